This is an optimization exercise on Yosys and OpenROAD, whose aim is small area, not a production implementation.
RTL that was checked went through simulation tests only; none was proved equivalent to the original.
Order is by start time. A run may have started before the one above it ended, and the first run may already hold edits.
Some runs may be left out. An edit can pass the tests and still lose a function that they never use.
For runs 2 to 6, 8, 15, 16, 18 and 24, only the layout was checked, not whether the RTL still works.
Power figures rest on the tool's default switching activity, not on a simulated workload.

==> flow/design.v <==
module AddRawFN(
  input         clock,
  input         reset,
  input         io_a_isNaN,
  input         io_a_isInf,
  input         io_a_isZero,
  input  [8:0]  io_a_exp,
  input  [22:0] io_a_sig,
  input         io_b_isNaN,
  input         io_b_isInf,
  input         io_b_isZero,
  input  [8:0]  io_b_exp,
  input  [22:0] io_b_sig,
  output        io_invalidExc,
  output        io_rawOut_isNaN,
  output        io_rawOut_isInf,
  output        io_rawOut_isZero,
  output [8:0]  io_rawOut_exp,
  output [22:0] io_rawOut_sig
);
  wire  notSigNaN_invalidExc = io_a_isInf & io_b_isZero | io_a_isZero & io_b_isInf;  
  wire [9:0] _sDiffExps_T = {1'h0,io_a_exp};  
  wire [9:0] _sDiffExps_T_1 = {1'h0,io_b_exp};  
  wire  _io_invalidExc_T_12 = io_a_isNaN & ~io_a_isInf & ~io_a_isZero & io_a_exp[7:0] == 8'hff & ~io_a_sig[22] &
    io_a_sig[21:0] != 22'h0;  
  wire  _io_invalidExc_T_25 = io_b_isNaN & ~io_b_isInf & ~io_b_isZero & io_b_exp[7:0] == 8'hff & ~io_b_sig[22] &
    io_b_sig[21:0] != 22'h0;  
  reg [9:0] sDiffExps_reg;  
  reg [8:0] a_exp_s1, b_exp_s1;
  reg [22:0] a_sig_s1, b_sig_s1;
  reg [3:0] flags_s1;
  wire [8:0] _modNatAlignDist_T_2 = 9'h0 - sDiffExps_reg[8:0];  
  wire [8:0] _GEN_0 = sDiffExps_reg[9] ? _modNatAlignDist_T_2 : sDiffExps_reg[8:0];  
  wire [8:0] common_exp = sDiffExps_reg[9] ? b_exp_s1 : a_exp_s1;  
  wire [22:0] small_sig = sDiffExps_reg[9] ? a_sig_s1 : b_sig_s1;  
  wire [22:0] large_sig = sDiffExps_reg[9] ? b_sig_s1 : a_sig_s1;  
  wire [47:0] _pre_shifted_sig_T = {2'h1,small_sig,23'h0};  
  wire [9:0] modNatAlignDist = {{1'd0}, _GEN_0};  
  reg [47:0] pre_shifted_sig_reg;  
  reg [9:0] modNatAlignDist_s2;
  reg [8:0] common_exp_s2;
  reg [22:0] large_sig_s2;
  reg [3:0] flags_s2;
  reg [47:0] shifted_sig_reg;  
  reg [8:0] common_exp_s3;
  reg [22:0] large_sig_s3;
  reg [3:0] flags_s3;
  wire [47:0] _sig_sum_T = {2'h1,large_sig_s3,23'h0};  
  wire [47:0] sig_sum = _sig_sum_T + shifted_sig_reg;  
  reg [47:0] sig_sum_reg;  
  reg [8:0] common_exp_s4;
  reg [3:0] flags_s4;
  wire [48:0] _fullrawout_sig_T = {sig_sum_reg, 1'h0};  
  wire [8:0] _fullrawout_exp_T_1 = common_exp_s4 + 9'h1;  
  wire [49:0] _fullrawout_sig_T_1 = {sig_sum_reg, 2'h0};  
  wire [49:0] _GEN_4 = sig_sum_reg[47] ? {{1'd0}, _fullrawout_sig_T} : _fullrawout_sig_T_1;  
  reg [47:0] fullrawout_sig_reg;  
  reg [8:0] fullrawout_exp_reg;
  reg [3:0] flags_s5;
  wire  guardBit = fullrawout_sig_reg[24];  
  wire  roundBit = fullrawout_sig_reg[23];  
  wire  stickyBit = |fullrawout_sig_reg[22:0];  
  wire  leastSigBitOfResult = fullrawout_sig_reg[25];  
  wire  roundUp = guardBit & (roundBit | stickyBit | ~roundBit & ~stickyBit & leastSigBitOfResult);  
  wire [22:0] preRoundSig = fullrawout_sig_reg[47:25];  
  wire [22:0] _rawOut_sig_reg_T_1 = preRoundSig + 23'h1;  
  wire  roundCarry = roundUp & (&preRoundSig);
  reg [22:0] rawOut_sig_reg;  
  reg [8:0] rawOut_exp_reg;
  reg [3:0] flags_s6;
  assign io_invalidExc = flags_s6[3];  
  assign io_rawOut_isNaN = flags_s6[2];  
  assign io_rawOut_isInf = flags_s6[1];  
  assign io_rawOut_isZero = flags_s6[0];  
  assign io_rawOut_exp = rawOut_exp_reg;  
  assign io_rawOut_sig = rawOut_sig_reg;  
  always @(posedge clock) begin
    sDiffExps_reg <= _sDiffExps_T - _sDiffExps_T_1;  
    a_exp_s1 <= io_a_exp;
    b_exp_s1 <= io_b_exp;
    a_sig_s1 <= io_a_sig;
    b_sig_s1 <= io_b_sig;
    flags_s1 <= {_io_invalidExc_T_12 | _io_invalidExc_T_25 | notSigNaN_invalidExc, io_a_isNaN | io_b_isNaN,
                 io_a_isInf | io_b_isInf, io_a_isZero | io_b_isZero};
    pre_shifted_sig_reg <= _pre_shifted_sig_T >> modNatAlignDist;  
    modNatAlignDist_s2 <= modNatAlignDist;
    common_exp_s2 <= common_exp;
    large_sig_s2 <= large_sig;
    flags_s2 <= flags_s1;
    if (modNatAlignDist_s2 > 10'h18) begin  
      shifted_sig_reg <= 48'h0;
    end else begin
      shifted_sig_reg <= pre_shifted_sig_reg;
    end
    common_exp_s3 <= common_exp_s2;
    large_sig_s3 <= large_sig_s2;
    flags_s3 <= flags_s2;
    sig_sum_reg <= sig_sum;  
    common_exp_s4 <= common_exp_s3;
    flags_s4 <= flags_s3;
    fullrawout_sig_reg <= _GEN_4[47:0];  
    fullrawout_exp_reg <= sig_sum_reg[47] ? _fullrawout_exp_T_1 : common_exp_s4;
    flags_s5 <= flags_s4;
    if (roundUp) begin  
      rawOut_sig_reg <= _rawOut_sig_reg_T_1;
    end else begin
      rawOut_sig_reg <= preRoundSig;
    end
    rawOut_exp_reg <= fullrawout_exp_reg + {8'h0, roundCarry};
    flags_s6 <= flags_s5;
  end
endmodule
==> flow/run.sh <==
#!/bin/bash
# synth_recipe.tcl (not shown) runs the flow's synth.tcl, then flattens the netlist and writes it again
# the make line also repeats each setting of config.mk as NAME=value (left out here)
make -C /OpenROAD-flow-scripts/flow DESIGN_CONFIG=/design/flow/config.mk WORK_HOME=/design/flow/orfs CLKGATE_MAP_FILE= SYNTH_SCRIPT=/design/flow/synth_recipe.tcl finish
==> flow/config.mk <==
export PLATFORM = sky130hd
export DESIGN_NAME = AddRawFN
export DESIGN_NICKNAME = AddRawFN
export VERILOG_FILES = /design/flow/design.v
export SDC_FILE = /design/flow/constraint.sdc
export NUM_CORES = 4
export LEC_CHECK = 0
export CAP_MARGIN = 20
export CORE_MARGIN = 2
export CORE_UTILIZATION = 40
export SLEW_MARGIN = 20
==> flow/constraint.sdc <==
create_clock -name core_clock -period 4.0 [get_ports {clock}]
set_input_delay 0.8000 -clock core_clock [delete_from_list [all_inputs] [get_ports {clock}]]
set_output_delay 0.8000 -clock core_clock [all_outputs]
set_load 0.01 [all_outputs]
==> key figures, run 1 <==
Synth
  – Asr flop ratio synth: 0
  – Number of synthesized flops with an enable pin: 0
  – Top-count cell post-synth: dfxtp_1
  – Sequential share of the synthesized area: 0.585
  – Post-Syn Instances: 1216
  – Post-synth top cells: 410 x dfxtp_1, 93 x nand2_1, 89 x mux2_2, 53 x nor2_1, 51 x and2_1
  – FF+latch count, synth: slightly above 400
  – Warnings from Yosys: 1
  – Area leader, netlist: dfxtp_1
  – Avg Cell Area, Syn: 11.5 µm²
  – Commonest register cell after synthesis: dfxtp_1
  – Cell area after synthesis: between 10000 and 15000 µm²
  – Top cell type's share of synthesized area: 0.585
  – Synth top area cells: dfxtp_1 59%, mux2_2 7.1%, ha_1 3.3%
  – Syn nets: roughly 1300
  – Yosys cell types: between 60 and 70

GRT
  – Overall Global Routing Usage: 0.163
  – First-pass GRT wire length: about 46000 µm
  – Largest net degree at the start of global routing: 48
  – GR Overflow Total: 0
  – Initial antenna violation count: 2
  – Vias in the first global route: 8702

Setup path
  – Worst setup SP type: flop
  – Worst r2r dst: sig_sum_reg[47]$_DFF_P_
  – R2R Path Start: shifted_sig_reg[23]$_SDFF_PN0_
  – Worst reg2reg path depth: 10
  – Critical path class: flop to flop
  – Reg2reg setup slack: 0.83 ns
  – Worst Path Required: ~4.4 ns
  – Crit Path Max Fanout: 4
  – CP Data Arrival Time: between 3 and 4 ns
  – Worst setup EP type: flop

Placement
  – Final GP Congestion: roughly 0.87
  – Placed standard-cell area: between 15000 and 20000 µm²
  – Post-DP HPWL: around 22000 µm
  – Input/output buffers: between 100 and 150

Final layout
  – Final Cell Area: about 17000 µm²
  – Antenna fix cells: 0
  – Final nets: roughly 1400
  – Area grow syn2layout: 21.6%
  – Layout cells sized above 1: 0.154
  – Finished Core Util: 0.494
  – Largest register FFs: 48

Status
  – Outcome: timing/DRC/antenna clean

Min path
  – Hold path depth: 0
  – Hold Path Class: flop to flop
  – Worst Min Path Start: flags_s4[3]$_DFF_P_
  – Hold endpoint: flags_s5[3]$_DFF_P_

Power and ir drop
  – P_leak: 6.87 nW
  – PwrDens: between 500 and 600 nW/µm²
  – Pwr Total: between 10 and 15 mW
  – Maximum VDD drop: between 300 and 400 µV

Timing
  – Final min period: about 3.2 ns
  – Worst-Margin Slew: between 0.9 and 1 ns
  – Slew headroom: 0.385
  – RSZ-0062 raised after global routing: false
  – Setup violators final: 0
  – Final hold violation count: 0
  – Slew Viols, Final: 0
  – Max Fclk: between 300 and 400 MHz
  – Setup TNS: 0 ns
  – Clock skew: between 0.015 and 0.02 ns
  – Post-route clock period utilization: 0.792

Floorplanning
  – DIE WIDTH: ~190 µm
  – Row count: 68
  – Die Y-Extent: 191 µm
  – Initial Utilization: 0.406
  – Core region area: approximately 35000 µm²
  – Die area: 36600 µm²
  – Ports: 108

CTS
  – Clock Tree Root: clkbuf_16
  – Worst-path clk slew: 0.06 ns
  – H-tree Lvls: 2
  – CTS tree: yes
  – Clk latency of the worst-skew pair: ~0.53 ns
  – Deepest clock path buffer count: 3
  – CTS sink cnt: slightly above 400
  – Post-CTS Setup Inserts: 0
  – Total CTS buffers: about 40
  – Number of hold buffers added after CTS: 0
  – PostCTS Resize Cnt: 0

Route
  – Met2 wire len: 12400 µm
  – Wire per inst: approximately 16 µm
  – Vias: just under 9000
  – WL final: a little under 30000 µm
  – Vias per std cell: about 4.9
  – Met3 wire length: 1540 µm
  – DR iter-0 viols: between 500 and 600
  – Post-route antenna net violation count: 0
  – 1st-pass router iterations: 5
  – Met1 Wirelength: between 10000 and 15000 µm
  – Drt drc: 0
  – Top Metal Used: met4

Flow run
  – Number of max-cap violations: 0
## final cells by class
class                           count  area [µm²]
Multi-Input combinational cell    732        5560
Clock inverter                     14         229
Fill cell                        3134       17500
Timing Repair Buffer              126        1210
Tap cell                          455         569
Sequential cell                   410        8210
Clock buffer                       58        1170
Inverter                           27         101
## worst max-delay path: stages (launching register included)
cell	delay (ns)
dfxtp_1	0.30
ha_1	0.23
fa_1	0.42
a21o_1	0.19
a221oi_1	0.56
a211oi_1	0.22
o21ai_0	0.27
a31oi_1	0.20
a211o_1	0.30
a21oi_1	0.24
o21ai_0	0.11
## metrics by stage
step	hold slack [ns]	instances	worst slack (ns)
floorplan	0.310	1216	0.799
CTS	0.323	1822	0.817
global placement	0.310	1750	0.841
global route	0.329	1822	0.560
detailed placement	0.312	1750	0.806
finish	0.322	1822	0.832
## how the worst max path moves through the flow
stage,start,depth (start not counted),to
floorplan,sDiffExps_reg[0]$_DFF_P_,11,pre_shifted_sig_reg[20]$_SDFF_PP0_
global placement,io_a_exp[0],12,sDiffExps_reg[8]$_DFF_P_
detailed placement,shifted_sig_reg[23]$_SDFF_PN0_,10,sig_sum_reg[47]$_DFF_P_
CTS,shifted_sig_reg[23]$_SDFF_PN0_,10,sig_sum_reg[47]$_DFF_P_
global route,large_sig_s3[0]$_DFF_P_,10,sig_sum_reg[47]$_DFF_P_
finish,shifted_sig_reg[23]$_SDFF_PN0_,10,sig_sum_reg[47]$_DFF_P_
## cells in the final DEF, fill, tap and decap left out, types with 23 or more instances in the layout
master	count
nor2_1	53
dfxtp_1	408
mux2_2	89
o22ai_1	23
xnor2_1	48
inv_1	25
nand2_1	93
o21ai_0	37
clkbuf_16	42
a21oi_1	41
and2_1	51
ha_1	37
nand3_1	26
clkdlybuf4s50_1	106
## routing by layer
metal / vias up / track usage
met5: - / 0
met4: 0 / 0.0518
met3: 54 / 0.0286
met2: 245 / 0.249
met1: 4093 / 0.234
li1: 4518 / -
## report_power, final
| part | switching, mW | total [mW] | internal [mW] |
|---|---|---|---|
| sequential | 0.172 | 4.62 | 4.45 |
| combinational | 0.890 | 1.53 | 0.644 |
| clock | 1.52 | 3.89 | 2.38 |
## cells by family (layout without fill, tap and decap cells)
group	Yosys count	in the layout	synth area share
buffers and inverters	74	225	0.0211
muxes	129	129	0.117
adders and majority gates	39	39	0.0359
DFF	410	410	0.585
AOI/OAI and AO/OA	174	174	0.0815
xor gates and xnor gates	68	68	0.0425
and+or+nand+nor	322	322	0.117
==> run 2: changes to the inputs <==
==> flow/design.v (replaced) <==
module AddRawFN(
  input         clock,
  input         reset,
  input         io_a_isNaN,
  input         io_a_isInf,
  input         io_a_isZero,
  input  [8:0]  io_a_exp,
  input  [22:0] io_a_sig,
  input         io_b_isNaN,
  input         io_b_isInf,
  input         io_b_isZero,
  input  [8:0]  io_b_exp,
  input  [22:0] io_b_sig,
  output        io_invalidExc,
  output        io_rawOut_isNaN,
  output        io_rawOut_isInf,
  output        io_rawOut_isZero,
  output [8:0]  io_rawOut_exp,
  output [22:0] io_rawOut_sig
);
  wire sNaN_a = io_a_isNaN & ~io_a_isInf & ~io_a_isZero & (&io_a_exp[7:0]) & ~io_a_sig[22] & (|io_a_sig[21:0]);
  wire sNaN_b = io_b_isNaN & ~io_b_isInf & ~io_b_isZero & (&io_b_exp[7:0]) & ~io_b_sig[22] & (|io_b_sig[21:0]);
  wire [3:0] flags = {sNaN_a | sNaN_b | (io_a_isInf & io_b_isZero) | (io_a_isZero & io_b_isInf),
                      io_a_isNaN | io_b_isNaN, io_a_isInf | io_b_isInf, io_a_isZero | io_b_isZero};
  wire [9:0] dab = {1'b0, io_a_exp} - {1'b0, io_b_exp};
  wire [8:0] dba = io_b_exp - io_a_exp;
  wire swap = dab[9];
  wire [8:0] M = swap ? dba : dab[8:0];
  wire [8:0] E = swap ? io_b_exp : io_a_exp;
  wire [22:0] L = swap ? io_b_sig : io_a_sig;
  wire [22:0] S = swap ? io_a_sig : io_b_sig;
  wire far = M > 9'd24;
  wire [47:0] T = far ? 48'h0 : ({2'b01, S, 23'h0} >> M[4:0]);
  wire [25:0] Uhi = {2'b01, L} + T[47:23];
  wire ovf = Uhi[24];
  wire [22:0] F = ovf ? Uhi[23:1] : Uhi[22:0];
  wire G = ovf ? Uhi[0] : T[22];
  wire RS = ovf ? (|T[22:0]) : (|T[21:0]);
  wire up = G & (RS | F[0]);
  wire [23:0] Fr = {1'b0, F} + {23'h0, up};
  wire [8:0] Eo = E + {8'h0, ovf} + {8'h0, Fr[23]};
  reg [35:0] p1, p2, p3, p4, p5, p6;
  always @(posedge clock) begin
    p1 <= {flags, Eo, Fr[22:0]};
    p2 <= p1;
    p3 <= p2;
    p4 <= p3;
    p5 <= p4;
    p6 <= p5;
  end
  assign {io_invalidExc, io_rawOut_isNaN, io_rawOut_isInf, io_rawOut_isZero, io_rawOut_exp, io_rawOut_sig} = p6;
endmodule
==> run 2 against run 1 <==
- the layout now fails its checks (setup timing)
- synthesized area is 28% lower
- die area is 28% lower
- wire length is 22% higher
- global-route usage is 9.9 points higher
- register-to-register slack better by 2.7 ns
- core utilization is 19 points higher
- final area is 0.20% higher
- non-clock buffer count is 455 higher
- synthesized cell count is 9.3% lower
- clock power is 54% lower
- combinational power is 100% higher
- critical path type is now input port to flop
==> key figures, run 2 <==
Setup path
  – Worst r2r dst: p2[20]$_DFF_P_
  – Critical path class: input port to flop
  – Crit Path Max Fanout: 4
  – Slowest cell on the critical path: mux4_2
  – Worst Path Required: 4.32 ns
  – Worst reg2reg path depth: 0
  – CP Buf/Inv Count: 5
  – Critical path's largest stage delay: around 0.54 ns
  – Reg2reg setup slack: ~3.6 ns
  – Worst setup EP type: flop
  – Worst setup SP type: input port
  – CP Data Arrival Time: 7.15 ns
  – CP top delay family: simple AND/OR/NAND/NOR gates
  – R2R Path Start: p1[20]$_DFF_P_

CTS
  – Number of hold buffers added after CTS: 0
  – Total CTS buffers: 19
  – Clock Tree Root: clkbuf_16
  – Deepest clock path buffer count: 3
  – CTS tree: yes
  – H-tree Lvls: 1
  – Clk latency of the worst-skew pair: 0.46 ns
  – Worst-path clk slew: 0.07 ns
  – CTS sink cnt: between 200 and 250

Synth
  – Cell area after synthesis: ~10000 µm²
  – Synth top area cells: dfxtp_1 43%, nand2_1 5.8%, ha_1 5.2%
  – Avg Cell Area, Syn: 9.14 µm²
  – Sequential share of the synthesized area: 0.429
  – Post-synth top cells: 216 x dfxtp_1, 157 x nand2_1, 87 x nor2_1, 64 x a21oi_1
  – Commonest register cell after synthesis: dfxtp_1
  – FF+latch count, synth: between 200 and 250
  – Warnings from Yosys: 1
  – Area leader, netlist: dfxtp_1
  – Syn nets: roughly 1200
  – Post-Syn Instances: between 1000 and 1500
  – Top-count cell post-synth: dfxtp_1
  – Asr flop ratio synth: 0
  – Top cell type's share of synthesized area: 0.429
  – Yosys cell types: 77
  – Number of synthesized flops with an enable pin: 0

Route
  – Post-route antenna net violation count: 0
  – Wire per inst: approximately 18 µm
  – Vias per std cell: between 5 and 6
  – WL final: about 35000 µm
  – Vias: between 10000 and 15000
  – 1st-pass router iterations: 5
  – DR iter-0 viols: approximately 590
  – Drt drc: 0

Final layout
  – Area grow syn2layout: 69.4%
  – Finished Core Util: 0.684
  – Fin cells: ~2000
  – Final nets: roughly 1800
  – Most common cell after layout, fill and taps aside: buf_4
  – Commonest cells after routing, fill and taps aside: 426 x buf_4, 216 x dfxtp_1, 139 x nand2_1
  – Layout cells sized above 1: 0.455

Placement
  – Final GP Congestion: around 0.95
  – Placement Setup Slack: -4.27 ns
  – Placed Instances: 1860
  – Input/output buffers: 106
  – Post-DP HPWL: between 20000 and 30000 µm

Timing
  – Final WS setup: -2.82 ns
  – Setup TNS: -76.58 ns
  – Slew Viols, Final: 0
  – Post-route clock period utilization: 1.71
  – Max Fclk: approximately 150 MHz
  – RSZ-0062 raised after global routing: true
  – Final min period: slightly below 7 ns
  – Setup violators final: 32
  – Slew headroom: 0.496
  – Final hold violation count: 0
  – Clock skew: 0.0104 ns
  – Worst-Margin Slew: roughly 0.75 ns

GRT
  – GR Overflow Total: 0
  – Vias in the first global route: about 11000
  – Largest net degree at the start of global routing: 26
  – Overall Global Routing Usage: 0.262
  – First-pass GRT wire length: 54500 µm
  – Initial antenna violation count: 1

Status
  – Outcome: complete, but fails checks
  – Layout check faults: setup timing

Min path
  – Hold endpoint: p2[31]$_DFF_P_
  – Hold path depth: 0
  – Worst Min Path Start: p1[31]$_DFF_P_
  – Hold Path Class: flop to flop

Power and ir drop
  – Pwr Total: about 7.6 mW
  – PwrDens: between 400 and 500 nW/µm²
  – Maximum VDD drop: between 400 and 500 µV
  – P_leak: 7.50 nW

Floorplanning
  – Row count: 58
  – Die area: 26500 µm²
  – Initial Utilization: 0.404
  – DIE WIDTH: ~160 µm
  – Die Y-Extent: about 160 µm
  – Ports: roughly 110
  – Core region area: approximately 25000 µm²

Flow run
  – Number of max-cap violations: 0
## run 2: cell count changes after synthesis, sizes merged, moves of 10 or more
cell,previous run,this run
nor2,53,89
nand2,93,157
mux2i,21,38
dfxtp,410,216
xnor2,48,37
nor3,14,32
o22ai,23,4
and2,51,9
o21ai,37,47
a21oi,41,66
inv,25,44
mux2,89,3
## run 2: final cells by class
type,count,area [µm²]
antenna,1,2.50
inverter,44,185
clock inverter,8,125
clock buffer,25,518
fill,1913,7880
tap,330,413
timing repair buffer,581,4860
sequential,216,4320
multi-input combinational,798,6660
## run 2: worst max-delay path by stage
stage,cells past startpoint,slack [ns],endpoint,startpoint
3_5_place_dp,33,-4.27,p1[31]$_DFF_P_,io_a_exp[4]
3_3_place_gp,33,-4.08,p1[31]$_DFF_P_,io_a_exp[4]
4_1_cts,36,-2.87,p1[31]$_DFF_P_,io_a_exp[4]
6_report,36,-2.82,p1[31]$_DFF_P_,io_b_exp[4]
2_1_floorplan,40,-3.75,p1[20]$_DFF_P_,io_a_exp[4]
5_1_grt,34,-3.09,p1[20]$_DFF_P_,io_b_exp[6]
## run 2: through the flow
stage	hold WS [ns]	instance area, µm²
after floorplan	0.310	10300
after global placement	0.310	14300
after detailed placement	0.312	14300
after CTS	0.314	16500
after global routing	0.318	17100
final	0.313	17100
## run 2: what timing repair did
action                     CTS  global route
buffers inserted           114            38
cloned                       0             0
setup endpoints to repair   32            33
gates resized for setup    224           149
pin swaps                   80            84
## run 2: metal layers
metal | up-vias | track usage | share of wire
li1 | 5069 | - | -
met1 | 4923 | 0.313 | 0.41
met2 | 380 | 0.461 | 0.48
met3 | 120 | 0.0344 | 0.052
met4 | 0 | 0.134 | 0.060
met5 | - | 0 | 0
## run 2: kinds of logic after synthesis
logic type / count (synthesis) / synth area share
buffers and inverters: 89 / 0.0350
adder cells (fa/ha/maj): 46 / 0.0600
multiplexers: 60 / 0.0835
XOR/XNOR: 48 / 0.0417
AND/OR/NAND/NOR: 403 / 0.190
AO/OA/AOI/OAI: 241 / 0.161
flip-flops: 216 / 0.429
## run 2: report_power, final
group	switching, mW	total, mW	internal (mW)
combinational	1.50	3.12	1.62
clock	0.731	1.79	1.06
sequential	0.0912	2.68	2.59
==> run 3: changes to the inputs <==
--- a/flow/design.v
+++ b/flow/design.v
@@ -33,14 +33,34 @@
   wire [47:0] T = far ? 48'h0 : ({2'b01, S, 23'h0} >> M[4:0]);
-  wire [25:0] Uhi = {2'b01, L} + T[47:23];
-  wire ovf = Uhi[24];
-  wire [22:0] F = ovf ? Uhi[23:1] : Uhi[22:0];
-  wire G = ovf ? Uhi[0] : T[22];
-  wire RS = ovf ? (|T[22:0]) : (|T[21:0]);
+  wire [24:0] A = {2'b01, L};
+  wire [24:0] B = T[47:23];
+  wire [8:0] s0 = {1'b0, A[7:0]} + {1'b0, B[7:0]};
+  wire [8:0] s1 = {1'b0, A[15:8]} + {1'b0, B[15:8]};
+  wire [8:0] s2 = {1'b0, A[24:16]} + {1'b0, B[24:16]};
+  reg [24:0] q_s;
+  reg [1:0]  q_c;
+  reg        q_g, q_st;
+  reg [8:0]  q_e;
+  reg [3:0]  q_f;
+  always @(posedge clock) begin
+    q_s <= {s2[8:0], s1[7:0], s0[7:0]};
+    q_c <= {s1[8], s0[8]};
+    q_g <= T[22];
+    q_st <= |T[21:0];
+    q_e <= E;
+    q_f <= flags;
+  end
+  wire [7:0] u1 = q_s[15:8] + {7'h0, q_c[0]};
+  wire c16 = q_c[1] | (q_c[0] & (&q_s[15:8]));
+  wire [8:0] u2 = q_s[24:16] + {8'h0, c16};
+  wire [24:0] U = {u2, u1, q_s[7:0]};
+  wire ovf = U[24];
+  wire [22:0] F = ovf ? U[23:1] : U[22:0];
+  wire G = ovf ? U[0] : q_g;
+  wire RS = ovf ? (q_g | q_st) : q_st;
   wire up = G & (RS | F[0]);
   wire [23:0] Fr = {1'b0, F} + {23'h0, up};
-  wire [8:0] Eo = E + {8'h0, ovf} + {8'h0, Fr[23]};
-  reg [35:0] p1, p2, p3, p4, p5, p6;
+  wire [8:0] Eo = q_e + {8'h0, ovf} + {8'h0, Fr[23]};
+  reg [35:0] p2, p3, p4, p5, p6;
   always @(posedge clock) begin
-    p1 <= {flags, Eo, Fr[22:0]};
-    p2 <= p1;
+    p2 <= {q_f, Eo, Fr[22:0]};
     p3 <= p2;
--- a/flow/config.mk
+++ b/flow/config.mk
@@ -7,2 +7,3 @@
 export LEC_CHECK = 0
+export ABC_AREA = 1
 export CAP_MARGIN = 20
==> run 3 against run 2 <==
- still fails the layout checks on setup timing
- critical path depth down 7
- clock skew increased by 0.0058 ns
- register-to-register slack worse by 3.7 ns
- final area fell by 9.9%
- maximum frequency is 65% higher
- sequential power grew 4%
- global-route usage decreased by 5.2 points
- critical endpoint is now p2[29]$_DFF_P_
- largest power group is now sequential cells
==> key figures, run 3 <==
Status
  – Outcome: complete, but fails checks
  – Layout check faults: setup timing

Route
  – 1st-pass router iterations: 7
  – Drt drc: 0
  – WL final: between 20000 and 30000 µm
  – Wire per inst: around 15 µm
  – Vias: approximately 9600
  – Vias per std cell: roughly 4.9
  – DR iter-0 viols: about 550
  – Post-route antenna net violation count: 0

CTS
  – CTS tree: yes
  – Number of hold buffers added after CTS: 0
  – Worst-path clk slew: about 0.070 ns
  – H-tree Lvls: 1
  – Deepest clock path buffer count: 3
  – CTS sink cnt: ~220
  – Clock Tree Root: clkbuf_16
  – Total CTS buffers: 21
  – Clk latency of the worst-skew pair: about 0.50 ns

Setup path
  – Critical path's largest stage delay: 0.34 ns
  – Slowest cell on the critical path: xor2_4
  – Reg2reg setup slack: -0.13 ns
  – Crit path from: q_s[12]$_DFF_P_
  – Critical path class: flop to flop
  – R2R Path Start: q_s[12]$_DFF_P_
  – Worst r2r dst: p2[29]$_DFF_P_
  – CP Data Arrival Time: approximately 4.5 ns
  – Crit Path Max Fanout: 7
  – Worst reg2reg path depth: 29
  – Worst setup EP type: flop
  – Worst Path Required: approximately 4.4 ns
  – Worst setup endpoint: p2[29]$_DFF_P_
  – Worst setup SP type: flop

Timing
  – Slew headroom: 0.529
  – Worst-Margin Slew: 0.699 ns
  – Final hold violation count: 0
  – Final WS setup: -0.131 ns
  – Clock skew: 0.0163 ns
  – RSZ-0062 raised after global routing: true
  – WHS: 0.318 ns
  – Max Fclk: 242 MHz
  – Post-route clock period utilization: 1.03
  – Slew Viols, Final: 0
  – Setup violators final: 5
  – Final min period: around 4.1 ns

Synth
  – Yosys cell types: 51
  – Area leader, netlist: dfxtp_1
  – Syn nets: around 1300
  – Post-Syn Instances: 1215
  – Number of synthesized flops with an enable pin: 0
  – Cell area after synthesis: 9850 µm²
  – Commonest register cell after synthesis: dfxtp_1
  – Avg Cell Area, Syn: slightly above 8 µm²
  – FF+latch count, synth: 222
  – Warnings from Yosys: 1
  – Asr flop ratio synth: 0
  – Post-synth top cells: 253 x nand2_1, 222 x dfxtp_1, 183 x nand3_1, 113 x inv_1, 64 x nor2_1
  – Top cell type's share of synthesized area: 0.451
  – Top-count cell post-synth: nand2_1
  – Synth top area cells: dfxtp_1 45%, nand2_1 9.6%, nand3_1 9.3%
  – Sequential share of the synthesized area: 0.451

Power and ir drop
  – Maximum VDD drop: around 340 µV
  – Sequential share of power: 0.369
  – Pint: 5.20 mW
  – PwrDens: about 490 nW/µm²
  – Switch share: 0.314
  – Psw: 2.38 mW
  – Clk pwr share: 0.268
  – P_leak: 7.18 nW
  – Comb pwr share: 0.364

Floorplanning
  – Ports: between 100 and 150
  – DIE WIDTH: ~160 µm
  – Core region area: approximately 24000 µm²
  – Die Y-Extent: about 160 µm
  – Die area: between 20000 and 30000 µm²
  – Row count: 57
  – Initial Utilization: 0.406

Final layout
  – Area grow syn2layout: 56.3%
  – Most common cell after layout, fill and taps aside: buf_4
  – Antenna fix cells: 0
  – Commonest cells after routing, fill and taps aside: 270 x buf_4, 220 x dfxtp_1, 212 x nand2_1
  – Fin cells: around 2000
  – Final nets: between 1500 and 2000
  – Layout cells sized above 1: 0.368
  – Multi-input logic area: 5740 µm²
  – Fillers: between 2000 and 2500
  – Sequential cell area: 4450 µm²

GRT
  – Overall Global Routing Usage: 0.210
  – Vias in the first global route: ~9000
  – First-pass GRT wire length: between 40000 and 50000 µm
  – Initial antenna violation count: 0
  – Largest net degree at the start of global routing: 24
  – GR Overflow Total: 0

Placement
  – Input/output buffers: between 100 and 150
  – Placed Instances: approximately 1800
  – Post-DP HPWL: approximately 21000 µm
  – Final GP Congestion: around 0.95

Min path
  – Hold Path Class: flop to flop

Flow run
  – Number of max-cap violations: 0
[run 3: power groups by stage]
stage	logic [mW]	clock network (mW)	registers [mW]
CTS	2.46	2.08	2.80
floorplan	1.12	0	2.85
global route	2.97	2.17	2.84
detailed placement	2.24	0	2.84
finish	2.76	2.03	2.79
global placement	2.22	0	2.82
[run 3: how the worst min path moves through the flow]
stage                     cells past startpoint        endpoint            from  slack [ns]
after floorplan                               0  p2[32]$_DFF_P_  q_f[0]$_DFF_P_        0.31
after global placement                        0  p5[13]$_DFF_P_  p4[13]$_DFF_P_        0.31
after detailed placement                      0  p3[20]$_DFF_P_  p2[20]$_DFF_P_        0.31
after CTS                                     0  p5[33]$_DFF_P_  p4[33]$_DFF_P_        0.32
after global routing                          0  p4[28]$_DFF_P_  p3[28]$_DFF_P_        0.33
final                                         0  p5[33]$_DFF_P_  p4[33]$_DFF_P_        0.32
[run 3: stage by stage]
| stage | util | setup slack, ns | setup TNS, ns | area [µm²] | power [mW] |
|---|---|---|---|---|---|
| floorplan | - | -0.165 | -0.330 | 10100 | 3.97 |
| global placement | 0.541 | -0.759 | -15.32 | 13100 | 5.04 |
| detailed placement | 0.541 | -0.849 | -17.76 | 13100 | 5.07 |
| CTS | 0.601 | -0.497 | -3.32 | 14600 | 7.33 |
| global route | 0.635 | -0.487 | -3.33 | 15400 | 7.98 |
| finish | 0.635 | -0.131 | -0.440 | 15400 | 7.58 |
[run 3: layer usage]
metal  global-route usage  wire [µm]  vias up
met5                    0          0        -
met4               0.0731        884        0
met3               0.0204       1330       68
met2                0.375      14300      287
met1                0.264      12200     4397
li1                     -          -     4799
[run 3: timing repair]
action | in CTS | in global routing
pin swaps | 61 | 94
endpoints found under the setup margin | 24 | 31
buffers inserted | 46 | 33
gates cloned | 4 | 2
gates resized for setup | 101 | 192
[run 3: layout make-up]
class | count | area share
well taps | 324 | 0.0263
repair buffers | 414 | 0.234
inverters | 120 | 0.0315
multi-input cells | 833 | 0.373
clock buffers | 26 | 0.0379
flip-flops and latches | 222 | 0.289
clock inverters | 12 | 0.00886
[run 3: critical path, delay by kind of cell (launching register included)]
family          cells  cell delay (ns)
simple gates       15             1.71
fa+ha+maj           4             0.72
buf+inv             5             0.47
xor+xnor            2             0.46
flops               1             0.33
compound gates      3             0.31
[run 3: cells by family after synthesis]
logic type	Yosys count	share of synthesized area
and+or+nand+nor	589	0.279
buffers and inverters	162	0.0677
DFF	222	0.451
AOI/OAI and AO/OA	128	0.0740
adders and majority gates	52	0.0699
xor gates and xnor gates	62	0.0585
==> run 4: changes to the inputs <==
--- a/flow/config.mk
+++ b/flow/config.mk
@@ -7,3 +7,2 @@
 export LEC_CHECK = 0
-export ABC_AREA = 1
 export CAP_MARGIN = 20
==> run 4 against run 3 <==
- still fails the layout checks on setup timing
- final area grew 1.6%
- combinational power shrank 16%
- synthesized cell count shrank 8.3%
- count of clock-buffer cells in the layout grew 5
- wire length shrank 1.4%
- first-iteration DRC count grew 1.6%
==> key figures, run 4 <==
Status
  – Outcome: complete, but fails checks
  – Layout check faults: setup timing

Timing
  – Slew Viols, Final: 0
  – RSZ-0062 raised after global routing: true
  – Worst-Margin Slew: 0.782 ns
  – Setup violators final: 18
  – Final hold violation count: 0
  – Final WS setup: -0.487 ns
  – Setup TNS: -6.28 ns
  – Clock skew: between 0.02 and 0.025 ns
  – Slew headroom: 0.472
  – WHS: just over 0.3 ns
  – Post-route clock period utilization: 1.12
  – Max Fclk: 223 MHz
  – Final min period: around 4.5 ns

Min path
  – Hold Path Class: flop to flop
  – Worst Min Path Start: p3[13]$_DFF_P_
  – Hold path depth: 0
  – Hold endpoint: p4[13]$_DFF_P_

Synth
  – Sequential share of the synthesized area: 0.438
  – Syn nets: around 1200
  – Number of synthesized flops with an enable pin: 0
  – Post-synth top cells: 222 x dfxtp_1, 142 x nand2_1, 79 x o21ai_0, 63 x nor2_1, 58 x a21oi_1
  – Top cell type's share of synthesized area: 0.438
  – Post-Syn Instances: between 1000 and 1500
  – Yosys cell types: between 60 and 70
  – Area leader, netlist: dfxtp_1
  – Asr flop ratio synth: 0
  – Commonest register cell after synthesis: dfxtp_1
  – Warnings from Yosys: 1
  – Synth top area cells: dfxtp_1 44%, ha_1 5.8%, nand2_1 5.3%
  – Top-count cell post-synth: dfxtp_1
  – Avg Cell Area, Syn: approximately 9.1 µm²
  – Cell area after synthesis: 10100 µm²
  – FF+latch count, synth: ~220

Final layout
  – Commonest cells after routing, fill and taps aside: 298 x buf_4, 220 x dfxtp_1, 138 x nand2_1
  – Antenna fix cells: 0
  – Layout cells sized above 1: 0.344
  – Final nets: about 1600
  – Area grow syn2layout: 54.2%
  – Final Cell Area: 15600 µm²
  – Fin cells: 1863
  – Most common cell after layout, fill and taps aside: buf_4
  – Finished Core Util: 0.625

Floorplanning
  – Core region area: between 20000 and 30000 µm²
  – Ports: ~110
  – Die area: about 27000 µm²
  – Die Y-Extent: approximately 160 µm
  – Initial Utilization: 0.405
  – Row count: between 50 and 60
  – DIE WIDTH: between 150 and 200 µm

CTS
  – H-tree Lvls: 1
  – CTS sink cnt: 222
  – Number of hold buffers added after CTS: 0
  – Total CTS buffers: 22
  – Worst-path clk slew: 0.06 ns
  – Clock Tree Root: clkbuf_16
  – CTS tree: yes
  – Deepest clock path buffer count: 3
  – Clk latency of the worst-skew pair: 0.51 ns

Route
  – Vias: roughly 9400
  – 1st-pass router iterations: 5
  – WL final: roughly 28000 µm
  – Vias per std cell: ~5
  – Drt drc: 0
  – Post-route antenna net violation count: 0
  – Wire per inst: ~15 µm
  – DR iter-0 viols: about 560

GRT
  – Vias in the first global route: about 9100
  – Initial antenna violation count: 0
  – Overall Global Routing Usage: 0.209
  – GR Overflow Total: 0
  – First-pass GRT wire length: about 45000 µm
  – Largest net degree at the start of global routing: 29

Setup path
  – Worst r2r dst: p2[27]$_DFF_P_
  – Worst Path Required: between 4 and 5 ns
  – Slowest cell on the critical path: mux4_2
  – Most used cell, CP: buf_4
  – Worst reg2reg path depth: 21
  – Worst setup SP type: input port
  – CP Buf/Inv Count: 11
  – Reg2reg setup slack: between 0.1 and 0.15 ns
  – CP top delay family: buffers and inverters
  – CP Data Arrival Time: 4.92 ns
  – Critical path class: input port to flop
  – Worst setup EP type: flop
  – R2R Path Start: q_s[11]$_DFF_P_
  – Crit Path Max Fanout: 4
  – Critical path's largest stage delay: between 0.5 and 0.6 ns

Power and ir drop
  – P_leak: 6.82 nW
  – Pwr Total: between 7 and 8 mW
  – PwrDens: 463 nW/µm²
  – Maximum VDD drop: 342 µV

Placement
  – Placement Setup Slack: -1.56 ns
  – Placed standard-cell area: around 14000 µm²
  – Input/output buffers: about 110
  – Final GP Congestion: 0.934
  – Post-DP HPWL: 21400 µm
  – Placed Instances: 1770

Flow run
  – Number of max-cap violations: 0
## run 4: final cells by class
cell class                 count  area, µm²
clock inverter                 8        158
multi-input combinational    791       6060
timing repair buffer         430       3720
tap                          330        413
fill                        2128       9400
inverter                      51        208
clock buffer                  31        624
sequential                   222       4450
## run 4: what timing repair did
action / in CTS / in global routing
pin swaps: 60 / 73
cloned: 3 / 1
setup buffers: 41 / 19
hold endpoints to repair: 0 / 0
resized for setup: 121 / 95
setup endpoints to repair: 32 / 38
## run 4: cell families (layout without fill, tap and decap cells)
group	count (synthesis)	in the layout	share of synthesized area
AOI/OAI and AO/OA	259	259	0.163
xor gates and xnor gates	62	62	0.0535
adders and majority gates	52	52	0.0679
buffers and inverters	101	520	0.0400
DFF	222	222	0.438
muxes	56	56	0.0633
and+or+nand+nor	362	362	0.174
## run 4: layer usage
layer | vias up | part of all wire | routed length [µm] | GRT usage
met2 | 244 | 0.49 | 13800 | 0.373
met4 | 0 | 0.031 | 888 | 0.0656
met1 | 4355 | 0.44 | 12400 | 0.267
met3 | 53 | 0.042 | 1190 | 0.0190
li1 | 4740 | - | - | -
met5 | - | 0 | 0 | 0
## run 4: how the worst max path moves through the flow
stage / endpoint / startpoint / slack [ns] / cells after the start
after floorplan: q_c[1]$_DFF_P_ / io_a_exp[1] / -0.71 / 23
after global placement: q_s[22]$_DFF_P_ / io_a_exp[1] / -1.42 / 25
after detailed placement: q_s[23]$_DFF_P_ / io_a_exp[1] / -1.56 / 26
after CTS: q_s[22]$_DFF_P_ / io_a_exp[1] / -0.51 / 25
after global routing: q_c[1]$_DFF_P_ / io_b_exp[0] / -0.67 / 25
final: q_s[23]$_DFF_P_ / io_a_exp[3] / -0.49 / 27
## run 4: where the power goes
group          internal, mW  switching (mW)  leakage [nW]
combinational          1.21            1.13          4.57
clock                  1.35           0.791         0.378
sequential             2.62           0.138          1.87
total                  5.18            2.05          6.82
==> run 5: changes to the inputs <==
--- a/flow/design.v
+++ b/flow/design.v
@@ -33,9 +33,21 @@
   wire [47:0] T = far ? 48'h0 : ({2'b01, S, 23'h0} >> M[4:0]);
-  wire [24:0] A = {2'b01, L};
-  wire [24:0] B = T[47:23];
-  wire [8:0] s0 = {1'b0, A[7:0]} + {1'b0, B[7:0]};
-  wire [8:0] s1 = {1'b0, A[15:8]} + {1'b0, B[15:8]};
-  wire [8:0] s2 = {1'b0, A[24:16]} + {1'b0, B[24:16]};
-  reg [24:0] q_s;
-  reg [1:0]  q_c;
+  wire [23:0] A = {1'b1, L};
+  wire [23:0] B = T[46:23];
+  wire [23:0] s1;
+  wire [24:0] cc;
+  wire [5:0] c1;
+  genvar i;
+  generate for (i = 0; i < 24; i = i + 1) begin : rip
+    wire ci = (i == 0 || i == 4 || i == 8 || i == 12 || i == 16 || i == 20) ? 1'b0 : cc[i];
+    assign s1[i] = A[i] ^ B[i] ^ ci;
+    assign cc[i+1] = (A[i] & B[i]) | (ci & (A[i] ^ B[i]));
+  end endgenerate
+  assign c1[0] = cc[4];
+  assign c1[1] = cc[8];
+  assign c1[2] = cc[12];
+  assign c1[3] = cc[16];
+  assign c1[4] = cc[20];
+  assign c1[5] = cc[24];
+  reg [23:0] q_s;
+  reg [5:0] q_c;
   reg        q_g, q_st;
@@ -44,4 +56,4 @@
   always @(posedge clock) begin
-    q_s <= {s2[8:0], s1[7:0], s0[7:0]};
-    q_c <= {s1[8], s0[8]};
+    q_s <= s1;
+    q_c <= c1;
     q_g <= T[22];
@@ -51,16 +63,43 @@
   end
-  wire [7:0] u1 = q_s[15:8] + {7'h0, q_c[0]};
-  wire c16 = q_c[1] | (q_c[0] & (&q_s[15:8]));
-  wire [8:0] u2 = q_s[24:16] + {8'h0, c16};
-  wire [24:0] U = {u2, u1, q_s[7:0]};
-  wire ovf = U[24];
-  wire [22:0] F = ovf ? U[23:1] : U[22:0];
-  wire G = ovf ? U[0] : q_g;
-  wire RS = ovf ? (q_g | q_st) : q_st;
-  wire up = G & (RS | F[0]);
-  wire [23:0] Fr = {1'b0, F} + {23'h0, up};
-  wire [8:0] Eo = q_e + {8'h0, ovf} + {8'h0, Fr[23]};
+  wire bp0 = &q_s[3:0];
+  wire bp1 = &q_s[7:4];
+  wire bp2 = &q_s[11:8];
+  wire bp3 = &q_s[15:12];
+  wire bp4 = &q_s[19:16];
+  wire bp5 = &q_s[23:20];
+  wire gp1 = 1'b0, pp1 = 1'b1;
+  wire gp2 = q_c[1] | (bp1 & gp1);
+  wire pp2 = bp1 & pp1;
+  wire gp3 = q_c[2] | (bp2 & gp2);
+  wire pp3 = bp2 & pp2;
+  wire gp4 = q_c[3] | (bp3 & gp3);
+  wire pp4 = bp3 & pp3;
+  wire gp5 = q_c[4] | (bp4 & gp4);
+  wire pp5 = bp4 & pp4;
+  wire gp6 = q_c[5] | (bp5 & gp5);
+  wire pp6 = bp5 & pp5;
+  wire up0 = q_g & (q_st | q_s[0]);
+  wire up1 = q_s[0] & (q_g | q_st | q_s[1]);
+  wire ovf = gp6 | (pp6 & q_c[0]);
+  wire rnz = ovf ? up1 : up0;
+  wire [3:0] r0 = ovf ? {up1, 1'b0} : {1'b0, up0};
+  wire co0 = q_c[0] | (bp0 & rnz);
+  wire [23:0] V;
+  assign V[3:0] = q_s[3:0] + r0;
+  wire ci1 = gp1 | (pp1 & co0);
+  assign V[7:4] = q_s[7:4] + {3'd0, ci1};
+  wire ci2 = gp2 | (pp2 & co0);
+  assign V[11:8] = q_s[11:8] + {3'd0, ci2};
+  wire ci3 = gp3 | (pp3 & co0);
+  assign V[15:12] = q_s[15:12] + {3'd0, ci3};
+  wire ci4 = gp4 | (pp4 & co0);
+  assign V[19:16] = q_s[19:16] + {3'd0, ci4};
+  wire ci5 = gp5 | (pp5 & co0);
+  assign V[23:20] = q_s[23:20] + {3'd0, ci5};
+  wire V24 = gp6 | (pp6 & co0);
+  wire [22:0] F = V24 ? V[23:1] : V[22:0];
+  wire [8:0] Eo = q_e + {8'h0, V24};
   reg [35:0] p2, p3, p4, p5, p6;
   always @(posedge clock) begin
-    p2 <= {q_f, Eo, Fr[22:0]};
+    p2 <= {q_f, Eo, F};
     p3 <= p2;
==> run 5 against run 4 <==
- core utilization shrank 2.8 points
- the layout still fails its checks (setup timing)
- die area decreased by 5.9%
- combinational power decreased by 6%
- critical path type unchanged
- final cell count fell by 13%
- critical path depth shrank 7
- count of clock-buffer cells in the layout is 9 lower
- synthesized area fell by 6.0%
- wire length decreased by 9.5%
- largest cell class unchanged
==> key figures, run 5 <==
Status
  – Outcome: complete, but fails checks
  – Layout check faults: setup timing

Route
  – Vias: between 8000 and 9000
  – Vias per std cell: 5.00
  – 1st-pass router iterations: 5
  – Drt drc: 0
  – Wire per inst: around 16 µm
  – DR iter-0 viols: ~400
  – WL final: 25700 µm
  – Post-route antenna net violation count: 0

Setup path
  – Crit path from: io_a_exp[0]
  – Worst setup endpoint: q_s[11]$_DFF_P_
  – Critical path's largest stage delay: around 0.41 ns
  – Worst setup SP type: input port
  – Critical path class: input port to flop
  – CP Cell Sequence: buf_8 -> buf_4 -> ha_4 -> inv_2 -> fa_2 -> a21o_1 -> a21o_1 -> buf_4 -> mux2_4 -> buf_6 -> xnor2_4 -> o311ai_1 -> or3_4 -> or2_4 -> buf_6 -> a211o_1 -> fa_2 -> inv_2 -> fa_2 -> fa_2
  – R2R Path Start: q_s[11]$_DFF_P_
  – Levels on crit path: 20
  – Worst reg2reg path depth: 15
  – Worst Path Required: around 4.4 ns
  – CP Buf/Inv Count: 7
  – Most used cell, CP: fa_2
  – Worst r2r dst: p2[31]$_DFF_P_
  – Worst setup EP type: flop
  – Reg2reg setup slack: just under 0.9 ns
  – Slowest cell on the critical path: fa_2
  – Crit Path Max Fanout: 4
  – CP top delay family: adder cells
  – CP Data Arrival Time: between 4 and 5 ns

Timing
  – Final WS setup: -0.435 ns
  – Final hold violation count: 0
  – Clock skew: 0.00871 ns
  – Final min period: around 4.4 ns
  – Max Fclk: 225 MHz
  – RSZ-0062 raised after global routing: true
  – Post-route clock period utilization: 1.11
  – Slew Viols, Final: 0
  – Setup TNS: -4.33 ns
  – Slew headroom: 0.304
  – Setup violators final: 19
  – Worst-Margin Slew: roughly 1.0 ns

Synth
  – Top-count cell post-synth: dfxtp_1
  – Area leader, netlist: dfxtp_1
  – Warnings from Yosys: 1
  – Synth top area cells: dfxtp_1 47%, ha_1 5.0%, mux2i_1 4.8%
  – Post-synth top cells: 225 x dfxtp_1, 121 x nand2_1, 67 x o21ai_0, 54 x inv_1, 50 x nor2_1
  – Top cell type's share of synthesized area: 0.473
  – Commonest register cell after synthesis: dfxtp_1
  – Syn nets: between 1000 and 1500
  – Asr flop ratio synth: 0
  – Cell area after synthesis: between 9000 and 10000 µm²
  – Post-Syn Instances: around 1000
  – Sequential share of the synthesized area: 0.473
  – Avg Cell Area, Syn: 9.78 µm²
  – FF+latch count, synth: roughly 230
  – Yosys cell types: 75
  – Number of synthesized flops with an enable pin: 0

Placement
  – Placed standard-cell area: roughly 13000 µm²
  – Input/output buffers: roughly 110
  – Placement Setup Slack: -1.44 ns
  – Placed Instances: roughly 1600
  – Post-DP HPWL: around 20000 µm
  – Final GP Congestion: approximately 0.94

Flow run
  – Number of max-cap violations: 0

Floorplanning
  – Die area: around 25000 µm²
  – DIE WIDTH: roughly 160 µm
  – Initial Utilization: 0.407
  – Ports: roughly 110
  – Core region area: 23400 µm²
  – Row count: between 50 and 60
  – Die Y-Extent: ~160 µm

CTS
  – Worst-path clk slew: around 0.070 ns
  – Clock Tree Root: clkbuf_16
  – Clk latency of the worst-skew pair: between 0.4 and 0.5 ns
  – CTS sink cnt: about 230
  – CTS tree: yes
  – Deepest clock path buffer count: 3
  – Total CTS buffers: 18
  – H-tree Lvls: 1

Min path
  – Hold Path Class: flop to flop

GRT
  – Overall Global Routing Usage: 0.208
  – GR Overflow Total: 0
  – Largest net degree at the start of global routing: 45
  – Vias in the first global route: ~8000
  – Initial antenna violation count: 1
  – First-pass GRT wire length: between 40000 and 50000 µm

Power and ir drop
  – P_leak: about 6 nW
  – PwrDens: around 490 nW/µm²
  – Maximum VDD drop: 334 µV
  – Pwr Total: between 6 and 7 mW

Final layout
  – Fin cells: 1626
  – Final nets: around 1400
  – Final Cell Area: 14000 µm²
  – Most common cell after layout, fill and taps aside: dfxtp_1
  – Layout cells sized above 1: 0.335
  – Commonest cells after routing, fill and taps aside: 225 x dfxtp_1, 224 x buf_4, 120 x nand2_1
  – Area grow syn2layout: 46.5%
[run 5: final cells by class]
class / count / area (µm²)
clock buffer: 22 / 517
fill: 2095 / 9450
tap: 319 / 399
sequential: 225 / 4500
antenna: 1 / 2.50
inverter: 54 / 218
clock inverter: 9 / 106
timing repair buffer: 350 / 2980
multi-input combinational: 646 / 5230
[run 5: how the worst min path moves through the flow]
stage | start | to | slack [ns] | depth (start not counted)
detailed placement | q_f[3]$_DFF_P_ | p2[35]$_DFF_P_ | 0.31 | 0
finish | p2[2]$_DFF_P_ | p3[2]$_DFF_P_ | 0.32 | 0
floorplan | q_f[0]$_DFF_P_ | p2[32]$_DFF_P_ | 0.31 | 0
CTS | p2[22]$_DFF_P_ | p3[22]$_DFF_P_ | 0.32 | 0
global route | p3[8]$_DFF_P_ | p4[8]$_DFF_P_ | 0.33 | 0
global placement | p2[30]$_DFF_P_ | p3[30]$_DFF_P_ | 0.31 | 0
[run 5: per-stage QoR]
stage | hold slack [ns] | utilization
after floorplan | 0.310 | -
after global placement | 0.310 | 0.536
after detailed placement | 0.312 | 0.536
after CTS | 0.322 | 0.584
after global routing | 0.330 | 0.596
final | 0.318 | 0.596
[run 5: metal layers]
metal | part of all wire | track usage
met4 | 0.024 | 0.0579
met1 | 0.45 | 0.268
met3 | 0.052 | 0.0240
met5 | 0 | 0
met2 | 0.48 | 0.368
[run 5: kinds of logic (layout without fill, tap and decap cells)]
group / after synthesis / in the layout / share of synthesized area
adders and majority gates: 58 / 58 / 0.0919
and+or+nand+nor: 296 / 296 / 0.153
buffers and inverters: 103 / 435 / 0.0444
muxes: 59 / 59 / 0.0667
DFF: 225 / 225 / 0.473
AOI/OAI and AO/OA: 211 / 211 / 0.151
other: 0 / 1 / 0
xor gates and xnor gates: 22 / 22 / 0.0210
[run 5: power breakdown]
part | total, mW | switching [mW] | internal [mW]
clock | 1.77 | 0.716 | 1.05
sequential | 2.82 | 0.138 | 2.68
combinational | 2.20 | 1.07 | 1.14
[run 5: worst reg2reg max path, cell delays in order, from the launching register on]
cell,delay (ns)
dfxtp_1,0.44
and4_1,0.24
a21oi_1,0.07
o21bai_1,0.24
a21oi_1,0.16
o21ai_0,0.17
a21oi_1,0.15
o21ai_0,0.42
a21oi_4,0.13
inv_1,0.08
ha_1,0.19
ha_1,0.23
nand2_1,0.07
nor2_1,0.18
nand3_1,0.12
xnor2_1,0.14
[run 5: repair_timing]
| item | in CTS | in global routing |
|---|---|---|
| hold buffers | 0 | 0 |
| cloned | 1 | 0 |
| endpoints found under the setup margin | 26 | 25 |
| setup buffers | 14 | 13 |
| pin swaps | 33 | 38 |
| gates resized for setup | 140 | 75 |
==> run 6: changes to the inputs <==
--- a/flow/design.v
+++ b/flow/design.v
@@ -37,6 +37,6 @@
   wire [24:0] cc;
-  wire [5:0] c1;
+  wire [3:0] c1;
   genvar i;
   generate for (i = 0; i < 24; i = i + 1) begin : rip
-    wire ci = (i == 0 || i == 4 || i == 8 || i == 12 || i == 16 || i == 20) ? 1'b0 : cc[i];
+    wire ci = (i == 0 || i == 6 || i == 12 || i == 18) ? 1'b0 : cc[i];
     assign s1[i] = A[i] ^ B[i] ^ ci;
@@ -44,10 +44,8 @@
   end endgenerate
-  assign c1[0] = cc[4];
-  assign c1[1] = cc[8];
-  assign c1[2] = cc[12];
-  assign c1[3] = cc[16];
-  assign c1[4] = cc[20];
-  assign c1[5] = cc[24];
+  assign c1[0] = cc[6];
+  assign c1[1] = cc[12];
+  assign c1[2] = cc[18];
+  assign c1[3] = cc[24];
   reg [23:0] q_s;
-  reg [5:0] q_c;
+  reg [3:0] q_c;
   reg        q_g, q_st;
@@ -63,8 +61,6 @@
   end
-  wire bp0 = &q_s[3:0];
-  wire bp1 = &q_s[7:4];
-  wire bp2 = &q_s[11:8];
-  wire bp3 = &q_s[15:12];
-  wire bp4 = &q_s[19:16];
-  wire bp5 = &q_s[23:20];
+  wire bp0 = &q_s[5:0];
+  wire bp1 = &q_s[11:6];
+  wire bp2 = &q_s[17:12];
+  wire bp3 = &q_s[23:18];
   wire gp1 = 1'b0, pp1 = 1'b1;
@@ -76,25 +72,17 @@
   wire pp4 = bp3 & pp3;
-  wire gp5 = q_c[4] | (bp4 & gp4);
-  wire pp5 = bp4 & pp4;
-  wire gp6 = q_c[5] | (bp5 & gp5);
-  wire pp6 = bp5 & pp5;
   wire up0 = q_g & (q_st | q_s[0]);
   wire up1 = q_s[0] & (q_g | q_st | q_s[1]);
-  wire ovf = gp6 | (pp6 & q_c[0]);
+  wire ovf = gp4 | (pp4 & q_c[0]);
   wire rnz = ovf ? up1 : up0;
-  wire [3:0] r0 = ovf ? {up1, 1'b0} : {1'b0, up0};
+  wire [5:0] r0 = ovf ? {up1, 1'b0} : {1'b0, up0};
   wire co0 = q_c[0] | (bp0 & rnz);
   wire [23:0] V;
-  assign V[3:0] = q_s[3:0] + r0;
+  assign V[5:0] = q_s[5:0] + r0;
   wire ci1 = gp1 | (pp1 & co0);
-  assign V[7:4] = q_s[7:4] + {3'd0, ci1};
+  assign V[11:6] = q_s[11:6] + {5'd0, ci1};
   wire ci2 = gp2 | (pp2 & co0);
-  assign V[11:8] = q_s[11:8] + {3'd0, ci2};
+  assign V[17:12] = q_s[17:12] + {5'd0, ci2};
   wire ci3 = gp3 | (pp3 & co0);
-  assign V[15:12] = q_s[15:12] + {3'd0, ci3};
-  wire ci4 = gp4 | (pp4 & co0);
-  assign V[19:16] = q_s[19:16] + {3'd0, ci4};
-  wire ci5 = gp5 | (pp5 & co0);
-  assign V[23:20] = q_s[23:20] + {3'd0, ci5};
-  wire V24 = gp6 | (pp6 & co0);
+  assign V[23:18] = q_s[23:18] + {5'd0, ci3};
+  wire V24 = gp4 | (pp4 & co0);
   wire [22:0] F = V24 ? V[23:1] : V[22:0];
==> run 6 against run 5 <==
- largest cell class unchanged
- core utilization increased by 2.5 points
- via count increased by 3.9%
- wire length increased by 11%
- clock skew increased by 0.0048 ns
- final cell count increased by 2.6%
- still fails the layout checks on setup timing
- count of clock-buffer cells in the layout increased by 7
- worst setup slack got worse by 0.57 ns
- register-to-register slack got worse by 0.31 ns
==> key figures, run 6 <==
Floorplanning
  – Core region area: roughly 23000 µm²
  – DIE WIDTH: about 160 µm
  – Die area: ~25000 µm²
  – Ports: ~110
  – Row count: 56
  – Initial Utilization: 0.405
  – Die Y-Extent: ~160 µm

Timing
  – Setup TNS: -10.87 ns
  – Worst-Margin Slew: 0.762 ns
  – WHS: around 0.32 ns
  – Final min period: roughly 5 ns
  – Setup violators final: 18
  – Max Fclk: between 150 and 200 MHz
  – Slew headroom: 0.486
  – Slew Viols, Final: 0
  – Clock skew: around 0.014 ns
  – Post-route clock period utilization: 1.25
  – Final hold violation count: 0
  – RSZ-0062 raised after global routing: true
  – Final WS setup: -1.01 ns

Synth
  – Syn nets: around 1100
  – Commonest register cell after synthesis: dfxtp_1
  – Warnings from Yosys: 1
  – Synth top area cells: dfxtp_1 47%, nand2_1 4.9%, fa_1 4.6%
  – Area leader, netlist: dfxtp_1
  – Avg Cell Area, Syn: a little under 10 µm²
  – Post-synth top cells: 223 x dfxtp_1, 124 x nand2_1, 85 x nor2_1, 52 x a21oi_1, 46 x o21ai_0
  – Asr flop ratio synth: 0
  – FF+latch count, synth: approximately 220
  – Cell area after synthesis: between 9000 and 10000 µm²
  – Top cell type's share of synthesized area: 0.471
  – Top-count cell post-synth: dfxtp_1
  – Post-Syn Instances: about 980
  – Sequential share of the synthesized area: 0.471
  – Number of synthesized flops with an enable pin: 0
  – Yosys cell types: 75

Final layout
  – Commonest cells after routing, fill and taps aside: 233 x buf_4, 223 x dfxtp_1, 123 x nand2_1
  – Final nets: around 1500
  – Sequential cell area: about 4500 µm²
  – Finished Core Util: 0.621
  – Most common cell after layout, fill and taps aside: buf_4
  – Antenna fix cells: 0
  – Final Cell Area: 14500 µm²
  – Fillers: slightly below 2000
  – Layout cells sized above 1: 0.362
  – Multi-input logic area: between 5000 and 6000 µm²
  – Fin cells: 1668
  – Area grow syn2layout: 53.2%

Setup path
  – Slowest cell on the critical path: fa_2
  – Crit path from: io_a_exp[0]
  – Worst setup endpoint: q_s[11]$_DFF_P_
  – Worst Path Required: 4.42 ns
  – Worst setup SP type: input port
  – Most used cell, CP: fa_2
  – Crit Path Max Fanout: 11
  – Worst r2r dst: p2[22]$_DFF_P_
  – R2R Path Start: q_s[9]$_DFF_P_
  – Worst reg2reg path depth: 15
  – Levels on crit path: 25
  – Worst setup EP type: flop
  – CP top delay family: adder cells
  – CP Data Arrival Time: between 5 and 6 ns
  – Critical path's largest stage delay: 0.57 ns
  – Reg2reg setup slack: between 0.5 and 0.6 ns
  – Critical path class: input port to flop
  – CP Buf/Inv Count: 9

Route
  – Vias: between 8000 and 9000
  – 1st-pass router iterations: 5
  – Wire per inst: about 17 µm
  – WL final: around 28000 µm
  – DR iter-0 viols: around 670
  – Drt drc: 0
  – Post-route antenna net violation count: 0
  – Vias per std cell: between 5 and 6

Min path
  – Hold Path Class: flop to flop

Power and ir drop
  – Sequential share of power: 0.404
  – Switch share: 0.294
  – Pwr Total: 7.04 mW
  – Clk pwr share: 0.249
  – Pint: 4.97 mW
  – Maximum VDD drop: around 300 µV
  – P_leak: approximately 6.2 nW
  – Psw: 2.07 mW
  – PwrDens: 484 nW/µm²
  – Comb pwr share: 0.347

GRT
  – First-pass GRT wire length: roughly 44000 µm
  – Vias in the first global route: about 8300
  – Largest net degree at the start of global routing: 43
  – Overall Global Routing Usage: 0.227
  – GR Overflow Total: 0
  – Initial antenna violation count: 0

Placement
  – Input/output buffers: roughly 110
  – Placed standard-cell area: 12800 µm²
  – Final GP Congestion: around 0.94
  – Placement Setup Slack: -1.98 ns
  – Placed Instances: 1578
  – Post-DP HPWL: 22100 µm

CTS
  – H-tree Lvls: 1
  – Clock Tree Root: clkbuf_16
  – Clk latency of the worst-skew pair: 0.48 ns
  – Deepest clock path buffer count: 3
  – CTS sink cnt: around 220
  – Total CTS buffers: 20
  – Worst-path clk slew: about 0.06 ns
  – CTS tree: yes

Flow run
  – Number of max-cap violations: 0

Status
  – Outcome: complete, but fails checks
  – Layout check faults: setup timing
[run 6: cell types whose count changed after synthesis, moves of 9 or more]
cell      change
nor2_1       +35
o21ai_0      -21
mux2i_1      -19
a21oi_1      +16
nor3_1       +15
nor2b_1      -14
clkbuf_1      -9
inv_1         -9
[run 6: power groups by stage]
stage / combinational [mW] / sequential (mW) / clock, mW
global route: 2.61 / 2.90 / 1.90
CTS: 2.25 / 2.85 / 1.80
global placement: 1.98 / 2.88 / 0
floorplan: 0.958 / 2.88 / 0
finish: 2.44 / 2.85 / 1.75
detailed placement: 1.98 / 2.90 / 0
[run 6: final cells by class]
class / instances / area share
timing repair buffer: 378 / 0.233
multi-input combinational: 667 / 0.375
tap: 319 / 0.0275
clock inverter: 5 / 0.00293
inverter: 47 / 0.0147
clock buffer: 29 / 0.0396
sequential: 223 / 0.307
[run 6: cell families after synthesis]
| group | Yosys count | synth area share |
|---|---|---|
| AO/OA/AOI/OAI | 206 | 0.145 |
| XOR/XNOR | 19 | 0.0175 |
| adder cells (fa/ha/maj) | 54 | 0.0886 |
| buffers and inverters | 93 | 0.0404 |
| flip-flops | 223 | 0.471 |
| multiplexers | 56 | 0.0762 |
| AND/OR/NAND/NOR | 332 | 0.162 |
[run 6: what timing repair did]
action                     in CTS  in global routing
cloned                          0                  1
pin swaps                      32                 38
hold buffers                    0                  0
gates resized for setup       119                 78
setup buffers                  45                 14
setup endpoints to repair      25                 25
[run 6: worst min path at each step]
stage	startpoint	to	slack, ns	depth (start not counted)
final	p5[17]$_DFF_P_	p6[17]$_DFF_P_	0.32	0
after global routing	q_f[2]$_DFF_P_	p2[34]$_DFF_P_	0.33	0
after CTS	p5[17]$_DFF_P_	p6[17]$_DFF_P_	0.32	0
after detailed placement	p2[20]$_DFF_P_	p3[20]$_DFF_P_	0.31	0
after global placement	p3[8]$_DFF_P_	p4[8]$_DFF_P_	0.31	0
after floorplan	q_f[0]$_DFF_P_	p2[32]$_DFF_P_	0.31	0
[run 6: per-layer routing]
layer / GRT usage / up-vias / part of all wire
met5: 0 / - / 0
met4: 0.0828 / 0 / 0.031
met3: 0.0282 / 54 / 0.056
met2: 0.389 / 280 / 0.48
met1: 0.294 / 3956 / 0.44
li1: - / 4163 / -
==> run 7: changes to the inputs <==
--- a/flow/design.v
+++ b/flow/design.v
@@ -24,19 +24,25 @@
                       io_a_isNaN | io_b_isNaN, io_a_isInf | io_b_isInf, io_a_isZero | io_b_isZero};
-  wire [9:0] dab = {1'b0, io_a_exp} - {1'b0, io_b_exp};
-  wire [8:0] dba = io_b_exp - io_a_exp;
-  wire swap = dab[9];
-  wire [8:0] M = swap ? dba : dab[8:0];
+  wire [9:0] d = {1'b0, io_a_exp} - {1'b0, io_b_exp};
+  wire swap = d[9];
+  wire [8:0] nd = ~d[8:0];
+  wire far = swap ? (nd >= 9'd24) : (d[8:0] >= 9'd25);
+  wire [4:0] m = d[4:0] ^ {5{swap}};
+  wire sel_a = swap & ~far;
+  wire sel_b = ~swap & ~far;
+  wire [24:0] xa = {2'b01, io_a_sig};
+  wire [24:0] xb = {1'b1, io_b_sig, 1'b0};
+  wire [24:0] X = ({25{sel_a}} & xa) | ({25{sel_b}} & xb);
   wire [8:0] E = swap ? io_b_exp : io_a_exp;
   wire [22:0] L = swap ? io_b_sig : io_a_sig;
-  wire [22:0] S = swap ? io_a_sig : io_b_sig;
-  wire far = M > 9'd24;
-  wire [47:0] T = far ? 48'h0 : ({2'b01, S, 23'h0} >> M[4:0]);
+  wire [47:0] W = {X, 23'h0} >> m;
   wire [23:0] A = {1'b1, L};
-  wire [23:0] B = T[46:23];
+  wire [23:0] B = W[47:24];
+  wire Tg = W[23];
+  wire Tst = |W[22:1];
   wire [23:0] s1;
   wire [24:0] cc;
-  wire [3:0] c1;
+  wire [11:0] c1;
   genvar i;
   generate for (i = 0; i < 24; i = i + 1) begin : rip
-    wire ci = (i == 0 || i == 6 || i == 12 || i == 18) ? 1'b0 : cc[i];
+    wire ci = (i == 0 || i == 2 || i == 4 || i == 6 || i == 8 || i == 10 || i == 12 || i == 14 || i == 16 || i == 18 || i == 20 || i == 22) ? 1'b0 : cc[i];
     assign s1[i] = A[i] ^ B[i] ^ ci;
@@ -44,8 +50,16 @@
   end endgenerate
-  assign c1[0] = cc[6];
-  assign c1[1] = cc[12];
-  assign c1[2] = cc[18];
-  assign c1[3] = cc[24];
+  assign c1[0] = cc[2];
+  assign c1[1] = cc[4];
+  assign c1[2] = cc[6];
+  assign c1[3] = cc[8];
+  assign c1[4] = cc[10];
+  assign c1[5] = cc[12];
+  assign c1[6] = cc[14];
+  assign c1[7] = cc[16];
+  assign c1[8] = cc[18];
+  assign c1[9] = cc[20];
+  assign c1[10] = cc[22];
+  assign c1[11] = cc[24];
   reg [23:0] q_s;
-  reg [3:0] q_c;
+  reg [11:0] q_c;
   reg        q_g, q_st;
@@ -56,4 +70,4 @@
     q_c <= c1;
-    q_g <= T[22];
-    q_st <= |T[21:0];
+    q_g <= Tg;
+    q_st <= Tst;
     q_e <= E;
@@ -61,6 +75,14 @@
   end
-  wire bp0 = &q_s[5:0];
-  wire bp1 = &q_s[11:6];
-  wire bp2 = &q_s[17:12];
-  wire bp3 = &q_s[23:18];
+  wire bp0 = &q_s[1:0];
+  wire bp1 = &q_s[3:2];
+  wire bp2 = &q_s[5:4];
+  wire bp3 = &q_s[7:6];
+  wire bp4 = &q_s[9:8];
+  wire bp5 = &q_s[11:10];
+  wire bp6 = &q_s[13:12];
+  wire bp7 = &q_s[15:14];
+  wire bp8 = &q_s[17:16];
+  wire bp9 = &q_s[19:18];
+  wire bp10 = &q_s[21:20];
+  wire bp11 = &q_s[23:22];
   wire gp1 = 1'b0, pp1 = 1'b1;
@@ -72,17 +94,49 @@
   wire pp4 = bp3 & pp3;
+  wire gp5 = q_c[4] | (bp4 & gp4);
+  wire pp5 = bp4 & pp4;
+  wire gp6 = q_c[5] | (bp5 & gp5);
+  wire pp6 = bp5 & pp5;
+  wire gp7 = q_c[6] | (bp6 & gp6);
+  wire pp7 = bp6 & pp6;
+  wire gp8 = q_c[7] | (bp7 & gp7);
+  wire pp8 = bp7 & pp7;
+  wire gp9 = q_c[8] | (bp8 & gp8);
+  wire pp9 = bp8 & pp8;
+  wire gp10 = q_c[9] | (bp9 & gp9);
+  wire pp10 = bp9 & pp9;
+  wire gp11 = q_c[10] | (bp10 & gp10);
+  wire pp11 = bp10 & pp10;
+  wire gp12 = q_c[11] | (bp11 & gp11);
+  wire pp12 = bp11 & pp11;
   wire up0 = q_g & (q_st | q_s[0]);
   wire up1 = q_s[0] & (q_g | q_st | q_s[1]);
-  wire ovf = gp4 | (pp4 & q_c[0]);
+  wire ovf = gp12 | (pp12 & q_c[0]);
   wire rnz = ovf ? up1 : up0;
-  wire [5:0] r0 = ovf ? {up1, 1'b0} : {1'b0, up0};
+  wire [1:0] r0 = ovf ? {up1, 1'b0} : {1'b0, up0};
   wire co0 = q_c[0] | (bp0 & rnz);
   wire [23:0] V;
-  assign V[5:0] = q_s[5:0] + r0;
+  assign V[1:0] = q_s[1:0] + r0;
   wire ci1 = gp1 | (pp1 & co0);
-  assign V[11:6] = q_s[11:6] + {5'd0, ci1};
+  assign V[3:2] = q_s[3:2] + {1'd0, ci1};
   wire ci2 = gp2 | (pp2 & co0);
-  assign V[17:12] = q_s[17:12] + {5'd0, ci2};
+  assign V[5:4] = q_s[5:4] + {1'd0, ci2};
   wire ci3 = gp3 | (pp3 & co0);
-  assign V[23:18] = q_s[23:18] + {5'd0, ci3};
-  wire V24 = gp4 | (pp4 & co0);
+  assign V[7:6] = q_s[7:6] + {1'd0, ci3};
+  wire ci4 = gp4 | (pp4 & co0);
+  assign V[9:8] = q_s[9:8] + {1'd0, ci4};
+  wire ci5 = gp5 | (pp5 & co0);
+  assign V[11:10] = q_s[11:10] + {1'd0, ci5};
+  wire ci6 = gp6 | (pp6 & co0);
+  assign V[13:12] = q_s[13:12] + {1'd0, ci6};
+  wire ci7 = gp7 | (pp7 & co0);
+  assign V[15:14] = q_s[15:14] + {1'd0, ci7};
+  wire ci8 = gp8 | (pp8 & co0);
+  assign V[17:16] = q_s[17:16] + {1'd0, ci8};
+  wire ci9 = gp9 | (pp9 & co0);
+  assign V[19:18] = q_s[19:18] + {1'd0, ci9};
+  wire ci10 = gp10 | (pp10 & co0);
+  assign V[21:20] = q_s[21:20] + {1'd0, ci10};
+  wire ci11 = gp11 | (pp11 & co0);
+  assign V[23:22] = q_s[23:22] + {1'd0, ci11};
+  wire V24 = gp12 | (pp12 & co0);
   wire [22:0] F = V24 ? V[23:1] : V[22:0];
--- a/flow/config.mk
+++ b/flow/config.mk
@@ -7,2 +7,3 @@
 export LEC_CHECK = 0
+export ABC_AREA = 1
 export CAP_MARGIN = 20
==> run 7 against run 6 <==
- now clean on timing, DRC and antenna
- register-to-register slack worse by 0.11 ns
- final area down 12%
- via count down 9.1%
- critical path depth down 4
- wire length down 20%
- total power up 16%
- die area down 1.6%
- flip-flop and latch count up 8
- clock skew down 0.0055 ns
- synthesized cell count up 12%
- synthesized area down 1.7%
==> key figures, run 7 <==
Status
  – Outcome: timing/DRC/antenna clean

Synth
  – Area leader, netlist: dfxtp_1
  – Warnings from Yosys: 1
  – Post-synth top cells: 292 x nand2_1, 231 x dfxtp_1, 218 x nand3_1, 79 x inv_1, 38 x nor2_1
  – Sequential share of the synthesized area: 0.496
  – Syn nets: between 1000 and 1500
  – Cell area after synthesis: roughly 9300 µm²
  – Number of synthesized flops with an enable pin: 0
  – Avg Cell Area, Syn: around 8.5 µm²
  – Top cell type's share of synthesized area: 0.496
  – Commonest register cell after synthesis: dfxtp_1
  – FF+latch count, synth: about 230
  – Yosys cell types: just under 50
  – Asr flop ratio synth: 0
  – Synth top area cells: dfxtp_1 50%, nand2_1 12%, nand3_1 12%
  – Top-count cell post-synth: nand2_1
  – Post-Syn Instances: about 1100

Final layout
  – Final nets: approximately 1400
  – Final Cell Area: between 10000 and 15000 µm²
  – Finished Core Util: 0.559
  – Layout cells sized above 1: 0.217
  – Area grow syn2layout: 36.5%
  – Fin cells: 1615
  – Antenna fix cells: 0
  – Commonest cells after routing, fill and taps aside: 274 x nand2_1, 231 x dfxtp_1, 158 x nand3_1
  – Most common cell after layout, fill and taps aside: nand2_1

Flow run
  – Number of max-cap violations: 0

CTS
  – Total CTS buffers: 18
  – CTS tree: yes
  – H-tree Lvls: 1
  – Deepest clock path buffer count: 3
  – Clk latency of the worst-skew pair: roughly 0.47 ns
  – Worst-path clk slew: about 0.07 ns
  – CTS sink cnt: between 200 and 250
  – Clock Tree Root: clkbuf_16

Floorplanning
  – Die Y-Extent: roughly 160 µm
  – Die area: approximately 25000 µm²
  – Initial Utilization: 0.410
  – Core region area: ~23000 µm²
  – Row count: between 50 and 60
  – DIE WIDTH: about 160 µm
  – Ports: between 100 and 150

Placement
  – Final GP Congestion: roughly 0.90
  – Placed Instances: ~1600
  – Input/output buffers: roughly 110
  – Post-DP HPWL: roughly 18000 µm
  – Placed standard-cell area: about 11000 µm²
  – Placement Setup Slack: -0.609 ns

GRT
  – Largest net degree at the start of global routing: 26
  – First-pass GRT wire length: roughly 37000 µm
  – Initial antenna violation count: 0
  – GR Overflow Total: 0
  – Vias in the first global route: around 7500
  – Overall Global Routing Usage: 0.189

Timing
  – WHS: 0.321 ns
  – Final min period: 3.82 ns
  – Slew headroom: 0.749
  – Final hold violation count: 0
  – Max Fclk: about 260 MHz
  – Setup TNS: 0 ns
  – Final WS setup: about 0.18 ns
  – Slew Viols, Final: 0
  – Setup violators final: 0
  – Worst-Margin Slew: ~0.37 ns
  – Clock skew: slightly above 0.008 ns
  – Post-route clock period utilization: 0.955

Setup path
  – CP Data Arrival Time: ~4.2 ns
  – Worst reg2reg path depth: 24
  – Worst setup EP type: flop
  – Critical path class: input port to flop
  – Crit Path Max Fanout: 8
  – Worst setup SP type: input port
  – Worst r2r dst: p2[31]$_DFF_P_
  – Reg2reg setup slack: 0.45 ns
  – Worst Path Required: between 4 and 5 ns
  – R2R Path Start: q_s[3]$_DFF_P_
  – Crit path from: io_b_exp[8]
  – Worst setup endpoint: q_s[5]$_DFF_P_

Route
  – Vias: 7680
  – Wire per inst: approximately 14 µm
  – Vias per std cell: roughly 4.8
  – WL final: roughly 23000 µm
  – DR iter-0 viols: roughly 370
  – Post-route antenna net violation count: 0
  – Drt drc: 0
  – 1st-pass router iterations: 6

Min path
  – Hold Path Class: flop to flop

Power and ir drop
  – P_leak: around 6 nW
  – PwrDens: 642 nW/µm²
  – Pwr Total: a little over 8 mW
  – Maximum VDD drop: between 300 and 400 µV
-- run 7: how the worst min path moves through the flow --
stage	startpoint	end	slack [ns]	cells after the start
6_report	p5[17]$_DFF_P_	p6[17]$_DFF_P_	0.32	0
5_1_grt	p4[24]$_DFF_P_	p5[24]$_DFF_P_	0.33	0
4_1_cts	p3[23]$_DFF_P_	p4[23]$_DFF_P_	0.32	0
3_5_place_dp	p2[10]$_DFF_P_	p3[10]$_DFF_P_	0.31	0
3_3_place_gp	p5[8]$_DFF_P_	p6[8]$_DFF_P_	0.31	0
2_1_floorplan	q_f[0]$_DFF_P_	p2[32]$_DFF_P_	0.31	0
-- run 7: critical path, stage by stage --
cell	delay (ns)
clkdlybuf4s50_1	0.45
inv_1	0.06
ha_1	0.32
inv_2	0.11
o21bai_1	0.08
a31oi_2	0.21
nand3_4	0.21
buf_4	0.21
xor2_4	0.16
inv_1	0.12
buf_4	0.18
nand3_1	0.12
nand3_2	0.11
nand2_2	0.07
nand2_1	0.06
nand2_1	0.07
o21ai_1	0.14
ha_2	0.17
inv_1	0.04
fa_1	0.47
inv_1	0.03
-- run 7: cell type report --
class / count / area, µm²
Clock buffer: 25 / 508
Clock inverter: 6 / 133
Fill cell: 2055 / 10000
Inverter: 86 / 325
Multi-Input combinational cell: 742 / 4710
Sequential cell: 231 / 4620
Tap cell: 313 / 392
Timing Repair Buffer: 212 / 2040
-- run 7: report_power, final --
part           switching, mW  total [mW]  internal (mW)
registers              0.222        3.37           3.15
clock network          0.713        1.86           1.15
logic                   1.62        2.95           1.33
-- run 7: timing repair --
action	in CTS	in global routing
hold buffers	0	0
pin swaps	5	25
gates resized for setup	33	117
gates cloned	1	1
setup buffers	2	4
endpoints found under the setup margin	10	25
-- run 7: logic make-up after synthesis --
group / synth area share
compound gates: 0.0386
buf+inv: 0.0597
xor+xnor: 0.0313
mux: 0.00429
fa+ha+maj: 0.0740
simple gates: 0.296
flops: 0.496
-- run 7: layer usage --
metal | global-route usage | vias to the layer above | wire [µm]
met2 | 0.324 | 194 | 10800
met4 | 0.0625 | 0 | 476
met1 | 0.252 | 3463 | 10500
met5 | 0 | - | 0
met3 | 0.0166 | 34 | 1040
li1 | - | 3989 | -
==> run 8: changes to the inputs <==
--- a/flow/design.v
+++ b/flow/design.v
@@ -43,6 +43,6 @@
   wire [24:0] cc;
-  wire [11:0] c1;
+  wire [7:0] c1;
   genvar i;
   generate for (i = 0; i < 24; i = i + 1) begin : rip
-    wire ci = (i == 0 || i == 2 || i == 4 || i == 6 || i == 8 || i == 10 || i == 12 || i == 14 || i == 16 || i == 18 || i == 20 || i == 22) ? 1'b0 : cc[i];
+    wire ci = (i == 0 || i == 3 || i == 6 || i == 9 || i == 12 || i == 15 || i == 18 || i == 21) ? 1'b0 : cc[i];
     assign s1[i] = A[i] ^ B[i] ^ ci;
@@ -50,16 +50,12 @@
   end endgenerate
-  assign c1[0] = cc[2];
-  assign c1[1] = cc[4];
-  assign c1[2] = cc[6];
-  assign c1[3] = cc[8];
-  assign c1[4] = cc[10];
-  assign c1[5] = cc[12];
-  assign c1[6] = cc[14];
-  assign c1[7] = cc[16];
-  assign c1[8] = cc[18];
-  assign c1[9] = cc[20];
-  assign c1[10] = cc[22];
-  assign c1[11] = cc[24];
+  assign c1[0] = cc[3];
+  assign c1[1] = cc[6];
+  assign c1[2] = cc[9];
+  assign c1[3] = cc[12];
+  assign c1[4] = cc[15];
+  assign c1[5] = cc[18];
+  assign c1[6] = cc[21];
+  assign c1[7] = cc[24];
   reg [23:0] q_s;
-  reg [11:0] q_c;
+  reg [7:0] q_c;
   reg        q_g, q_st;
@@ -75,14 +71,10 @@
   end
-  wire bp0 = &q_s[1:0];
-  wire bp1 = &q_s[3:2];
-  wire bp2 = &q_s[5:4];
-  wire bp3 = &q_s[7:6];
-  wire bp4 = &q_s[9:8];
-  wire bp5 = &q_s[11:10];
-  wire bp6 = &q_s[13:12];
-  wire bp7 = &q_s[15:14];
-  wire bp8 = &q_s[17:16];
-  wire bp9 = &q_s[19:18];
-  wire bp10 = &q_s[21:20];
-  wire bp11 = &q_s[23:22];
+  wire bp0 = &q_s[2:0];
+  wire bp1 = &q_s[5:3];
+  wire bp2 = &q_s[8:6];
+  wire bp3 = &q_s[11:9];
+  wire bp4 = &q_s[14:12];
+  wire bp5 = &q_s[17:15];
+  wire bp6 = &q_s[20:18];
+  wire bp7 = &q_s[23:21];
   wire gp1 = 1'b0, pp1 = 1'b1;
@@ -102,41 +94,25 @@
   wire pp8 = bp7 & pp7;
-  wire gp9 = q_c[8] | (bp8 & gp8);
-  wire pp9 = bp8 & pp8;
-  wire gp10 = q_c[9] | (bp9 & gp9);
-  wire pp10 = bp9 & pp9;
-  wire gp11 = q_c[10] | (bp10 & gp10);
-  wire pp11 = bp10 & pp10;
-  wire gp12 = q_c[11] | (bp11 & gp11);
-  wire pp12 = bp11 & pp11;
   wire up0 = q_g & (q_st | q_s[0]);
   wire up1 = q_s[0] & (q_g | q_st | q_s[1]);
-  wire ovf = gp12 | (pp12 & q_c[0]);
+  wire ovf = gp8 | (pp8 & q_c[0]);
   wire rnz = ovf ? up1 : up0;
-  wire [1:0] r0 = ovf ? {up1, 1'b0} : {1'b0, up0};
+  wire [2:0] r0 = ovf ? {up1, 1'b0} : {1'b0, up0};
   wire co0 = q_c[0] | (bp0 & rnz);
   wire [23:0] V;
-  assign V[1:0] = q_s[1:0] + r0;
+  assign V[2:0] = q_s[2:0] + r0;
   wire ci1 = gp1 | (pp1 & co0);
-  assign V[3:2] = q_s[3:2] + {1'd0, ci1};
+  assign V[5:3] = q_s[5:3] + {2'd0, ci1};
   wire ci2 = gp2 | (pp2 & co0);
-  assign V[5:4] = q_s[5:4] + {1'd0, ci2};
+  assign V[8:6] = q_s[8:6] + {2'd0, ci2};
   wire ci3 = gp3 | (pp3 & co0);
-  assign V[7:6] = q_s[7:6] + {1'd0, ci3};
+  assign V[11:9] = q_s[11:9] + {2'd0, ci3};
   wire ci4 = gp4 | (pp4 & co0);
-  assign V[9:8] = q_s[9:8] + {1'd0, ci4};
+  assign V[14:12] = q_s[14:12] + {2'd0, ci4};
   wire ci5 = gp5 | (pp5 & co0);
-  assign V[11:10] = q_s[11:10] + {1'd0, ci5};
+  assign V[17:15] = q_s[17:15] + {2'd0, ci5};
   wire ci6 = gp6 | (pp6 & co0);
-  assign V[13:12] = q_s[13:12] + {1'd0, ci6};
+  assign V[20:18] = q_s[20:18] + {2'd0, ci6};
   wire ci7 = gp7 | (pp7 & co0);
-  assign V[15:14] = q_s[15:14] + {1'd0, ci7};
-  wire ci8 = gp8 | (pp8 & co0);
-  assign V[17:16] = q_s[17:16] + {1'd0, ci8};
-  wire ci9 = gp9 | (pp9 & co0);
-  assign V[19:18] = q_s[19:18] + {1'd0, ci9};
-  wire ci10 = gp10 | (pp10 & co0);
-  assign V[21:20] = q_s[21:20] + {1'd0, ci10};
-  wire ci11 = gp11 | (pp11 & co0);
-  assign V[23:22] = q_s[23:22] + {1'd0, ci11};
-  wire V24 = gp12 | (pp12 & co0);
+  assign V[23:21] = q_s[23:21] + {2'd0, ci7};
+  wire V24 = gp8 | (pp8 & co0);
   wire [22:0] F = V24 ? V[23:1] : V[22:0];
==> run 8 against run 7 <==
- worst setup slack got worse by 0.31 ns
- clock power barely moved
- via count rose by 9.9%
- now fails the layout checks on setup timing
- largest cell class unchanged
- highest routed layer unchanged
- critical endpoint is now q_s[8]$_DFF_P_
==> key figures, run 8 <==
Synth
  – Top cell type's share of synthesized area: 0.502
  – Asr flop ratio synth: 0
  – Area leader, netlist: dfxtp_1
  – Syn nets: roughly 1200
  – Post-synth top cells: 241 x nand2_1, 227 x dfxtp_1, 179 x nand3_1, 81 x inv_1, 56 x nand4_1
  – Cell area after synthesis: 9040 µm²
  – Warnings from Yosys: 1
  – Post-Syn Instances: approximately 1100
  – Synth top area cells: dfxtp_1 50%, nand2_1 10%, nand3_1 9.9%
  – Top-count cell post-synth: nand2_1
  – FF+latch count, synth: 227
  – Avg Cell Area, Syn: 8.57 µm²
  – Sequential share of the synthesized area: 0.502
  – Commonest register cell after synthesis: dfxtp_1
  – Number of synthesized flops with an enable pin: 0
  – Yosys cell types: 39

Final layout
  – Most common cell after layout, fill and taps aside: dfxtp_1
  – Finished Core Util: 0.609
  – Antenna fix cells: 0
  – Area grow syn2layout: 50.9%
  – Commonest cells after routing, fill and taps aside: 227 x dfxtp_1, 191 x nand2_1, 150 x buf_4
  – Final nets: around 1500
  – Fillers: around 1900
  – Layout cells sized above 1: 0.321

CTS
  – Clk latency of the worst-skew pair: 0.48 ns
  – Worst-path clk slew: ~0.070 ns
  – Clock Tree Root: clkbuf_16
  – Deepest clock path buffer count: 3
  – CTS tree: yes
  – CTS sink cnt: roughly 230
  – H-tree Lvls: 1
  – Total CTS buffers: 19

Route
  – Vias per std cell: just over 5
  – Drt drc: 0
  – WL final: about 27000 µm
  – 1st-pass router iterations: 7
  – Vias: 8442
  – DR iter-0 viols: about 540
  – Post-route antenna net violation count: 0
  – Wire per inst: 16.8 µm

Timing
  – Slew Viols, Final: 0
  – Max Fclk: ~240 MHz
  – Worst-Margin Slew: ~0.8 ns
  – WHS: 0.319 ns
  – Clock skew: around 0.014 ns
  – RSZ-0062 raised after global routing: true
  – Final hold violation count: 0
  – Setup violators final: 4
  – Final min period: between 4 and 5 ns
  – Slew headroom: 0.460
  – Final WS setup: -0.130 ns
  – Setup TNS: -0.232 ns
  – Post-route clock period utilization: 1.03

Setup path
  – Slowest cell on the critical path: fa_1
  – CP Buf/Inv Count: 6
  – Worst Path Required: about 4.4 ns
  – CP Data Arrival Time: ~4.5 ns
  – CP top delay family: simple AND/OR/NAND/NOR gates
  – Worst setup SP type: input port
  – Worst setup EP type: flop
  – Critical path class: input port to flop
  – Critical path's largest stage delay: between 0.5 and 0.6 ns
  – Crit Path Max Fanout: 6
  – Most used cell, CP: nand2_2

Floorplanning
  – Core region area: 22400 µm²
  – Ports: approximately 110
  – Die Y-Extent: between 150 and 200 µm
  – DIE WIDTH: 154 µm
  – Row count: 55
  – Die area: roughly 24000 µm²
  – Initial Utilization: 0.403

GRT
  – Initial antenna violation count: 0
  – GR Overflow Total: 0
  – Vias in the first global route: 8342
  – Overall Global Routing Usage: 0.223
  – First-pass GRT wire length: between 40000 and 50000 µm
  – Largest net degree at the start of global routing: 27

Power and ir drop
  – Sequential share of power: 0.389
  – PwrDens: around 630 nW/µm²
  – Pint: between 5 and 6 mW
  – Maximum VDD drop: around 310 µV
  – Switch share: 0.326
  – P_leak: 6.31 nW
  – Psw: between 2 and 3 mW
  – Pwr Total: about 8.6 mW
  – Clk pwr share: 0.217
  – Comb pwr share: 0.394

Placement
  – Input/output buffers: between 100 and 150
  – Post-DP HPWL: between 15000 and 20000 µm
  – Final GP Congestion: about 1

Status
  – Outcome: complete, but fails checks
  – Layout check faults: setup timing

Min path
  – Hold Path Class: flop to flop

Flow run
  – Number of max-cap violations: 0
==> run 8: layout make-up <==
cell class | count | area [µm²] | share of cell area
Sequential cell | 227 | 4540 | 0.333
Clock inverter | 15 | 178 | 0.0130
Tap cell | 285 | 357 | 0.0261
Timing Repair Buffer | 297 | 2900 | 0.212
Inverter | 89 | 359 | 0.0263
Multi-Input combinational cell | 697 | 4840 | 0.355
Clock buffer | 19 | 475 | 0.0348
==> run 8: worst register-to-register path: cells and delay by family (launching register included) <==
kind	cells	cell delay, ns
DFF	1	0.35
AOI/OAI and AO/OA	8	1.21
xor gates and xnor gates	1	0.13
adders and majority gates	2	0.38
buffers and inverters	1	0.10
and+or+nand+nor	8	0.96
==> run 8: power by group through the flow <==
stage	Clock, mW	Sequential (mW)	Combinational, mW
after floorplan	0	3.41	1.45
after global placement	0	3.37	2.72
after detailed placement	0	3.40	2.72
after CTS	1.91	3.35	3.16
after global routing	2.01	3.42	3.71
final	1.87	3.34	3.39
==> run 8: logic make-up (layout without fill, tap and decap cells) <==
logic type | count (synthesis) | in the layout | synth area share
simple gates | 542 | 542 | 0.274
flops | 227 | 227 | 0.502
buf+inv | 131 | 420 | 0.0585
compound gates | 74 | 74 | 0.0452
mux | 8 | 8 | 0.00885
fa+ha+maj | 52 | 52 | 0.0860
xor+xnor | 21 | 21 | 0.0249
==> run 8: worst paths after layout <==
kind | start | endpoint | slack [ns] | depth (start not counted)
worst max-delay path | io_a_exp[2] | q_s[8]$_DFF_P_ | -0.13 | 25
worst min-delay path | p2[15]$_DFF_P_ | p3[15]$_DFF_P_ | 0.32 | 0
worst max register to register | q_s[6]$_DFF_P_ | p2[31]$_DFF_P_ | 0.75 | 20
worst min register to register | p2[15]$_DFF_P_ | p3[15]$_DFF_P_ | 0.32 | 0
==> run 8: routing by layer <==
| metal | up-vias | routed length, µm | global-route usage |
|---|---|---|---|
| li1 | 4084 | - | - |
| met1 | 3894 | 11100 | 0.271 |
| met2 | 353 | 12900 | 0.384 |
| met3 | 111 | 1700 | 0.0339 |
| met4 | 0 | 1710 | 0.119 |
| met5 | - | 0 | 0 |
==> run 8: per-stage QoR <==
stage / instance area, µm² / cells / worst slack [ns]
global route: 13700 / 1629 / -0.264
global placement: 11400 / 1529 / -0.904
floorplan: 9190 / 1055 / -0.0114
finish: 13700 / 1629 / -0.130
CTS: 13200 / 1610 / 0.0183
detailed placement: 11400 / 1529 / -0.887
==> run 8: timing repair <==
action,CTS,global route
endpoints found under the setup margin,15,17
setup buffers,39,16
resized for setup,155,124
pin swaps,39,60
hold buffers,0,0
cloned,8,3
==> run 9: changes to the inputs <==
==> flow/design.v: back to that of run 7 <==
--- a/flow/config.mk
+++ b/flow/config.mk
@@ -10,3 +10,4 @@
 export CORE_MARGIN = 2
-export CORE_UTILIZATION = 40
+export CORE_UTILIZATION = 60
+export GPL_TIMING_DRIVEN = 0
 export SLEW_MARGIN = 20
==> run 9 against run 8 <==
- the layout still fails its checks (setup timing)
- maximum frequency fell by 1.7%
- combinational power is essentially flat
- synthesized area grew 3.1%
- worst hold slack gained 0.011 ns
- final area fell by 8.4%
- die area is 31% lower
- via count is 11% higher
- clock skew grew 0.0044 ns
- critical endpoint is now p2[27]$_DFF_P_
- largest power group is now sequential cells
==> key figures, run 9 <==
Route
  – Vias per std cell: about 6.4
  – Post-route antenna net violation count: 0
  – Drt drc: 0
  – DR iter-0 viols: about 1300
  – Vias: roughly 9400
  – Wire per inst: between 20 and 25 µm
  – WL final: roughly 36000 µm
  – 1st-pass router iterations: 6

Power and ir drop
  – P_leak: a little under 6 nW
  – PwrDens: between 700 and 800 nW/µm²
  – Pwr Total: 8.82 mW
  – Maximum VDD drop: ~430 µV

CTS
  – Clk latency of the worst-skew pair: 0.51 ns
  – Worst-path clk slew: about 0.080 ns
  – Clock Tree Root: clkbuf_16
  – CTS sink cnt: between 200 and 250
  – CTS tree: yes
  – Total CTS buffers: 19
  – Deepest clock path buffer count: 3
  – H-tree Lvls: 1

Placement
  – Input/output buffers: 106
  – Placement Setup Slack: -1.04 ns
  – Placed Instances: between 1000 and 1500
  – Final GP Congestion: ~1
  – Post-DP HPWL: approximately 20000 µm

Min path
  – Hold Path Class: flop to flop

Synth
  – Warnings from Yosys: 1
  – Sequential share of the synthesized area: 0.496
  – Area leader, netlist: dfxtp_1
  – Asr flop ratio synth: 0
  – Post-Syn Instances: between 1000 and 1500
  – Top cell type's share of synthesized area: 0.496
  – FF+latch count, synth: ~230
  – Yosys cell types: between 40 and 50
  – Cell area after synthesis: about 9300 µm²
  – Synth top area cells: dfxtp_1 50%, nand2_1 12%, nand3_1 12%
  – Avg Cell Area, Syn: about 8.5 µm²
  – Top-count cell post-synth: nand2_1
  – Number of synthesized flops with an enable pin: 0
  – Post-synth top cells: 292 x nand2_1, 231 x dfxtp_1, 218 x nand3_1, 79 x inv_1, 38 x nor2_1
  – Commonest register cell after synthesis: dfxtp_1
  – Syn nets: approximately 1200

GRT
  – Initial antenna violation count: 1
  – GR Overflow Total: 0
  – First-pass GRT wire length: 48300 µm
  – Vias in the first global route: 8794
  – Largest net degree at the start of global routing: 19
  – Overall Global Routing Usage: 0.382

Final layout
  – Layout cells sized above 1: 0.227
  – Commonest cells after routing, fill and taps aside: 264 x nand2_1, 226 x dfxtp_1, 150 x nand3_1
  – Sequential cell area: roughly 4600 µm²
  – Multi-input logic area: roughly 5000 µm²
  – Finished Core Util: 0.823
  – Fin cells: around 1500
  – Final nets: 1390
  – Most common cell after layout, fill and taps aside: nand2_1
  – Fillers: roughly 830
  – Area grow syn2layout: 34.1%

Timing
  – Final WS setup: -0.202 ns
  – Max Fclk: between 200 and 250 MHz
  – Setup violators final: 12
  – Post-route clock period utilization: 1.05
  – Final min period: roughly 4.2 ns
  – Slew headroom: 0.505
  – Worst-Margin Slew: 0.743 ns
  – Final hold violation count: 0
  – RSZ-0062 raised after global routing: true
  – Slew Viols, Final: 0
  – WHS: between 0.3 and 0.4 ns
  – Clock skew: between 0.015 and 0.02 ns

Floorplanning
  – Core region area: between 15000 and 20000 µm²
  – Die Y-Extent: ~130 µm
  – Die area: approximately 17000 µm²
  – Ports: ~110
  – Row count: 45
  – DIE WIDTH: approximately 130 µm
  – Initial Utilization: 0.614

Setup path
  – Crit Path Max Fanout: 10
  – CP Data Arrival Time: approximately 4.6 ns
  – Worst setup SP type: flop
  – Worst Path Required: 4.38 ns
  – Worst setup EP type: flop
  – Critical path class: flop to flop

Flow run
  – Number of max-cap violations: 0

Status
  – Outcome: complete, but fails checks
  – Layout check faults: setup timing
==> run 9: worst paths after layout <==
| kind | startpoint | endpoint | slack [ns] | cells past startpoint |
|---|---|---|---|---|
| hold reg to reg | p5[14]$_DFF_P_ | p6[14]$_DFF_P_ | 0.33 | 0 |
| setup reg to reg | q_s[2]$_DFF_P_ | p2[27]$_DFF_P_ | -0.20 | 24 |
| setup / recovery | q_s[2]$_DFF_P_ | p2[27]$_DFF_P_ | -0.20 | 24 |
| hold / removal | p5[14]$_DFF_P_ | p6[14]$_DFF_P_ | 0.33 | 0 |
==> run 9: metrics by stage <==
step | instance area [µm²] | TNS [ns]
after detailed placement | 10600 | -22.64
final | 12500 | -1.40
after CTS | 11800 | 0
after floorplan | 9330 | 0
after global placement | 10600 | -20.87
after global routing | 12500 | -3.48
==> run 9: power by group <==
part	internal (mW)	leakage (nW)	switching [mW]
combinational	1.24	3.62	2.14
sequential	3.16	1.94	0.402
clock	0.995	0.303	0.880
total	5.40	5.86	3.42
==> run 9: layer usage <==
metal | global-route usage | vias to the layer above | wire [µm]
met1 | 0.441 | 4303 | 12200
met2 | 0.666 | 844 | 16800
met4 | 0.225 | 0 | 3260
met5 | 0 | - | 0
li1 | - | 3965 | -
met3 | 0.0640 | 296 | 4010
==> run 9: cell type report <==
| cell class | count | share of cell area |
|---|---|---|
| tap | 188 | 0.0188 |
| clock buffer | 24 | 0.0411 |
| clock inverter | 10 | 0.00750 |
| buffer | 42 | 0.0230 |
| multi-input combinational | 742 | 0.395 |
| sequential | 231 | 0.370 |
| inverter | 86 | 0.0266 |
| timing repair buffer | 148 | 0.117 |
| antenna | 1 | 0.000200 |
==> run 9: critical path, cell delays in order (launching register included) <==
cell      delay, ns
dfxtp_2        0.37
nand4_1        0.15
nor2_2         0.19
nand2_1        0.14
nor2_2         0.18
nand2_2        0.15
nor2_2         0.16
nand2_1        0.12
nor2_1         0.15
inv_1          0.08
nor2_1         0.11
inv_1          0.11
nor2_4         0.18
nand2_1        0.12
nand3_2        0.12
o21bai_1       0.09
nand2_2        0.16
nand2_4        0.13
nand2_4        0.12
buf_8          0.16
ha_4           0.16
ha_2           0.22
nand2_1        0.11
nor2_1         0.23
xor2_1         0.33
==> run 9: repair_timing <==
item,in CTS,in global routing
endpoints found under the setup margin,24,42
pin swaps,23,53
gates cloned,2,2
gates resized for setup,101,142
hold buffers,0,0
setup buffers,16,23
==> run 9: logic make-up after synthesis <==
kind of cell             share of synthesized area
AND/OR/NAND/NOR                              0.296
flip-flops                                   0.496
buffers and inverters                       0.0597
AO/OA/AOI/OAI                               0.0386
adder cells (fa/ha/maj)                     0.0740
XOR/XNOR                                    0.0313
multiplexers                               0.00429
==> run 10: changes to the inputs <==
==> flow/flow/run.sh (new file) <==
#!/bin/bash
# Standard ORFS layout, but with plain buf_1 cells as the port buffers instead of the
# delay cells buffer_ports would otherwise pick. Full make output goes to standard.log.
set -euo pipefail
bash standard.sh "BUFFER_PORTS_ARGS=-buffer_cell sky130_fd_sc_hd__buf_1" finish > standard.log 2>&1
==> flow/standard.sh (new file) <==
#!/bin/bash
# synth_recipe.tcl (not shown) runs the flow's synth.tcl, then flattens the netlist and writes it again
# the make line also repeats each setting of config.mk as NAME=value (left out here)
make -C /OpenROAD-flow-scripts/flow DESIGN_CONFIG=/design/flow/config.mk WORK_HOME=/design/flow/orfs CLKGATE_MAP_FILE= SYNTH_SCRIPT=/design/flow/synth_recipe.tcl "${@:-finish}"
--- a/flow/config.mk
+++ b/flow/config.mk
@@ -10,4 +10,3 @@
 export CORE_MARGIN = 2
-export CORE_UTILIZATION = 60
-export GPL_TIMING_DRIVEN = 0
+export CORE_UTILIZATION = 40
 export SLEW_MARGIN = 20
removed: flow/run.sh
==> run 10 against run 9 <==
- now clean on timing, DRC and antenna
- flip-flop and latch count is the same
- worst setup slack gained 0.36 ns
- worst hold slack lost 0.0040 ns
- synthesized cell count is the same
- wire length shrank 40%
- critical endpoint is now q_s[1]$_DFF_P_
- clock power is essentially flat
- combinational power shrank 26%
- via count shrank 19%
- total power shrank 13%
==> key figures, run 10 <==
Synth
  – Post-Syn Instances: roughly 1100
  – Post-synth top cells: 292 x nand2_1, 231 x dfxtp_1, 218 x nand3_1, 79 x inv_1, 38 x nor2_1
  – Cell area after synthesis: between 9000 and 10000 µm²
  – Asr flop ratio synth: 0
  – Top cell type's share of synthesized area: 0.496
  – Yosys cell types: between 40 and 50
  – Avg Cell Area, Syn: approximately 8.5 µm²
  – Warnings from Yosys: 1
  – Top-count cell post-synth: nand2_1
  – Commonest register cell after synthesis: dfxtp_1
  – Synth top area cells: dfxtp_1 50%, nand2_1 12%, nand3_1 12%
  – FF+latch count, synth: about 230
  – Syn nets: around 1200
  – Area leader, netlist: dfxtp_1
  – Sequential share of the synthesized area: 0.496
  – Number of synthesized flops with an enable pin: 0

Final layout
  – Fillers: around 2200
  – Layout cells sized above 1: 0.127
  – Area grow syn2layout: 22.1%
  – Sequential cell area: ~4600 µm²
  – Multi-input logic area: 4200 µm²
  – Antenna fix cells: 0
  – Final nets: between 1000 and 1500
  – Most common cell after layout, fill and taps aside: nand2_1
  – Finished Core Util: 0.500
  – Commonest cells after routing, fill and taps aside: 290 x nand2_1, 231 x dfxtp_1, 212 x nand3_1

CTS
  – CTS tree: yes
  – H-tree Lvls: 1
  – Deepest clock path buffer count: 3
  – Worst-path clk slew: around 0.060 ns
  – Clk latency of the worst-skew pair: approximately 0.47 ns
  – Clock Tree Root: clkbuf_16
  – CTS sink cnt: 231
  – Total CTS buffers: 19
  – Number of hold buffers added after CTS: 0

Floorplanning
  – Ports: roughly 110
  – Die area: between 20000 and 25000 µm²
  – Die Y-Extent: roughly 160 µm
  – Row count: 55
  – Core region area: between 20000 and 25000 µm²
  – DIE WIDTH: 157 µm
  – Initial Utilization: 0.410

Setup path
  – Worst setup EP type: flop
  – Slowest cell on the critical path: fa_1
  – Reg2reg setup slack: 0.52 ns
  – Worst Path Required: 4.37 ns
  – Worst setup SP type: input port
  – Worst reg2reg path depth: 24
  – Crit path from: io_a_exp[0]
  – Most used cell, CP: nand2_1
  – Crit Path Max Fanout: 6
  – R2R Path Start: q_s[3]$_DFF_P_
  – Worst r2r dst: p2[31]$_DFF_P_
  – CP Data Arrival Time: 4.21 ns
  – Critical path class: input port to flop
  – Critical path's largest stage delay: between 0.5 and 0.6 ns

Flow run
  – Number of max-cap violations: 0

Timing
  – Final min period: a little under 4 ns
  – Setup violators final: 0
  – Post-route clock period utilization: 0.960
  – Worst-Margin Slew: roughly 0.56 ns
  – Final hold violation count: 0
  – Final WS setup: 0.159 ns
  – Clock skew: 0.00483 ns
  – Max Fclk: 260 MHz
  – Slew headroom: 0.617
  – Slew Viols, Final: 0

Power and ir drop
  – P_leak: 5.34 nW
  – Pwr Total: between 7 and 8 mW
  – PwrDens: between 600 and 700 nW/µm²
  – Maximum VDD drop: between 300 and 400 µV

Placement
  – Placement Setup Slack: -0.274 ns
  – Post-DP HPWL: ~17000 µm
  – Input/output buffers: around 110
  – Final GP Congestion: 0.909

GRT
  – Vias in the first global route: roughly 7200
  – GR Overflow Total: 0
  – First-pass GRT wire length: about 36000 µm
  – Largest net degree at the start of global routing: 30
  – Overall Global Routing Usage: 0.179
  – Initial antenna violation count: 1

Route
  – Wire per inst: about 14 µm
  – Vias per std cell: 4.76
  – Drt drc: 0
  – 1st-pass router iterations: 5
  – DR iter-0 viols: ~450
  – Vias: 7601
  – WL final: approximately 22000 µm
  – Post-route antenna net violation count: 0

Min path
  – Worst Min Path Start: p4[4]$_DFF_P_
  – Hold Path Class: flop to flop
  – Hold path depth: 0
  – Hold endpoint: p5[4]$_DFF_P_

Status
  – Outcome: timing/DRC/antenna clean
-- run 10: timing repair --
action | 4_1_cts | 5_1_grt
setup endpoints to repair | 0 | 7
buffers inserted | 0 | 1
gates resized for setup | 0 | 17
-- run 10: layout make-up --
class	instances	area share
sequential	231	0.406
clock inverter	9	0.00923
inverter	86	0.0286
tap	313	0.0344
multi-input combinational	742	0.369
clock buffer	24	0.0469
timing repair buffer	193	0.106
-- run 10: metal layers --
| layer | track usage | wire length (µm) |
|---|---|---|
| met1 | 0.248 | 10100 |
| met2 | 0.299 | 10000 |
| met3 | 0.0163 | 1220 |
| met4 | 0.0507 | 475 |
| met5 | 0 | 16 |
-- run 10: logic make-up after synthesis --
group / Yosys count / synth area share
flops: 231 / 0.496
mux: 4 / 0.00429
simple gates: 603 / 0.296
xor+xnor: 26 / 0.0313
compound gates: 61 / 0.0386
buf+inv: 128 / 0.0597
fa+ha+maj: 48 / 0.0740
-- run 10: worst max-delay path by stage --
stage,cells past startpoint,to
2_1_floorplan,26,q_s[3]$_DFF_P_
3_3_place_gp,25,q_s[1]$_DFF_P_
3_5_place_dp,25,q_s[1]$_DFF_P_
4_1_cts,25,q_s[1]$_DFF_P_
5_1_grt,27,q_s[7]$_DFF_P_
6_report,26,q_s[1]$_DFF_P_
-- run 10: report_power, final --
group / switching [mW] / total (mW) / internal (mW) / leakage [nW]
clock: 0.753 / 1.84 / 1.08 / 0.322
sequential: 0.221 / 3.37 / 3.15 / 1.94
combinational: 1.51 / 2.51 / 1.00 / 3.08
-- run 10: per-stage QoR --
stage	hold slack, ns	cell area, µm²	instances	TNS (ns)
detailed placement	0.312	10600	1561	-2.64
finish	0.326	11400	1598	0
CTS	0.326	11300	1594	0
global placement	0.310	10600	1561	-2.09
global route	0.329	11400	1598	-0.299
floorplan	0.310	9330	1101	0
-- run 10: worst max-delay path: cells and delay by family --
kind / cells / cell delay, ns
buf+inv: 8 / 0.79
compound gates: 3 / 0.46
simple gates: 12 / 1.09
fa+ha+maj: 3 / 1.08
==> run 11: changes to the inputs <==
--- a/flow/config.mk
+++ b/flow/config.mk
@@ -11,2 +11,3 @@
 export CORE_UTILIZATION = 40
+export CTS_BUF_LIST = sky130_fd_sc_hd__clkbuf_4
 export SLEW_MARGIN = 20
==> run 11 against run 10 <==
- worst hold slack worse by 0.0022 ns
- register-to-register slack better by 0.04 ns
- sequential power hardly changed
- sequential share of layout area is 0.69 points higher
- largest power group unchanged
==> key figures, run 11 <==
Timing
  – Final hold violation count: 0
  – Final WS setup: roughly 0.31 ns
  – Final min period: 3.69 ns
  – Slew Viols, Final: 0
  – Slew headroom: 0.603
  – WHS: 0.324 ns
  – Post-route clock period utilization: 0.923
  – RSZ-0062 raised after global routing: false
  – Setup violators final: 0
  – Worst-Margin Slew: between 0.5 and 0.6 ns
  – Clock skew: between 0.02 and 0.025 ns
  – Max Fclk: 271 MHz

Synth
  – Number of synthesized flops with an enable pin: 0
  – Yosys cell types: 49
  – Compound-gate portion of the synthesized area: 0.0386
  – Top-count cell post-synth: nand2_1
  – Post-synthesis xor/xnor area fraction: 0.0313
  – Simple logic cell fraction of the synthesized area: 0.296
  – FF+latch count, synth: 231
  – Post-synthesis mux area share: 0.00429
  – Top cell type's share of synthesized area: 0.496
  – Syn nets: ~1200
  – Avg Cell Area, Syn: approximately 8.5 µm²
  – Sequential share of the synthesized area: 0.496
  – Post-synth top cells: 292 x nand2_1, 231 x dfxtp_1, 218 x nand3_1, 79 x inv_1, 38 x nor2_1
  – Area leader, netlist: dfxtp_1
  – Main combinational cell family by area after synthesis: simple AND/OR/NAND/NOR gates
  – Commonest register cell after synthesis: dfxtp_1
  – Warnings from Yosys: 1
  – Asr flop ratio synth: 0
  – Post-Syn Instances: 1101
  – Synth Area in Adders: 0.0740
  – Synth top area cells: dfxtp_1 50%, nand2_1 12%, nand3_1 12%
  – Cell area after synthesis: 9330 µm²

Status
  – Outcome: timing/DRC/antenna clean

Placement
  – Placed Instances: between 1500 and 2000
  – Input/output buffers: roughly 110
  – Final GP Congestion: around 0.9
  – Placement Setup Slack: -0.274 ns
  – Placed standard-cell area: roughly 11000 µm²
  – Post-DP HPWL: between 15000 and 20000 µm

Power and ir drop
  – Maximum VDD drop: roughly 250 µV
  – PwrDens: between 600 and 700 nW/µm²
  – P_leak: approximately 5.3 nW

GRT
  – GR Overflow Total: 0
  – Vias in the first global route: approximately 7400
  – Initial antenna violation count: 2
  – Largest net degree at the start of global routing: 30
  – First-pass GRT wire length: 35600 µm
  – Overall Global Routing Usage: 0.180

Flow run
  – Number of max-cap violations: 0

Floorplanning
  – Initial Utilization: 0.410
  – Core region area: 22800 µm²
  – DIE WIDTH: about 160 µm
  – Die area: ~25000 µm²
  – Die Y-Extent: approximately 160 µm
  – Row count: 55
  – Ports: between 100 and 150

Setup path
  – CP Data Arrival Time: between 4 and 5 ns
  – Reg2reg setup slack: about 0.56 ns
  – Worst setup EP type: flop
  – Worst setup SP type: input port
  – Critical path class: input port to flop
  – Worst Path Required: 4.47 ns
  – R2R Path Start: q_s[3]$_DFF_P_
  – Crit Path Max Fanout: 15
  – Worst reg2reg path depth: 24
  – Worst r2r dst: p2[31]$_DFF_P_

CTS
  – Clk latency of the worst-skew pair: 0.57 ns
  – Clock Tree Root: clkbuf_4
  – PostCTS Resize Cnt: 0
  – CTS sink cnt: between 200 and 250
  – Total CTS buffers: 46
  – H-tree Lvls: 2
  – Post-CTS Setup Inserts: 0
  – CTS tree: yes
  – Deepest clock path buffer count: 3
  – Number of hold buffers added after CTS: 0
  – Worst-path clk slew: approximately 0.07 ns

Final layout
  – Final Cell Area: 11200 µm²
  – Fin cells: around 1600
  – Most common cell after layout, fill and taps aside: nand2_1
  – Area grow syn2layout: 20.0%
  – Layout cells sized above 1: 0.143
  – Commonest cells after routing, fill and taps aside: 292 x nand2_1, 231 x dfxtp_1, 218 x nand3_1
  – Final nets: 1416

Route
  – Post-route antenna net violation count: 0
  – 1st-pass router iterations: 5
  – Drt drc: 0
  – Vias: 7726
  – WL final: ~22000 µm
  – Wire per inst: about 13 µm
  – Vias per std cell: approximately 4.7
  – DR iter-0 viols: 474

Min path
  – Hold path depth: 0
  – Hold endpoint: p3[3]$_DFF_P_
  – Hold Path Class: flop to flop
  – Worst Min Path Start: p2[3]$_DFF_P_
==> run 11: cell counts after synthesis <==
No cell type changed its count.
==> run 11: worst max-delay path: stages <==
cell	delay [ns]
buf_1	0.08
inv_1	0.08
ha_1	0.15
inv_1	0.06
fa_1	0.39
nand3_1	0.11
nand2_1	0.10
nand2_1	0.12
nand3_1	0.08
nand2_1	0.11
nand3_1	0.18
nor2_8	0.16
buf_12	0.16
nand3_2	0.08
nand3_1	0.11
nand3_1	0.13
nand3_1	0.12
nand2_1	0.09
nand2_1	0.07
nand2_1	0.10
o21ai_0	0.17
ha_1	0.16
inv_1	0.05
fa_1	0.47
inv_1	0.03
==> run 11: power breakdown <==
group	internal, mW	switching [mW]
logic	0.974	1.48
registers	3.14	0.219
clock network	0.797	0.730
==> run 11: kinds of logic (layout without fill, tap and decap cells) <==
family,after synthesis,in the layout
compound gates,61,61
flops,231,231
buf+inv,128,354
mux,4,4
fa+ha+maj,48,48
xor+xnor,26,26
simple gates,603,603
other cells,0,2
==> run 11: worst max-delay path by stage <==
stage                 from        endpoint  slack [ns]  cells after the start
6_report       io_a_exp[0]  q_s[1]$_DFF_P_        0.31                     25
2_1_floorplan  io_a_exp[0]  q_s[3]$_DFF_P_        0.15                     26
3_3_place_gp   io_a_exp[0]  q_s[1]$_DFF_P_       -0.24                     25
4_1_cts        io_a_exp[0]  q_s[1]$_DFF_P_        0.36                     25
3_5_place_dp   io_a_exp[0]  q_s[1]$_DFF_P_       -0.27                     25
5_1_grt        io_a_exp[0]  q_s[7]$_DFF_P_        0.04                     24
==> run 11: final cells by class <==
class                           instances  area [µm²]
Timing Repair Buffer                  189        1130
Fill cell                            2278       11600
Clock buffer                           70         526
Inverter                               86         325
Multi-Input combinational cell        742        4150
Clock inverter                          9        38.8
Antenna cell                            2        5.00
Sequential cell                       231        4620
Tap cell                              313         392
==> run 11: layer usage <==
metal / global-route usage / routed length (µm) / vias to the layer above / part of all wire
met3: 0.0219 / 999 / 26 / 0.046
li1: - / - / 4041 / -
met4: 0.0603 / 363 / 0 / 0.017
met5: 0 / 0 / - / 0
met1: 0.242 / 10100 / 3459 / 0.47
met2: 0.301 / 9990 / 200 / 0.46
==> run 11: through the flow <==
stage,power (mW),util,setup TNS [ns]
2_1_floorplan,4.98,-,0
3_3_place_gp,5.84,0.466,-2.09
3_5_place_dp,5.88,0.466,-2.64
4_1_cts,7.45,0.491,0
5_1_grt,8.00,0.491,0
6_report,7.35,0.492,0
==> run 12: changes to the inputs <==
--- a/flow/config.mk
+++ b/flow/config.mk
@@ -11,3 +11,3 @@
 export CORE_UTILIZATION = 40
-export CTS_BUF_LIST = sky130_fd_sc_hd__clkbuf_4
+export CTS_BUF_LIST = sky130_fd_sc_hd__clkbuf_8
 export SLEW_MARGIN = 20
==> run 12 against run 11 <==
- first-iteration DRC count decreased by 12%
- clock power up 7%
- clock skew is 0.0039 ns lower
- combinational power is essentially flat
- via count decreased by 1.2%
- synthesized area stayed put
- non-clock buffer count is 1 higher
- critical path type unchanged
- largest cell class unchanged
==> key figures, run 12 <==
Synth
  – Asr flop ratio synth: 0
  – Post-synth top cells: 292 x nand2_1, 231 x dfxtp_1, 218 x nand3_1, 79 x inv_1, 38 x nor2_1
  – Top cell type's share of synthesized area: 0.496
  – Number of synthesized flops with an enable pin: 0
  – Area leader, netlist: dfxtp_1
  – Yosys cell types: roughly 50
  – Synth top area cells: dfxtp_1 50%, nand2_1 12%, nand3_1 12%
  – Post-Syn Instances: 1101
  – Cell area after synthesis: between 9000 and 10000 µm²
  – Syn nets: 1221
  – Warnings from Yosys: 1
  – Commonest register cell after synthesis: dfxtp_1
  – Top-count cell post-synth: nand2_1
  – Sequential share of the synthesized area: 0.496
  – FF+latch count, synth: around 230
  – Avg Cell Area, Syn: approximately 8.5 µm²

Floorplanning
  – Ports: ~110
  – Die area: about 25000 µm²
  – DIE WIDTH: between 150 and 200 µm
  – Die Y-Extent: around 160 µm
  – Core region area: roughly 23000 µm²
  – Row count: 55
  – Initial Utilization: 0.410

Final layout
  – Layout cells sized above 1: 0.127
  – Commonest cells after routing, fill and taps aside: 292 x nand2_1, 231 x dfxtp_1, 216 x nand3_1
  – Sequential cell area: roughly 4600 µm²
  – Multi-input logic area: between 4000 and 5000 µm²
  – Fillers: approximately 2200
  – Final nets: 1400
  – Area grow syn2layout: 20.8%
  – Finished Core Util: 0.495
  – Most common cell after layout, fill and taps aside: nand2_1
  – Antenna fix cells: 0

CTS
  – Deepest clock path buffer count: 3
  – CTS tree: yes
  – H-tree Lvls: 1
  – Post-CTS Setup Inserts: 0
  – Number of hold buffers added after CTS: 0
  – Total CTS buffers: 29
  – Clock Tree Root: clkbuf_8
  – CTS sink cnt: approximately 230
  – Worst-path clk slew: around 0.060 ns
  – Clk latency of the worst-skew pair: 0.52 ns

Route
  – Vias per std cell: about 4.7
  – Vias: 7636
  – Post-route antenna net violation count: 0
  – DR iter-0 viols: approximately 420
  – Wire per inst: about 13 µm
  – 1st-pass router iterations: 7
  – Drt drc: 0
  – WL final: around 21000 µm

GRT
  – Overall Global Routing Usage: 0.177
  – Largest net degree at the start of global routing: 30
  – Initial antenna violation count: 1
  – Vias in the first global route: slightly above 7000
  – First-pass GRT wire length: between 30000 and 40000 µm
  – GR Overflow Total: 0

Power and ir drop
  – Comb pwr share: 0.331
  – Sequential share of power: 0.450
  – Clk pwr share: 0.219
  – Switch share: 0.326
  – PwrDens: approximately 660 nW/µm²
  – Pint: just over 5 mW
  – Psw: 2.44 mW
  – Maximum VDD drop: between 200 and 300 µV
  – Pwr Total: 7.48 mW
  – P_leak: ~5.3 nW

Setup path
  – Worst setup SP type: input port
  – Worst Path Required: approximately 4.4 ns
  – CP Data Arrival Time: 4.19 ns
  – Critical path class: input port to flop
  – Worst setup EP type: flop
  – Crit Path Max Fanout: 13

Timing
  – Setup violators final: 0
  – Clock skew: ~0.017 ns
  – Max Fclk: 265 MHz
  – Final WS setup: between 0.2 and 0.25 ns
  – Final min period: between 3 and 4 ns
  – Slew Viols, Final: 0
  – Post-route clock period utilization: 0.944
  – Worst-Margin Slew: between 0.5 and 0.6 ns
  – Final hold violation count: 0
  – Slew headroom: 0.612

Placement
  – Placement Setup Slack: -0.274 ns
  – Input/output buffers: around 110
  – Post-DP HPWL: 17100 µm
  – Final GP Congestion: 0.909

Status
  – Outcome: timing/DRC/antenna clean

Flow run
  – Number of max-cap violations: 0

Min path
  – Hold Path Class: flop to flop
## run 12: changes by cell type in the layout (fill, tap and decap cells not counted), moves of 2 or more
cell / before / now
nand3_1: 218 / 216
diode_2: 2 / 0
clkinv_1: 9 / 3
inv_1: 79 / 82
clkbuf_8: 0 / 38
nand3_2: 11 / 13
clkbuf_4: 70 / 0
clkinvlp_4: 1 / 3
## run 12: kinds of logic after synthesis
group                      synth area share
AOI/OAI and AO/OA                    0.0386
and+or+nand+nor                       0.296
DFF                                   0.496
buffers and inverters                0.0597
xor gates and xnor gates             0.0313
muxes                               0.00429
adders and majority gates            0.0740
## run 12: final timing paths
path / startpoint / end / slack, ns / cells past startpoint
hold / removal: p3[29]$_DFF_P_ / p4[29]$_DFF_P_ / 0.32 / 0
setup reg to reg: q_s[3]$_DFF_P_ / p2[31]$_DFF_P_ / 0.59 / 24
hold reg to reg: p3[29]$_DFF_P_ / p4[29]$_DFF_P_ / 0.32 / 0
setup / recovery: io_a_exp[0] / q_s[7]$_DFF_P_ / 0.23 / 27
## run 12: power by group through the flow
stage,registers (mW),clock network [mW],logic [mW]
6_report,3.37,1.64,2.47
3_3_place_gp,3.40,0,2.44
2_1_floorplan,3.44,0,1.55
3_5_place_dp,3.43,0,2.45
5_1_grt,3.47,1.81,2.82
4_1_cts,3.38,1.70,2.46
## run 12: cell type report
class | count | share of cell area
multi-input cells | 742 | 0.370
clock inverters | 9 | 0.00655
well taps | 313 | 0.0348
repair buffers | 190 | 0.103
clock buffers | 38 | 0.0464
inverters | 86 | 0.0289
flip-flops and latches | 231 | 0.410
## run 12: worst max-delay path, stage by stage
cell and delay [ns]:
buf_1 0.08, inv_1 0.08, ha_1 0.15, inv_1 0.06
fa_1 0.39, nand3_1 0.11, nand2_1 0.10, nand2_1 0.12
nand2_1 0.07, nand2_1 0.06, nand2_1 0.10, nand2_1 0.09
nor2_1 0.06, nor2_4 0.15, clkbuf_16 0.21, nand3_1 0.09
nand3_1 0.11, nand3_1 0.11, nand3_1 0.11, nand2_1 0.09
nand2_1 0.07, nand2_1 0.07, o21ai_0 0.16, ha_1 0.17
inv_1 0.05, fa_1 0.48, inv_1 0.04
## run 12: repair_timing
| item | 4_1_cts | 5_1_grt |
|---|---|---|
| endpoints found under the hold margin | 0 | 0 |
| resized for setup | 0 | 5 |
| endpoints found under the setup margin | 0 | 4 |
## run 12: layer usage
layer  track usage  part of all wire  vias up
li1              -                 -     3969
met1         0.243              0.47     3417
met2         0.298              0.46      212
met3        0.0186             0.049       36
met4        0.0476             0.017        2
met5             0           0.00074        -
## run 12: per-stage QoR
| step | TNS [ns] | hold WS [ns] | std cells | instance area [µm²] |
|---|---|---|---|---|
| after floorplan | 0 | 0.310 | 1101 | 9330 |
| after global placement | -2.09 | 0.310 | 1561 | 10600 |
| after detailed placement | -2.64 | 0.312 | 1561 | 10600 |
| after CTS | 0 | 0.321 | 1608 | 11200 |
| after global routing | -0.0266 | 0.320 | 1609 | 11300 |
| final | 0 | 0.322 | 1609 | 11300 |
==> run 13: changes to the inputs <==
--- a/flow/config.mk
+++ b/flow/config.mk
@@ -11,3 +11,3 @@
 export CORE_UTILIZATION = 40
-export CTS_BUF_LIST = sky130_fd_sc_hd__clkbuf_8
+export GPL_TIMING_DRIVEN = 0
 export SLEW_MARGIN = 20
==> run 13 against run 12 <==
- final cell count shrank 2.8%
- wire length rose by 12%
- critical path type unchanged
- total power rose by 3.0%
- largest power group unchanged
==> key figures, run 13 <==
Floorplanning
  – Core region area: about 23000 µm²
  – DIE WIDTH: between 150 and 200 µm
  – Die Y-Extent: 157 µm
  – Initial Utilization: 0.410
  – Ports: about 110
  – Die area: 24600 µm²
  – Row count: 55

Power and ir drop
  – Clk pwr share: 0.247
  – Psw: 2.57 mW
  – PwrDens: a little under 700 nW/µm²
  – Comb pwr share: 0.316
  – Maximum VDD drop: 310 µV
  – Switch share: 0.334
  – P_leak: ~5 nW
  – Pint: 5.13 mW
  – Sequential share of power: 0.437

Setup path
  – Worst setup SP type: input port
  – Worst setup EP type: flop
  – Crit Path Max Fanout: 10
  – CP Data Arrival Time: 4.24 ns
  – Worst Path Required: 4.38 ns
  – Critical path class: input port to flop

Timing
  – Slew headroom: 0.522
  – Final WS setup: about 0.14 ns
  – Final hold violation count: 0
  – Setup violators final: 0
  – Clock skew: 0.00461 ns
  – Worst-Margin Slew: a little over 0.7 ns
  – RSZ-0062 raised after global routing: true
  – Post-route clock period utilization: 0.966
  – Slew Viols, Final: 0
  – Setup TNS: 0 ns
  – Final min period: 3.86 ns
  – WHS: roughly 0.32 ns
  – Max Fclk: 259 MHz

Synth
  – Synth top area cells: dfxtp_1 50%, nand2_1 12%, nand3_1 12%
  – Cell area after synthesis: a little over 9000 µm²
  – Sequential share of the synthesized area: 0.496
  – Yosys cell types: 49
  – Commonest register cell after synthesis: dfxtp_1
  – Top cell type's share of synthesized area: 0.496
  – Area leader, netlist: dfxtp_1
  – Asr flop ratio synth: 0
  – Number of synthesized flops with an enable pin: 0
  – Post-synth top cells: 292 x nand2_1, 231 x dfxtp_1, 218 x nand3_1, 79 x inv_1, 38 x nor2_1
  – Warnings from Yosys: 1
  – Post-Syn Instances: 1101
  – Top-count cell post-synth: nand2_1
  – FF+latch count, synth: roughly 230
  – Syn nets: between 1000 and 1500
  – Avg Cell Area, Syn: 8.47 µm²

Route
  – 1st-pass router iterations: 7
  – Wire per inst: roughly 15 µm
  – Vias per std cell: a little under 5
  – Post-route antenna net violation count: 0
  – DR iter-0 viols: roughly 490
  – WL final: around 24000 µm
  – Drt drc: 0
  – Vias: between 7000 and 8000

CTS
  – Clock Tree Root: clkbuf_16
  – Clk latency of the worst-skew pair: 0.48 ns
  – H-tree Lvls: 1
  – Worst-path clk slew: ~0.06 ns
  – CTS sink cnt: about 230
  – CTS tree: yes
  – Total CTS buffers: 20
  – Number of hold buffers added after CTS: 0
  – Deepest clock path buffer count: 3

GRT
  – Busiest grt layer: met2
  – M3 GR Usage: 0.0172
  – Met1 usage: 0.265
  – Global routing usage on met2: 0.340
  – First-pass GRT wire length: approximately 38000 µm
  – Initial antenna violation count: 0
  – GR Overflow Total: 0
  – Largest net degree at the start of global routing: 18
  – Overall Global Routing Usage: 0.199
  – Vias in the first global route: ~7300

Status
  – Outcome: timing/DRC/antenna clean

Flow run
  – Number of max-cap violations: 0

Min path
  – Hold Path Class: flop to flop

Placement
  – Post-DP HPWL: about 20000 µm
  – Input/output buffers: ~110
  – Final GP Congestion: 0.966
  – Placement Setup Slack: -0.756 ns

Final layout
  – Most common cell after layout, fill and taps aside: nand2_1
  – Commonest cells after routing, fill and taps aside: 285 x nand2_1, 231 x dfxtp_1, 196 x nand3_1
  – Final nets: 1358
  – Layout cells sized above 1: 0.120
  – Area grow syn2layout: 19.2%
  – Antenna fix cells: 0
-- run 13: cells by family after synthesis --
family          after synthesis  synth area share
xor+xnor                     26            0.0313
mux                           4           0.00429
compound gates               61            0.0386
flops                       231             0.496
fa+ha+maj                    48            0.0740
simple gates                603             0.296
buf+inv                     128            0.0597
-- run 13: routing by layer --
metal,vias to the layer above,wire (µm)
met5,-,0
met4,0,650
met3,42,1260
met2,246,11200
met1,3494,11000
li1,3887,-
-- run 13: area by class of cell --
type	instances	area, µm²
Buffer	42	265
Inverter	86	325
Clock inverter	8	106
Clock buffer	27	568
Fill cell	2243	11700
Timing Repair Buffer	115	505
Tap cell	313	392
Sequential cell	231	4620
Multi-Input combinational cell	742	4330
-- run 13: path summary, 6_finish.rpt --
path / to / startpoint / cells after the start / slack [ns]
hold / removal: p4[3]$_DFF_P_ / p3[3]$_DFF_P_ / 0 / 0.32
setup / recovery: q_s[3]$_DFF_P_ / io_b_exp[6] / 23 / 0.14
setup reg to reg: p2[31]$_DFF_P_ / q_s[2]$_DFF_P_ / 25 / 0.43
hold reg to reg: p4[3]$_DFF_P_ / p3[3]$_DFF_P_ / 0 / 0.32
-- run 13: power groups by stage --
stage          clock, mW  sequential, mW  combinational [mW]
2_1_floorplan          0            3.44                1.55
3_3_place_gp           0            3.40                2.30
3_5_place_dp           0            3.43                2.30
4_1_cts             1.96            3.38                2.33
5_1_grt             2.06            3.46                2.75
6_report            1.90            3.37                2.43
-- run 13: stage by stage --
step / total power [mW] / util / area, µm² / std cells
floorplan: 4.98 / - / 9330 / 1101
finish: 7.70 / 0.488 / 11100 / 1564
global route: 8.27 / 0.488 / 11100 / 1564
CTS: 7.68 / 0.476 / 10800 / 1559
global placement: 5.70 / 0.444 / 10100 / 1520
detailed placement: 5.73 / 0.444 / 10100 / 1520
-- run 13: repair_timing --
item	CTS	global route
cloned	0	2
pin swaps	4	12
resized for setup	9	64
setup endpoints to repair	8	17
buffers inserted	4	3
-- run 13: worst max-delay path, cell delays in order --
cell and delay, ns:
buf_1 0.09, inv_1 0.08, ha_1 0.40, inv_2 0.07, o21bai_1 0.26, a31oi_2 0.17
nand3_4 0.16, buf_12 0.18, inv_4 0.06, nor2_8 0.23, clkbuf_16 0.20, nand3_2 0.08
nand3_1 0.10, nand3_1 0.12, nand3_1 0.11, nand2_1 0.10, o21ai_2 0.17, nand2_1 0.08
o21ai_2 0.08, ha_1 0.15, inv_1 0.04, fa_1 0.47, inv_1 0.03
==> run 14: changes to the inputs <==
--- a/flow/config.mk
+++ b/flow/config.mk
@@ -11,2 +11,4 @@
 export CORE_UTILIZATION = 40
+export CTS_CLUSTER_DIAMETER = 100
+export CTS_CLUSTER_SIZE = 30
 export GPL_TIMING_DRIVEN = 0
==> run 14 against run 13 <==
- synthesized area unchanged
- flip-flop and latch count unchanged
- maximum frequency down 0.22%
- total power down 9.3%
- final cell count down 1.2%
- first-iteration DRC count down 15%
- global-route usage down 0.15 points
- worst hold slack better by 0.0097 ns
- via count down 1.3%
==> key figures, run 14 <==
Route
  – Wire per inst: between 15 and 20 µm
  – Drt drc: 0
  – DR iter-0 viols: 422
  – Post-route antenna net violation count: 0
  – WL final: ~24000 µm
  – Vias: around 7600
  – 1st-pass router iterations: 7
  – Vias per std cell: around 5

GRT
  – Vias in the first global route: a little over 7000
  – Overall Global Routing Usage: 0.197
  – First-pass GRT wire length: 38000 µm
  – Initial antenna violation count: 0
  – GR Overflow Total: 0
  – Largest net degree at the start of global routing: 31

CTS
  – Total CTS buffers: 11
  – Deepest clock path buffer count: 3
  – CTS tree: yes
  – H-tree Lvls: 1
  – Number of hold buffers added after CTS: 0
  – Worst-path clk slew: around 0.1 ns
  – Clock Tree Root: clkbuf_16
  – Clk latency of the worst-skew pair: 0.44 ns
  – CTS sink cnt: 231

Floorplanning
  – Die Y-Extent: 157 µm
  – Row count: 55
  – DIE WIDTH: 157 µm
  – Core region area: 22800 µm²
  – Initial Utilization: 0.410
  – Ports: ~110
  – Die area: about 25000 µm²

Setup path
  – Critical path class: input port to flop
  – CP Data Arrival Time: roughly 4.2 ns
  – Worst reg2reg path depth: 25
  – R2R Path Start: q_s[2]$_DFF_P_
  – Worst r2r dst: p2[31]$_DFF_P_
  – CP Cell Sequence: buf_1 -> inv_1 -> ha_2 -> inv_2 -> fa_2 -> nand3_2 -> nand2_2 -> nand2_2 -> nand2_1 -> nand2_1 -> nand2_2 -> nand2_1 -> nor2_1 -> nor2_4 -> buf_6 -> nand3_1 -> nand3_1 -> nand3_2 -> nand3_1 -> nand2_1 -> o21ai_2 -> o21ai_1 -> fa_1 -> inv_1
  – Most used cell, CP: nand2_1
  – Crit path from: io_a_exp[0]
  – Worst setup EP type: flop
  – Slowest cell on the critical path: fa_1
  – Worst setup SP type: input port
  – Worst Path Required: approximately 4.4 ns
  – Crit Path Max Fanout: 8
  – Reg2reg setup slack: 0.47 ns
  – Critical path's largest stage delay: roughly 0.53 ns

Placement
  – Final GP Congestion: about 0.97
  – Input/output buffers: about 110
  – Post-DP HPWL: between 15000 and 20000 µm

Synth
  – Asr flop ratio synth: 0
  – Commonest register cell after synthesis: dfxtp_1
  – Post-Syn Instances: around 1100
  – Area leader, netlist: dfxtp_1
  – Syn nets: 1221
  – Warnings from Yosys: 1
  – Cell area after synthesis: 9330 µm²
  – Top-count cell post-synth: nand2_1
  – Yosys cell types: 49
  – Synth top area cells: dfxtp_1 50%, nand2_1 12%, nand3_1 12%
  – Number of synthesized flops with an enable pin: 0
  – FF+latch count, synth: between 200 and 250
  – Sequential share of the synthesized area: 0.496
  – Avg Cell Area, Syn: between 8 and 9 µm²
  – Top cell type's share of synthesized area: 0.496
  – Post-synth top cells: 292 x nand2_1, 231 x dfxtp_1, 218 x nand3_1, 79 x inv_1, 38 x nor2_1

Final layout
  – Finished Core Util: 0.479
  – Commonest cells after routing, fill and taps aside: 281 x nand2_1, 231 x dfxtp_1, 175 x nand3_1
  – Final nets: about 1400
  – Area grow syn2layout: 17.0%
  – Layout cells sized above 1: 0.129
  – Antenna fix cells: 0
  – Most common cell after layout, fill and taps aside: nand2_1

Timing
  – Slew headroom: 0.524
  – Setup violators final: 0
  – Setup TNS: 0 ns
  – Final hold violation count: 0
  – Clock skew: approximately 0.0076 ns
  – Max Fclk: approximately 260 MHz
  – Slew Viols, Final: 0
  – Final min period: approximately 3.9 ns
  – Post-route clock period utilization: 0.968
  – Worst-Margin Slew: 0.714 ns
  – WHS: between 0.3 and 0.4 ns

Flow run
  – Number of max-cap violations: 0

Power and ir drop
  – Clk pwr share: 0.160
  – P_leak: between 5 and 6 nW
  – Maximum VDD drop: between 300 and 400 µV
  – Psw: roughly 2.5 mW
  – Switch share: 0.352
  – Comb pwr share: 0.359
  – Pint: between 4 and 5 mW
  – Sequential share of power: 0.481
  – PwrDens: 640 nW/µm²

Status
  – Outcome: timing/DRC/antenna clean

Min path
  – Hold path depth: 0
  – Hold endpoint: p6[11]$_DFF_P_
  – Hold Path Class: flop to flop
  – Worst Min Path Start: p5[11]$_DFF_P_
run 14: worst max-delay path by stage:
| stage | endpoint | cells after the start |
|---|---|---|
| floorplan | q_s[3]$_DFF_P_ | 26 |
| global placement | q_s[5]$_DFF_P_ | 26 |
| detailed placement | q_s[1]$_DFF_P_ | 23 |
| CTS | q_s[1]$_DFF_P_ | 24 |
| global route | q_s[1]$_DFF_P_ | 23 |
| finish | q_s[1]$_DFF_P_ | 24 |
run 14: final cells by class:
cell class	count	area [µm²]
fill	2248	11900
sequential	231	4620
multi-input combinational	742	4460
timing repair buffer	119	557
tap	313	392
inverter	86	325
clock buffer	11	275
buffer	42	272
clock inverter	1	11.3
run 14: power groups by stage:
stage / combinational, mW / clock (mW) / sequential [mW]
2_1_floorplan: 1.55 / 0 / 3.44
3_3_place_gp: 2.30 / 0 / 3.40
3_5_place_dp: 2.30 / 0 / 3.43
4_1_cts: 2.34 / 1.17 / 3.37
5_1_grt: 2.83 / 1.26 / 3.46
6_report: 2.51 / 1.12 / 3.36
run 14: timing repair:
action	CTS	global route
resized for setup	12	89
gates cloned	0	3
setup buffers	4	6
pin swaps	4	18
endpoints found under the setup margin	12	16
run 14: routing by layer:
metal / part of all wire / routed length [µm] / GRT usage
met1: 0.46 / 11100 / 0.266
met2: 0.47 / 11300 / 0.339
met3: 0.047 / 1130 / 0.0147
met4: 0.025 / 615 / 0.0546
met5: 0 / 0 / 0
run 14: through the flow:
stage / setup slack, ns / instances / total power [mW] / area, µm²
after CTS: 0.0544 / 1536 / 6.89 / 10500
after detailed placement: -0.756 / 1520 / 5.73 / 10100
after global routing: -0.0443 / 1545 / 7.54 / 10900
after floorplan: 0.151 / 1101 / 4.98 / 9330
final: 0.127 / 1545 / 6.99 / 10900
after global placement: -0.749 / 1520 / 5.70 / 10100
run 14: cells by family after synthesis:
family,count (synthesis),synth area share
simple gates,603,0.296
flops,231,0.496
buf+inv,128,0.0597
compound gates,61,0.0386
fa+ha+maj,48,0.0740
xor+xnor,26,0.0313
mux,4,0.00429
run 14: worst max-delay path, delay by kind of cell:
kind | cells | cell delay (ns)
compound gates | 2 | 0.36
fa+ha+maj | 3 | 1.10
buf+inv | 5 | 0.47
simple gates | 14 | 1.50
==> run 15: changes to the inputs <==
==> flow/design.v (replaced) <==
module AddRawFN(
  input         clock,
  input         reset,
  input         io_a_isNaN,
  input         io_a_isInf,
  input         io_a_isZero,
  input  [8:0]  io_a_exp,
  input  [22:0] io_a_sig,
  input         io_b_isNaN,
  input         io_b_isInf,
  input         io_b_isZero,
  input  [8:0]  io_b_exp,
  input  [22:0] io_b_sig,
  output        io_invalidExc,
  output        io_rawOut_isNaN,
  output        io_rawOut_isInf,
  output        io_rawOut_isZero,
  output [8:0]  io_rawOut_exp,
  output [22:0] io_rawOut_sig
);
  wire [3:0] flags;
  m_flags uf(io_a_isNaN, io_a_isInf, io_a_isZero, io_a_exp, io_a_sig,
             io_b_isNaN, io_b_isInf, io_b_isZero, io_b_exp, io_b_sig, flags);
  wire swap, swapn, far, pA, pB, m24;
  wire [4:0] m, mn;
  wire [8:0] E;
  m_exp ue(io_a_exp, io_b_exp, swap, swapn, m, mn, far, pA, pB, m24, E);
  wire a0m = io_a_sig[0] & ~m24;
  wire b0m = io_b_sig[0] & ~m24;
  wire [24:0] Xn;
  assign Xn[24] = swap;
  c_nor2 ux23(swap, io_b_sig[22], Xn[23]);
  c_o22ai ux1(swapn, io_a_sig[1], swap, b0m, Xn[1]);
  c_nand2 ux0(swap, a0m, Xn[0]);
  genvar i;
  generate for (i = 2; i <= 22; i = i + 1) begin : gx
    c_o22ai u(swapn, io_a_sig[i], swap, io_b_sig[i-1], Xn[i]);
  end endgenerate
  wire [24:0] y1;
  generate for (i = 0; i <= 23; i = i + 1) begin : gy1
    c_o22ai u(mn[0], Xn[i+1], m[0], Xn[i], y1[i]);
  end endgenerate
  generate for (i = 24; i <= 24; i = i + 1) begin : fy1
    c_nor2 u(m[0], Xn[i], y1[i]);
  end endgenerate
  wire [24:0] y2n;
  generate for (i = 0; i <= 22; i = i + 1) begin : gy2n
    c_o22ai u(mn[1], y1[i+2], m[1], y1[i], y2n[i]);
  end endgenerate
  generate for (i = 23; i <= 24; i = i + 1) begin : fy2n
    c_nand2 u(mn[1], y1[i], y2n[i]);
  end endgenerate
  wire [24:0] y3;
  generate for (i = 0; i <= 20; i = i + 1) begin : gy3
    c_o22ai u(mn[2], y2n[i+4], m[2], y2n[i], y3[i]);
  end endgenerate
  generate for (i = 21; i <= 24; i = i + 1) begin : fy3
    c_nor2 u(m[2], y2n[i], y3[i]);
  end endgenerate
  wire [24:0] y4n;
  generate for (i = 0; i <= 16; i = i + 1) begin : gy4n
    c_o22ai u(mn[3], y3[i+8], m[3], y3[i], y4n[i]);
  end endgenerate
  generate for (i = 17; i <= 24; i = i + 1) begin : fy4n
    c_nand2 u(mn[3], y3[i], y4n[i]);
  end endgenerate
  wire [24:0] y5;
  generate for (i = 0; i <= 8; i = i + 1) begin : gy5
    c_o22ai u(pA, y4n[i+16], pB, y4n[i], y5[i]);
  end endgenerate
  generate for (i = 9; i <= 24; i = i + 1) begin : fy5
    c_nor2 u(pB, y4n[i], y5[i]);
  end endgenerate
  wire Tst;
  m_sticky ust(m, far, Xn[0], y1[1:0], y2n[3:0], y3[7:0], y4n[15:0], Tst);
  wire [23:0] B = y5[24:1];
  wire Tg = y5[0];
  wire [23:0] s1;
  wire [11:0] c1;
  m_ladd ul(swap, io_a_sig, io_b_sig, B, s1, c1);
  reg [23:0] q_s;
  reg [11:0] q_c;
  reg        q_g, q_st;
  reg [8:0]  q_e;
  reg [3:0]  q_f;
  always @(posedge clock) begin
    q_s <= s1;
    q_c <= c1;
    q_g <= Tg;
    q_st <= Tst;
    q_e <= E;
    q_f <= flags;
  end
  wire [22:0] F;
  wire [8:0] Eo;
  m_s2 u2(q_s, q_c, q_g, q_st, q_e, F, Eo);
  reg [35:0] p2, p3, p4, p5, p6;
  always @(posedge clock) begin
    p2 <= {q_f, Eo, F};
    p3 <= p2;
    p4 <= p3;
    p5 <= p4;
    p6 <= p5;
  end
  assign {io_invalidExc, io_rawOut_isNaN, io_rawOut_isInf, io_rawOut_isZero, io_rawOut_exp, io_rawOut_sig} = p6;
endmodule
module c_o22ai(input a1, a2, b1, b2, output y);
  assign y = ~((a1 | a2) & (b1 | b2));
endmodule
module c_nand2(input a, b, output y);
  assign y = ~(a & b);
endmodule
module c_nor2(input a, b, output y);
  assign y = ~(a | b);
endmodule
module m_flags(input an, ai, az, input [8:0] ae, input [22:0] as, input bn, bi, bz, input [8:0] be, input [22:0] bs,
               output [3:0] flags);
  wire sNaN_a = an & ~ai & ~az & (&ae[7:0]) & ~as[22] & (|as[21:0]);
  wire sNaN_b = bn & ~bi & ~bz & (&be[7:0]) & ~bs[22] & (|bs[21:0]);
  assign flags = {sNaN_a | sNaN_b | (ai & bz) | (az & bi), an | bn, ai | bi, az | bz};
endmodule
module m_exp(input [8:0] ae, be, output swap, swapn, output [4:0] m, mn, output far, pA, pB, m24, output [8:0] E);
  wire [9:0] d = {1'b0, ae} - {1'b0, be};
  assign swap = d[9];
  assign swapn = ~d[9];
  wire [8:0] nd = ~d[8:0];
  assign far = swap ? (nd >= 9'd24) : (d[8:0] >= 9'd25);
  assign m24 = swap ? (nd == 9'd23) : (d[8:0] == 9'd24);
  assign m = d[4:0] ^ {5{swap}};
  assign mn = ~m;
  assign pA = mn[4] | far;
  assign pB = m[4] | far;
  assign E = swap ? be : ae;
endmodule
module m_sticky(input [4:0] m, input far, input x0n, input [1:0] y1, input [3:0] y2n, input [7:0] y3,
                input [15:0] y4n, output st);
  wire t = (m[0] & ~x0n) | (m[1] & (|y1)) | (m[2] & ~(&y2n)) | (m[3] & (|y3)) | (m[4] & ~(&y4n));
  assign st = t & ~far;
endmodule
module m_ladd(input swap, input [22:0] as, bs, input [23:0] B, output [23:0] s, output [11:0] c);
  wire [23:0] A = {1'b1, swap ? bs : as};
  genvar i;
  generate for (i = 0; i < 12; i = i + 1) begin : blk
    wire a0 = A[2*i], a1 = A[2*i+1], b0 = B[2*i], b1 = B[2*i+1];
    wire c0 = a0 & b0;
    assign s[2*i] = a0 ^ b0;
    assign s[2*i+1] = a1 ^ b1 ^ c0;
    assign c[i] = (a1 & b1) | (c0 & (a1 ^ b1));
  end endgenerate
endmodule
module m_s2(input [23:0] q_s, input [11:0] q_c, input q_g, q_st, input [8:0] q_e, output [22:0] F, output [8:0] Eo);
  wire [23:0] Vn;
  wire V24;
  m_s2v uv(q_s, q_c, q_g, q_st, Vn, V24);
  wire V24n = ~V24;
  genvar j;
  generate for (j = 0; j < 23; j = j + 1) begin : fm
    c_o22ai u(V24n, Vn[j+1], V24, Vn[j], F[j]);
  end endgenerate
  assign Eo = q_e + {8'h0, V24};
endmodule
module m_s2v(input [23:0] q_s, input [11:0] q_c, input q_g, q_st, output [23:0] Vn, output V24);
  wire [11:0] bp, gp, pp;
  genvar k;
  generate for (k = 0; k < 12; k = k + 1) begin : b
    assign bp[k] = q_s[2*k] & q_s[2*k+1];
  end endgenerate
  assign gp[1] = 1'b0; assign pp[1] = 1'b1;
  generate for (k = 1; k < 11; k = k + 1) begin : pf
    assign gp[k+1] = q_c[k] | (bp[k] & gp[k]);
    assign pp[k+1] = bp[k] & pp[k];
  end endgenerate
  wire gpt = q_c[11] | (bp[11] & gp[11]);
  wire ppt = bp[11] & pp[11];
  wire up0 = q_g & (q_st | q_s[0]);
  wire up1 = q_s[0] & (q_g | q_st | q_s[1]);
  wire ovf = gpt | (ppt & q_c[0]);
  wire rnz = ovf ? up1 : up0;
  wire [1:0] r0 = ovf ? {up1, 1'b0} : {1'b0, up0};
  wire co0 = q_c[0] | (bp[0] & rnz);
  wire [1:0] v0 = q_s[1:0] + r0;
  assign Vn[1:0] = ~v0;
  generate for (k = 1; k < 12; k = k + 1) begin : inc
    wire ci = gp[k] | (pp[k] & co0);
    assign Vn[2*k] = ~(q_s[2*k] ^ ci);
    assign Vn[2*k+1] = ~(q_s[2*k+1] ^ (ci & q_s[2*k]));
  end endgenerate
  assign V24 = gpt | (ppt & co0);
endmodule
--- a/flow/config.mk
+++ b/flow/config.mk
@@ -7,3 +7,3 @@
 export LEC_CHECK = 0
-export ABC_AREA = 1
+export ABC_AREA = 0
 export CAP_MARGIN = 20
@@ -15 +15,3 @@
 export SLEW_MARGIN = 20
+export SYNTH_HIERARCHICAL = 1
+export SYNTH_MINIMUM_KEEP_SIZE = 0
==> run 15 against run 14 <==
- the layout now fails its checks (setup timing)
- sequential power decreased by 15%
- flip-flop and latch count unchanged
- clock skew increased by 0.0012 ns
- count of clock-buffer cells in the layout unchanged
- synthesized area decreased by 9.6%
- register-to-register slack improved by 0.17 ns
- sequential share of layout area decreased by 1.2 points
- die area decreased by 9.3%
- largest cell class unchanged
==> key figures, run 15 <==
GRT
  – Vias in the first global route: around 6000
  – Overall Global Routing Usage: 0.172
  – First-pass GRT wire length: 30500 µm
  – GR Overflow Total: 0
  – Largest net degree at the start of global routing: 32
  – Initial antenna violation count: 0

CTS
  – H-tree Lvls: 1
  – CTS sink cnt: roughly 230
  – Worst-path clk slew: about 0.1 ns
  – CTS tree: yes
  – Total CTS buffers: 11
  – Number of hold buffers added after CTS: 0
  – Deepest clock path buffer count: 3
  – Clk latency of the worst-skew pair: roughly 0.45 ns
  – Clock Tree Root: clkbuf_16

Timing
  – Setup violators final: 10
  – Final WS setup: -0.119 ns
  – Final min period: between 4 and 5 ns
  – Post-route clock period utilization: 1.03
  – Final hold violation count: 0
  – RSZ-0062 raised after global routing: true
  – Clock skew: approximately 0.0087 ns
  – Max Fclk: 243 MHz
  – Slew Viols, Final: 0
  – Slew headroom: 0.345
  – Worst-Margin Slew: roughly 0.98 ns

Setup path
  – CP top delay family: compound AO/OA/AOI/OAI gates
  – Crit Path Max Fanout: 6
  – R2R Path Start: q_s[2]$_DFF_P_
  – CP Cell Sequence: buf_2 -> inv_2 -> ha_4 -> nand2_4 -> a211oi_4 -> o211ai_1 -> a21oi_2 -> inv_2 -> buf_12 -> xnor2_4 -> buf_12 -> clkinvlp_4 -> buf_12 -> o22ai_4 -> o22ai_4 -> o22ai_4 -> o22ai_2 -> o22ai_2 -> ha_2 -> inv_1 -> fa_1 -> inv_1
  – CP Buf/Inv Count: 9
  – Worst setup SP type: input port
  – Worst Path Required: 4.36 ns
  – Critical path's largest stage delay: between 0.4 and 0.5 ns
  – Worst setup EP type: flop
  – Crit path from: io_b_exp[4]
  – Critical path class: input port to flop
  – Slowest cell on the critical path: fa_1
  – CP Data Arrival Time: ~4.5 ns

Final layout
  – Area grow syn2layout: 33.2%
  – Commonest cells after routing, fill and taps aside: 231 x dfxtp_1, 95 x buf_1, 77 x o22ai_2
  – Most common cell after layout, fill and taps aside: dfxtp_1
  – Antenna fix cells: 0
  – Final nets: 1076
  – Layout cells sized above 1: 0.281

Synth
  – Syn nets: approximately 910
  – Cell area after synthesis: approximately 8400 µm²
  – Warnings from Yosys: 7
  – Post-Syn Instances: about 790
  – Avg Cell Area, Syn: about 11 µm²

Route
  – Drt drc: 0
  – Vias: around 6500
  – DR iter-0 viols: approximately 360
  – WL final: between 20000 and 25000 µm
  – 1st-pass router iterations: 4
  – Post-route antenna net violation count: 0
  – Wire per inst: 16.5 µm
  – Vias per std cell: 5.26

Power and ir drop
  – P_leak: 4.47 nW
  – PwrDens: between 500 and 600 nW/µm²
  – Maximum VDD drop: between 200 and 250 µV
  – Pwr Total: between 6 and 7 mW

Min path
  – Worst Min Path Start: p2[21]$_DFF_P_
  – Hold Path Class: flop to flop

Placement
  – Input/output buffers: between 100 and 150
  – Placement Setup Slack: -2.20 ns
  – Final GP Congestion: 0.901
  – Post-DP HPWL: 14600 µm

Flow run
  – Number of max-cap violations: 0

Status
  – Outcome: complete, but fails checks
  – Layout check faults: setup timing

Floorplanning
  – DIE WIDTH: 149 µm
  – Die area: around 22000 µm²
  – Core region area: approximately 21000 µm²
  – Row count: 53
  – Ports: roughly 110
  – Die Y-Extent: around 150 µm
  – Initial Utilization: 0.404
run 15: cell type report:
cell class / count / area [µm²]
Timing Repair inverter: 4 / 30.0
Fill cell: 1860 / 9650
Tap cell: 275 / 344
Multi-Input combinational cell: 472 / 4600
Inverter: 80 / 335
Sequential cell: 231 / 4620
Clock inverter: 1 / 11.3
Buffer: 6 / 86.3
Timing Repair Buffer: 150 / 936
Clock buffer: 11 / 275
run 15: report_power, final:
group	leakage, nW	switching, mW	internal [mW]
registers	1.94	0.132	2.74
logic	2.38	1.32	0.998
clock network	0.142	0.618	0.504
total	4.47	2.07	4.24
run 15: per-layer routing:
| layer | track usage | wire (µm) | vias up |
|---|---|---|---|
| li1 | - | - | 3215 |
| met1 | 0.219 | 8850 | 3018 |
| met2 | 0.307 | 9980 | 193 |
| met3 | 0.0156 | 889 | 42 |
| met4 | 0.0595 | 628 | 0 |
| met5 | 0 | 0 | - |
run 15: final timing paths:
path | end | slack, ns | cells past startpoint
max | q_s[5]$_DFF_P_ | -0.12 | 22
min | p3[21]$_DFF_P_ | 0.33 | 0
max reg2reg | p2[31]$_DFF_P_ | 0.64 | 10
min reg2reg | p3[21]$_DFF_P_ | 0.33 | 0
run 15: what timing repair did:
item	4_1_cts	5_1_grt
resized for setup	145	44
pin swaps	61	41
buffers inserted	24	15
endpoints found under the setup margin	38	21
hold endpoints to repair	0	0
gates cloned	8	1
run 15: through the flow:
stage / TNS, ns / instance area (µm²) / hold WS [ns] / utilization / std cells
3_5_place_dp: -65.39 / 9440 / 0.312 / 0.452 / 1170
3_3_place_gp: -66.92 / 9400 / 0.310 / 0.450 / 1167
4_1_cts: -0.111 / 10800 / 0.331 / 0.519 / 1214
2_1_floorplan: -16.79 / 8660 / 0.310 / - / 786
5_1_grt: -2.03 / 11200 / 0.329 / 0.538 / 1230
6_report: -0.689 / 11200 / 0.330 / 0.538 / 1230
run 15: worst reg2reg max path, delay by kind of cell (launching register included):
family / cells / cell delay [ns]
adders and majority gates: 2 / 0.56
AOI/OAI and AO/OA: 2 / 1.11
DFF: 1 / 0.39
xor gates and xnor gates: 1 / 0.14
and+or+nand+nor: 5 / 1.07
==> run 16: changes to the inputs <==
--- a/flow/design.v
+++ b/flow/design.v
@@ -77,7 +77,6 @@
   wire Tg = y5[0];
-  wire [23:0] s1;
-  wire [11:0] c1;
-  m_ladd ul(swap, io_a_sig, io_b_sig, B, s1, c1);
-  reg [23:0] q_s;
-  reg [11:0] q_c;
+  wire [22:0] L;
+  m_lmux ulm(swap, io_a_sig, io_b_sig, L);
+  reg [22:0] q_l;
+  reg [23:0] q_b;
   reg        q_g, q_st;
@@ -86,4 +85,4 @@
   always @(posedge clock) begin
-    q_s <= s1;
-    q_c <= c1;
+    q_l <= L;
+    q_b <= B;
     q_g <= Tg;
@@ -93,2 +92,5 @@
   end
+  wire [23:0] q_s;
+  wire [11:0] q_c;
+  m_badd ub({1'b1, q_l}, q_b, q_s, q_c);
   wire [22:0] F;
@@ -139,4 +141,6 @@
 endmodule
-module m_ladd(input swap, input [22:0] as, bs, input [23:0] B, output [23:0] s, output [11:0] c);
-  wire [23:0] A = {1'b1, swap ? bs : as};
+module m_lmux(input swap, input [22:0] as, bs, output [22:0] L);
+  assign L = swap ? bs : as;
+endmodule
+module m_badd(input [23:0] A, B, output [23:0] s, output [11:0] c);
   genvar i;
==> run 16 against run 15 <==
- still fails the layout checks on setup timing
- sequential share of layout area up 2.7 points
- synthesized area is 2.8% higher
- final cell count up 1.7%
- global-route usage up 1.2 points
- first-iteration DRC count increased by 39%
- critical path depth decreased by 4
- sequential power grew 2%
- synthesized cell count increased by 2.9%
- total power rose by 1.0%
- wire length up 5.0%
- critical path type unchanged
- highest routed layer unchanged
==> key figures, run 16 <==
Status
  – Outcome: complete, but fails checks
  – Layout check faults: setup timing

Setup path
  – Most used cell, CP: o22ai_2
  – Reg2reg setup slack: 0.32 ns
  – CP Cell Sequence: buf_2 -> inv_1 -> ha_4 -> nand2b_4 -> a211oi_4 -> o211ai_1 -> a21oi_2 -> inv_4 -> buf_12 -> xnor2_4 -> clkinvlp_4 -> buf_6 -> o22ai_2 -> o22ai_2 -> o22ai_2 -> nand4_1 -> o41ai_2 -> a31oi_2
  – Critical path class: input port to flop
  – Worst setup SP type: input port
  – Worst Path Required: ~4.3 ns
  – Worst setup EP type: flop
  – Slowest cell on the critical path: o41ai_2
  – Worst r2r dst: p2[31]$_DFF_P_
  – CP Data Arrival Time: roughly 4.5 ns
  – R2R Path Start: q_l[4]$_DFF_P_
  – Crit Path Max Fanout: 13
  – Worst reg2reg path depth: 15
  – Critical path's largest stage delay: roughly 0.45 ns

Power and ir drop
  – Maximum VDD drop: 230 µV
  – Clk pwr share: 0.205
  – Psw: 2.03 mW
  – Pint: between 4 and 5 mW
  – P_leak: between 4 and 5 nW
  – Pwr Total: 6.38 mW
  – PwrDens: just under 600 nW/µm²
  – Comb pwr share: 0.336
  – Sequential share of power: 0.459
  – Switch share: 0.319

CTS
  – CTS tree: yes
  – CTS sink cnt: about 240
  – Clk latency of the worst-skew pair: ~0.48 ns
  – Deepest clock path buffer count: 3
  – H-tree Lvls: 1
  – Worst-path clk slew: around 0.1 ns
  – Total CTS buffers: 12
  – Clock Tree Root: clkbuf_16

Timing
  – Final WS setup: -0.184 ns
  – Max Fclk: ~240 MHz
  – WHS: 0.329 ns
  – Slew Viols, Final: 0
  – Final hold violation count: 0
  – Worst-Margin Slew: 0.968 ns
  – Post-route clock period utilization: 1.05
  – RSZ-0062 raised after global routing: true
  – Final min period: between 4 and 5 ns
  – Slew headroom: 0.351
  – Clock skew: 0.0292 ns
  – Setup violators final: 1

Floorplanning
  – Core region area: between 20000 and 25000 µm²
  – Die Y-Extent: about 150 µm
  – Ports: 108
  – Die area: between 20000 and 25000 µm²
  – DIE WIDTH: approximately 150 µm
  – Row count: 53
  – Initial Utilization: 0.410

Flow run
  – Number of max-cap violations: 0

Final layout
  – Final nets: about 1100
  – Final Cell Area: between 10000 and 15000 µm²
  – Antenna fix cells: 0
  – Fillers: approximately 1900
  – Most common cell after layout, fill and taps aside: dfxtp_1
  – Commonest cells after routing, fill and taps aside: 242 x dfxtp_1, 100 x buf_1, 85 x inv_1
  – Area grow syn2layout: 27.2%
  – Layout cells sized above 1: 0.221
  – Fin cells: between 1000 and 1500

Synth
  – Post-Syn Instances: just over 800
  – Syn nets: 929
  – Cell area after synthesis: approximately 8700 µm²
  – Avg Cell Area, Syn: 10.7 µm²
  – Warnings from Yosys: 7

Placement
  – Final GP Congestion: 0.895
  – Placed Instances: 1191
  – Placed standard-cell area: slightly below 10000 µm²
  – Placement Setup Slack: -1.75 ns
  – Post-DP HPWL: around 15000 µm
  – Input/output buffers: about 110

GRT
  – Met1 usage: 0.245
  – GR Overflow Total: 0
  – Global routing usage on met2: 0.301
  – First-pass GRT wire length: 32900 µm
  – Overall Global Routing Usage: 0.185
  – Vias in the first global route: roughly 6200
  – Largest net degree at the start of global routing: 32
  – Initial antenna violation count: 0
  – Busiest grt layer: met2
  – M3 GR Usage: 0.0238

Min path
  – Worst Min Path Start: p2[0]$_DFF_P_
  – Hold endpoint: p3[0]$_DFF_P_
  – Hold Path Class: flop to flop
  – Hold path depth: 0

Route
  – Drt drc: 0
  – WL final: 21400 µm
  – Post-route antenna net violation count: 0
  – DR iter-0 viols: ~500
  – Vias per std cell: roughly 5.3
  – Vias: around 6600
  – 1st-pass router iterations: 6
  – Wire per inst: approximately 17 µm
run 16: timing repair:
item	4_1_cts	5_1_grt
cloned	10	1
gates resized for setup	47	67
buffers inserted	18	16
pin swaps	24	35
hold buffers	0	0
setup endpoints to repair	27	9
run 16: power groups by stage:
stage / Clock (mW) / Sequential (mW) / Combinational [mW]
finish: 1.31 / 2.92 / 2.14
global route: 1.46 / 2.98 / 2.27
detailed placement: 0 / 2.99 / 1.44
CTS: 1.37 / 2.93 / 1.78
global placement: 0 / 2.97 / 1.48
floorplan: 0 / 3.00 / 0.989
run 16: area by class of cell:
cell class | count | area, µm² | share of cell area
Timing Repair Buffer | 143 | 800 | 0.0724
Inverter | 92 | 368 | 0.0333
Timing Repair inverter | 5 | 37.5 | 0.00340
Clock buffer | 14 | 329 | 0.0298
Buffer | 5 | 61.3 | 0.00555
Sequential cell | 242 | 4840 | 0.439
Tap cell | 275 | 344 | 0.0312
Clock inverter | 1 | 30.0 | 0.00272
Multi-Input combinational cell | 474 | 4220 | 0.383
run 16: worst max path at each step:
| stage | start | endpoint | slack (ns) | cells after the start |
|---|---|---|---|---|
| global route | io_b_exp[1] | q_st$_DFF_P_ | -0.26 | 18 |
| finish | io_b_exp[1] | q_st$_DFF_P_ | -0.18 | 18 |
| floorplan | io_a_exp[0] | q_st$_DFF_P_ | -0.23 | 17 |
| detailed placement | io_b_exp[1] | q_st$_DFF_P_ | -1.75 | 18 |
| CTS | io_a_exp[0] | q_st$_DFF_P_ | -0.12 | 18 |
| global placement | io_b_exp[1] | q_st$_DFF_P_ | -2.04 | 18 |
run 16: per-layer routing:
layer	wire, µm	share of wire
met3	1160	0.054
met4	960	0.045
met1	9400	0.44
met5	0	0
met2	9850	0.46
run 16: critical path, delay by kind of cell:
| family | cells | cell delay (ns) |
|---|---|---|
| simple gates | 2 | 0.21 |
| xor+xnor | 1 | 0.33 |
| fa+ha+maj | 1 | 0.27 |
| compound gates | 8 | 2.00 |
| buf+inv | 6 | 0.84 |
run 16: per-stage QoR:
| step | util | TNS [ns] |
|---|---|---|
| after floorplan | - | -0.637 |
| after CTS | 0.498 | -0.119 |
| after detailed placement | 0.455 | -30.82 |
| final | 0.522 | -0.184 |
| after global routing | 0.522 | -0.295 |
| after global placement | 0.454 | -34.71 |
==> run 17: changes to the inputs <==
==> flow/design.v: back to that of run 7 <==
==> flow/config.mk (replaced) <==
export PLATFORM = sky130hd
export DESIGN_NAME = AddRawFN
export DESIGN_NICKNAME = AddRawFN
export VERILOG_FILES = /design/flow/design.v
export SDC_FILE = /design/flow/constraint.sdc
export NUM_CORES = 4
export LEC_CHECK = 0
export ABC_AREA = 1
export CAP_MARGIN = 20
export CORE_MARGIN = 2
export CORE_UTILIZATION = 40
export CTS_CLUSTER_DIAMETER = 150
export CTS_CLUSTER_SIZE = 40
export GPL_TIMING_DRIVEN = 0
export SLEW_MARGIN = 20
==> run 17 against run 16 <==
- the run now finishes clean
- critical path depth grew 1
- combinational power grew 13%
- flip-flop and latch count down 11
- wire length is 11% higher
- final area is 4.0% lower
- largest power group unchanged
- synthesized cell count is 36% higher
- highest routed layer unchanged
- first-iteration DRC count decreased by 13%
- largest cell class unchanged
- critical path type unchanged
==> key figures, run 17 <==
Setup path
  – Crit path from: io_b_exp[6]
  – CP Buf/Inv Count: 7
  – Levels on crit path: 19
  – Slowest cell on the critical path: clkbuf_1
  – CP Cell Sequence: buf_1 -> inv_1 -> ha_1 -> inv_2 -> o21bai_1 -> a31oi_2 -> nand3_4 -> buf_12 -> xor2_4 -> clkbuf_1 -> nand3_1 -> nand2_1 -> nand2_1 -> nand2_1 -> o21ai_2 -> ha_1 -> inv_1 -> fa_1 -> inv_1
  – CP Data Arrival Time: 4.25 ns
  – CP top delay family: buffers and inverters
  – Critical path's largest stage delay: about 0.44 ns
  – Worst setup SP type: input port
  – R2R Path Start: q_s[2]$_DFF_P_
  – Worst r2r dst: p2[31]$_DFF_P_
  – Critical path class: input port to flop
  – Crit Path Max Fanout: 10
  – Worst setup endpoint: q_s[5]$_DFF_P_
  – Reg2reg setup slack: approximately 0.43 ns
  – Worst reg2reg path depth: 25
  – Worst setup EP type: flop
  – Worst Path Required: roughly 4.4 ns

Floorplanning
  – Core region area: 22800 µm²
  – Die Y-Extent: around 160 µm
  – Die area: 24600 µm²
  – DIE WIDTH: around 160 µm
  – Row count: 55
  – Ports: between 100 and 150
  – Initial Utilization: 0.410

CTS
  – CTS tree: yes
  – H-tree Lvls: 1
  – Deepest clock path buffer count: 3
  – Number of hold buffers added after CTS: 0
  – CTS sink cnt: 231
  – Clk latency of the worst-skew pair: roughly 0.46 ns
  – Worst-path clk slew: 0.12 ns
  – Clock Tree Root: clkbuf_16
  – Total CTS buffers: 9

Route
  – Wire per inst: about 15 µm
  – 1st-pass router iterations: 7
  – Vias per std cell: roughly 4.9
  – Drt drc: 0
  – Post-route antenna net violation count: 0
  – WL final: between 20000 and 25000 µm
  – Vias: roughly 7600
  – DR iter-0 viols: ~430

GRT
  – GR Overflow Total: 0
  – Met1 usage: 0.267
  – First-pass GRT wire length: 38000 µm
  – Vias in the first global route: 7216
  – Largest net degree at the start of global routing: approximately 40
  – M3 GR Usage: 0.0122
  – Initial antenna violation count: 0
  – Overall Global Routing Usage: 0.197
  – Busiest grt layer: met2
  – Global routing usage on met2: 0.340

Synth
  – Post-synthesis xor/xnor area fraction: 0.0313
  – Compound-gate portion of the synthesized area: 0.0386
  – Commonest register cell after synthesis: dfxtp_1
  – Warnings from Yosys: 1
  – Simple logic cell fraction of the synthesized area: 0.296
  – Yosys cell types: slightly below 50
  – Area leader, netlist: dfxtp_1
  – Synth top area cells: dfxtp_1 50%, nand2_1 12%, nand3_1 12%
  – Top cell type's share of synthesized area: 0.496
  – Asr flop ratio synth: 0
  – Main combinational cell family by area after synthesis: simple AND/OR/NAND/NOR gates
  – Sequential share of the synthesized area: 0.496
  – Avg Cell Area, Syn: 8.47 µm²
  – Cell area after synthesis: just over 9000 µm²
  – Synth Area in Adders: 0.0740
  – Post-synth top cells: 292 x nand2_1, 231 x dfxtp_1, 218 x nand3_1, 79 x inv_1, 38 x nor2_1
  – Post-Syn Instances: 1101
  – Number of synthesized flops with an enable pin: 0
  – Syn nets: between 1000 and 1500
  – Post-synthesis mux area share: 0.00429
  – FF+latch count, synth: 231
  – Top-count cell post-synth: nand2_1

Min path
  – Hold Path Class: flop to flop

Power and ir drop
  – Maximum VDD drop: 318 µV
  – PwrDens: around 640 nW/µm²
  – P_leak: 4.90 nW

Timing
  – Final min period: 3.83 ns
  – Slew Viols, Final: 0
  – Final hold violation count: 0
  – Clock skew: between 0.007 and 0.008 ns
  – Final WS setup: about 0.17 ns
  – Setup TNS: 0 ns
  – Worst-Margin Slew: approximately 0.72 ns
  – Max Fclk: ~260 MHz
  – Setup violators final: 0
  – Slew headroom: 0.517
  – RSZ-0062 raised after global routing: true
  – Post-route clock period utilization: 0.958

Final layout
  – Most common cell after layout, fill and taps aside: nand2_1
  – Layout cells sized above 1: 0.0962
  – Antenna fix cells: 0
  – Finished Core Util: 0.465
  – Final nets: 1347
  – Area grow syn2layout: 13.5%
  – Commonest cells after routing, fill and taps aside: 285 x nand2_1, 230 x dfxtp_1, 205 x nand3_1

Placement
  – Final GP Congestion: a little under 1
  – Post-DP HPWL: approximately 20000 µm
  – Input/output buffers: about 110
  – Placement Setup Slack: -0.756 ns

Status
  – Outcome: timing/DRC/antenna clean

Flow run
  – Number of max-cap violations: 0
-- run 17: changes by cell type in the layout (fill, tap and decap cells not counted), sizes merged, moves of 18 or more --
| cell | change |
|---|---|
| mux2 | -23 |
| xor2 | +18 |
| nand3 | +224 |
| xnor2 | -21 |
| nand2 | +257 |
| o22ai | -139 |
-- run 17: worst min path at each step --
stage | startpoint | end | depth (start not counted)
2_1_floorplan | q_f[0]$_DFF_P_ | p2[32]$_DFF_P_ | 0
6_report | p4[19]$_DFF_P_ | p5[19]$_DFF_P_ | 0
3_5_place_dp | p2[12]$_DFF_P_ | p3[12]$_DFF_P_ | 0
4_1_cts | p2[27]$_DFF_P_ | p3[27]$_DFF_P_ | 0
3_3_place_gp | p4[8]$_DFF_P_ | p5[8]$_DFF_P_ | 0
5_1_grt | p5[12]$_DFF_P_ | p6[12]$_DFF_P_ | 0
-- run 17: per-stage QoR --
step / power (mW) / instances / hold WS (ns) / instance area, µm²
after floorplan: 4.98 / 1101 / 0.310 / 9330
after CTS: 6.77 / 1534 / 0.340 / 10400
after global placement: 5.70 / 1520 / 0.310 / 10100
final: 6.79 / 1539 / 0.336 / 10600
after detailed placement: 5.73 / 1520 / 0.312 / 10100
after global routing: 7.34 / 1539 / 0.345 / 10600
-- run 17: layout make-up --
cell class	count	area (µm²)
clock buffer	9	225
inverter	86	325
buffer	42	267
clock inverter	1	11.3
timing repair buffer	115	470
sequential	231	4630
fill	2269	12200
multi-input combinational	742	4280
tap	313	392
-- run 17: what timing repair did --
action                                  CTS  global route
endpoints found under the setup margin    8            17
gates cloned                              0             0
setup buffers                             4             5
pin swaps                                 4             6
resized for setup                         9            52
-- run 17: cell families (layout without fill, tap and decap cells) --
group                    count (synthesis)  count (layout)
AND/OR/NAND/NOR                        603             603
XOR/XNOR                                26              26
flip-flops                             231             231
AO/OA/AOI/OAI                           61              61
adder cells (fa/ha/maj)                 48              48
buffers and inverters                  128             253
multiplexers                             4               4
-- run 17: routing by layer --
metal  part of all wire  vias up
met3              0.042       40
met2               0.47      231
met4              0.026        0
met1               0.46     3445
met5                  0        -
li1                   -     3852
-- run 17: worst reg2reg max path, cell delays in order, from the launching register on --
cell and delay, ns:
dfxtp_1 0.42, nand4_1 0.17, nor2_2 0.13, nand2_1 0.08
nor2_1 0.14, nand2_1 0.10, nor2_2 0.13, nand2_1 0.08
nor2_1 0.09, inv_1 0.06, nor2_1 0.08, inv_1 0.08
nor2_4 0.12, nand2_1 0.06, nand3_1 0.13, o21bai_1 0.09
nand2_2 0.15, nand2_4 0.10, nand2_4 0.10, buf_4 0.18
ha_1 0.20, ha_1 0.19, nand2_1 0.10, nor3b_2 0.25
nand3_1 0.12, xnor2_1 0.14
-- run 17: report_power, final --
part / leakage (nW) / internal [mW] / switching, mW / total (mW)
clock: 0.117 / 0.418 / 0.596 / 1.01
combinational: 2.84 / 0.839 / 1.58 / 2.42
sequential: 1.94 / 3.14 / 0.222 / 3.36
total: 4.90 / 4.40 / 2.40 / 6.79
==> run 18: changes to the inputs <==
==> flow/design.v (replaced) <==
module AddRawFN(
  input         clock,
  input         reset,
  input         io_a_isNaN,
  input         io_a_isInf,
  input         io_a_isZero,
  input  [8:0]  io_a_exp,
  input  [22:0] io_a_sig,
  input         io_b_isNaN,
  input         io_b_isInf,
  input         io_b_isZero,
  input  [8:0]  io_b_exp,
  input  [22:0] io_b_sig,
  output        io_invalidExc,
  output        io_rawOut_isNaN,
  output        io_rawOut_isInf,
  output        io_rawOut_isZero,
  output [8:0]  io_rawOut_exp,
  output [22:0] io_rawOut_sig
);
  wire [3:0] flags;
  m_flags uf(io_a_isNaN, io_a_isInf, io_a_isZero, io_a_exp, io_a_sig,
             io_b_isNaN, io_b_isInf, io_b_isZero, io_b_exp, io_b_sig, flags);
  wire swap, swapn, far, pA, pB, m24;
  wire [4:0] m, mn;
  wire [8:0] E;
  m_exp ue(io_a_exp, io_b_exp, swap, swapn, m, mn, far, pA, pB, m24, E);
  wire [24:0] Xn;
  assign Xn[24] = swap;
  c_nor2 ux23(swap, io_b_sig[22], Xn[23]);
  c_o22ai ux1(swapn, io_a_sig[1], swap, io_b_sig[0], Xn[1]);
  c_nand2 ux0(swap, io_a_sig[0], Xn[0]);
  genvar i;
  generate for (i = 2; i <= 22; i = i + 1) begin : gx
    c_o22ai u(swapn, io_a_sig[i], swap, io_b_sig[i-1], Xn[i]);
  end endgenerate
  wire [24:0] y1;
  generate for (i = 0; i <= 8; i = i + 1) begin : gy1
    c_o22ai u(mn[4], Xn[i+16], m[4], Xn[i], y1[i]);
  end endgenerate
  generate for (i = 9; i <= 24; i = i + 1) begin : fy1
    c_nor2 u(m[4], Xn[i], y1[i]);
  end endgenerate
  wire [24:0] y2n;
  generate for (i = 0; i <= 16; i = i + 1) begin : gy2n
    c_o22ai u(mn[3], y1[i+8], m[3], y1[i], y2n[i]);
  end endgenerate
  generate for (i = 17; i <= 24; i = i + 1) begin : fy2n
    c_nand2 u(mn[3], y1[i], y2n[i]);
  end endgenerate
  wire [24:0] y3;
  generate for (i = 0; i <= 20; i = i + 1) begin : gy3
    c_o22ai u(mn[2], y2n[i+4], m[2], y2n[i], y3[i]);
  end endgenerate
  generate for (i = 21; i <= 24; i = i + 1) begin : fy3
    c_nor2 u(m[2], y2n[i], y3[i]);
  end endgenerate
  wire [24:0] y4n;
  generate for (i = 0; i <= 22; i = i + 1) begin : gy4n
    c_o22ai u(mn[1], y3[i+2], m[1], y3[i], y4n[i]);
  end endgenerate
  generate for (i = 23; i <= 24; i = i + 1) begin : fy4n
    c_nand2 u(mn[1], y3[i], y4n[i]);
  end endgenerate
  wire [24:0] y5;
  generate for (i = 0; i <= 23; i = i + 1) begin : gy5
    c_o22ai u(pA, y4n[i+1], pB, y4n[i], y5[i]);
  end endgenerate
  c_nor2 uy5(pB, y4n[24], y5[24]);
  wire Tst;
  m_sticky ust(m, far, m24, swap, Xn[15:0], y1[7:0], y2n[3:0], y3[1:0], y4n[0], Tst);
  wire [23:0] B = y5[24:1];
  wire Tg = y5[0];
  wire [22:0] L;
  m_lmux ulm(swap, io_a_sig, io_b_sig, L);
  reg [22:0] q_l;
  reg [23:0] q_b;
  reg        q_g, q_st;
  reg [8:0]  q_e;
  reg [3:0]  q_f;
  always @(posedge clock) begin
    q_l <= L;
    q_b <= B;
    q_g <= Tg;
    q_st <= Tst;
    q_e <= E;
    q_f <= flags;
  end
  wire [23:0] q_s;
  wire [11:0] q_c;
  m_badd ub({1'b1, q_l}, q_b, q_s, q_c);
  wire [22:0] F;
  wire [8:0] Eo;
  m_s2 u2(q_s, q_c, q_g, q_st, q_e, F, Eo);
  reg [35:0] p2, p3, p4, p5, p6;
  always @(posedge clock) begin
    p2 <= {q_f, Eo, F};
    p3 <= p2;
    p4 <= p3;
    p5 <= p4;
    p6 <= p5;
  end
  assign {io_invalidExc, io_rawOut_isNaN, io_rawOut_isInf, io_rawOut_isZero, io_rawOut_exp, io_rawOut_sig} = p6;
endmodule
module c_o22ai(input a1, a2, b1, b2, output y);
  assign y = ~((a1 | a2) & (b1 | b2));
endmodule
module c_nand2(input a, b, output y);
  assign y = ~(a & b);
endmodule
module c_nor2(input a, b, output y);
  assign y = ~(a | b);
endmodule
module m_flags(input an, ai, az, input [8:0] ae, input [22:0] as, input bn, bi, bz, input [8:0] be, input [22:0] bs,
               output [3:0] flags);
  wire sNaN_a = an & ~ai & ~az & (&ae[7:0]) & ~as[22] & (|as[21:0]);
  wire sNaN_b = bn & ~bi & ~bz & (&be[7:0]) & ~bs[22] & (|bs[21:0]);
  assign flags = {sNaN_a | sNaN_b | (ai & bz) | (az & bi), an | bn, ai | bi, az | bz};
endmodule
module m_exp(input [8:0] ae, be, output swap, swapn, output [4:0] m, mn, output far, pA, pB, m24, output [8:0] E);
  wire [9:0] d = {1'b0, ae} - {1'b0, be};
  wire lt;
  m_cmp uc(ae, be, lt);
  assign swap = lt;
  assign swapn = ~lt;
  wire [8:0] nd = ~d[8:0];
  assign far = lt ? (nd >= 9'd24) : (d[8:0] >= 9'd25);
  assign m24 = lt ? (nd == 9'd23) : (d[8:0] == 9'd24);
  wire [4:0] dl = d[4:0];
  genvar k;
  generate for (k = 0; k < 5; k = k + 1) begin : mx
    m_xx ux(dl[k], lt, m[k], mn[k]);
  end endgenerate
  assign pA = mn[0] | far;
  assign pB = m[0] | far;
  assign E = lt ? be : ae;
endmodule
module m_xx(input d, s, output m, mn);
  assign m = d ^ s;
  assign mn = ~(d ^ s);
endmodule
module m_cmp(input [8:0] a, b, output lt);
  wire [8:0] l0 = ~a & b;
  wire [8:0] e0 = ~(a ^ b);
  wire [3:0] l1, e1;
  genvar k;
  generate for (k = 0; k < 4; k = k + 1) begin : t1
    assign l1[k] = l0[2*k+1] | (e0[2*k+1] & l0[2*k]);
    assign e1[k] = e0[2*k+1] & e0[2*k];
  end endgenerate
  wire [1:0] l2, e2;
  generate for (k = 0; k < 2; k = k + 1) begin : t2
    assign l2[k] = l1[2*k+1] | (e1[2*k+1] & l1[2*k]);
    assign e2[k] = e1[2*k+1] & e1[2*k];
  end endgenerate
  wire l3 = l2[1] | (e2[1] & l2[0]);
  wire e3 = e2[1] & e2[0];
  assign lt = l0[8] | (e0[8] & l3);
endmodule
module m_sticky(input [4:0] m, input far, m24, swap, input [15:0] xn, input [7:0] y1, input [3:0] y2n,
                input [1:0] y3, input y4n0, output st);
  wire x16 = ~(&xn[15:2]) | (~xn[1] & ~(m24 & ~swap)) | (~xn[0] & ~m24);
  wire early = (m[4] & x16) | (m[3] & (|y1)) | (m[2] & ~(&y2n));
  wire t = early | (m[1] & (|y3)) | (m[0] & ~y4n0);
  assign st = t & ~far;
endmodule
module m_lmux(input swap, input [22:0] as, bs, output [22:0] L);
  assign L = swap ? bs : as;
endmodule
module m_badd(input [23:0] A, B, output [23:0] s, output [11:0] c);
  genvar i;
  generate for (i = 0; i < 12; i = i + 1) begin : blk
    m_b2 u(A[2*i+1:2*i], B[2*i+1:2*i], s[2*i+1:2*i], c[i]);
  end endgenerate
endmodule
module m_b2(input [1:0] a, b, output [1:0] s, output c);
  wire g0 = a[0] & b[0];
  assign s[0] = a[0] ^ b[0];
  m_fa f(a[1], b[1], g0, s[1], c);
endmodule
module m_fa(input a, b, ci, output s, co);
  assign s = a ^ b ^ ci;
  assign co = (a & b) | (ci & (a | b));
endmodule
module m_s2(input [23:0] q_s, input [11:0] q_c, input q_g, q_st, input [8:0] q_e, output [22:0] F, output [8:0] Eo);
  wire [23:0] Vn;
  wire V24;
  m_s2v uv(q_s, q_c, q_g, q_st, Vn, V24);
  wire V24n = ~V24;
  genvar j;
  generate for (j = 0; j < 23; j = j + 1) begin : fm
    c_o22ai u(V24n, Vn[j+1], V24, Vn[j], F[j]);
  end endgenerate
  assign Eo = q_e + {8'h0, V24};
endmodule
module m_s2v(input [23:0] q_s, input [11:0] q_c, input q_g, q_st, output [23:0] Vn, output V24);
  wire [11:0] bp, gp, pp;
  genvar k;
  generate for (k = 0; k < 12; k = k + 1) begin : b
    assign bp[k] = q_s[2*k] & q_s[2*k+1];
  end endgenerate
  assign gp[1] = 1'b0; assign pp[1] = 1'b1;
  generate for (k = 1; k < 11; k = k + 1) begin : pf
    assign gp[k+1] = q_c[k] | (bp[k] & gp[k]);
    assign pp[k+1] = bp[k] & pp[k];
  end endgenerate
  wire gpt = q_c[11] | (bp[11] & gp[11]);
  wire ppt = bp[11] & pp[11];
  wire up0 = q_g & (q_st | q_s[0]);
  wire up1 = q_s[0] & (q_g | q_st | q_s[1]);
  wire ovf = gpt | (ppt & q_c[0]);
  wire rnz = ovf ? up1 : up0;
  wire [1:0] r0 = ovf ? {up1, 1'b0} : {1'b0, up0};
  wire co0 = q_c[0] | (bp[0] & rnz);
  wire [1:0] v0 = q_s[1:0] + r0;
  assign Vn[1:0] = ~v0;
  generate for (k = 1; k < 12; k = k + 1) begin : inc
    wire ci = gp[k] | (pp[k] & co0);
    assign Vn[2*k] = ~(q_s[2*k] ^ ci);
    assign Vn[2*k+1] = ~(q_s[2*k+1] ^ (ci & q_s[2*k]));
  end endgenerate
  assign V24 = gpt | (ppt & co0);
endmodule
--- a/flow/config.mk
+++ b/flow/config.mk
@@ -7,3 +7,3 @@
 export LEC_CHECK = 0
-export ABC_AREA = 1
+export ABC_AREA = 0
 export CAP_MARGIN = 20
@@ -11,5 +11,7 @@
 export CORE_UTILIZATION = 40
-export CTS_CLUSTER_DIAMETER = 150
-export CTS_CLUSTER_SIZE = 40
+export CTS_CLUSTER_DIAMETER = 100
+export CTS_CLUSTER_SIZE = 30
 export GPL_TIMING_DRIVEN = 0
 export SLEW_MARGIN = 20
+export SYNTH_HIERARCHICAL = 1
+export SYNTH_MINIMUM_KEEP_SIZE = 0
==> run 18 against run 17 <==
- the layout now fails its checks (setup timing)
- synthesized area down 7.9%
- global-route usage down 1.1 points
- combinational power down 31%
- count of clock-buffer cells in the layout up 5
- flip-flop and latch count up 11
- total power down 12%
- non-clock buffer count down 31
- sequential share of layout area up 3.9 points
==> key figures, run 18 <==
Status
  – Outcome: complete, but fails checks
  – Layout check faults: setup timing

Setup path
  – Worst setup EP type: flop
  – Critical path's largest stage delay: around 0.37 ns
  – Crit Path Max Fanout: 11
  – Worst reg2reg path depth: 13
  – Critical path class: input port to flop
  – Slowest cell on the critical path: nor4_1
  – R2R Path Start: q_l[4]$_DFF_P_
  – Crit path from: io_a_exp[7]
  – Worst Path Required: between 4 and 5 ns
  – CP Data Arrival Time: 4.33 ns
  – CP Cell Sequence: buf_1 -> inv_1 -> ha_1 -> nand3_1 -> a211oi_4 -> a211o_4 -> buf_4 -> clkinvlp_4 -> buf_4 -> o22ai_1 -> o22ai_1 -> nor4_1 -> nand2_1 -> a221oi_1 -> a21oi_1
  – Reg2reg setup slack: 0.26 ns
  – Worst r2r dst: p2[31]$_DFF_P_
  – Worst setup endpoint: q_st$_DFF_P_
  – Worst setup SP type: input port

Synth
  – Warnings from Yosys: 7
  – Avg Cell Area, Syn: between 10 and 15 µm²
  – FF+latch count, synth: between 200 and 250
  – Cell area after synthesis: roughly 8600 µm²
  – Number of synthesized flops with an enable pin: 0
  – Yosys cell types: between 50 and 60
  – Top-count cell post-synth: dfxtp_1
  – Synth top area cells: dfxtp_1 56%, o22ai_1 10%, ha_1 6.1%
  – Sequential share of the synthesized area: 0.564
  – Post-synth top cells: 242 x dfxtp_1, 140 x o22ai_1, 42 x ha_1, 41 x inv_1, 38 x nor2_1
  – Syn nets: around 900
  – Commonest register cell after synthesis: dfxtp_1
  – Area leader, netlist: dfxtp_1
  – Top cell type's share of synthesized area: 0.564
  – Asr flop ratio synth: 0
  – Post-Syn Instances: around 760

CTS
  – CTS sink cnt: between 200 and 250
  – Clock Tree Root: clkbuf_16
  – Worst-path clk slew: 0.10 ns
  – H-tree Lvls: 1
  – Deepest clock path buffer count: 3
  – Clk latency of the worst-skew pair: between 0.4 and 0.5 ns
  – Number of hold buffers added after CTS: 0
  – CTS tree: yes
  – Total CTS buffers: 12

Timing
  – Clock skew: approximately 0.023 ns
  – Setup violators final: 1
  – Post-route clock period utilization: 1.00
  – Worst-Margin Slew: 0.742 ns
  – Max Fclk: ~250 MHz
  – Final hold violation count: 0
  – Final min period: about 4.0 ns
  – Slew headroom: 0.505
  – Final WS setup: -0.00929 ns
  – Slew Viols, Final: 0
  – RSZ-0062 raised after global routing: true

Power and ir drop
  – Pint: between 4 and 5 mW
  – PwrDens: 590 nW/µm²
  – Switch share: 0.310
  – Clk pwr share: 0.224
  – Comb pwr share: 0.278
  – Sequential share of power: 0.498
  – P_leak: 4.01 nW
  – Psw: around 1.9 mW
  – Maximum VDD drop: approximately 270 µV

Placement
  – Placement Setup Slack: -1.22 ns
  – Input/output buffers: 106
  – Post-DP HPWL: 15400 µm
  – Final GP Congestion: approximately 0.90
  – Placed standard-cell area: approximately 9500 µm²

Floorplanning
  – Die area: between 20000 and 25000 µm²
  – Ports: around 110
  – Die Y-Extent: approximately 150 µm
  – Core region area: approximately 21000 µm²
  – Row count: 53
  – Initial Utilization: 0.408
  – DIE WIDTH: around 150 µm

Route
  – DR iter-0 viols: between 500 and 600
  – Wire per inst: 18.1 µm
  – Vias: 6409
  – Drt drc: 0
  – 1st-pass router iterations: 6
  – Vias per std cell: between 5 and 6
  – WL final: 21300 µm
  – Post-route antenna net violation count: 0

Final layout
  – Sequential cell area: between 4000 and 5000 µm²
  – Final nets: between 1000 and 1500
  – Commonest cells after routing, fill and taps aside: 242 x dfxtp_1, 135 x o22ai_1, 106 x buf_1
  – Area grow syn2layout: 18.5%
  – Most common cell after layout, fill and taps aside: dfxtp_1
  – Multi-input logic area: roughly 3800 µm²
  – Fillers: between 1500 and 2000
  – Final Cell Area: a little over 10000 µm²
  – Finished Core Util: 0.483
  – Layout cells sized above 1: 0.127
  – Antenna fix cells: 0

GRT
  – GR Overflow Total: 0
  – Largest net degree at the start of global routing: 31
  – Overall Global Routing Usage: 0.186
  – Initial antenna violation count: 0
  – Vias in the first global route: 5919
  – First-pass GRT wire length: roughly 32000 µm

Min path
  – Hold Path Class: flop to flop

Flow run
  – Number of max-cap violations: 0
[run 18: cells by family (layout without fill, tap and decap cells)]
logic type,after synthesis,after routing,synth area share
adders and majority gates,55,55,0.0914
other,1,1,0.000436
muxes,31,31,0.0406
buffers and inverters,44,183,0.0210
AOI/OAI and AO/OA,211,213,0.160
DFF,242,242,0.564
xor gates and xnor gates,36,37,0.0367
and+or+nand+nor,139,139,0.0865
[run 18: how the worst min path moves through the flow]
stage	from	end	slack, ns	depth (start not counted)
finish	p4[17]$_DFF_P_	p5[17]$_DFF_P_	0.33	0
global route	p3[22]$_DFF_P_	p4[22]$_DFF_P_	0.34	0
CTS	p4[24]$_DFF_P_	p5[24]$_DFF_P_	0.34	0
detailed placement	q_f[0]$_DFF_P_	p2[32]$_DFF_P_	0.31	0
global placement	p4[15]$_DFF_P_	p5[15]$_DFF_P_	0.31	0
floorplan	q_f[0]$_DFF_P_	p2[32]$_DFF_P_	0.31	0
[run 18: modules after synthesis (local to each module, per instance), a selection]
module,cells,times used
m_exp,84,1
m_s2,20,1
m_xx,2,5
m_b2,1,12
c_nor2,1,22
m_flags,28,1
m_s2v,107,1
c_o22ai,1,139
m_lmux,25,1
m_cmp,29,1
c_nand2,1,11
[run 18: cell type report]
type / count / share of cell area
plain buffers: 3 / 0.00295
clock buffers: 14 / 0.0333
clock inverters: 1 / 0.00295
inverters: 41 / 0.0155
multi-input cells: 476 / 0.376
flip-flops and latches: 242 / 0.476
well taps: 275 / 0.0338
repair buffers: 123 / 0.0593
repair inverters: 1 / 0.000737
[run 18: timing repair]
action / CTS / global route
setup buffers: 0 / 9
resized for setup: 13 / 12
pin swaps: 3 / 2
endpoints found under the setup margin: 24 / 12
cloned: 4 / 0
[run 18: power by group through the flow]
stage                     clock, mW  combinational (mW)  sequential (mW)
after floorplan                   0               0.979             3.07
after global placement            0                1.46             3.04
after detailed placement          0                1.51             3.06
after CTS                      1.39                1.56             3.00
after global routing           1.48                1.81             3.04
final                          1.35                1.67             2.99
[run 18: critical path, delay by kind of cell]
family,cells,cell delay [ns]
simple gates,3,0.62
compound gates,6,1.62
buf+inv,5,0.97
fa+ha+maj,1,0.29
[run 18: metrics by stage]
stage | instances | setup TNS (ns) | hold WS, ns | power [mW]
6_report | 1176 | -0.00929 | 0.327 | 6.01
5_1_grt | 1176 | -0.0373 | 0.339 | 6.33
4_1_cts | 1167 | -0.136 | 0.335 | 5.95
3_5_place_dp | 1148 | -18.36 | 0.312 | 4.56
3_3_place_gp | 1140 | -28.94 | 0.310 | 4.50
2_1_floorplan | 759 | 0 | 0.310 | 4.05
[run 18: routing by layer]
metal,global-route usage,routed length (µm),vias up
li1,-,-,3108
met5,0,0,-
met3,0.0236,1030,48
met2,0.308,9750,218
met4,0.0692,763,0
met1,0.250,9740,3035
==> run 19: changes to the inputs <==
--- a/flow/design.v
+++ b/flow/design.v
@@ -23,6 +23,6 @@
              io_b_isNaN, io_b_isInf, io_b_isZero, io_b_exp, io_b_sig, flags);
-  wire swap, swapn, far, pA, pB, m24;
+  wire swap, swapn, swl, far, pA, pB, m24;
   wire [4:0] m, mn;
   wire [8:0] E;
-  m_exp ue(io_a_exp, io_b_exp, swap, swapn, m, mn, far, pA, pB, m24, E);
+  m_exp ue(io_a_exp, io_b_exp, swap, swapn, swl, m, mn, far, pA, pB, m24, E);
   wire [24:0] Xn;
@@ -70,3 +70,3 @@
   wire Tst;
-  m_sticky ust(m, far, m24, swap, Xn[15:0], y1[7:0], y2n[3:0], y3[1:0], y4n[0], Tst);
+  m_sticky ust(m, far, m24, swl, Xn[15:0], y1[7:0], y2n[3:0], y3[1:0], y4n[0], Tst);
   wire [23:0] B = y5[24:1];
@@ -74,3 +74,3 @@
   wire [22:0] L;
-  m_lmux ulm(swap, io_a_sig, io_b_sig, L);
+  m_lmux ulm(swl, io_a_sig, io_b_sig, L);
   reg [22:0] q_l;
@@ -119,3 +119,3 @@
 endmodule
-module m_exp(input [8:0] ae, be, output swap, swapn, output [4:0] m, mn, output far, pA, pB, m24, output [8:0] E);
+module m_exp(input [8:0] ae, be, output swap, swapn, swl, output [4:0] m, mn, output far, pA, pB, m24, output [8:0] E);
   wire [9:0] d = {1'b0, ae} - {1'b0, be};
@@ -125,5 +125,6 @@
   assign swapn = ~lt;
+  assign swl = d[9];
   wire [8:0] nd = ~d[8:0];
-  assign far = lt ? (nd >= 9'd24) : (d[8:0] >= 9'd25);
-  assign m24 = lt ? (nd == 9'd23) : (d[8:0] == 9'd24);
+  assign far = d[9] ? (nd >= 9'd24) : (d[8:0] >= 9'd25);
+  assign m24 = d[9] ? (nd == 9'd23) : (d[8:0] == 9'd24);
   wire [4:0] dl = d[4:0];
@@ -135,3 +136,3 @@
   assign pB = m[0] | far;
-  assign E = lt ? be : ae;
+  assign E = d[9] ? be : ae;
 endmodule
--- a/flow/config.mk
+++ b/flow/config.mk
@@ -14,2 +14,3 @@
 export GPL_TIMING_DRIVEN = 0
+export SETUP_SLACK_MARGIN = 0.15
 export SLEW_MARGIN = 20
==> run 19 against run 18 <==
- the run now finishes clean
- clock skew rose by 0.0036 ns
- count of clock-buffer cells in the layout unchanged
- wire length is 1.5% lower
- synthesized cell count grew 2.2%
- final area grew 0.68%
- combinational power is essentially flat
- non-clock buffer count decreased by 2
- worst hold slack gained 0.0061 ns
- critical path type unchanged
- worst setup slack better by 0.19 ns
==> key figures, run 19 <==
Timing
  – Final hold violation count: 0
  – Slew headroom: 0.273
  – RSZ-0062 raised after global routing: true
  – Post-route clock period utilization: 0.954
  – Slew Viols, Final: 0
  – Final min period: approximately 3.8 ns
  – Setup violators final: 0
  – Setup TNS: 0 ns
  – Final WS setup: around 0.18 ns
  – Worst-Margin Slew: 1.09 ns
  – Max Fclk: 262 MHz
  – Clock skew: ~0.027 ns

GRT
  – Met1 usage: 0.242
  – Global routing usage on met2: 0.290
  – Busiest grt layer: met2
  – Vias in the first global route: 5851
  – Overall Global Routing Usage: 0.174
  – Largest net degree at the start of global routing: 39
  – Initial antenna violation count: 0
  – GR Overflow Total: 0
  – M3 GR Usage: 0.0172
  – First-pass GRT wire length: approximately 31000 µm

Setup path
  – Critical path's largest stage delay: roughly 0.46 ns
  – Worst Path Required: ~4.3 ns
  – CP Data Arrival Time: 4.16 ns
  – CP Cell Sequence: buf_1 -> inv_1 -> ha_1 -> inv_1 -> fa_2 -> a211oi_4 -> nor2_1 -> xor2_4 -> buf_4 -> inv_1 -> nor4b_2 -> o211a_1 -> o211ai_1 -> or4_1 -> o21ai_2 -> a21oi_2
  – CP top delay family: compound AO/OA/AOI/OAI gates
  – Critical path class: input port to flop
  – Crit Path Max Fanout: 6
  – Most used cell, CP: inv_1
  – Worst setup SP type: input port
  – Slowest cell on the critical path: xor2_4
  – Worst setup EP type: flop
  – CP Buf/Inv Count: 5

Placement
  – Placed standard-cell area: about 9600 µm²
  – Final GP Congestion: about 0.93
  – Placement Setup Slack: -0.976 ns
  – Input/output buffers: 106
  – Post-DP HPWL: 15400 µm

Final layout
  – Area grow syn2layout: 18.2%
  – Layout cells sized above 1: 0.134
  – Most common cell after layout, fill and taps aside: dfxtp_1
  – Final Cell Area: slightly above 10000 µm²
  – Commonest cells after routing, fill and taps aside: 242 x dfxtp_1, 132 x o22ai_1, 105 x buf_1
  – Final nets: between 1000 and 1500
  – Antenna fix cells: 0

Min path
  – Hold Path Class: flop to flop

Route
  – Post-route antenna net violation count: 0
  – Drt drc: 0
  – Vias: 6397
  – Vias per std cell: between 5 and 6
  – DR iter-0 viols: 497
  – Wire per inst: roughly 18 µm
  – 1st-pass router iterations: 5
  – WL final: around 21000 µm

Synth
  – Compound-gate portion of the synthesized area: 0.174
  – Synth Area in Adders: 0.0920
  – Post-synthesis mux area share: 0.0312
  – Syn nets: 904
  – Simple logic cell fraction of the synthesized area: 0.0897
  – Area leader, netlist: dfxtp_1
  – Main combinational cell family by area after synthesis: compound AO/OA/AOI/OAI gates
  – Synth top area cells: dfxtp_1 56%, o22ai_1 10%, ha_1 6.2%
  – Asr flop ratio synth: 0
  – Yosys cell types: 69
  – Number of synthesized flops with an enable pin: 0
  – Top-count cell post-synth: dfxtp_1
  – Commonest register cell after synthesis: dfxtp_1
  – Post-synthesis xor/xnor area fraction: 0.0323
  – Sequential share of the synthesized area: 0.558
  – Avg Cell Area, Syn: approximately 11 µm²
  – Post-Syn Instances: between 700 and 800
  – FF+latch count, synth: about 240
  – Post-synth top cells: 242 x dfxtp_1, 140 x o22ai_1, 43 x ha_1, 42 x inv_1, 39 x nor2_1
  – Cell area after synthesis: around 8700 µm²
  – Top cell type's share of synthesized area: 0.558
  – Warnings from Yosys: 7

Power and ir drop
  – Maximum VDD drop: ~240 µV
  – P_leak: 4.06 nW
  – Psw: between 1.5 and 2 mW
  – Comb pwr share: 0.279
  – Sequential share of power: 0.500
  – Clk pwr share: 0.222
  – Pint: around 4.2 mW
  – Switch share: 0.310
  – PwrDens: 588 nW/µm²

CTS
  – CTS tree: yes
  – H-tree Lvls: 1
  – Number of hold buffers added after CTS: 0
  – Clk latency of the worst-skew pair: approximately 0.47 ns
  – Total CTS buffers: 12
  – Deepest clock path buffer count: 3
  – Worst-path clk slew: roughly 0.11 ns
  – Clock Tree Root: clkbuf_16
  – CTS sink cnt: ~240

Floorplanning
  – Die Y-Extent: about 150 µm
  – Initial Utilization: 0.410
  – Core region area: around 21000 µm²
  – Ports: 108
  – Die area: around 23000 µm²
  – Row count: 53
  – DIE WIDTH: ~150 µm

Status
  – Outcome: timing/DRC/antenna clean

Flow run
  – Number of max-cap violations: 0
run 19: cell families (layout without fill, tap and decap cells):
| family | count (synthesis) | in the layout |
|---|---|---|
| multiplexers | 24 | 24 |
| AO/OA/AOI/OAI | 227 | 229 |
| flip-flops | 242 | 242 |
| AND/OR/NAND/NOR | 147 | 147 |
| buffers and inverters | 47 | 183 |
| other | 1 | 1 |
| XOR/XNOR | 32 | 33 |
| adder cells (fa/ha/maj) | 56 | 56 |
run 19: Yosys stat by module (local to each module, per instance), a selection:
module	cell area, µm²	cells inside	times used
m_fa	20.0	1	12
m_xx	17.5	2	5
m_b2	12.5	1	12
m_s2v	733	107	1
m_lmux	282	25	1
AddRawFN	4850	243	1
c_nor2	3.75	1	22
m_s2	145	20	1
run 19: layout make-up:
class | count | area, µm²
clock inverters | 1 | 30.0
fillers | 1979 | 10900
repair inverters | 1 | 7.51
multi-input cells | 490 | 3950
well taps | 275 | 344
clock buffers | 14 | 339
plain buffers | 4 | 31.3
repair buffers | 120 | 548
flip-flops and latches | 242 | 4840
inverters | 43 | 165
run 19: final timing paths:
check,start,endpoint,slack (ns),cells past startpoint
worst max register to register,q_l[4]$_DFF_P_,p2[31]$_DFF_P_,0.37,12
worst max-delay path,io_a_exp[0],q_st$_DFF_P_,0.18,16
worst min register to register,p2[13]$_DFF_P_,p3[13]$_DFF_P_,0.33,0
worst min-delay path,p2[13]$_DFF_P_,p3[13]$_DFF_P_,0.33,0
run 19: layer usage:
metal / up-vias / wire length [µm]
met2: 169 / 9680
met5: - / 0
met1: 3011 / 9670
li1: 3165 / -
met4: 0 / 759
met3: 52 / 838
run 19: per-stage QoR:
stage                     power [mW]  cells  hold slack (ns)  utilization
after floorplan                 4.10    776            0.310            -
after detailed placement        4.58   1162            0.312        0.452
after CTS                       5.94   1178            0.335        0.472
after global placement          4.55   1157            0.310        0.447
after global routing            6.38   1190            0.341        0.485
final                           6.03   1190            0.333        0.485
run 19: repair_timing:
item	in CTS	in global routing
setup endpoints to repair	47	23
setup buffers	0	9
pin swaps	2	11
gates cloned	1	3
resized for setup	12	19
run 19: power groups by stage:
| stage | clock [mW] | sequential, mW | combinational [mW] |
|---|---|---|---|
| floorplan | 0 | 3.09 | 1.01 |
| global placement | 0 | 3.06 | 1.48 |
| detailed placement | 0 | 3.08 | 1.50 |
| CTS | 1.39 | 3.02 | 1.53 |
| global route | 1.48 | 3.07 | 1.84 |
| finish | 1.34 | 3.01 | 1.68 |
run 19: worst register-to-register path, cell delays in order (launching register included):
cell	delay (ns)
dfxtp_1	0.32
ha_1	0.21
fa_1	0.59
nand4_1	0.17
nor3_2	0.41
nand4_1	0.19
o31ai_2	0.35
a211o_4	0.37
ha_1	0.25
ha_1	0.21
and4_1	0.23
nand4_1	0.12
xnor2_1	0.14
==> run 20: changes to the inputs <==
--- a/flow/config.mk
+++ b/flow/config.mk
@@ -10,3 +10,3 @@
 export CORE_MARGIN = 2
-export CORE_UTILIZATION = 40
+export CORE_UTILIZATION = 55
 export CTS_CLUSTER_DIAMETER = 100
@@ -14,3 +14,2 @@
 export GPL_TIMING_DRIVEN = 0
-export SETUP_SLACK_MARGIN = 0.15
 export SLEW_MARGIN = 20
==> run 20 against run 19 <==
- via count grew 3.8%
- synthesized cell count is the same
- flip-flop and latch count is the same
- first-iteration DRC count grew 2.0%
- die area shrank 27%
- synthesized area is the same
- worst setup slack lost 0.093 ns
- highest routed layer unchanged
- sequential power is essentially flat
- worst hold slack is essentially flat
==> key figures, run 20 <==
Status
  – Outcome: timing/DRC/antenna clean

Synth
  – Area leader, netlist: dfxtp_1
  – Post-synth top cells: 242 x dfxtp_1, 140 x o22ai_1, 43 x ha_1, 42 x inv_1, 39 x nor2_1
  – Number of synthesized flops with an enable pin: 0
  – Commonest register cell after synthesis: dfxtp_1
  – Top cell type's share of synthesized area: 0.558
  – Top-count cell post-synth: dfxtp_1
  – Asr flop ratio synth: 0
  – Avg Cell Area, Syn: about 11 µm²
  – Warnings from Yosys: 7
  – Sequential share of the synthesized area: 0.558
  – Post-Syn Instances: ~780
  – Syn nets: around 900
  – Synth top area cells: dfxtp_1 56%, o22ai_1 10%, ha_1 6.2%
  – FF+latch count, synth: between 200 and 250
  – Cell area after synthesis: between 8000 and 9000 µm²
  – Yosys cell types: around 70

Timing
  – Final WS setup: between 0.09 and 0.1 ns
  – Clock skew: around 0.009 ns
  – Max Fclk: 256 MHz
  – Worst-Margin Slew: between 0.9 and 1 ns
  – Setup violators final: 0
  – Final min period: between 3 and 4 ns
  – WHS: roughly 0.33 ns
  – RSZ-0062 raised after global routing: true
  – Slew Viols, Final: 0
  – Post-route clock period utilization: 0.977
  – Slew headroom: 0.399
  – Setup TNS: 0 ns
  – Final hold violation count: 0

GRT
  – Largest net degree at the start of global routing: 31
  – Vias in the first global route: roughly 6600
  – Overall Global Routing Usage: 0.249
  – Initial antenna violation count: 0
  – GR Overflow Total: 0
  – First-pass GRT wire length: between 30000 and 40000 µm

Route
  – Wire per inst: 18.7 µm
  – Vias: about 6600
  – Vias per std cell: between 5 and 6
  – DR iter-0 viols: just over 500
  – Post-route antenna net violation count: 0
  – 1st-pass router iterations: 6
  – Drt drc: 0
  – WL final: ~21000 µm

Setup path
  – CP Data Arrival Time: roughly 4.3 ns
  – Critical path class: input port to flop
  – Crit Path Max Fanout: 13
  – Worst setup EP type: flop
  – Slowest cell on the critical path: fa_1
  – Critical path's largest stage delay: around 0.44 ns
  – Worst setup SP type: input port
  – Most used cell, CP: o22ai_1
  – Worst Path Required: approximately 4.3 ns
  – CP Cell Sequence: buf_1 -> ha_1 -> inv_1 -> fa_1 -> a211oi_4 -> nor2_1 -> xor2_4 -> xor2_4 -> buf_12 -> o22ai_1 -> o22ai_1 -> o22ai_1 -> o22ai_1 -> o21ai_0 -> a221oi_1 -> a21oi_1

Final layout
  – Commonest cells after routing, fill and taps aside: 242 x dfxtp_1, 139 x o22ai_1, 106 x buf_1
  – Finished Core Util: 0.657
  – Layout cells sized above 1: 0.114
  – Area grow syn2layout: 16.1%
  – Sequential cell area: around 4800 µm²
  – Antenna fix cells: 0
  – Final nets: between 1000 and 1500
  – Most common cell after layout, fill and taps aside: dfxtp_1
  – Multi-input logic area: roughly 3900 µm²
  – Fillers: ~1200

Floorplanning
  – Die area: ~17000 µm²
  – Row count: 45
  – Initial Utilization: 0.567
  – Core region area: roughly 15000 µm²
  – DIE WIDTH: around 130 µm
  – Ports: approximately 110
  – Die Y-Extent: between 100 and 150 µm

CTS
  – Deepest clock path buffer count: 3
  – Clock Tree Root: clkbuf_16
  – CTS tree: yes
  – Clk latency of the worst-skew pair: approximately 0.47 ns
  – H-tree Lvls: 1
  – CTS sink cnt: between 200 and 250
  – Number of hold buffers added after CTS: 0
  – Total CTS buffers: 12
  – Worst-path clk slew: around 0.10 ns

Power and ir drop
  – Pwr Total: approximately 6.0 mW
  – PwrDens: just under 600 nW/µm²
  – P_leak: around 4 nW
  – Maximum VDD drop: around 300 µV

Placement
  – Placement Setup Slack: -1.03 ns
  – Post-DP HPWL: about 15000 µm
  – Input/output buffers: approximately 110
  – Final GP Congestion: 0.948

Min path
  – Hold Path Class: flop to flop

Flow run
  – Number of max-cap violations: 0
## run 20: cell count changes in the layout (fill, tap and decap cells not counted), moves of 3 or more
| cell | previous run | this run |
|---|---|---|
| nor2_2 | 5 | 2 |
| o22ai_2 | 8 | 1 |
| o22ai_1 | 132 | 139 |
| buf_4 | 7 | 3 |
| nor2_1 | 36 | 39 |
## run 20: through the flow
stage	instance area (µm²)	cells
after global routing	10100	1123
after CTS	9890	1114
after floorplan	8700	776
after detailed placement	9460	1097
final	10100	1123
after global placement	9370	1093
## run 20: final cells by class
| type | count | share of cell area |
|---|---|---|
| Clock inverter | 2 | 0.00311 |
| Tap cell | 211 | 0.0262 |
| Timing Repair Buffer | 117 | 0.0533 |
| Inverter | 43 | 0.0164 |
| Clock buffer | 13 | 0.0323 |
| Timing Repair inverter | 1 | 0.000746 |
| Multi-Input combinational cell | 490 | 0.384 |
| Sequential cell | 242 | 0.481 |
| Buffer | 4 | 0.00311 |
## run 20: what timing repair did
item,4_1_cts,5_1_grt
setup endpoints to repair,13,19
hold endpoints to repair,0,0
cloned,2,2
buffers inserted,0,6
resized for setup,6,10
pin swaps,2,2
## run 20: worst paths after layout
kind | from | endpoint | slack, ns | depth (start not counted)
worst max-delay path | io_b_exp[0] | q_st$_DFF_P_ | 0.09 | 16
worst min register to register | p5[35]$_DFF_P_ | p6[35]$_DFF_P_ | 0.33 | 0
worst max register to register | q_l[4]$_DFF_P_ | p2[31]$_DFF_P_ | 0.26 | 12
worst min-delay path | p5[35]$_DFF_P_ | p6[35]$_DFF_P_ | 0.33 | 0
## run 20: kinds of logic (layout without fill, tap and decap cells)
group                      Yosys count  count (layout)  share of synthesized area
adders and majority gates           56              56                     0.0920
DFF                                242             242                      0.558
other                                1               1                   0.000432
AOI/OAI and AO/OA                  227             229                      0.174
buffers and inverters               47             180                     0.0222
muxes                               24              24                     0.0312
and+or+nand+nor                    147             147                     0.0897
xor gates and xnor gates            32              33                     0.0323
## run 20: metal layers
metal,share of wire,track usage
met1,0.43,0.316
met2,0.48,0.445
met3,0.053,0.0285
met4,0.030,0.0753
met5,0,0
## run 20: Yosys stat by module (local to each module, per instance), a selection
module | cells | cell area [µm²] | flip-flops and latches
c_o22ai | 1 | 6.26 | 0
m_b2 | 1 | 12.5 | 0
AddRawFN | 243 | 4850 | 242
m_flags | 28 | 201 | 0
m_exp | 101 | 699 | 0
m_s2 | 20 | 145 | 0
m_fa | 1 | 20.0 | 0
m_xx | 2 | 17.5 | 0
m_s2v | 107 | 733 | 0
m_lmux | 25 | 282 | 0
c_nor2 | 1 | 3.75 | 0
m_sticky | 17 | 97.6 | 0
m_cmp | 29 | 198 | 0
c_nand2 | 1 | 3.75 | 0
## run 20: power breakdown
part	leakage, nW	total [mW]	internal [mW]	switching [mW]
combinational	1.81	1.63	0.617	1.02
sequential	2.03	3.04	2.90	0.142
clock	0.176	1.33	0.606	0.722
total	4.02	6.01	4.13	1.88
## run 20: worst max-delay path: cells and delay by family
family                     cells  cell delay (ns)
AOI/OAI and AO/OA              8             1.68
xor gates and xnor gates       2             0.59
adders and majority gates      2             0.63
buffers and inverters          3             0.38
and+or+nand+nor                1             0.16
==> run 21: changes to the inputs <==
--- a/flow/config.mk
+++ b/flow/config.mk
@@ -11,4 +11,5 @@
 export CORE_UTILIZATION = 55
-export CTS_CLUSTER_DIAMETER = 100
-export CTS_CLUSTER_SIZE = 30
+export CTS_BUF_LIST = sky130_fd_sc_hd__clkbuf_8
+export CTS_CLUSTER_DIAMETER = 60
+export CTS_CLUSTER_SIZE = 20
 export GPL_TIMING_DRIVEN = 0
==> run 21 against run 20 <==
- clock skew is 0.015 ns higher
- register-to-register slack lost 0.04 ns
- core utilization fell by 0.14 points
- synthesized area is the same
- flip-flop and latch count unchanged
- clock power shrank 5%
- global-route usage fell by 0.99 points
==> key figures, run 21 <==
Floorplanning
  – Ports: 108
  – Initial Utilization: 0.567
  – Core region area: about 15000 µm²
  – Row count: 45
  – Die Y-Extent: between 100 and 150 µm
  – DIE WIDTH: approximately 130 µm
  – Die area: around 17000 µm²

Placement
  – Post-DP HPWL: 15400 µm
  – Final GP Congestion: between 0.9 and 1
  – Input/output buffers: about 110

Timing
  – WHS: 0.323 ns
  – Slew Viols, Final: 0
  – Worst-Margin Slew: about 0.9 ns
  – Final hold violation count: 0
  – Setup violators final: 0
  – Post-route clock period utilization: 0.959
  – Max Fclk: approximately 260 MHz
  – Final min period: ~3.8 ns
  – Clock skew: approximately 0.024 ns
  – Slew headroom: 0.394

Min path
  – Hold Path Class: flop to flop

Setup path
  – Worst setup EP type: flop
  – Critical path class: input port to flop
  – Crit Path Max Fanout: 4
  – Worst Path Required: around 4.4 ns
  – Worst setup SP type: input port
  – CP Data Arrival Time: 4.22 ns

CTS
  – Total CTS buffers: 19
  – CTS tree: yes
  – Number of hold buffers added after CTS: 0
  – H-tree Lvls: 1
  – Worst-path clk slew: roughly 0.10 ns
  – Clk latency of the worst-skew pair: 0.51 ns
  – Clock Tree Root: clkbuf_8
  – CTS sink cnt: 242
  – Deepest clock path buffer count: 3

Final layout
  – Area grow syn2layout: 15.8%
  – Finished Core Util: 0.656
  – Layout cells sized above 1: 0.124
  – Final nets: 1048
  – Most common cell after layout, fill and taps aside: dfxtp_1
  – Antenna fix cells: 0
  – Commonest cells after routing, fill and taps aside: 242 x dfxtp_1, 139 x o22ai_1, 106 x buf_1

Synth
  – Commonest register cell after synthesis: dfxtp_1
  – Warnings from Yosys: 7
  – Syn nets: between 900 and 1000
  – Yosys cell types: slightly below 70
  – Area leader, netlist: dfxtp_1
  – Post-synth top cells: 242 x dfxtp_1, 140 x o22ai_1, 43 x ha_1, 42 x inv_1, 39 x nor2_1
  – Sequential share of the synthesized area: 0.558
  – Synth top area cells: dfxtp_1 56%, o22ai_1 10%, ha_1 6.2%
  – Number of synthesized flops with an enable pin: 0
  – FF+latch count, synth: ~240
  – Top-count cell post-synth: dfxtp_1
  – Top cell type's share of synthesized area: 0.558
  – Cell area after synthesis: 8680 µm²
  – Avg Cell Area, Syn: about 11 µm²
  – Post-Syn Instances: a little under 800
  – Asr flop ratio synth: 0

GRT
  – First-pass GRT wire length: ~32000 µm
  – GR Overflow Total: 0
  – Initial antenna violation count: 0
  – Overall Global Routing Usage: 0.239
  – Largest net degree at the start of global routing: 26
  – Vias in the first global route: ~6500

Route
  – Wire per inst: roughly 18 µm
  – WL final: between 20000 and 25000 µm
  – Vias: roughly 6600
  – Post-route antenna net violation count: 0
  – Vias per std cell: between 5 and 6
  – 1st-pass router iterations: 5
  – Drt drc: 0
  – DR iter-0 viols: around 440

Flow run
  – Number of max-cap violations: 0

Power and ir drop
  – P_leak: between 4 and 5 nW
  – Maximum VDD drop: between 200 and 300 µV
  – PwrDens: around 590 nW/µm²

Status
  – Outcome: timing/DRC/antenna clean
-- run 21: final cells by class --
type	instances	area, µm²
clock inverter	7	88.8
timing repair inverter	1	7.51
buffer	4	31.3
tap	211	264
sequential	242	4840
clock buffer	19	262
multi-input combinational	490	3860
timing repair buffer	119	527
inverter	43	165
fill	1195	5270
-- run 21: through the flow --
stage	instance area [µm²]	total power [mW]	TNS, ns	worst slack (ns)	instances
2_1_floorplan	8700	4.10	0	0.103	776
3_3_place_gp	9370	4.50	-14.79	-0.911	1093
3_5_place_dp	9460	4.58	-11.97	-1.03	1097
4_1_cts	9890	5.87	-0.00204	-0.00204	1126
5_1_grt	10000	6.24	-0.0105	-0.0105	1136
6_report	10000	5.92	0	0.164	1136
-- run 21: metal layers --
layer  track usage  vias up  share of wire
li1              -     3189              -
met1         0.302     3134           0.43
met2         0.425      262           0.48
met3        0.0268       56          0.054
met4        0.0835        0          0.034
met5             0        -              0
-- run 21: worst paths after layout --
path                            cells after the start  slack [ns]              to            from
worst max-delay path                               14        0.16    q_st$_DFF_P_     io_b_exp[0]
worst min-delay path                                0        0.32  p2[33]$_DFF_P_  q_f[1]$_DFF_P_
worst max register to register                     12        0.22  p2[31]$_DFF_P_  q_l[4]$_DFF_P_
worst min register to register                      0        0.32  p2[33]$_DFF_P_  q_f[1]$_DFF_P_
-- run 21: kinds of logic (layout without fill, tap and decap cells) --
logic type / after synthesis / in the layout / synth area share
AO/OA/AOI/OAI: 227 / 229 / 0.174
buffers and inverters: 47 / 193 / 0.0222
other: 1 / 1 / 0.000432
multiplexers: 24 / 24 / 0.0312
adder cells (fa/ha/maj): 56 / 56 / 0.0920
flip-flops: 242 / 242 / 0.558
AND/OR/NAND/NOR: 147 / 147 / 0.0897
XOR/XNOR: 32 / 33 / 0.0323
-- run 21: what timing repair did --
item | 4_1_cts | 5_1_grt
pin swaps | 2 | 2
gates cloned | 3 | 1
gates resized for setup | 8 | 7
endpoints found under the setup margin | 10 | 18
setup buffers | 0 | 8
-- run 21: where the power goes --
part / switching [mW] / total [mW] / internal (mW)
sequential: 0.132 / 3.03 / 2.90
clock: 0.778 / 1.27 / 0.488
combinational: 1.00 / 1.62 / 0.611
-- run 21: critical path, stage by stage --
cell      delay (ns)
buf_1           0.19
ha_1            0.20
inv_1           0.05
fa_1            0.44
a211oi_4        0.30
o211ai_1        0.17
a221oi_2        0.36
nand4_1         0.14
nor4b_1         0.38
o211a_1         0.26
o211ai_1        0.11
or4_1           0.53
o21ai_1         0.18
a21oi_1         0.11
-- run 21: modules after synthesis, one instance, submodules excluded, excerpt --
module / times used / cells inside / area, µm² / flip-flops and latches
m_sticky: 1 / 17 / 97.6 / 0
m_fa: 12 / 1 / 20.0 / 0
m_s2v: 1 / 107 / 733 / 0
AddRawFN: 1 / 243 / 4850 / 242
m_xx: 5 / 2 / 17.5 / 0
m_lmux: 1 / 25 / 282 / 0
m_s2: 1 / 20 / 145 / 0
c_o22ai: 139 / 1 / 6.26 / 0
m_b2: 12 / 1 / 12.5 / 0
c_nand2: 11 / 1 / 3.75 / 0
m_flags: 1 / 28 / 201 / 0
m_cmp: 1 / 29 / 198 / 0
m_exp: 1 / 101 / 699 / 0
c_nor2: 22 / 1 / 3.75 / 0
==> run 22: changes to the inputs <==
--- a/flow/design.v
+++ b/flow/design.v
@@ -23,6 +23,6 @@
              io_b_isNaN, io_b_isInf, io_b_isZero, io_b_exp, io_b_sig, flags);
-  wire swap, swapn, swl, far, pA, pB, m24;
+  wire swap, swapn, swl, far, m24;
   wire [4:0] m, mn;
   wire [8:0] E;
-  m_exp ue(io_a_exp, io_b_exp, swap, swapn, swl, m, mn, far, pA, pB, m24, E);
+  m_exp ue(io_a_exp, io_b_exp, swap, swapn, swl, m, mn, far, m24, E);
   wire [24:0] Xn;
@@ -64,11 +64,4 @@
   end endgenerate
-  wire [24:0] y5;
-  generate for (i = 0; i <= 23; i = i + 1) begin : gy5
-    c_o22ai u(pA, y4n[i+1], pB, y4n[i], y5[i]);
-  end endgenerate
-  c_nor2 uy5(pB, y4n[24], y5[24]);
-  wire Tst;
-  m_sticky ust(m, far, m24, swl, Xn[15:0], y1[7:0], y2n[3:0], y3[1:0], y4n[0], Tst);
-  wire [23:0] B = y5[24:1];
-  wire Tg = y5[0];
+  wire Tpre;
+  m_sticky ust(m[4:1], m24, swl, Xn[15:0], y1[7:0], y2n[3:0], y3[1:0], Tpre);
   wire [22:0] L;
@@ -76,4 +69,4 @@
   reg [22:0] q_l;
-  reg [23:0] q_b;
-  reg        q_g, q_st;
+  reg [24:0] q_yn;
+  reg        q_m0, q_far, q_t;
   reg [8:0]  q_e;
@@ -82,5 +75,6 @@
     q_l <= L;
-    q_b <= B;
-    q_g <= Tg;
-    q_st <= Tst;
+    q_yn <= y4n;
+    q_m0 <= m[0];
+    q_far <= far;
+    q_t <= Tpre;
     q_e <= E;
@@ -88,2 +82,12 @@
   end
+  wire qpA = ~q_m0 | q_far;
+  wire qpB = q_m0 | q_far;
+  wire [24:0] y5;
+  generate for (i = 0; i <= 23; i = i + 1) begin : gy5
+    c_o22ai u(qpA, q_yn[i+1], qpB, q_yn[i], y5[i]);
+  end endgenerate
+  c_nor2 uy5(qpB, q_yn[24], y5[24]);
+  wire [23:0] q_b = y5[24:1];
+  wire q_g = y5[0];
+  wire q_st = (q_t | (q_m0 & ~q_yn[0])) & ~q_far;
   wire [23:0] q_s;
@@ -119,3 +123,3 @@
 endmodule
-module m_exp(input [8:0] ae, be, output swap, swapn, swl, output [4:0] m, mn, output far, pA, pB, m24, output [8:0] E);
+module m_exp(input [8:0] ae, be, output swap, swapn, swl, output [4:0] m, mn, output far, m24, output [8:0] E);
   wire [9:0] d = {1'b0, ae} - {1'b0, be};
@@ -134,4 +138,2 @@
   end endgenerate
-  assign pA = mn[0] | far;
-  assign pB = m[0] | far;
   assign E = d[9] ? be : ae;
@@ -160,8 +162,26 @@
 endmodule
-module m_sticky(input [4:0] m, input far, m24, swap, input [15:0] xn, input [7:0] y1, input [3:0] y2n,
-                input [1:0] y3, input y4n0, output st);
+module m_sticky(input [4:1] m, input m24, swap, input [15:0] xn, input [7:0] y1, input [3:0] y2n,
+                input [1:0] y3, output t);
   wire x16 = ~(&xn[15:2]) | (~xn[1] & ~(m24 & ~swap)) | (~xn[0] & ~m24);
-  wire early = (m[4] & x16) | (m[3] & (|y1)) | (m[2] & ~(&y2n));
-  wire t = early | (m[1] & (|y3)) | (m[0] & ~y4n0);
-  assign st = t & ~far;
+  wire [3:0] w;
+  c_nor2 u0(y1[0], y1[1], w[0]);
+  c_nor2 u1(y1[2], y1[3], w[1]);
+  c_nor2 u2(y1[4], y1[5], w[2]);
+  c_nor2 u3(y1[6], y1[7], w[3]);
+  wire o8, o4, o2n, ta, tb;
+  c_nand4 u4(w[0], w[1], w[2], w[3], o8);
+  c_nand4 u5(y2n[0], y2n[1], y2n[2], y2n[3], o4);
+  c_nor2 u6(y3[0], y3[1], o2n);
+  c_a22oi u7(m[4], x16, m[3], o8, ta);
+  m_st2 u8(m[2], o4, m[1], o2n, tb);
+  c_nand2 u9(ta, tb, t);
+endmodule
+module m_st2(input m2, o4, m1, o2n, output y);
+  assign y = ~((m2 & o4) | (m1 & ~o2n));
+endmodule
+module c_nand4(input a, b, c, d, output y);
+  assign y = ~(a & b & c & d);
+endmodule
+module c_a22oi(input a1, a2, b1, b2, output y);
+  assign y = ~((a1 & a2) | (b1 & b2));
 endmodule
--- a/flow/config.mk
+++ b/flow/config.mk
@@ -11,5 +11,4 @@
 export CORE_UTILIZATION = 55
-export CTS_BUF_LIST = sky130_fd_sc_hd__clkbuf_8
-export CTS_CLUSTER_DIAMETER = 60
-export CTS_CLUSTER_SIZE = 20
+export CTS_CLUSTER_DIAMETER = 100
+export CTS_CLUSTER_SIZE = 30
 export GPL_TIMING_DRIVEN = 0
==> run 22 against run 21 <==
- still clean on timing, DRC and antenna
- critical path depth up 1
- wire length up 3.1%
- clock power about the same
- first-iteration DRC count down 16%
==> key figures, run 22 <==
Status
  – Outcome: timing/DRC/antenna clean

Setup path
  – Reg2reg setup slack: between 0.2 and 0.25 ns
  – Worst setup SP type: input port
  – Worst reg2reg path depth: 14
  – R2R Path Start: q_far$_DFF_P_
  – Crit path from: io_b_exp[0]
  – Crit Path Max Fanout: 9
  – Critical path class: input port to flop
  – Worst setup EP type: flop
  – CP Data Arrival Time: 4.10 ns
  – Worst Path Required: between 4 and 5 ns

Floorplanning
  – Core region area: around 16000 µm²
  – Row count: 46
  – Initial Utilization: 0.555
  – Ports: roughly 110
  – DIE WIDTH: 130 µm
  – Die area: 16900 µm²
  – Die Y-Extent: approximately 130 µm

Final layout
  – Final nets: between 1000 and 1500
  – Most common cell after layout, fill and taps aside: dfxtp_1
  – Layout cells sized above 1: 0.122
  – Final Cell Area: around 10000 µm²
  – Commonest cells after routing, fill and taps aside: 243 x dfxtp_1, 141 x o22ai_1, 106 x buf_1
  – Area grow syn2layout: 15.2%
  – Antenna fix cells: 0

Route
  – 1st-pass router iterations: 5
  – Vias: ~6500
  – DR iter-0 viols: about 370
  – Post-route antenna net violation count: 0
  – Wire per inst: 18.6 µm
  – Drt drc: 0
  – Vias per std cell: roughly 5.8
  – WL final: roughly 21000 µm

Synth
  – Syn nets: ~900
  – Cell area after synthesis: 8720 µm²
  – Avg Cell Area, Syn: 11.4 µm²
  – Warnings from Yosys: 7
  – Post-Syn Instances: 768

GRT
  – GR Overflow Total: 0
  – Vias in the first global route: slightly above 6000
  – First-pass GRT wire length: around 31000 µm
  – Overall Global Routing Usage: 0.232
  – Largest net degree at the start of global routing: 37
  – Initial antenna violation count: 1

Timing
  – Clock skew: between 0.02 and 0.025 ns
  – Worst-Margin Slew: between 0.8 and 0.9 ns
  – Final hold violation count: 0
  – Slew headroom: 0.410
  – Final WS setup: 0.227 ns
  – Final min period: roughly 3.8 ns
  – Post-route clock period utilization: 0.943
  – Setup violators final: 0
  – Max Fclk: 265 MHz
  – Slew Viols, Final: 0
  – Setup TNS: 0 ns
  – WHS: 0.328 ns

CTS
  – CTS sink cnt: around 240
  – Clk latency of the worst-skew pair: approximately 0.46 ns
  – Worst-path clk slew: 0.10 ns
  – Clock Tree Root: clkbuf_16
  – Deepest clock path buffer count: 3
  – CTS tree: yes
  – Total CTS buffers: 12
  – H-tree Lvls: 1

Flow run
  – Number of max-cap violations: 0

Placement
  – Final GP Congestion: a little over 0.9
  – Post-DP HPWL: ~15000 µm
  – Input/output buffers: roughly 110
  – Placed standard-cell area: about 9500 µm²
  – Placement Setup Slack: -0.722 ns

Power and ir drop
  – Pwr Total: 5.88 mW
  – Maximum VDD drop: ~360 µV
  – P_leak: 4.08 nW
  – PwrDens: roughly 600 nW/µm²

Min path
  – Hold path depth: 0
  – Worst Min Path Start: p4[16]$_DFF_P_
  – Hold Path Class: flop to flop
## run 22: timing repair
action,CTS,global route
hold endpoints to repair,0,0
gates cloned,0,6
resized for setup,10,9
setup endpoints to repair,34,28
buffers inserted,0,7
hold buffers,0,0
pin swaps,2,6
## run 22: final timing paths
check | end
worst max-delay path | q_t$_DFF_P_
worst min-delay path | p5[16]$_DFF_P_
worst max register to register | p2[31]$_DFF_P_
worst min register to register | p5[16]$_DFF_P_
## run 22: cell type report
type / count / area (µm²)
Timing Repair Buffer: 117 / 495
Tap cell: 216 / 270
Timing Repair inverter: 1 / 7.51
Clock buffer: 13 / 325
Buffer: 3 / 30.0
Clock inverter: 1 / 30.0
Multi-Input combinational cell: 484 / 3840
Sequential cell: 244 / 4890
Fill cell: 1218 / 5670
Inverter: 42 / 161
## run 22: where the power goes
part           switching (mW)  internal, mW
Clock                   0.684         0.598
Sequential              0.178          2.96
Combinational           0.905         0.550
## run 22: metal layers
metal | global-route usage | wire, µm | vias up
met3 | 0.0369 | 1050 | 47
li1 | - | - | 3137
met5 | 0 | 16 | -
met1 | 0.302 | 9140 | 3043
met2 | 0.389 | 9870 | 235
met4 | 0.0879 | 750 | 2
## run 22: per-stage QoR
| stage | instances | util |
|---|---|---|
| 2_1_floorplan | 768 | - |
| 3_3_place_gp | 1090 | 0.598 |
| 3_5_place_dp | 1094 | 0.604 |
| 4_1_cts | 1108 | 0.629 |
| 5_1_grt | 1121 | 0.639 |
| 6_report | 1121 | 0.639 |
## run 22: worst max-delay path, stage by stage
cell and delay (ns):
buf_1 0.20, ha_1 0.22, inv_1 0.07, fa_1 0.41, a21o_1 0.21, a21oi_1 0.32
xnor2_2 0.28, xnor2_2 0.50, o22ai_1 0.22, o22ai_1 0.28, o22ai_1 0.17, nor2_1 0.14
inv_1 0.05, a22oi_2 0.14, nand2_1 0.09
==> run 23: changes to the inputs <==
--- a/flow/config.mk
+++ b/flow/config.mk
@@ -11,4 +11,5 @@
 export CORE_UTILIZATION = 55
-export CTS_CLUSTER_DIAMETER = 100
-export CTS_CLUSTER_SIZE = 30
+export CTS_BUF_LIST = sky130_fd_sc_hd__clkbuf_8
+export CTS_CLUSTER_DIAMETER = 60
+export CTS_CLUSTER_SIZE = 20
 export GPL_TIMING_DRIVEN = 0
==> run 23 against run 22 <==
- still clean
- largest cell class unchanged
- worst hold slack improved by 0.0044 ns
- sequential power barely moved
- maximum frequency fell by 0.77%
==> key figures, run 23 <==
Status
  – Outcome: timing/DRC/antenna clean

Final layout
  – Layout cells sized above 1: 0.123
  – Fin cells: approximately 1100
  – Sequential cell area: a little under 5000 µm²
  – Final Cell Area: roughly 9900 µm²
  – Area grow syn2layout: 13.7%
  – Multi-input logic area: 3830 µm²
  – Fillers: 1243
  – Commonest cells after routing, fill and taps aside: 242 x dfxtp_1, 141 x o22ai_1, 106 x buf_1
  – Final nets: approximately 1000
  – Antenna fix cells: 0
  – Most common cell after layout, fill and taps aside: dfxtp_1

Setup path
  – Worst Path Required: between 4 and 5 ns
  – Crit Path Max Fanout: 19
  – Worst setup EP type: flop
  – Critical path's largest stage delay: just over 0.5 ns
  – Most used cell, CP: o22ai_1
  – CP Data Arrival Time: between 4 and 5 ns
  – Slowest cell on the critical path: a211oi_1
  – CP Cell Sequence: buf_1 -> inv_1 -> ha_1 -> nand3_1 -> a211oi_1 -> a211o_4 -> clkinvlp_4 -> o22ai_1 -> o22ai_1 -> o22ai_1 -> o22ai_1 -> nor2_1 -> inv_1 -> a22oi_2 -> nand2_1
  – Critical path class: input port to flop
  – Worst setup SP type: input port
  – Reg2reg setup slack: ~0.21 ns

Min path
  – Hold Path Class: flop to flop

CTS
  – Total CTS buffers: 16
  – H-tree Lvls: 1
  – Worst-path clk slew: ~0.11 ns
  – Clock Tree Root: clkbuf_8
  – Clk latency of the worst-skew pair: ~0.5 ns
  – Number of hold buffers added after CTS: 0
  – CTS tree: yes
  – Deepest clock path buffer count: 3
  – CTS sink cnt: around 240

Synth
  – Avg Cell Area, Syn: between 10 and 15 µm²
  – Warnings from Yosys: 7
  – Cell area after synthesis: 8720 µm²
  – Post-Syn Instances: 768
  – Syn nets: about 900

Placement
  – Final GP Congestion: roughly 0.92
  – Input/output buffers: between 100 and 150
  – Placed standard-cell area: between 9000 and 10000 µm²
  – Placed Instances: between 1000 and 1500
  – Post-DP HPWL: 15100 µm
  – Placement Setup Slack: -0.722 ns

Timing
  – Final min period: approximately 3.8 ns
  – Clock skew: about 0.021 ns
  – Setup TNS: 0 ns
  – Worst-Margin Slew: approximately 0.87 ns
  – Max Fclk: 263 MHz
  – Post-route clock period utilization: 0.951
  – Final hold violation count: 0
  – Setup violators final: 0
  – Slew headroom: 0.417
  – Slew Viols, Final: 0
  – WHS: about 0.33 ns
  – Final WS setup: 0.197 ns

GRT
  – Overall Global Routing Usage: 0.233
  – First-pass GRT wire length: 31200 µm
  – Vias in the first global route: ~6300
  – GR Overflow Total: 0
  – Largest net degree at the start of global routing: 37
  – Initial antenna violation count: 0

Floorplanning
  – Core region area: 15700 µm²
  – DIE WIDTH: between 100 and 150 µm
  – Ports: between 100 and 150
  – Row count: 46
  – Die area: 16900 µm²
  – Initial Utilization: 0.555
  – Die Y-Extent: 130 µm

Route
  – 1st-pass router iterations: 5
  – Drt drc: 0
  – DR iter-0 viols: between 300 and 400
  – WL final: around 21000 µm
  – Post-route antenna net violation count: 0
  – Vias per std cell: approximately 5.8
  – Vias: around 6500
  – Wire per inst: 18.5 µm

Power and ir drop
  – Maximum VDD drop: about 330 µV
  – PwrDens: between 500 and 600 nW/µm²
  – P_leak: 4.02 nW

Flow run
  – Number of max-cap violations: 0
-- run 23: worst max-delay path: cells and delay by family --
| kind | cells | cell delay (ns) |
|---|---|---|
| compound gates | 7 | 2.08 |
| fa+ha+maj | 1 | 0.30 |
| buf+inv | 4 | 0.66 |
| simple gates | 3 | 0.32 |
-- run 23: path summary, 6_finish.rpt --
check | startpoint | depth (start not counted) | end
hold / removal | p5[30]$_DFF_P_ | 0 | p6[30]$_DFF_P_
setup reg to reg | q_far$_DFF_P_ | 15 | p2[31]$_DFF_P_
hold reg to reg | p5[30]$_DFF_P_ | 0 | p6[30]$_DFF_P_
setup / recovery | io_a_exp[7] | 15 | q_t$_DFF_P_
-- run 23: cell type report --
type,count,area share
flip-flops and latches,244,0.493
multi-input cells,484,0.387
repair buffers,114,0.0477
well taps,216,0.0273
clock buffers,17,0.0236
inverters,42,0.0163
plain buffers,3,0.00303
clock inverters,1,0.00164
repair inverters,1,0.000757
-- run 23: power breakdown --
part	internal [mW]	switching, mW	total (mW)	leakage, nW
Sequential	2.96	0.178	3.14	2.06
Combinational	0.549	0.899	1.45	1.83
Clock	0.396	0.659	1.05	0.130
-- run 23: timing repair --
item,4_1_cts,5_1_grt
endpoints found under the hold margin,0,0
resized for setup,10,9
setup endpoints to repair,34,29
gates cloned,0,6
setup buffers,0,4
pin swaps,2,6
-- run 23: per-layer routing --
layer  vias up  global-route usage  share of wire
li1       3153                   -              -
met1      3075               0.303           0.44
met2       211               0.404           0.48
met3        48              0.0283          0.045
met4         0              0.0810          0.035
met5         -                   0              0
-- run 23: metrics by stage --
step	power, mW	utilization
4_1_cts	5.63	0.623
5_1_grt	5.93	0.631
6_report	5.64	0.631
3_5_place_dp	4.56	0.604
3_3_place_gp	4.50	0.598
2_1_floorplan	4.09	-
==> run 24: changes to the inputs <==
--- a/flow/design.v
+++ b/flow/design.v
@@ -66,5 +66,8 @@
   m_sticky ust(m[4:1], m24, swl, Xn[15:0], y1[7:0], y2n[3:0], y3[1:0], Tpre);
-  wire [22:0] L;
-  m_lmux ulm(swl, io_a_sig, io_b_sig, L);
-  reg [22:0] q_l;
+  wire [22:0] Ln;
+  wire swln = ~swl;
+  generate for (i = 0; i <= 22; i = i + 1) begin : gl
+    c_o22ai u(swln, io_b_sig[i], swl, io_a_sig[i], Ln[i]);
+  end endgenerate
+  reg [22:0] q_ln;
   reg [24:0] q_yn;
@@ -74,3 +77,3 @@
   always @(posedge clock) begin
-    q_l <= L;
+    q_ln <= Ln;
     q_yn <= y4n;
@@ -94,3 +97,3 @@
   wire [11:0] q_c;
-  m_badd ub({1'b1, q_l}, q_b, q_s, q_c);
+  m_badd ub({1'b0, q_ln}, q_b, q_s, q_c);
   wire [22:0] F;
@@ -125,4 +128,3 @@
   wire [9:0] d = {1'b0, ae} - {1'b0, be};
-  wire lt;
-  m_cmp uc(ae, be, lt);
+  wire lt = d[9];
   assign swap = lt;
@@ -143,20 +145,2 @@
   assign mn = ~(d ^ s);
-endmodule
-module m_cmp(input [8:0] a, b, output lt);
-  wire [8:0] l0 = ~a & b;
-  wire [8:0] e0 = ~(a ^ b);
-  wire [3:0] l1, e1;
-  genvar k;
-  generate for (k = 0; k < 4; k = k + 1) begin : t1
-    assign l1[k] = l0[2*k+1] | (e0[2*k+1] & l0[2*k]);
-    assign e1[k] = e0[2*k+1] & e0[2*k];
-  end endgenerate
-  wire [1:0] l2, e2;
-  generate for (k = 0; k < 2; k = k + 1) begin : t2
-    assign l2[k] = l1[2*k+1] | (e1[2*k+1] & l1[2*k]);
-    assign e2[k] = e1[2*k+1] & e1[2*k];
-  end endgenerate
-  wire l3 = l2[1] | (e2[1] & l2[0]);
-  wire e3 = e2[1] & e2[0];
-  assign lt = l0[8] | (e0[8] & l3);
 endmodule
@@ -187,12 +171,10 @@
 endmodule
-module m_lmux(input swap, input [22:0] as, bs, output [22:0] L);
-  assign L = swap ? bs : as;
-endmodule
-module m_badd(input [23:0] A, B, output [23:0] s, output [11:0] c);
+module m_badd(input [23:0] An, B, output [23:0] s, output [11:0] c);
   genvar i;
   generate for (i = 0; i < 12; i = i + 1) begin : blk
-    m_b2 u(A[2*i+1:2*i], B[2*i+1:2*i], s[2*i+1:2*i], c[i]);
-  end endgenerate
-endmodule
-module m_b2(input [1:0] a, b, output [1:0] s, output c);
+    m_b2 u(An[2*i+1:2*i], B[2*i+1:2*i], s[2*i+1:2*i], c[i]);
+  end endgenerate
+endmodule
+module m_b2(input [1:0] an, b, output [1:0] s, output c);
+  wire [1:0] a = ~an;
   wire g0 = a[0] & b[0];
==> run 24 against run 23 <==
- count of clock-buffer cells in the layout increased by 2
- critical endpoint is now p2[31]$_DFF_P_
- global-route usage is 0.31 points lower
- sequential share of layout area decreased by 0.27 points
- critical path type is now flop to flop
- final area increased by 0.56%
- total power grew 6.1%
==> key figures, run 24 <==
CTS
  – CTS sink cnt: between 200 and 250
  – CTS tree: yes
  – Clock Tree Root: clkbuf_8
  – H-tree Lvls: 1
  – Total CTS buffers: 16
  – Deepest clock path buffer count: 3
  – Number of hold buffers added after CTS: 0
  – Worst-path clk slew: around 0.11 ns
  – Clk latency of the worst-skew pair: ~0.5 ns

Timing
  – Final WS setup: around 0.2 ns
  – WHS: 0.328 ns
  – Post-route clock period utilization: 0.950
  – Setup violators final: 0
  – Final min period: about 3.8 ns
  – Clock skew: about 0.02 ns
  – Worst-Margin Slew: approximately 1.2 ns
  – Slew Viols, Final: 0
  – Final hold violation count: 0
  – Max Fclk: 263 MHz
  – Setup TNS: 0 ns
  – Slew headroom: 0.184

Final layout
  – Fin cells: 1111
  – Most common cell after layout, fill and taps aside: dfxtp_1
  – Multi-input logic area: between 3000 and 4000 µm²
  – Final nets: about 1000
  – Area grow syn2layout: 17.5%
  – Antenna fix cells: 0
  – Final Cell Area: roughly 10000 µm²
  – Commonest cells after routing, fill and taps aside: 242 x dfxtp_1, 154 x o22ai_1, 105 x buf_1
  – Sequential cell area: slightly below 5000 µm²
  – Layout cells sized above 1: 0.121
  – Fillers: 1209

Route
  – Wire per inst: 17.7 µm
  – Post-route antenna net violation count: 0
  – Vias: roughly 6500
  – 1st-pass router iterations: 5
  – DR iter-0 viols: approximately 420
  – Vias per std cell: 5.88
  – WL final: 19700 µm
  – Drt drc: 0

Power and ir drop
  – PwrDens: around 600 nW/µm²
  – Maximum VDD drop: around 290 µV
  – P_leak: 4.02 nW

Setup path
  – Worst Path Required: around 4.4 ns
  – Worst setup SP type: flop
  – Slowest cell on the critical path: fa_1
  – CP top delay family: simple AND/OR/NAND/NOR gates
  – Critical path class: flop to flop
  – CP Data Arrival Time: between 4 and 5 ns
  – Crit Path Max Fanout: 7
  – Worst setup EP type: flop
  – Critical path's largest stage delay: ~0.56 ns
  – CP Cell Sequence: or2_4 -> o22ai_1 -> ha_1 -> fa_1 -> nand4_1 -> nor3_4 -> nand4_1 -> o31ai_4 -> a211o_4 -> ha_1 -> ha_1 -> and4_1 -> nand4_1 -> xnor2_1
  – CP Buf/Inv Count: 0

GRT
  – GR Overflow Total: 0
  – Vias in the first global route: about 6100
  – Overall Global Routing Usage: 0.230
  – Largest net degree at the start of global routing: 33
  – Initial antenna violation count: 1
  – First-pass GRT wire length: 30200 µm

Floorplanning
  – Row count: 45
  – Ports: 108
  – Initial Utilization: 0.560
  – Die area: roughly 16000 µm²
  – DIE WIDTH: 128 µm
  – Die Y-Extent: between 100 and 150 µm
  – Core region area: approximately 15000 µm²

Status
  – Outcome: timing/DRC/antenna clean

Placement
  – Post-DP HPWL: ~14000 µm
  – Placed Instances: roughly 1100
  – Input/output buffers: approximately 110
  – Placed standard-cell area: between 9000 and 10000 µm²
  – Placement Setup Slack: -1.48 ns
  – Final GP Congestion: 0.930

Flow run
  – Number of max-cap violations: 0

Synth
  – Cell area after synthesis: between 8000 and 9000 µm²
  – Avg Cell Area, Syn: 11.0 µm²
  – Warnings from Yosys: 7
  – Syn nets: about 900
  – Post-Syn Instances: about 770

Min path
  – Hold Path Class: flop to flop
run 24: timing repair:
item                                    in CTS  in global routing
buffers inserted                             4                 11
cloned                                       5                  3
endpoints found under the setup margin      81                 41
resized for setup                           15                  8
pin swaps                                    3                  6
run 24: per-stage QoR:
step	util	power [mW]
after floorplan	-	4.31
after global placement	0.614	4.75
after detailed placement	0.617	4.80
after CTS	0.645	5.92
after global routing	0.658	6.31
final	0.658	5.99
run 24: area by class of cell:
type                       instances  share of cell area
timing repair inverter             1            0.000753
buffer                             3             0.00389
clock inverter                     1             0.00163
sequential                       244               0.490
timing repair buffer             123              0.0569
inverter                          57              0.0239
clock buffer                      19              0.0262
multi-input combinational        475               0.373
tap                              188              0.0236
run 24: final timing paths:
check	depth (start not counted)	startpoint	end	slack [ns]
worst min register to register	0	p2[12]$_DFF_P_	p3[12]$_DFF_P_	0.33
worst max-delay path	14	q_m0$_DFF_P_	p2[31]$_DFF_P_	0.20
worst min-delay path	0	p2[12]$_DFF_P_	p3[12]$_DFF_P_	0.33
worst max register to register	14	q_m0$_DFF_P_	p2[31]$_DFF_P_	0.20
run 24: where the power goes:
group	internal (mW)	switching, mW	leakage (nW)
Sequential	3.06	0.185	2.05
Combinational	0.641	1.01	1.82
Clock	0.433	0.656	0.144
Total	4.14	1.85	4.02
run 24: routing by layer:
layer	up-vias	wire length, µm	share of wire	global-route usage
met5	-	0	0	0
met4	0	632	0.032	0.0879
met3	41	961	0.049	0.0334
met2	233	9560	0.49	0.394
met1	3092	8520	0.43	0.295
li1	3170	-	-	-
==> run 25: changes to the inputs <==
--- a/flow/design.v
+++ b/flow/design.v
@@ -128,3 +128,4 @@
   wire [9:0] d = {1'b0, ae} - {1'b0, be};
-  wire lt = d[9];
+  wire lt;
+  m_cmp uc(ae, be, lt);
   assign swap = lt;
@@ -145,2 +146,20 @@
   assign mn = ~(d ^ s);
+endmodule
+module m_cmp(input [8:0] a, b, output lt);
+  wire [8:0] l0 = ~a & b;
+  wire [8:0] e0 = ~(a ^ b);
+  wire [3:0] l1, e1;
+  genvar k;
+  generate for (k = 0; k < 4; k = k + 1) begin : t1
+    assign l1[k] = l0[2*k+1] | (e0[2*k+1] & l0[2*k]);
+    assign e1[k] = e0[2*k+1] & e0[2*k];
+  end endgenerate
+  wire [1:0] l2, e2;
+  generate for (k = 0; k < 2; k = k + 1) begin : t2
+    assign l2[k] = l1[2*k+1] | (e1[2*k+1] & l1[2*k]);
+    assign e2[k] = e1[2*k+1] & e1[2*k];
+  end endgenerate
+  wire l3 = l2[1] | (e2[1] & l2[0]);
+  wire e3 = e2[1] & e2[0];
+  assign lt = l0[8] | (e0[8] & l3);
 endmodule
--- a/flow/config.mk
+++ b/flow/config.mk
@@ -11,5 +11,5 @@
 export CORE_UTILIZATION = 55
-export CTS_BUF_LIST = sky130_fd_sc_hd__clkbuf_8
-export CTS_CLUSTER_DIAMETER = 60
-export CTS_CLUSTER_SIZE = 20
+export CTS_BUF_LIST = sky130_fd_sc_hd__clkbuf_4 sky130_fd_sc_hd__clkbuf_8
+export CTS_CLUSTER_DIAMETER = 50
+export CTS_CLUSTER_SIZE = 16
 export GPL_TIMING_DRIVEN = 0
==> run 25 against run 24 <==
- highest routed layer unchanged
- final cell count grew 3.4%
- wire length rose by 0.24%
- synthesized area rose by 2.3%
- die area grew 2.2%
- global-route usage increased by 0.43 points
- largest power group unchanged
- still clean on timing, DRC and antenna
==> key figures, run 25 <==
Setup path
  – Worst setup EP type: flop
  – CP Data Arrival Time: between 4 and 5 ns
  – Most used cell, CP: o22ai_1
  – Crit Path Max Fanout: 26
  – Worst Path Required: around 4.4 ns
  – Critical path's largest stage delay: roughly 0.58 ns
  – Critical path class: input port to flop
  – CP Cell Sequence: buf_1 -> ha_1 -> inv_1 -> fa_1 -> a21o_1 -> a21oi_1 -> xnor2_1 -> xor2_4 -> o22ai_1 -> o22ai_1 -> o22ai_1 -> nor2_1 -> inv_1 -> a22oi_2 -> nand2_1
  – Slowest cell on the critical path: xor2_4
  – Worst setup SP type: input port

Route
  – Post-route antenna net violation count: 0
  – Drt drc: 0
  – WL final: between 15000 and 20000 µm
  – Vias: between 6000 and 7000
  – DR iter-0 viols: 435
  – Vias per std cell: roughly 5.7
  – 1st-pass router iterations: 7
  – Wire per inst: approximately 17 µm

Final layout
  – Final nets: approximately 1100
  – Area grow syn2layout: 14.7%
  – Final Cell Area: between 9000 and 10000 µm²
  – Layout cells sized above 1: 0.0991
  – Most common cell after layout, fill and taps aside: dfxtp_1
  – Commonest cells after routing, fill and taps aside: 242 x dfxtp_1, 164 x o22ai_1, 106 x buf_1
  – Antenna fix cells: 0

Placement
  – Final GP Congestion: 0.927
  – Input/output buffers: 106
  – Placed standard-cell area: approximately 9400 µm²
  – Placement Setup Slack: -0.683 ns
  – Post-DP HPWL: 14900 µm

Timing
  – Slew headroom: 0.429
  – Final WS setup: roughly 0.16 ns
  – Final hold violation count: 0
  – Worst-Margin Slew: between 0.8 and 0.9 ns
  – Post-route clock period utilization: 0.959
  – RSZ-0062 raised after global routing: true
  – Setup TNS: 0 ns
  – Setup violators final: 0
  – Final min period: about 3.8 ns
  – Max Fclk: ~260 MHz
  – Slew Viols, Final: 0
  – Clock skew: about 0.014 ns

Status
  – Outcome: timing/DRC/antenna clean

Floorplanning
  – Ports: around 110
  – DIE WIDTH: ~130 µm
  – Die Y-Extent: between 100 and 150 µm
  – Initial Utilization: 0.566
  – Row count: 45
  – Core region area: ~15000 µm²
  – Die area: roughly 17000 µm²

Min path
  – Hold Path Class: flop to flop

Synth
  – Warnings from Yosys: 7
  – Cell area after synthesis: roughly 8700 µm²
  – Post-Syn Instances: slightly below 800
  – Avg Cell Area, Syn: approximately 11 µm²
  – Syn nets: ~920

GRT
  – Initial antenna violation count: 0
  – GR Overflow Total: 0
  – Overall Global Routing Usage: 0.234
  – Largest net degree at the start of global routing: 37
  – Vias in the first global route: approximately 6300
  – First-pass GRT wire length: 31300 µm

CTS
  – CTS tree: yes
  – Worst-path clk slew: about 0.090 ns
  – CTS sink cnt: roughly 240
  – Number of hold buffers added after CTS: 0
  – Total CTS buffers: 21
  – Deepest clock path buffer count: 3
  – Clock Tree Root: clkbuf_8
  – Clk latency of the worst-skew pair: 0.50 ns
  – H-tree Lvls: 1

Power and ir drop
  – Maximum VDD drop: ~270 µV
  – P_leak: about 4.1 nW
  – PwrDens: 594 nW/µm²

Flow run
  – Number of max-cap violations: 0
==> run 25: changes by cell type in the layout (fill, tap and decap cells not counted), sizes merged, moves of 3 or more <==
cell	delta
a21o	+3
buf	-5
ha	+8
inv	+13
mux2	+7
nand2	-7
nand2b	-3
nor3	-3
o21ai	-3
xor2	-3
==> run 25: worst max-delay path, delay by kind of cell <==
family                     cells  cell delay, ns
xor gates and xnor gates       2            1.01
adders and majority gates      2            0.61
AOI/OAI and AO/OA              6            1.34
buffers and inverters          3            0.30
and+or+nand+nor                2            0.19
==> run 25: worst paths after layout <==
kind                            slack (ns)        endpoint      startpoint  cells past startpoint
worst min register to register        0.32  p3[10]$_DFF_P_  p2[10]$_DFF_P_                      0
worst min-delay path                  0.32  p3[10]$_DFF_P_  p2[10]$_DFF_P_                      0
worst max register to register        0.23   p2[3]$_DFF_P_    q_m0$_DFF_P_                     13
worst max-delay path                  0.16     q_t$_DFF_P_     io_b_exp[0]                     15
==> run 25: through the flow <==
step | hold WS [ns] | power [mW] | utilization | instances
floorplan | 0.310 | 4.18 | - | 791
global placement | 0.310 | 4.60 | 0.610 | 1108
detailed placement | 0.312 | 4.67 | 0.616 | 1112
CTS | 0.319 | 5.91 | 0.643 | 1140
global route | 0.319 | 6.25 | 0.650 | 1149
finish | 0.323 | 5.91 | 0.650 | 1149
==> run 25: layer usage <==
metal | up-vias | part of all wire | global-route usage
met2 | 272 | 0.46 | 0.394
met4 | 0 | 0.034 | 0.0892
met3 | 56 | 0.054 | 0.0326
li1 | 3225 | - | -
met5 | - | 0 | 0
met1 | 3049 | 0.45 | 0.308
==> run 25: timing repair <==
item | 4_1_cts | 5_1_grt
endpoints found under the setup margin | 33 | 41
cloned | 3 | 0
setup buffers | 0 | 9
resized for setup | 11 | 5
pin swaps | 2 | 4
==> run 25: power breakdown <==
part / switching, mW / total (mW) / internal, mW
registers: 0.178 / 3.19 / 3.02
clock network: 0.731 / 1.23 / 0.503
logic: 0.930 / 1.48 / 0.554
==> run 25: area by class of cell <==
class	count	area (µm²)
buffer	1	7.51
clock buffer	21	289
clock inverter	4	55.1
fill	1206	5370
inverter	67	251
multi-input combinational	482	3680
sequential	244	4890
tap	211	264
timing repair buffer	119	510
==> run 26: changes to the inputs <==
--- a/flow/config.mk
+++ b/flow/config.mk
@@ -11,5 +11,5 @@
 export CORE_UTILIZATION = 55
-export CTS_BUF_LIST = sky130_fd_sc_hd__clkbuf_4 sky130_fd_sc_hd__clkbuf_8
-export CTS_CLUSTER_DIAMETER = 50
-export CTS_CLUSTER_SIZE = 16
+export CTS_BUF_LIST = sky130_fd_sc_hd__clkbuf_8
+export CTS_CLUSTER_DIAMETER = 60
+export CTS_CLUSTER_SIZE = 20
 export GPL_TIMING_DRIVEN = 0
==> run 26 against run 25 <==
- synthesized cell count unchanged
- clock power down 4%
- synthesized area unchanged
- sequential share of layout area up 0.39 points
- worst setup slack worse by 0.017 ns
- clock skew up 0.011 ns
- critical path depth unchanged
- sequential power about the same
- combinational power about the same
- final cell count down 0.78%
- critical path type unchanged
- largest power group unchanged
==> key figures, run 26 <==
GRT
  – First-pass GRT wire length: 30700 µm
  – Initial antenna violation count: 0
  – Met1 usage: 0.302
  – Largest net degree at the start of global routing: 37
  – Vias in the first global route: between 6000 and 7000
  – Global routing usage on met2: 0.392
  – Overall Global Routing Usage: 0.229
  – Busiest grt layer: met2
  – GR Overflow Total: 0
  – M3 GR Usage: 0.0310

Setup path
  – Slowest cell on the critical path: xor2_4
  – Critical path class: input port to flop
  – Crit path from: io_b_exp[0]
  – Crit Path Max Fanout: 26
  – Most used cell, CP: o22ai_1
  – Worst setup EP type: flop
  – CP Data Arrival Time: between 4 and 5 ns
  – CP Cell Sequence: buf_1 -> ha_1 -> inv_1 -> fa_1 -> a21o_1 -> a21oi_1 -> xnor2_1 -> xor2_4 -> o22ai_1 -> o22ai_1 -> o22ai_1 -> nor2_1 -> inv_1 -> a22oi_2 -> nand2_1
  – Critical path's largest stage delay: about 0.58 ns
  – R2R Path Start: q_m0$_DFF_P_
  – Worst Path Required: between 4 and 5 ns
  – Worst setup SP type: input port

Min path
  – Hold Path Class: flop to flop
  – Worst Min Path Start: p5[35]$_DFF_P_

Placement
  – Post-DP HPWL: approximately 15000 µm
  – Placement Setup Slack: -0.683 ns
  – Input/output buffers: between 100 and 150
  – Final GP Congestion: about 0.9

Route
  – Post-route antenna net violation count: 0
  – Drt drc: 0
  – Wire per inst: between 15 and 20 µm
  – Vias per std cell: ~5.7
  – WL final: 19600 µm
  – 1st-pass router iterations: 5
  – Vias: about 6500
  – DR iter-0 viols: between 500 and 600

CTS
  – Total CTS buffers: 17
  – Worst-path clk slew: between 0.1 and 0.15 ns
  – H-tree Lvls: 1
  – CTS sink cnt: ~240
  – Clock Tree Root: clkbuf_8
  – Clk latency of the worst-skew pair: ~0.50 ns
  – CTS tree: yes
  – Deepest clock path buffer count: 3

Flow run
  – Number of max-cap violations: 0

Synth
  – Warnings from Yosys: 7
  – Post-Syn Instances: slightly below 800
  – Syn nets: around 920
  – Cell area after synthesis: 8670 µm²
  – Avg Cell Area, Syn: between 10 and 15 µm²

Final layout
  – Antenna fix cells: 0
  – Finished Core Util: 0.645
  – Final nets: 1055
  – Layout cells sized above 1: 0.0904
  – Most common cell after layout, fill and taps aside: dfxtp_1
  – Commonest cells after routing, fill and taps aside: 242 x dfxtp_1, 164 x o22ai_1, 106 x buf_1
  – Area grow syn2layout: 13.8%

Timing
  – Setup violators final: 0
  – Clock skew: around 0.026 ns
  – RSZ-0062 raised after global routing: true
  – Final hold violation count: 0
  – WHS: 0.328 ns
  – Final min period: just under 4 ns
  – Worst-Margin Slew: ~0.85 ns
  – Post-route clock period utilization: 0.963
  – Setup TNS: 0 ns
  – Slew Viols, Final: 0
  – Slew headroom: 0.427
  – Max Fclk: about 260 MHz
  – Final WS setup: approximately 0.15 ns

Power and ir drop
  – P_leak: 4.07 nW
  – Maximum VDD drop: ~250 µV
  – Pwr Total: around 5.9 mW
  – PwrDens: 593 nW/µm²

Floorplanning
  – Core region area: 15300 µm²
  – Row count: 45
  – Initial Utilization: 0.566
  – Die Y-Extent: about 130 µm
  – Ports: 108
  – DIE WIDTH: between 100 and 150 µm
  – Die area: 16800 µm²

Status
  – Outcome: timing/DRC/antenna clean
## run 26: metal layers
metal  vias to the layer above  wire, µm
li1                       3199         -
met1                      3008      8790
met2                       244      9260
met3                        48      1070
met4                         0       504
met5                         -         0
## run 26: cell type report
cell class | instances | area, µm²
fillers | 1223 | 5440
flip-flops and latches | 244 | 4890
multi-input cells | 482 | 3680
repair buffers | 114 | 473
well taps | 211 | 264
inverters | 67 | 251
clock buffers | 17 | 234
clock inverters | 4 | 70.1
plain buffers | 1 | 7.51
## run 26: where the power goes
part	leakage (nW)	total (mW)	switching (mW)	internal, mW
Combinational	1.86	1.48	0.924	0.552
Clock	0.151	1.18	0.707	0.475
Sequential	2.06	3.20	0.183	3.02
Total	4.07	5.86	1.81	4.04
## run 26: worst paths after layout
kind / depth (start not counted) / end / slack (ns)
max: 15 / q_t$_DFF_P_ / 0.15
min: 0 / p6[35]$_DFF_P_ / 0.33
max reg2reg: 13 / p2[3]$_DFF_P_ / 0.17
min reg2reg: 0 / p6[35]$_DFF_P_ / 0.33
## run 26: what timing repair did
| item | in CTS | in global routing |
|---|---|---|
| endpoints found under the setup margin | 33 | 40 |
| resized for setup | 10 | 6 |
| gates cloned | 1 | 2 |
| pin swaps | 1 | 4 |
| hold buffers | 0 | 0 |
| setup buffers | 0 | 4 |
## run 26: per-stage QoR
step | area, µm² | cells
final | 9870 | 1140
after global routing | 9870 | 1140
after CTS | 9800 | 1134
after detailed placement | 9440 | 1112
after global placement | 9340 | 1108
after floorplan | 8680 | 791
## run 26: critical path: cells and delay by family
family / cells / cell delay (ns)
AO/OA/AOI/OAI: 6 / 1.34
XOR/XNOR: 2 / 1.01
adder cells (fa/ha/maj): 2 / 0.61
buffers and inverters: 3 / 0.30
AND/OR/NAND/NOR: 2 / 0.19
==> run 27: changes to the inputs <==
--- a/flow/config.mk
+++ b/flow/config.mk
@@ -14,3 +14,3 @@
 export CTS_CLUSTER_SIZE = 20
-export GPL_TIMING_DRIVEN = 0
+export GPL_TIMING_DRIVEN = 1
 export SLEW_MARGIN = 20
==> run 27 against run 26 <==
- still clean
- synthesized cell count stayed put
- maximum frequency increased by 1.5%
- sequential power about the same
- first-iteration DRC count down 3.3%
- non-clock buffer count increased by 16
- final area rose by 0.25%
- critical path depth unchanged
- synthesized area unchanged
- total power is 0.83% higher
- clock power about the same
- core utilization rose by 0.16 points
- critical path type is now flop to flop
- largest power group unchanged
==> key figures, run 27 <==
Status
  – Outcome: timing/DRC/antenna clean

Floorplanning
  – Initial Utilization: 0.566
  – Die Y-Extent: 130 µm
  – Ports: 108
  – DIE WIDTH: 130 µm
  – Core region area: about 15000 µm²
  – Row count: 45
  – Die area: 16800 µm²

Synth
  – Syn nets: between 900 and 1000
  – Cell area after synthesis: approximately 8700 µm²
  – Warnings from Yosys: 7
  – Post-Syn Instances: 791
  – Avg Cell Area, Syn: 11.0 µm²

Timing
  – WHS: approximately 0.34 ns
  – Final min period: between 3 and 4 ns
  – Post-route clock period utilization: 0.949
  – Final WS setup: around 0.20 ns
  – Worst-Margin Slew: a little under 0.7 ns
  – Setup TNS: 0 ns
  – RSZ-0062 raised after global routing: false
  – Setup violators final: 0
  – Max Fclk: between 200 and 300 MHz
  – Final hold violation count: 0
  – Slew headroom: 0.546
  – Slew Viols, Final: 0
  – Clock skew: ~0.013 ns

Setup path
  – Worst Path Required: between 4 and 5 ns
  – Worst setup EP type: flop
  – Slowest cell on the critical path: fa_1
  – R2R Path Start: q_far$_DFF_P_
  – Crit Path Max Fanout: 11
  – CP top delay family: simple AND/OR/NAND/NOR gates
  – CP Buf/Inv Count: 1
  – Critical path class: flop to flop
  – Crit path from: q_far$_DFF_P_
  – Worst setup SP type: flop
  – Critical path's largest stage delay: roughly 0.57 ns
  – CP Cell Sequence: nand2b_2 -> buf_4 -> o22ai_1 -> ha_1 -> fa_1 -> nand4_1 -> nor2_1 -> nand4_1 -> o31ai_2 -> a211o_2 -> ha_1 -> ha_1 -> and4_1 -> nand4_1 -> xnor2_1
  – CP Data Arrival Time: roughly 4.2 ns

Final layout
  – Antenna fix cells: 0
  – Finished Core Util: 0.646
  – Commonest cells after routing, fill and taps aside: 244 x dfxtp_1, 164 x o22ai_1, 106 x buf_1
  – Multi-input logic area: 3570 µm²
  – Final nets: 1067
  – Area grow syn2layout: 14.1%
  – Sequential cell area: between 4000 and 5000 µm²
  – Fillers: 1216
  – Most common cell after layout, fill and taps aside: dfxtp_1
  – Layout cells sized above 1: 0.0935

Power and ir drop
  – P_leak: a little over 4 nW
  – Maximum VDD drop: roughly 290 µV
  – Pwr Total: between 5 and 6 mW
  – PwrDens: 597 nW/µm²

Flow run
  – Number of max-cap violations: 0

CTS
  – H-tree Lvls: 1
  – Clk latency of the worst-skew pair: approximately 0.5 ns
  – Clock Tree Root: clkbuf_8
  – Number of hold buffers added after CTS: 0
  – Post-CTS Setup Inserts: 0
  – Worst-path clk slew: roughly 0.10 ns
  – Total CTS buffers: 16
  – Deepest clock path buffer count: 3
  – CTS sink cnt: roughly 240
  – CTS tree: yes

Placement
  – Placement Setup Slack: around 0.002 ns
  – Final GP Congestion: 0.946
  – Input/output buffers: between 100 and 150
  – Post-DP HPWL: approximately 16000 µm

Min path
  – Hold Path Class: flop to flop
  – Worst Min Path Start: p5[0]$_DFF_P_

Route
  – DR iter-0 viols: 495
  – Vias: 6704
  – WL final: between 20000 and 25000 µm
  – Drt drc: 0
  – Wire per inst: around 18 µm
  – Vias per std cell: around 5.8
  – Post-route antenna net violation count: 0
  – 1st-pass router iterations: 6

GRT
  – Overall Global Routing Usage: 0.246
  – Busiest grt layer: met2
  – Vias in the first global route: roughly 6500
  – Met1 usage: 0.324
  – Initial antenna violation count: 0
  – Largest net degree at the start of global routing: 36
  – GR Overflow Total: 0
  – M3 GR Usage: 0.0252
  – First-pass GRT wire length: ~33000 µm
  – Global routing usage on met2: 0.423
==> run 27: cell count changes in the layout (fill, tap and decap cells not counted), sizes merged <==
| cell | before | now |
|---|---|---|
| a211o | 5 | 4 |
| buf | 115 | 131 |
| bufinv | 1 | 2 |
| clkinv | 1 | 0 |
| clkinvlp | 1 | 0 |
| nand2b | 6 | 5 |
| or2 | 6 | 5 |
==> run 27: metrics by stage <==
| stage | area [µm²] | std cells |
|---|---|---|
| after floorplan | 8680 | 791 |
| after global placement | 9560 | 1132 |
| after detailed placement | 9560 | 1132 |
| after CTS | 9870 | 1152 |
| after global routing | 9900 | 1152 |
| final | 9900 | 1152 |
==> run 27: repair_timing <==
| item | in CTS | in global routing |
|---|---|---|
| gates resized for setup | 2 | 6 |
| endpoints found under the hold margin | 0 | 0 |
| pin swaps | 0 | 1 |
| endpoints found under the setup margin | 1 | 22 |
==> run 27: layer usage <==
metal / part of all wire / wire [µm]
met4: 0.030 / 612
met1: 0.44 / 9170
met5: 0 / 0
met3: 0.047 / 977
met2: 0.48 / 9880
==> run 27: final timing paths <==
| check | endpoint | slack [ns] | cells after the start |
|---|---|---|---|
| worst max-delay path | p2[31]$_DFF_P_ | 0.20 | 15 |
| worst min-delay path | p6[0]$_DFF_P_ | 0.34 | 0 |
| worst max register to register | p2[31]$_DFF_P_ | 0.20 | 15 |
| worst min register to register | p6[0]$_DFF_P_ | 0.34 | 0 |
==> run 27: report_power, final <==
| part | switching [mW] | internal, mW | total [mW] | leakage [nW] |
|---|---|---|---|---|
| combinational | 0.942 | 0.573 | 1.52 | 1.89 |
| sequential | 0.188 | 3.02 | 3.20 | 2.06 |
| clock | 0.663 | 0.523 | 1.19 | 0.155 |
| total | 1.79 | 4.11 | 5.91 | 4.10 |
==> run 27: final cells by class <==
| class | instances | area share |
|---|---|---|
| Clock buffer | 17 | 0.0236 |
| Tap cell | 211 | 0.0267 |
| Sequential cell | 244 | 0.494 |
| Timing Repair Buffer | 131 | 0.0630 |
| Multi-Input combinational cell | 479 | 0.361 |
| Clock inverter | 3 | 0.00695 |
| Inverter | 67 | 0.0254 |
==> run 27: worst register-to-register path, delay by kind of cell (launching register included) <==
kind                     cells  cell delay, ns
adder cells (fa/ha/maj)      4            1.18
buffers and inverters        1            0.19
flip-flops                   1            0.37
AND/OR/NAND/NOR              6            1.23
AO/OA/AOI/OAI                3            0.59
XOR/XNOR                     1            0.14
==> run 28: changes to the inputs <==
--- a/flow/design.v
+++ b/flow/design.v
@@ -25,4 +25,8 @@
   wire [4:0] m, mn;
-  wire [8:0] E;
-  m_exp ue(io_a_exp, io_b_exp, swap, swapn, swl, m, mn, far, m24, E);
+  m_exp ue(io_a_exp, io_b_exp, swap, swapn, swl, m, mn, far, m24);
+  wire [8:0] En;
+  genvar i;
+  generate for (i = 0; i <= 8; i = i + 1) begin : ge
+    c_o22ai u(~swl, io_b_exp[i], swl, io_a_exp[i], En[i]);
+  end endgenerate
   wire [24:0] Xn;
@@ -32,3 +36,2 @@
   c_nand2 ux0(swap, io_a_sig[0], Xn[0]);
-  genvar i;
   generate for (i = 2; i <= 22; i = i + 1) begin : gx
@@ -74,3 +77,3 @@
   reg        q_m0, q_far, q_t;
-  reg [8:0]  q_e;
+  reg [8:0]  q_en;
   reg [3:0]  q_f;
@@ -82,3 +85,3 @@
     q_t <= Tpre;
-    q_e <= E;
+    q_en <= En;
     q_f <= flags;
@@ -100,3 +103,3 @@
   wire [8:0] Eo;
-  m_s2 u2(q_s, q_c, q_g, q_st, q_e, F, Eo);
+  m_s2 u2(q_s, q_c, q_g, q_st, q_en, F, Eo);
   reg [35:0] p2, p3, p4, p5, p6;
@@ -126,3 +129,3 @@
 endmodule
-module m_exp(input [8:0] ae, be, output swap, swapn, swl, output [4:0] m, mn, output far, m24, output [8:0] E);
+module m_exp(input [8:0] ae, be, output swap, swapn, swl, output [4:0] m, mn, output far, m24);
   wire [9:0] d = {1'b0, ae} - {1'b0, be};
@@ -133,5 +136,6 @@
   assign swl = d[9];
-  wire [8:0] nd = ~d[8:0];
-  assign far = d[9] ? (nd >= 9'd24) : (d[8:0] >= 9'd25);
-  assign m24 = d[9] ? (nd == 9'd23) : (d[8:0] == 9'd24);
+  wire [8:0] m9 = d[8:0] ^ {9{d[9]}};
+  wire hi = |m9[8:5];
+  assign far = hi | (m9[4] & m9[3] & (d[9] | (|m9[2:0])));
+  assign m24 = ~hi & (d[9] ? (m9[4:0] == 5'b10111) : (m9[4:0] == 5'b11000));
   wire [4:0] dl = d[4:0];
@@ -141,3 +145,2 @@
   end endgenerate
-  assign E = d[9] ? be : ae;
 endmodule
@@ -206,3 +209,10 @@
 endmodule
-module m_s2(input [23:0] q_s, input [11:0] q_c, input q_g, q_st, input [8:0] q_e, output [22:0] F, output [8:0] Eo);
+module m_eones(input [8:0] en, output [8:0] P);
+  assign P[0] = 1'b1;
+  genvar j;
+  generate for (j = 1; j < 9; j = j + 1) begin : p
+    assign P[j] = P[j-1] & ~en[j-1];
+  end endgenerate
+endmodule
+module m_s2(input [23:0] q_s, input [11:0] q_c, input q_g, q_st, input [8:0] q_en, output [22:0] F, output [8:0] Eo);
   wire [23:0] Vn;
@@ -215,3 +225,7 @@
   end endgenerate
-  assign Eo = q_e + {8'h0, V24};
+  wire [8:0] P;
+  m_eones ueo(q_en, P);
+  generate for (j = 0; j < 9; j = j + 1) begin : ei
+    assign Eo[j] = ~(q_en[j] ^ (V24 & P[j]));
+  end endgenerate
 endmodule
==> run 28 against run 27 <==
- via count decreased by 2.0%
- largest power group unchanged
- wire length decreased by 9.1%
- critical path type unchanged
- first-iteration DRC count is 22% lower
- synthesized area shrank 0.91%
==> key figures, run 28 <==
Power and ir drop
  – Maximum VDD drop: about 300 µV
  – Pint: between 4 and 5 mW
  – P_leak: 4.06 nW
  – Pwr Total: 5.84 mW
  – Clk pwr share: 0.193
  – Switch share: 0.307
  – PwrDens: roughly 600 nW/µm²
  – Comb pwr share: 0.251
  – Sequential share of power: 0.556
  – Psw: between 1.5 and 2 mW

Final layout
  – Sequential cell area: between 4000 and 5000 µm²
  – Commonest cells after routing, fill and taps aside: 244 x dfxtp_1, 175 x o22ai_1, 106 x buf_1
  – Most common cell after layout, fill and taps aside: dfxtp_1
  – Layout cells sized above 1: 0.0967
  – Area grow syn2layout: 14.9%
  – Multi-input logic area: approximately 3400 µm²
  – Final nets: 1084
  – Fillers: roughly 1200
  – Final Cell Area: slightly below 10000 µm²
  – Antenna fix cells: 0

Placement
  – Post-DP HPWL: ~15000 µm
  – Input/output buffers: between 100 and 150
  – Final GP Congestion: about 0.96
  – Placed standard-cell area: between 9000 and 10000 µm²

Min path
  – Hold Path Class: flop to flop
  – Worst Min Path Start: q_f[3]$_DFF_P_

Timing
  – Slew headroom: 0.566
  – Setup violators final: 0
  – Worst-Margin Slew: approximately 0.65 ns
  – Final min period: approximately 3.7 ns
  – RSZ-0062 raised after global routing: false
  – Max Fclk: around 270 MHz
  – Clock skew: between 0.015 and 0.02 ns
  – Post-route clock period utilization: 0.930
  – Final hold violation count: 0
  – Slew Viols, Final: 0

GRT
  – Largest net degree at the start of global routing: 33
  – Vias in the first global route: a little over 6000
  – GR Overflow Total: 0
  – Initial antenna violation count: 0
  – Overall Global Routing Usage: 0.227
  – First-pass GRT wire length: approximately 30000 µm

Setup path
  – Critical path's largest stage delay: 0.50 ns
  – CP Cell Sequence: nand2b_1 -> buf_12 -> o22ai_1 -> ha_1 -> fa_1 -> buf_4 -> nand4_1 -> nor4_1 -> buf_4 -> nand2_1 -> o22ai_1 -> a31o_2 -> a31o_2 -> clkinvlp_4 -> o22ai_1
  – Worst setup EP type: flop
  – Worst Path Required: between 4 and 5 ns
  – Most used cell, CP: o22ai_1
  – Slowest cell on the critical path: fa_1
  – CP top delay family: compound AO/OA/AOI/OAI gates
  – Worst setup SP type: flop
  – Crit path from: q_far$_DFF_P_
  – Critical path class: flop to flop
  – Crit Path Max Fanout: 24
  – CP Data Arrival Time: between 4 and 5 ns
  – R2R Path Start: q_far$_DFF_P_
  – CP Buf/Inv Count: 4

Route
  – Post-route antenna net violation count: 0
  – 1st-pass router iterations: 5
  – Wire per inst: between 15 and 20 µm
  – DR iter-0 viols: ~380
  – Drt drc: 0
  – Vias per std cell: around 5.6
  – Vias: around 6600
  – WL final: about 19000 µm

Floorplanning
  – DIE WIDTH: 129 µm
  – Row count: 45
  – Core region area: 15300 µm²
  – Die area: approximately 17000 µm²
  – Die Y-Extent: between 100 and 150 µm
  – Initial Utilization: 0.563
  – Ports: about 110

Synth
  – Cell area after synthesis: approximately 8600 µm²
  – Syn nets: a little over 900
  – Avg Cell Area, Syn: about 11 µm²
  – Post-Syn Instances: just under 800
  – Warnings from Yosys: 7

CTS
  – CTS tree: yes
  – Total CTS buffers: 17
  – H-tree Lvls: 1
  – Clk latency of the worst-skew pair: ~0.5 ns
  – Post-CTS Setup Inserts: 0
  – Deepest clock path buffer count: 3
  – Worst-path clk slew: 0.11 ns
  – Number of hold buffers added after CTS: 0
  – CTS sink cnt: around 240
  – Clock Tree Root: clkbuf_8

Flow run
  – Number of max-cap violations: 0

Status
  – Outcome: timing/DRC/antenna clean
==> run 28: final cells by class <==
| cell class | count | share of cell area |
|---|---|---|
| clock buffers | 17 | 0.0237 |
| clock inverters | 6 | 0.00507 |
| inverters | 72 | 0.0277 |
| multi-input cells | 474 | 0.348 |
| flip-flops and latches | 244 | 0.495 |
| well taps | 211 | 0.0267 |
| repair buffers | 149 | 0.0742 |
==> run 28: per-stage QoR <==
step | utilization | cells | setup slack [ns] | TNS, ns | hold WS [ns]
6_report | 0.647 | 1173 | 0.281 | 0 | 0.322
5_1_grt | 0.647 | 1173 | 0.0423 | 0 | 0.333
2_1_floorplan | - | 792 | 0.106 | 0 | 0.310
3_3_place_gp | 0.628 | 1150 | 0.0326 | 0 | 0.309
3_5_place_dp | 0.628 | 1150 | -0.0178 | -0.0178 | 0.312
4_1_cts | 0.647 | 1173 | 0.0633 | 0 | 0.324
==> run 28: timing repair <==
item	4_1_cts	5_1_grt
setup endpoints to repair	1	26
pin swaps	0	0
resized for setup	1	3
==> run 28: per-layer routing <==
layer | up-vias | GRT usage | wire [µm]
met5 | - | 0 | 0
met1 | 3036 | 0.302 | 8510
met2 | 260 | 0.387 | 8750
met4 | 0 | 0.0620 | 391
met3 | 33 | 0.0341 | 1110
li1 | 3239 | - | -
==> run 28: path summary, 6_finish.rpt <==
path / end / slack [ns] / depth (start not counted)
max: p2[6]$_DFF_P_ / 0.28 / 15
min: p2[35]$_DFF_P_ / 0.32 / 0
max reg2reg: p2[6]$_DFF_P_ / 0.28 / 15
min reg2reg: p2[35]$_DFF_P_ / 0.32 / 0
==> run 28: power groups by stage <==
stage | Clock [mW] | Combinational [mW] | Sequential, mW
2_1_floorplan | 0 | 0.932 | 3.30
3_3_place_gp | 0 | 1.43 | 3.28
3_5_place_dp | 0 | 1.44 | 3.31
4_1_cts | 1.16 | 1.45 | 3.26
5_1_grt | 1.27 | 1.62 | 3.32
6_report | 1.13 | 1.47 | 3.25
==> run 29: changes to the inputs <==
--- a/flow/config.mk
+++ b/flow/config.mk
@@ -14,3 +14,4 @@
 export CTS_CLUSTER_SIZE = 20
-export GPL_TIMING_DRIVEN = 1
+export GPL_TIMING_DRIVEN = 0
+export SETUP_SLACK_MARGIN = 0.08
 export SLEW_MARGIN = 20
==> run 29 against run 28 <==
- largest cell class unchanged
- final area fell by 0.28%
- register-to-register slack lost 0.02 ns
- critical path type is now input port to flop
- largest power group unchanged
- non-clock buffer count down 35
- via count is 0.64% higher
==> key figures, run 29 <==
Setup path
  – Crit Path Max Fanout: 19
  – Most used cell, CP: o22ai_1
  – CP Cell Sequence: buf_1 -> inv_1 -> ha_1 -> nand3_1 -> o22ai_1 -> a211o_4 -> clkinvlp_4 -> o22ai_1 -> o22ai_1 -> o22ai_1 -> o22ai_1 -> nor2_1 -> inv_1 -> a22oi_2 -> nand2_1
  – Reg2reg setup slack: 0.26 ns
  – Worst setup SP type: input port
  – R2R Path Start: q_m0$_DFF_P_
  – Critical path class: input port to flop
  – Crit path from: io_a_exp[7]
  – Worst reg2reg path depth: 13
  – Worst Path Required: around 4.4 ns
  – CP Data Arrival Time: 4.20 ns
  – Worst r2r dst: p2[15]$_DFF_P_
  – Critical path's largest stage delay: 0.42 ns
  – Slowest cell on the critical path: a211o_4
  – Worst setup EP type: flop
  – Worst setup endpoint: q_t$_DFF_P_

Power and ir drop
  – PwrDens: around 600 nW/µm²
  – Comb pwr share: 0.258
  – Pint: 4.04 mW
  – P_leak: a little under 4 nW
  – Clk pwr share: 0.190
  – Maximum VDD drop: ~250 µV
  – Switch share: 0.314
  – Psw: 1.85 mW
  – Sequential share of power: 0.553

Route
  – WL final: roughly 21000 µm
  – 1st-pass router iterations: 6
  – Wire per inst: approximately 18 µm
  – Vias: 6610
  – DR iter-0 viols: 436
  – Post-route antenna net violation count: 0
  – Drt drc: 0
  – Vias per std cell: a little under 6

CTS
  – Clk latency of the worst-skew pair: roughly 0.50 ns
  – Deepest clock path buffer count: 3
  – H-tree Lvls: 1
  – Clock Tree Root: clkbuf_8
  – Worst-path clk slew: approximately 0.11 ns
  – Number of hold buffers added after CTS: 0
  – Total CTS buffers: 17
  – CTS tree: yes
  – CTS sink cnt: 244

Timing
  – Clock skew: ~0.018 ns
  – Final min period: around 3.8 ns
  – Final hold violation count: 0
  – Slew headroom: 0.433
  – Post-route clock period utilization: 0.956
  – Slew Viols, Final: 0
  – Setup violators final: 0
  – Max Fclk: 261 MHz
  – RSZ-0062 raised after global routing: false
  – Setup TNS: 0 ns
  – Worst-Margin Slew: about 0.84 ns

Floorplanning
  – DIE WIDTH: between 100 and 150 µm
  – Row count: 45
  – Die Y-Extent: around 130 µm
  – Initial Utilization: 0.563
  – Die area: ~17000 µm²
  – Core region area: 15300 µm²
  – Ports: around 110

Final layout
  – Fin cells: 1144
  – Area grow syn2layout: 14.6%
  – Commonest cells after routing, fill and taps aside: 242 x dfxtp_1, 174 x o22ai_1, 106 x buf_1
  – Final nets: between 1000 and 1500
  – Antenna fix cells: 0
  – Layout cells sized above 1: 0.0922
  – Most common cell after layout, fill and taps aside: dfxtp_1

Min path
  – Worst Min Path Start: p2[35]$_DFF_P_
  – Hold Path Class: flop to flop

GRT
  – Vias in the first global route: between 6000 and 7000
  – Overall Global Routing Usage: 0.232
  – Initial antenna violation count: 0
  – Largest net degree at the start of global routing: 37
  – GR Overflow Total: 0
  – First-pass GRT wire length: about 30000 µm

Flow run
  – Number of max-cap violations: 0

Synth
  – Avg Cell Area, Syn: between 10 and 15 µm²
  – Cell area after synthesis: between 8000 and 9000 µm²
  – Syn nets: roughly 920
  – Post-Syn Instances: 792
  – Warnings from Yosys: 7

Placement
  – Placed Instances: about 1100
  – Final GP Congestion: 0.906
  – Post-DP HPWL: 14900 µm
  – Input/output buffers: 106

Status
  – Outcome: timing/DRC/antenna clean
run 29: stage by stage:
stage	worst slack [ns]	cell area (µm²)	total power, mW	hold slack (ns)	util
floorplan	0.106	8600	4.23	0.310	-
global placement	-1.15	9260	4.65	0.310	0.607
detailed placement	-0.654	9370	4.75	0.312	0.614
CTS	0.0925	9720	5.87	0.322	0.637
global route	0.0612	9850	6.22	0.307	0.646
finish	0.175	9850	5.89	0.325	0.646
run 29: routing by layer:
metal	vias up	part of all wire	global-route usage	wire length [µm]
met5	-	0	0	0
met4	0	0.034	0.0870	706
met3	47	0.052	0.0266	1080
met2	264	0.48	0.383	9840
met1	3108	0.44	0.315	8980
li1	3191	-	-	-
run 29: worst min path at each step:
| stage | to | depth (start not counted) |
|---|---|---|
| after floorplan | p2[32]$_DFF_P_ | 0 |
| after global placement | p6[4]$_DFF_P_ | 0 |
| after detailed placement | p3[16]$_DFF_P_ | 0 |
| after CTS | p3[35]$_DFF_P_ | 0 |
| after global routing | p3[35]$_DFF_P_ | 0 |
| final | p3[35]$_DFF_P_ | 0 |
run 29: layout make-up:
type	instances	area, µm²
plain buffers	2	18.8
clock inverters	3	43.8
flip-flops and latches	244	4890
repair inverters	4	27.5
clock buffers	17	234
multi-input cells	479	3620
fillers	1210	5410
inverters	72	285
repair buffers	112	469
well taps	211	264
run 29: critical path, delay by kind of cell:
family | cells | cell delay [ns]
compound gates | 7 | 2.07
simple gates | 3 | 0.31
buf+inv | 4 | 0.71
fa+ha+maj | 1 | 0.30
run 29: power by group through the flow:
stage	Sequential [mW]	Combinational, mW	Clock (mW)
floorplan	3.30	0.932	0
global placement	3.28	1.37	0
detailed placement	3.32	1.43	0
CTS	3.26	1.45	1.15
global route	3.32	1.66	1.25
finish	3.25	1.52	1.12
run 29: repair_timing:
action	in CTS	in global routing
gates cloned	1	8
pin swaps	0	7
buffers inserted	0	1
endpoints found under the setup margin	33	61
gates resized for setup	12	14
==> run 30: changes to the inputs <==
--- a/flow/config.mk
+++ b/flow/config.mk
@@ -10,3 +10,3 @@
 export CORE_MARGIN = 2
-export CORE_UTILIZATION = 55
+export CORE_UTILIZATION = 60
 export CTS_BUF_LIST = sky130_fd_sc_hd__clkbuf_8
==> run 30 against run 29 <==
- synthesized area stayed put
- total power up 0.40%
- non-clock buffer count rose by 4
- via count up 2.7%
- count of clock-buffer cells in the layout did not move
- combinational power is essentially flat
- register-to-register slack worse by 0.07 ns
- worst hold slack improved by 0.0080 ns
- critical path depth decreased by 2
- sequential power about the same
- worst setup slack improved by 0.011 ns
- clock power hardly changed
- critical path type is now flop to flop
==> key figures, run 30 <==
Power and ir drop
  – P_leak: just under 4 nW
  – Maximum VDD drop: around 230 µV
  – PwrDens: 602 nW/µm²

Floorplanning
  – DIE WIDTH: approximately 120 µm
  – Core region area: about 14000 µm²
  – Initial Utilization: 0.617
  – Ports: about 110
  – Die Y-Extent: 124 µm
  – Die area: between 15000 and 20000 µm²
  – Row count: 43

Final layout
  – Layout cells sized above 1: 0.0950
  – Commonest cells after routing, fill and taps aside: 242 x dfxtp_1, 175 x o22ai_1, 106 x buf_1
  – Final Cell Area: between 9000 and 10000 µm²
  – Fin cells: roughly 1100
  – Area grow syn2layout: 14.3%
  – Fillers: 1054
  – Final nets: about 1100
  – Antenna fix cells: 0
  – Sequential cell area: 4890 µm²
  – Multi-input logic area: 3620 µm²
  – Most common cell after layout, fill and taps aside: dfxtp_1
  – Finished Core Util: 0.705

Route
  – Vias per std cell: about 6.1
  – Vias: between 6000 and 7000
  – DR iter-0 viols: 531
  – Drt drc: 0
  – Wire per inst: 18.8 µm
  – 1st-pass router iterations: 6
  – WL final: around 21000 µm
  – Post-route antenna net violation count: 0

Setup path
  – R2R Path Start: q_m0$_DFF_P_
  – Critical path's largest stage delay: 0.57 ns
  – Slowest cell on the critical path: fa_1
  – CP top delay family: compound AO/OA/AOI/OAI gates
  – Crit Path Max Fanout: 12
  – CP Data Arrival Time: ~4.2 ns
  – Critical path class: flop to flop
  – Worst Path Required: 4.38 ns
  – Worst setup EP type: flop
  – CP Cell Sequence: or2_2 -> o22ai_1 -> ha_1 -> fa_1 -> a311o_1 -> a31oi_1 -> o41a_1 -> inv_2 -> a2111oi_2 -> o31ai_1 -> ha_1 -> xnor2_1 -> o22ai_1
  – Worst setup SP type: flop
  – CP Buf/Inv Count: 1
  – Crit path from: q_m0$_DFF_P_

Timing
  – Slew Viols, Final: 0
  – Slew headroom: 0.424
  – Final hold violation count: 0
  – Setup violators final: 0
  – Max Fclk: around 260 MHz
  – Clock skew: about 0.022 ns
  – Final WS setup: approximately 0.19 ns
  – Post-route clock period utilization: 0.954
  – Worst-Margin Slew: 0.859 ns
  – Setup TNS: 0 ns
  – RSZ-0062 raised after global routing: true
  – Final min period: 3.81 ns

Placement
  – Input/output buffers: ~110
  – Placed Instances: 1082
  – Post-DP HPWL: 14800 µm
  – Final GP Congestion: ~0.98
  – Placed standard-cell area: 9320 µm²
  – Placement Setup Slack: -0.615 ns

CTS
  – H-tree Lvls: 1
  – CTS tree: yes
  – Clock Tree Root: clkbuf_8
  – CTS sink cnt: ~240
  – Deepest clock path buffer count: 3
  – Worst-path clk slew: approximately 0.11 ns
  – Number of hold buffers added after CTS: 0
  – Clk latency of the worst-skew pair: 0.50 ns
  – Total CTS buffers: 17

Synth
  – Post-Syn Instances: approximately 790
  – Cell area after synthesis: roughly 8600 µm²
  – Syn nets: 918
  – Warnings from Yosys: 7
  – Avg Cell Area, Syn: 10.9 µm²

Min path
  – Worst Min Path Start: p4[33]$_DFF_P_
  – Hold Path Class: flop to flop

Flow run
  – Number of max-cap violations: 0

Status
  – Outcome: timing/DRC/antenna clean

GRT
  – Initial antenna violation count: 0
  – Largest net degree at the start of global routing: 37
  – Vias in the first global route: 6237
  – First-pass GRT wire length: 30300 µm
  – Overall Global Routing Usage: 0.252
  – GR Overflow Total: 0
run 30: routing by layer:
metal  global-route usage  up-vias  part of all wire
li1                     -     3205                 -
met1                0.323     3140              0.40
met2                0.435      364              0.48
met3               0.0362       79             0.069
met4               0.0881        0             0.048
met5                    0        -                 0
run 30: layout make-up:
cell class                      count  share of cell area
Clock buffer                       17              0.0238
Clock inverter                      4             0.00459
Sequential cell                   244               0.498
Multi-Input combinational cell    479               0.369
Buffer                              2             0.00191
Timing Repair inverter              3             0.00204
Timing Repair Buffer              116              0.0497
Tap cell                          180              0.0229
Inverter                           72              0.0287
run 30: power by group:
| group | internal (mW) | switching (mW) |
|---|---|---|
| Sequential | 3.07 | 0.204 |
| Clock | 0.414 | 0.714 |
| Combinational | 0.554 | 0.959 |
| Total | 4.03 | 1.88 |
run 30: stage by stage:
step | hold slack, ns | total power [mW]
4_1_cts | 0.330 | 5.86
3_3_place_gp | 0.310 | 4.63
5_1_grt | 0.342 | 6.23
6_report | 0.333 | 5.91
3_5_place_dp | 0.312 | 4.73
2_1_floorplan | 0.310 | 4.23
run 30: worst paths after layout:
check	to	slack [ns]	cells after the start
worst max-delay path	p2[15]$_DFF_P_	0.19	13
worst min-delay path	p5[33]$_DFF_P_	0.33	0
worst max register to register	p2[15]$_DFF_P_	0.19	13
worst min register to register	p5[33]$_DFF_P_	0.33	0
run 30: repair_timing:
action	in CTS	in global routing
pin swaps	0	6
resized for setup	10	15
setup endpoints to repair	33	59
buffers inserted	0	6
cloned	0	8
==> run 31: changes to the inputs <==
--- a/flow/config.mk
+++ b/flow/config.mk
@@ -8,5 +8,6 @@
 export ABC_AREA = 0
+export ABC_CLOCK_PERIOD_IN_PS = 8000
 export CAP_MARGIN = 20
 export CORE_MARGIN = 2
-export CORE_UTILIZATION = 60
+export CORE_UTILIZATION = 55
 export CTS_BUF_LIST = sky130_fd_sc_hd__clkbuf_8
==> run 31 against run 30 <==
- largest power group unchanged
- final cell count is 2.4% higher
- die area increased by 8.8%
- maximum frequency down 0.29%
- synthesized area unchanged
==> key figures, run 31 <==
Status
  – Outcome: timing/DRC/antenna clean

Timing
  – WHS: between 0.3 and 0.4 ns
  – Max Fclk: roughly 260 MHz
  – Slew headroom: 0.433
  – Final min period: approximately 3.8 ns
  – Final WS setup: 0.175 ns
  – Post-route clock period utilization: 0.956
  – Slew Viols, Final: 0
  – Worst-Margin Slew: about 0.84 ns
  – Final hold violation count: 0
  – Setup violators final: 0
  – RSZ-0062 raised after global routing: false
  – Clock skew: around 0.018 ns

Flow run
  – Number of max-cap violations: 0

Placement
  – Input/output buffers: around 110
  – Placed standard-cell area: 9370 µm²
  – Post-DP HPWL: between 10000 and 15000 µm
  – Placed Instances: about 1100
  – Placement Setup Slack: -0.654 ns
  – Final GP Congestion: between 0.9 and 1

Synth
  – Avg Cell Area, Syn: about 11 µm²
  – Syn nets: just over 900
  – Post-Syn Instances: 792
  – Warnings from Yosys: 7
  – Cell area after synthesis: around 8600 µm²

Final layout
  – Final nets: between 1000 and 1500
  – Antenna fix cells: 0
  – Fin cells: roughly 1100
  – Commonest cells after routing, fill and taps aside: 242 x dfxtp_1, 174 x o22ai_1, 106 x buf_1
  – Area grow syn2layout: 14.6%
  – Fillers: 1210
  – Layout cells sized above 1: 0.0922
  – Most common cell after layout, fill and taps aside: dfxtp_1
  – Final Cell Area: about 9800 µm²

Floorplanning
  – Die area: 16600 µm²
  – Initial Utilization: 0.563
  – Die Y-Extent: ~130 µm
  – Row count: 45
  – Ports: 108
  – DIE WIDTH: approximately 130 µm
  – Core region area: around 15000 µm²

Route
  – Vias: 6610
  – WL final: slightly above 20000 µm
  – Vias per std cell: 5.78
  – Post-route antenna net violation count: 0
  – 1st-pass router iterations: 6
  – DR iter-0 viols: 436
  – Drt drc: 0
  – Wire per inst: approximately 18 µm

GRT
  – Initial antenna violation count: 0
  – Largest net degree at the start of global routing: 37
  – First-pass GRT wire length: between 30000 and 40000 µm
  – GR Overflow Total: 0
  – Vias in the first global route: slightly above 6000
  – Overall Global Routing Usage: 0.232

Setup path
  – CP Cell Sequence: buf_1 -> inv_1 -> ha_1 -> nand3_1 -> o22ai_1 -> a211o_4 -> clkinvlp_4 -> o22ai_1 -> o22ai_1 -> o22ai_1 -> o22ai_1 -> nor2_1 -> inv_1 -> a22oi_2 -> nand2_1
  – Slowest cell on the critical path: a211o_4
  – Critical path's largest stage delay: around 0.42 ns
  – CP Data Arrival Time: between 4 and 5 ns
  – CP top delay family: compound AO/OA/AOI/OAI gates
  – Most used cell, CP: o22ai_1
  – Worst setup EP type: flop
  – Worst Path Required: ~4.4 ns
  – Worst setup SP type: input port
  – Crit Path Max Fanout: 19
  – Critical path class: input port to flop
  – CP Buf/Inv Count: 4

Power and ir drop
  – PwrDens: roughly 600 nW/µm²
  – Pwr Total: ~6 mW
  – Maximum VDD drop: 249 µV
  – P_leak: between 3 and 4 nW

CTS
  – H-tree Lvls: 1
  – Worst-path clk slew: around 0.11 ns
  – Clock Tree Root: clkbuf_8
  – CTS tree: yes
  – Total CTS buffers: 17
  – CTS sink cnt: between 200 and 250
  – Deepest clock path buffer count: 3
  – Clk latency of the worst-skew pair: approximately 0.50 ns

Min path
  – Hold Path Class: flop to flop
==> run 31: what timing repair did <==
| item | in CTS | in global routing |
|---|---|---|
| endpoints found under the setup margin | 33 | 61 |
| resized for setup | 12 | 14 |
| gates cloned | 1 | 8 |
| hold buffers | 0 | 0 |
| pin swaps | 0 | 7 |
| setup buffers | 0 | 1 |
==> run 31: final timing paths <==
kind,startpoint,endpoint,slack (ns),cells after the start
max,io_a_exp[7],q_t$_DFF_P_,0.17,15
min,p2[35]$_DFF_P_,p3[35]$_DFF_P_,0.33,0
max reg2reg,q_m0$_DFF_P_,p2[15]$_DFF_P_,0.26,13
min reg2reg,p2[35]$_DFF_P_,p3[35]$_DFF_P_,0.33,0
==> run 31: area by class of cell <==
class	instances	area [µm²]	area share
multi-input cells	479	3620	0.368
inverters	72	285	0.0290
repair buffers	112	469	0.0476
flip-flops and latches	244	4890	0.496
clock buffers	17	234	0.0238
well taps	211	264	0.0268
plain buffers	2	18.8	0.00191
repair inverters	4	27.5	0.00279
clock inverters	3	43.8	0.00445
==> run 31: power by group <==
| part | internal [mW] | switching (mW) | leakage [nW] | total [mW] |
|---|---|---|---|---|
| logic | 0.560 | 0.956 | 1.74 | 1.52 |
| registers | 3.06 | 0.190 | 2.06 | 3.25 |
| clock network | 0.411 | 0.704 | 0.139 | 1.12 |
| total | 4.04 | 1.85 | 3.93 | 5.89 |
==> run 31: metal layers <==
| layer | part of all wire | up-vias | track usage | routed length (µm) |
|---|---|---|---|---|
| li1 | - | 3191 | - | - |
| met1 | 0.44 | 3108 | 0.315 | 8980 |
| met2 | 0.48 | 264 | 0.383 | 9840 |
| met3 | 0.052 | 47 | 0.0266 | 1080 |
| met4 | 0.034 | 0 | 0.0870 | 706 |
| met5 | 0 | - | 0 | 0 |
==> run 31: metrics by stage <==
stage / TNS (ns) / util
global placement: -41.09 / 0.607
finish: 0 / 0.646
floorplan: 0 / -
global route: 0 / 0.646
CTS: 0 / 0.637
detailed placement: -29.73 / 0.614
==> run 32: changes to the inputs <==
--- a/flow/config.mk
+++ b/flow/config.mk
@@ -8,3 +8,3 @@
 export ABC_AREA = 0
-export ABC_CLOCK_PERIOD_IN_PS = 8000
+export ABC_CLOCK_PERIOD_IN_PS = 3000
 export CAP_MARGIN = 20
==> run 32 against run 31 <==
- still clean on timing, DRC and antenna
- highest routed layer unchanged
- sequential share of layout area is the same
- final area unchanged
- largest cell class unchanged
- worst setup slack is the same
==> key figures, run 32 <==
Status
  – Outcome: timing/DRC/antenna clean

CTS
  – CTS tree: yes
  – Worst-path clk slew: approximately 0.11 ns
  – Number of hold buffers added after CTS: 0
  – Clock Tree Root: clkbuf_8
  – Clk latency of the worst-skew pair: about 0.5 ns
  – Deepest clock path buffer count: 3
  – Total CTS buffers: 17
  – H-tree Lvls: 1
  – CTS sink cnt: roughly 240

Timing
  – Worst-Margin Slew: 0.844 ns
  – Setup violators final: 0
  – Post-route clock period utilization: 0.956
  – Final hold violation count: 0
  – Slew Viols, Final: 0
  – Final min period: approximately 3.8 ns
  – Clock skew: between 0.015 and 0.02 ns
  – RSZ-0062 raised after global routing: false
  – WHS: ~0.33 ns
  – Slew headroom: 0.433
  – Max Fclk: 261 MHz

Final layout
  – Commonest cells after routing, fill and taps aside: 242 x dfxtp_1, 174 x o22ai_1, 106 x buf_1
  – Area grow syn2layout: 14.6%
  – Antenna fix cells: 0
  – Fin cells: 1144
  – Most common cell after layout, fill and taps aside: dfxtp_1
  – Layout cells sized above 1: 0.0922
  – Multi-input logic area: between 3000 and 4000 µm²
  – Final nets: 1058
  – Finished Core Util: 0.646
  – Fillers: ~1200
  – Sequential cell area: approximately 4900 µm²

Route
  – Drt drc: 0
  – DR iter-0 viols: 436
  – Top Metal Used: met4
  – Vias per std cell: 5.78
  – Post-route antenna net violation count: 0
  – Vias: about 6600
  – 1st-pass router iterations: 6
  – Met1 Wirelength: around 9000 µm
  – Met2 wire len: around 9800 µm
  – Wire per inst: ~18 µm
  – WL final: around 21000 µm
  – Met3 wire length: about 1100 µm

Synth
  – Syn nets: 918
  – Post-Syn Instances: about 800
  – Warnings from Yosys: 7
  – Avg Cell Area, Syn: approximately 11 µm²
  – Cell area after synthesis: about 8600 µm²

Placement
  – Placed Instances: 1114
  – Input/output buffers: approximately 110
  – Post-DP HPWL: roughly 15000 µm
  – Final GP Congestion: about 0.91

Power and ir drop
  – PwrDens: approximately 600 nW/µm²
  – P_leak: about 4 nW
  – Maximum VDD drop: ~250 µV
  – Pwr Total: between 5 and 6 mW

Setup path
  – Worst setup EP type: flop
  – Worst setup SP type: input port
  – R2R Path Start: q_m0$_DFF_P_
  – Worst Path Required: between 4 and 5 ns
  – CP Data Arrival Time: between 4 and 5 ns
  – Crit Path Max Fanout: 19
  – Critical path class: input port to flop
  – Crit path from: io_a_exp[7]

GRT
  – Initial antenna violation count: 0
  – Overall Global Routing Usage: 0.232
  – GR Overflow Total: 0
  – First-pass GRT wire length: 30600 µm
  – Vias in the first global route: 6183
  – Largest net degree at the start of global routing: 37

Flow run
  – Number of max-cap violations: 0

Min path
  – Worst Min Path Start: p2[35]$_DFF_P_
  – Hold Path Class: flop to flop

Floorplanning
  – Core region area: between 15000 and 20000 µm²
  – Die Y-Extent: between 100 and 150 µm
  – Die area: approximately 17000 µm²
  – DIE WIDTH: about 130 µm
  – Initial Utilization: 0.563
  – Row count: 45
  – Ports: around 110
## run 32: where the power goes
part	internal (mW)	leakage [nW]	switching [mW]
clock network	0.411	0.139	0.704
registers	3.06	2.06	0.190
logic	0.560	1.74	0.956
## run 32: layer usage
metal  vias up  track usage
met5         -            0
met2       264        0.383
met4         0       0.0870
met3        47       0.0266
met1      3108        0.315
li1       3191            -
## run 32: stage by stage
| stage | setup TNS, ns | worst slack [ns] | area [µm²] |
|---|---|---|---|
| after global placement | -41.09 | -1.15 | 9260 |
| after floorplan | 0 | 0.106 | 8600 |
| after global routing | 0 | 0.0612 | 9850 |
| after detailed placement | -29.73 | -0.654 | 9370 |
| after CTS | 0 | 0.0925 | 9720 |
| final | 0 | 0.175 | 9850 |
## run 32: worst paths after layout
check                           cells past startpoint  slack (ns)              to
worst max-delay path                               15        0.17     q_t$_DFF_P_
worst min-delay path                                0        0.33  p3[35]$_DFF_P_
worst max register to register                     13        0.26  p2[15]$_DFF_P_
worst min register to register                      0        0.33  p3[35]$_DFF_P_
## run 32: layout make-up
| class | instances | share of cell area |
|---|---|---|
| inverter | 72 | 0.0290 |
| clock inverter | 3 | 0.00445 |
| tap | 211 | 0.0268 |
| timing repair buffer | 112 | 0.0476 |
| sequential | 244 | 0.496 |
| clock buffer | 17 | 0.0238 |
| multi-input combinational | 479 | 0.368 |
| buffer | 2 | 0.00191 |
| timing repair inverter | 4 | 0.00279 |
## run 32: critical path, stage by stage
cell and delay, ns:
buf_1 0.22, inv_1 0.08, ha_1 0.30, nand3_1 0.12, o22ai_1 0.39, a211o_4 0.42
clkinvlp_4 0.35, o22ai_1 0.35, o22ai_1 0.18, o22ai_1 0.36, o22ai_1 0.22, nor2_1 0.12
inv_1 0.06, a22oi_2 0.15, nand2_1 0.07
## run 32: timing repair
action	CTS	global route
pin swaps	0	7
resized for setup	12	14
buffers inserted	0	1
setup endpoints to repair	33	61
cloned	1	8
==> run 33: changes to the inputs <==
--- a/flow/config.mk
+++ b/flow/config.mk
@@ -8,3 +8,2 @@
 export ABC_AREA = 0
-export ABC_CLOCK_PERIOD_IN_PS = 3000
 export CAP_MARGIN = 20
@@ -20 +19,2 @@
 export SYNTH_MINIMUM_KEEP_SIZE = 0
+export TNS_END_PERCENT = 5
==> run 33 against run 32 <==
- synthesized cell count unchanged
- wire length decreased by 2.4%
- clock skew increased by 0.0026 ns
- first-iteration DRC count decreased by 5.7%
- sequential share of layout area increased by 0.16 points
- largest cell class unchanged
- largest power group unchanged
==> key figures, run 33 <==
Status
  – Outcome: timing/DRC/antenna clean

Power and ir drop
  – Maximum VDD drop: ~250 µV
  – PwrDens: 598 nW/µm²
  – Pwr Total: ~5.9 mW
  – P_leak: ~3.9 nW

Placement
  – Final GP Congestion: 0.906
  – Placement Setup Slack: -0.654 ns
  – Placed Instances: 1114
  – Input/output buffers: roughly 110
  – Post-DP HPWL: between 10000 and 15000 µm
  – Placed standard-cell area: between 9000 and 10000 µm²

Route
  – WL final: ~20000 µm
  – Vias per std cell: 5.79
  – 1st-pass router iterations: 5
  – Drt drc: 0
  – Wire per inst: 17.6 µm
  – Vias: 6623
  – DR iter-0 viols: 411
  – Post-route antenna net violation count: 0

Final layout
  – Area grow syn2layout: 14.2%
  – Most common cell after layout, fill and taps aside: dfxtp_1
  – Final Cell Area: 9820 µm²
  – Layout cells sized above 1: 0.0880
  – Antenna fix cells: 0
  – Fin cells: ~1100
  – Final nets: 1057
  – Commonest cells after routing, fill and taps aside: 243 x dfxtp_1, 174 x o22ai_1, 106 x buf_1

Synth
  – Syn nets: between 900 and 1000
  – Post-Syn Instances: roughly 790
  – Avg Cell Area, Syn: between 10 and 15 µm²
  – Cell area after synthesis: approximately 8600 µm²
  – Warnings from Yosys: 7

GRT
  – GR Overflow Total: 0
  – Overall Global Routing Usage: 0.231
  – Largest net degree at the start of global routing: 37
  – First-pass GRT wire length: between 30000 and 40000 µm
  – Initial antenna violation count: 0
  – Vias in the first global route: 6179

Setup path
  – Worst setup SP type: input port
  – Worst setup EP type: flop
  – Crit Path Max Fanout: 38
  – Worst Path Required: 4.38 ns
  – CP Data Arrival Time: roughly 4.3 ns
  – Critical path class: input port to flop

CTS
  – H-tree Lvls: 1
  – Total CTS buffers: 17
  – Deepest clock path buffer count: 3
  – Clk latency of the worst-skew pair: approximately 0.5 ns
  – Number of hold buffers added after CTS: 0
  – Clock Tree Root: clkbuf_8
  – Worst-path clk slew: 0.11 ns
  – CTS sink cnt: about 240
  – CTS tree: yes

Flow run
  – Number of max-cap violations: 0

Timing
  – Slew Viols, Final: 0
  – Slew headroom: 0.443
  – Clock skew: ~0.02 ns
  – Max Fclk: about 260 MHz
  – Worst-Margin Slew: between 0.8 and 0.9 ns
  – Final min period: 3.89 ns
  – Final hold violation count: 0
  – Setup violators final: 0
  – RSZ-0062 raised after global routing: true
  – Post-route clock period utilization: 0.971
  – Final WS setup: ~0.11 ns

Floorplanning
  – Die Y-Extent: approximately 130 µm
  – Initial Utilization: 0.563
  – Row count: 45
  – Die area: approximately 17000 µm²
  – Ports: between 100 and 150
  – DIE WIDTH: approximately 130 µm
  – Core region area: 15300 µm²

Min path
  – Hold Path Class: flop to flop
[run 33: final timing paths]
path             startpoint             end  slack, ns  depth (start not counted)
max             io_a_exp[7]     q_t$_DFF_P_       0.11                         15
min          p2[35]$_DFF_P_  p3[35]$_DFF_P_       0.32                          0
max reg2reg   q_far$_DFF_P_   p2[1]$_DFF_P_       0.26                         13
min reg2reg  p2[35]$_DFF_P_  p3[35]$_DFF_P_       0.32                          0
[run 33: worst max-delay path: stages]
cell        delay (ns)
buf_1             0.21
inv_1             0.07
ha_1              0.30
nand3_1           0.09
a211oi_1          0.24
a211o_4           0.57
clkinvlp_4        0.44
o22ai_1           0.36
o22ai_1           0.17
o22ai_1           0.36
o22ai_1           0.22
nor2_1            0.12
inv_1             0.06
a22oi_2           0.14
nand2_1           0.07
[run 33: what timing repair did]
action	4_1_cts	5_1_grt
setup buffers	0	1
endpoints found under the setup margin	33	56
pin swaps	1	7
cloned	0	8
gates resized for setup	12	9
[run 33: final cells by class]
type	count	area, µm²
clock buffer	17	234
fill	1214	5440
clock inverter	3	43.8
buffer	2	18.8
multi-input combinational	478	3590
tap	211	264
sequential	244	4890
timing repair buffer	112	469
inverter	72	285
timing repair inverter	4	25.0
[run 33: layer usage]
metal,part of all wire,vias up,track usage
li1,-,3191,-
met1,0.44,3132,0.315
met2,0.47,250,0.380
met3,0.050,50,0.0266
met4,0.035,0,0.0870
met5,0,-,0
[run 33: power breakdown]
group	switching [mW]	total, mW	leakage, nW	internal (mW)
registers	0.190	3.25	2.06	3.06
logic	0.946	1.50	1.73	0.556
clock network	0.704	1.11	0.139	0.411
[run 33: per-stage QoR]
step / setup TNS, ns / hold WS [ns] / utilization
5_1_grt: 0 / 0.308 / 0.643
3_5_place_dp: -29.73 / 0.312 / 0.614
3_3_place_gp: -41.09 / 0.310 / 0.607
2_1_floorplan: 0 / 0.310 / -
4_1_cts: 0 / 0.322 / 0.637
6_report: 0 / 0.324 / 0.643
==> run 34: changes to the inputs <==
--- a/flow/config.mk
+++ b/flow/config.mk
@@ -15,2 +15,3 @@
 export GPL_TIMING_DRIVEN = 0
+export PLACE_DENSITY = 0.75
 export SETUP_SLACK_MARGIN = 0.08
@@ -19,2 +20 @@
 export SYNTH_MINIMUM_KEEP_SIZE = 0
-export TNS_END_PERCENT = 5
==> run 34 against run 33 <==
- clock skew about the same
- final cell count decreased by 0.17%
- worst setup slack improved by 0.060 ns
- total power decreased by 0.56%
- synthesized area unchanged
- sequential share of layout area increased by 0.11 points
- critical path type unchanged
- critical endpoint unchanged
==> key figures, run 34 <==
Final layout
  – Layout cells sized above 1: 0.0839
  – Antenna fix cells: 0
  – Fin cells: roughly 1100
  – Sequential cell area: 4890 µm²
  – Most common cell after layout, fill and taps aside: dfxtp_1
  – Area grow syn2layout: 14.0%
  – Fillers: between 1000 and 1500
  – Final nets: around 1100
  – Final Cell Area: between 9000 and 10000 µm²
  – Multi-input logic area: roughly 3600 µm²
  – Commonest cells after routing, fill and taps aside: 242 x dfxtp_1, 175 x o22ai_1, 106 x buf_1

GRT
  – Largest net degree at the start of global routing: 37
  – Initial antenna violation count: 0
  – Overall Global Routing Usage: 0.210
  – GR Overflow Total: 0
  – First-pass GRT wire length: 28000 µm
  – Vias in the first global route: around 5800

Route
  – Vias: roughly 6400
  – Drt drc: 0
  – Post-route antenna net violation count: 0
  – Vias per std cell: about 5.6
  – 1st-pass router iterations: 6
  – DR iter-0 viols: 365
  – Wire per inst: approximately 16 µm
  – WL final: between 15000 and 20000 µm

Min path
  – Hold path depth: 0
  – Hold endpoint: p3[31]$_DFF_P_
  – Hold Path Class: flop to flop
  – Worst Min Path Start: p2[31]$_DFF_P_

Timing
  – Clock skew: just over 0.02 ns
  – Worst-Margin Slew: between 0.7 and 0.8 ns
  – Setup violators final: 0
  – Max Fclk: 261 MHz
  – Post-route clock period utilization: 0.956
  – Final hold violation count: 0
  – Final min period: ~3.8 ns
  – Slew Viols, Final: 0
  – RSZ-0062 raised after global routing: true
  – Slew headroom: 0.520

Floorplanning
  – Initial Utilization: 0.563
  – Ports: between 100 and 150
  – DIE WIDTH: 129 µm
  – Row count: 45
  – Die area: about 17000 µm²
  – Core region area: between 15000 and 20000 µm²
  – Die Y-Extent: roughly 130 µm

Setup path
  – CP Data Arrival Time: ~4.2 ns
  – Worst Path Required: ~4.4 ns
  – Worst setup SP type: input port
  – Worst r2r dst: p2[13]$_DFF_P_
  – Worst setup EP type: flop
  – Crit Path Max Fanout: 4
  – R2R Path Start: q_m0$_DFF_P_
  – Critical path class: input port to flop
  – Reg2reg setup slack: ~0.23 ns
  – Worst reg2reg path depth: 14

CTS
  – H-tree Lvls: 1
  – Total CTS buffers: 16
  – Worst-path clk slew: approximately 0.12 ns
  – Number of hold buffers added after CTS: 0
  – Deepest clock path buffer count: 3
  – CTS sink cnt: 244
  – Clk latency of the worst-skew pair: ~0.5 ns
  – Clock Tree Root: clkbuf_8
  – CTS tree: yes

Placement
  – Post-DP HPWL: 13400 µm
  – Placed standard-cell area: approximately 9400 µm²
  – Placed Instances: approximately 1100
  – Final GP Congestion: a little under 1
  – Input/output buffers: around 110

Power and ir drop
  – P_leak: 3.93 nW
  – Maximum VDD drop: 270 µV
  – PwrDens: between 500 and 600 nW/µm²

Synth
  – Avg Cell Area, Syn: ~11 µm²
  – Cell area after synthesis: about 8600 µm²
  – Warnings from Yosys: 7
  – Post-Syn Instances: about 790
  – Syn nets: a little over 900

Flow run
  – Number of max-cap violations: 0

Status
  – Outcome: timing/DRC/antenna clean
[run 34: stage by stage]
stage               utilization  worst slack (ns)  TNS, ns  hold WS (ns)  power, mW
detailed placement        0.614            -0.600   -23.61         0.312       4.71
CTS                       0.637            0.0988        0         0.323       5.85
floorplan                     -             0.106        0         0.310       4.23
global route              0.642           0.00770        0         0.329       6.19
finish                    0.642             0.175        0         0.331       5.84
global placement          0.607             -1.10   -39.60         0.310       4.63
[run 34: repair_timing]
| item | CTS | global route |
|---|---|---|
| resized for setup | 11 | 10 |
| gates cloned | 1 | 6 |
| pin swaps | 0 | 4 |
| endpoints found under the setup margin | 33 | 49 |
| buffers inserted | 0 | 0 |
[run 34: how the worst max path moves through the flow]
stage | from | endpoint | slack, ns | depth (start not counted)
after global placement | io_a_exp[2] | q_t$_DFF_P_ | -1.10 | 15
after floorplan | io_a_exp[8] | q_t$_DFF_P_ | 0.11 | 14
after CTS | io_a_exp[0] | q_t$_DFF_P_ | 0.1 | 16
final | io_a_exp[0] | q_t$_DFF_P_ | 0.18 | 16
after detailed placement | io_a_exp[0] | q_t$_DFF_P_ | -0.60 | 16
after global routing | io_a_exp[0] | q_t$_DFF_P_ | 0.008 | 16
[run 34: cell type report]
cell class | count | share of cell area
Inverter | 72 | 0.0287
Buffer | 2 | 0.00192
Clock inverter | 3 | 0.00511
Tap cell | 211 | 0.0270
Multi-Input combinational cell | 478 | 0.366
Timing Repair Buffer | 111 | 0.0464
Sequential cell | 244 | 0.499
Timing Repair inverter | 3 | 0.00230
Clock buffer | 17 | 0.0239
[run 34: power breakdown]
part / internal (mW) / switching [mW] / total, mW
clock: 0.460 / 0.672 / 1.13
combinational: 0.549 / 0.914 / 1.46
sequential: 3.06 / 0.181 / 3.24
[run 34: per-layer routing]
| metal | vias to the layer above | GRT usage | share of wire |
|---|---|---|---|
| li1 | 3183 | - | - |
| met1 | 2990 | 0.282 | 0.45 |
| met2 | 226 | 0.363 | 0.48 |
| met3 | 23 | 0.0249 | 0.050 |
| met4 | 0 | 0.0524 | 0.017 |
| met5 | - | 0 | 0 |
[run 34: critical path, cell delays in order]
cell and delay (ns):
buf_1 0.15, inv_1 0.07, ha_1 0.23, fa_1 0.42, nand2b_1 0.19, a21oi_2 0.24
o22ai_1 0.13, xor2_1 0.16, or3_1 0.33, or3_1 0.34, a21boi_2 0.28, o211ai_1 0.16
nor4_1 0.30, o21ai_1 0.13, a22oi_2 0.16, nand2_1 0.12

==> afterwards: timing with drivers on the ports <==
The flow's constraints put no driver on any port. The routed layouts listed below were extracted and timed again, unchanged, in two steps.
Step 1 (the two cells are an assumption about what drives the block):
set clk [get_ports {clock}]
set_driving_cell -lib_cell sky130_fd_sc_hd__clkbuf_16 $clk
set_driving_cell -lib_cell sky130_fd_sc_hd__buf_2 [delete_from_list [all_inputs] $clk]
Step 2 also shifts input and output timing later by t, the mid clock arrival at the registers, as if the neighbouring blocks saw the same clock.
Slacks: no drivers / after step 1 / after step 2; pairs: no drivers / after step 1.
run	t (ns)	setup slack, ns	worst setup path at the end	slew at the worst register clock pin (ns)
run 1	0.575	0.832 / 0.832 / 0.832	register to register	0.06 / 0.06
run 2	0.494	-2.822 / -2.845 / -3.339	input to register	0.07 / 0.07
run 3	0.536	-0.131 / -0.131 / -0.457	input to register	0.09 / 0.09
run 4	0.538	-0.487 / -0.493 / -1.032	input to register	0.06 / 0.06
run 5	0.503	-0.435 / -0.442 / -0.945	input to register	0.07 / 0.07
run 6	0.522	-1.010 / -1.001 / -1.523	input to register	0.07 / 0.07
run 7	0.502	0.179 / 0.174 / -0.328	input to register	0.07 / 0.07
run 8	0.510	-0.130 / -0.122 / -0.632	input to register	0.07 / 0.07
run 9	0.541	-0.202 / -0.202 / -0.492	input to register	0.08 / 0.08
run 10	0.514	0.159 / 0.172 / -0.342	input to register	0.07 / 0.07
run 11	0.595	0.307 / 0.307 / -0.289	input to register	0.07 / 0.07
run 12	0.553	0.226 / 0.230 / -0.323	input to register	0.07 / 0.07
run 13	0.516	0.136 / 0.148 / -0.369	input to register	0.06 / 0.06
run 14	0.479	0.127 / 0.146 / -0.333	input to register	0.10 / 0.10
run 15	0.486	-0.119 / -0.147 / -0.634	input to register	0.10 / 0.10
run 16	0.504	-0.184 / -0.166 / -0.671	input to register	0.11 / 0.11
run 17	0.491	0.169 / 0.180 / -0.311	input to register	0.13 / 0.13
run 18	0.511	-0.009 / 0.015 / -0.496	input to register	0.11 / 0.11
run 19	0.501	0.183 / 0.202 / -0.299	input to register	0.11 / 0.11
run 20	0.504	0.090 / 0.109 / -0.395	input to register	0.11 / 0.11
run 21	0.534	0.164 / 0.175 / -0.360	input to register	0.11 / 0.11
run 22	0.498	0.227 / 0.239 / -0.246	input to register	0.10 / 0.10
run 23	0.532	0.197 / 0.212 / -0.319	input to register	0.11 / 0.11
run 24	0.522	0.201 / 0.201 / -0.296	input to register	0.11 / 0.11
run 25	0.539	0.163 / 0.186 / -0.353	input to register	0.09 / 0.09
run 26	0.536	0.147 / 0.170 / -0.366	input to register	0.11 / 0.11
run 27	0.530	0.203 / 0.203 / 0.044	input to register	0.11 / 0.11
run 28	0.528	0.281 / 0.281 / -0.019	input to register	0.11 / 0.11
run 29	0.526	0.175 / 0.197 / -0.329	input to register	0.11 / 0.11
run 30	0.524	0.186 / 0.186 / -0.256	input to register	0.11 / 0.11
run 31	0.526	0.175 / 0.197 / -0.329	input to register	0.11 / 0.11
run 32	0.526	0.175 / 0.197 / -0.329	input to register	0.11 / 0.11
run 33	0.530	0.115 / 0.139 / -0.391	input to register	0.11 / 0.11
run 34	0.528	0.175 / 0.189 / -0.339	input to register	0.12 / 0.12
Met with ideal ports but missed after step 2: setup timing in 22 of these runs. For run 11, which loses most, drivers alone change the setup slack by 0.000 ns; drivers and shift together by -0.596 ns.
